Background: an optimization exercise with open tools, aiming at small area. Do not read the settings as production practice. Function was checked by simulation only, so behaviour that the tests miss may differ from the original. Runs are listed by start time; runs that overlapped did not see each other's results, and the first one shown may already differ from the original design. Some runs may be left out. An edit can pass the tests and still lose a function that they never use. Power figures rest on the tool's default switching activity, not on a simulated workload. The flow treats the clock pin as an ideal source, which a real chip does not have.

===== flow/config.mk =====
export PLATFORM = sky130hd
export DESIGN_NAME = ConvertAB_RCA_n3k32_1
export DESIGN_NICKNAME = ConvertAB_RCA_n3k32_1
export VERILOG_FILES = /design/flow/design.v
export SDC_FILE = /design/flow/constraint.sdc
export NUM_CORES = 8
export LEC_CHECK = 0
export CAP_MARGIN = 20
export CORE_MARGIN = 2
export CORE_UTILIZATION = 40
export PLACE_DENSITY = 0.6
export SETUP_SLACK_MARGIN = 0.3
export SLEW_MARGIN = 20

===== flow/constraint.sdc =====
create_clock -name core_clock -period 5.0 [get_ports {clk_i}]
set_input_delay 1.0000 -clock core_clock [delete_from_list [all_inputs] [get_ports {clk_i}]]
set_output_delay 1.0000 -clock core_clock [all_outputs]
set_load 0.01 [all_outputs]

===== flow/design.v =====
`default_nettype none
`timescale 1ns/1ps
module lix_and  #(
    parameter  W = 32
  )(
    input  wire [W-1:0] i_x,
    input  wire [W-1:0] i_y,
    output wire [W-1:0] o_z);
  genvar i;
  generate
  for (i = 0 ; i < W ; i = i + 1)begin: GAND
    assign o_z[i] = i_x[i] & i_y[i];
  end
  endgenerate
endmodule
`default_nettype none
`timescale 1ns/1ps
module lix_not #(
    parameter  W = 32
  )(
    input  wire  [W-1:0] i_x,
    output wire  [W-1:0] o_z);
  genvar i;
  generate
  for (i = 0 ; i < W ; i = i + 1)begin: GNOT
    assign o_z[i] = ~ i_x[i];
  end
  endgenerate
endmodule
`default_nettype none
`timescale 1ns/1ps
module lix_or  #(
    parameter  W = 32
  )(
    input  wire [W-1:0] i_x,
    input  wire [W-1:0] i_y,
    output wire [W-1:0] o_z);
  genvar i;
  generate
  for (i = 0 ; i < W ; i = i + 1)begin: GOR
    assign o_z[i] = i_x[i] | i_y[i];
  end
  endgenerate
endmodule
`default_nettype none
`timescale 1ns/1ps
module lix_reg #(
    parameter  W = 32
  )(
    input  wire          clk_i,
    input  wire          rst_ni,
    input  wire          i_vld,
    input  wire          i_en,
    input  wire  [W-1:0] i_x,
    output wire  [W-1:0] o_z);
  reg [W-1:0] data;
  genvar i;
  generate
  for (i = 0 ; i < W ; i = i + 1)begin: GREG
    always@(negedge rst_ni or posedge clk_i) begin
      if (~rst_ni)begin
        data[i] <= 1'b0;
      end else if (i_vld && i_en) begin
        data[i] <= i_x[i];
      end
    end
    assign o_z[i] = data[i];
  end
  endgenerate
endmodule
`default_nettype none
`timescale 1ns/1ps
module lix_shr0 #(
    parameter  W = 32   ,
    parameter  N = 2    
  )(
    input  wire          clk_i,
    input  wire          rst_ni,
    input  wire          i_vld,
    input  wire          i_en,
    input  wire  [W-1:0] i_x,
    output wire  [W-1:0] o_z);
  genvar i;
  wire [N-1:0] valid;
  wire [W-1:0] data [N:0];
  assign valid[0] = i_vld;
  generate
    for (i = 0 ; i < N -1; i = i +1)begin: GVLD
      lix_reg #(.W(1))
      u_reg_vld(
        .clk_i   (clk_i),
        .rst_ni  (rst_ni),
        .i_vld   (i_en),
        .i_en    (i_en),
        .i_x     (valid[i]),
        .o_z     (valid[i+1]));
    end
  endgenerate
  assign data[0] = i_x;
  generate
    for (i = 0 ; i < N ; i = i +1) begin: GDAT
      lix_reg #(.W(W))
      u_reg_dat(
        .clk_i   (clk_i),
        .rst_ni  (rst_ni),
        .i_vld   (valid[i]),
        .i_en    (i_en),
        .i_x     (data[i]),
        .o_z     (data[i+1]));
    end
  endgenerate
  assign o_z = data[N];
endmodule
`default_nettype none
`timescale 1ns/1ps
module lix_shr1 #(
    parameter  W = 32   ,
    parameter  N = 2    
  )(
    input  wire          clk_i,
    input  wire          rst_ni,
    input  wire          i_vld,
    input  wire          i_en,
    input  wire  [W-1:0] i_x,
    output wire          o_vld,
    output wire  [W-1:0] o_z);
  genvar i;
  wire [N:0] valid;
  wire [W-1:0] data [N:0];
  assign valid[0] = i_vld;
  generate
    for (i = 0 ; i < N ; i = i +1)begin: GVLD
      lix_reg #(.W(1))
      u_reg_vld(
        .clk_i   (clk_i),
        .rst_ni  (rst_ni),
        .i_vld   (i_en),
        .i_en    (i_en),
        .i_x     (valid[i]),
        .o_z     (valid[i+1]));
    end
  endgenerate
  assign o_vld = valid[N];
  assign data[0] = i_x;
  generate
    for (i = 0 ; i < N ; i = i +1) begin: GDAT
      lix_reg #(.W(W))
      u_reg_dat(
        .clk_i   (clk_i),
        .rst_ni  (rst_ni),
        .i_vld   (valid[i]),
        .i_en    (i_en),
        .i_x     (data[i]),
        .o_z     (data[i+1]));
    end
  endgenerate
  assign o_z = data[N];
endmodule
`default_nettype none
`timescale 1ns/1ps
module lix_xor  #(
    parameter  W = 32
  )(
    input  wire [W-1:0] i_x,
    input  wire [W-1:0] i_y,
    output wire [W-1:0] o_z);
  genvar i;
  generate
  for (i = 0 ; i < W ; i = i + 1)begin: GXOR
    assign o_z[i] = i_x[i] ^ i_y[i];
  end
  endgenerate
endmodule
`timescale 1ns/1ps
module ConvertAB_RCA_n3k32_1(
    input  wire         clk_i,
    input  wire         rst_ni,
    input  wire         i_dvld,
    input  wire         i_rvld,
    input  wire [123:0] i_n,
    input  wire  [95:0] i_a,
    output wire  [95:0] o_z,
    output wire         o_dvld);
wire     [31:0] x;
wire     [31:0] xd;
wire     [95:0] xp;
wire     [63:0] y;
wire     [63:0] yd;
wire     [95:0] yp;
wire            vrl;
wire            vy;
wire            vll;
assign vll = i_dvld;
assign x[ 0+:32] = i_a[ 0+:32];
lix_shr0
  #(.W (32),
    .N (62))
  u0_lix_shr0
   (.clk_i  (clk_i),
    .rst_ni (rst_ni),
    .i_vld  (vll),
    .i_en   (i_rvld),
    .i_x    (x[0+:32]),
    .o_z    (xd[0+:32]));
Expand1_n1o3k32
  u1_Expand1_n1o3k32
   (.i_x  (xd[0+:32]),
    .o_xp (xp[0+:96]));
ConvertAB_RCA_n2k32_1
  u2_ConvertAB_RCA_n2k32_1
   (.clk_i  (clk_i),
    .rst_ni (rst_ni),
    .i_dvld (i_dvld),
    .i_rvld (i_rvld),
    .i_n    (i_n[0+:31]),
    .i_a    (i_a[32+:64]),
    .o_z    (y[0+:64]),
    .o_dvld (vrl));
assign vy = vrl;
assign yd[ 0+:64] = y[ 0+:64];
Expand2_n2o3k32
  u3_Expand2_n2o3k32
   (.i_x  (yd[0+:64]),
    .o_xp (yp[0+:96]));
SecRCA_n3k32_1
  u4_SecRCA_n3k32_1
   (.clk_i  (clk_i),
    .rst_ni (rst_ni),
    .i_dvld (vy),
    .i_rvld (i_rvld),
    .i_n    (i_n[31+:93]),
    .i_x    (xp[0+:96]),
    .i_y    (yp[0+:96]),
    .o_z    (o_z[0+:96]),
    .o_dvld (o_dvld));
endmodule
`timescale 1ns/1ps
module Expand1_n1o3k32(
    input  wire [31:0] i_x,
    output wire [95:0] o_xp);
assign o_xp[ 0+:32] = i_x[ 0+:32];
assign o_xp[32+:32] = 32'd0;
assign o_xp[64+:32] = 32'd0;
endmodule
`timescale 1ns/1ps
module Expand2_n2o3k32(
    input  wire [63:0] i_x,
    output wire [95:0] o_xp);
assign o_xp[ 0+:32] = 32'd0;
assign o_xp[32+:32] = i_x[ 0+:32];
assign o_xp[64+:32] = i_x[32+:32];
endmodule
`timescale 1ns/1ps
module SecRCA_n3k32_1(
    input  wire        clk_i,
    input  wire        rst_ni,
    input  wire        i_dvld,
    input  wire        i_rvld,
    input  wire [92:0] i_n,
    input  wire [95:0] i_x,
    input  wire [95:0] i_y,
    output wire [95:0] o_z,
    output wire        o_dvld);
wire            dvld_0;
wire     [95:0] a_0;
wire     [95:0] x_0;
wire            c_0;
wire            dvld_1;
wire     [95:0] a_1;
wire     [92:0] x_1;
wire      [2:0] c_1;
wire            dvld_2;
wire     [95:0] a_2;
wire     [89:0] x_2;
wire      [5:0] c_2;
wire            dvld_3;
wire     [95:0] a_3;
wire     [86:0] x_3;
wire      [8:0] c_3;
wire            dvld_4;
wire     [95:0] a_4;
wire     [83:0] x_4;
wire     [11:0] c_4;
wire            dvld_5;
wire     [95:0] a_5;
wire     [80:0] x_5;
wire     [14:0] c_5;
wire            dvld_6;
wire     [95:0] a_6;
wire     [77:0] x_6;
wire     [17:0] c_6;
wire            dvld_7;
wire     [95:0] a_7;
wire     [74:0] x_7;
wire     [20:0] c_7;
wire            dvld_8;
wire     [95:0] a_8;
wire     [71:0] x_8;
wire     [23:0] c_8;
wire            dvld_9;
wire     [95:0] a_9;
wire     [68:0] x_9;
wire     [26:0] c_9;
wire            dvld_10;
wire     [95:0] a_10;
wire     [65:0] x_10;
wire     [29:0] c_10;
wire            dvld_11;
wire     [95:0] a_11;
wire     [62:0] x_11;
wire     [32:0] c_11;
wire            dvld_12;
wire     [95:0] a_12;
wire     [59:0] x_12;
wire     [35:0] c_12;
wire            dvld_13;
wire     [95:0] a_13;
wire     [56:0] x_13;
wire     [38:0] c_13;
wire            dvld_14;
wire     [95:0] a_14;
wire     [53:0] x_14;
wire     [41:0] c_14;
wire            dvld_15;
wire     [95:0] a_15;
wire     [50:0] x_15;
wire     [44:0] c_15;
wire            dvld_16;
wire     [95:0] a_16;
wire     [47:0] x_16;
wire     [47:0] c_16;
wire            dvld_17;
wire     [95:0] a_17;
wire     [44:0] x_17;
wire     [50:0] c_17;
wire            dvld_18;
wire     [95:0] a_18;
wire     [41:0] x_18;
wire     [53:0] c_18;
wire            dvld_19;
wire     [95:0] a_19;
wire     [38:0] x_19;
wire     [56:0] c_19;
wire            dvld_20;
wire     [95:0] a_20;
wire     [35:0] x_20;
wire     [59:0] c_20;
wire            dvld_21;
wire     [95:0] a_21;
wire     [32:0] x_21;
wire     [62:0] c_21;
wire            dvld_22;
wire     [95:0] a_22;
wire     [29:0] x_22;
wire     [65:0] c_22;
wire            dvld_23;
wire     [95:0] a_23;
wire     [26:0] x_23;
wire     [68:0] c_23;
wire            dvld_24;
wire     [95:0] a_24;
wire     [23:0] x_24;
wire     [71:0] c_24;
wire            dvld_25;
wire     [95:0] a_25;
wire     [20:0] x_25;
wire     [74:0] c_25;
wire            dvld_26;
wire     [95:0] a_26;
wire     [17:0] x_26;
wire     [77:0] c_26;
wire            dvld_27;
wire     [95:0] a_27;
wire     [14:0] x_27;
wire     [80:0] c_27;
wire            dvld_28;
wire     [95:0] a_28;
wire     [11:0] x_28;
wire     [83:0] c_28;
wire            dvld_29;
wire     [95:0] a_29;
wire      [8:0] x_29;
wire     [86:0] c_29;
wire            dvld_30;
wire     [95:0] a_30;
wire      [5:0] x_30;
wire     [89:0] c_30;
wire            dvld_31;
wire     [95:0] a_31;
wire      [2:0] x_31;
wire     [92:0] c_31;
wire     [95:0] c_e;
assign c_0 = 1'd0;
lix_xor
  #(.W (96))
  u0_lix_xor
   (.i_x (i_x),
    .i_y (i_y),
    .o_z (a_0));
assign x_0[ 0+:96] = i_x[ 0+:96];
assign dvld_0 = i_dvld;
SecRCA_1b_n3k32_0
  u1_SecRCA_1b_n3k32_0
   (.clk_i  (clk_i),
    .rst_ni (rst_ni),
    .i_dvld (dvld_0),
    .i_rvld (i_rvld),
    .i_n    (i_n[0+:3]),
    .i_a    (a_0),
    .i_x    (x_0),
    .i_c    (c_0),
    .o_a    (a_1),
    .o_x    (x_1),
    .o_c    (c_1),
    .o_dvld (dvld_1));
SecRCA_1b_n3k32_1
  u2_SecRCA_1b_n3k32_1
   (.clk_i  (clk_i),
    .rst_ni (rst_ni),
    .i_dvld (dvld_1),
    .i_rvld (i_rvld),
    .i_n    (i_n[3+:3]),
    .i_a    (a_1),
    .i_x    (x_1),
    .i_c    (c_1),
    .o_a    (a_2),
    .o_x    (x_2),
    .o_c    (c_2),
    .o_dvld (dvld_2));
SecRCA_1b_n3k32_2
  u3_SecRCA_1b_n3k32_2
   (.clk_i  (clk_i),
    .rst_ni (rst_ni),
    .i_dvld (dvld_2),
    .i_rvld (i_rvld),
    .i_n    (i_n[6+:3]),
    .i_a    (a_2),
    .i_x    (x_2),
    .i_c    (c_2),
    .o_a    (a_3),
    .o_x    (x_3),
    .o_c    (c_3),
    .o_dvld (dvld_3));
SecRCA_1b_n3k32_3
  u4_SecRCA_1b_n3k32_3
   (.clk_i  (clk_i),
    .rst_ni (rst_ni),
    .i_dvld (dvld_3),
    .i_rvld (i_rvld),
    .i_n    (i_n[9+:3]),
    .i_a    (a_3),
    .i_x    (x_3),
    .i_c    (c_3),
    .o_a    (a_4),
    .o_x    (x_4),
    .o_c    (c_4),
    .o_dvld (dvld_4));
SecRCA_1b_n3k32_4
  u5_SecRCA_1b_n3k32_4
   (.clk_i  (clk_i),
    .rst_ni (rst_ni),
    .i_dvld (dvld_4),
    .i_rvld (i_rvld),
    .i_n    (i_n[12+:3]),
    .i_a    (a_4),
    .i_x    (x_4),
    .i_c    (c_4),
    .o_a    (a_5),
    .o_x    (x_5),
    .o_c    (c_5),
    .o_dvld (dvld_5));
SecRCA_1b_n3k32_5
  u6_SecRCA_1b_n3k32_5
   (.clk_i  (clk_i),
    .rst_ni (rst_ni),
    .i_dvld (dvld_5),
    .i_rvld (i_rvld),
    .i_n    (i_n[15+:3]),
    .i_a    (a_5),
    .i_x    (x_5),
    .i_c    (c_5),
    .o_a    (a_6),
    .o_x    (x_6),
    .o_c    (c_6),
    .o_dvld (dvld_6));
SecRCA_1b_n3k32_6
  u7_SecRCA_1b_n3k32_6
   (.clk_i  (clk_i),
    .rst_ni (rst_ni),
    .i_dvld (dvld_6),
    .i_rvld (i_rvld),
    .i_n    (i_n[18+:3]),
    .i_a    (a_6),
    .i_x    (x_6),
    .i_c    (c_6),
    .o_a    (a_7),
    .o_x    (x_7),
    .o_c    (c_7),
    .o_dvld (dvld_7));
SecRCA_1b_n3k32_7
  u8_SecRCA_1b_n3k32_7
   (.clk_i  (clk_i),
    .rst_ni (rst_ni),
    .i_dvld (dvld_7),
    .i_rvld (i_rvld),
    .i_n    (i_n[21+:3]),
    .i_a    (a_7),
    .i_x    (x_7),
    .i_c    (c_7),
    .o_a    (a_8),
    .o_x    (x_8),
    .o_c    (c_8),
    .o_dvld (dvld_8));
SecRCA_1b_n3k32_8
  u9_SecRCA_1b_n3k32_8
   (.clk_i  (clk_i),
    .rst_ni (rst_ni),
    .i_dvld (dvld_8),
    .i_rvld (i_rvld),
    .i_n    (i_n[24+:3]),
    .i_a    (a_8),
    .i_x    (x_8),
    .i_c    (c_8),
    .o_a    (a_9),
    .o_x    (x_9),
    .o_c    (c_9),
    .o_dvld (dvld_9));
SecRCA_1b_n3k32_9
  u10_SecRCA_1b_n3k32_9
   (.clk_i  (clk_i),
    .rst_ni (rst_ni),
    .i_dvld (dvld_9),
    .i_rvld (i_rvld),
    .i_n    (i_n[27+:3]),
    .i_a    (a_9),
    .i_x    (x_9),
    .i_c    (c_9),
    .o_a    (a_10),
    .o_x    (x_10),
    .o_c    (c_10),
    .o_dvld (dvld_10));
SecRCA_1b_n3k32_10
  u11_SecRCA_1b_n3k32_10
   (.clk_i  (clk_i),
    .rst_ni (rst_ni),
    .i_dvld (dvld_10),
    .i_rvld (i_rvld),
    .i_n    (i_n[30+:3]),
    .i_a    (a_10),
    .i_x    (x_10),
    .i_c    (c_10),
    .o_a    (a_11),
    .o_x    (x_11),
    .o_c    (c_11),
    .o_dvld (dvld_11));
SecRCA_1b_n3k32_11
  u12_SecRCA_1b_n3k32_11
   (.clk_i  (clk_i),
    .rst_ni (rst_ni),
    .i_dvld (dvld_11),
    .i_rvld (i_rvld),
    .i_n    (i_n[33+:3]),
    .i_a    (a_11),
    .i_x    (x_11),
    .i_c    (c_11),
    .o_a    (a_12),
    .o_x    (x_12),
    .o_c    (c_12),
    .o_dvld (dvld_12));
SecRCA_1b_n3k32_12
  u13_SecRCA_1b_n3k32_12
   (.clk_i  (clk_i),
    .rst_ni (rst_ni),
    .i_dvld (dvld_12),
    .i_rvld (i_rvld),
    .i_n    (i_n[36+:3]),
    .i_a    (a_12),
    .i_x    (x_12),
    .i_c    (c_12),
    .o_a    (a_13),
    .o_x    (x_13),
    .o_c    (c_13),
    .o_dvld (dvld_13));
SecRCA_1b_n3k32_13
  u14_SecRCA_1b_n3k32_13
   (.clk_i  (clk_i),
    .rst_ni (rst_ni),
    .i_dvld (dvld_13),
    .i_rvld (i_rvld),
    .i_n    (i_n[39+:3]),
    .i_a    (a_13),
    .i_x    (x_13),
    .i_c    (c_13),
    .o_a    (a_14),
    .o_x    (x_14),
    .o_c    (c_14),
    .o_dvld (dvld_14));
SecRCA_1b_n3k32_14
  u15_SecRCA_1b_n3k32_14
   (.clk_i  (clk_i),
    .rst_ni (rst_ni),
    .i_dvld (dvld_14),
    .i_rvld (i_rvld),
    .i_n    (i_n[42+:3]),
    .i_a    (a_14),
    .i_x    (x_14),
    .i_c    (c_14),
    .o_a    (a_15),
    .o_x    (x_15),
    .o_c    (c_15),
    .o_dvld (dvld_15));
SecRCA_1b_n3k32_15
  u16_SecRCA_1b_n3k32_15
   (.clk_i  (clk_i),
    .rst_ni (rst_ni),
    .i_dvld (dvld_15),
    .i_rvld (i_rvld),
    .i_n    (i_n[45+:3]),
    .i_a    (a_15),
    .i_x    (x_15),
    .i_c    (c_15),
    .o_a    (a_16),
    .o_x    (x_16),
    .o_c    (c_16),
    .o_dvld (dvld_16));
SecRCA_1b_n3k32_16
  u17_SecRCA_1b_n3k32_16
   (.clk_i  (clk_i),
    .rst_ni (rst_ni),
    .i_dvld (dvld_16),
    .i_rvld (i_rvld),
    .i_n    (i_n[48+:3]),
    .i_a    (a_16),
    .i_x    (x_16),
    .i_c    (c_16),
    .o_a    (a_17),
    .o_x    (x_17),
    .o_c    (c_17),
    .o_dvld (dvld_17));
SecRCA_1b_n3k32_17
  u18_SecRCA_1b_n3k32_17
   (.clk_i  (clk_i),
    .rst_ni (rst_ni),
    .i_dvld (dvld_17),
    .i_rvld (i_rvld),
    .i_n    (i_n[51+:3]),
    .i_a    (a_17),
    .i_x    (x_17),
    .i_c    (c_17),
    .o_a    (a_18),
    .o_x    (x_18),
    .o_c    (c_18),
    .o_dvld (dvld_18));
SecRCA_1b_n3k32_18
  u19_SecRCA_1b_n3k32_18
   (.clk_i  (clk_i),
    .rst_ni (rst_ni),
    .i_dvld (dvld_18),
    .i_rvld (i_rvld),
    .i_n    (i_n[54+:3]),
    .i_a    (a_18),
    .i_x    (x_18),
    .i_c    (c_18),
    .o_a    (a_19),
    .o_x    (x_19),
    .o_c    (c_19),
    .o_dvld (dvld_19));
SecRCA_1b_n3k32_19
  u20_SecRCA_1b_n3k32_19
   (.clk_i  (clk_i),
    .rst_ni (rst_ni),
    .i_dvld (dvld_19),
    .i_rvld (i_rvld),
    .i_n    (i_n[57+:3]),
    .i_a    (a_19),
    .i_x    (x_19),
    .i_c    (c_19),
    .o_a    (a_20),
    .o_x    (x_20),
    .o_c    (c_20),
    .o_dvld (dvld_20));
SecRCA_1b_n3k32_20
  u21_SecRCA_1b_n3k32_20
   (.clk_i  (clk_i),
    .rst_ni (rst_ni),
    .i_dvld (dvld_20),
    .i_rvld (i_rvld),
    .i_n    (i_n[60+:3]),
    .i_a    (a_20),
    .i_x    (x_20),
    .i_c    (c_20),
    .o_a    (a_21),
    .o_x    (x_21),
    .o_c    (c_21),
    .o_dvld (dvld_21));
SecRCA_1b_n3k32_21
  u22_SecRCA_1b_n3k32_21
   (.clk_i  (clk_i),
    .rst_ni (rst_ni),
    .i_dvld (dvld_21),
    .i_rvld (i_rvld),
    .i_n    (i_n[63+:3]),
    .i_a    (a_21),
    .i_x    (x_21),
    .i_c    (c_21),
    .o_a    (a_22),
    .o_x    (x_22),
    .o_c    (c_22),
    .o_dvld (dvld_22));
SecRCA_1b_n3k32_22
  u23_SecRCA_1b_n3k32_22
   (.clk_i  (clk_i),
    .rst_ni (rst_ni),
    .i_dvld (dvld_22),
    .i_rvld (i_rvld),
    .i_n    (i_n[66+:3]),
    .i_a    (a_22),
    .i_x    (x_22),
    .i_c    (c_22),
    .o_a    (a_23),
    .o_x    (x_23),
    .o_c    (c_23),
    .o_dvld (dvld_23));
SecRCA_1b_n3k32_23
  u24_SecRCA_1b_n3k32_23
   (.clk_i  (clk_i),
    .rst_ni (rst_ni),
    .i_dvld (dvld_23),
    .i_rvld (i_rvld),
    .i_n    (i_n[69+:3]),
    .i_a    (a_23),
    .i_x    (x_23),
    .i_c    (c_23),
    .o_a    (a_24),
    .o_x    (x_24),
    .o_c    (c_24),
    .o_dvld (dvld_24));
SecRCA_1b_n3k32_24
  u25_SecRCA_1b_n3k32_24
   (.clk_i  (clk_i),
    .rst_ni (rst_ni),
    .i_dvld (dvld_24),
    .i_rvld (i_rvld),
    .i_n    (i_n[72+:3]),
    .i_a    (a_24),
    .i_x    (x_24),
    .i_c    (c_24),
    .o_a    (a_25),
    .o_x    (x_25),
    .o_c    (c_25),
    .o_dvld (dvld_25));
SecRCA_1b_n3k32_25
  u26_SecRCA_1b_n3k32_25
   (.clk_i  (clk_i),
    .rst_ni (rst_ni),
    .i_dvld (dvld_25),
    .i_rvld (i_rvld),
    .i_n    (i_n[75+:3]),
    .i_a    (a_25),
    .i_x    (x_25),
    .i_c    (c_25),
    .o_a    (a_26),
    .o_x    (x_26),
    .o_c    (c_26),
    .o_dvld (dvld_26));
SecRCA_1b_n3k32_26
  u27_SecRCA_1b_n3k32_26
   (.clk_i  (clk_i),
    .rst_ni (rst_ni),
    .i_dvld (dvld_26),
    .i_rvld (i_rvld),
    .i_n    (i_n[78+:3]),
    .i_a    (a_26),
    .i_x    (x_26),
    .i_c    (c_26),
    .o_a    (a_27),
    .o_x    (x_27),
    .o_c    (c_27),
    .o_dvld (dvld_27));
SecRCA_1b_n3k32_27
  u28_SecRCA_1b_n3k32_27
   (.clk_i  (clk_i),
    .rst_ni (rst_ni),
    .i_dvld (dvld_27),
    .i_rvld (i_rvld),
    .i_n    (i_n[81+:3]),
    .i_a    (a_27),
    .i_x    (x_27),
    .i_c    (c_27),
    .o_a    (a_28),
    .o_x    (x_28),
    .o_c    (c_28),
    .o_dvld (dvld_28));
SecRCA_1b_n3k32_28
  u29_SecRCA_1b_n3k32_28
   (.clk_i  (clk_i),
    .rst_ni (rst_ni),
    .i_dvld (dvld_28),
    .i_rvld (i_rvld),
    .i_n    (i_n[84+:3]),
    .i_a    (a_28),
    .i_x    (x_28),
    .i_c    (c_28),
    .o_a    (a_29),
    .o_x    (x_29),
    .o_c    (c_29),
    .o_dvld (dvld_29));
SecRCA_1b_n3k32_29
  u30_SecRCA_1b_n3k32_29
   (.clk_i  (clk_i),
    .rst_ni (rst_ni),
    .i_dvld (dvld_29),
    .i_rvld (i_rvld),
    .i_n    (i_n[87+:3]),
    .i_a    (a_29),
    .i_x    (x_29),
    .i_c    (c_29),
    .o_a    (a_30),
    .o_x    (x_30),
    .o_c    (c_30),
    .o_dvld (dvld_30));
SecRCA_1b_n3k32_30
  u31_SecRCA_1b_n3k32_30
   (.clk_i  (clk_i),
    .rst_ni (rst_ni),
    .i_dvld (dvld_30),
    .i_rvld (i_rvld),
    .i_n    (i_n[90+:3]),
    .i_a    (a_30),
    .i_x    (x_30),
    .i_c    (c_30),
    .o_a    (a_31),
    .o_x    (x_31),
    .o_c    (c_31),
    .o_dvld (dvld_31));
assign c_e[ 0+:32] = {c_31[ 0+:31],1'd0};
assign c_e[32+:32] = {c_31[31+:31],1'd0};
assign c_e[64+:32] = {c_31[62+:31],1'd0};
lix_xor
  #(.W (96))
  u32_lix_xor
   (.i_x (a_31),
    .i_y (c_e),
    .o_z (o_z));
assign o_dvld = dvld_31;
endmodule
`timescale 1ns/1ps
module SecRCA_1b_n3k32_0(
    input  wire        clk_i,
    input  wire        rst_ni,
    input  wire        i_dvld,
    input  wire        i_rvld,
    input  wire  [2:0] i_n,
    input  wire [95:0] i_a,
    input  wire [95:0] i_x,
    input  wire        i_c,
    output wire [95:0] o_a,
    output wire [92:0] o_x,
    output wire  [2:0] o_c,
    output wire        o_dvld);
wire      [2:0] aj;
wire      [2:0] xj;
wire     [92:0] xrs;
wire      [2:0] b;
wire      [2:0] tmp;
wire      [2:0] cj;
wire      [2:0] tx;
wire     [95:0] ad;
wire     [92:0] xd;
wire            cd;
wire      [2:0] xjd;
assign aj[ 0] = i_a[ 0];
assign aj[ 1] = i_a[32];
assign aj[ 2] = i_a[64];
assign xj[ 0] = i_x[ 0];
assign xj[ 1] = i_x[32];
assign xj[ 2] = i_x[64];
assign xrs[ 0+:31] = i_x[ 1+:31];
assign xrs[31+:31] = i_x[33+:31];
assign xrs[62+:31] = i_x[65+:31];
assign cj[0] = i_c;
assign cj[1] = i_c;
assign cj[2] = i_c;
lix_xor
  #(.W (3))
  u0_lix_xor
   (.i_x (xj),
    .i_y (cj),
    .o_z (b));
SecAnd_PINI1_n3k1_1
  u1_SecAnd_PINI1_n3k1_1
   (.clk_i  (clk_i),
    .rst_ni (rst_ni),
    .i_dvld (i_dvld),
    .i_rvld (i_rvld),
    .i_n    (i_n),
    .i_x    (b),
    .i_y    (aj),
    .o_c    (tmp),
    .o_dvld (o_dvld));
lix_shr0
  #(.W (96),
    .N (2))
  u2_lix_shr0
   (.clk_i  (clk_i),
    .rst_ni (rst_ni),
    .i_vld  (i_dvld),
    .i_en   (i_rvld),
    .i_x    (i_a[0+:96]),
    .o_z    (ad[0+:96]));
assign o_a[ 0+:96] = ad[ 0+:96];
lix_shr0
  #(.W (93),
    .N (2))
  u3_lix_shr0
   (.clk_i  (clk_i),
    .rst_ni (rst_ni),
    .i_vld  (i_dvld),
    .i_en   (i_rvld),
    .i_x    (xrs[0+:93]),
    .o_z    (xd[0+:93]));
assign o_x[ 0+:93] = xd[ 0+:93];
lix_shr0
  #(.W (1),
    .N (2))
  u4_lix_shr0
   (.clk_i  (clk_i),
    .rst_ni (rst_ni),
    .i_vld  (i_dvld),
    .i_en   (i_rvld),
    .i_x    (i_c),
    .o_z    (cd));
lix_shr0
  #(.W (3),
    .N (2))
  u5_lix_shr0
   (.clk_i  (clk_i),
    .rst_ni (rst_ni),
    .i_vld  (i_dvld),
    .i_en   (i_rvld),
    .i_x    (xj[0+:3]),
    .o_z    (xjd[0+:3]));
lix_xor
  #(.W (3))
  u6_lix_xor
   (.i_x (tmp),
    .i_y (xjd),
    .o_z (tx));
assign o_c[0] = {tx[0]};
assign o_c[1] = {tx[1]};
assign o_c[2] = {tx[2]};
endmodule
`timescale 1ns/1ps
module SecRCA_1b_n3k32_1(
    input  wire        clk_i,
    input  wire        rst_ni,
    input  wire        i_dvld,
    input  wire        i_rvld,
    input  wire  [2:0] i_n,
    input  wire [95:0] i_a,
    input  wire [92:0] i_x,
    input  wire  [2:0] i_c,
    output wire [95:0] o_a,
    output wire [89:0] o_x,
    output wire  [5:0] o_c,
    output wire        o_dvld);
wire      [2:0] aj;
wire      [2:0] xj;
wire     [89:0] xrs;
wire      [2:0] b;
wire      [2:0] tmp;
wire      [2:0] cj;
wire      [2:0] tx;
wire     [95:0] ad;
wire     [89:0] xd;
wire      [2:0] cd;
wire      [2:0] xjd;
assign aj[ 0] = i_a[ 1];
assign aj[ 1] = i_a[33];
assign aj[ 2] = i_a[65];
assign xj[ 0] = i_x[ 0];
assign xj[ 1] = i_x[31];
assign xj[ 2] = i_x[62];
assign xrs[ 0+:30] = i_x[ 1+:30];
assign xrs[30+:30] = i_x[32+:30];
assign xrs[60+:30] = i_x[63+:30];
assign cj[0] = i_c[0];
assign cj[1] = i_c[1];
assign cj[2] = i_c[2];
lix_xor
  #(.W (3))
  u0_lix_xor
   (.i_x (xj),
    .i_y (cj),
    .o_z (b));
SecAnd_PINI1_n3k1_1
  u1_SecAnd_PINI1_n3k1_1
   (.clk_i  (clk_i),
    .rst_ni (rst_ni),
    .i_dvld (i_dvld),
    .i_rvld (i_rvld),
    .i_n    (i_n),
    .i_x    (b),
    .i_y    (aj),
    .o_c    (tmp),
    .o_dvld (o_dvld));
lix_shr0
  #(.W (96),
    .N (2))
  u2_lix_shr0
   (.clk_i  (clk_i),
    .rst_ni (rst_ni),
    .i_vld  (i_dvld),
    .i_en   (i_rvld),
    .i_x    (i_a[0+:96]),
    .o_z    (ad[0+:96]));
assign o_a[ 0+:96] = ad[ 0+:96];
lix_shr0
  #(.W (90),
    .N (2))
  u3_lix_shr0
   (.clk_i  (clk_i),
    .rst_ni (rst_ni),
    .i_vld  (i_dvld),
    .i_en   (i_rvld),
    .i_x    (xrs[0+:90]),
    .o_z    (xd[0+:90]));
assign o_x[ 0+:90] = xd[ 0+:90];
lix_shr0
  #(.W (3),
    .N (2))
  u4_lix_shr0
   (.clk_i  (clk_i),
    .rst_ni (rst_ni),
    .i_vld  (i_dvld),
    .i_en   (i_rvld),
    .i_x    (i_c[0+:3]),
    .o_z    (cd[0+:3]));
lix_shr0
  #(.W (3),
    .N (2))
  u5_lix_shr0
   (.clk_i  (clk_i),
    .rst_ni (rst_ni),
    .i_vld  (i_dvld),
    .i_en   (i_rvld),
    .i_x    (xj[0+:3]),
    .o_z    (xjd[0+:3]));
lix_xor
  #(.W (3))
  u6_lix_xor
   (.i_x (tmp),
    .i_y (xjd),
    .o_z (tx));
assign o_c[0+:2] = {tx[0],cd[0]};
assign o_c[2+:2] = {tx[1],cd[1]};
assign o_c[4+:2] = {tx[2],cd[2]};
endmodule
`timescale 1ns/1ps
module SecRCA_1b_n3k32_2(
    input  wire        clk_i,
    input  wire        rst_ni,
    input  wire        i_dvld,
    input  wire        i_rvld,
    input  wire  [2:0] i_n,
    input  wire [95:0] i_a,
    input  wire [89:0] i_x,
    input  wire  [5:0] i_c,
    output wire [95:0] o_a,
    output wire [86:0] o_x,
    output wire  [8:0] o_c,
    output wire        o_dvld);
wire      [2:0] aj;
wire      [2:0] xj;
wire     [86:0] xrs;
wire      [2:0] b;
wire      [2:0] tmp;
wire      [2:0] cj;
wire      [2:0] tx;
wire     [95:0] ad;
wire     [86:0] xd;
wire      [5:0] cd;
wire      [2:0] xjd;
assign aj[ 0] = i_a[ 2];
assign aj[ 1] = i_a[34];
assign aj[ 2] = i_a[66];
assign xj[ 0] = i_x[ 0];
assign xj[ 1] = i_x[30];
assign xj[ 2] = i_x[60];
assign xrs[ 0+:29] = i_x[ 1+:29];
assign xrs[29+:29] = i_x[31+:29];
assign xrs[58+:29] = i_x[61+:29];
assign cj[0] = i_c[1];
assign cj[1] = i_c[3];
assign cj[2] = i_c[5];
lix_xor
  #(.W (3))
  u0_lix_xor
   (.i_x (xj),
    .i_y (cj),
    .o_z (b));
SecAnd_PINI1_n3k1_1
  u1_SecAnd_PINI1_n3k1_1
   (.clk_i  (clk_i),
    .rst_ni (rst_ni),
    .i_dvld (i_dvld),
    .i_rvld (i_rvld),
    .i_n    (i_n),
    .i_x    (b),
    .i_y    (aj),
    .o_c    (tmp),
    .o_dvld (o_dvld));
lix_shr0
  #(.W (96),
    .N (2))
  u2_lix_shr0
   (.clk_i  (clk_i),
    .rst_ni (rst_ni),
    .i_vld  (i_dvld),
    .i_en   (i_rvld),
    .i_x    (i_a[0+:96]),
    .o_z    (ad[0+:96]));
assign o_a[ 0+:96] = ad[ 0+:96];
lix_shr0
  #(.W (87),
    .N (2))
  u3_lix_shr0
   (.clk_i  (clk_i),
    .rst_ni (rst_ni),
    .i_vld  (i_dvld),
    .i_en   (i_rvld),
    .i_x    (xrs[0+:87]),
    .o_z    (xd[0+:87]));
assign o_x[ 0+:87] = xd[ 0+:87];
lix_shr0
  #(.W (6),
    .N (2))
  u4_lix_shr0
   (.clk_i  (clk_i),
    .rst_ni (rst_ni),
    .i_vld  (i_dvld),
    .i_en   (i_rvld),
    .i_x    (i_c[0+:6]),
    .o_z    (cd[0+:6]));
lix_shr0
  #(.W (3),
    .N (2))
  u5_lix_shr0
   (.clk_i  (clk_i),
    .rst_ni (rst_ni),
    .i_vld  (i_dvld),
    .i_en   (i_rvld),
    .i_x    (xj[0+:3]),
    .o_z    (xjd[0+:3]));
lix_xor
  #(.W (3))
  u6_lix_xor
   (.i_x (tmp),
    .i_y (xjd),
    .o_z (tx));
assign o_c[0+:3] = {tx[0],cd[0+:2]};
assign o_c[3+:3] = {tx[1],cd[2+:2]};
assign o_c[6+:3] = {tx[2],cd[4+:2]};
endmodule
`timescale 1ns/1ps
module SecRCA_1b_n3k32_3(
    input  wire        clk_i,
    input  wire        rst_ni,
    input  wire        i_dvld,
    input  wire        i_rvld,
    input  wire  [2:0] i_n,
    input  wire [95:0] i_a,
    input  wire [86:0] i_x,
    input  wire  [8:0] i_c,
    output wire [95:0] o_a,
    output wire [83:0] o_x,
    output wire [11:0] o_c,
    output wire        o_dvld);
wire      [2:0] aj;
wire      [2:0] xj;
wire     [83:0] xrs;
wire      [2:0] b;
wire      [2:0] tmp;
wire      [2:0] cj;
wire      [2:0] tx;
wire     [95:0] ad;
wire     [83:0] xd;
wire      [8:0] cd;
wire      [2:0] xjd;
assign aj[ 0] = i_a[ 3];
assign aj[ 1] = i_a[35];
assign aj[ 2] = i_a[67];
assign xj[ 0] = i_x[ 0];
assign xj[ 1] = i_x[29];
assign xj[ 2] = i_x[58];
assign xrs[ 0+:28] = i_x[ 1+:28];
assign xrs[28+:28] = i_x[30+:28];
assign xrs[56+:28] = i_x[59+:28];
assign cj[0] = i_c[2];
assign cj[1] = i_c[5];
assign cj[2] = i_c[8];
lix_xor
  #(.W (3))
  u0_lix_xor
   (.i_x (xj),
    .i_y (cj),
    .o_z (b));
SecAnd_PINI1_n3k1_1
  u1_SecAnd_PINI1_n3k1_1
   (.clk_i  (clk_i),
    .rst_ni (rst_ni),
    .i_dvld (i_dvld),
    .i_rvld (i_rvld),
    .i_n    (i_n),
    .i_x    (b),
    .i_y    (aj),
    .o_c    (tmp),
    .o_dvld (o_dvld));
lix_shr0
  #(.W (96),
    .N (2))
  u2_lix_shr0
   (.clk_i  (clk_i),
    .rst_ni (rst_ni),
    .i_vld  (i_dvld),
    .i_en   (i_rvld),
    .i_x    (i_a[0+:96]),
    .o_z    (ad[0+:96]));
assign o_a[ 0+:96] = ad[ 0+:96];
lix_shr0
  #(.W (84),
    .N (2))
  u3_lix_shr0
   (.clk_i  (clk_i),
    .rst_ni (rst_ni),
    .i_vld  (i_dvld),
    .i_en   (i_rvld),
    .i_x    (xrs[0+:84]),
    .o_z    (xd[0+:84]));
assign o_x[ 0+:84] = xd[ 0+:84];
lix_shr0
  #(.W (9),
    .N (2))
  u4_lix_shr0
   (.clk_i  (clk_i),
    .rst_ni (rst_ni),
    .i_vld  (i_dvld),
    .i_en   (i_rvld),
    .i_x    (i_c[0+:9]),
    .o_z    (cd[0+:9]));
lix_shr0
  #(.W (3),
    .N (2))
  u5_lix_shr0
   (.clk_i  (clk_i),
    .rst_ni (rst_ni),
    .i_vld  (i_dvld),
    .i_en   (i_rvld),
    .i_x    (xj[0+:3]),
    .o_z    (xjd[0+:3]));
lix_xor
  #(.W (3))
  u6_lix_xor
   (.i_x (tmp),
    .i_y (xjd),
    .o_z (tx));
assign o_c[ 0+: 4] = {tx[0],cd[ 0+: 3]};
assign o_c[ 4+: 4] = {tx[1],cd[ 3+: 3]};
assign o_c[ 8+: 4] = {tx[2],cd[ 6+: 3]};
endmodule
`timescale 1ns/1ps
module SecRCA_1b_n3k32_4(
    input  wire        clk_i,
    input  wire        rst_ni,
    input  wire        i_dvld,
    input  wire        i_rvld,
    input  wire  [2:0] i_n,
    input  wire [95:0] i_a,
    input  wire [83:0] i_x,
    input  wire [11:0] i_c,
    output wire [95:0] o_a,
    output wire [80:0] o_x,
    output wire [14:0] o_c,
    output wire        o_dvld);
wire      [2:0] aj;
wire      [2:0] xj;
wire     [80:0] xrs;
wire      [2:0] b;
wire      [2:0] tmp;
wire      [2:0] cj;
wire      [2:0] tx;
wire     [95:0] ad;
wire     [80:0] xd;
wire     [11:0] cd;
wire      [2:0] xjd;
assign aj[ 0] = i_a[ 4];
assign aj[ 1] = i_a[36];
assign aj[ 2] = i_a[68];
assign xj[ 0] = i_x[ 0];
assign xj[ 1] = i_x[28];
assign xj[ 2] = i_x[56];
assign xrs[ 0+:27] = i_x[ 1+:27];
assign xrs[27+:27] = i_x[29+:27];
assign xrs[54+:27] = i_x[57+:27];
assign cj[ 0] = i_c[ 3];
assign cj[ 1] = i_c[ 7];
assign cj[ 2] = i_c[11];
lix_xor
  #(.W (3))
  u0_lix_xor
   (.i_x (xj),
    .i_y (cj),
    .o_z (b));
SecAnd_PINI1_n3k1_1
  u1_SecAnd_PINI1_n3k1_1
   (.clk_i  (clk_i),
    .rst_ni (rst_ni),
    .i_dvld (i_dvld),
    .i_rvld (i_rvld),
    .i_n    (i_n),
    .i_x    (b),
    .i_y    (aj),
    .o_c    (tmp),
    .o_dvld (o_dvld));
lix_shr0
  #(.W (96),
    .N (2))
  u2_lix_shr0
   (.clk_i  (clk_i),
    .rst_ni (rst_ni),
    .i_vld  (i_dvld),
    .i_en   (i_rvld),
    .i_x    (i_a[0+:96]),
    .o_z    (ad[0+:96]));
assign o_a[ 0+:96] = ad[ 0+:96];
lix_shr0
  #(.W (81),
    .N (2))
  u3_lix_shr0
   (.clk_i  (clk_i),
    .rst_ni (rst_ni),
    .i_vld  (i_dvld),
    .i_en   (i_rvld),
    .i_x    (xrs[0+:81]),
    .o_z    (xd[0+:81]));
assign o_x[ 0+:81] = xd[ 0+:81];
lix_shr0
  #(.W (12),
    .N (2))
  u4_lix_shr0
   (.clk_i  (clk_i),
    .rst_ni (rst_ni),
    .i_vld  (i_dvld),
    .i_en   (i_rvld),
    .i_x    (i_c[0+:12]),
    .o_z    (cd[0+:12]));
lix_shr0
  #(.W (3),
    .N (2))
  u5_lix_shr0
   (.clk_i  (clk_i),
    .rst_ni (rst_ni),
    .i_vld  (i_dvld),
    .i_en   (i_rvld),
    .i_x    (xj[0+:3]),
    .o_z    (xjd[0+:3]));
lix_xor
  #(.W (3))
  u6_lix_xor
   (.i_x (tmp),
    .i_y (xjd),
    .o_z (tx));
assign o_c[ 0+: 5] = {tx[0],cd[ 0+: 4]};
assign o_c[ 5+: 5] = {tx[1],cd[ 4+: 4]};
assign o_c[10+: 5] = {tx[2],cd[ 8+: 4]};
endmodule
`timescale 1ns/1ps
module SecRCA_1b_n3k32_5(
    input  wire        clk_i,
    input  wire        rst_ni,
    input  wire        i_dvld,
    input  wire        i_rvld,
    input  wire  [2:0] i_n,
    input  wire [95:0] i_a,
    input  wire [80:0] i_x,
    input  wire [14:0] i_c,
    output wire [95:0] o_a,
    output wire [77:0] o_x,
    output wire [17:0] o_c,
    output wire        o_dvld);
wire      [2:0] aj;
wire      [2:0] xj;
wire     [77:0] xrs;
wire      [2:0] b;
wire      [2:0] tmp;
wire      [2:0] cj;
wire      [2:0] tx;
wire     [95:0] ad;
wire     [77:0] xd;
wire     [14:0] cd;
wire      [2:0] xjd;
assign aj[ 0] = i_a[ 5];
assign aj[ 1] = i_a[37];
assign aj[ 2] = i_a[69];
assign xj[ 0] = i_x[ 0];
assign xj[ 1] = i_x[27];
assign xj[ 2] = i_x[54];
assign xrs[ 0+:26] = i_x[ 1+:26];
assign xrs[26+:26] = i_x[28+:26];
assign xrs[52+:26] = i_x[55+:26];
assign cj[ 0] = i_c[ 4];
assign cj[ 1] = i_c[ 9];
assign cj[ 2] = i_c[14];
lix_xor
  #(.W (3))
  u0_lix_xor
   (.i_x (xj),
    .i_y (cj),
    .o_z (b));
SecAnd_PINI1_n3k1_1
  u1_SecAnd_PINI1_n3k1_1
   (.clk_i  (clk_i),
    .rst_ni (rst_ni),
    .i_dvld (i_dvld),
    .i_rvld (i_rvld),
    .i_n    (i_n),
    .i_x    (b),
    .i_y    (aj),
    .o_c    (tmp),
    .o_dvld (o_dvld));
lix_shr0
  #(.W (96),
    .N (2))
  u2_lix_shr0
   (.clk_i  (clk_i),
    .rst_ni (rst_ni),
    .i_vld  (i_dvld),
    .i_en   (i_rvld),
    .i_x    (i_a[0+:96]),
    .o_z    (ad[0+:96]));
assign o_a[ 0+:96] = ad[ 0+:96];
lix_shr0
  #(.W (78),
    .N (2))
  u3_lix_shr0
   (.clk_i  (clk_i),
    .rst_ni (rst_ni),
    .i_vld  (i_dvld),
    .i_en   (i_rvld),
    .i_x    (xrs[0+:78]),
    .o_z    (xd[0+:78]));
assign o_x[ 0+:78] = xd[ 0+:78];
lix_shr0
  #(.W (15),
    .N (2))
  u4_lix_shr0
   (.clk_i  (clk_i),
    .rst_ni (rst_ni),
    .i_vld  (i_dvld),
    .i_en   (i_rvld),
    .i_x    (i_c[0+:15]),
    .o_z    (cd[0+:15]));
lix_shr0
  #(.W (3),
    .N (2))
  u5_lix_shr0
   (.clk_i  (clk_i),
    .rst_ni (rst_ni),
    .i_vld  (i_dvld),
    .i_en   (i_rvld),
    .i_x    (xj[0+:3]),
    .o_z    (xjd[0+:3]));
lix_xor
  #(.W (3))
  u6_lix_xor
   (.i_x (tmp),
    .i_y (xjd),
    .o_z (tx));
assign o_c[ 0+: 6] = {tx[0],cd[ 0+: 5]};
assign o_c[ 6+: 6] = {tx[1],cd[ 5+: 5]};
assign o_c[12+: 6] = {tx[2],cd[10+: 5]};
endmodule
`timescale 1ns/1ps
module SecRCA_1b_n3k32_6(
    input  wire        clk_i,
    input  wire        rst_ni,
    input  wire        i_dvld,
    input  wire        i_rvld,
    input  wire  [2:0] i_n,
    input  wire [95:0] i_a,
    input  wire [77:0] i_x,
    input  wire [17:0] i_c,
    output wire [95:0] o_a,
    output wire [74:0] o_x,
    output wire [20:0] o_c,
    output wire        o_dvld);
wire      [2:0] aj;
wire      [2:0] xj;
wire     [74:0] xrs;
wire      [2:0] b;
wire      [2:0] tmp;
wire      [2:0] cj;
wire      [2:0] tx;
wire     [95:0] ad;
wire     [74:0] xd;
wire     [17:0] cd;
wire      [2:0] xjd;
assign aj[ 0] = i_a[ 6];
assign aj[ 1] = i_a[38];
assign aj[ 2] = i_a[70];
assign xj[ 0] = i_x[ 0];
assign xj[ 1] = i_x[26];
assign xj[ 2] = i_x[52];
assign xrs[ 0+:25] = i_x[ 1+:25];
assign xrs[25+:25] = i_x[27+:25];
assign xrs[50+:25] = i_x[53+:25];
assign cj[ 0] = i_c[ 5];
assign cj[ 1] = i_c[11];
assign cj[ 2] = i_c[17];
lix_xor
  #(.W (3))
  u0_lix_xor
   (.i_x (xj),
    .i_y (cj),
    .o_z (b));
SecAnd_PINI1_n3k1_1
  u1_SecAnd_PINI1_n3k1_1
   (.clk_i  (clk_i),
    .rst_ni (rst_ni),
    .i_dvld (i_dvld),
    .i_rvld (i_rvld),
    .i_n    (i_n),
    .i_x    (b),
    .i_y    (aj),
    .o_c    (tmp),
    .o_dvld (o_dvld));
lix_shr0
  #(.W (96),
    .N (2))
  u2_lix_shr0
   (.clk_i  (clk_i),
    .rst_ni (rst_ni),
    .i_vld  (i_dvld),
    .i_en   (i_rvld),
    .i_x    (i_a[0+:96]),
    .o_z    (ad[0+:96]));
assign o_a[ 0+:96] = ad[ 0+:96];
lix_shr0
  #(.W (75),
    .N (2))
  u3_lix_shr0
   (.clk_i  (clk_i),
    .rst_ni (rst_ni),
    .i_vld  (i_dvld),
    .i_en   (i_rvld),
    .i_x    (xrs[0+:75]),
    .o_z    (xd[0+:75]));
assign o_x[ 0+:75] = xd[ 0+:75];
lix_shr0
  #(.W (18),
    .N (2))
  u4_lix_shr0
   (.clk_i  (clk_i),
    .rst_ni (rst_ni),
    .i_vld  (i_dvld),
    .i_en   (i_rvld),
    .i_x    (i_c[0+:18]),
    .o_z    (cd[0+:18]));
lix_shr0
  #(.W (3),
    .N (2))
  u5_lix_shr0
   (.clk_i  (clk_i),
    .rst_ni (rst_ni),
    .i_vld  (i_dvld),
    .i_en   (i_rvld),
    .i_x    (xj[0+:3]),
    .o_z    (xjd[0+:3]));
lix_xor
  #(.W (3))
  u6_lix_xor
   (.i_x (tmp),
    .i_y (xjd),
    .o_z (tx));
assign o_c[ 0+: 7] = {tx[0],cd[ 0+: 6]};
assign o_c[ 7+: 7] = {tx[1],cd[ 6+: 6]};
assign o_c[14+: 7] = {tx[2],cd[12+: 6]};
endmodule
`timescale 1ns/1ps
module SecRCA_1b_n3k32_7(
    input  wire        clk_i,
    input  wire        rst_ni,
    input  wire        i_dvld,
    input  wire        i_rvld,
    input  wire  [2:0] i_n,
    input  wire [95:0] i_a,
    input  wire [74:0] i_x,
    input  wire [20:0] i_c,
    output wire [95:0] o_a,
    output wire [71:0] o_x,
    output wire [23:0] o_c,
    output wire        o_dvld);
wire      [2:0] aj;
wire      [2:0] xj;
wire     [71:0] xrs;
wire      [2:0] b;
wire      [2:0] tmp;
wire      [2:0] cj;
wire      [2:0] tx;
wire     [95:0] ad;
wire     [71:0] xd;
wire     [20:0] cd;
wire      [2:0] xjd;
assign aj[ 0] = i_a[ 7];
assign aj[ 1] = i_a[39];
assign aj[ 2] = i_a[71];
assign xj[ 0] = i_x[ 0];
assign xj[ 1] = i_x[25];
assign xj[ 2] = i_x[50];
assign xrs[ 0+:24] = i_x[ 1+:24];
assign xrs[24+:24] = i_x[26+:24];
assign xrs[48+:24] = i_x[51+:24];
assign cj[ 0] = i_c[ 6];
assign cj[ 1] = i_c[13];
assign cj[ 2] = i_c[20];
lix_xor
  #(.W (3))
  u0_lix_xor
   (.i_x (xj),
    .i_y (cj),
    .o_z (b));
SecAnd_PINI1_n3k1_1
  u1_SecAnd_PINI1_n3k1_1
   (.clk_i  (clk_i),
    .rst_ni (rst_ni),
    .i_dvld (i_dvld),
    .i_rvld (i_rvld),
    .i_n    (i_n),
    .i_x    (b),
    .i_y    (aj),
    .o_c    (tmp),
    .o_dvld (o_dvld));
lix_shr0
  #(.W (96),
    .N (2))
  u2_lix_shr0
   (.clk_i  (clk_i),
    .rst_ni (rst_ni),
    .i_vld  (i_dvld),
    .i_en   (i_rvld),
    .i_x    (i_a[0+:96]),
    .o_z    (ad[0+:96]));
assign o_a[ 0+:96] = ad[ 0+:96];
lix_shr0
  #(.W (72),
    .N (2))
  u3_lix_shr0
   (.clk_i  (clk_i),
    .rst_ni (rst_ni),
    .i_vld  (i_dvld),
    .i_en   (i_rvld),
    .i_x    (xrs[0+:72]),
    .o_z    (xd[0+:72]));
assign o_x[ 0+:72] = xd[ 0+:72];
lix_shr0
  #(.W (21),
    .N (2))
  u4_lix_shr0
   (.clk_i  (clk_i),
    .rst_ni (rst_ni),
    .i_vld  (i_dvld),
    .i_en   (i_rvld),
    .i_x    (i_c[0+:21]),
    .o_z    (cd[0+:21]));
lix_shr0
  #(.W (3),
    .N (2))
  u5_lix_shr0
   (.clk_i  (clk_i),
    .rst_ni (rst_ni),
    .i_vld  (i_dvld),
    .i_en   (i_rvld),
    .i_x    (xj[0+:3]),
    .o_z    (xjd[0+:3]));
lix_xor
  #(.W (3))
  u6_lix_xor
   (.i_x (tmp),
    .i_y (xjd),
    .o_z (tx));
assign o_c[ 0+: 8] = {tx[0],cd[ 0+: 7]};
assign o_c[ 8+: 8] = {tx[1],cd[ 7+: 7]};
assign o_c[16+: 8] = {tx[2],cd[14+: 7]};
endmodule
`timescale 1ns/1ps
module SecRCA_1b_n3k32_8(
    input  wire        clk_i,
    input  wire        rst_ni,
    input  wire        i_dvld,
    input  wire        i_rvld,
    input  wire  [2:0] i_n,
    input  wire [95:0] i_a,
    input  wire [71:0] i_x,
    input  wire [23:0] i_c,
    output wire [95:0] o_a,
    output wire [68:0] o_x,
    output wire [26:0] o_c,
    output wire        o_dvld);
wire      [2:0] aj;
wire      [2:0] xj;
wire     [68:0] xrs;
wire      [2:0] b;
wire      [2:0] tmp;
wire      [2:0] cj;
wire      [2:0] tx;
wire     [95:0] ad;
wire     [68:0] xd;
wire     [23:0] cd;
wire      [2:0] xjd;
assign aj[ 0] = i_a[ 8];
assign aj[ 1] = i_a[40];
assign aj[ 2] = i_a[72];
assign xj[ 0] = i_x[ 0];
assign xj[ 1] = i_x[24];
assign xj[ 2] = i_x[48];
assign xrs[ 0+:23] = i_x[ 1+:23];
assign xrs[23+:23] = i_x[25+:23];
assign xrs[46+:23] = i_x[49+:23];
assign cj[ 0] = i_c[ 7];
assign cj[ 1] = i_c[15];
assign cj[ 2] = i_c[23];
lix_xor
  #(.W (3))
  u0_lix_xor
   (.i_x (xj),
    .i_y (cj),
    .o_z (b));
SecAnd_PINI1_n3k1_1
  u1_SecAnd_PINI1_n3k1_1
   (.clk_i  (clk_i),
    .rst_ni (rst_ni),
    .i_dvld (i_dvld),
    .i_rvld (i_rvld),
    .i_n    (i_n),
    .i_x    (b),
    .i_y    (aj),
    .o_c    (tmp),
    .o_dvld (o_dvld));
lix_shr0
  #(.W (96),
    .N (2))
  u2_lix_shr0
   (.clk_i  (clk_i),
    .rst_ni (rst_ni),
    .i_vld  (i_dvld),
    .i_en   (i_rvld),
    .i_x    (i_a[0+:96]),
    .o_z    (ad[0+:96]));
assign o_a[ 0+:96] = ad[ 0+:96];
lix_shr0
  #(.W (69),
    .N (2))
  u3_lix_shr0
   (.clk_i  (clk_i),
    .rst_ni (rst_ni),
    .i_vld  (i_dvld),
    .i_en   (i_rvld),
    .i_x    (xrs[0+:69]),
    .o_z    (xd[0+:69]));
assign o_x[ 0+:69] = xd[ 0+:69];
lix_shr0
  #(.W (24),
    .N (2))
  u4_lix_shr0
   (.clk_i  (clk_i),
    .rst_ni (rst_ni),
    .i_vld  (i_dvld),
    .i_en   (i_rvld),
    .i_x    (i_c[0+:24]),
    .o_z    (cd[0+:24]));
lix_shr0
  #(.W (3),
    .N (2))
  u5_lix_shr0
   (.clk_i  (clk_i),
    .rst_ni (rst_ni),
    .i_vld  (i_dvld),
    .i_en   (i_rvld),
    .i_x    (xj[0+:3]),
    .o_z    (xjd[0+:3]));
lix_xor
  #(.W (3))
  u6_lix_xor
   (.i_x (tmp),
    .i_y (xjd),
    .o_z (tx));
assign o_c[ 0+: 9] = {tx[0],cd[ 0+: 8]};
assign o_c[ 9+: 9] = {tx[1],cd[ 8+: 8]};
assign o_c[18+: 9] = {tx[2],cd[16+: 8]};
endmodule
`timescale 1ns/1ps
module SecRCA_1b_n3k32_9(
    input  wire        clk_i,
    input  wire        rst_ni,
    input  wire        i_dvld,
    input  wire        i_rvld,
    input  wire  [2:0] i_n,
    input  wire [95:0] i_a,
    input  wire [68:0] i_x,
    input  wire [26:0] i_c,
    output wire [95:0] o_a,
    output wire [65:0] o_x,
    output wire [29:0] o_c,
    output wire        o_dvld);
wire      [2:0] aj;
wire      [2:0] xj;
wire     [65:0] xrs;
wire      [2:0] b;
wire      [2:0] tmp;
wire      [2:0] cj;
wire      [2:0] tx;
wire     [95:0] ad;
wire     [65:0] xd;
wire     [26:0] cd;
wire      [2:0] xjd;
assign aj[ 0] = i_a[ 9];
assign aj[ 1] = i_a[41];
assign aj[ 2] = i_a[73];
assign xj[ 0] = i_x[ 0];
assign xj[ 1] = i_x[23];
assign xj[ 2] = i_x[46];
assign xrs[ 0+:22] = i_x[ 1+:22];
assign xrs[22+:22] = i_x[24+:22];
assign xrs[44+:22] = i_x[47+:22];
assign cj[ 0] = i_c[ 8];
assign cj[ 1] = i_c[17];
assign cj[ 2] = i_c[26];
lix_xor
  #(.W (3))
  u0_lix_xor
   (.i_x (xj),
    .i_y (cj),
    .o_z (b));
SecAnd_PINI1_n3k1_1
  u1_SecAnd_PINI1_n3k1_1
   (.clk_i  (clk_i),
    .rst_ni (rst_ni),
    .i_dvld (i_dvld),
    .i_rvld (i_rvld),
    .i_n    (i_n),
    .i_x    (b),
    .i_y    (aj),
    .o_c    (tmp),
    .o_dvld (o_dvld));
lix_shr0
  #(.W (96),
    .N (2))
  u2_lix_shr0
   (.clk_i  (clk_i),
    .rst_ni (rst_ni),
    .i_vld  (i_dvld),
    .i_en   (i_rvld),
    .i_x    (i_a[0+:96]),
    .o_z    (ad[0+:96]));
assign o_a[ 0+:96] = ad[ 0+:96];
lix_shr0
  #(.W (66),
    .N (2))
  u3_lix_shr0
   (.clk_i  (clk_i),
    .rst_ni (rst_ni),
    .i_vld  (i_dvld),
    .i_en   (i_rvld),
    .i_x    (xrs[0+:66]),
    .o_z    (xd[0+:66]));
assign o_x[ 0+:66] = xd[ 0+:66];
lix_shr0
  #(.W (27),
    .N (2))
  u4_lix_shr0
   (.clk_i  (clk_i),
    .rst_ni (rst_ni),
    .i_vld  (i_dvld),
    .i_en   (i_rvld),
    .i_x    (i_c[0+:27]),
    .o_z    (cd[0+:27]));
lix_shr0
  #(.W (3),
    .N (2))
  u5_lix_shr0
   (.clk_i  (clk_i),
    .rst_ni (rst_ni),
    .i_vld  (i_dvld),
    .i_en   (i_rvld),
    .i_x    (xj[0+:3]),
    .o_z    (xjd[0+:3]));
lix_xor
  #(.W (3))
  u6_lix_xor
   (.i_x (tmp),
    .i_y (xjd),
    .o_z (tx));
assign o_c[ 0+:10] = {tx[0],cd[ 0+: 9]};
assign o_c[10+:10] = {tx[1],cd[ 9+: 9]};
assign o_c[20+:10] = {tx[2],cd[18+: 9]};
endmodule
`timescale 1ns/1ps
module SecRCA_1b_n3k32_10(
    input  wire        clk_i,
    input  wire        rst_ni,
    input  wire        i_dvld,
    input  wire        i_rvld,
    input  wire  [2:0] i_n,
    input  wire [95:0] i_a,
    input  wire [65:0] i_x,
    input  wire [29:0] i_c,
    output wire [95:0] o_a,
    output wire [62:0] o_x,
    output wire [32:0] o_c,
    output wire        o_dvld);
wire      [2:0] aj;
wire      [2:0] xj;
wire     [62:0] xrs;
wire      [2:0] b;
wire      [2:0] tmp;
wire      [2:0] cj;
wire      [2:0] tx;
wire     [95:0] ad;
wire     [62:0] xd;
wire     [29:0] cd;
wire      [2:0] xjd;
assign aj[ 0] = i_a[10];
assign aj[ 1] = i_a[42];
assign aj[ 2] = i_a[74];
assign xj[ 0] = i_x[ 0];
assign xj[ 1] = i_x[22];
assign xj[ 2] = i_x[44];
assign xrs[ 0+:21] = i_x[ 1+:21];
assign xrs[21+:21] = i_x[23+:21];
assign xrs[42+:21] = i_x[45+:21];
assign cj[ 0] = i_c[ 9];
assign cj[ 1] = i_c[19];
assign cj[ 2] = i_c[29];
lix_xor
  #(.W (3))
  u0_lix_xor
   (.i_x (xj),
    .i_y (cj),
    .o_z (b));
SecAnd_PINI1_n3k1_1
  u1_SecAnd_PINI1_n3k1_1
   (.clk_i  (clk_i),
    .rst_ni (rst_ni),
    .i_dvld (i_dvld),
    .i_rvld (i_rvld),
    .i_n    (i_n),
    .i_x    (b),
    .i_y    (aj),
    .o_c    (tmp),
    .o_dvld (o_dvld));
lix_shr0
  #(.W (96),
    .N (2))
  u2_lix_shr0
   (.clk_i  (clk_i),
    .rst_ni (rst_ni),
    .i_vld  (i_dvld),
    .i_en   (i_rvld),
    .i_x    (i_a[0+:96]),
    .o_z    (ad[0+:96]));
assign o_a[ 0+:96] = ad[ 0+:96];
lix_shr0
  #(.W (63),
    .N (2))
  u3_lix_shr0
   (.clk_i  (clk_i),
    .rst_ni (rst_ni),
    .i_vld  (i_dvld),
    .i_en   (i_rvld),
    .i_x    (xrs[0+:63]),
    .o_z    (xd[0+:63]));
assign o_x[ 0+:63] = xd[ 0+:63];
lix_shr0
  #(.W (30),
    .N (2))
  u4_lix_shr0
   (.clk_i  (clk_i),
    .rst_ni (rst_ni),
    .i_vld  (i_dvld),
    .i_en   (i_rvld),
    .i_x    (i_c[0+:30]),
    .o_z    (cd[0+:30]));
lix_shr0
  #(.W (3),
    .N (2))
  u5_lix_shr0
   (.clk_i  (clk_i),
    .rst_ni (rst_ni),
    .i_vld  (i_dvld),
    .i_en   (i_rvld),
    .i_x    (xj[0+:3]),
    .o_z    (xjd[0+:3]));
lix_xor
  #(.W (3))
  u6_lix_xor
   (.i_x (tmp),
    .i_y (xjd),
    .o_z (tx));
assign o_c[ 0+:11] = {tx[0],cd[ 0+:10]};
assign o_c[11+:11] = {tx[1],cd[10+:10]};
assign o_c[22+:11] = {tx[2],cd[20+:10]};
endmodule
`timescale 1ns/1ps
module SecRCA_1b_n3k32_11(
    input  wire        clk_i,
    input  wire        rst_ni,
    input  wire        i_dvld,
    input  wire        i_rvld,
    input  wire  [2:0] i_n,
    input  wire [95:0] i_a,
    input  wire [62:0] i_x,
    input  wire [32:0] i_c,
    output wire [95:0] o_a,
    output wire [59:0] o_x,
    output wire [35:0] o_c,
    output wire        o_dvld);
wire      [2:0] aj;
wire      [2:0] xj;
wire     [59:0] xrs;
wire      [2:0] b;
wire      [2:0] tmp;
wire      [2:0] cj;
wire      [2:0] tx;
wire     [95:0] ad;
wire     [59:0] xd;
wire     [32:0] cd;
wire      [2:0] xjd;
assign aj[ 0] = i_a[11];
assign aj[ 1] = i_a[43];
assign aj[ 2] = i_a[75];
assign xj[ 0] = i_x[ 0];
assign xj[ 1] = i_x[21];
assign xj[ 2] = i_x[42];
assign xrs[ 0+:20] = i_x[ 1+:20];
assign xrs[20+:20] = i_x[22+:20];
assign xrs[40+:20] = i_x[43+:20];
assign cj[ 0] = i_c[10];
assign cj[ 1] = i_c[21];
assign cj[ 2] = i_c[32];
lix_xor
  #(.W (3))
  u0_lix_xor
   (.i_x (xj),
    .i_y (cj),
    .o_z (b));
SecAnd_PINI1_n3k1_1
  u1_SecAnd_PINI1_n3k1_1
   (.clk_i  (clk_i),
    .rst_ni (rst_ni),
    .i_dvld (i_dvld),
    .i_rvld (i_rvld),
    .i_n    (i_n),
    .i_x    (b),
    .i_y    (aj),
    .o_c    (tmp),
    .o_dvld (o_dvld));
lix_shr0
  #(.W (96),
    .N (2))
  u2_lix_shr0
   (.clk_i  (clk_i),
    .rst_ni (rst_ni),
    .i_vld  (i_dvld),
    .i_en   (i_rvld),
    .i_x    (i_a[0+:96]),
    .o_z    (ad[0+:96]));
assign o_a[ 0+:96] = ad[ 0+:96];
lix_shr0
  #(.W (60),
    .N (2))
  u3_lix_shr0
   (.clk_i  (clk_i),
    .rst_ni (rst_ni),
    .i_vld  (i_dvld),
    .i_en   (i_rvld),
    .i_x    (xrs[0+:60]),
    .o_z    (xd[0+:60]));
assign o_x[ 0+:60] = xd[ 0+:60];
lix_shr0
  #(.W (33),
    .N (2))
  u4_lix_shr0
   (.clk_i  (clk_i),
    .rst_ni (rst_ni),
    .i_vld  (i_dvld),
    .i_en   (i_rvld),
    .i_x    (i_c[0+:33]),
    .o_z    (cd[0+:33]));
lix_shr0
  #(.W (3),
    .N (2))
  u5_lix_shr0
   (.clk_i  (clk_i),
    .rst_ni (rst_ni),
    .i_vld  (i_dvld),
    .i_en   (i_rvld),
    .i_x    (xj[0+:3]),
    .o_z    (xjd[0+:3]));
lix_xor
  #(.W (3))
  u6_lix_xor
   (.i_x (tmp),
    .i_y (xjd),
    .o_z (tx));
assign o_c[ 0+:12] = {tx[0],cd[ 0+:11]};
assign o_c[12+:12] = {tx[1],cd[11+:11]};
assign o_c[24+:12] = {tx[2],cd[22+:11]};
endmodule
`timescale 1ns/1ps
module SecRCA_1b_n3k32_12(
    input  wire        clk_i,
    input  wire        rst_ni,
    input  wire        i_dvld,
    input  wire        i_rvld,
    input  wire  [2:0] i_n,
    input  wire [95:0] i_a,
    input  wire [59:0] i_x,
    input  wire [35:0] i_c,
    output wire [95:0] o_a,
    output wire [56:0] o_x,
    output wire [38:0] o_c,
    output wire        o_dvld);
wire      [2:0] aj;
wire      [2:0] xj;
wire     [56:0] xrs;
wire      [2:0] b;
wire      [2:0] tmp;
wire      [2:0] cj;
wire      [2:0] tx;
wire     [95:0] ad;
wire     [56:0] xd;
wire     [35:0] cd;
wire      [2:0] xjd;
assign aj[ 0] = i_a[12];
assign aj[ 1] = i_a[44];
assign aj[ 2] = i_a[76];
assign xj[ 0] = i_x[ 0];
assign xj[ 1] = i_x[20];
assign xj[ 2] = i_x[40];
assign xrs[ 0+:19] = i_x[ 1+:19];
assign xrs[19+:19] = i_x[21+:19];
assign xrs[38+:19] = i_x[41+:19];
assign cj[ 0] = i_c[11];
assign cj[ 1] = i_c[23];
assign cj[ 2] = i_c[35];
lix_xor
  #(.W (3))
  u0_lix_xor
   (.i_x (xj),
    .i_y (cj),
    .o_z (b));
SecAnd_PINI1_n3k1_1
  u1_SecAnd_PINI1_n3k1_1
   (.clk_i  (clk_i),
    .rst_ni (rst_ni),
    .i_dvld (i_dvld),
    .i_rvld (i_rvld),
    .i_n    (i_n),
    .i_x    (b),
    .i_y    (aj),
    .o_c    (tmp),
    .o_dvld (o_dvld));
lix_shr0
  #(.W (96),
    .N (2))
  u2_lix_shr0
   (.clk_i  (clk_i),
    .rst_ni (rst_ni),
    .i_vld  (i_dvld),
    .i_en   (i_rvld),
    .i_x    (i_a[0+:96]),
    .o_z    (ad[0+:96]));
assign o_a[ 0+:96] = ad[ 0+:96];
lix_shr0
  #(.W (57),
    .N (2))
  u3_lix_shr0
   (.clk_i  (clk_i),
    .rst_ni (rst_ni),
    .i_vld  (i_dvld),
    .i_en   (i_rvld),
    .i_x    (xrs[0+:57]),
    .o_z    (xd[0+:57]));
assign o_x[ 0+:57] = xd[ 0+:57];
lix_shr0
  #(.W (36),
    .N (2))
  u4_lix_shr0
   (.clk_i  (clk_i),
    .rst_ni (rst_ni),
    .i_vld  (i_dvld),
    .i_en   (i_rvld),
    .i_x    (i_c[0+:36]),
    .o_z    (cd[0+:36]));
lix_shr0
  #(.W (3),
    .N (2))
  u5_lix_shr0
   (.clk_i  (clk_i),
    .rst_ni (rst_ni),
    .i_vld  (i_dvld),
    .i_en   (i_rvld),
    .i_x    (xj[0+:3]),
    .o_z    (xjd[0+:3]));
lix_xor
  #(.W (3))
  u6_lix_xor
   (.i_x (tmp),
    .i_y (xjd),
    .o_z (tx));
assign o_c[ 0+:13] = {tx[0],cd[ 0+:12]};
assign o_c[13+:13] = {tx[1],cd[12+:12]};
assign o_c[26+:13] = {tx[2],cd[24+:12]};
endmodule
`timescale 1ns/1ps
module SecRCA_1b_n3k32_13(
    input  wire        clk_i,
    input  wire        rst_ni,
    input  wire        i_dvld,
    input  wire        i_rvld,
    input  wire  [2:0] i_n,
    input  wire [95:0] i_a,
    input  wire [56:0] i_x,
    input  wire [38:0] i_c,
    output wire [95:0] o_a,
    output wire [53:0] o_x,
    output wire [41:0] o_c,
    output wire        o_dvld);
wire      [2:0] aj;
wire      [2:0] xj;
wire     [53:0] xrs;
wire      [2:0] b;
wire      [2:0] tmp;
wire      [2:0] cj;
wire      [2:0] tx;
wire     [95:0] ad;
wire     [53:0] xd;
wire     [38:0] cd;
wire      [2:0] xjd;
assign aj[ 0] = i_a[13];
assign aj[ 1] = i_a[45];
assign aj[ 2] = i_a[77];
assign xj[ 0] = i_x[ 0];
assign xj[ 1] = i_x[19];
assign xj[ 2] = i_x[38];
assign xrs[ 0+:18] = i_x[ 1+:18];
assign xrs[18+:18] = i_x[20+:18];
assign xrs[36+:18] = i_x[39+:18];
assign cj[ 0] = i_c[12];
assign cj[ 1] = i_c[25];
assign cj[ 2] = i_c[38];
lix_xor
  #(.W (3))
  u0_lix_xor
   (.i_x (xj),
    .i_y (cj),
    .o_z (b));
SecAnd_PINI1_n3k1_1
  u1_SecAnd_PINI1_n3k1_1
   (.clk_i  (clk_i),
    .rst_ni (rst_ni),
    .i_dvld (i_dvld),
    .i_rvld (i_rvld),
    .i_n    (i_n),
    .i_x    (b),
    .i_y    (aj),
    .o_c    (tmp),
    .o_dvld (o_dvld));
lix_shr0
  #(.W (96),
    .N (2))
  u2_lix_shr0
   (.clk_i  (clk_i),
    .rst_ni (rst_ni),
    .i_vld  (i_dvld),
    .i_en   (i_rvld),
    .i_x    (i_a[0+:96]),
    .o_z    (ad[0+:96]));
assign o_a[ 0+:96] = ad[ 0+:96];
lix_shr0
  #(.W (54),
    .N (2))
  u3_lix_shr0
   (.clk_i  (clk_i),
    .rst_ni (rst_ni),
    .i_vld  (i_dvld),
    .i_en   (i_rvld),
    .i_x    (xrs[0+:54]),
    .o_z    (xd[0+:54]));
assign o_x[ 0+:54] = xd[ 0+:54];
lix_shr0
  #(.W (39),
    .N (2))
  u4_lix_shr0
   (.clk_i  (clk_i),
    .rst_ni (rst_ni),
    .i_vld  (i_dvld),
    .i_en   (i_rvld),
    .i_x    (i_c[0+:39]),
    .o_z    (cd[0+:39]));
lix_shr0
  #(.W (3),
    .N (2))
  u5_lix_shr0
   (.clk_i  (clk_i),
    .rst_ni (rst_ni),
    .i_vld  (i_dvld),
    .i_en   (i_rvld),
    .i_x    (xj[0+:3]),
    .o_z    (xjd[0+:3]));
lix_xor
  #(.W (3))
  u6_lix_xor
   (.i_x (tmp),
    .i_y (xjd),
    .o_z (tx));
assign o_c[ 0+:14] = {tx[0],cd[ 0+:13]};
assign o_c[14+:14] = {tx[1],cd[13+:13]};
assign o_c[28+:14] = {tx[2],cd[26+:13]};
endmodule
`timescale 1ns/1ps
module SecRCA_1b_n3k32_14(
    input  wire        clk_i,
    input  wire        rst_ni,
    input  wire        i_dvld,
    input  wire        i_rvld,
    input  wire  [2:0] i_n,
    input  wire [95:0] i_a,
    input  wire [53:0] i_x,
    input  wire [41:0] i_c,
    output wire [95:0] o_a,
    output wire [50:0] o_x,
    output wire [44:0] o_c,
    output wire        o_dvld);
wire      [2:0] aj;
wire      [2:0] xj;
wire     [50:0] xrs;
wire      [2:0] b;
wire      [2:0] tmp;
wire      [2:0] cj;
wire      [2:0] tx;
wire     [95:0] ad;
wire     [50:0] xd;
wire     [41:0] cd;
wire      [2:0] xjd;
assign aj[ 0] = i_a[14];
assign aj[ 1] = i_a[46];
assign aj[ 2] = i_a[78];
assign xj[ 0] = i_x[ 0];
assign xj[ 1] = i_x[18];
assign xj[ 2] = i_x[36];
assign xrs[ 0+:17] = i_x[ 1+:17];
assign xrs[17+:17] = i_x[19+:17];
assign xrs[34+:17] = i_x[37+:17];
assign cj[ 0] = i_c[13];
assign cj[ 1] = i_c[27];
assign cj[ 2] = i_c[41];
lix_xor
  #(.W (3))
  u0_lix_xor
   (.i_x (xj),
    .i_y (cj),
    .o_z (b));
SecAnd_PINI1_n3k1_1
  u1_SecAnd_PINI1_n3k1_1
   (.clk_i  (clk_i),
    .rst_ni (rst_ni),
    .i_dvld (i_dvld),
    .i_rvld (i_rvld),
    .i_n    (i_n),
    .i_x    (b),
    .i_y    (aj),
    .o_c    (tmp),
    .o_dvld (o_dvld));
lix_shr0
  #(.W (96),
    .N (2))
  u2_lix_shr0
   (.clk_i  (clk_i),
    .rst_ni (rst_ni),
    .i_vld  (i_dvld),
    .i_en   (i_rvld),
    .i_x    (i_a[0+:96]),
    .o_z    (ad[0+:96]));
assign o_a[ 0+:96] = ad[ 0+:96];
lix_shr0
  #(.W (51),
    .N (2))
  u3_lix_shr0
   (.clk_i  (clk_i),
    .rst_ni (rst_ni),
    .i_vld  (i_dvld),
    .i_en   (i_rvld),
    .i_x    (xrs[0+:51]),
    .o_z    (xd[0+:51]));
assign o_x[ 0+:51] = xd[ 0+:51];
lix_shr0
  #(.W (42),
    .N (2))
  u4_lix_shr0
   (.clk_i  (clk_i),
    .rst_ni (rst_ni),
    .i_vld  (i_dvld),
    .i_en   (i_rvld),
    .i_x    (i_c[0+:42]),
    .o_z    (cd[0+:42]));
lix_shr0
  #(.W (3),
    .N (2))
  u5_lix_shr0
   (.clk_i  (clk_i),
    .rst_ni (rst_ni),
    .i_vld  (i_dvld),
    .i_en   (i_rvld),
    .i_x    (xj[0+:3]),
    .o_z    (xjd[0+:3]));
lix_xor
  #(.W (3))
  u6_lix_xor
   (.i_x (tmp),
    .i_y (xjd),
    .o_z (tx));
assign o_c[ 0+:15] = {tx[0],cd[ 0+:14]};
assign o_c[15+:15] = {tx[1],cd[14+:14]};
assign o_c[30+:15] = {tx[2],cd[28+:14]};
endmodule
`timescale 1ns/1ps
module SecRCA_1b_n3k32_15(
    input  wire        clk_i,
    input  wire        rst_ni,
    input  wire        i_dvld,
    input  wire        i_rvld,
    input  wire  [2:0] i_n,
    input  wire [95:0] i_a,
    input  wire [50:0] i_x,
    input  wire [44:0] i_c,
    output wire [95:0] o_a,
    output wire [47:0] o_x,
    output wire [47:0] o_c,
    output wire        o_dvld);
wire      [2:0] aj;
wire      [2:0] xj;
wire     [47:0] xrs;
wire      [2:0] b;
wire      [2:0] tmp;
wire      [2:0] cj;
wire      [2:0] tx;
wire     [95:0] ad;
wire     [47:0] xd;
wire     [44:0] cd;
wire      [2:0] xjd;
assign aj[ 0] = i_a[15];
assign aj[ 1] = i_a[47];
assign aj[ 2] = i_a[79];
assign xj[ 0] = i_x[ 0];
assign xj[ 1] = i_x[17];
assign xj[ 2] = i_x[34];
assign xrs[ 0+:16] = i_x[ 1+:16];
assign xrs[16+:16] = i_x[18+:16];
assign xrs[32+:16] = i_x[35+:16];
assign cj[ 0] = i_c[14];
assign cj[ 1] = i_c[29];
assign cj[ 2] = i_c[44];
lix_xor
  #(.W (3))
  u0_lix_xor
   (.i_x (xj),
    .i_y (cj),
    .o_z (b));
SecAnd_PINI1_n3k1_1
  u1_SecAnd_PINI1_n3k1_1
   (.clk_i  (clk_i),
    .rst_ni (rst_ni),
    .i_dvld (i_dvld),
    .i_rvld (i_rvld),
    .i_n    (i_n),
    .i_x    (b),
    .i_y    (aj),
    .o_c    (tmp),
    .o_dvld (o_dvld));
lix_shr0
  #(.W (96),
    .N (2))
  u2_lix_shr0
   (.clk_i  (clk_i),
    .rst_ni (rst_ni),
    .i_vld  (i_dvld),
    .i_en   (i_rvld),
    .i_x    (i_a[0+:96]),
    .o_z    (ad[0+:96]));
assign o_a[ 0+:96] = ad[ 0+:96];
lix_shr0
  #(.W (48),
    .N (2))
  u3_lix_shr0
   (.clk_i  (clk_i),
    .rst_ni (rst_ni),
    .i_vld  (i_dvld),
    .i_en   (i_rvld),
    .i_x    (xrs[0+:48]),
    .o_z    (xd[0+:48]));
assign o_x[ 0+:48] = xd[ 0+:48];
lix_shr0
  #(.W (45),
    .N (2))
  u4_lix_shr0
   (.clk_i  (clk_i),
    .rst_ni (rst_ni),
    .i_vld  (i_dvld),
    .i_en   (i_rvld),
    .i_x    (i_c[0+:45]),
    .o_z    (cd[0+:45]));
lix_shr0
  #(.W (3),
    .N (2))
  u5_lix_shr0
   (.clk_i  (clk_i),
    .rst_ni (rst_ni),
    .i_vld  (i_dvld),
    .i_en   (i_rvld),
    .i_x    (xj[0+:3]),
    .o_z    (xjd[0+:3]));
lix_xor
  #(.W (3))
  u6_lix_xor
   (.i_x (tmp),
    .i_y (xjd),
    .o_z (tx));
assign o_c[ 0+:16] = {tx[0],cd[ 0+:15]};
assign o_c[16+:16] = {tx[1],cd[15+:15]};
assign o_c[32+:16] = {tx[2],cd[30+:15]};
endmodule
`timescale 1ns/1ps
module SecRCA_1b_n3k32_16(
    input  wire        clk_i,
    input  wire        rst_ni,
    input  wire        i_dvld,
    input  wire        i_rvld,
    input  wire  [2:0] i_n,
    input  wire [95:0] i_a,
    input  wire [47:0] i_x,
    input  wire [47:0] i_c,
    output wire [95:0] o_a,
    output wire [44:0] o_x,
    output wire [50:0] o_c,
    output wire        o_dvld);
wire      [2:0] aj;
wire      [2:0] xj;
wire     [44:0] xrs;
wire      [2:0] b;
wire      [2:0] tmp;
wire      [2:0] cj;
wire      [2:0] tx;
wire     [95:0] ad;
wire     [44:0] xd;
wire     [47:0] cd;
wire      [2:0] xjd;
assign aj[ 0] = i_a[16];
assign aj[ 1] = i_a[48];
assign aj[ 2] = i_a[80];
assign xj[ 0] = i_x[ 0];
assign xj[ 1] = i_x[16];
assign xj[ 2] = i_x[32];
assign xrs[ 0+:15] = i_x[ 1+:15];
assign xrs[15+:15] = i_x[17+:15];
assign xrs[30+:15] = i_x[33+:15];
assign cj[ 0] = i_c[15];
assign cj[ 1] = i_c[31];
assign cj[ 2] = i_c[47];
lix_xor
  #(.W (3))
  u0_lix_xor
   (.i_x (xj),
    .i_y (cj),
    .o_z (b));
SecAnd_PINI1_n3k1_1
  u1_SecAnd_PINI1_n3k1_1
   (.clk_i  (clk_i),
    .rst_ni (rst_ni),
    .i_dvld (i_dvld),
    .i_rvld (i_rvld),
    .i_n    (i_n),
    .i_x    (b),
    .i_y    (aj),
    .o_c    (tmp),
    .o_dvld (o_dvld));
lix_shr0
  #(.W (96),
    .N (2))
  u2_lix_shr0
   (.clk_i  (clk_i),
    .rst_ni (rst_ni),
    .i_vld  (i_dvld),
    .i_en   (i_rvld),
    .i_x    (i_a[0+:96]),
    .o_z    (ad[0+:96]));
assign o_a[ 0+:96] = ad[ 0+:96];
lix_shr0
  #(.W (45),
    .N (2))
  u3_lix_shr0
   (.clk_i  (clk_i),
    .rst_ni (rst_ni),
    .i_vld  (i_dvld),
    .i_en   (i_rvld),
    .i_x    (xrs[0+:45]),
    .o_z    (xd[0+:45]));
assign o_x[ 0+:45] = xd[ 0+:45];
lix_shr0
  #(.W (48),
    .N (2))
  u4_lix_shr0
   (.clk_i  (clk_i),
    .rst_ni (rst_ni),
    .i_vld  (i_dvld),
    .i_en   (i_rvld),
    .i_x    (i_c[0+:48]),
    .o_z    (cd[0+:48]));
lix_shr0
  #(.W (3),
    .N (2))
  u5_lix_shr0
   (.clk_i  (clk_i),
    .rst_ni (rst_ni),
    .i_vld  (i_dvld),
    .i_en   (i_rvld),
    .i_x    (xj[0+:3]),
    .o_z    (xjd[0+:3]));
lix_xor
  #(.W (3))
  u6_lix_xor
   (.i_x (tmp),
    .i_y (xjd),
    .o_z (tx));
assign o_c[ 0+:17] = {tx[0],cd[ 0+:16]};
assign o_c[17+:17] = {tx[1],cd[16+:16]};
assign o_c[34+:17] = {tx[2],cd[32+:16]};
endmodule
`timescale 1ns/1ps
module SecRCA_1b_n3k32_17(
    input  wire        clk_i,
    input  wire        rst_ni,
    input  wire        i_dvld,
    input  wire        i_rvld,
    input  wire  [2:0] i_n,
    input  wire [95:0] i_a,
    input  wire [44:0] i_x,
    input  wire [50:0] i_c,
    output wire [95:0] o_a,
    output wire [41:0] o_x,
    output wire [53:0] o_c,
    output wire        o_dvld);
wire      [2:0] aj;
wire      [2:0] xj;
wire     [41:0] xrs;
wire      [2:0] b;
wire      [2:0] tmp;
wire      [2:0] cj;
wire      [2:0] tx;
wire     [95:0] ad;
wire     [41:0] xd;
wire     [50:0] cd;
wire      [2:0] xjd;
assign aj[ 0] = i_a[17];
assign aj[ 1] = i_a[49];
assign aj[ 2] = i_a[81];
assign xj[ 0] = i_x[ 0];
assign xj[ 1] = i_x[15];
assign xj[ 2] = i_x[30];
assign xrs[ 0+:14] = i_x[ 1+:14];
assign xrs[14+:14] = i_x[16+:14];
assign xrs[28+:14] = i_x[31+:14];
assign cj[ 0] = i_c[16];
assign cj[ 1] = i_c[33];
assign cj[ 2] = i_c[50];
lix_xor
  #(.W (3))
  u0_lix_xor
   (.i_x (xj),
    .i_y (cj),
    .o_z (b));
SecAnd_PINI1_n3k1_1
  u1_SecAnd_PINI1_n3k1_1
   (.clk_i  (clk_i),
    .rst_ni (rst_ni),
    .i_dvld (i_dvld),
    .i_rvld (i_rvld),
    .i_n    (i_n),
    .i_x    (b),
    .i_y    (aj),
    .o_c    (tmp),
    .o_dvld (o_dvld));
lix_shr0
  #(.W (96),
    .N (2))
  u2_lix_shr0
   (.clk_i  (clk_i),
    .rst_ni (rst_ni),
    .i_vld  (i_dvld),
    .i_en   (i_rvld),
    .i_x    (i_a[0+:96]),
    .o_z    (ad[0+:96]));
assign o_a[ 0+:96] = ad[ 0+:96];
lix_shr0
  #(.W (42),
    .N (2))
  u3_lix_shr0
   (.clk_i  (clk_i),
    .rst_ni (rst_ni),
    .i_vld  (i_dvld),
    .i_en   (i_rvld),
    .i_x    (xrs[0+:42]),
    .o_z    (xd[0+:42]));
assign o_x[ 0+:42] = xd[ 0+:42];
lix_shr0
  #(.W (51),
    .N (2))
  u4_lix_shr0
   (.clk_i  (clk_i),
    .rst_ni (rst_ni),
    .i_vld  (i_dvld),
    .i_en   (i_rvld),
    .i_x    (i_c[0+:51]),
    .o_z    (cd[0+:51]));
lix_shr0
  #(.W (3),
    .N (2))
  u5_lix_shr0
   (.clk_i  (clk_i),
    .rst_ni (rst_ni),
    .i_vld  (i_dvld),
    .i_en   (i_rvld),
    .i_x    (xj[0+:3]),
    .o_z    (xjd[0+:3]));
lix_xor
  #(.W (3))
  u6_lix_xor
   (.i_x (tmp),
    .i_y (xjd),
    .o_z (tx));
assign o_c[ 0+:18] = {tx[0],cd[ 0+:17]};
assign o_c[18+:18] = {tx[1],cd[17+:17]};
assign o_c[36+:18] = {tx[2],cd[34+:17]};
endmodule
`timescale 1ns/1ps
module SecRCA_1b_n3k32_18(
    input  wire        clk_i,
    input  wire        rst_ni,
    input  wire        i_dvld,
    input  wire        i_rvld,
    input  wire  [2:0] i_n,
    input  wire [95:0] i_a,
    input  wire [41:0] i_x,
    input  wire [53:0] i_c,
    output wire [95:0] o_a,
    output wire [38:0] o_x,
    output wire [56:0] o_c,
    output wire        o_dvld);
wire      [2:0] aj;
wire      [2:0] xj;
wire     [38:0] xrs;
wire      [2:0] b;
wire      [2:0] tmp;
wire      [2:0] cj;
wire      [2:0] tx;
wire     [95:0] ad;
wire     [38:0] xd;
wire     [53:0] cd;
wire      [2:0] xjd;
assign aj[ 0] = i_a[18];
assign aj[ 1] = i_a[50];
assign aj[ 2] = i_a[82];
assign xj[ 0] = i_x[ 0];
assign xj[ 1] = i_x[14];
assign xj[ 2] = i_x[28];
assign xrs[ 0+:13] = i_x[ 1+:13];
assign xrs[13+:13] = i_x[15+:13];
assign xrs[26+:13] = i_x[29+:13];
assign cj[ 0] = i_c[17];
assign cj[ 1] = i_c[35];
assign cj[ 2] = i_c[53];
lix_xor
  #(.W (3))
  u0_lix_xor
   (.i_x (xj),
    .i_y (cj),
    .o_z (b));
SecAnd_PINI1_n3k1_1
  u1_SecAnd_PINI1_n3k1_1
   (.clk_i  (clk_i),
    .rst_ni (rst_ni),
    .i_dvld (i_dvld),
    .i_rvld (i_rvld),
    .i_n    (i_n),
    .i_x    (b),
    .i_y    (aj),
    .o_c    (tmp),
    .o_dvld (o_dvld));
lix_shr0
  #(.W (96),
    .N (2))
  u2_lix_shr0
   (.clk_i  (clk_i),
    .rst_ni (rst_ni),
    .i_vld  (i_dvld),
    .i_en   (i_rvld),
    .i_x    (i_a[0+:96]),
    .o_z    (ad[0+:96]));
assign o_a[ 0+:96] = ad[ 0+:96];
lix_shr0
  #(.W (39),
    .N (2))
  u3_lix_shr0
   (.clk_i  (clk_i),
    .rst_ni (rst_ni),
    .i_vld  (i_dvld),
    .i_en   (i_rvld),
    .i_x    (xrs[0+:39]),
    .o_z    (xd[0+:39]));
assign o_x[ 0+:39] = xd[ 0+:39];
lix_shr0
  #(.W (54),
    .N (2))
  u4_lix_shr0
   (.clk_i  (clk_i),
    .rst_ni (rst_ni),
    .i_vld  (i_dvld),
    .i_en   (i_rvld),
    .i_x    (i_c[0+:54]),
    .o_z    (cd[0+:54]));
lix_shr0
  #(.W (3),
    .N (2))
  u5_lix_shr0
   (.clk_i  (clk_i),
    .rst_ni (rst_ni),
    .i_vld  (i_dvld),
    .i_en   (i_rvld),
    .i_x    (xj[0+:3]),
    .o_z    (xjd[0+:3]));
lix_xor
  #(.W (3))
  u6_lix_xor
   (.i_x (tmp),
    .i_y (xjd),
    .o_z (tx));
assign o_c[ 0+:19] = {tx[0],cd[ 0+:18]};
assign o_c[19+:19] = {tx[1],cd[18+:18]};
assign o_c[38+:19] = {tx[2],cd[36+:18]};
endmodule
`timescale 1ns/1ps
module SecRCA_1b_n3k32_19(
    input  wire        clk_i,
    input  wire        rst_ni,
    input  wire        i_dvld,
    input  wire        i_rvld,
    input  wire  [2:0] i_n,
    input  wire [95:0] i_a,
    input  wire [38:0] i_x,
    input  wire [56:0] i_c,
    output wire [95:0] o_a,
    output wire [35:0] o_x,
    output wire [59:0] o_c,
    output wire        o_dvld);
wire      [2:0] aj;
wire      [2:0] xj;
wire     [35:0] xrs;
wire      [2:0] b;
wire      [2:0] tmp;
wire      [2:0] cj;
wire      [2:0] tx;
wire     [95:0] ad;
wire     [35:0] xd;
wire     [56:0] cd;
wire      [2:0] xjd;
assign aj[ 0] = i_a[19];
assign aj[ 1] = i_a[51];
assign aj[ 2] = i_a[83];
assign xj[ 0] = i_x[ 0];
assign xj[ 1] = i_x[13];
assign xj[ 2] = i_x[26];
assign xrs[ 0+:12] = i_x[ 1+:12];
assign xrs[12+:12] = i_x[14+:12];
assign xrs[24+:12] = i_x[27+:12];
assign cj[ 0] = i_c[18];
assign cj[ 1] = i_c[37];
assign cj[ 2] = i_c[56];
lix_xor
  #(.W (3))
  u0_lix_xor
   (.i_x (xj),
    .i_y (cj),
    .o_z (b));
SecAnd_PINI1_n3k1_1
  u1_SecAnd_PINI1_n3k1_1
   (.clk_i  (clk_i),
    .rst_ni (rst_ni),
    .i_dvld (i_dvld),
    .i_rvld (i_rvld),
    .i_n    (i_n),
    .i_x    (b),
    .i_y    (aj),
    .o_c    (tmp),
    .o_dvld (o_dvld));
lix_shr0
  #(.W (96),
    .N (2))
  u2_lix_shr0
   (.clk_i  (clk_i),
    .rst_ni (rst_ni),
    .i_vld  (i_dvld),
    .i_en   (i_rvld),
    .i_x    (i_a[0+:96]),
    .o_z    (ad[0+:96]));
assign o_a[ 0+:96] = ad[ 0+:96];
lix_shr0
  #(.W (36),
    .N (2))
  u3_lix_shr0
   (.clk_i  (clk_i),
    .rst_ni (rst_ni),
    .i_vld  (i_dvld),
    .i_en   (i_rvld),
    .i_x    (xrs[0+:36]),
    .o_z    (xd[0+:36]));
assign o_x[ 0+:36] = xd[ 0+:36];
lix_shr0
  #(.W (57),
    .N (2))
  u4_lix_shr0
   (.clk_i  (clk_i),
    .rst_ni (rst_ni),
    .i_vld  (i_dvld),
    .i_en   (i_rvld),
    .i_x    (i_c[0+:57]),
    .o_z    (cd[0+:57]));
lix_shr0
  #(.W (3),
    .N (2))
  u5_lix_shr0
   (.clk_i  (clk_i),
    .rst_ni (rst_ni),
    .i_vld  (i_dvld),
    .i_en   (i_rvld),
    .i_x    (xj[0+:3]),
    .o_z    (xjd[0+:3]));
lix_xor
  #(.W (3))
  u6_lix_xor
   (.i_x (tmp),
    .i_y (xjd),
    .o_z (tx));
assign o_c[ 0+:20] = {tx[0],cd[ 0+:19]};
assign o_c[20+:20] = {tx[1],cd[19+:19]};
assign o_c[40+:20] = {tx[2],cd[38+:19]};
endmodule
`timescale 1ns/1ps
module SecRCA_1b_n3k32_20(
    input  wire        clk_i,
    input  wire        rst_ni,
    input  wire        i_dvld,
    input  wire        i_rvld,
    input  wire  [2:0] i_n,
    input  wire [95:0] i_a,
    input  wire [35:0] i_x,
    input  wire [59:0] i_c,
    output wire [95:0] o_a,
    output wire [32:0] o_x,
    output wire [62:0] o_c,
    output wire        o_dvld);
wire      [2:0] aj;
wire      [2:0] xj;
wire     [32:0] xrs;
wire      [2:0] b;
wire      [2:0] tmp;
wire      [2:0] cj;
wire      [2:0] tx;
wire     [95:0] ad;
wire     [32:0] xd;
wire     [59:0] cd;
wire      [2:0] xjd;
assign aj[ 0] = i_a[20];
assign aj[ 1] = i_a[52];
assign aj[ 2] = i_a[84];
assign xj[ 0] = i_x[ 0];
assign xj[ 1] = i_x[12];
assign xj[ 2] = i_x[24];
assign xrs[ 0+:11] = i_x[ 1+:11];
assign xrs[11+:11] = i_x[13+:11];
assign xrs[22+:11] = i_x[25+:11];
assign cj[ 0] = i_c[19];
assign cj[ 1] = i_c[39];
assign cj[ 2] = i_c[59];
lix_xor
  #(.W (3))
  u0_lix_xor
   (.i_x (xj),
    .i_y (cj),
    .o_z (b));
SecAnd_PINI1_n3k1_1
  u1_SecAnd_PINI1_n3k1_1
   (.clk_i  (clk_i),
    .rst_ni (rst_ni),
    .i_dvld (i_dvld),
    .i_rvld (i_rvld),
    .i_n    (i_n),
    .i_x    (b),
    .i_y    (aj),
    .o_c    (tmp),
    .o_dvld (o_dvld));
lix_shr0
  #(.W (96),
    .N (2))
  u2_lix_shr0
   (.clk_i  (clk_i),
    .rst_ni (rst_ni),
    .i_vld  (i_dvld),
    .i_en   (i_rvld),
    .i_x    (i_a[0+:96]),
    .o_z    (ad[0+:96]));
assign o_a[ 0+:96] = ad[ 0+:96];
lix_shr0
  #(.W (33),
    .N (2))
  u3_lix_shr0
   (.clk_i  (clk_i),
    .rst_ni (rst_ni),
    .i_vld  (i_dvld),
    .i_en   (i_rvld),
    .i_x    (xrs[0+:33]),
    .o_z    (xd[0+:33]));
assign o_x[ 0+:33] = xd[ 0+:33];
lix_shr0
  #(.W (60),
    .N (2))
  u4_lix_shr0
   (.clk_i  (clk_i),
    .rst_ni (rst_ni),
    .i_vld  (i_dvld),
    .i_en   (i_rvld),
    .i_x    (i_c[0+:60]),
    .o_z    (cd[0+:60]));
lix_shr0
  #(.W (3),
    .N (2))
  u5_lix_shr0
   (.clk_i  (clk_i),
    .rst_ni (rst_ni),
    .i_vld  (i_dvld),
    .i_en   (i_rvld),
    .i_x    (xj[0+:3]),
    .o_z    (xjd[0+:3]));
lix_xor
  #(.W (3))
  u6_lix_xor
   (.i_x (tmp),
    .i_y (xjd),
    .o_z (tx));
assign o_c[ 0+:21] = {tx[0],cd[ 0+:20]};
assign o_c[21+:21] = {tx[1],cd[20+:20]};
assign o_c[42+:21] = {tx[2],cd[40+:20]};
endmodule
`timescale 1ns/1ps
module SecRCA_1b_n3k32_21(
    input  wire        clk_i,
    input  wire        rst_ni,
    input  wire        i_dvld,
    input  wire        i_rvld,
    input  wire  [2:0] i_n,
    input  wire [95:0] i_a,
    input  wire [32:0] i_x,
    input  wire [62:0] i_c,
    output wire [95:0] o_a,
    output wire [29:0] o_x,
    output wire [65:0] o_c,
    output wire        o_dvld);
wire      [2:0] aj;
wire      [2:0] xj;
wire     [29:0] xrs;
wire      [2:0] b;
wire      [2:0] tmp;
wire      [2:0] cj;
wire      [2:0] tx;
wire     [95:0] ad;
wire     [29:0] xd;
wire     [62:0] cd;
wire      [2:0] xjd;
assign aj[ 0] = i_a[21];
assign aj[ 1] = i_a[53];
assign aj[ 2] = i_a[85];
assign xj[ 0] = i_x[ 0];
assign xj[ 1] = i_x[11];
assign xj[ 2] = i_x[22];
assign xrs[ 0+:10] = i_x[ 1+:10];
assign xrs[10+:10] = i_x[12+:10];
assign xrs[20+:10] = i_x[23+:10];
assign cj[ 0] = i_c[20];
assign cj[ 1] = i_c[41];
assign cj[ 2] = i_c[62];
lix_xor
  #(.W (3))
  u0_lix_xor
   (.i_x (xj),
    .i_y (cj),
    .o_z (b));
SecAnd_PINI1_n3k1_1
  u1_SecAnd_PINI1_n3k1_1
   (.clk_i  (clk_i),
    .rst_ni (rst_ni),
    .i_dvld (i_dvld),
    .i_rvld (i_rvld),
    .i_n    (i_n),
    .i_x    (b),
    .i_y    (aj),
    .o_c    (tmp),
    .o_dvld (o_dvld));
lix_shr0
  #(.W (96),
    .N (2))
  u2_lix_shr0
   (.clk_i  (clk_i),
    .rst_ni (rst_ni),
    .i_vld  (i_dvld),
    .i_en   (i_rvld),
    .i_x    (i_a[0+:96]),
    .o_z    (ad[0+:96]));
assign o_a[ 0+:96] = ad[ 0+:96];
lix_shr0
  #(.W (30),
    .N (2))
  u3_lix_shr0
   (.clk_i  (clk_i),
    .rst_ni (rst_ni),
    .i_vld  (i_dvld),
    .i_en   (i_rvld),
    .i_x    (xrs[0+:30]),
    .o_z    (xd[0+:30]));
assign o_x[ 0+:30] = xd[ 0+:30];
lix_shr0
  #(.W (63),
    .N (2))
  u4_lix_shr0
   (.clk_i  (clk_i),
    .rst_ni (rst_ni),
    .i_vld  (i_dvld),
    .i_en   (i_rvld),
    .i_x    (i_c[0+:63]),
    .o_z    (cd[0+:63]));
lix_shr0
  #(.W (3),
    .N (2))
  u5_lix_shr0
   (.clk_i  (clk_i),
    .rst_ni (rst_ni),
    .i_vld  (i_dvld),
    .i_en   (i_rvld),
    .i_x    (xj[0+:3]),
    .o_z    (xjd[0+:3]));
lix_xor
  #(.W (3))
  u6_lix_xor
   (.i_x (tmp),
    .i_y (xjd),
    .o_z (tx));
assign o_c[ 0+:22] = {tx[0],cd[ 0+:21]};
assign o_c[22+:22] = {tx[1],cd[21+:21]};
assign o_c[44+:22] = {tx[2],cd[42+:21]};
endmodule
`timescale 1ns/1ps
module SecRCA_1b_n3k32_22(
    input  wire        clk_i,
    input  wire        rst_ni,
    input  wire        i_dvld,
    input  wire        i_rvld,
    input  wire  [2:0] i_n,
    input  wire [95:0] i_a,
    input  wire [29:0] i_x,
    input  wire [65:0] i_c,
    output wire [95:0] o_a,
    output wire [26:0] o_x,
    output wire [68:0] o_c,
    output wire        o_dvld);
wire      [2:0] aj;
wire      [2:0] xj;
wire     [26:0] xrs;
wire      [2:0] b;
wire      [2:0] tmp;
wire      [2:0] cj;
wire      [2:0] tx;
wire     [95:0] ad;
wire     [26:0] xd;
wire     [65:0] cd;
wire      [2:0] xjd;
assign aj[ 0] = i_a[22];
assign aj[ 1] = i_a[54];
assign aj[ 2] = i_a[86];
assign xj[ 0] = i_x[ 0];
assign xj[ 1] = i_x[10];
assign xj[ 2] = i_x[20];
assign xrs[ 0+: 9] = i_x[ 1+: 9];
assign xrs[ 9+: 9] = i_x[11+: 9];
assign xrs[18+: 9] = i_x[21+: 9];
assign cj[ 0] = i_c[21];
assign cj[ 1] = i_c[43];
assign cj[ 2] = i_c[65];
lix_xor
  #(.W (3))
  u0_lix_xor
   (.i_x (xj),
    .i_y (cj),
    .o_z (b));
SecAnd_PINI1_n3k1_1
  u1_SecAnd_PINI1_n3k1_1
   (.clk_i  (clk_i),
    .rst_ni (rst_ni),
    .i_dvld (i_dvld),
    .i_rvld (i_rvld),
    .i_n    (i_n),
    .i_x    (b),
    .i_y    (aj),
    .o_c    (tmp),
    .o_dvld (o_dvld));
lix_shr0
  #(.W (96),
    .N (2))
  u2_lix_shr0
   (.clk_i  (clk_i),
    .rst_ni (rst_ni),
    .i_vld  (i_dvld),
    .i_en   (i_rvld),
    .i_x    (i_a[0+:96]),
    .o_z    (ad[0+:96]));
assign o_a[ 0+:96] = ad[ 0+:96];
lix_shr0
  #(.W (27),
    .N (2))
  u3_lix_shr0
   (.clk_i  (clk_i),
    .rst_ni (rst_ni),
    .i_vld  (i_dvld),
    .i_en   (i_rvld),
    .i_x    (xrs[0+:27]),
    .o_z    (xd[0+:27]));
assign o_x[ 0+:27] = xd[ 0+:27];
lix_shr0
  #(.W (66),
    .N (2))
  u4_lix_shr0
   (.clk_i  (clk_i),
    .rst_ni (rst_ni),
    .i_vld  (i_dvld),
    .i_en   (i_rvld),
    .i_x    (i_c[0+:66]),
    .o_z    (cd[0+:66]));
lix_shr0
  #(.W (3),
    .N (2))
  u5_lix_shr0
   (.clk_i  (clk_i),
    .rst_ni (rst_ni),
    .i_vld  (i_dvld),
    .i_en   (i_rvld),
    .i_x    (xj[0+:3]),
    .o_z    (xjd[0+:3]));
lix_xor
  #(.W (3))
  u6_lix_xor
   (.i_x (tmp),
    .i_y (xjd),
    .o_z (tx));
assign o_c[ 0+:23] = {tx[0],cd[ 0+:22]};
assign o_c[23+:23] = {tx[1],cd[22+:22]};
assign o_c[46+:23] = {tx[2],cd[44+:22]};
endmodule
`timescale 1ns/1ps
module SecRCA_1b_n3k32_23(
    input  wire        clk_i,
    input  wire        rst_ni,
    input  wire        i_dvld,
    input  wire        i_rvld,
    input  wire  [2:0] i_n,
    input  wire [95:0] i_a,
    input  wire [26:0] i_x,
    input  wire [68:0] i_c,
    output wire [95:0] o_a,
    output wire [23:0] o_x,
    output wire [71:0] o_c,
    output wire        o_dvld);
wire      [2:0] aj;
wire      [2:0] xj;
wire     [23:0] xrs;
wire      [2:0] b;
wire      [2:0] tmp;
wire      [2:0] cj;
wire      [2:0] tx;
wire     [95:0] ad;
wire     [23:0] xd;
wire     [68:0] cd;
wire      [2:0] xjd;
assign aj[ 0] = i_a[23];
assign aj[ 1] = i_a[55];
assign aj[ 2] = i_a[87];
assign xj[ 0] = i_x[ 0];
assign xj[ 1] = i_x[ 9];
assign xj[ 2] = i_x[18];
assign xrs[ 0+: 8] = i_x[ 1+: 8];
assign xrs[ 8+: 8] = i_x[10+: 8];
assign xrs[16+: 8] = i_x[19+: 8];
assign cj[ 0] = i_c[22];
assign cj[ 1] = i_c[45];
assign cj[ 2] = i_c[68];
lix_xor
  #(.W (3))
  u0_lix_xor
   (.i_x (xj),
    .i_y (cj),
    .o_z (b));
SecAnd_PINI1_n3k1_1
  u1_SecAnd_PINI1_n3k1_1
   (.clk_i  (clk_i),
    .rst_ni (rst_ni),
    .i_dvld (i_dvld),
    .i_rvld (i_rvld),
    .i_n    (i_n),
    .i_x    (b),
    .i_y    (aj),
    .o_c    (tmp),
    .o_dvld (o_dvld));
lix_shr0
  #(.W (96),
    .N (2))
  u2_lix_shr0
   (.clk_i  (clk_i),
    .rst_ni (rst_ni),
    .i_vld  (i_dvld),
    .i_en   (i_rvld),
    .i_x    (i_a[0+:96]),
    .o_z    (ad[0+:96]));
assign o_a[ 0+:96] = ad[ 0+:96];
lix_shr0
  #(.W (24),
    .N (2))
  u3_lix_shr0
   (.clk_i  (clk_i),
    .rst_ni (rst_ni),
    .i_vld  (i_dvld),
    .i_en   (i_rvld),
    .i_x    (xrs[0+:24]),
    .o_z    (xd[0+:24]));
assign o_x[ 0+:24] = xd[ 0+:24];
lix_shr0
  #(.W (69),
    .N (2))
  u4_lix_shr0
   (.clk_i  (clk_i),
    .rst_ni (rst_ni),
    .i_vld  (i_dvld),
    .i_en   (i_rvld),
    .i_x    (i_c[0+:69]),
    .o_z    (cd[0+:69]));
lix_shr0
  #(.W (3),
    .N (2))
  u5_lix_shr0
   (.clk_i  (clk_i),
    .rst_ni (rst_ni),
    .i_vld  (i_dvld),
    .i_en   (i_rvld),
    .i_x    (xj[0+:3]),
    .o_z    (xjd[0+:3]));
lix_xor
  #(.W (3))
  u6_lix_xor
   (.i_x (tmp),
    .i_y (xjd),
    .o_z (tx));
assign o_c[ 0+:24] = {tx[0],cd[ 0+:23]};
assign o_c[24+:24] = {tx[1],cd[23+:23]};
assign o_c[48+:24] = {tx[2],cd[46+:23]};
endmodule
`timescale 1ns/1ps
module SecRCA_1b_n3k32_24(
    input  wire        clk_i,
    input  wire        rst_ni,
    input  wire        i_dvld,
    input  wire        i_rvld,
    input  wire  [2:0] i_n,
    input  wire [95:0] i_a,
    input  wire [23:0] i_x,
    input  wire [71:0] i_c,
    output wire [95:0] o_a,
    output wire [20:0] o_x,
    output wire [74:0] o_c,
    output wire        o_dvld);
wire      [2:0] aj;
wire      [2:0] xj;
wire     [20:0] xrs;
wire      [2:0] b;
wire      [2:0] tmp;
wire      [2:0] cj;
wire      [2:0] tx;
wire     [95:0] ad;
wire     [20:0] xd;
wire     [71:0] cd;
wire      [2:0] xjd;
assign aj[ 0] = i_a[24];
assign aj[ 1] = i_a[56];
assign aj[ 2] = i_a[88];
assign xj[ 0] = i_x[ 0];
assign xj[ 1] = i_x[ 8];
assign xj[ 2] = i_x[16];
assign xrs[ 0+: 7] = i_x[ 1+: 7];
assign xrs[ 7+: 7] = i_x[ 9+: 7];
assign xrs[14+: 7] = i_x[17+: 7];
assign cj[ 0] = i_c[23];
assign cj[ 1] = i_c[47];
assign cj[ 2] = i_c[71];
lix_xor
  #(.W (3))
  u0_lix_xor
   (.i_x (xj),
    .i_y (cj),
    .o_z (b));
SecAnd_PINI1_n3k1_1
  u1_SecAnd_PINI1_n3k1_1
   (.clk_i  (clk_i),
    .rst_ni (rst_ni),
    .i_dvld (i_dvld),
    .i_rvld (i_rvld),
    .i_n    (i_n),
    .i_x    (b),
    .i_y    (aj),
    .o_c    (tmp),
    .o_dvld (o_dvld));
lix_shr0
  #(.W (96),
    .N (2))
  u2_lix_shr0
   (.clk_i  (clk_i),
    .rst_ni (rst_ni),
    .i_vld  (i_dvld),
    .i_en   (i_rvld),
    .i_x    (i_a[0+:96]),
    .o_z    (ad[0+:96]));
assign o_a[ 0+:96] = ad[ 0+:96];
lix_shr0
  #(.W (21),
    .N (2))
  u3_lix_shr0
   (.clk_i  (clk_i),
    .rst_ni (rst_ni),
    .i_vld  (i_dvld),
    .i_en   (i_rvld),
    .i_x    (xrs[0+:21]),
    .o_z    (xd[0+:21]));
assign o_x[ 0+:21] = xd[ 0+:21];
lix_shr0
  #(.W (72),
    .N (2))
  u4_lix_shr0
   (.clk_i  (clk_i),
    .rst_ni (rst_ni),
    .i_vld  (i_dvld),
    .i_en   (i_rvld),
    .i_x    (i_c[0+:72]),
    .o_z    (cd[0+:72]));
lix_shr0
  #(.W (3),
    .N (2))
  u5_lix_shr0
   (.clk_i  (clk_i),
    .rst_ni (rst_ni),
    .i_vld  (i_dvld),
    .i_en   (i_rvld),
    .i_x    (xj[0+:3]),
    .o_z    (xjd[0+:3]));
lix_xor
  #(.W (3))
  u6_lix_xor
   (.i_x (tmp),
    .i_y (xjd),
    .o_z (tx));
assign o_c[ 0+:25] = {tx[0],cd[ 0+:24]};
assign o_c[25+:25] = {tx[1],cd[24+:24]};
assign o_c[50+:25] = {tx[2],cd[48+:24]};
endmodule
`timescale 1ns/1ps
module SecRCA_1b_n3k32_25(
    input  wire        clk_i,
    input  wire        rst_ni,
    input  wire        i_dvld,
    input  wire        i_rvld,
    input  wire  [2:0] i_n,
    input  wire [95:0] i_a,
    input  wire [20:0] i_x,
    input  wire [74:0] i_c,
    output wire [95:0] o_a,
    output wire [17:0] o_x,
    output wire [77:0] o_c,
    output wire        o_dvld);
wire      [2:0] aj;
wire      [2:0] xj;
wire     [17:0] xrs;
wire      [2:0] b;
wire      [2:0] tmp;
wire      [2:0] cj;
wire      [2:0] tx;
wire     [95:0] ad;
wire     [17:0] xd;
wire     [74:0] cd;
wire      [2:0] xjd;
assign aj[ 0] = i_a[25];
assign aj[ 1] = i_a[57];
assign aj[ 2] = i_a[89];
assign xj[ 0] = i_x[ 0];
assign xj[ 1] = i_x[ 7];
assign xj[ 2] = i_x[14];
assign xrs[ 0+: 6] = i_x[ 1+: 6];
assign xrs[ 6+: 6] = i_x[ 8+: 6];
assign xrs[12+: 6] = i_x[15+: 6];
assign cj[ 0] = i_c[24];
assign cj[ 1] = i_c[49];
assign cj[ 2] = i_c[74];
lix_xor
  #(.W (3))
  u0_lix_xor
   (.i_x (xj),
    .i_y (cj),
    .o_z (b));
SecAnd_PINI1_n3k1_1
  u1_SecAnd_PINI1_n3k1_1
   (.clk_i  (clk_i),
    .rst_ni (rst_ni),
    .i_dvld (i_dvld),
    .i_rvld (i_rvld),
    .i_n    (i_n),
    .i_x    (b),
    .i_y    (aj),
    .o_c    (tmp),
    .o_dvld (o_dvld));
lix_shr0
  #(.W (96),
    .N (2))
  u2_lix_shr0
   (.clk_i  (clk_i),
    .rst_ni (rst_ni),
    .i_vld  (i_dvld),
    .i_en   (i_rvld),
    .i_x    (i_a[0+:96]),
    .o_z    (ad[0+:96]));
assign o_a[ 0+:96] = ad[ 0+:96];
lix_shr0
  #(.W (18),
    .N (2))
  u3_lix_shr0
   (.clk_i  (clk_i),
    .rst_ni (rst_ni),
    .i_vld  (i_dvld),
    .i_en   (i_rvld),
    .i_x    (xrs[0+:18]),
    .o_z    (xd[0+:18]));
assign o_x[ 0+:18] = xd[ 0+:18];
lix_shr0
  #(.W (75),
    .N (2))
  u4_lix_shr0
   (.clk_i  (clk_i),
    .rst_ni (rst_ni),
    .i_vld  (i_dvld),
    .i_en   (i_rvld),
    .i_x    (i_c[0+:75]),
    .o_z    (cd[0+:75]));
lix_shr0
  #(.W (3),
    .N (2))
  u5_lix_shr0
   (.clk_i  (clk_i),
    .rst_ni (rst_ni),
    .i_vld  (i_dvld),
    .i_en   (i_rvld),
    .i_x    (xj[0+:3]),
    .o_z    (xjd[0+:3]));
lix_xor
  #(.W (3))
  u6_lix_xor
   (.i_x (tmp),
    .i_y (xjd),
    .o_z (tx));
assign o_c[ 0+:26] = {tx[0],cd[ 0+:25]};
assign o_c[26+:26] = {tx[1],cd[25+:25]};
assign o_c[52+:26] = {tx[2],cd[50+:25]};
endmodule
`timescale 1ns/1ps
module SecRCA_1b_n3k32_26(
    input  wire        clk_i,
    input  wire        rst_ni,
    input  wire        i_dvld,
    input  wire        i_rvld,
    input  wire  [2:0] i_n,
    input  wire [95:0] i_a,
    input  wire [17:0] i_x,
    input  wire [77:0] i_c,
    output wire [95:0] o_a,
    output wire [14:0] o_x,
    output wire [80:0] o_c,
    output wire        o_dvld);
wire      [2:0] aj;
wire      [2:0] xj;
wire     [14:0] xrs;
wire      [2:0] b;
wire      [2:0] tmp;
wire      [2:0] cj;
wire      [2:0] tx;
wire     [95:0] ad;
wire     [14:0] xd;
wire     [77:0] cd;
wire      [2:0] xjd;
assign aj[ 0] = i_a[26];
assign aj[ 1] = i_a[58];
assign aj[ 2] = i_a[90];
assign xj[ 0] = i_x[ 0];
assign xj[ 1] = i_x[ 6];
assign xj[ 2] = i_x[12];
assign xrs[ 0+: 5] = i_x[ 1+: 5];
assign xrs[ 5+: 5] = i_x[ 7+: 5];
assign xrs[10+: 5] = i_x[13+: 5];
assign cj[ 0] = i_c[25];
assign cj[ 1] = i_c[51];
assign cj[ 2] = i_c[77];
lix_xor
  #(.W (3))
  u0_lix_xor
   (.i_x (xj),
    .i_y (cj),
    .o_z (b));
SecAnd_PINI1_n3k1_1
  u1_SecAnd_PINI1_n3k1_1
   (.clk_i  (clk_i),
    .rst_ni (rst_ni),
    .i_dvld (i_dvld),
    .i_rvld (i_rvld),
    .i_n    (i_n),
    .i_x    (b),
    .i_y    (aj),
    .o_c    (tmp),
    .o_dvld (o_dvld));
lix_shr0
  #(.W (96),
    .N (2))
  u2_lix_shr0
   (.clk_i  (clk_i),
    .rst_ni (rst_ni),
    .i_vld  (i_dvld),
    .i_en   (i_rvld),
    .i_x    (i_a[0+:96]),
    .o_z    (ad[0+:96]));
assign o_a[ 0+:96] = ad[ 0+:96];
lix_shr0
  #(.W (15),
    .N (2))
  u3_lix_shr0
   (.clk_i  (clk_i),
    .rst_ni (rst_ni),
    .i_vld  (i_dvld),
    .i_en   (i_rvld),
    .i_x    (xrs[0+:15]),
    .o_z    (xd[0+:15]));
assign o_x[ 0+:15] = xd[ 0+:15];
lix_shr0
  #(.W (78),
    .N (2))
  u4_lix_shr0
   (.clk_i  (clk_i),
    .rst_ni (rst_ni),
    .i_vld  (i_dvld),
    .i_en   (i_rvld),
    .i_x    (i_c[0+:78]),
    .o_z    (cd[0+:78]));
lix_shr0
  #(.W (3),
    .N (2))
  u5_lix_shr0
   (.clk_i  (clk_i),
    .rst_ni (rst_ni),
    .i_vld  (i_dvld),
    .i_en   (i_rvld),
    .i_x    (xj[0+:3]),
    .o_z    (xjd[0+:3]));
lix_xor
  #(.W (3))
  u6_lix_xor
   (.i_x (tmp),
    .i_y (xjd),
    .o_z (tx));
assign o_c[ 0+:27] = {tx[0],cd[ 0+:26]};
assign o_c[27+:27] = {tx[1],cd[26+:26]};
assign o_c[54+:27] = {tx[2],cd[52+:26]};
endmodule
`timescale 1ns/1ps
module SecRCA_1b_n3k32_27(
    input  wire        clk_i,
    input  wire        rst_ni,
    input  wire        i_dvld,
    input  wire        i_rvld,
    input  wire  [2:0] i_n,
    input  wire [95:0] i_a,
    input  wire [14:0] i_x,
    input  wire [80:0] i_c,
    output wire [95:0] o_a,
    output wire [11:0] o_x,
    output wire [83:0] o_c,
    output wire        o_dvld);
wire      [2:0] aj;
wire      [2:0] xj;
wire     [11:0] xrs;
wire      [2:0] b;
wire      [2:0] tmp;
wire      [2:0] cj;
wire      [2:0] tx;
wire     [95:0] ad;
wire     [11:0] xd;
wire     [80:0] cd;
wire      [2:0] xjd;
assign aj[ 0] = i_a[27];
assign aj[ 1] = i_a[59];
assign aj[ 2] = i_a[91];
assign xj[ 0] = i_x[ 0];
assign xj[ 1] = i_x[ 5];
assign xj[ 2] = i_x[10];
assign xrs[ 0+: 4] = i_x[ 1+: 4];
assign xrs[ 4+: 4] = i_x[ 6+: 4];
assign xrs[ 8+: 4] = i_x[11+: 4];
assign cj[ 0] = i_c[26];
assign cj[ 1] = i_c[53];
assign cj[ 2] = i_c[80];
lix_xor
  #(.W (3))
  u0_lix_xor
   (.i_x (xj),
    .i_y (cj),
    .o_z (b));
SecAnd_PINI1_n3k1_1
  u1_SecAnd_PINI1_n3k1_1
   (.clk_i  (clk_i),
    .rst_ni (rst_ni),
    .i_dvld (i_dvld),
    .i_rvld (i_rvld),
    .i_n    (i_n),
    .i_x    (b),
    .i_y    (aj),
    .o_c    (tmp),
    .o_dvld (o_dvld));
lix_shr0
  #(.W (96),
    .N (2))
  u2_lix_shr0
   (.clk_i  (clk_i),
    .rst_ni (rst_ni),
    .i_vld  (i_dvld),
    .i_en   (i_rvld),
    .i_x    (i_a[0+:96]),
    .o_z    (ad[0+:96]));
assign o_a[ 0+:96] = ad[ 0+:96];
lix_shr0
  #(.W (12),
    .N (2))
  u3_lix_shr0
   (.clk_i  (clk_i),
    .rst_ni (rst_ni),
    .i_vld  (i_dvld),
    .i_en   (i_rvld),
    .i_x    (xrs[0+:12]),
    .o_z    (xd[0+:12]));
assign o_x[ 0+:12] = xd[ 0+:12];
lix_shr0
  #(.W (81),
    .N (2))
  u4_lix_shr0
   (.clk_i  (clk_i),
    .rst_ni (rst_ni),
    .i_vld  (i_dvld),
    .i_en   (i_rvld),
    .i_x    (i_c[0+:81]),
    .o_z    (cd[0+:81]));
lix_shr0
  #(.W (3),
    .N (2))
  u5_lix_shr0
   (.clk_i  (clk_i),
    .rst_ni (rst_ni),
    .i_vld  (i_dvld),
    .i_en   (i_rvld),
    .i_x    (xj[0+:3]),
    .o_z    (xjd[0+:3]));
lix_xor
  #(.W (3))
  u6_lix_xor
   (.i_x (tmp),
    .i_y (xjd),
    .o_z (tx));
assign o_c[ 0+:28] = {tx[0],cd[ 0+:27]};
assign o_c[28+:28] = {tx[1],cd[27+:27]};
assign o_c[56+:28] = {tx[2],cd[54+:27]};
endmodule
`timescale 1ns/1ps
module SecRCA_1b_n3k32_28(
    input  wire        clk_i,
    input  wire        rst_ni,
    input  wire        i_dvld,
    input  wire        i_rvld,
    input  wire  [2:0] i_n,
    input  wire [95:0] i_a,
    input  wire [11:0] i_x,
    input  wire [83:0] i_c,
    output wire [95:0] o_a,
    output wire  [8:0] o_x,
    output wire [86:0] o_c,
    output wire        o_dvld);
wire      [2:0] aj;
wire      [2:0] xj;
wire      [8:0] xrs;
wire      [2:0] b;
wire      [2:0] tmp;
wire      [2:0] cj;
wire      [2:0] tx;
wire     [95:0] ad;
wire      [8:0] xd;
wire     [83:0] cd;
wire      [2:0] xjd;
assign aj[ 0] = i_a[28];
assign aj[ 1] = i_a[60];
assign aj[ 2] = i_a[92];
assign xj[ 0] = i_x[ 0];
assign xj[ 1] = i_x[ 4];
assign xj[ 2] = i_x[ 8];
assign xrs[ 0+: 3] = i_x[ 1+: 3];
assign xrs[ 3+: 3] = i_x[ 5+: 3];
assign xrs[ 6+: 3] = i_x[ 9+: 3];
assign cj[ 0] = i_c[27];
assign cj[ 1] = i_c[55];
assign cj[ 2] = i_c[83];
lix_xor
  #(.W (3))
  u0_lix_xor
   (.i_x (xj),
    .i_y (cj),
    .o_z (b));
SecAnd_PINI1_n3k1_1
  u1_SecAnd_PINI1_n3k1_1
   (.clk_i  (clk_i),
    .rst_ni (rst_ni),
    .i_dvld (i_dvld),
    .i_rvld (i_rvld),
    .i_n    (i_n),
    .i_x    (b),
    .i_y    (aj),
    .o_c    (tmp),
    .o_dvld (o_dvld));
lix_shr0
  #(.W (96),
    .N (2))
  u2_lix_shr0
   (.clk_i  (clk_i),
    .rst_ni (rst_ni),
    .i_vld  (i_dvld),
    .i_en   (i_rvld),
    .i_x    (i_a[0+:96]),
    .o_z    (ad[0+:96]));
assign o_a[ 0+:96] = ad[ 0+:96];
lix_shr0
  #(.W (9),
    .N (2))
  u3_lix_shr0
   (.clk_i  (clk_i),
    .rst_ni (rst_ni),
    .i_vld  (i_dvld),
    .i_en   (i_rvld),
    .i_x    (xrs[0+:9]),
    .o_z    (xd[0+:9]));
assign o_x[0+:9] = xd[0+:9];
lix_shr0
  #(.W (84),
    .N (2))
  u4_lix_shr0
   (.clk_i  (clk_i),
    .rst_ni (rst_ni),
    .i_vld  (i_dvld),
    .i_en   (i_rvld),
    .i_x    (i_c[0+:84]),
    .o_z    (cd[0+:84]));
lix_shr0
  #(.W (3),
    .N (2))
  u5_lix_shr0
   (.clk_i  (clk_i),
    .rst_ni (rst_ni),
    .i_vld  (i_dvld),
    .i_en   (i_rvld),
    .i_x    (xj[0+:3]),
    .o_z    (xjd[0+:3]));
lix_xor
  #(.W (3))
  u6_lix_xor
   (.i_x (tmp),
    .i_y (xjd),
    .o_z (tx));
assign o_c[ 0+:29] = {tx[0],cd[ 0+:28]};
assign o_c[29+:29] = {tx[1],cd[28+:28]};
assign o_c[58+:29] = {tx[2],cd[56+:28]};
endmodule
`timescale 1ns/1ps
module SecRCA_1b_n3k32_29(
    input  wire        clk_i,
    input  wire        rst_ni,
    input  wire        i_dvld,
    input  wire        i_rvld,
    input  wire  [2:0] i_n,
    input  wire [95:0] i_a,
    input  wire  [8:0] i_x,
    input  wire [86:0] i_c,
    output wire [95:0] o_a,
    output wire  [5:0] o_x,
    output wire [89:0] o_c,
    output wire        o_dvld);
wire      [2:0] aj;
wire      [2:0] xj;
wire      [5:0] xrs;
wire      [2:0] b;
wire      [2:0] tmp;
wire      [2:0] cj;
wire      [2:0] tx;
wire     [95:0] ad;
wire      [5:0] xd;
wire     [86:0] cd;
wire      [2:0] xjd;
assign aj[ 0] = i_a[29];
assign aj[ 1] = i_a[61];
assign aj[ 2] = i_a[93];
assign xj[0] = i_x[0];
assign xj[1] = i_x[3];
assign xj[2] = i_x[6];
assign xrs[0+:2] = i_x[1+:2];
assign xrs[2+:2] = i_x[4+:2];
assign xrs[4+:2] = i_x[7+:2];
assign cj[ 0] = i_c[28];
assign cj[ 1] = i_c[57];
assign cj[ 2] = i_c[86];
lix_xor
  #(.W (3))
  u0_lix_xor
   (.i_x (xj),
    .i_y (cj),
    .o_z (b));
SecAnd_PINI1_n3k1_1
  u1_SecAnd_PINI1_n3k1_1
   (.clk_i  (clk_i),
    .rst_ni (rst_ni),
    .i_dvld (i_dvld),
    .i_rvld (i_rvld),
    .i_n    (i_n),
    .i_x    (b),
    .i_y    (aj),
    .o_c    (tmp),
    .o_dvld (o_dvld));
lix_shr0
  #(.W (96),
    .N (2))
  u2_lix_shr0
   (.clk_i  (clk_i),
    .rst_ni (rst_ni),
    .i_vld  (i_dvld),
    .i_en   (i_rvld),
    .i_x    (i_a[0+:96]),
    .o_z    (ad[0+:96]));
assign o_a[ 0+:96] = ad[ 0+:96];
lix_shr0
  #(.W (6),
    .N (2))
  u3_lix_shr0
   (.clk_i  (clk_i),
    .rst_ni (rst_ni),
    .i_vld  (i_dvld),
    .i_en   (i_rvld),
    .i_x    (xrs[0+:6]),
    .o_z    (xd[0+:6]));
assign o_x[0+:6] = xd[0+:6];
lix_shr0
  #(.W (87),
    .N (2))
  u4_lix_shr0
   (.clk_i  (clk_i),
    .rst_ni (rst_ni),
    .i_vld  (i_dvld),
    .i_en   (i_rvld),
    .i_x    (i_c[0+:87]),
    .o_z    (cd[0+:87]));
lix_shr0
  #(.W (3),
    .N (2))
  u5_lix_shr0
   (.clk_i  (clk_i),
    .rst_ni (rst_ni),
    .i_vld  (i_dvld),
    .i_en   (i_rvld),
    .i_x    (xj[0+:3]),
    .o_z    (xjd[0+:3]));
lix_xor
  #(.W (3))
  u6_lix_xor
   (.i_x (tmp),
    .i_y (xjd),
    .o_z (tx));
assign o_c[ 0+:30] = {tx[0],cd[ 0+:29]};
assign o_c[30+:30] = {tx[1],cd[29+:29]};
assign o_c[60+:30] = {tx[2],cd[58+:29]};
endmodule
`timescale 1ns/1ps
module SecRCA_1b_n3k32_30(
    input  wire        clk_i,
    input  wire        rst_ni,
    input  wire        i_dvld,
    input  wire        i_rvld,
    input  wire  [2:0] i_n,
    input  wire [95:0] i_a,
    input  wire  [5:0] i_x,
    input  wire [89:0] i_c,
    output wire [95:0] o_a,
    output wire  [2:0] o_x,
    output wire [92:0] o_c,
    output wire        o_dvld);
wire      [2:0] aj;
wire      [2:0] xj;
wire      [2:0] xrs;
wire      [2:0] b;
wire      [2:0] tmp;
wire      [2:0] cj;
wire      [2:0] tx;
wire     [95:0] ad;
wire      [2:0] xd;
wire     [89:0] cd;
wire      [2:0] xjd;
assign aj[ 0] = i_a[30];
assign aj[ 1] = i_a[62];
assign aj[ 2] = i_a[94];
assign xj[0] = i_x[0];
assign xj[1] = i_x[2];
assign xj[2] = i_x[4];
assign xrs[0+:1] = i_x[1+:1];
assign xrs[1+:1] = i_x[3+:1];
assign xrs[2+:1] = i_x[5+:1];
assign cj[ 0] = i_c[29];
assign cj[ 1] = i_c[59];
assign cj[ 2] = i_c[89];
lix_xor
  #(.W (3))
  u0_lix_xor
   (.i_x (xj),
    .i_y (cj),
    .o_z (b));
SecAnd_PINI1_n3k1_1
  u1_SecAnd_PINI1_n3k1_1
   (.clk_i  (clk_i),
    .rst_ni (rst_ni),
    .i_dvld (i_dvld),
    .i_rvld (i_rvld),
    .i_n    (i_n),
    .i_x    (b),
    .i_y    (aj),
    .o_c    (tmp),
    .o_dvld (o_dvld));
lix_shr0
  #(.W (96),
    .N (2))
  u2_lix_shr0
   (.clk_i  (clk_i),
    .rst_ni (rst_ni),
    .i_vld  (i_dvld),
    .i_en   (i_rvld),
    .i_x    (i_a[0+:96]),
    .o_z    (ad[0+:96]));
assign o_a[ 0+:96] = ad[ 0+:96];
lix_shr0
  #(.W (3),
    .N (2))
  u3_lix_shr0
   (.clk_i  (clk_i),
    .rst_ni (rst_ni),
    .i_vld  (i_dvld),
    .i_en   (i_rvld),
    .i_x    (xrs[0+:3]),
    .o_z    (xd[0+:3]));
assign o_x[0+:3] = xd[0+:3];
lix_shr0
  #(.W (90),
    .N (2))
  u4_lix_shr0
   (.clk_i  (clk_i),
    .rst_ni (rst_ni),
    .i_vld  (i_dvld),
    .i_en   (i_rvld),
    .i_x    (i_c[0+:90]),
    .o_z    (cd[0+:90]));
lix_shr0
  #(.W (3),
    .N (2))
  u5_lix_shr0
   (.clk_i  (clk_i),
    .rst_ni (rst_ni),
    .i_vld  (i_dvld),
    .i_en   (i_rvld),
    .i_x    (xj[0+:3]),
    .o_z    (xjd[0+:3]));
lix_xor
  #(.W (3))
  u6_lix_xor
   (.i_x (tmp),
    .i_y (xjd),
    .o_z (tx));
assign o_c[ 0+:31] = {tx[0],cd[ 0+:30]};
assign o_c[31+:31] = {tx[1],cd[30+:30]};
assign o_c[62+:31] = {tx[2],cd[60+:30]};
endmodule
`timescale 1ns/1ps
module SecAnd_PINI1_n3k1_1(
    input  wire       clk_i,
    input  wire       rst_ni,
    input  wire       i_dvld,
    input  wire       i_rvld,
    input  wire [2:0] i_n,
    input  wire [2:0] i_x,
    input  wire [2:0] i_y,
    output wire [2:0] o_c,
    output wire       o_dvld);
(*DONT_TOUCH="YES"*)(*KEEP="TRUE"*)wire  vldd1; 
(*DONT_TOUCH="YES"*)(*KEEP="TRUE"*)wire [0:0] xd_0; 
(*DONT_TOUCH="YES"*)(*KEEP="TRUE"*)wire [0:0] xd_1; 
(*DONT_TOUCH="YES"*)(*KEEP="TRUE"*)wire [0:0] xd_2; 
(*DONT_TOUCH="YES"*)(*KEEP="TRUE"*)wire [0:0] yd_0; 
(*DONT_TOUCH="YES"*)(*KEEP="TRUE"*)wire [0:0] yd_1; 
(*DONT_TOUCH="YES"*)(*KEEP="TRUE"*)wire [0:0] yd_2; 
(*DONT_TOUCH="YES"*)(*KEEP="TRUE"*)wire [0:0] r_0; 
(*DONT_TOUCH="YES"*)(*KEEP="TRUE"*)wire [0:0] r_1; 
(*DONT_TOUCH="YES"*)(*KEEP="TRUE"*)wire [0:0] r_2; 
(*DONT_TOUCH="YES"*)(*KEEP="TRUE"*)wire [0:0] r_3; 
(*DONT_TOUCH="YES"*)(*KEEP="TRUE"*)wire [0:0] r_4; 
(*DONT_TOUCH="YES"*)(*KEEP="TRUE"*)wire [0:0] r_5; 
(*DONT_TOUCH="YES"*)(*KEEP="TRUE"*)wire [0:0] yxn_0; 
(*DONT_TOUCH="YES"*)(*KEEP="TRUE"*)wire [0:0] yxn_1; 
(*DONT_TOUCH="YES"*)(*KEEP="TRUE"*)wire [0:0] yxn_2; 
(*DONT_TOUCH="YES"*)(*KEEP="TRUE"*)wire [0:0] yxn_3; 
(*DONT_TOUCH="YES"*)(*KEEP="TRUE"*)wire [0:0] yxn_4; 
(*DONT_TOUCH="YES"*)(*KEEP="TRUE"*)wire [0:0] yxn_5; 
(*DONT_TOUCH="YES"*)(*KEEP="TRUE"*)wire [0:0] v_0; 
(*DONT_TOUCH="YES"*)(*KEEP="TRUE"*)wire [0:0] v_1; 
(*DONT_TOUCH="YES"*)(*KEEP="TRUE"*)wire [0:0] v_2; 
(*DONT_TOUCH="YES"*)(*KEEP="TRUE"*)wire [0:0] v_3; 
(*DONT_TOUCH="YES"*)(*KEEP="TRUE"*)wire [0:0] v_4; 
(*DONT_TOUCH="YES"*)(*KEEP="TRUE"*)wire [0:0] v_5; 
(*DONT_TOUCH="YES"*)(*KEEP="TRUE"*)wire vldd2;
(*DONT_TOUCH="YES"*)(*KEEP="TRUE"*)wire [0:0] xdn_0; 
(*DONT_TOUCH="YES"*)(*KEEP="TRUE"*)wire [0:0] xdn_1; 
(*DONT_TOUCH="YES"*)(*KEEP="TRUE"*)wire [0:0] xdn_2; 
(*DONT_TOUCH="YES"*)(*KEEP="TRUE"*)wire [0:0] xdn_3; 
(*DONT_TOUCH="YES"*)(*KEEP="TRUE"*)wire [0:0] xdn_4; 
(*DONT_TOUCH="YES"*)(*KEEP="TRUE"*)wire [0:0] xdn_5; 
(*DONT_TOUCH="YES"*)(*KEEP="TRUE"*)wire [0:0] xar_0; 
(*DONT_TOUCH="YES"*)(*KEEP="TRUE"*)wire [0:0] xar_1; 
(*DONT_TOUCH="YES"*)(*KEEP="TRUE"*)wire [0:0] xar_2; 
(*DONT_TOUCH="YES"*)(*KEEP="TRUE"*)wire [0:0] xar_3; 
(*DONT_TOUCH="YES"*)(*KEEP="TRUE"*)wire [0:0] xar_4; 
(*DONT_TOUCH="YES"*)(*KEEP="TRUE"*)wire [0:0] xar_5; 
(*DONT_TOUCH="YES"*)(*KEEP="TRUE"*)wire [0:0] u_0; 
(*DONT_TOUCH="YES"*)(*KEEP="TRUE"*)wire [0:0] u_1; 
(*DONT_TOUCH="YES"*)(*KEEP="TRUE"*)wire [0:0] u_2; 
(*DONT_TOUCH="YES"*)(*KEEP="TRUE"*)wire [0:0] u_3; 
(*DONT_TOUCH="YES"*)(*KEEP="TRUE"*)wire [0:0] u_4; 
(*DONT_TOUCH="YES"*)(*KEEP="TRUE"*)wire [0:0] u_5; 
(*DONT_TOUCH="YES"*)(*KEEP="TRUE"*)wire [0:0] xay_0; 
(*DONT_TOUCH="YES"*)(*KEEP="TRUE"*)wire [0:0] xay_1; 
(*DONT_TOUCH="YES"*)(*KEEP="TRUE"*)wire [0:0] xay_2; 
(*DONT_TOUCH="YES"*)(*KEEP="TRUE"*)wire [0:0] k_0; 
(*DONT_TOUCH="YES"*)(*KEEP="TRUE"*)wire [0:0] k_1; 
(*DONT_TOUCH="YES"*)(*KEEP="TRUE"*)wire [0:0] k_2; 
(*DONT_TOUCH="YES"*)(*KEEP="TRUE"*)wire [0:0] xav_0; 
(*DONT_TOUCH="YES"*)(*KEEP="TRUE"*)wire [0:0] xav_1; 
(*DONT_TOUCH="YES"*)(*KEEP="TRUE"*)wire [0:0] xav_2; 
(*DONT_TOUCH="YES"*)(*KEEP="TRUE"*)wire [0:0] xav_3; 
(*DONT_TOUCH="YES"*)(*KEEP="TRUE"*)wire [0:0] xav_4; 
(*DONT_TOUCH="YES"*)(*KEEP="TRUE"*)wire [0:0] xav_5; 
(*DONT_TOUCH="YES"*)(*KEEP="TRUE"*)wire [0:0] t_0; 
(*DONT_TOUCH="YES"*)(*KEEP="TRUE"*)wire [0:0] t_1; 
(*DONT_TOUCH="YES"*)(*KEEP="TRUE"*)wire [0:0] t_2; 
(*DONT_TOUCH="YES"*)(*KEEP="TRUE"*)wire [0:0] t_3; 
(*DONT_TOUCH="YES"*)(*KEEP="TRUE"*)wire [0:0] t_4; 
(*DONT_TOUCH="YES"*)(*KEEP="TRUE"*)wire [0:0] t_5; 
(*DONT_TOUCH="YES"*)(*KEEP="TRUE"*)wire [0:0] z_0; 
(*DONT_TOUCH="YES"*)(*KEEP="TRUE"*)wire [0:0] z_1; 
(*DONT_TOUCH="YES"*)(*KEEP="TRUE"*)wire [0:0] z_2; 
(*DONT_TOUCH="YES"*)(*KEEP="TRUE"*)wire [0:0] z_3; 
(*DONT_TOUCH="YES"*)(*KEEP="TRUE"*)wire [0:0] z_4; 
(*DONT_TOUCH="YES"*)(*KEEP="TRUE"*)wire [0:0] z_5; 
(*DONT_TOUCH="YES"*)(*KEEP="TRUE"*)wire [0:0] zxz_0; 
(*DONT_TOUCH="YES"*)(*KEEP="TRUE"*)wire [0:0] zxz_1; 
(*DONT_TOUCH="YES"*)(*KEEP="TRUE"*)wire [0:0] zxz_2; 
lix_reg
  #(.W (1))
  u0_lix_reg
   (.clk_i  (clk_i),
    .rst_ni (rst_ni),
    .i_vld  (1'd1),
    .i_en   (i_rvld),
    .i_x    (i_dvld),
    .o_z    (vldd1));
lix_reg
  #(.W (1))
  u1_lix_reg
   (.clk_i  (clk_i),
    .rst_ni (rst_ni),
    .i_vld  (i_dvld),
    .i_en   (i_rvld),
    .i_x    (i_x[0+:1]),
    .o_z    (xd_0));
lix_reg
  #(.W (1))
  u2_lix_reg
   (.clk_i  (clk_i),
    .rst_ni (rst_ni),
    .i_vld  (i_dvld),
    .i_en   (i_rvld),
    .i_x    (i_x[1+:1]),
    .o_z    (xd_1));
lix_reg
  #(.W (1))
  u3_lix_reg
   (.clk_i  (clk_i),
    .rst_ni (rst_ni),
    .i_vld  (i_dvld),
    .i_en   (i_rvld),
    .i_x    (i_x[2+:1]),
    .o_z    (xd_2));
lix_reg
  #(.W (1))
  u4_lix_reg
   (.clk_i  (clk_i),
    .rst_ni (rst_ni),
    .i_vld  (i_dvld),
    .i_en   (i_rvld),
    .i_x    (i_y[0+:1]),
    .o_z    (yd_0));
lix_reg
  #(.W (1))
  u5_lix_reg
   (.clk_i  (clk_i),
    .rst_ni (rst_ni),
    .i_vld  (i_dvld),
    .i_en   (i_rvld),
    .i_x    (i_y[1+:1]),
    .o_z    (yd_1));
lix_reg
  #(.W (1))
  u6_lix_reg
   (.clk_i  (clk_i),
    .rst_ni (rst_ni),
    .i_vld  (i_dvld),
    .i_en   (i_rvld),
    .i_x    (i_y[2+:1]),
    .o_z    (yd_2));
lix_reg
  #(.W (1))
  u7_lix_reg
   (.clk_i  (clk_i),
    .rst_ni (rst_ni),
    .i_vld  (i_dvld),
    .i_en   (i_rvld),
    .i_x    (i_n[0+:1]),
    .o_z    (r_0));
lix_reg
  #(.W (1))
  u8_lix_reg
   (.clk_i  (clk_i),
    .rst_ni (rst_ni),
    .i_vld  (i_dvld),
    .i_en   (i_rvld),
    .i_x    (i_n[1+:1]),
    .o_z    (r_1));
lix_reg
  #(.W (1))
  u9_lix_reg
   (.clk_i  (clk_i),
    .rst_ni (rst_ni),
    .i_vld  (i_dvld),
    .i_en   (i_rvld),
    .i_x    (i_n[0+:1]),
    .o_z    (r_2));
lix_reg
  #(.W (1))
  u10_lix_reg
   (.clk_i  (clk_i),
    .rst_ni (rst_ni),
    .i_vld  (i_dvld),
    .i_en   (i_rvld),
    .i_x    (i_n[2+:1]),
    .o_z    (r_3));
lix_reg
  #(.W (1))
  u11_lix_reg
   (.clk_i  (clk_i),
    .rst_ni (rst_ni),
    .i_vld  (i_dvld),
    .i_en   (i_rvld),
    .i_x    (i_n[1+:1]),
    .o_z    (r_4));
lix_reg
  #(.W (1))
  u12_lix_reg
   (.clk_i  (clk_i),
    .rst_ni (rst_ni),
    .i_vld  (i_dvld),
    .i_en   (i_rvld),
    .i_x    (i_n[2+:1]),
    .o_z    (r_5));
lix_xor
  #(.W (1))
  u13_lix_xor
   (.i_x (i_y[1+:1]),
    .i_y (i_n[0+:1]),
    .o_z (yxn_0));
lix_xor
  #(.W (1))
  u14_lix_xor
   (.i_x (i_y[2+:1]),
    .i_y (i_n[1+:1]),
    .o_z (yxn_1));
lix_xor
  #(.W (1))
  u15_lix_xor
   (.i_x (i_y[0+:1]),
    .i_y (i_n[0+:1]),
    .o_z (yxn_2));
lix_xor
  #(.W (1))
  u16_lix_xor
   (.i_x (i_y[2+:1]),
    .i_y (i_n[2+:1]),
    .o_z (yxn_3));
lix_xor
  #(.W (1))
  u17_lix_xor
   (.i_x (i_y[0+:1]),
    .i_y (i_n[1+:1]),
    .o_z (yxn_4));
lix_xor
  #(.W (1))
  u18_lix_xor
   (.i_x (i_y[1+:1]),
    .i_y (i_n[2+:1]),
    .o_z (yxn_5));
lix_reg
  #(.W (1))
  u19_lix_reg
   (.clk_i  (clk_i),
    .rst_ni (rst_ni),
    .i_vld  (i_dvld),
    .i_en   (i_rvld),
    .i_x    (yxn_0),
    .o_z    (v_0));
lix_reg
  #(.W (1))
  u20_lix_reg
   (.clk_i  (clk_i),
    .rst_ni (rst_ni),
    .i_vld  (i_dvld),
    .i_en   (i_rvld),
    .i_x    (yxn_1),
    .o_z    (v_1));
lix_reg
  #(.W (1))
  u21_lix_reg
   (.clk_i  (clk_i),
    .rst_ni (rst_ni),
    .i_vld  (i_dvld),
    .i_en   (i_rvld),
    .i_x    (yxn_2),
    .o_z    (v_2));
lix_reg
  #(.W (1))
  u22_lix_reg
   (.clk_i  (clk_i),
    .rst_ni (rst_ni),
    .i_vld  (i_dvld),
    .i_en   (i_rvld),
    .i_x    (yxn_3),
    .o_z    (v_3));
lix_reg
  #(.W (1))
  u23_lix_reg
   (.clk_i  (clk_i),
    .rst_ni (rst_ni),
    .i_vld  (i_dvld),
    .i_en   (i_rvld),
    .i_x    (yxn_4),
    .o_z    (v_4));
lix_reg
  #(.W (1))
  u24_lix_reg
   (.clk_i  (clk_i),
    .rst_ni (rst_ni),
    .i_vld  (i_dvld),
    .i_en   (i_rvld),
    .i_x    (yxn_5),
    .o_z    (v_5));
lix_reg
  #(.W (1))
  u25_lix_reg
   (.clk_i  (clk_i),
    .rst_ni (rst_ni),
    .i_vld  (1'd1),
    .i_en   (i_rvld),
    .i_x    (vldd1),
    .o_z    (vldd2));
lix_not
  #(.W (1))
  u26_lix_not
   (.i_x (xd_0),
    .o_z (xdn_0));
lix_not
  #(.W (1))
  u27_lix_not
   (.i_x (xd_1),
    .o_z (xdn_1));
lix_not
  #(.W (1))
  u28_lix_not
   (.i_x (xd_2),
    .o_z (xdn_2));
lix_and
  #(.W (1))
  u29_lix_and
   (.i_x (xdn_0),
    .i_y (r_0),
    .o_z (xar_0));
lix_and
  #(.W (1))
  u30_lix_and
   (.i_x (xdn_0),
    .i_y (r_1),
    .o_z (xar_1));
lix_and
  #(.W (1))
  u31_lix_and
   (.i_x (xdn_1),
    .i_y (r_2),
    .o_z (xar_2));
lix_and
  #(.W (1))
  u32_lix_and
   (.i_x (xdn_1),
    .i_y (r_3),
    .o_z (xar_3));
lix_and
  #(.W (1))
  u33_lix_and
   (.i_x (xdn_2),
    .i_y (r_4),
    .o_z (xar_4));
lix_and
  #(.W (1))
  u34_lix_and
   (.i_x (xdn_2),
    .i_y (r_5),
    .o_z (xar_5));
lix_reg
  #(.W (1))
  u35_lix_reg
   (.clk_i  (clk_i),
    .rst_ni (rst_ni),
    .i_vld  (vldd1),
    .i_en   (i_rvld),
    .i_x    (xar_0),
    .o_z    (u_0));
lix_reg
  #(.W (1))
  u36_lix_reg
   (.clk_i  (clk_i),
    .rst_ni (rst_ni),
    .i_vld  (vldd1),
    .i_en   (i_rvld),
    .i_x    (xar_1),
    .o_z    (u_1));
lix_reg
  #(.W (1))
  u37_lix_reg
   (.clk_i  (clk_i),
    .rst_ni (rst_ni),
    .i_vld  (vldd1),
    .i_en   (i_rvld),
    .i_x    (xar_2),
    .o_z    (u_2));
lix_reg
  #(.W (1))
  u38_lix_reg
   (.clk_i  (clk_i),
    .rst_ni (rst_ni),
    .i_vld  (vldd1),
    .i_en   (i_rvld),
    .i_x    (xar_3),
    .o_z    (u_3));
lix_reg
  #(.W (1))
  u39_lix_reg
   (.clk_i  (clk_i),
    .rst_ni (rst_ni),
    .i_vld  (vldd1),
    .i_en   (i_rvld),
    .i_x    (xar_4),
    .o_z    (u_4));
lix_reg
  #(.W (1))
  u40_lix_reg
   (.clk_i  (clk_i),
    .rst_ni (rst_ni),
    .i_vld  (vldd1),
    .i_en   (i_rvld),
    .i_x    (xar_5),
    .o_z    (u_5));
lix_and
  #(.W (1))
  u41_lix_and
   (.i_x (xd_0),
    .i_y (yd_0),
    .o_z (xay_0));
lix_and
  #(.W (1))
  u42_lix_and
   (.i_x (xd_1),
    .i_y (yd_1),
    .o_z (xay_1));
lix_and
  #(.W (1))
  u43_lix_and
   (.i_x (xd_2),
    .i_y (yd_2),
    .o_z (xay_2));
lix_reg
  #(.W (1))
  u44_lix_reg
   (.clk_i  (clk_i),
    .rst_ni (rst_ni),
    .i_vld  (vldd1),
    .i_en   (i_rvld),
    .i_x    (xay_0),
    .o_z    (k_0));
lix_reg
  #(.W (1))
  u45_lix_reg
   (.clk_i  (clk_i),
    .rst_ni (rst_ni),
    .i_vld  (vldd1),
    .i_en   (i_rvld),
    .i_x    (xay_1),
    .o_z    (k_1));
lix_reg
  #(.W (1))
  u46_lix_reg
   (.clk_i  (clk_i),
    .rst_ni (rst_ni),
    .i_vld  (vldd1),
    .i_en   (i_rvld),
    .i_x    (xay_2),
    .o_z    (k_2));
lix_and
  #(.W (1))
  u47_lix_and
   (.i_x (xd_0),
    .i_y (v_0),
    .o_z (xav_0));
lix_and
  #(.W (1))
  u48_lix_and
   (.i_x (xd_0),
    .i_y (v_1),
    .o_z (xav_1));
lix_and
  #(.W (1))
  u49_lix_and
   (.i_x (xd_1),
    .i_y (v_2),
    .o_z (xav_2));
lix_and
  #(.W (1))
  u50_lix_and
   (.i_x (xd_1),
    .i_y (v_3),
    .o_z (xav_3));
lix_and
  #(.W (1))
  u51_lix_and
   (.i_x (xd_2),
    .i_y (v_4),
    .o_z (xav_4));
lix_and
  #(.W (1))
  u52_lix_and
   (.i_x (xd_2),
    .i_y (v_5),
    .o_z (xav_5));
lix_reg
  #(.W (1))
  u53_lix_reg
   (.clk_i  (clk_i),
    .rst_ni (rst_ni),
    .i_vld  (vldd1),
    .i_en   (i_rvld),
    .i_x    (xav_0),
    .o_z    (t_0));
lix_reg
  #(.W (1))
  u54_lix_reg
   (.clk_i  (clk_i),
    .rst_ni (rst_ni),
    .i_vld  (vldd1),
    .i_en   (i_rvld),
    .i_x    (xav_1),
    .o_z    (t_1));
lix_reg
  #(.W (1))
  u55_lix_reg
   (.clk_i  (clk_i),
    .rst_ni (rst_ni),
    .i_vld  (vldd1),
    .i_en   (i_rvld),
    .i_x    (xav_2),
    .o_z    (t_2));
lix_reg
  #(.W (1))
  u56_lix_reg
   (.clk_i  (clk_i),
    .rst_ni (rst_ni),
    .i_vld  (vldd1),
    .i_en   (i_rvld),
    .i_x    (xav_3),
    .o_z    (t_3));
lix_reg
  #(.W (1))
  u57_lix_reg
   (.clk_i  (clk_i),
    .rst_ni (rst_ni),
    .i_vld  (vldd1),
    .i_en   (i_rvld),
    .i_x    (xav_4),
    .o_z    (t_4));
lix_reg
  #(.W (1))
  u58_lix_reg
   (.clk_i  (clk_i),
    .rst_ni (rst_ni),
    .i_vld  (vldd1),
    .i_en   (i_rvld),
    .i_x    (xav_5),
    .o_z    (t_5));
lix_xor
  #(.W (1))
  u59_lix_xor
   (.i_x (u_0),
    .i_y (t_0),
    .o_z (z_0));
lix_xor
  #(.W (1))
  u60_lix_xor
   (.i_x (u_1),
    .i_y (t_1),
    .o_z (z_1));
lix_xor
  #(.W (1))
  u61_lix_xor
   (.i_x (u_2),
    .i_y (t_2),
    .o_z (z_2));
lix_xor
  #(.W (1))
  u62_lix_xor
   (.i_x (u_3),
    .i_y (t_3),
    .o_z (z_3));
lix_xor
  #(.W (1))
  u63_lix_xor
   (.i_x (u_4),
    .i_y (t_4),
    .o_z (z_4));
lix_xor
  #(.W (1))
  u64_lix_xor
   (.i_x (u_5),
    .i_y (t_5),
    .o_z (z_5));
lix_xor
  #(.W (1))
  u65_lix_xor
   (.i_x (z_0),
    .i_y (z_1),
    .o_z (zxz_0));
lix_xor
  #(.W (1))
  u66_lix_xor
   (.i_x (z_2),
    .i_y (z_3),
    .o_z (zxz_1));
lix_xor
  #(.W (1))
  u67_lix_xor
   (.i_x (z_4),
    .i_y (z_5),
    .o_z (zxz_2));
lix_xor
  #(.W (1))
  u68_lix_xor
   (.i_x (k_0),
    .i_y (zxz_0),
    .o_z (o_c[0+:1]));
lix_xor
  #(.W (1))
  u69_lix_xor
   (.i_x (k_1),
    .i_y (zxz_1),
    .o_z (o_c[1+:1]));
lix_xor
  #(.W (1))
  u70_lix_xor
   (.i_x (k_2),
    .i_y (zxz_2),
    .o_z (o_c[2+:1]));
assign o_dvld = vldd2;
endmodule
`timescale 1ns/1ps
module ConvertAB_RCA_n2k32_1(
    input  wire        clk_i,
    input  wire        rst_ni,
    input  wire        i_dvld,
    input  wire        i_rvld,
    input  wire [30:0] i_n,
    input  wire [63:0] i_a,
    output wire [63:0] o_z,
    output wire        o_dvld);
wire     [31:0] x;
wire     [31:0] xd;
wire     [63:0] xp;
wire     [31:0] y;
wire     [31:0] yd;
wire     [63:0] yp;
wire            vrl;
wire            vy;
assign x[ 0+:32] = i_a[ 0+:32];
assign xd[ 0+:32] = x[ 0+:32];
Expand1_n1o2k32
  u0_Expand1_n1o2k32
   (.i_x  (xd[0+:32]),
    .o_xp (xp[0+:64]));
assign vrl = i_dvld;
assign y[ 0+:32] = i_a[32+:32];
assign vy = vrl;
assign yd[ 0+:32] = y[ 0+:32];
Expand2_n1o2k32
  u1_Expand2_n1o2k32
   (.i_x  (yd[0+:32]),
    .o_xp (yp[0+:64]));
SecRCA_n2k32_1
  u2_SecRCA_n2k32_1
   (.clk_i  (clk_i),
    .rst_ni (rst_ni),
    .i_dvld (vy),
    .i_rvld (i_rvld),
    .i_n    (i_n[0+:31]),
    .i_x    (xp[0+:64]),
    .i_y    (yp[0+:64]),
    .o_z    (o_z[0+:64]),
    .o_dvld (o_dvld));
endmodule
`timescale 1ns/1ps
module Expand1_n1o2k32(
    input  wire [31:0] i_x,
    output wire [63:0] o_xp);
assign o_xp[ 0+:32] = i_x[ 0+:32];
assign o_xp[32+:32] = 32'd0;
endmodule
`timescale 1ns/1ps
module Expand2_n1o2k32(
    input  wire [31:0] i_x,
    output wire [63:0] o_xp);
assign o_xp[ 0+:32] = 32'd0;
assign o_xp[32+:32] = i_x[ 0+:32];
endmodule
`timescale 1ns/1ps
module SecRCA_n2k32_1(
    input  wire        clk_i,
    input  wire        rst_ni,
    input  wire        i_dvld,
    input  wire        i_rvld,
    input  wire [30:0] i_n,
    input  wire [63:0] i_x,
    input  wire [63:0] i_y,
    output wire [63:0] o_z,
    output wire        o_dvld);
wire            dvld_0;
wire     [63:0] a_0;
wire     [63:0] x_0;
wire            c_0;
wire            dvld_1;
wire     [63:0] a_1;
wire     [61:0] x_1;
wire      [1:0] c_1;
wire            dvld_2;
wire     [63:0] a_2;
wire     [59:0] x_2;
wire      [3:0] c_2;
wire            dvld_3;
wire     [63:0] a_3;
wire     [57:0] x_3;
wire      [5:0] c_3;
wire            dvld_4;
wire     [63:0] a_4;
wire     [55:0] x_4;
wire      [7:0] c_4;
wire            dvld_5;
wire     [63:0] a_5;
wire     [53:0] x_5;
wire      [9:0] c_5;
wire            dvld_6;
wire     [63:0] a_6;
wire     [51:0] x_6;
wire     [11:0] c_6;
wire            dvld_7;
wire     [63:0] a_7;
wire     [49:0] x_7;
wire     [13:0] c_7;
wire            dvld_8;
wire     [63:0] a_8;
wire     [47:0] x_8;
wire     [15:0] c_8;
wire            dvld_9;
wire     [63:0] a_9;
wire     [45:0] x_9;
wire     [17:0] c_9;
wire            dvld_10;
wire     [63:0] a_10;
wire     [43:0] x_10;
wire     [19:0] c_10;
wire            dvld_11;
wire     [63:0] a_11;
wire     [41:0] x_11;
wire     [21:0] c_11;
wire            dvld_12;
wire     [63:0] a_12;
wire     [39:0] x_12;
wire     [23:0] c_12;
wire            dvld_13;
wire     [63:0] a_13;
wire     [37:0] x_13;
wire     [25:0] c_13;
wire            dvld_14;
wire     [63:0] a_14;
wire     [35:0] x_14;
wire     [27:0] c_14;
wire            dvld_15;
wire     [63:0] a_15;
wire     [33:0] x_15;
wire     [29:0] c_15;
wire            dvld_16;
wire     [63:0] a_16;
wire     [31:0] x_16;
wire     [31:0] c_16;
wire            dvld_17;
wire     [63:0] a_17;
wire     [29:0] x_17;
wire     [33:0] c_17;
wire            dvld_18;
wire     [63:0] a_18;
wire     [27:0] x_18;
wire     [35:0] c_18;
wire            dvld_19;
wire     [63:0] a_19;
wire     [25:0] x_19;
wire     [37:0] c_19;
wire            dvld_20;
wire     [63:0] a_20;
wire     [23:0] x_20;
wire     [39:0] c_20;
wire            dvld_21;
wire     [63:0] a_21;
wire     [21:0] x_21;
wire     [41:0] c_21;
wire            dvld_22;
wire     [63:0] a_22;
wire     [19:0] x_22;
wire     [43:0] c_22;
wire            dvld_23;
wire     [63:0] a_23;
wire     [17:0] x_23;
wire     [45:0] c_23;
wire            dvld_24;
wire     [63:0] a_24;
wire     [15:0] x_24;
wire     [47:0] c_24;
wire            dvld_25;
wire     [63:0] a_25;
wire     [13:0] x_25;
wire     [49:0] c_25;
wire            dvld_26;
wire     [63:0] a_26;
wire     [11:0] x_26;
wire     [51:0] c_26;
wire            dvld_27;
wire     [63:0] a_27;
wire      [9:0] x_27;
wire     [53:0] c_27;
wire            dvld_28;
wire     [63:0] a_28;
wire      [7:0] x_28;
wire     [55:0] c_28;
wire            dvld_29;
wire     [63:0] a_29;
wire      [5:0] x_29;
wire     [57:0] c_29;
wire            dvld_30;
wire     [63:0] a_30;
wire      [3:0] x_30;
wire     [59:0] c_30;
wire            dvld_31;
wire     [63:0] a_31;
wire      [1:0] x_31;
wire     [61:0] c_31;
wire     [63:0] c_e;
assign c_0 = 1'd0;
lix_xor
  #(.W (64))
  u0_lix_xor
   (.i_x (i_x),
    .i_y (i_y),
    .o_z (a_0));
assign x_0[ 0+:64] = i_x[ 0+:64];
assign dvld_0 = i_dvld;
SecRCA_1b_n2k32_0
  u1_SecRCA_1b_n2k32_0
   (.clk_i  (clk_i),
    .rst_ni (rst_ni),
    .i_dvld (dvld_0),
    .i_rvld (i_rvld),
    .i_n    (i_n[0+:1]),
    .i_a    (a_0),
    .i_x    (x_0),
    .i_c    (c_0),
    .o_a    (a_1),
    .o_x    (x_1),
    .o_c    (c_1),
    .o_dvld (dvld_1));
SecRCA_1b_n2k32_1
  u2_SecRCA_1b_n2k32_1
   (.clk_i  (clk_i),
    .rst_ni (rst_ni),
    .i_dvld (dvld_1),
    .i_rvld (i_rvld),
    .i_n    (i_n[1+:1]),
    .i_a    (a_1),
    .i_x    (x_1),
    .i_c    (c_1),
    .o_a    (a_2),
    .o_x    (x_2),
    .o_c    (c_2),
    .o_dvld (dvld_2));
SecRCA_1b_n2k32_2
  u3_SecRCA_1b_n2k32_2
   (.clk_i  (clk_i),
    .rst_ni (rst_ni),
    .i_dvld (dvld_2),
    .i_rvld (i_rvld),
    .i_n    (i_n[2+:1]),
    .i_a    (a_2),
    .i_x    (x_2),
    .i_c    (c_2),
    .o_a    (a_3),
    .o_x    (x_3),
    .o_c    (c_3),
    .o_dvld (dvld_3));
SecRCA_1b_n2k32_3
  u4_SecRCA_1b_n2k32_3
   (.clk_i  (clk_i),
    .rst_ni (rst_ni),
    .i_dvld (dvld_3),
    .i_rvld (i_rvld),
    .i_n    (i_n[3+:1]),
    .i_a    (a_3),
    .i_x    (x_3),
    .i_c    (c_3),
    .o_a    (a_4),
    .o_x    (x_4),
    .o_c    (c_4),
    .o_dvld (dvld_4));
SecRCA_1b_n2k32_4
  u5_SecRCA_1b_n2k32_4
   (.clk_i  (clk_i),
    .rst_ni (rst_ni),
    .i_dvld (dvld_4),
    .i_rvld (i_rvld),
    .i_n    (i_n[4+:1]),
    .i_a    (a_4),
    .i_x    (x_4),
    .i_c    (c_4),
    .o_a    (a_5),
    .o_x    (x_5),
    .o_c    (c_5),
    .o_dvld (dvld_5));
SecRCA_1b_n2k32_5
  u6_SecRCA_1b_n2k32_5
   (.clk_i  (clk_i),
    .rst_ni (rst_ni),
    .i_dvld (dvld_5),
    .i_rvld (i_rvld),
    .i_n    (i_n[5+:1]),
    .i_a    (a_5),
    .i_x    (x_5),
    .i_c    (c_5),
    .o_a    (a_6),
    .o_x    (x_6),
    .o_c    (c_6),
    .o_dvld (dvld_6));
SecRCA_1b_n2k32_6
  u7_SecRCA_1b_n2k32_6
   (.clk_i  (clk_i),
    .rst_ni (rst_ni),
    .i_dvld (dvld_6),
    .i_rvld (i_rvld),
    .i_n    (i_n[6+:1]),
    .i_a    (a_6),
    .i_x    (x_6),
    .i_c    (c_6),
    .o_a    (a_7),
    .o_x    (x_7),
    .o_c    (c_7),
    .o_dvld (dvld_7));
SecRCA_1b_n2k32_7
  u8_SecRCA_1b_n2k32_7
   (.clk_i  (clk_i),
    .rst_ni (rst_ni),
    .i_dvld (dvld_7),
    .i_rvld (i_rvld),
    .i_n    (i_n[7+:1]),
    .i_a    (a_7),
    .i_x    (x_7),
    .i_c    (c_7),
    .o_a    (a_8),
    .o_x    (x_8),
    .o_c    (c_8),
    .o_dvld (dvld_8));
SecRCA_1b_n2k32_8
  u9_SecRCA_1b_n2k32_8
   (.clk_i  (clk_i),
    .rst_ni (rst_ni),
    .i_dvld (dvld_8),
    .i_rvld (i_rvld),
    .i_n    (i_n[8+:1]),
    .i_a    (a_8),
    .i_x    (x_8),
    .i_c    (c_8),
    .o_a    (a_9),
    .o_x    (x_9),
    .o_c    (c_9),
    .o_dvld (dvld_9));
SecRCA_1b_n2k32_9
  u10_SecRCA_1b_n2k32_9
   (.clk_i  (clk_i),
    .rst_ni (rst_ni),
    .i_dvld (dvld_9),
    .i_rvld (i_rvld),
    .i_n    (i_n[9+:1]),
    .i_a    (a_9),
    .i_x    (x_9),
    .i_c    (c_9),
    .o_a    (a_10),
    .o_x    (x_10),
    .o_c    (c_10),
    .o_dvld (dvld_10));
SecRCA_1b_n2k32_10
  u11_SecRCA_1b_n2k32_10
   (.clk_i  (clk_i),
    .rst_ni (rst_ni),
    .i_dvld (dvld_10),
    .i_rvld (i_rvld),
    .i_n    (i_n[10+:1]),
    .i_a    (a_10),
    .i_x    (x_10),
    .i_c    (c_10),
    .o_a    (a_11),
    .o_x    (x_11),
    .o_c    (c_11),
    .o_dvld (dvld_11));
SecRCA_1b_n2k32_11
  u12_SecRCA_1b_n2k32_11
   (.clk_i  (clk_i),
    .rst_ni (rst_ni),
    .i_dvld (dvld_11),
    .i_rvld (i_rvld),
    .i_n    (i_n[11+:1]),
    .i_a    (a_11),
    .i_x    (x_11),
    .i_c    (c_11),
    .o_a    (a_12),
    .o_x    (x_12),
    .o_c    (c_12),
    .o_dvld (dvld_12));
SecRCA_1b_n2k32_12
  u13_SecRCA_1b_n2k32_12
   (.clk_i  (clk_i),
    .rst_ni (rst_ni),
    .i_dvld (dvld_12),
    .i_rvld (i_rvld),
    .i_n    (i_n[12+:1]),
    .i_a    (a_12),
    .i_x    (x_12),
    .i_c    (c_12),
    .o_a    (a_13),
    .o_x    (x_13),
    .o_c    (c_13),
    .o_dvld (dvld_13));
SecRCA_1b_n2k32_13
  u14_SecRCA_1b_n2k32_13
   (.clk_i  (clk_i),
    .rst_ni (rst_ni),
    .i_dvld (dvld_13),
    .i_rvld (i_rvld),
    .i_n    (i_n[13+:1]),
    .i_a    (a_13),
    .i_x    (x_13),
    .i_c    (c_13),
    .o_a    (a_14),
    .o_x    (x_14),
    .o_c    (c_14),
    .o_dvld (dvld_14));
SecRCA_1b_n2k32_14
  u15_SecRCA_1b_n2k32_14
   (.clk_i  (clk_i),
    .rst_ni (rst_ni),
    .i_dvld (dvld_14),
    .i_rvld (i_rvld),
    .i_n    (i_n[14+:1]),
    .i_a    (a_14),
    .i_x    (x_14),
    .i_c    (c_14),
    .o_a    (a_15),
    .o_x    (x_15),
    .o_c    (c_15),
    .o_dvld (dvld_15));
SecRCA_1b_n2k32_15
  u16_SecRCA_1b_n2k32_15
   (.clk_i  (clk_i),
    .rst_ni (rst_ni),
    .i_dvld (dvld_15),
    .i_rvld (i_rvld),
    .i_n    (i_n[15+:1]),
    .i_a    (a_15),
    .i_x    (x_15),
    .i_c    (c_15),
    .o_a    (a_16),
    .o_x    (x_16),
    .o_c    (c_16),
    .o_dvld (dvld_16));
SecRCA_1b_n2k32_16
  u17_SecRCA_1b_n2k32_16
   (.clk_i  (clk_i),
    .rst_ni (rst_ni),
    .i_dvld (dvld_16),
    .i_rvld (i_rvld),
    .i_n    (i_n[16+:1]),
    .i_a    (a_16),
    .i_x    (x_16),
    .i_c    (c_16),
    .o_a    (a_17),
    .o_x    (x_17),
    .o_c    (c_17),
    .o_dvld (dvld_17));
SecRCA_1b_n2k32_17
  u18_SecRCA_1b_n2k32_17
   (.clk_i  (clk_i),
    .rst_ni (rst_ni),
    .i_dvld (dvld_17),
    .i_rvld (i_rvld),
    .i_n    (i_n[17+:1]),
    .i_a    (a_17),
    .i_x    (x_17),
    .i_c    (c_17),
    .o_a    (a_18),
    .o_x    (x_18),
    .o_c    (c_18),
    .o_dvld (dvld_18));
SecRCA_1b_n2k32_18
  u19_SecRCA_1b_n2k32_18
   (.clk_i  (clk_i),
    .rst_ni (rst_ni),
    .i_dvld (dvld_18),
    .i_rvld (i_rvld),
    .i_n    (i_n[18+:1]),
    .i_a    (a_18),
    .i_x    (x_18),
    .i_c    (c_18),
    .o_a    (a_19),
    .o_x    (x_19),
    .o_c    (c_19),
    .o_dvld (dvld_19));
SecRCA_1b_n2k32_19
  u20_SecRCA_1b_n2k32_19
   (.clk_i  (clk_i),
    .rst_ni (rst_ni),
    .i_dvld (dvld_19),
    .i_rvld (i_rvld),
    .i_n    (i_n[19+:1]),
    .i_a    (a_19),
    .i_x    (x_19),
    .i_c    (c_19),
    .o_a    (a_20),
    .o_x    (x_20),
    .o_c    (c_20),
    .o_dvld (dvld_20));
SecRCA_1b_n2k32_20
  u21_SecRCA_1b_n2k32_20
   (.clk_i  (clk_i),
    .rst_ni (rst_ni),
    .i_dvld (dvld_20),
    .i_rvld (i_rvld),
    .i_n    (i_n[20+:1]),
    .i_a    (a_20),
    .i_x    (x_20),
    .i_c    (c_20),
    .o_a    (a_21),
    .o_x    (x_21),
    .o_c    (c_21),
    .o_dvld (dvld_21));
SecRCA_1b_n2k32_21
  u22_SecRCA_1b_n2k32_21
   (.clk_i  (clk_i),
    .rst_ni (rst_ni),
    .i_dvld (dvld_21),
    .i_rvld (i_rvld),
    .i_n    (i_n[21+:1]),
    .i_a    (a_21),
    .i_x    (x_21),
    .i_c    (c_21),
    .o_a    (a_22),
    .o_x    (x_22),
    .o_c    (c_22),
    .o_dvld (dvld_22));
SecRCA_1b_n2k32_22
  u23_SecRCA_1b_n2k32_22
   (.clk_i  (clk_i),
    .rst_ni (rst_ni),
    .i_dvld (dvld_22),
    .i_rvld (i_rvld),
    .i_n    (i_n[22+:1]),
    .i_a    (a_22),
    .i_x    (x_22),
    .i_c    (c_22),
    .o_a    (a_23),
    .o_x    (x_23),
    .o_c    (c_23),
    .o_dvld (dvld_23));
SecRCA_1b_n2k32_23
  u24_SecRCA_1b_n2k32_23
   (.clk_i  (clk_i),
    .rst_ni (rst_ni),
    .i_dvld (dvld_23),
    .i_rvld (i_rvld),
    .i_n    (i_n[23+:1]),
    .i_a    (a_23),
    .i_x    (x_23),
    .i_c    (c_23),
    .o_a    (a_24),
    .o_x    (x_24),
    .o_c    (c_24),
    .o_dvld (dvld_24));
SecRCA_1b_n2k32_24
  u25_SecRCA_1b_n2k32_24
   (.clk_i  (clk_i),
    .rst_ni (rst_ni),
    .i_dvld (dvld_24),
    .i_rvld (i_rvld),
    .i_n    (i_n[24+:1]),
    .i_a    (a_24),
    .i_x    (x_24),
    .i_c    (c_24),
    .o_a    (a_25),
    .o_x    (x_25),
    .o_c    (c_25),
    .o_dvld (dvld_25));
SecRCA_1b_n2k32_25
  u26_SecRCA_1b_n2k32_25
   (.clk_i  (clk_i),
    .rst_ni (rst_ni),
    .i_dvld (dvld_25),
    .i_rvld (i_rvld),
    .i_n    (i_n[25+:1]),
    .i_a    (a_25),
    .i_x    (x_25),
    .i_c    (c_25),
    .o_a    (a_26),
    .o_x    (x_26),
    .o_c    (c_26),
    .o_dvld (dvld_26));
SecRCA_1b_n2k32_26
  u27_SecRCA_1b_n2k32_26
   (.clk_i  (clk_i),
    .rst_ni (rst_ni),
    .i_dvld (dvld_26),
    .i_rvld (i_rvld),
    .i_n    (i_n[26+:1]),
    .i_a    (a_26),
    .i_x    (x_26),
    .i_c    (c_26),
    .o_a    (a_27),
    .o_x    (x_27),
    .o_c    (c_27),
    .o_dvld (dvld_27));
SecRCA_1b_n2k32_27
  u28_SecRCA_1b_n2k32_27
   (.clk_i  (clk_i),
    .rst_ni (rst_ni),
    .i_dvld (dvld_27),
    .i_rvld (i_rvld),
    .i_n    (i_n[27+:1]),
    .i_a    (a_27),
    .i_x    (x_27),
    .i_c    (c_27),
    .o_a    (a_28),
    .o_x    (x_28),
    .o_c    (c_28),
    .o_dvld (dvld_28));
SecRCA_1b_n2k32_28
  u29_SecRCA_1b_n2k32_28
   (.clk_i  (clk_i),
    .rst_ni (rst_ni),
    .i_dvld (dvld_28),
    .i_rvld (i_rvld),
    .i_n    (i_n[28+:1]),
    .i_a    (a_28),
    .i_x    (x_28),
    .i_c    (c_28),
    .o_a    (a_29),
    .o_x    (x_29),
    .o_c    (c_29),
    .o_dvld (dvld_29));
SecRCA_1b_n2k32_29
  u30_SecRCA_1b_n2k32_29
   (.clk_i  (clk_i),
    .rst_ni (rst_ni),
    .i_dvld (dvld_29),
    .i_rvld (i_rvld),
    .i_n    (i_n[29+:1]),
    .i_a    (a_29),
    .i_x    (x_29),
    .i_c    (c_29),
    .o_a    (a_30),
    .o_x    (x_30),
    .o_c    (c_30),
    .o_dvld (dvld_30));
SecRCA_1b_n2k32_30
  u31_SecRCA_1b_n2k32_30
   (.clk_i  (clk_i),
    .rst_ni (rst_ni),
    .i_dvld (dvld_30),
    .i_rvld (i_rvld),
    .i_n    (i_n[30+:1]),
    .i_a    (a_30),
    .i_x    (x_30),
    .i_c    (c_30),
    .o_a    (a_31),
    .o_x    (x_31),
    .o_c    (c_31),
    .o_dvld (dvld_31));
assign c_e[ 0+:32] = {c_31[ 0+:31],1'd0};
assign c_e[32+:32] = {c_31[31+:31],1'd0};
lix_xor
  #(.W (64))
  u32_lix_xor
   (.i_x (a_31),
    .i_y (c_e),
    .o_z (o_z));
assign o_dvld = dvld_31;
endmodule
`timescale 1ns/1ps
module SecRCA_1b_n2k32_0(
    input  wire        clk_i,
    input  wire        rst_ni,
    input  wire        i_dvld,
    input  wire        i_rvld,
    input  wire  [0:0] i_n,
    input  wire [63:0] i_a,
    input  wire [63:0] i_x,
    input  wire        i_c,
    output wire [63:0] o_a,
    output wire [61:0] o_x,
    output wire  [1:0] o_c,
    output wire        o_dvld);
wire      [1:0] aj;
wire      [1:0] xj;
wire     [61:0] xrs;
wire      [1:0] b;
wire      [1:0] tmp;
wire      [1:0] cj;
wire      [1:0] tx;
wire     [63:0] ad;
wire     [61:0] xd;
wire            cd;
wire      [1:0] xjd;
assign aj[ 0] = i_a[ 0];
assign aj[ 1] = i_a[32];
assign xj[ 0] = i_x[ 0];
assign xj[ 1] = i_x[32];
assign xrs[ 0+:31] = i_x[ 1+:31];
assign xrs[31+:31] = i_x[33+:31];
assign cj[0] = i_c;
assign cj[1] = i_c;
lix_xor
  #(.W (2))
  u0_lix_xor
   (.i_x (xj),
    .i_y (cj),
    .o_z (b));
SecAnd_PINI1_n2k1_1
  u1_SecAnd_PINI1_n2k1_1
   (.clk_i  (clk_i),
    .rst_ni (rst_ni),
    .i_dvld (i_dvld),
    .i_rvld (i_rvld),
    .i_n    (i_n),
    .i_x    (b),
    .i_y    (aj),
    .o_c    (tmp),
    .o_dvld (o_dvld));
lix_shr0
  #(.W (64),
    .N (2))
  u2_lix_shr0
   (.clk_i  (clk_i),
    .rst_ni (rst_ni),
    .i_vld  (i_dvld),
    .i_en   (i_rvld),
    .i_x    (i_a[0+:64]),
    .o_z    (ad[0+:64]));
assign o_a[ 0+:64] = ad[ 0+:64];
lix_shr0
  #(.W (62),
    .N (2))
  u3_lix_shr0
   (.clk_i  (clk_i),
    .rst_ni (rst_ni),
    .i_vld  (i_dvld),
    .i_en   (i_rvld),
    .i_x    (xrs[0+:62]),
    .o_z    (xd[0+:62]));
assign o_x[ 0+:62] = xd[ 0+:62];
lix_shr0
  #(.W (1),
    .N (2))
  u4_lix_shr0
   (.clk_i  (clk_i),
    .rst_ni (rst_ni),
    .i_vld  (i_dvld),
    .i_en   (i_rvld),
    .i_x    (i_c),
    .o_z    (cd));
lix_shr0
  #(.W (2),
    .N (2))
  u5_lix_shr0
   (.clk_i  (clk_i),
    .rst_ni (rst_ni),
    .i_vld  (i_dvld),
    .i_en   (i_rvld),
    .i_x    (xj[0+:2]),
    .o_z    (xjd[0+:2]));
lix_xor
  #(.W (2))
  u6_lix_xor
   (.i_x (tmp),
    .i_y (xjd),
    .o_z (tx));
assign o_c[0] = {tx[0]};
assign o_c[1] = {tx[1]};
endmodule
`timescale 1ns/1ps
module SecRCA_1b_n2k32_1(
    input  wire        clk_i,
    input  wire        rst_ni,
    input  wire        i_dvld,
    input  wire        i_rvld,
    input  wire  [0:0] i_n,
    input  wire [63:0] i_a,
    input  wire [61:0] i_x,
    input  wire  [1:0] i_c,
    output wire [63:0] o_a,
    output wire [59:0] o_x,
    output wire  [3:0] o_c,
    output wire        o_dvld);
wire      [1:0] aj;
wire      [1:0] xj;
wire     [59:0] xrs;
wire      [1:0] b;
wire      [1:0] tmp;
wire      [1:0] cj;
wire      [1:0] tx;
wire     [63:0] ad;
wire     [59:0] xd;
wire      [1:0] cd;
wire      [1:0] xjd;
assign aj[ 0] = i_a[ 1];
assign aj[ 1] = i_a[33];
assign xj[ 0] = i_x[ 0];
assign xj[ 1] = i_x[31];
assign xrs[ 0+:30] = i_x[ 1+:30];
assign xrs[30+:30] = i_x[32+:30];
assign cj[0] = i_c[0];
assign cj[1] = i_c[1];
lix_xor
  #(.W (2))
  u0_lix_xor
   (.i_x (xj),
    .i_y (cj),
    .o_z (b));
SecAnd_PINI1_n2k1_1
  u1_SecAnd_PINI1_n2k1_1
   (.clk_i  (clk_i),
    .rst_ni (rst_ni),
    .i_dvld (i_dvld),
    .i_rvld (i_rvld),
    .i_n    (i_n),
    .i_x    (b),
    .i_y    (aj),
    .o_c    (tmp),
    .o_dvld (o_dvld));
lix_shr0
  #(.W (64),
    .N (2))
  u2_lix_shr0
   (.clk_i  (clk_i),
    .rst_ni (rst_ni),
    .i_vld  (i_dvld),
    .i_en   (i_rvld),
    .i_x    (i_a[0+:64]),
    .o_z    (ad[0+:64]));
assign o_a[ 0+:64] = ad[ 0+:64];
lix_shr0
  #(.W (60),
    .N (2))
  u3_lix_shr0
   (.clk_i  (clk_i),
    .rst_ni (rst_ni),
    .i_vld  (i_dvld),
    .i_en   (i_rvld),
    .i_x    (xrs[0+:60]),
    .o_z    (xd[0+:60]));
assign o_x[ 0+:60] = xd[ 0+:60];
lix_shr0
  #(.W (2),
    .N (2))
  u4_lix_shr0
   (.clk_i  (clk_i),
    .rst_ni (rst_ni),
    .i_vld  (i_dvld),
    .i_en   (i_rvld),
    .i_x    (i_c[0+:2]),
    .o_z    (cd[0+:2]));
lix_shr0
  #(.W (2),
    .N (2))
  u5_lix_shr0
   (.clk_i  (clk_i),
    .rst_ni (rst_ni),
    .i_vld  (i_dvld),
    .i_en   (i_rvld),
    .i_x    (xj[0+:2]),
    .o_z    (xjd[0+:2]));
lix_xor
  #(.W (2))
  u6_lix_xor
   (.i_x (tmp),
    .i_y (xjd),
    .o_z (tx));
assign o_c[0+:2] = {tx[0],cd[0]};
assign o_c[2+:2] = {tx[1],cd[1]};
endmodule
`timescale 1ns/1ps
module SecRCA_1b_n2k32_2(
    input  wire        clk_i,
    input  wire        rst_ni,
    input  wire        i_dvld,
    input  wire        i_rvld,
    input  wire  [0:0] i_n,
    input  wire [63:0] i_a,
    input  wire [59:0] i_x,
    input  wire  [3:0] i_c,
    output wire [63:0] o_a,
    output wire [57:0] o_x,
    output wire  [5:0] o_c,
    output wire        o_dvld);
wire      [1:0] aj;
wire      [1:0] xj;
wire     [57:0] xrs;
wire      [1:0] b;
wire      [1:0] tmp;
wire      [1:0] cj;
wire      [1:0] tx;
wire     [63:0] ad;
wire     [57:0] xd;
wire      [3:0] cd;
wire      [1:0] xjd;
assign aj[ 0] = i_a[ 2];
assign aj[ 1] = i_a[34];
assign xj[ 0] = i_x[ 0];
assign xj[ 1] = i_x[30];
assign xrs[ 0+:29] = i_x[ 1+:29];
assign xrs[29+:29] = i_x[31+:29];
assign cj[0] = i_c[1];
assign cj[1] = i_c[3];
lix_xor
  #(.W (2))
  u0_lix_xor
   (.i_x (xj),
    .i_y (cj),
    .o_z (b));
SecAnd_PINI1_n2k1_1
  u1_SecAnd_PINI1_n2k1_1
   (.clk_i  (clk_i),
    .rst_ni (rst_ni),
    .i_dvld (i_dvld),
    .i_rvld (i_rvld),
    .i_n    (i_n),
    .i_x    (b),
    .i_y    (aj),
    .o_c    (tmp),
    .o_dvld (o_dvld));
lix_shr0
  #(.W (64),
    .N (2))
  u2_lix_shr0
   (.clk_i  (clk_i),
    .rst_ni (rst_ni),
    .i_vld  (i_dvld),
    .i_en   (i_rvld),
    .i_x    (i_a[0+:64]),
    .o_z    (ad[0+:64]));
assign o_a[ 0+:64] = ad[ 0+:64];
lix_shr0
  #(.W (58),
    .N (2))
  u3_lix_shr0
   (.clk_i  (clk_i),
    .rst_ni (rst_ni),
    .i_vld  (i_dvld),
    .i_en   (i_rvld),
    .i_x    (xrs[0+:58]),
    .o_z    (xd[0+:58]));
assign o_x[ 0+:58] = xd[ 0+:58];
lix_shr0
  #(.W (4),
    .N (2))
  u4_lix_shr0
   (.clk_i  (clk_i),
    .rst_ni (rst_ni),
    .i_vld  (i_dvld),
    .i_en   (i_rvld),
    .i_x    (i_c[0+:4]),
    .o_z    (cd[0+:4]));
lix_shr0
  #(.W (2),
    .N (2))
  u5_lix_shr0
   (.clk_i  (clk_i),
    .rst_ni (rst_ni),
    .i_vld  (i_dvld),
    .i_en   (i_rvld),
    .i_x    (xj[0+:2]),
    .o_z    (xjd[0+:2]));
lix_xor
  #(.W (2))
  u6_lix_xor
   (.i_x (tmp),
    .i_y (xjd),
    .o_z (tx));
assign o_c[0+:3] = {tx[0],cd[0+:2]};
assign o_c[3+:3] = {tx[1],cd[2+:2]};
endmodule
`timescale 1ns/1ps
module SecRCA_1b_n2k32_3(
    input  wire        clk_i,
    input  wire        rst_ni,
    input  wire        i_dvld,
    input  wire        i_rvld,
    input  wire  [0:0] i_n,
    input  wire [63:0] i_a,
    input  wire [57:0] i_x,
    input  wire  [5:0] i_c,
    output wire [63:0] o_a,
    output wire [55:0] o_x,
    output wire  [7:0] o_c,
    output wire        o_dvld);
wire      [1:0] aj;
wire      [1:0] xj;
wire     [55:0] xrs;
wire      [1:0] b;
wire      [1:0] tmp;
wire      [1:0] cj;
wire      [1:0] tx;
wire     [63:0] ad;
wire     [55:0] xd;
wire      [5:0] cd;
wire      [1:0] xjd;
assign aj[ 0] = i_a[ 3];
assign aj[ 1] = i_a[35];
assign xj[ 0] = i_x[ 0];
assign xj[ 1] = i_x[29];
assign xrs[ 0+:28] = i_x[ 1+:28];
assign xrs[28+:28] = i_x[30+:28];
assign cj[0] = i_c[2];
assign cj[1] = i_c[5];
lix_xor
  #(.W (2))
  u0_lix_xor
   (.i_x (xj),
    .i_y (cj),
    .o_z (b));
SecAnd_PINI1_n2k1_1
  u1_SecAnd_PINI1_n2k1_1
   (.clk_i  (clk_i),
    .rst_ni (rst_ni),
    .i_dvld (i_dvld),
    .i_rvld (i_rvld),
    .i_n    (i_n),
    .i_x    (b),
    .i_y    (aj),
    .o_c    (tmp),
    .o_dvld (o_dvld));
lix_shr0
  #(.W (64),
    .N (2))
  u2_lix_shr0
   (.clk_i  (clk_i),
    .rst_ni (rst_ni),
    .i_vld  (i_dvld),
    .i_en   (i_rvld),
    .i_x    (i_a[0+:64]),
    .o_z    (ad[0+:64]));
assign o_a[ 0+:64] = ad[ 0+:64];
lix_shr0
  #(.W (56),
    .N (2))
  u3_lix_shr0
   (.clk_i  (clk_i),
    .rst_ni (rst_ni),
    .i_vld  (i_dvld),
    .i_en   (i_rvld),
    .i_x    (xrs[0+:56]),
    .o_z    (xd[0+:56]));
assign o_x[ 0+:56] = xd[ 0+:56];
lix_shr0
  #(.W (6),
    .N (2))
  u4_lix_shr0
   (.clk_i  (clk_i),
    .rst_ni (rst_ni),
    .i_vld  (i_dvld),
    .i_en   (i_rvld),
    .i_x    (i_c[0+:6]),
    .o_z    (cd[0+:6]));
lix_shr0
  #(.W (2),
    .N (2))
  u5_lix_shr0
   (.clk_i  (clk_i),
    .rst_ni (rst_ni),
    .i_vld  (i_dvld),
    .i_en   (i_rvld),
    .i_x    (xj[0+:2]),
    .o_z    (xjd[0+:2]));
lix_xor
  #(.W (2))
  u6_lix_xor
   (.i_x (tmp),
    .i_y (xjd),
    .o_z (tx));
assign o_c[0+:4] = {tx[0],cd[0+:3]};
assign o_c[4+:4] = {tx[1],cd[3+:3]};
endmodule
`timescale 1ns/1ps
module SecRCA_1b_n2k32_4(
    input  wire        clk_i,
    input  wire        rst_ni,
    input  wire        i_dvld,
    input  wire        i_rvld,
    input  wire  [0:0] i_n,
    input  wire [63:0] i_a,
    input  wire [55:0] i_x,
    input  wire  [7:0] i_c,
    output wire [63:0] o_a,
    output wire [53:0] o_x,
    output wire  [9:0] o_c,
    output wire        o_dvld);
wire      [1:0] aj;
wire      [1:0] xj;
wire     [53:0] xrs;
wire      [1:0] b;
wire      [1:0] tmp;
wire      [1:0] cj;
wire      [1:0] tx;
wire     [63:0] ad;
wire     [53:0] xd;
wire      [7:0] cd;
wire      [1:0] xjd;
assign aj[ 0] = i_a[ 4];
assign aj[ 1] = i_a[36];
assign xj[ 0] = i_x[ 0];
assign xj[ 1] = i_x[28];
assign xrs[ 0+:27] = i_x[ 1+:27];
assign xrs[27+:27] = i_x[29+:27];
assign cj[0] = i_c[3];
assign cj[1] = i_c[7];
lix_xor
  #(.W (2))
  u0_lix_xor
   (.i_x (xj),
    .i_y (cj),
    .o_z (b));
SecAnd_PINI1_n2k1_1
  u1_SecAnd_PINI1_n2k1_1
   (.clk_i  (clk_i),
    .rst_ni (rst_ni),
    .i_dvld (i_dvld),
    .i_rvld (i_rvld),
    .i_n    (i_n),
    .i_x    (b),
    .i_y    (aj),
    .o_c    (tmp),
    .o_dvld (o_dvld));
lix_shr0
  #(.W (64),
    .N (2))
  u2_lix_shr0
   (.clk_i  (clk_i),
    .rst_ni (rst_ni),
    .i_vld  (i_dvld),
    .i_en   (i_rvld),
    .i_x    (i_a[0+:64]),
    .o_z    (ad[0+:64]));
assign o_a[ 0+:64] = ad[ 0+:64];
lix_shr0
  #(.W (54),
    .N (2))
  u3_lix_shr0
   (.clk_i  (clk_i),
    .rst_ni (rst_ni),
    .i_vld  (i_dvld),
    .i_en   (i_rvld),
    .i_x    (xrs[0+:54]),
    .o_z    (xd[0+:54]));
assign o_x[ 0+:54] = xd[ 0+:54];
lix_shr0
  #(.W (8),
    .N (2))
  u4_lix_shr0
   (.clk_i  (clk_i),
    .rst_ni (rst_ni),
    .i_vld  (i_dvld),
    .i_en   (i_rvld),
    .i_x    (i_c[0+:8]),
    .o_z    (cd[0+:8]));
lix_shr0
  #(.W (2),
    .N (2))
  u5_lix_shr0
   (.clk_i  (clk_i),
    .rst_ni (rst_ni),
    .i_vld  (i_dvld),
    .i_en   (i_rvld),
    .i_x    (xj[0+:2]),
    .o_z    (xjd[0+:2]));
lix_xor
  #(.W (2))
  u6_lix_xor
   (.i_x (tmp),
    .i_y (xjd),
    .o_z (tx));
assign o_c[0+:5] = {tx[0],cd[0+:4]};
assign o_c[5+:5] = {tx[1],cd[4+:4]};
endmodule
`timescale 1ns/1ps
module SecRCA_1b_n2k32_5(
    input  wire        clk_i,
    input  wire        rst_ni,
    input  wire        i_dvld,
    input  wire        i_rvld,
    input  wire  [0:0] i_n,
    input  wire [63:0] i_a,
    input  wire [53:0] i_x,
    input  wire  [9:0] i_c,
    output wire [63:0] o_a,
    output wire [51:0] o_x,
    output wire [11:0] o_c,
    output wire        o_dvld);
wire      [1:0] aj;
wire      [1:0] xj;
wire     [51:0] xrs;
wire      [1:0] b;
wire      [1:0] tmp;
wire      [1:0] cj;
wire      [1:0] tx;
wire     [63:0] ad;
wire     [51:0] xd;
wire      [9:0] cd;
wire      [1:0] xjd;
assign aj[ 0] = i_a[ 5];
assign aj[ 1] = i_a[37];
assign xj[ 0] = i_x[ 0];
assign xj[ 1] = i_x[27];
assign xrs[ 0+:26] = i_x[ 1+:26];
assign xrs[26+:26] = i_x[28+:26];
assign cj[0] = i_c[4];
assign cj[1] = i_c[9];
lix_xor
  #(.W (2))
  u0_lix_xor
   (.i_x (xj),
    .i_y (cj),
    .o_z (b));
SecAnd_PINI1_n2k1_1
  u1_SecAnd_PINI1_n2k1_1
   (.clk_i  (clk_i),
    .rst_ni (rst_ni),
    .i_dvld (i_dvld),
    .i_rvld (i_rvld),
    .i_n    (i_n),
    .i_x    (b),
    .i_y    (aj),
    .o_c    (tmp),
    .o_dvld (o_dvld));
lix_shr0
  #(.W (64),
    .N (2))
  u2_lix_shr0
   (.clk_i  (clk_i),
    .rst_ni (rst_ni),
    .i_vld  (i_dvld),
    .i_en   (i_rvld),
    .i_x    (i_a[0+:64]),
    .o_z    (ad[0+:64]));
assign o_a[ 0+:64] = ad[ 0+:64];
lix_shr0
  #(.W (52),
    .N (2))
  u3_lix_shr0
   (.clk_i  (clk_i),
    .rst_ni (rst_ni),
    .i_vld  (i_dvld),
    .i_en   (i_rvld),
    .i_x    (xrs[0+:52]),
    .o_z    (xd[0+:52]));
assign o_x[ 0+:52] = xd[ 0+:52];
lix_shr0
  #(.W (10),
    .N (2))
  u4_lix_shr0
   (.clk_i  (clk_i),
    .rst_ni (rst_ni),
    .i_vld  (i_dvld),
    .i_en   (i_rvld),
    .i_x    (i_c[0+:10]),
    .o_z    (cd[0+:10]));
lix_shr0
  #(.W (2),
    .N (2))
  u5_lix_shr0
   (.clk_i  (clk_i),
    .rst_ni (rst_ni),
    .i_vld  (i_dvld),
    .i_en   (i_rvld),
    .i_x    (xj[0+:2]),
    .o_z    (xjd[0+:2]));
lix_xor
  #(.W (2))
  u6_lix_xor
   (.i_x (tmp),
    .i_y (xjd),
    .o_z (tx));
assign o_c[ 0+: 6] = {tx[0],cd[ 0+: 5]};
assign o_c[ 6+: 6] = {tx[1],cd[ 5+: 5]};
endmodule
`timescale 1ns/1ps
module SecRCA_1b_n2k32_6(
    input  wire        clk_i,
    input  wire        rst_ni,
    input  wire        i_dvld,
    input  wire        i_rvld,
    input  wire  [0:0] i_n,
    input  wire [63:0] i_a,
    input  wire [51:0] i_x,
    input  wire [11:0] i_c,
    output wire [63:0] o_a,
    output wire [49:0] o_x,
    output wire [13:0] o_c,
    output wire        o_dvld);
wire      [1:0] aj;
wire      [1:0] xj;
wire     [49:0] xrs;
wire      [1:0] b;
wire      [1:0] tmp;
wire      [1:0] cj;
wire      [1:0] tx;
wire     [63:0] ad;
wire     [49:0] xd;
wire     [11:0] cd;
wire      [1:0] xjd;
assign aj[ 0] = i_a[ 6];
assign aj[ 1] = i_a[38];
assign xj[ 0] = i_x[ 0];
assign xj[ 1] = i_x[26];
assign xrs[ 0+:25] = i_x[ 1+:25];
assign xrs[25+:25] = i_x[27+:25];
assign cj[ 0] = i_c[ 5];
assign cj[ 1] = i_c[11];
lix_xor
  #(.W (2))
  u0_lix_xor
   (.i_x (xj),
    .i_y (cj),
    .o_z (b));
SecAnd_PINI1_n2k1_1
  u1_SecAnd_PINI1_n2k1_1
   (.clk_i  (clk_i),
    .rst_ni (rst_ni),
    .i_dvld (i_dvld),
    .i_rvld (i_rvld),
    .i_n    (i_n),
    .i_x    (b),
    .i_y    (aj),
    .o_c    (tmp),
    .o_dvld (o_dvld));
lix_shr0
  #(.W (64),
    .N (2))
  u2_lix_shr0
   (.clk_i  (clk_i),
    .rst_ni (rst_ni),
    .i_vld  (i_dvld),
    .i_en   (i_rvld),
    .i_x    (i_a[0+:64]),
    .o_z    (ad[0+:64]));
assign o_a[ 0+:64] = ad[ 0+:64];
lix_shr0
  #(.W (50),
    .N (2))
  u3_lix_shr0
   (.clk_i  (clk_i),
    .rst_ni (rst_ni),
    .i_vld  (i_dvld),
    .i_en   (i_rvld),
    .i_x    (xrs[0+:50]),
    .o_z    (xd[0+:50]));
assign o_x[ 0+:50] = xd[ 0+:50];
lix_shr0
  #(.W (12),
    .N (2))
  u4_lix_shr0
   (.clk_i  (clk_i),
    .rst_ni (rst_ni),
    .i_vld  (i_dvld),
    .i_en   (i_rvld),
    .i_x    (i_c[0+:12]),
    .o_z    (cd[0+:12]));
lix_shr0
  #(.W (2),
    .N (2))
  u5_lix_shr0
   (.clk_i  (clk_i),
    .rst_ni (rst_ni),
    .i_vld  (i_dvld),
    .i_en   (i_rvld),
    .i_x    (xj[0+:2]),
    .o_z    (xjd[0+:2]));
lix_xor
  #(.W (2))
  u6_lix_xor
   (.i_x (tmp),
    .i_y (xjd),
    .o_z (tx));
assign o_c[ 0+: 7] = {tx[0],cd[ 0+: 6]};
assign o_c[ 7+: 7] = {tx[1],cd[ 6+: 6]};
endmodule
`timescale 1ns/1ps
module SecRCA_1b_n2k32_7(
    input  wire        clk_i,
    input  wire        rst_ni,
    input  wire        i_dvld,
    input  wire        i_rvld,
    input  wire  [0:0] i_n,
    input  wire [63:0] i_a,
    input  wire [49:0] i_x,
    input  wire [13:0] i_c,
    output wire [63:0] o_a,
    output wire [47:0] o_x,
    output wire [15:0] o_c,
    output wire        o_dvld);
wire      [1:0] aj;
wire      [1:0] xj;
wire     [47:0] xrs;
wire      [1:0] b;
wire      [1:0] tmp;
wire      [1:0] cj;
wire      [1:0] tx;
wire     [63:0] ad;
wire     [47:0] xd;
wire     [13:0] cd;
wire      [1:0] xjd;
assign aj[ 0] = i_a[ 7];
assign aj[ 1] = i_a[39];
assign xj[ 0] = i_x[ 0];
assign xj[ 1] = i_x[25];
assign xrs[ 0+:24] = i_x[ 1+:24];
assign xrs[24+:24] = i_x[26+:24];
assign cj[ 0] = i_c[ 6];
assign cj[ 1] = i_c[13];
lix_xor
  #(.W (2))
  u0_lix_xor
   (.i_x (xj),
    .i_y (cj),
    .o_z (b));
SecAnd_PINI1_n2k1_1
  u1_SecAnd_PINI1_n2k1_1
   (.clk_i  (clk_i),
    .rst_ni (rst_ni),
    .i_dvld (i_dvld),
    .i_rvld (i_rvld),
    .i_n    (i_n),
    .i_x    (b),
    .i_y    (aj),
    .o_c    (tmp),
    .o_dvld (o_dvld));
lix_shr0
  #(.W (64),
    .N (2))
  u2_lix_shr0
   (.clk_i  (clk_i),
    .rst_ni (rst_ni),
    .i_vld  (i_dvld),
    .i_en   (i_rvld),
    .i_x    (i_a[0+:64]),
    .o_z    (ad[0+:64]));
assign o_a[ 0+:64] = ad[ 0+:64];
lix_shr0
  #(.W (48),
    .N (2))
  u3_lix_shr0
   (.clk_i  (clk_i),
    .rst_ni (rst_ni),
    .i_vld  (i_dvld),
    .i_en   (i_rvld),
    .i_x    (xrs[0+:48]),
    .o_z    (xd[0+:48]));
assign o_x[ 0+:48] = xd[ 0+:48];
lix_shr0
  #(.W (14),
    .N (2))
  u4_lix_shr0
   (.clk_i  (clk_i),
    .rst_ni (rst_ni),
    .i_vld  (i_dvld),
    .i_en   (i_rvld),
    .i_x    (i_c[0+:14]),
    .o_z    (cd[0+:14]));
lix_shr0
  #(.W (2),
    .N (2))
  u5_lix_shr0
   (.clk_i  (clk_i),
    .rst_ni (rst_ni),
    .i_vld  (i_dvld),
    .i_en   (i_rvld),
    .i_x    (xj[0+:2]),
    .o_z    (xjd[0+:2]));
lix_xor
  #(.W (2))
  u6_lix_xor
   (.i_x (tmp),
    .i_y (xjd),
    .o_z (tx));
assign o_c[ 0+: 8] = {tx[0],cd[ 0+: 7]};
assign o_c[ 8+: 8] = {tx[1],cd[ 7+: 7]};
endmodule
`timescale 1ns/1ps
module SecRCA_1b_n2k32_8(
    input  wire        clk_i,
    input  wire        rst_ni,
    input  wire        i_dvld,
    input  wire        i_rvld,
    input  wire  [0:0] i_n,
    input  wire [63:0] i_a,
    input  wire [47:0] i_x,
    input  wire [15:0] i_c,
    output wire [63:0] o_a,
    output wire [45:0] o_x,
    output wire [17:0] o_c,
    output wire        o_dvld);
wire      [1:0] aj;
wire      [1:0] xj;
wire     [45:0] xrs;
wire      [1:0] b;
wire      [1:0] tmp;
wire      [1:0] cj;
wire      [1:0] tx;
wire     [63:0] ad;
wire     [45:0] xd;
wire     [15:0] cd;
wire      [1:0] xjd;
assign aj[ 0] = i_a[ 8];
assign aj[ 1] = i_a[40];
assign xj[ 0] = i_x[ 0];
assign xj[ 1] = i_x[24];
assign xrs[ 0+:23] = i_x[ 1+:23];
assign xrs[23+:23] = i_x[25+:23];
assign cj[ 0] = i_c[ 7];
assign cj[ 1] = i_c[15];
lix_xor
  #(.W (2))
  u0_lix_xor
   (.i_x (xj),
    .i_y (cj),
    .o_z (b));
SecAnd_PINI1_n2k1_1
  u1_SecAnd_PINI1_n2k1_1
   (.clk_i  (clk_i),
    .rst_ni (rst_ni),
    .i_dvld (i_dvld),
    .i_rvld (i_rvld),
    .i_n    (i_n),
    .i_x    (b),
    .i_y    (aj),
    .o_c    (tmp),
    .o_dvld (o_dvld));
lix_shr0
  #(.W (64),
    .N (2))
  u2_lix_shr0
   (.clk_i  (clk_i),
    .rst_ni (rst_ni),
    .i_vld  (i_dvld),
    .i_en   (i_rvld),
    .i_x    (i_a[0+:64]),
    .o_z    (ad[0+:64]));
assign o_a[ 0+:64] = ad[ 0+:64];
lix_shr0
  #(.W (46),
    .N (2))
  u3_lix_shr0
   (.clk_i  (clk_i),
    .rst_ni (rst_ni),
    .i_vld  (i_dvld),
    .i_en   (i_rvld),
    .i_x    (xrs[0+:46]),
    .o_z    (xd[0+:46]));
assign o_x[ 0+:46] = xd[ 0+:46];
lix_shr0
  #(.W (16),
    .N (2))
  u4_lix_shr0
   (.clk_i  (clk_i),
    .rst_ni (rst_ni),
    .i_vld  (i_dvld),
    .i_en   (i_rvld),
    .i_x    (i_c[0+:16]),
    .o_z    (cd[0+:16]));
lix_shr0
  #(.W (2),
    .N (2))
  u5_lix_shr0
   (.clk_i  (clk_i),
    .rst_ni (rst_ni),
    .i_vld  (i_dvld),
    .i_en   (i_rvld),
    .i_x    (xj[0+:2]),
    .o_z    (xjd[0+:2]));
lix_xor
  #(.W (2))
  u6_lix_xor
   (.i_x (tmp),
    .i_y (xjd),
    .o_z (tx));
assign o_c[ 0+: 9] = {tx[0],cd[ 0+: 8]};
assign o_c[ 9+: 9] = {tx[1],cd[ 8+: 8]};
endmodule
`timescale 1ns/1ps
module SecRCA_1b_n2k32_9(
    input  wire        clk_i,
    input  wire        rst_ni,
    input  wire        i_dvld,
    input  wire        i_rvld,
    input  wire  [0:0] i_n,
    input  wire [63:0] i_a,
    input  wire [45:0] i_x,
    input  wire [17:0] i_c,
    output wire [63:0] o_a,
    output wire [43:0] o_x,
    output wire [19:0] o_c,
    output wire        o_dvld);
wire      [1:0] aj;
wire      [1:0] xj;
wire     [43:0] xrs;
wire      [1:0] b;
wire      [1:0] tmp;
wire      [1:0] cj;
wire      [1:0] tx;
wire     [63:0] ad;
wire     [43:0] xd;
wire     [17:0] cd;
wire      [1:0] xjd;
assign aj[ 0] = i_a[ 9];
assign aj[ 1] = i_a[41];
assign xj[ 0] = i_x[ 0];
assign xj[ 1] = i_x[23];
assign xrs[ 0+:22] = i_x[ 1+:22];
assign xrs[22+:22] = i_x[24+:22];
assign cj[ 0] = i_c[ 8];
assign cj[ 1] = i_c[17];
lix_xor
  #(.W (2))
  u0_lix_xor
   (.i_x (xj),
    .i_y (cj),
    .o_z (b));
SecAnd_PINI1_n2k1_1
  u1_SecAnd_PINI1_n2k1_1
   (.clk_i  (clk_i),
    .rst_ni (rst_ni),
    .i_dvld (i_dvld),
    .i_rvld (i_rvld),
    .i_n    (i_n),
    .i_x    (b),
    .i_y    (aj),
    .o_c    (tmp),
    .o_dvld (o_dvld));
lix_shr0
  #(.W (64),
    .N (2))
  u2_lix_shr0
   (.clk_i  (clk_i),
    .rst_ni (rst_ni),
    .i_vld  (i_dvld),
    .i_en   (i_rvld),
    .i_x    (i_a[0+:64]),
    .o_z    (ad[0+:64]));
assign o_a[ 0+:64] = ad[ 0+:64];
lix_shr0
  #(.W (44),
    .N (2))
  u3_lix_shr0
   (.clk_i  (clk_i),
    .rst_ni (rst_ni),
    .i_vld  (i_dvld),
    .i_en   (i_rvld),
    .i_x    (xrs[0+:44]),
    .o_z    (xd[0+:44]));
assign o_x[ 0+:44] = xd[ 0+:44];
lix_shr0
  #(.W (18),
    .N (2))
  u4_lix_shr0
   (.clk_i  (clk_i),
    .rst_ni (rst_ni),
    .i_vld  (i_dvld),
    .i_en   (i_rvld),
    .i_x    (i_c[0+:18]),
    .o_z    (cd[0+:18]));
lix_shr0
  #(.W (2),
    .N (2))
  u5_lix_shr0
   (.clk_i  (clk_i),
    .rst_ni (rst_ni),
    .i_vld  (i_dvld),
    .i_en   (i_rvld),
    .i_x    (xj[0+:2]),
    .o_z    (xjd[0+:2]));
lix_xor
  #(.W (2))
  u6_lix_xor
   (.i_x (tmp),
    .i_y (xjd),
    .o_z (tx));
assign o_c[ 0+:10] = {tx[0],cd[ 0+: 9]};
assign o_c[10+:10] = {tx[1],cd[ 9+: 9]};
endmodule
`timescale 1ns/1ps
module SecRCA_1b_n2k32_10(
    input  wire        clk_i,
    input  wire        rst_ni,
    input  wire        i_dvld,
    input  wire        i_rvld,
    input  wire  [0:0] i_n,
    input  wire [63:0] i_a,
    input  wire [43:0] i_x,
    input  wire [19:0] i_c,
    output wire [63:0] o_a,
    output wire [41:0] o_x,
    output wire [21:0] o_c,
    output wire        o_dvld);
wire      [1:0] aj;
wire      [1:0] xj;
wire     [41:0] xrs;
wire      [1:0] b;
wire      [1:0] tmp;
wire      [1:0] cj;
wire      [1:0] tx;
wire     [63:0] ad;
wire     [41:0] xd;
wire     [19:0] cd;
wire      [1:0] xjd;
assign aj[ 0] = i_a[10];
assign aj[ 1] = i_a[42];
assign xj[ 0] = i_x[ 0];
assign xj[ 1] = i_x[22];
assign xrs[ 0+:21] = i_x[ 1+:21];
assign xrs[21+:21] = i_x[23+:21];
assign cj[ 0] = i_c[ 9];
assign cj[ 1] = i_c[19];
lix_xor
  #(.W (2))
  u0_lix_xor
   (.i_x (xj),
    .i_y (cj),
    .o_z (b));
SecAnd_PINI1_n2k1_1
  u1_SecAnd_PINI1_n2k1_1
   (.clk_i  (clk_i),
    .rst_ni (rst_ni),
    .i_dvld (i_dvld),
    .i_rvld (i_rvld),
    .i_n    (i_n),
    .i_x    (b),
    .i_y    (aj),
    .o_c    (tmp),
    .o_dvld (o_dvld));
lix_shr0
  #(.W (64),
    .N (2))
  u2_lix_shr0
   (.clk_i  (clk_i),
    .rst_ni (rst_ni),
    .i_vld  (i_dvld),
    .i_en   (i_rvld),
    .i_x    (i_a[0+:64]),
    .o_z    (ad[0+:64]));
assign o_a[ 0+:64] = ad[ 0+:64];
lix_shr0
  #(.W (42),
    .N (2))
  u3_lix_shr0
   (.clk_i  (clk_i),
    .rst_ni (rst_ni),
    .i_vld  (i_dvld),
    .i_en   (i_rvld),
    .i_x    (xrs[0+:42]),
    .o_z    (xd[0+:42]));
assign o_x[ 0+:42] = xd[ 0+:42];
lix_shr0
  #(.W (20),
    .N (2))
  u4_lix_shr0
   (.clk_i  (clk_i),
    .rst_ni (rst_ni),
    .i_vld  (i_dvld),
    .i_en   (i_rvld),
    .i_x    (i_c[0+:20]),
    .o_z    (cd[0+:20]));
lix_shr0
  #(.W (2),
    .N (2))
  u5_lix_shr0
   (.clk_i  (clk_i),
    .rst_ni (rst_ni),
    .i_vld  (i_dvld),
    .i_en   (i_rvld),
    .i_x    (xj[0+:2]),
    .o_z    (xjd[0+:2]));
lix_xor
  #(.W (2))
  u6_lix_xor
   (.i_x (tmp),
    .i_y (xjd),
    .o_z (tx));
assign o_c[ 0+:11] = {tx[0],cd[ 0+:10]};
assign o_c[11+:11] = {tx[1],cd[10+:10]};
endmodule
`timescale 1ns/1ps
module SecRCA_1b_n2k32_11(
    input  wire        clk_i,
    input  wire        rst_ni,
    input  wire        i_dvld,
    input  wire        i_rvld,
    input  wire  [0:0] i_n,
    input  wire [63:0] i_a,
    input  wire [41:0] i_x,
    input  wire [21:0] i_c,
    output wire [63:0] o_a,
    output wire [39:0] o_x,
    output wire [23:0] o_c,
    output wire        o_dvld);
wire      [1:0] aj;
wire      [1:0] xj;
wire     [39:0] xrs;
wire      [1:0] b;
wire      [1:0] tmp;
wire      [1:0] cj;
wire      [1:0] tx;
wire     [63:0] ad;
wire     [39:0] xd;
wire     [21:0] cd;
wire      [1:0] xjd;
assign aj[ 0] = i_a[11];
assign aj[ 1] = i_a[43];
assign xj[ 0] = i_x[ 0];
assign xj[ 1] = i_x[21];
assign xrs[ 0+:20] = i_x[ 1+:20];
assign xrs[20+:20] = i_x[22+:20];
assign cj[ 0] = i_c[10];
assign cj[ 1] = i_c[21];
lix_xor
  #(.W (2))
  u0_lix_xor
   (.i_x (xj),
    .i_y (cj),
    .o_z (b));
SecAnd_PINI1_n2k1_1
  u1_SecAnd_PINI1_n2k1_1
   (.clk_i  (clk_i),
    .rst_ni (rst_ni),
    .i_dvld (i_dvld),
    .i_rvld (i_rvld),
    .i_n    (i_n),
    .i_x    (b),
    .i_y    (aj),
    .o_c    (tmp),
    .o_dvld (o_dvld));
lix_shr0
  #(.W (64),
    .N (2))
  u2_lix_shr0
   (.clk_i  (clk_i),
    .rst_ni (rst_ni),
    .i_vld  (i_dvld),
    .i_en   (i_rvld),
    .i_x    (i_a[0+:64]),
    .o_z    (ad[0+:64]));
assign o_a[ 0+:64] = ad[ 0+:64];
lix_shr0
  #(.W (40),
    .N (2))
  u3_lix_shr0
   (.clk_i  (clk_i),
    .rst_ni (rst_ni),
    .i_vld  (i_dvld),
    .i_en   (i_rvld),
    .i_x    (xrs[0+:40]),
    .o_z    (xd[0+:40]));
assign o_x[ 0+:40] = xd[ 0+:40];
lix_shr0
  #(.W (22),
    .N (2))
  u4_lix_shr0
   (.clk_i  (clk_i),
    .rst_ni (rst_ni),
    .i_vld  (i_dvld),
    .i_en   (i_rvld),
    .i_x    (i_c[0+:22]),
    .o_z    (cd[0+:22]));
lix_shr0
  #(.W (2),
    .N (2))
  u5_lix_shr0
   (.clk_i  (clk_i),
    .rst_ni (rst_ni),
    .i_vld  (i_dvld),
    .i_en   (i_rvld),
    .i_x    (xj[0+:2]),
    .o_z    (xjd[0+:2]));
lix_xor
  #(.W (2))
  u6_lix_xor
   (.i_x (tmp),
    .i_y (xjd),
    .o_z (tx));
assign o_c[ 0+:12] = {tx[0],cd[ 0+:11]};
assign o_c[12+:12] = {tx[1],cd[11+:11]};
endmodule
`timescale 1ns/1ps
module SecRCA_1b_n2k32_12(
    input  wire        clk_i,
    input  wire        rst_ni,
    input  wire        i_dvld,
    input  wire        i_rvld,
    input  wire  [0:0] i_n,
    input  wire [63:0] i_a,
    input  wire [39:0] i_x,
    input  wire [23:0] i_c,
    output wire [63:0] o_a,
    output wire [37:0] o_x,
    output wire [25:0] o_c,
    output wire        o_dvld);
wire      [1:0] aj;
wire      [1:0] xj;
wire     [37:0] xrs;
wire      [1:0] b;
wire      [1:0] tmp;
wire      [1:0] cj;
wire      [1:0] tx;
wire     [63:0] ad;
wire     [37:0] xd;
wire     [23:0] cd;
wire      [1:0] xjd;
assign aj[ 0] = i_a[12];
assign aj[ 1] = i_a[44];
assign xj[ 0] = i_x[ 0];
assign xj[ 1] = i_x[20];
assign xrs[ 0+:19] = i_x[ 1+:19];
assign xrs[19+:19] = i_x[21+:19];
assign cj[ 0] = i_c[11];
assign cj[ 1] = i_c[23];
lix_xor
  #(.W (2))
  u0_lix_xor
   (.i_x (xj),
    .i_y (cj),
    .o_z (b));
SecAnd_PINI1_n2k1_1
  u1_SecAnd_PINI1_n2k1_1
   (.clk_i  (clk_i),
    .rst_ni (rst_ni),
    .i_dvld (i_dvld),
    .i_rvld (i_rvld),
    .i_n    (i_n),
    .i_x    (b),
    .i_y    (aj),
    .o_c    (tmp),
    .o_dvld (o_dvld));
lix_shr0
  #(.W (64),
    .N (2))
  u2_lix_shr0
   (.clk_i  (clk_i),
    .rst_ni (rst_ni),
    .i_vld  (i_dvld),
    .i_en   (i_rvld),
    .i_x    (i_a[0+:64]),
    .o_z    (ad[0+:64]));
assign o_a[ 0+:64] = ad[ 0+:64];
lix_shr0
  #(.W (38),
    .N (2))
  u3_lix_shr0
   (.clk_i  (clk_i),
    .rst_ni (rst_ni),
    .i_vld  (i_dvld),
    .i_en   (i_rvld),
    .i_x    (xrs[0+:38]),
    .o_z    (xd[0+:38]));
assign o_x[ 0+:38] = xd[ 0+:38];
lix_shr0
  #(.W (24),
    .N (2))
  u4_lix_shr0
   (.clk_i  (clk_i),
    .rst_ni (rst_ni),
    .i_vld  (i_dvld),
    .i_en   (i_rvld),
    .i_x    (i_c[0+:24]),
    .o_z    (cd[0+:24]));
lix_shr0
  #(.W (2),
    .N (2))
  u5_lix_shr0
   (.clk_i  (clk_i),
    .rst_ni (rst_ni),
    .i_vld  (i_dvld),
    .i_en   (i_rvld),
    .i_x    (xj[0+:2]),
    .o_z    (xjd[0+:2]));
lix_xor
  #(.W (2))
  u6_lix_xor
   (.i_x (tmp),
    .i_y (xjd),
    .o_z (tx));
assign o_c[ 0+:13] = {tx[0],cd[ 0+:12]};
assign o_c[13+:13] = {tx[1],cd[12+:12]};
endmodule
`timescale 1ns/1ps
module SecRCA_1b_n2k32_13(
    input  wire        clk_i,
    input  wire        rst_ni,
    input  wire        i_dvld,
    input  wire        i_rvld,
    input  wire  [0:0] i_n,
    input  wire [63:0] i_a,
    input  wire [37:0] i_x,
    input  wire [25:0] i_c,
    output wire [63:0] o_a,
    output wire [35:0] o_x,
    output wire [27:0] o_c,
    output wire        o_dvld);
wire      [1:0] aj;
wire      [1:0] xj;
wire     [35:0] xrs;
wire      [1:0] b;
wire      [1:0] tmp;
wire      [1:0] cj;
wire      [1:0] tx;
wire     [63:0] ad;
wire     [35:0] xd;
wire     [25:0] cd;
wire      [1:0] xjd;
assign aj[ 0] = i_a[13];
assign aj[ 1] = i_a[45];
assign xj[ 0] = i_x[ 0];
assign xj[ 1] = i_x[19];
assign xrs[ 0+:18] = i_x[ 1+:18];
assign xrs[18+:18] = i_x[20+:18];
assign cj[ 0] = i_c[12];
assign cj[ 1] = i_c[25];
lix_xor
  #(.W (2))
  u0_lix_xor
   (.i_x (xj),
    .i_y (cj),
    .o_z (b));
SecAnd_PINI1_n2k1_1
  u1_SecAnd_PINI1_n2k1_1
   (.clk_i  (clk_i),
    .rst_ni (rst_ni),
    .i_dvld (i_dvld),
    .i_rvld (i_rvld),
    .i_n    (i_n),
    .i_x    (b),
    .i_y    (aj),
    .o_c    (tmp),
    .o_dvld (o_dvld));
lix_shr0
  #(.W (64),
    .N (2))
  u2_lix_shr0
   (.clk_i  (clk_i),
    .rst_ni (rst_ni),
    .i_vld  (i_dvld),
    .i_en   (i_rvld),
    .i_x    (i_a[0+:64]),
    .o_z    (ad[0+:64]));
assign o_a[ 0+:64] = ad[ 0+:64];
lix_shr0
  #(.W (36),
    .N (2))
  u3_lix_shr0
   (.clk_i  (clk_i),
    .rst_ni (rst_ni),
    .i_vld  (i_dvld),
    .i_en   (i_rvld),
    .i_x    (xrs[0+:36]),
    .o_z    (xd[0+:36]));
assign o_x[ 0+:36] = xd[ 0+:36];
lix_shr0
  #(.W (26),
    .N (2))
  u4_lix_shr0
   (.clk_i  (clk_i),
    .rst_ni (rst_ni),
    .i_vld  (i_dvld),
    .i_en   (i_rvld),
    .i_x    (i_c[0+:26]),
    .o_z    (cd[0+:26]));
lix_shr0
  #(.W (2),
    .N (2))
  u5_lix_shr0
   (.clk_i  (clk_i),
    .rst_ni (rst_ni),
    .i_vld  (i_dvld),
    .i_en   (i_rvld),
    .i_x    (xj[0+:2]),
    .o_z    (xjd[0+:2]));
lix_xor
  #(.W (2))
  u6_lix_xor
   (.i_x (tmp),
    .i_y (xjd),
    .o_z (tx));
assign o_c[ 0+:14] = {tx[0],cd[ 0+:13]};
assign o_c[14+:14] = {tx[1],cd[13+:13]};
endmodule
`timescale 1ns/1ps
module SecRCA_1b_n2k32_14(
    input  wire        clk_i,
    input  wire        rst_ni,
    input  wire        i_dvld,
    input  wire        i_rvld,
    input  wire  [0:0] i_n,
    input  wire [63:0] i_a,
    input  wire [35:0] i_x,
    input  wire [27:0] i_c,
    output wire [63:0] o_a,
    output wire [33:0] o_x,
    output wire [29:0] o_c,
    output wire        o_dvld);
wire      [1:0] aj;
wire      [1:0] xj;
wire     [33:0] xrs;
wire      [1:0] b;
wire      [1:0] tmp;
wire      [1:0] cj;
wire      [1:0] tx;
wire     [63:0] ad;
wire     [33:0] xd;
wire     [27:0] cd;
wire      [1:0] xjd;
assign aj[ 0] = i_a[14];
assign aj[ 1] = i_a[46];
assign xj[ 0] = i_x[ 0];
assign xj[ 1] = i_x[18];
assign xrs[ 0+:17] = i_x[ 1+:17];
assign xrs[17+:17] = i_x[19+:17];
assign cj[ 0] = i_c[13];
assign cj[ 1] = i_c[27];
lix_xor
  #(.W (2))
  u0_lix_xor
   (.i_x (xj),
    .i_y (cj),
    .o_z (b));
SecAnd_PINI1_n2k1_1
  u1_SecAnd_PINI1_n2k1_1
   (.clk_i  (clk_i),
    .rst_ni (rst_ni),
    .i_dvld (i_dvld),
    .i_rvld (i_rvld),
    .i_n    (i_n),
    .i_x    (b),
    .i_y    (aj),
    .o_c    (tmp),
    .o_dvld (o_dvld));
lix_shr0
  #(.W (64),
    .N (2))
  u2_lix_shr0
   (.clk_i  (clk_i),
    .rst_ni (rst_ni),
    .i_vld  (i_dvld),
    .i_en   (i_rvld),
    .i_x    (i_a[0+:64]),
    .o_z    (ad[0+:64]));
assign o_a[ 0+:64] = ad[ 0+:64];
lix_shr0
  #(.W (34),
    .N (2))
  u3_lix_shr0
   (.clk_i  (clk_i),
    .rst_ni (rst_ni),
    .i_vld  (i_dvld),
    .i_en   (i_rvld),
    .i_x    (xrs[0+:34]),
    .o_z    (xd[0+:34]));
assign o_x[ 0+:34] = xd[ 0+:34];
lix_shr0
  #(.W (28),
    .N (2))
  u4_lix_shr0
   (.clk_i  (clk_i),
    .rst_ni (rst_ni),
    .i_vld  (i_dvld),
    .i_en   (i_rvld),
    .i_x    (i_c[0+:28]),
    .o_z    (cd[0+:28]));
lix_shr0
  #(.W (2),
    .N (2))
  u5_lix_shr0
   (.clk_i  (clk_i),
    .rst_ni (rst_ni),
    .i_vld  (i_dvld),
    .i_en   (i_rvld),
    .i_x    (xj[0+:2]),
    .o_z    (xjd[0+:2]));
lix_xor
  #(.W (2))
  u6_lix_xor
   (.i_x (tmp),
    .i_y (xjd),
    .o_z (tx));
assign o_c[ 0+:15] = {tx[0],cd[ 0+:14]};
assign o_c[15+:15] = {tx[1],cd[14+:14]};
endmodule
`timescale 1ns/1ps
module SecRCA_1b_n2k32_15(
    input  wire        clk_i,
    input  wire        rst_ni,
    input  wire        i_dvld,
    input  wire        i_rvld,
    input  wire  [0:0] i_n,
    input  wire [63:0] i_a,
    input  wire [33:0] i_x,
    input  wire [29:0] i_c,
    output wire [63:0] o_a,
    output wire [31:0] o_x,
    output wire [31:0] o_c,
    output wire        o_dvld);
wire      [1:0] aj;
wire      [1:0] xj;
wire     [31:0] xrs;
wire      [1:0] b;
wire      [1:0] tmp;
wire      [1:0] cj;
wire      [1:0] tx;
wire     [63:0] ad;
wire     [31:0] xd;
wire     [29:0] cd;
wire      [1:0] xjd;
assign aj[ 0] = i_a[15];
assign aj[ 1] = i_a[47];
assign xj[ 0] = i_x[ 0];
assign xj[ 1] = i_x[17];
assign xrs[ 0+:16] = i_x[ 1+:16];
assign xrs[16+:16] = i_x[18+:16];
assign cj[ 0] = i_c[14];
assign cj[ 1] = i_c[29];
lix_xor
  #(.W (2))
  u0_lix_xor
   (.i_x (xj),
    .i_y (cj),
    .o_z (b));
SecAnd_PINI1_n2k1_1
  u1_SecAnd_PINI1_n2k1_1
   (.clk_i  (clk_i),
    .rst_ni (rst_ni),
    .i_dvld (i_dvld),
    .i_rvld (i_rvld),
    .i_n    (i_n),
    .i_x    (b),
    .i_y    (aj),
    .o_c    (tmp),
    .o_dvld (o_dvld));
lix_shr0
  #(.W (64),
    .N (2))
  u2_lix_shr0
   (.clk_i  (clk_i),
    .rst_ni (rst_ni),
    .i_vld  (i_dvld),
    .i_en   (i_rvld),
    .i_x    (i_a[0+:64]),
    .o_z    (ad[0+:64]));
assign o_a[ 0+:64] = ad[ 0+:64];
lix_shr0
  #(.W (32),
    .N (2))
  u3_lix_shr0
   (.clk_i  (clk_i),
    .rst_ni (rst_ni),
    .i_vld  (i_dvld),
    .i_en   (i_rvld),
    .i_x    (xrs[0+:32]),
    .o_z    (xd[0+:32]));
assign o_x[ 0+:32] = xd[ 0+:32];
lix_shr0
  #(.W (30),
    .N (2))
  u4_lix_shr0
   (.clk_i  (clk_i),
    .rst_ni (rst_ni),
    .i_vld  (i_dvld),
    .i_en   (i_rvld),
    .i_x    (i_c[0+:30]),
    .o_z    (cd[0+:30]));
lix_shr0
  #(.W (2),
    .N (2))
  u5_lix_shr0
   (.clk_i  (clk_i),
    .rst_ni (rst_ni),
    .i_vld  (i_dvld),
    .i_en   (i_rvld),
    .i_x    (xj[0+:2]),
    .o_z    (xjd[0+:2]));
lix_xor
  #(.W (2))
  u6_lix_xor
   (.i_x (tmp),
    .i_y (xjd),
    .o_z (tx));
assign o_c[ 0+:16] = {tx[0],cd[ 0+:15]};
assign o_c[16+:16] = {tx[1],cd[15+:15]};
endmodule
`timescale 1ns/1ps
module SecRCA_1b_n2k32_16(
    input  wire        clk_i,
    input  wire        rst_ni,
    input  wire        i_dvld,
    input  wire        i_rvld,
    input  wire  [0:0] i_n,
    input  wire [63:0] i_a,
    input  wire [31:0] i_x,
    input  wire [31:0] i_c,
    output wire [63:0] o_a,
    output wire [29:0] o_x,
    output wire [33:0] o_c,
    output wire        o_dvld);
wire      [1:0] aj;
wire      [1:0] xj;
wire     [29:0] xrs;
wire      [1:0] b;
wire      [1:0] tmp;
wire      [1:0] cj;
wire      [1:0] tx;
wire     [63:0] ad;
wire     [29:0] xd;
wire     [31:0] cd;
wire      [1:0] xjd;
assign aj[ 0] = i_a[16];
assign aj[ 1] = i_a[48];
assign xj[ 0] = i_x[ 0];
assign xj[ 1] = i_x[16];
assign xrs[ 0+:15] = i_x[ 1+:15];
assign xrs[15+:15] = i_x[17+:15];
assign cj[ 0] = i_c[15];
assign cj[ 1] = i_c[31];
lix_xor
  #(.W (2))
  u0_lix_xor
   (.i_x (xj),
    .i_y (cj),
    .o_z (b));
SecAnd_PINI1_n2k1_1
  u1_SecAnd_PINI1_n2k1_1
   (.clk_i  (clk_i),
    .rst_ni (rst_ni),
    .i_dvld (i_dvld),
    .i_rvld (i_rvld),
    .i_n    (i_n),
    .i_x    (b),
    .i_y    (aj),
    .o_c    (tmp),
    .o_dvld (o_dvld));
lix_shr0
  #(.W (64),
    .N (2))
  u2_lix_shr0
   (.clk_i  (clk_i),
    .rst_ni (rst_ni),
    .i_vld  (i_dvld),
    .i_en   (i_rvld),
    .i_x    (i_a[0+:64]),
    .o_z    (ad[0+:64]));
assign o_a[ 0+:64] = ad[ 0+:64];
lix_shr0
  #(.W (30),
    .N (2))
  u3_lix_shr0
   (.clk_i  (clk_i),
    .rst_ni (rst_ni),
    .i_vld  (i_dvld),
    .i_en   (i_rvld),
    .i_x    (xrs[0+:30]),
    .o_z    (xd[0+:30]));
assign o_x[ 0+:30] = xd[ 0+:30];
lix_shr0
  #(.W (32),
    .N (2))
  u4_lix_shr0
   (.clk_i  (clk_i),
    .rst_ni (rst_ni),
    .i_vld  (i_dvld),
    .i_en   (i_rvld),
    .i_x    (i_c[0+:32]),
    .o_z    (cd[0+:32]));
lix_shr0
  #(.W (2),
    .N (2))
  u5_lix_shr0
   (.clk_i  (clk_i),
    .rst_ni (rst_ni),
    .i_vld  (i_dvld),
    .i_en   (i_rvld),
    .i_x    (xj[0+:2]),
    .o_z    (xjd[0+:2]));
lix_xor
  #(.W (2))
  u6_lix_xor
   (.i_x (tmp),
    .i_y (xjd),
    .o_z (tx));
assign o_c[ 0+:17] = {tx[0],cd[ 0+:16]};
assign o_c[17+:17] = {tx[1],cd[16+:16]};
endmodule
`timescale 1ns/1ps
module SecRCA_1b_n2k32_17(
    input  wire        clk_i,
    input  wire        rst_ni,
    input  wire        i_dvld,
    input  wire        i_rvld,
    input  wire  [0:0] i_n,
    input  wire [63:0] i_a,
    input  wire [29:0] i_x,
    input  wire [33:0] i_c,
    output wire [63:0] o_a,
    output wire [27:0] o_x,
    output wire [35:0] o_c,
    output wire        o_dvld);
wire      [1:0] aj;
wire      [1:0] xj;
wire     [27:0] xrs;
wire      [1:0] b;
wire      [1:0] tmp;
wire      [1:0] cj;
wire      [1:0] tx;
wire     [63:0] ad;
wire     [27:0] xd;
wire     [33:0] cd;
wire      [1:0] xjd;
assign aj[ 0] = i_a[17];
assign aj[ 1] = i_a[49];
assign xj[ 0] = i_x[ 0];
assign xj[ 1] = i_x[15];
assign xrs[ 0+:14] = i_x[ 1+:14];
assign xrs[14+:14] = i_x[16+:14];
assign cj[ 0] = i_c[16];
assign cj[ 1] = i_c[33];
lix_xor
  #(.W (2))
  u0_lix_xor
   (.i_x (xj),
    .i_y (cj),
    .o_z (b));
SecAnd_PINI1_n2k1_1
  u1_SecAnd_PINI1_n2k1_1
   (.clk_i  (clk_i),
    .rst_ni (rst_ni),
    .i_dvld (i_dvld),
    .i_rvld (i_rvld),
    .i_n    (i_n),
    .i_x    (b),
    .i_y    (aj),
    .o_c    (tmp),
    .o_dvld (o_dvld));
lix_shr0
  #(.W (64),
    .N (2))
  u2_lix_shr0
   (.clk_i  (clk_i),
    .rst_ni (rst_ni),
    .i_vld  (i_dvld),
    .i_en   (i_rvld),
    .i_x    (i_a[0+:64]),
    .o_z    (ad[0+:64]));
assign o_a[ 0+:64] = ad[ 0+:64];
lix_shr0
  #(.W (28),
    .N (2))
  u3_lix_shr0
   (.clk_i  (clk_i),
    .rst_ni (rst_ni),
    .i_vld  (i_dvld),
    .i_en   (i_rvld),
    .i_x    (xrs[0+:28]),
    .o_z    (xd[0+:28]));
assign o_x[ 0+:28] = xd[ 0+:28];
lix_shr0
  #(.W (34),
    .N (2))
  u4_lix_shr0
   (.clk_i  (clk_i),
    .rst_ni (rst_ni),
    .i_vld  (i_dvld),
    .i_en   (i_rvld),
    .i_x    (i_c[0+:34]),
    .o_z    (cd[0+:34]));
lix_shr0
  #(.W (2),
    .N (2))
  u5_lix_shr0
   (.clk_i  (clk_i),
    .rst_ni (rst_ni),
    .i_vld  (i_dvld),
    .i_en   (i_rvld),
    .i_x    (xj[0+:2]),
    .o_z    (xjd[0+:2]));
lix_xor
  #(.W (2))
  u6_lix_xor
   (.i_x (tmp),
    .i_y (xjd),
    .o_z (tx));
assign o_c[ 0+:18] = {tx[0],cd[ 0+:17]};
assign o_c[18+:18] = {tx[1],cd[17+:17]};
endmodule
`timescale 1ns/1ps
module SecRCA_1b_n2k32_18(
    input  wire        clk_i,
    input  wire        rst_ni,
    input  wire        i_dvld,
    input  wire        i_rvld,
    input  wire  [0:0] i_n,
    input  wire [63:0] i_a,
    input  wire [27:0] i_x,
    input  wire [35:0] i_c,
    output wire [63:0] o_a,
    output wire [25:0] o_x,
    output wire [37:0] o_c,
    output wire        o_dvld);
wire      [1:0] aj;
wire      [1:0] xj;
wire     [25:0] xrs;
wire      [1:0] b;
wire      [1:0] tmp;
wire      [1:0] cj;
wire      [1:0] tx;
wire     [63:0] ad;
wire     [25:0] xd;
wire     [35:0] cd;
wire      [1:0] xjd;
assign aj[ 0] = i_a[18];
assign aj[ 1] = i_a[50];
assign xj[ 0] = i_x[ 0];
assign xj[ 1] = i_x[14];
assign xrs[ 0+:13] = i_x[ 1+:13];
assign xrs[13+:13] = i_x[15+:13];
assign cj[ 0] = i_c[17];
assign cj[ 1] = i_c[35];
lix_xor
  #(.W (2))
  u0_lix_xor
   (.i_x (xj),
    .i_y (cj),
    .o_z (b));
SecAnd_PINI1_n2k1_1
  u1_SecAnd_PINI1_n2k1_1
   (.clk_i  (clk_i),
    .rst_ni (rst_ni),
    .i_dvld (i_dvld),
    .i_rvld (i_rvld),
    .i_n    (i_n),
    .i_x    (b),
    .i_y    (aj),
    .o_c    (tmp),
    .o_dvld (o_dvld));
lix_shr0
  #(.W (64),
    .N (2))
  u2_lix_shr0
   (.clk_i  (clk_i),
    .rst_ni (rst_ni),
    .i_vld  (i_dvld),
    .i_en   (i_rvld),
    .i_x    (i_a[0+:64]),
    .o_z    (ad[0+:64]));
assign o_a[ 0+:64] = ad[ 0+:64];
lix_shr0
  #(.W (26),
    .N (2))
  u3_lix_shr0
   (.clk_i  (clk_i),
    .rst_ni (rst_ni),
    .i_vld  (i_dvld),
    .i_en   (i_rvld),
    .i_x    (xrs[0+:26]),
    .o_z    (xd[0+:26]));
assign o_x[ 0+:26] = xd[ 0+:26];
lix_shr0
  #(.W (36),
    .N (2))
  u4_lix_shr0
   (.clk_i  (clk_i),
    .rst_ni (rst_ni),
    .i_vld  (i_dvld),
    .i_en   (i_rvld),
    .i_x    (i_c[0+:36]),
    .o_z    (cd[0+:36]));
lix_shr0
  #(.W (2),
    .N (2))
  u5_lix_shr0
   (.clk_i  (clk_i),
    .rst_ni (rst_ni),
    .i_vld  (i_dvld),
    .i_en   (i_rvld),
    .i_x    (xj[0+:2]),
    .o_z    (xjd[0+:2]));
lix_xor
  #(.W (2))
  u6_lix_xor
   (.i_x (tmp),
    .i_y (xjd),
    .o_z (tx));
assign o_c[ 0+:19] = {tx[0],cd[ 0+:18]};
assign o_c[19+:19] = {tx[1],cd[18+:18]};
endmodule
`timescale 1ns/1ps
module SecRCA_1b_n2k32_19(
    input  wire        clk_i,
    input  wire        rst_ni,
    input  wire        i_dvld,
    input  wire        i_rvld,
    input  wire  [0:0] i_n,
    input  wire [63:0] i_a,
    input  wire [25:0] i_x,
    input  wire [37:0] i_c,
    output wire [63:0] o_a,
    output wire [23:0] o_x,
    output wire [39:0] o_c,
    output wire        o_dvld);
wire      [1:0] aj;
wire      [1:0] xj;
wire     [23:0] xrs;
wire      [1:0] b;
wire      [1:0] tmp;
wire      [1:0] cj;
wire      [1:0] tx;
wire     [63:0] ad;
wire     [23:0] xd;
wire     [37:0] cd;
wire      [1:0] xjd;
assign aj[ 0] = i_a[19];
assign aj[ 1] = i_a[51];
assign xj[ 0] = i_x[ 0];
assign xj[ 1] = i_x[13];
assign xrs[ 0+:12] = i_x[ 1+:12];
assign xrs[12+:12] = i_x[14+:12];
assign cj[ 0] = i_c[18];
assign cj[ 1] = i_c[37];
lix_xor
  #(.W (2))
  u0_lix_xor
   (.i_x (xj),
    .i_y (cj),
    .o_z (b));
SecAnd_PINI1_n2k1_1
  u1_SecAnd_PINI1_n2k1_1
   (.clk_i  (clk_i),
    .rst_ni (rst_ni),
    .i_dvld (i_dvld),
    .i_rvld (i_rvld),
    .i_n    (i_n),
    .i_x    (b),
    .i_y    (aj),
    .o_c    (tmp),
    .o_dvld (o_dvld));
lix_shr0
  #(.W (64),
    .N (2))
  u2_lix_shr0
   (.clk_i  (clk_i),
    .rst_ni (rst_ni),
    .i_vld  (i_dvld),
    .i_en   (i_rvld),
    .i_x    (i_a[0+:64]),
    .o_z    (ad[0+:64]));
assign o_a[ 0+:64] = ad[ 0+:64];
lix_shr0
  #(.W (24),
    .N (2))
  u3_lix_shr0
   (.clk_i  (clk_i),
    .rst_ni (rst_ni),
    .i_vld  (i_dvld),
    .i_en   (i_rvld),
    .i_x    (xrs[0+:24]),
    .o_z    (xd[0+:24]));
assign o_x[ 0+:24] = xd[ 0+:24];
lix_shr0
  #(.W (38),
    .N (2))
  u4_lix_shr0
   (.clk_i  (clk_i),
    .rst_ni (rst_ni),
    .i_vld  (i_dvld),
    .i_en   (i_rvld),
    .i_x    (i_c[0+:38]),
    .o_z    (cd[0+:38]));
lix_shr0
  #(.W (2),
    .N (2))
  u5_lix_shr0
   (.clk_i  (clk_i),
    .rst_ni (rst_ni),
    .i_vld  (i_dvld),
    .i_en   (i_rvld),
    .i_x    (xj[0+:2]),
    .o_z    (xjd[0+:2]));
lix_xor
  #(.W (2))
  u6_lix_xor
   (.i_x (tmp),
    .i_y (xjd),
    .o_z (tx));
assign o_c[ 0+:20] = {tx[0],cd[ 0+:19]};
assign o_c[20+:20] = {tx[1],cd[19+:19]};
endmodule
`timescale 1ns/1ps
module SecRCA_1b_n2k32_20(
    input  wire        clk_i,
    input  wire        rst_ni,
    input  wire        i_dvld,
    input  wire        i_rvld,
    input  wire  [0:0] i_n,
    input  wire [63:0] i_a,
    input  wire [23:0] i_x,
    input  wire [39:0] i_c,
    output wire [63:0] o_a,
    output wire [21:0] o_x,
    output wire [41:0] o_c,
    output wire        o_dvld);
wire      [1:0] aj;
wire      [1:0] xj;
wire     [21:0] xrs;
wire      [1:0] b;
wire      [1:0] tmp;
wire      [1:0] cj;
wire      [1:0] tx;
wire     [63:0] ad;
wire     [21:0] xd;
wire     [39:0] cd;
wire      [1:0] xjd;
assign aj[ 0] = i_a[20];
assign aj[ 1] = i_a[52];
assign xj[ 0] = i_x[ 0];
assign xj[ 1] = i_x[12];
assign xrs[ 0+:11] = i_x[ 1+:11];
assign xrs[11+:11] = i_x[13+:11];
assign cj[ 0] = i_c[19];
assign cj[ 1] = i_c[39];
lix_xor
  #(.W (2))
  u0_lix_xor
   (.i_x (xj),
    .i_y (cj),
    .o_z (b));
SecAnd_PINI1_n2k1_1
  u1_SecAnd_PINI1_n2k1_1
   (.clk_i  (clk_i),
    .rst_ni (rst_ni),
    .i_dvld (i_dvld),
    .i_rvld (i_rvld),
    .i_n    (i_n),
    .i_x    (b),
    .i_y    (aj),
    .o_c    (tmp),
    .o_dvld (o_dvld));
lix_shr0
  #(.W (64),
    .N (2))
  u2_lix_shr0
   (.clk_i  (clk_i),
    .rst_ni (rst_ni),
    .i_vld  (i_dvld),
    .i_en   (i_rvld),
    .i_x    (i_a[0+:64]),
    .o_z    (ad[0+:64]));
assign o_a[ 0+:64] = ad[ 0+:64];
lix_shr0
  #(.W (22),
    .N (2))
  u3_lix_shr0
   (.clk_i  (clk_i),
    .rst_ni (rst_ni),
    .i_vld  (i_dvld),
    .i_en   (i_rvld),
    .i_x    (xrs[0+:22]),
    .o_z    (xd[0+:22]));
assign o_x[ 0+:22] = xd[ 0+:22];
lix_shr0
  #(.W (40),
    .N (2))
  u4_lix_shr0
   (.clk_i  (clk_i),
    .rst_ni (rst_ni),
    .i_vld  (i_dvld),
    .i_en   (i_rvld),
    .i_x    (i_c[0+:40]),
    .o_z    (cd[0+:40]));
lix_shr0
  #(.W (2),
    .N (2))
  u5_lix_shr0
   (.clk_i  (clk_i),
    .rst_ni (rst_ni),
    .i_vld  (i_dvld),
    .i_en   (i_rvld),
    .i_x    (xj[0+:2]),
    .o_z    (xjd[0+:2]));
lix_xor
  #(.W (2))
  u6_lix_xor
   (.i_x (tmp),
    .i_y (xjd),
    .o_z (tx));
assign o_c[ 0+:21] = {tx[0],cd[ 0+:20]};
assign o_c[21+:21] = {tx[1],cd[20+:20]};
endmodule
`timescale 1ns/1ps
module SecRCA_1b_n2k32_21(
    input  wire        clk_i,
    input  wire        rst_ni,
    input  wire        i_dvld,
    input  wire        i_rvld,
    input  wire  [0:0] i_n,
    input  wire [63:0] i_a,
    input  wire [21:0] i_x,
    input  wire [41:0] i_c,
    output wire [63:0] o_a,
    output wire [19:0] o_x,
    output wire [43:0] o_c,
    output wire        o_dvld);
wire      [1:0] aj;
wire      [1:0] xj;
wire     [19:0] xrs;
wire      [1:0] b;
wire      [1:0] tmp;
wire      [1:0] cj;
wire      [1:0] tx;
wire     [63:0] ad;
wire     [19:0] xd;
wire     [41:0] cd;
wire      [1:0] xjd;
assign aj[ 0] = i_a[21];
assign aj[ 1] = i_a[53];
assign xj[ 0] = i_x[ 0];
assign xj[ 1] = i_x[11];
assign xrs[ 0+:10] = i_x[ 1+:10];
assign xrs[10+:10] = i_x[12+:10];
assign cj[ 0] = i_c[20];
assign cj[ 1] = i_c[41];
lix_xor
  #(.W (2))
  u0_lix_xor
   (.i_x (xj),
    .i_y (cj),
    .o_z (b));
SecAnd_PINI1_n2k1_1
  u1_SecAnd_PINI1_n2k1_1
   (.clk_i  (clk_i),
    .rst_ni (rst_ni),
    .i_dvld (i_dvld),
    .i_rvld (i_rvld),
    .i_n    (i_n),
    .i_x    (b),
    .i_y    (aj),
    .o_c    (tmp),
    .o_dvld (o_dvld));
lix_shr0
  #(.W (64),
    .N (2))
  u2_lix_shr0
   (.clk_i  (clk_i),
    .rst_ni (rst_ni),
    .i_vld  (i_dvld),
    .i_en   (i_rvld),
    .i_x    (i_a[0+:64]),
    .o_z    (ad[0+:64]));
assign o_a[ 0+:64] = ad[ 0+:64];
lix_shr0
  #(.W (20),
    .N (2))
  u3_lix_shr0
   (.clk_i  (clk_i),
    .rst_ni (rst_ni),
    .i_vld  (i_dvld),
    .i_en   (i_rvld),
    .i_x    (xrs[0+:20]),
    .o_z    (xd[0+:20]));
assign o_x[ 0+:20] = xd[ 0+:20];
lix_shr0
  #(.W (42),
    .N (2))
  u4_lix_shr0
   (.clk_i  (clk_i),
    .rst_ni (rst_ni),
    .i_vld  (i_dvld),
    .i_en   (i_rvld),
    .i_x    (i_c[0+:42]),
    .o_z    (cd[0+:42]));
lix_shr0
  #(.W (2),
    .N (2))
  u5_lix_shr0
   (.clk_i  (clk_i),
    .rst_ni (rst_ni),
    .i_vld  (i_dvld),
    .i_en   (i_rvld),
    .i_x    (xj[0+:2]),
    .o_z    (xjd[0+:2]));
lix_xor
  #(.W (2))
  u6_lix_xor
   (.i_x (tmp),
    .i_y (xjd),
    .o_z (tx));
assign o_c[ 0+:22] = {tx[0],cd[ 0+:21]};
assign o_c[22+:22] = {tx[1],cd[21+:21]};
endmodule
`timescale 1ns/1ps
module SecRCA_1b_n2k32_22(
    input  wire        clk_i,
    input  wire        rst_ni,
    input  wire        i_dvld,
    input  wire        i_rvld,
    input  wire  [0:0] i_n,
    input  wire [63:0] i_a,
    input  wire [19:0] i_x,
    input  wire [43:0] i_c,
    output wire [63:0] o_a,
    output wire [17:0] o_x,
    output wire [45:0] o_c,
    output wire        o_dvld);
wire      [1:0] aj;
wire      [1:0] xj;
wire     [17:0] xrs;
wire      [1:0] b;
wire      [1:0] tmp;
wire      [1:0] cj;
wire      [1:0] tx;
wire     [63:0] ad;
wire     [17:0] xd;
wire     [43:0] cd;
wire      [1:0] xjd;
assign aj[ 0] = i_a[22];
assign aj[ 1] = i_a[54];
assign xj[ 0] = i_x[ 0];
assign xj[ 1] = i_x[10];
assign xrs[ 0+: 9] = i_x[ 1+: 9];
assign xrs[ 9+: 9] = i_x[11+: 9];
assign cj[ 0] = i_c[21];
assign cj[ 1] = i_c[43];
lix_xor
  #(.W (2))
  u0_lix_xor
   (.i_x (xj),
    .i_y (cj),
    .o_z (b));
SecAnd_PINI1_n2k1_1
  u1_SecAnd_PINI1_n2k1_1
   (.clk_i  (clk_i),
    .rst_ni (rst_ni),
    .i_dvld (i_dvld),
    .i_rvld (i_rvld),
    .i_n    (i_n),
    .i_x    (b),
    .i_y    (aj),
    .o_c    (tmp),
    .o_dvld (o_dvld));
lix_shr0
  #(.W (64),
    .N (2))
  u2_lix_shr0
   (.clk_i  (clk_i),
    .rst_ni (rst_ni),
    .i_vld  (i_dvld),
    .i_en   (i_rvld),
    .i_x    (i_a[0+:64]),
    .o_z    (ad[0+:64]));
assign o_a[ 0+:64] = ad[ 0+:64];
lix_shr0
  #(.W (18),
    .N (2))
  u3_lix_shr0
   (.clk_i  (clk_i),
    .rst_ni (rst_ni),
    .i_vld  (i_dvld),
    .i_en   (i_rvld),
    .i_x    (xrs[0+:18]),
    .o_z    (xd[0+:18]));
assign o_x[ 0+:18] = xd[ 0+:18];
lix_shr0
  #(.W (44),
    .N (2))
  u4_lix_shr0
   (.clk_i  (clk_i),
    .rst_ni (rst_ni),
    .i_vld  (i_dvld),
    .i_en   (i_rvld),
    .i_x    (i_c[0+:44]),
    .o_z    (cd[0+:44]));
lix_shr0
  #(.W (2),
    .N (2))
  u5_lix_shr0
   (.clk_i  (clk_i),
    .rst_ni (rst_ni),
    .i_vld  (i_dvld),
    .i_en   (i_rvld),
    .i_x    (xj[0+:2]),
    .o_z    (xjd[0+:2]));
lix_xor
  #(.W (2))
  u6_lix_xor
   (.i_x (tmp),
    .i_y (xjd),
    .o_z (tx));
assign o_c[ 0+:23] = {tx[0],cd[ 0+:22]};
assign o_c[23+:23] = {tx[1],cd[22+:22]};
endmodule
`timescale 1ns/1ps
module SecRCA_1b_n2k32_23(
    input  wire        clk_i,
    input  wire        rst_ni,
    input  wire        i_dvld,
    input  wire        i_rvld,
    input  wire  [0:0] i_n,
    input  wire [63:0] i_a,
    input  wire [17:0] i_x,
    input  wire [45:0] i_c,
    output wire [63:0] o_a,
    output wire [15:0] o_x,
    output wire [47:0] o_c,
    output wire        o_dvld);
wire      [1:0] aj;
wire      [1:0] xj;
wire     [15:0] xrs;
wire      [1:0] b;
wire      [1:0] tmp;
wire      [1:0] cj;
wire      [1:0] tx;
wire     [63:0] ad;
wire     [15:0] xd;
wire     [45:0] cd;
wire      [1:0] xjd;
assign aj[ 0] = i_a[23];
assign aj[ 1] = i_a[55];
assign xj[ 0] = i_x[ 0];
assign xj[ 1] = i_x[ 9];
assign xrs[ 0+: 8] = i_x[ 1+: 8];
assign xrs[ 8+: 8] = i_x[10+: 8];
assign cj[ 0] = i_c[22];
assign cj[ 1] = i_c[45];
lix_xor
  #(.W (2))
  u0_lix_xor
   (.i_x (xj),
    .i_y (cj),
    .o_z (b));
SecAnd_PINI1_n2k1_1
  u1_SecAnd_PINI1_n2k1_1
   (.clk_i  (clk_i),
    .rst_ni (rst_ni),
    .i_dvld (i_dvld),
    .i_rvld (i_rvld),
    .i_n    (i_n),
    .i_x    (b),
    .i_y    (aj),
    .o_c    (tmp),
    .o_dvld (o_dvld));
lix_shr0
  #(.W (64),
    .N (2))
  u2_lix_shr0
   (.clk_i  (clk_i),
    .rst_ni (rst_ni),
    .i_vld  (i_dvld),
    .i_en   (i_rvld),
    .i_x    (i_a[0+:64]),
    .o_z    (ad[0+:64]));
assign o_a[ 0+:64] = ad[ 0+:64];
lix_shr0
  #(.W (16),
    .N (2))
  u3_lix_shr0
   (.clk_i  (clk_i),
    .rst_ni (rst_ni),
    .i_vld  (i_dvld),
    .i_en   (i_rvld),
    .i_x    (xrs[0+:16]),
    .o_z    (xd[0+:16]));
assign o_x[ 0+:16] = xd[ 0+:16];
lix_shr0
  #(.W (46),
    .N (2))
  u4_lix_shr0
   (.clk_i  (clk_i),
    .rst_ni (rst_ni),
    .i_vld  (i_dvld),
    .i_en   (i_rvld),
    .i_x    (i_c[0+:46]),
    .o_z    (cd[0+:46]));
lix_shr0
  #(.W (2),
    .N (2))
  u5_lix_shr0
   (.clk_i  (clk_i),
    .rst_ni (rst_ni),
    .i_vld  (i_dvld),
    .i_en   (i_rvld),
    .i_x    (xj[0+:2]),
    .o_z    (xjd[0+:2]));
lix_xor
  #(.W (2))
  u6_lix_xor
   (.i_x (tmp),
    .i_y (xjd),
    .o_z (tx));
assign o_c[ 0+:24] = {tx[0],cd[ 0+:23]};
assign o_c[24+:24] = {tx[1],cd[23+:23]};
endmodule
`timescale 1ns/1ps
module SecRCA_1b_n2k32_24(
    input  wire        clk_i,
    input  wire        rst_ni,
    input  wire        i_dvld,
    input  wire        i_rvld,
    input  wire  [0:0] i_n,
    input  wire [63:0] i_a,
    input  wire [15:0] i_x,
    input  wire [47:0] i_c,
    output wire [63:0] o_a,
    output wire [13:0] o_x,
    output wire [49:0] o_c,
    output wire        o_dvld);
wire      [1:0] aj;
wire      [1:0] xj;
wire     [13:0] xrs;
wire      [1:0] b;
wire      [1:0] tmp;
wire      [1:0] cj;
wire      [1:0] tx;
wire     [63:0] ad;
wire     [13:0] xd;
wire     [47:0] cd;
wire      [1:0] xjd;
assign aj[ 0] = i_a[24];
assign aj[ 1] = i_a[56];
assign xj[ 0] = i_x[ 0];
assign xj[ 1] = i_x[ 8];
assign xrs[ 0+: 7] = i_x[ 1+: 7];
assign xrs[ 7+: 7] = i_x[ 9+: 7];
assign cj[ 0] = i_c[23];
assign cj[ 1] = i_c[47];
lix_xor
  #(.W (2))
  u0_lix_xor
   (.i_x (xj),
    .i_y (cj),
    .o_z (b));
SecAnd_PINI1_n2k1_1
  u1_SecAnd_PINI1_n2k1_1
   (.clk_i  (clk_i),
    .rst_ni (rst_ni),
    .i_dvld (i_dvld),
    .i_rvld (i_rvld),
    .i_n    (i_n),
    .i_x    (b),
    .i_y    (aj),
    .o_c    (tmp),
    .o_dvld (o_dvld));
lix_shr0
  #(.W (64),
    .N (2))
  u2_lix_shr0
   (.clk_i  (clk_i),
    .rst_ni (rst_ni),
    .i_vld  (i_dvld),
    .i_en   (i_rvld),
    .i_x    (i_a[0+:64]),
    .o_z    (ad[0+:64]));
assign o_a[ 0+:64] = ad[ 0+:64];
lix_shr0
  #(.W (14),
    .N (2))
  u3_lix_shr0
   (.clk_i  (clk_i),
    .rst_ni (rst_ni),
    .i_vld  (i_dvld),
    .i_en   (i_rvld),
    .i_x    (xrs[0+:14]),
    .o_z    (xd[0+:14]));
assign o_x[ 0+:14] = xd[ 0+:14];
lix_shr0
  #(.W (48),
    .N (2))
  u4_lix_shr0
   (.clk_i  (clk_i),
    .rst_ni (rst_ni),
    .i_vld  (i_dvld),
    .i_en   (i_rvld),
    .i_x    (i_c[0+:48]),
    .o_z    (cd[0+:48]));
lix_shr0
  #(.W (2),
    .N (2))
  u5_lix_shr0
   (.clk_i  (clk_i),
    .rst_ni (rst_ni),
    .i_vld  (i_dvld),
    .i_en   (i_rvld),
    .i_x    (xj[0+:2]),
    .o_z    (xjd[0+:2]));
lix_xor
  #(.W (2))
  u6_lix_xor
   (.i_x (tmp),
    .i_y (xjd),
    .o_z (tx));
assign o_c[ 0+:25] = {tx[0],cd[ 0+:24]};
assign o_c[25+:25] = {tx[1],cd[24+:24]};
endmodule
`timescale 1ns/1ps
module SecRCA_1b_n2k32_25(
    input  wire        clk_i,
    input  wire        rst_ni,
    input  wire        i_dvld,
    input  wire        i_rvld,
    input  wire  [0:0] i_n,
    input  wire [63:0] i_a,
    input  wire [13:0] i_x,
    input  wire [49:0] i_c,
    output wire [63:0] o_a,
    output wire [11:0] o_x,
    output wire [51:0] o_c,
    output wire        o_dvld);
wire      [1:0] aj;
wire      [1:0] xj;
wire     [11:0] xrs;
wire      [1:0] b;
wire      [1:0] tmp;
wire      [1:0] cj;
wire      [1:0] tx;
wire     [63:0] ad;
wire     [11:0] xd;
wire     [49:0] cd;
wire      [1:0] xjd;
assign aj[ 0] = i_a[25];
assign aj[ 1] = i_a[57];
assign xj[ 0] = i_x[ 0];
assign xj[ 1] = i_x[ 7];
assign xrs[ 0+: 6] = i_x[ 1+: 6];
assign xrs[ 6+: 6] = i_x[ 8+: 6];
assign cj[ 0] = i_c[24];
assign cj[ 1] = i_c[49];
lix_xor
  #(.W (2))
  u0_lix_xor
   (.i_x (xj),
    .i_y (cj),
    .o_z (b));
SecAnd_PINI1_n2k1_1
  u1_SecAnd_PINI1_n2k1_1
   (.clk_i  (clk_i),
    .rst_ni (rst_ni),
    .i_dvld (i_dvld),
    .i_rvld (i_rvld),
    .i_n    (i_n),
    .i_x    (b),
    .i_y    (aj),
    .o_c    (tmp),
    .o_dvld (o_dvld));
lix_shr0
  #(.W (64),
    .N (2))
  u2_lix_shr0
   (.clk_i  (clk_i),
    .rst_ni (rst_ni),
    .i_vld  (i_dvld),
    .i_en   (i_rvld),
    .i_x    (i_a[0+:64]),
    .o_z    (ad[0+:64]));
assign o_a[ 0+:64] = ad[ 0+:64];
lix_shr0
  #(.W (12),
    .N (2))
  u3_lix_shr0
   (.clk_i  (clk_i),
    .rst_ni (rst_ni),
    .i_vld  (i_dvld),
    .i_en   (i_rvld),
    .i_x    (xrs[0+:12]),
    .o_z    (xd[0+:12]));
assign o_x[ 0+:12] = xd[ 0+:12];
lix_shr0
  #(.W (50),
    .N (2))
  u4_lix_shr0
   (.clk_i  (clk_i),
    .rst_ni (rst_ni),
    .i_vld  (i_dvld),
    .i_en   (i_rvld),
    .i_x    (i_c[0+:50]),
    .o_z    (cd[0+:50]));
lix_shr0
  #(.W (2),
    .N (2))
  u5_lix_shr0
   (.clk_i  (clk_i),
    .rst_ni (rst_ni),
    .i_vld  (i_dvld),
    .i_en   (i_rvld),
    .i_x    (xj[0+:2]),
    .o_z    (xjd[0+:2]));
lix_xor
  #(.W (2))
  u6_lix_xor
   (.i_x (tmp),
    .i_y (xjd),
    .o_z (tx));
assign o_c[ 0+:26] = {tx[0],cd[ 0+:25]};
assign o_c[26+:26] = {tx[1],cd[25+:25]};
endmodule
`timescale 1ns/1ps
module SecRCA_1b_n2k32_26(
    input  wire        clk_i,
    input  wire        rst_ni,
    input  wire        i_dvld,
    input  wire        i_rvld,
    input  wire  [0:0] i_n,
    input  wire [63:0] i_a,
    input  wire [11:0] i_x,
    input  wire [51:0] i_c,
    output wire [63:0] o_a,
    output wire  [9:0] o_x,
    output wire [53:0] o_c,
    output wire        o_dvld);
wire      [1:0] aj;
wire      [1:0] xj;
wire      [9:0] xrs;
wire      [1:0] b;
wire      [1:0] tmp;
wire      [1:0] cj;
wire      [1:0] tx;
wire     [63:0] ad;
wire      [9:0] xd;
wire     [51:0] cd;
wire      [1:0] xjd;
assign aj[ 0] = i_a[26];
assign aj[ 1] = i_a[58];
assign xj[ 0] = i_x[ 0];
assign xj[ 1] = i_x[ 6];
assign xrs[ 0+: 5] = i_x[ 1+: 5];
assign xrs[ 5+: 5] = i_x[ 7+: 5];
assign cj[ 0] = i_c[25];
assign cj[ 1] = i_c[51];
lix_xor
  #(.W (2))
  u0_lix_xor
   (.i_x (xj),
    .i_y (cj),
    .o_z (b));
SecAnd_PINI1_n2k1_1
  u1_SecAnd_PINI1_n2k1_1
   (.clk_i  (clk_i),
    .rst_ni (rst_ni),
    .i_dvld (i_dvld),
    .i_rvld (i_rvld),
    .i_n    (i_n),
    .i_x    (b),
    .i_y    (aj),
    .o_c    (tmp),
    .o_dvld (o_dvld));
lix_shr0
  #(.W (64),
    .N (2))
  u2_lix_shr0
   (.clk_i  (clk_i),
    .rst_ni (rst_ni),
    .i_vld  (i_dvld),
    .i_en   (i_rvld),
    .i_x    (i_a[0+:64]),
    .o_z    (ad[0+:64]));
assign o_a[ 0+:64] = ad[ 0+:64];
lix_shr0
  #(.W (10),
    .N (2))
  u3_lix_shr0
   (.clk_i  (clk_i),
    .rst_ni (rst_ni),
    .i_vld  (i_dvld),
    .i_en   (i_rvld),
    .i_x    (xrs[0+:10]),
    .o_z    (xd[0+:10]));
assign o_x[0+:10] = xd[0+:10];
lix_shr0
  #(.W (52),
    .N (2))
  u4_lix_shr0
   (.clk_i  (clk_i),
    .rst_ni (rst_ni),
    .i_vld  (i_dvld),
    .i_en   (i_rvld),
    .i_x    (i_c[0+:52]),
    .o_z    (cd[0+:52]));
lix_shr0
  #(.W (2),
    .N (2))
  u5_lix_shr0
   (.clk_i  (clk_i),
    .rst_ni (rst_ni),
    .i_vld  (i_dvld),
    .i_en   (i_rvld),
    .i_x    (xj[0+:2]),
    .o_z    (xjd[0+:2]));
lix_xor
  #(.W (2))
  u6_lix_xor
   (.i_x (tmp),
    .i_y (xjd),
    .o_z (tx));
assign o_c[ 0+:27] = {tx[0],cd[ 0+:26]};
assign o_c[27+:27] = {tx[1],cd[26+:26]};
endmodule
`timescale 1ns/1ps
module SecRCA_1b_n2k32_27(
    input  wire        clk_i,
    input  wire        rst_ni,
    input  wire        i_dvld,
    input  wire        i_rvld,
    input  wire  [0:0] i_n,
    input  wire [63:0] i_a,
    input  wire  [9:0] i_x,
    input  wire [53:0] i_c,
    output wire [63:0] o_a,
    output wire  [7:0] o_x,
    output wire [55:0] o_c,
    output wire        o_dvld);
wire      [1:0] aj;
wire      [1:0] xj;
wire      [7:0] xrs;
wire      [1:0] b;
wire      [1:0] tmp;
wire      [1:0] cj;
wire      [1:0] tx;
wire     [63:0] ad;
wire      [7:0] xd;
wire     [53:0] cd;
wire      [1:0] xjd;
assign aj[ 0] = i_a[27];
assign aj[ 1] = i_a[59];
assign xj[0] = i_x[0];
assign xj[1] = i_x[5];
assign xrs[0+:4] = i_x[1+:4];
assign xrs[4+:4] = i_x[6+:4];
assign cj[ 0] = i_c[26];
assign cj[ 1] = i_c[53];
lix_xor
  #(.W (2))
  u0_lix_xor
   (.i_x (xj),
    .i_y (cj),
    .o_z (b));
SecAnd_PINI1_n2k1_1
  u1_SecAnd_PINI1_n2k1_1
   (.clk_i  (clk_i),
    .rst_ni (rst_ni),
    .i_dvld (i_dvld),
    .i_rvld (i_rvld),
    .i_n    (i_n),
    .i_x    (b),
    .i_y    (aj),
    .o_c    (tmp),
    .o_dvld (o_dvld));
lix_shr0
  #(.W (64),
    .N (2))
  u2_lix_shr0
   (.clk_i  (clk_i),
    .rst_ni (rst_ni),
    .i_vld  (i_dvld),
    .i_en   (i_rvld),
    .i_x    (i_a[0+:64]),
    .o_z    (ad[0+:64]));
assign o_a[ 0+:64] = ad[ 0+:64];
lix_shr0
  #(.W (8),
    .N (2))
  u3_lix_shr0
   (.clk_i  (clk_i),
    .rst_ni (rst_ni),
    .i_vld  (i_dvld),
    .i_en   (i_rvld),
    .i_x    (xrs[0+:8]),
    .o_z    (xd[0+:8]));
assign o_x[0+:8] = xd[0+:8];
lix_shr0
  #(.W (54),
    .N (2))
  u4_lix_shr0
   (.clk_i  (clk_i),
    .rst_ni (rst_ni),
    .i_vld  (i_dvld),
    .i_en   (i_rvld),
    .i_x    (i_c[0+:54]),
    .o_z    (cd[0+:54]));
lix_shr0
  #(.W (2),
    .N (2))
  u5_lix_shr0
   (.clk_i  (clk_i),
    .rst_ni (rst_ni),
    .i_vld  (i_dvld),
    .i_en   (i_rvld),
    .i_x    (xj[0+:2]),
    .o_z    (xjd[0+:2]));
lix_xor
  #(.W (2))
  u6_lix_xor
   (.i_x (tmp),
    .i_y (xjd),
    .o_z (tx));
assign o_c[ 0+:28] = {tx[0],cd[ 0+:27]};
assign o_c[28+:28] = {tx[1],cd[27+:27]};
endmodule
`timescale 1ns/1ps
module SecRCA_1b_n2k32_28(
    input  wire        clk_i,
    input  wire        rst_ni,
    input  wire        i_dvld,
    input  wire        i_rvld,
    input  wire  [0:0] i_n,
    input  wire [63:0] i_a,
    input  wire  [7:0] i_x,
    input  wire [55:0] i_c,
    output wire [63:0] o_a,
    output wire  [5:0] o_x,
    output wire [57:0] o_c,
    output wire        o_dvld);
wire      [1:0] aj;
wire      [1:0] xj;
wire      [5:0] xrs;
wire      [1:0] b;
wire      [1:0] tmp;
wire      [1:0] cj;
wire      [1:0] tx;
wire     [63:0] ad;
wire      [5:0] xd;
wire     [55:0] cd;
wire      [1:0] xjd;
assign aj[ 0] = i_a[28];
assign aj[ 1] = i_a[60];
assign xj[0] = i_x[0];
assign xj[1] = i_x[4];
assign xrs[0+:3] = i_x[1+:3];
assign xrs[3+:3] = i_x[5+:3];
assign cj[ 0] = i_c[27];
assign cj[ 1] = i_c[55];
lix_xor
  #(.W (2))
  u0_lix_xor
   (.i_x (xj),
    .i_y (cj),
    .o_z (b));
SecAnd_PINI1_n2k1_1
  u1_SecAnd_PINI1_n2k1_1
   (.clk_i  (clk_i),
    .rst_ni (rst_ni),
    .i_dvld (i_dvld),
    .i_rvld (i_rvld),
    .i_n    (i_n),
    .i_x    (b),
    .i_y    (aj),
    .o_c    (tmp),
    .o_dvld (o_dvld));
lix_shr0
  #(.W (64),
    .N (2))
  u2_lix_shr0
   (.clk_i  (clk_i),
    .rst_ni (rst_ni),
    .i_vld  (i_dvld),
    .i_en   (i_rvld),
    .i_x    (i_a[0+:64]),
    .o_z    (ad[0+:64]));
assign o_a[ 0+:64] = ad[ 0+:64];
lix_shr0
  #(.W (6),
    .N (2))
  u3_lix_shr0
   (.clk_i  (clk_i),
    .rst_ni (rst_ni),
    .i_vld  (i_dvld),
    .i_en   (i_rvld),
    .i_x    (xrs[0+:6]),
    .o_z    (xd[0+:6]));
assign o_x[0+:6] = xd[0+:6];
lix_shr0
  #(.W (56),
    .N (2))
  u4_lix_shr0
   (.clk_i  (clk_i),
    .rst_ni (rst_ni),
    .i_vld  (i_dvld),
    .i_en   (i_rvld),
    .i_x    (i_c[0+:56]),
    .o_z    (cd[0+:56]));
lix_shr0
  #(.W (2),
    .N (2))
  u5_lix_shr0
   (.clk_i  (clk_i),
    .rst_ni (rst_ni),
    .i_vld  (i_dvld),
    .i_en   (i_rvld),
    .i_x    (xj[0+:2]),
    .o_z    (xjd[0+:2]));
lix_xor
  #(.W (2))
  u6_lix_xor
   (.i_x (tmp),
    .i_y (xjd),
    .o_z (tx));
assign o_c[ 0+:29] = {tx[0],cd[ 0+:28]};
assign o_c[29+:29] = {tx[1],cd[28+:28]};
endmodule
`timescale 1ns/1ps
module SecRCA_1b_n2k32_29(
    input  wire        clk_i,
    input  wire        rst_ni,
    input  wire        i_dvld,
    input  wire        i_rvld,
    input  wire  [0:0] i_n,
    input  wire [63:0] i_a,
    input  wire  [5:0] i_x,
    input  wire [57:0] i_c,
    output wire [63:0] o_a,
    output wire  [3:0] o_x,
    output wire [59:0] o_c,
    output wire        o_dvld);
wire      [1:0] aj;
wire      [1:0] xj;
wire      [3:0] xrs;
wire      [1:0] b;
wire      [1:0] tmp;
wire      [1:0] cj;
wire      [1:0] tx;
wire     [63:0] ad;
wire      [3:0] xd;
wire     [57:0] cd;
wire      [1:0] xjd;
assign aj[ 0] = i_a[29];
assign aj[ 1] = i_a[61];
assign xj[0] = i_x[0];
assign xj[1] = i_x[3];
assign xrs[0+:2] = i_x[1+:2];
assign xrs[2+:2] = i_x[4+:2];
assign cj[ 0] = i_c[28];
assign cj[ 1] = i_c[57];
lix_xor
  #(.W (2))
  u0_lix_xor
   (.i_x (xj),
    .i_y (cj),
    .o_z (b));
SecAnd_PINI1_n2k1_1
  u1_SecAnd_PINI1_n2k1_1
   (.clk_i  (clk_i),
    .rst_ni (rst_ni),
    .i_dvld (i_dvld),
    .i_rvld (i_rvld),
    .i_n    (i_n),
    .i_x    (b),
    .i_y    (aj),
    .o_c    (tmp),
    .o_dvld (o_dvld));
lix_shr0
  #(.W (64),
    .N (2))
  u2_lix_shr0
   (.clk_i  (clk_i),
    .rst_ni (rst_ni),
    .i_vld  (i_dvld),
    .i_en   (i_rvld),
    .i_x    (i_a[0+:64]),
    .o_z    (ad[0+:64]));
assign o_a[ 0+:64] = ad[ 0+:64];
lix_shr0
  #(.W (4),
    .N (2))
  u3_lix_shr0
   (.clk_i  (clk_i),
    .rst_ni (rst_ni),
    .i_vld  (i_dvld),
    .i_en   (i_rvld),
    .i_x    (xrs[0+:4]),
    .o_z    (xd[0+:4]));
assign o_x[0+:4] = xd[0+:4];
lix_shr0
  #(.W (58),
    .N (2))
  u4_lix_shr0
   (.clk_i  (clk_i),
    .rst_ni (rst_ni),
    .i_vld  (i_dvld),
    .i_en   (i_rvld),
    .i_x    (i_c[0+:58]),
    .o_z    (cd[0+:58]));
lix_shr0
  #(.W (2),
    .N (2))
  u5_lix_shr0
   (.clk_i  (clk_i),
    .rst_ni (rst_ni),
    .i_vld  (i_dvld),
    .i_en   (i_rvld),
    .i_x    (xj[0+:2]),
    .o_z    (xjd[0+:2]));
lix_xor
  #(.W (2))
  u6_lix_xor
   (.i_x (tmp),
    .i_y (xjd),
    .o_z (tx));
assign o_c[ 0+:30] = {tx[0],cd[ 0+:29]};
assign o_c[30+:30] = {tx[1],cd[29+:29]};
endmodule
`timescale 1ns/1ps
module SecRCA_1b_n2k32_30(
    input  wire        clk_i,
    input  wire        rst_ni,
    input  wire        i_dvld,
    input  wire        i_rvld,
    input  wire  [0:0] i_n,
    input  wire [63:0] i_a,
    input  wire  [3:0] i_x,
    input  wire [59:0] i_c,
    output wire [63:0] o_a,
    output wire  [1:0] o_x,
    output wire [61:0] o_c,
    output wire        o_dvld);
wire      [1:0] aj;
wire      [1:0] xj;
wire      [1:0] xrs;
wire      [1:0] b;
wire      [1:0] tmp;
wire      [1:0] cj;
wire      [1:0] tx;
wire     [63:0] ad;
wire      [1:0] xd;
wire     [59:0] cd;
wire      [1:0] xjd;
assign aj[ 0] = i_a[30];
assign aj[ 1] = i_a[62];
assign xj[0] = i_x[0];
assign xj[1] = i_x[2];
assign xrs[0+:1] = i_x[1+:1];
assign xrs[1+:1] = i_x[3+:1];
assign cj[ 0] = i_c[29];
assign cj[ 1] = i_c[59];
lix_xor
  #(.W (2))
  u0_lix_xor
   (.i_x (xj),
    .i_y (cj),
    .o_z (b));
SecAnd_PINI1_n2k1_1
  u1_SecAnd_PINI1_n2k1_1
   (.clk_i  (clk_i),
    .rst_ni (rst_ni),
    .i_dvld (i_dvld),
    .i_rvld (i_rvld),
    .i_n    (i_n),
    .i_x    (b),
    .i_y    (aj),
    .o_c    (tmp),
    .o_dvld (o_dvld));
lix_shr0
  #(.W (64),
    .N (2))
  u2_lix_shr0
   (.clk_i  (clk_i),
    .rst_ni (rst_ni),
    .i_vld  (i_dvld),
    .i_en   (i_rvld),
    .i_x    (i_a[0+:64]),
    .o_z    (ad[0+:64]));
assign o_a[ 0+:64] = ad[ 0+:64];
lix_shr0
  #(.W (2),
    .N (2))
  u3_lix_shr0
   (.clk_i  (clk_i),
    .rst_ni (rst_ni),
    .i_vld  (i_dvld),
    .i_en   (i_rvld),
    .i_x    (xrs[0+:2]),
    .o_z    (xd[0+:2]));
assign o_x[0+:2] = xd[0+:2];
lix_shr0
  #(.W (60),
    .N (2))
  u4_lix_shr0
   (.clk_i  (clk_i),
    .rst_ni (rst_ni),
    .i_vld  (i_dvld),
    .i_en   (i_rvld),
    .i_x    (i_c[0+:60]),
    .o_z    (cd[0+:60]));
lix_shr0
  #(.W (2),
    .N (2))
  u5_lix_shr0
   (.clk_i  (clk_i),
    .rst_ni (rst_ni),
    .i_vld  (i_dvld),
    .i_en   (i_rvld),
    .i_x    (xj[0+:2]),
    .o_z    (xjd[0+:2]));
lix_xor
  #(.W (2))
  u6_lix_xor
   (.i_x (tmp),
    .i_y (xjd),
    .o_z (tx));
assign o_c[ 0+:31] = {tx[0],cd[ 0+:30]};
assign o_c[31+:31] = {tx[1],cd[30+:30]};
endmodule
`timescale 1ns/1ps
module SecAnd_PINI1_n2k1_1(
    input  wire       clk_i,
    input  wire       rst_ni,
    input  wire       i_dvld,
    input  wire       i_rvld,
    input  wire [0:0] i_n,
    input  wire [1:0] i_x,
    input  wire [1:0] i_y,
    output wire [1:0] o_c,
    output wire       o_dvld);
(*DONT_TOUCH="YES"*)(*KEEP="TRUE"*)wire  vldd1; 
(*DONT_TOUCH="YES"*)(*KEEP="TRUE"*)wire [0:0] xd_0; 
(*DONT_TOUCH="YES"*)(*KEEP="TRUE"*)wire [0:0] xd_1; 
(*DONT_TOUCH="YES"*)(*KEEP="TRUE"*)wire [0:0] yd_0; 
(*DONT_TOUCH="YES"*)(*KEEP="TRUE"*)wire [0:0] yd_1; 
(*DONT_TOUCH="YES"*)(*KEEP="TRUE"*)wire [0:0] r_0; 
(*DONT_TOUCH="YES"*)(*KEEP="TRUE"*)wire [0:0] r_1; 
(*DONT_TOUCH="YES"*)(*KEEP="TRUE"*)wire [0:0] yxn_0; 
(*DONT_TOUCH="YES"*)(*KEEP="TRUE"*)wire [0:0] yxn_1; 
(*DONT_TOUCH="YES"*)(*KEEP="TRUE"*)wire [0:0] v_0; 
(*DONT_TOUCH="YES"*)(*KEEP="TRUE"*)wire [0:0] v_1; 
(*DONT_TOUCH="YES"*)(*KEEP="TRUE"*)wire vldd2;
(*DONT_TOUCH="YES"*)(*KEEP="TRUE"*)wire [0:0] xdn_0; 
(*DONT_TOUCH="YES"*)(*KEEP="TRUE"*)wire [0:0] xdn_1; 
(*DONT_TOUCH="YES"*)(*KEEP="TRUE"*)wire [0:0] xar_0; 
(*DONT_TOUCH="YES"*)(*KEEP="TRUE"*)wire [0:0] xar_1; 
(*DONT_TOUCH="YES"*)(*KEEP="TRUE"*)wire [0:0] u_0; 
(*DONT_TOUCH="YES"*)(*KEEP="TRUE"*)wire [0:0] u_1; 
(*DONT_TOUCH="YES"*)(*KEEP="TRUE"*)wire [0:0] xay_0; 
(*DONT_TOUCH="YES"*)(*KEEP="TRUE"*)wire [0:0] xay_1; 
(*DONT_TOUCH="YES"*)(*KEEP="TRUE"*)wire [0:0] k_0; 
(*DONT_TOUCH="YES"*)(*KEEP="TRUE"*)wire [0:0] k_1; 
(*DONT_TOUCH="YES"*)(*KEEP="TRUE"*)wire [0:0] xav_0; 
(*DONT_TOUCH="YES"*)(*KEEP="TRUE"*)wire [0:0] xav_1; 
(*DONT_TOUCH="YES"*)(*KEEP="TRUE"*)wire [0:0] t_0; 
(*DONT_TOUCH="YES"*)(*KEEP="TRUE"*)wire [0:0] t_1; 
(*DONT_TOUCH="YES"*)(*KEEP="TRUE"*)wire [0:0] z_0; 
(*DONT_TOUCH="YES"*)(*KEEP="TRUE"*)wire [0:0] z_1; 
lix_reg
  #(.W (1))
  u0_lix_reg
   (.clk_i  (clk_i),
    .rst_ni (rst_ni),
    .i_vld  (1'd1),
    .i_en   (i_rvld),
    .i_x    (i_dvld),
    .o_z    (vldd1));
lix_reg
  #(.W (1))
  u1_lix_reg
   (.clk_i  (clk_i),
    .rst_ni (rst_ni),
    .i_vld  (i_dvld),
    .i_en   (i_rvld),
    .i_x    (i_x[0+:1]),
    .o_z    (xd_0));
lix_reg
  #(.W (1))
  u2_lix_reg
   (.clk_i  (clk_i),
    .rst_ni (rst_ni),
    .i_vld  (i_dvld),
    .i_en   (i_rvld),
    .i_x    (i_x[1+:1]),
    .o_z    (xd_1));
lix_reg
  #(.W (1))
  u3_lix_reg
   (.clk_i  (clk_i),
    .rst_ni (rst_ni),
    .i_vld  (i_dvld),
    .i_en   (i_rvld),
    .i_x    (i_y[0+:1]),
    .o_z    (yd_0));
lix_reg
  #(.W (1))
  u4_lix_reg
   (.clk_i  (clk_i),
    .rst_ni (rst_ni),
    .i_vld  (i_dvld),
    .i_en   (i_rvld),
    .i_x    (i_y[1+:1]),
    .o_z    (yd_1));
lix_reg
  #(.W (1))
  u5_lix_reg
   (.clk_i  (clk_i),
    .rst_ni (rst_ni),
    .i_vld  (i_dvld),
    .i_en   (i_rvld),
    .i_x    (i_n[0+:1]),
    .o_z    (r_0));
lix_reg
  #(.W (1))
  u6_lix_reg
   (.clk_i  (clk_i),
    .rst_ni (rst_ni),
    .i_vld  (i_dvld),
    .i_en   (i_rvld),
    .i_x    (i_n[0+:1]),
    .o_z    (r_1));
lix_xor
  #(.W (1))
  u7_lix_xor
   (.i_x (i_y[1+:1]),
    .i_y (i_n[0+:1]),
    .o_z (yxn_0));
lix_xor
  #(.W (1))
  u8_lix_xor
   (.i_x (i_y[0+:1]),
    .i_y (i_n[0+:1]),
    .o_z (yxn_1));
lix_reg
  #(.W (1))
  u9_lix_reg
   (.clk_i  (clk_i),
    .rst_ni (rst_ni),
    .i_vld  (i_dvld),
    .i_en   (i_rvld),
    .i_x    (yxn_0),
    .o_z    (v_0));
lix_reg
  #(.W (1))
  u10_lix_reg
   (.clk_i  (clk_i),
    .rst_ni (rst_ni),
    .i_vld  (i_dvld),
    .i_en   (i_rvld),
    .i_x    (yxn_1),
    .o_z    (v_1));
lix_reg
  #(.W (1))
  u11_lix_reg
   (.clk_i  (clk_i),
    .rst_ni (rst_ni),
    .i_vld  (1'd1),
    .i_en   (i_rvld),
    .i_x    (vldd1),
    .o_z    (vldd2));
lix_not
  #(.W (1))
  u12_lix_not
   (.i_x (xd_0),
    .o_z (xdn_0));
lix_not
  #(.W (1))
  u13_lix_not
   (.i_x (xd_1),
    .o_z (xdn_1));
lix_and
  #(.W (1))
  u14_lix_and
   (.i_x (xdn_0),
    .i_y (r_0),
    .o_z (xar_0));
lix_and
  #(.W (1))
  u15_lix_and
   (.i_x (xdn_1),
    .i_y (r_1),
    .o_z (xar_1));
lix_reg
  #(.W (1))
  u16_lix_reg
   (.clk_i  (clk_i),
    .rst_ni (rst_ni),
    .i_vld  (vldd1),
    .i_en   (i_rvld),
    .i_x    (xar_0),
    .o_z    (u_0));
lix_reg
  #(.W (1))
  u17_lix_reg
   (.clk_i  (clk_i),
    .rst_ni (rst_ni),
    .i_vld  (vldd1),
    .i_en   (i_rvld),
    .i_x    (xar_1),
    .o_z    (u_1));
lix_and
  #(.W (1))
  u18_lix_and
   (.i_x (xd_0),
    .i_y (yd_0),
    .o_z (xay_0));
lix_and
  #(.W (1))
  u19_lix_and
   (.i_x (xd_1),
    .i_y (yd_1),
    .o_z (xay_1));
lix_reg
  #(.W (1))
  u20_lix_reg
   (.clk_i  (clk_i),
    .rst_ni (rst_ni),
    .i_vld  (vldd1),
    .i_en   (i_rvld),
    .i_x    (xay_0),
    .o_z    (k_0));
lix_reg
  #(.W (1))
  u21_lix_reg
   (.clk_i  (clk_i),
    .rst_ni (rst_ni),
    .i_vld  (vldd1),
    .i_en   (i_rvld),
    .i_x    (xay_1),
    .o_z    (k_1));
lix_and
  #(.W (1))
  u22_lix_and
   (.i_x (xd_0),
    .i_y (v_0),
    .o_z (xav_0));
lix_and
  #(.W (1))
  u23_lix_and
   (.i_x (xd_1),
    .i_y (v_1),
    .o_z (xav_1));
lix_reg
  #(.W (1))
  u24_lix_reg
   (.clk_i  (clk_i),
    .rst_ni (rst_ni),
    .i_vld  (vldd1),
    .i_en   (i_rvld),
    .i_x    (xav_0),
    .o_z    (t_0));
lix_reg
  #(.W (1))
  u25_lix_reg
   (.clk_i  (clk_i),
    .rst_ni (rst_ni),
    .i_vld  (vldd1),
    .i_en   (i_rvld),
    .i_x    (xav_1),
    .o_z    (t_1));
lix_xor
  #(.W (1))
  u26_lix_xor
   (.i_x (u_0),
    .i_y (t_0),
    .o_z (z_0));
lix_xor
  #(.W (1))
  u27_lix_xor
   (.i_x (u_1),
    .i_y (t_1),
    .o_z (z_1));
lix_xor
  #(.W (1))
  u28_lix_xor
   (.i_x (k_0),
    .i_y (z_0),
    .o_z (o_c[0+:1]));
lix_xor
  #(.W (1))
  u29_lix_xor
   (.i_x (k_1),
    .i_y (z_1),
    .o_z (o_c[1+:1]));
assign o_dvld = vldd2;
endmodule

===== flow/run.sh =====
#!/bin/bash
# synth_recipe.tcl (not shown) runs the flow's synth.tcl, then flattens the netlist and writes it again
# the make line also repeats each setting of config.mk as NAME=value (left out here)
make -C /OpenROAD-flow-scripts/flow DESIGN_CONFIG=/design/flow/config.mk WORK_HOME=/design/flow/orfs CLKGATE_MAP_FILE= SYNTH_SCRIPT=/design/flow/synth_recipe.tcl finish

==> flow_results.org, run 1 <==
** Status
- The run finished with no timing, DRC or antenna violations.

** Global route
- Vias in the first global route :: around 350k
- Entering global routing, the biggest net connects about 140 pins.
- Summed over all layers, the global routing overflow is 0.
- The initial antenna violation count was 152.
- The first global-routing pass estimated approximately 2100000 um of wire.
- Across every metal layer, demand over resource in global routing totals approximately 16%.

** Cells and area
- Multi-input logic area :: 212000 sq um
- Of the cells placed in the final design, the portion with a size suffix greater than 1 is between 40% and 50%.
- Final-layout fill cell count :: 143000
- The final layout contains about 42000 nets.
- Relative to the synthesized area, the layout overhead comes to 13.8%.
- Combined flip-flop and latch cell area :: approximately 440000 sq um

** Synthesis
- Synthesis instantiated 16 different standard cells from the library.
- Total of warnings raised by yosys :: 111
- The number of nets handed over by synthesis was around 41000.
- After synthesis, flip-flops and latches occupy between 60% and 70% of the total area.
- Summing the areas of all compound-gate instances in the mapped netlist gives less than 1% of the synthesized area.
- After Yosys synthesis, full adders, half adders and majority gates account for 0% of the synthesized area.
- Average cell area after synthesis :: roughly 16 sq um
- Mux contribution to synthesized area :: between 20% and 30%
- The synthesized netlist devotes between 1 and 1.5% of its cell area to simple gates.
- Counting every instance in the synthesized netlist gives about 40000.
- Main combinational cell family by area after synthesis :: multiplexers
- The synthesized design contains 17700 register bits.
- The cell area that synthesis handed to floorplanning was about 670000 sq um.
- After Yosys synthesis, XOR and XNOR cells account for 1.61% of the synthesized area.

** Power
- Part of the total power dissipated in the clock network :: approximately two fifths
- Of the total power, the share spent switching nets is between 20% and 30%.
- Largest vdd supply drop :: between 0.3 and 0.4 mV
- In this run, the combinational gates consume 9.1% of the power.
- In this run the power density over the cells is roughly 430 nW/um^2.
- Internal power comes to about 250 mW.
- Summed over all cells, the static leakage comes to 387 nW.
- Net Sw Power :: about 77 mW
- Sequential cells burn 49.6% of the power.

** STA
- Worst path setup slack after routing :: 0.764 ns
- Worst slew margin relative to its limit :: between 20% and 30%
- Final-report hold violation count :: 0
- The final number of max-transition violations was 0.
- Worst hold-check slack :: around 0.28 ns
- Max Clock Freq :: 236 MHz
- Setup violations remaining at the end of the flow were counted as 0.
- Setup repair after global routing left no endpoint under its margin.
- For the final database, setup skew stands at between 0.1 and 0.15 ns.
- At the pin with the least slew margin, the transition time is between 1 and 1.5 ns.
- After layout, the minimum clock period comes to 4.24 ns.
- Setup_tns :: 0 ns
- Final cycle utilization of the critical path :: 84.7%

** Worst hold path
- Min-Delay Path Class :: input port to register
- Counting instances, the worst hold path has a depth of 2.

** CTS
- CTS clock-pin slew for the worst setup and hold paths :: ~0.060 ns
- Worst skew pair latency :: roughly 1.4 ns
- Number of cells upsized or downsized after cts :: 0
- In this run the number of H-tree levels came out at 7.
- TritonCTS built the clock tree.
- CTS Sinks :: 17700
- # Post-CTS Setup Buffers :: 0
- Counting the buffers created by CTS gives 1830.
- Root buffer selected by CTS :: clkbuf_16
- Clk buf depth :: 6
- Buffers inserted to repair hold after CTS numbered 0.

** Routing
- For this run, design rule violations remaining after detail routing come to 0.
- Highest metal layer used by the detailed router :: met5
- Dividing the detail-routed via count by the number of cells gives a little under 5.
- Summed over all nets, wire length on met2 after detailed routing comes to between 600000 and 700000 um.
- Per-cell routed wire length :: between 20 and 25 um
- Detailed-route via count :: between 300k and 400k
- Detailed-route wire length :: ~1300000 um
- For this run, the detailed router's first-pass iteration total came to 5.
- Initial DRC Count :: between 10000 and 15000
- Met3 wire len :: approximately 37000 um
- In the final routing, the length of wire on met1 measures about 580000 um.
- Final antenna-violating net count :: 0

** Floorplan
- Number of primary I/O pins :: around 320
- The die covers between 1500000 and 2000000 sq um.
- # rows :: 474
- Core outline area :: around 1700000 sq um
- Initial standard-cell utilization of the core :: 40.0%
- The floorplan step set the die height to between 1000 and 1500 um.
- The die is roughly 1300 um wide.

** Worst setup path
- Critical path data required time :: approximately 4.0 ns
- Endpoint class of the critical path :: output pin
- Launching element type of the critical path :: register
- Reg2reg path depth :: 3
- Data arrival time at the worst-slack endpoint :: about 3.2 ns
- For flop-to-flop paths, the worst setup slack is between 2 and 3 ns.
- Of all nets on the critical path, the largest fanout is 2.
- The critical path is of the register to output pin type.

** Placed design
- Worst setup slack after placement :: ~1.1 ns
- Count of port buffers added during placement :: 320
- At the end of routability-driven placement, the weighted congestion stood at 0.764.
- Half-perimeter wire length after detailed placement :: 887000 um

** Job
- Across the run, the number of max-cap violations was 0.
per-layer routing:
metal | GRT usage [%] | up-vias
met5 | 0 | -
met4 | 3.93 | 24
met3 | 1.90 | 2157
met2 | 27.1 | 3282
met1 | 20.9 | 170000
li1 | - | 144000
power groups by stage:
| stage | Sequential [mW] | Clock [mW] | Combinational (mW) |
|---|---|---|---|
| floorplan | 161 | 0 | 22.2 |
| global placement | 165 | 0 | 29.7 |
| detailed placement | 165 | 0 | 30.6 |
| CTS | 163 | 139 | 30.7 |
| global route | 164 | 145 | 33.2 |
| finish | 162 | 135 | 29.9 |
per-stage QoR:
stage | instances | power, mW | util (%) | cell area, sq um
after floorplan | 40500 | 183 | - | 666000
after global placement | 61700 | 194 | 41.9 | 697000
after detailed placement | 61700 | 196 | 41.9 | 697000
after CTS | 65000 | 332 | 45.5 | 757000
after global routing | 65000 | 342 | 45.6 | 757000
final | 65000 | 327 | 45.6 | 757000
worst paths after layout:
check | start | endpoint
max | register | o_z[4]
min | i_a[46] | register
max reg2reg | register | register
min reg2reg | register | register
max in group asynchronous | rst_ni | u0_lix_shr0.GDAT[6].u_reg_dat.data[20]$_DFFE_PN0P_
min in group asynchronous | rst_ni | async pin
cells in the mapped netlist:
master / number / area (sq um)
xor2_1: 136 / 1190
buf_6: 19 / 214
nand2b_1: 243 / 1520
buf_2: 1557 / 7790
xor3_1: 29 / 689
xnor2_1: 633 / 5540
nand2_1: 1617 / 6070
dfrtp_1: 17700 / 444000
inv_1: 124 / 465
buf_4: 250 / 1880
xnor3_1: 147 / 3310
buf_1: 13 / 48.8
mux2_2: 16500 / 186000
nand2_2: 33 / 206
clkbuf_1: 208 / 781
o21ai_0: 1257 / 6290
worst max-delay path, stage by stage (launching register included):
cell and delay, ns:
dfrtp_1 0.39, xor2_1 0.86, clkdlybuf4s50_1 0.70
final cells by class:
| type | count | area share, % |
|---|---|---|
| Antenna cell | 50 | 0.0165 |
| Clock buffer | 2809 | 7.28 |
| Clock inverter | 436 | 0.678 |
| Inverter | 124 | 0.0615 |
| Multi-Input combinational cell | 20600 | 27.9 |
| Sequential cell | 17700 | 58.6 |
| Tap cell | 22100 | 3.66 |
| Timing Repair Buffer | 1129 | 1.75 |
cells by family after synthesis:
family	after synthesis
XOR/XNOR	945
AND/OR/NAND/NOR	1893
AO/OA/AOI/OAI	1257
flip-flops	17700
buffers and inverters	2171
multiplexers	16500
cell usage in the layout, fill, tap and decap left out:
cell type        synthesis  final
buf_12                   0    307
buf_16                   0      6
buf_4                  250    497
buf_8                    0      1
bufinv_16                0     99
clkbuf_1               208    441
clkbuf_16                0   1852
clkbuf_8                 0    516
clkdlybuf4s50_1          0    318
clkinv_16                0      6
clkinv_2                 0    282
clkinv_4                 0      2
clkinv_8                 0      8
clkinvlp_4               0     16
dfrtp_1              17700  17700
diode_2                  0     50
inv_1                  124    124
inv_16                   0      8
inv_6                    0     11
inv_8                    0      4
mux2_2               16500  16500
nand2_1               1617   1526
nand2_4                  0    102
nand2_8                  0     22
nand2b_1               243    243
o21ai_0               1257   1257
xnor2_1                633    632
xnor2_2                  0      1
xnor3_1                147    147
xor2_1                 136    136
xor3_1                  29     29
==> run 2, diff against run 1 <==
==> flow/design.v (replaced) <==
`default_nettype none
`timescale 1ns/1ps
module lix_and  #(
    parameter  W = 32
  )(
    input  wire [W-1:0] i_x,
    input  wire [W-1:0] i_y,
    output wire [W-1:0] o_z);
  genvar i;
  generate
  for (i = 0 ; i < W ; i = i + 1)begin: GAND
    assign o_z[i] = i_x[i] & i_y[i];
  end
  endgenerate
endmodule
`default_nettype none
`timescale 1ns/1ps
module lix_not #(
    parameter  W = 32
  )(
    input  wire  [W-1:0] i_x,
    output wire  [W-1:0] o_z);
  genvar i;
  generate
  for (i = 0 ; i < W ; i = i + 1)begin: GNOT
    assign o_z[i] = ~ i_x[i];
  end
  endgenerate
endmodule
`default_nettype none
`timescale 1ns/1ps
module lix_or  #(
    parameter  W = 32
  )(
    input  wire [W-1:0] i_x,
    input  wire [W-1:0] i_y,
    output wire [W-1:0] o_z);
  genvar i;
  generate
  for (i = 0 ; i < W ; i = i + 1)begin: GOR
    assign o_z[i] = i_x[i] | i_y[i];
  end
  endgenerate
endmodule
`default_nettype none
`timescale 1ns/1ps
module lix_reg #(
    parameter  W = 32
  )(
    input  wire          clk_i,
    input  wire          i_en,
    input  wire  [W-1:0] i_x,
    output wire  [W-1:0] o_z);
  reg [W-1:0] data;
  always @(posedge clk_i) begin
    if (i_en) begin
      data <= i_x;
    end
  end
  assign o_z = data;
endmodule
`default_nettype none
`timescale 1ns/1ps
module lix_shr0 #(
    parameter  W = 32   ,
    parameter  N = 2
  )(
    input  wire          clk_i,
    input  wire          i_en,
    input  wire  [W-1:0] i_x,
    output wire  [W-1:0] o_z);
  genvar i;
  wire [W-1:0] data [N:0];
  assign data[0] = i_x;
  generate
    for (i = 0 ; i < N ; i = i + 1) begin: GDAT
      lix_reg #(.W(W))
      u_reg_dat(
        .clk_i   (clk_i),
        .i_en    (i_en),
        .i_x     (data[i]),
        .o_z     (data[i+1]));
    end
  endgenerate
  assign o_z = data[N];
endmodule
`default_nettype none
`timescale 1ns/1ps
module lix_shr1 #(
    parameter  N = 2
  )(
    input  wire          clk_i,
    input  wire          rst_ni,
    input  wire          i_vld,
    input  wire          i_en,
    output wire          o_vld);
  reg [N-1:0] valid;
  always @(negedge rst_ni or posedge clk_i) begin
    if (~rst_ni) begin
      valid <= {N{1'b0}};
    end else if (i_en) begin
      valid <= {valid[N-2:0], i_vld};
    end
  end
  assign o_vld = valid[N-1];
endmodule
`default_nettype none
`timescale 1ns/1ps
module lix_xor  #(
    parameter  W = 32
  )(
    input  wire [W-1:0] i_x,
    input  wire [W-1:0] i_y,
    output wire [W-1:0] o_z);
  genvar i;
  generate
  for (i = 0 ; i < W ; i = i + 1)begin: GXOR
    assign o_z[i] = i_x[i] ^ i_y[i];
  end
  endgenerate
endmodule
`timescale 1ns/1ps
module ConvertAB_RCA_n3k32_1(
    input  wire         clk_i,
    input  wire         rst_ni,
    input  wire         i_dvld,
    input  wire         i_rvld,
    input  wire [123:0] i_n,
    input  wire  [95:0] i_a,
    output wire  [95:0] o_z,
    output wire         o_dvld);
wire     [31:0] xd;
wire     [63:0] y;
lix_shr1
  #(.N (124))
  u0_lix_shr1
   (.clk_i  (clk_i),
    .rst_ni (rst_ni),
    .i_vld  (i_dvld),
    .i_en   (i_rvld),
    .o_vld  (o_dvld));
lix_shr0
  #(.W (32),
    .N (62))
  u1_lix_shr0
   (.clk_i  (clk_i),
    .i_en   (i_rvld),
    .i_x    (i_a[0+:32]),
    .o_z    (xd));
ConvertAB_RCA_n2k32_1
  u2_ConvertAB_RCA_n2k32_1
   (.clk_i  (clk_i),
    .i_rvld (i_rvld),
    .i_n    (i_n[0+:31]),
    .i_a    (i_a[32+:64]),
    .o_z    (y));
SecRCA_n3k32_1
  u4_SecRCA_n3k32_1
   (.clk_i  (clk_i),
    .i_rvld (i_rvld),
    .i_n    (i_n[31+:93]),
    .i_x0   (xd),
    .i_y    (y),
    .o_z    (o_z));
endmodule
`timescale 1ns/1ps
module SecRCA_n3k32_1(
    input  wire        clk_i,
    input  wire        i_rvld,
    input  wire [92:0] i_n,
    input  wire [31:0] i_x0,
    input  wire [63:0] i_y,
    output wire [95:0] o_z);
wire [95:0] a [0:31];
wire  [2:0] c [0:31];
assign a[0] = {i_y, i_x0};
assign c[0] = 3'd0;
genvar j;
generate
  for (j = 0; j < 31; j = j + 1) begin: GBIT
    SecRCA_1b_n3k32
      #(.J (j))
      u_SecRCA_1b_n3k32
       (.clk_i  (clk_i),
        .i_rvld (i_rvld),
        .i_n    (i_n[3*j +: 3]),
        .i_a    (a[j]),
        .i_c    (c[j]),
        .o_a    (a[j+1]),
        .o_c    (c[j+1]));
  end
endgenerate
assign o_z[ 0+:31] = a[31][ 0+:31];
assign o_z[32+:31] = a[31][32+:31];
assign o_z[64+:31] = a[31][64+:31];
assign o_z[31]     = a[31][31] ^ c[31][0];
assign o_z[63]     = a[31][63] ^ c[31][1];
assign o_z[95]     = a[31][95] ^ c[31][2];
endmodule
`timescale 1ns/1ps
module SecRCA_1b_n3k32 #(
    parameter J = 0
  )(
    input  wire        clk_i,
    input  wire        i_rvld,
    input  wire  [2:0] i_n,
    input  wire [95:0] i_a,
    input  wire  [2:0] i_c,
    output wire [95:0] o_a,
    output wire  [2:0] o_c);
wire      [2:0] aj;
wire      [2:0] xj;
wire      [2:0] b;
wire      [2:0] xd;
wire      [2:0] tmp;
wire     [95:0] ad;
wire     [95:0] zd;
wire            xjd;
assign aj = {i_a[64+J], i_a[32+J], i_a[J]};
assign xj = {2'd0, i_a[J]};
lix_xor #(.W (3)) u0_lix_xor (.i_x (xj), .i_y (i_c), .o_z (b));
SecAnd_PINI1_n3k1_1
  u1_SecAnd_PINI1_n3k1_1
   (.clk_i  (clk_i),
    .i_rvld (i_rvld),
    .i_n    (i_n),
    .i_x    (b),
    .i_y    (aj),
    .o_xd   (xd),
    .o_c    (tmp));
lix_reg #(.W (96)) u2_lix_reg (.clk_i (clk_i), .i_en (i_rvld), .i_x (i_a), .o_z (ad));
genvar s;
generate
  for (s = 0; s < 3; s = s + 1) begin: GSUM
    if (J > 0) begin: GLO
      assign zd[32*s +: J] = ad[32*s +: J];
    end
    if (s == 0) begin: GS0
      assign zd[32*s + J] = xd[0];
    end else begin: GSN
      assign zd[32*s + J] = ad[32*s + J] ^ xd[s];
    end
    if (J < 31) begin: GHI
      assign zd[32*s + J + 1 +: 31 - J] = ad[32*s + J + 1 +: 31 - J];
    end
  end
endgenerate
lix_reg #(.W (96)) u3_lix_reg (.clk_i (clk_i), .i_en (i_rvld), .i_x (zd), .o_z (o_a));
lix_reg #(.W (1)) u4_lix_reg (.clk_i (clk_i), .i_en (i_rvld), .i_x (ad[J]), .o_z (xjd));
assign o_c = tmp ^ {2'd0, xjd};
endmodule
`timescale 1ns/1ps
module SecAnd_PINI1_n3k1_1(
    input  wire       clk_i,
    input  wire       i_rvld,
    input  wire [2:0] i_n,
    input  wire [2:0] i_x,
    input  wire [2:0] i_y,
    output wire [2:0] o_xd,
    output wire [2:0] o_c);
wire [2:0] xd;
wire [2:0] yd;
wire [5:0] r;
wire [5:0] yxn;
wire [5:0] v;
wire [2:0] xdn;
wire [5:0] xar;
wire [5:0] u;
wire [2:0] xay;
wire [2:0] k;
wire [5:0] xav;
wire [5:0] t;
wire [5:0] z;
wire [2:0] zxz;
lix_reg #(.W (3))  u0_lix_reg (.clk_i (clk_i), .i_en (i_rvld), .i_x (i_x), .o_z (xd));
lix_reg #(.W (3))  u1_lix_reg (.clk_i (clk_i), .i_en (i_rvld), .i_x (i_y), .o_z (yd));
lix_reg #(.W (6))  u2_lix_reg (.clk_i (clk_i), .i_en (i_rvld),
                               .i_x ({i_n[2], i_n[1], i_n[2], i_n[0], i_n[1], i_n[0]}),
                               .o_z (r));
lix_xor #(.W (6))  u3_lix_xor (.i_x ({i_y[1], i_y[0], i_y[2], i_y[0], i_y[2], i_y[1]}),
                               .i_y ({i_n[2], i_n[1], i_n[2], i_n[0], i_n[1], i_n[0]}),
                               .o_z (yxn));
lix_reg #(.W (6))  u4_lix_reg (.clk_i (clk_i), .i_en (i_rvld), .i_x (yxn), .o_z (v));
lix_not #(.W (3))  u5_lix_not (.i_x (xd), .o_z (xdn));
lix_and #(.W (6))  u6_lix_and (.i_x ({xdn[2], xdn[2], xdn[1], xdn[1], xdn[0], xdn[0]}),
                               .i_y (r), .o_z (xar));
lix_reg #(.W (6))  u7_lix_reg (.clk_i (clk_i), .i_en (i_rvld), .i_x (xar), .o_z (u));
lix_and #(.W (3))  u8_lix_and (.i_x (xd), .i_y (yd), .o_z (xay));
lix_reg #(.W (3))  u9_lix_reg (.clk_i (clk_i), .i_en (i_rvld), .i_x (xay), .o_z (k));
lix_and #(.W (6))  u10_lix_and (.i_x ({xd[2], xd[2], xd[1], xd[1], xd[0], xd[0]}),
                                .i_y (v), .o_z (xav));
lix_reg #(.W (6))  u11_lix_reg (.clk_i (clk_i), .i_en (i_rvld), .i_x (xav), .o_z (t));
lix_xor #(.W (6))  u12_lix_xor (.i_x (u), .i_y (t), .o_z (z));
lix_xor #(.W (3))  u13_lix_xor (.i_x ({z[4], z[2], z[0]}), .i_y ({z[5], z[3], z[1]}), .o_z (zxz));
lix_xor #(.W (3))  u14_lix_xor (.i_x (k), .i_y (zxz), .o_z (o_c));
assign o_xd = xd;
endmodule
`timescale 1ns/1ps
module ConvertAB_RCA_n2k32_1(
    input  wire        clk_i,
    input  wire        i_rvld,
    input  wire [30:0] i_n,
    input  wire [63:0] i_a,
    output wire [63:0] o_z);
SecRCA_n2k32_1
  u2_SecRCA_n2k32_1
   (.clk_i  (clk_i),
    .i_rvld (i_rvld),
    .i_n    (i_n),
    .i_x0   (i_a[ 0+:32]),
    .i_y1   (i_a[32+:32]),
    .o_z    (o_z));
endmodule
`timescale 1ns/1ps
module SecRCA_n2k32_1(
    input  wire        clk_i,
    input  wire        i_rvld,
    input  wire [30:0] i_n,
    input  wire [31:0] i_x0,
    input  wire [31:0] i_y1,
    output wire [63:0] o_z);
wire [63:0] a [0:31];
wire  [1:0] c [0:31];
assign a[0] = {i_y1, i_x0};
assign c[0] = 2'd0;
genvar j;
generate
  for (j = 0; j < 31; j = j + 1) begin: GBIT
    SecRCA_1b_n2k32
      #(.J (j))
      u_SecRCA_1b_n2k32
       (.clk_i  (clk_i),
        .i_rvld (i_rvld),
        .i_n    (i_n[j]),
        .i_a    (a[j]),
        .i_c    (c[j]),
        .o_a    (a[j+1]),
        .o_c    (c[j+1]));
  end
endgenerate
assign o_z[ 0+:31] = a[31][ 0+:31];
assign o_z[32+:31] = a[31][32+:31];
assign o_z[31]     = a[31][31] ^ c[31][0];
assign o_z[63]     = a[31][63] ^ c[31][1];
endmodule
`timescale 1ns/1ps
module SecRCA_1b_n2k32 #(
    parameter J = 0
  )(
    input  wire        clk_i,
    input  wire        i_rvld,
    input  wire  [0:0] i_n,
    input  wire [63:0] i_a,
    input  wire  [1:0] i_c,
    output wire [63:0] o_a,
    output wire  [1:0] o_c);
wire      [1:0] aj;
wire      [1:0] xj;
wire      [1:0] b;
wire      [1:0] xd;
wire      [1:0] tmp;
wire     [63:0] ad;
wire     [63:0] zd;
wire            xjd;
assign aj = {i_a[32+J], i_a[J]};
assign xj = {1'd0, i_a[J]};
lix_xor #(.W (2)) u0_lix_xor (.i_x (xj), .i_y (i_c), .o_z (b));
SecAnd_PINI1_n2k1_1
  u1_SecAnd_PINI1_n2k1_1
   (.clk_i  (clk_i),
    .i_rvld (i_rvld),
    .i_n    (i_n),
    .i_x    (b),
    .i_y    (aj),
    .o_xd   (xd),
    .o_c    (tmp));
lix_reg #(.W (64)) u2_lix_reg (.clk_i (clk_i), .i_en (i_rvld), .i_x (i_a), .o_z (ad));
genvar s;
generate
  for (s = 0; s < 2; s = s + 1) begin: GSUM
    if (J > 0) begin: GLO
      assign zd[32*s +: J] = ad[32*s +: J];
    end
    if (s == 0) begin: GS0
      assign zd[32*s + J] = xd[0];
    end else begin: GSN
      assign zd[32*s + J] = ad[32*s + J] ^ xd[s];
    end
    if (J < 31) begin: GHI
      assign zd[32*s + J + 1 +: 31 - J] = ad[32*s + J + 1 +: 31 - J];
    end
  end
endgenerate
lix_reg #(.W (64)) u3_lix_reg (.clk_i (clk_i), .i_en (i_rvld), .i_x (zd), .o_z (o_a));
lix_reg #(.W (1)) u4_lix_reg (.clk_i (clk_i), .i_en (i_rvld), .i_x (ad[J]), .o_z (xjd));
assign o_c = tmp ^ {1'd0, xjd};
endmodule
`timescale 1ns/1ps
module SecAnd_PINI1_n2k1_1(
    input  wire       clk_i,
    input  wire       i_rvld,
    input  wire [0:0] i_n,
    input  wire [1:0] i_x,
    input  wire [1:0] i_y,
    output wire [1:0] o_xd,
    output wire [1:0] o_c);
wire [1:0] xd;
wire [1:0] yd;
wire [1:0] r;
wire [1:0] yxn;
wire [1:0] v;
wire [1:0] xdn;
wire [1:0] xar;
wire [1:0] u;
wire [1:0] xay;
wire [1:0] k;
wire [1:0] xav;
wire [1:0] t;
wire [1:0] z;
lix_reg #(.W (2))  u0_lix_reg (.clk_i (clk_i), .i_en (i_rvld), .i_x (i_x), .o_z (xd));
lix_reg #(.W (2))  u1_lix_reg (.clk_i (clk_i), .i_en (i_rvld), .i_x (i_y), .o_z (yd));
lix_reg #(.W (2))  u2_lix_reg (.clk_i (clk_i), .i_en (i_rvld), .i_x ({i_n[0], i_n[0]}), .o_z (r));
lix_xor #(.W (2))  u3_lix_xor (.i_x ({i_y[0], i_y[1]}), .i_y ({i_n[0], i_n[0]}), .o_z (yxn));
lix_reg #(.W (2))  u4_lix_reg (.clk_i (clk_i), .i_en (i_rvld), .i_x (yxn), .o_z (v));
lix_not #(.W (2))  u5_lix_not (.i_x (xd), .o_z (xdn));
lix_and #(.W (2))  u6_lix_and (.i_x (xdn), .i_y (r), .o_z (xar));
lix_reg #(.W (2))  u7_lix_reg (.clk_i (clk_i), .i_en (i_rvld), .i_x (xar), .o_z (u));
lix_and #(.W (2))  u8_lix_and (.i_x (xd), .i_y (yd), .o_z (xay));
lix_reg #(.W (2))  u9_lix_reg (.clk_i (clk_i), .i_en (i_rvld), .i_x (xay), .o_z (k));
lix_and #(.W (2))  u10_lix_and (.i_x (xd), .i_y (v), .o_z (xav));
lix_reg #(.W (2))  u11_lix_reg (.clk_i (clk_i), .i_en (i_rvld), .i_x (xav), .o_z (t));
lix_xor #(.W (2))  u12_lix_xor (.i_x (u), .i_y (t), .o_z (z));
lix_xor #(.W (2))  u13_lix_xor (.i_x (k), .i_y (z), .o_z (o_c));
assign o_xd = xd;
endmodule
==> run 2 against run 1 <==
  * Largest power group unchanged
  * Synthesized cell count decreased by 63%
  * Still clean
  * Routed wire length decreased by 65%
  * Count of clock-buffer cells in the layout decreased by 1197
  * Critical path depth increased by 1
  * Register-to-register slack improved by 0.94 ns
  * Via count decreased by 58%
  * Die area decreased by 38%
  * Clock power decreased by about 30%
  * Sequential power decreased by 17%
  * Area after synthesis decreased by 38%
  * First-iteration DRC count decreased by 19%
  * Sequential share of layout area increased by 25 points
==> flow_results.org, run 2 <==
** Synthesis
- Most instantiated flip-flop cell in the synthesis netlist :: edfxtp_1
- The fraction of synthesis flops using an asynchronous set or reset pin is 0.936% (-99 points).
- The average cell area after synthesis came to 27.8 sq um (+69%).
- The net count after synthesis was 15100 (-63%).
- The number of enable-type register cells in the synthesized netlist is 13100 (+13100).
- After synthesis, the most frequently instantiated cells are edfxtp_1, xor2_1, and2_1.
- The sequential-to-total area share from yosys stat was 96.3% (+30 points).
- Top cells by area, synth :: edfxtp_1, xnor3_1, dfrtp_1
- The summed instance area of the synthesized netlist is 412000 sq um (-38%).
- Cell type with the largest total area after synthesis :: edfxtp_1
- The cell count after synthesis was 14800 (-63%).
- The number of synthesized register bits came to 13200 (-25%).
- Unique masters post-synth :: 13 (-3)
- The count of yosys warnings during synthesis was 11 (-90%).
- The share of the synthesized area in the top cell type was 95.6% (+29 points).
- edfxtp_1 is the most common cell in the netlist.

** Power
- The combinational share of power is 2.4% (-6.7 points).
- The sequential group share of total power came to 57.1% (+7.5 points).
- Total power consumption of the routed design :: 234 mW (-28%)
- The worst IR drop on VDD was 0.322 mV (-3.9%).
- The switching power was 45.8 mW (-41%).
- Internal power summed over all cells :: 188 mW (-25%)
- The power density of the placed cells was 490 nW/um^2 (+13%).
- Leakage :: 161 nW (-58%)
- Switching fraction of total power :: 19.6% (-4.0 points)
- The proportion of power drawn by the clock network is 40.4% (-0.9 points).

** STA
- The count of endpoints failing hold in the final timing report is 0 (unchanged).
- Slew at the pin closest to its max-slew limit :: 1.01 ns (-0.147 ns)
- Setup violators final :: 0 (unchanged)
- The final clock skew was 0.0693 ns (-0.0511 ns).
- The worst slew slack as a fraction of its limit is 32.8% (+9.8 points).
- Setup repair after global routing missed its margin :: false
- Final cycle utilization of the critical path :: 74.2% (-11 points)
- The final number of max-transition violations came to 0 (unchanged).
- Setup_tns :: 0 ns (unchanged)
- The post-route minimum period came to 3.71 ns (-0.528 ns).
- The maximum clock frequency came to 270 MHz (+14%).

** Global route
- Total overflow reported by the global router :: 0 (unchanged)
- Total routing resource utilization after global routing :: 8.47% (-7.2 points)
- The initial antenna violation count came to 81 (-47%).
- The maximum number of pins on one net before global-route repair is 182 (+28%).
- The via count of the first global-routing pass was 135000 (-61%).
- The wire length of the first global-routing pass came to 726000 um (-66%).

** Cells and area
- The library cell used most frequently in the layout, excluding fill and tap cells, is edfxtp_1.
- Final-layout fill cell count :: 83200 (-42%)
- The area used by sequential logic in the layout came to 397000 sq um (-11%).
- The share of cells above drive strength 1 came to 12.4% (-35 points).
- The net count reported at finish came to 16900 (-59%).
- Multi-input logic area :: 14400 sq um (-93%)
- Highest-count cells in the layout ignoring fill and taps :: edfxtp_1, clkbuf_16, xor2_1
- Compared with the post-synthesis result, the final layout area differs by 15.7%.

** Floorplan
- Initial standard-cell utilization of the core :: 40.0% (about the same)
- The die extent in x is 1020 um (-21%).
- Number of primary I/O pins :: 321 (unchanged)
- The die span in y was 1020 um (-21%).
- The total die area was 1040000 sq um (-38%).
- # rows :: 373 (-21%)
- The area inside the core boundary came to 1030000 sq um (-38%).

** Worst setup path
- End of the critical path :: o_z[31]
- The critical path arrival is 2.71 ns (-0.53 ns).
- Critical path fanouts, max :: 1 (-1)
- Class of the most critical setup path :: register to output pin
- The worst setup path is launched from a register.
- STA classifies the critical path endpoint as an output pin.
- Reg2reg path depth :: 2 (-1)
- The required time at the worst-slack endpoint came to 4.00 ns (about the same).
- The register-to-register setup slack is 3.49 ns (+0.94 ns).

** Job
- The number of violations of the max-capacitance limit came to 0 (unchanged).

** CTS
- TritonCTS built the clock tree.
- The TritonCTS buffer count came to 1322 (-28%).
- The sink count of the clock tree was 13200 (-25%).
- CTS clock-pin slew for the worst setup and hold paths :: 0.06 ns (about the same)
- The worst-skew pair later-pin latency was 1.23 ns (-0.14 ns).
- Clk buf depth :: 5 (-1)
- Root buffer selected by CTS :: clkbuf_16
- H-tree lvl count :: 7 (unchanged)

** Routing
- The count of TritonRoute iterations in the first routing pass was 5 (unchanged).
- The count of routing violations after the opening detailed-route iteration was 11600 (-19%).
- Final antenna-violating net count :: 0 (unchanged)
- DR DRC count :: 0 (unchanged)
- Per-cell routed wire length :: 14.7 um (-27%)
- Detailed-route wire length :: 462000 um (-65%)
- Avg Vias per Cell :: 4.28 (-13%)
- Detailed-route via count :: 134000 (-58%)

** Worst hold path
- Min-Delay Path Class :: input port to async pin

** Placed design
- Count of port buffers added during placement :: 320 (unchanged)
- The routability-driven placement congestion ratio came to 0.674 (-12%).
- The half-perimeter wire length after placement was 219000 um (-75%).

** Status
- Run status :: no timing/DRC/antenna violations
[run 2: changes by cell type after synthesis, sizes merged, moves of 416 or more]
cell	delta
nand2	-1650
mux2	-16400
buf	-1732
dfrtp	-17600
xnor2	-416
edfxtp	+13100
o21ai	-1257
[run 2: worst min path at each step]
stage | cells after the start | endpoint | slack [ns]
global route | 2 | u0_lix_shr1.valid[1]$_DFFE_PN0P_ | 0.10
detailed placement | 0 | u1_lix_shr0.GDAT[10].u_reg_dat.data[24]$_DFFE_PP_ | 0.40
floorplan | 0 | u1_lix_shr0.GDAT[10].u_reg_dat.data[0]$_DFFE_PP_ | 0.40
global placement | 0 | register | 0.40
finish | 2 | u0_lix_shr1.valid[115]$_DFFE_PN0P_ | 0.20
CTS | 2 | u0_lix_shr1.valid[114]$_DFFE_PN0P_ | 0.03
[run 2: critical path, cell delays in order, from the launching register on]
cell	delay (ns)
edfxtp_1	0.37
xnor3_1	0.38
xnor3_1	0.23
clkdlybuf4s50_1	0.54
[run 2: power groups by stage]
stage          clock, mW  combinational (mW)  sequential (mW)
6_report            94.6                5.69              134
3_3_place_gp           0                5.66              136
4_1_cts             98.5                5.90              134
3_5_place_dp           0                5.87              136
5_1_grt              103                6.35              134
2_1_floorplan          0                2.65              135
[run 2: per-layer routing]
layer / wire length (um) / global-route usage [%] / vias up
li1: - / - / 63100
met1: 210000 / 11.6 / 67900
met2: 205000 / 12.6 / 2031
met3: 28400 / 2.62 / 1339
met4: 17200 / 3.64 / 54
met5: 340 / 0 / -
[run 2: timing repair]
item / 4_1_cts / 5_1_grt
hold endpoints to repair: 63 / 0
buffers inserted: 0 / 0
setup endpoints to repair: 0 / 0
resized for setup: 0 / 0
hold buffers: 1 / 0
[run 2: area by class of cell]
type / instances / share of cell area [%]
Sequential cell: 13200 / 83.2
Clock inverter: 784 / 1.57
Timing Repair Buffer: 573 / 1.34
Tap cell: 13700 / 3.59
Antenna cell: 21 / 0.0110
Multi-Input combinational cell: 1463 / 3.02
Clock buffer: 1612 / 7.26
[run 2: cells by family after synthesis]
group | Yosys count | synth area share, %
flops | 13200 | 96.3
xor+xnor | 703 | 2.00
simple gates | 546 | 0.828
mux | 124 | 0.393
buf+inv | 107 | 0.198
fa+ha+maj | 90 | 0.273
[run 2: metrics by stage]
stage / std cells / worst slack [ns] / cell area (sq um) / utilization (%) / hold slack, ns
after CTS: 31400 / 1.11 / 477000 / 46.4 / 0.0338
after global placement: 29000 / 1.70 / 435000 / 42.3 / 0.400
after global routing: 31400 / 1.11 / 477000 / 46.4 / 0.100
after floorplan: 14800 / 3.04 / 412000 / - / 0.400
after detailed placement: 29000 / 1.66 / 435000 / 42.3 / 0.405
final: 31400 / 1.29 / 477000 / 46.4 / 0.204
==> run 3, diff against run 2 <==
--- a/flow/config.mk
+++ b/flow/config.mk
@@ -8,6 +8,8 @@
 export CAP_MARGIN = 20
 export CORE_MARGIN = 2
 export CORE_UTILIZATION = 40
+export CTS_CLUSTER_DIAMETER = 100
+export CTS_CLUSTER_SIZE = 30
 export PLACE_DENSITY = 0.6
 export SETUP_SLACK_MARGIN = 0.3
 export SLEW_MARGIN = 20
==> run 3 against run 2 <==
  * Die area stayed put
  * Power is 18% lower
  * Via count is 4.3% lower
  * Utilization is 2.5 points lower
  * Worst setup slack better by 0.17 ns
  * Sequential cell count stayed put
  * Area after synthesis stayed put
  * Critical path type unchanged
  * Largest power group unchanged
==> flow_results.org, run 3 <==
** Cells and area
- The net count reported at finish came to 16200 (-4.5%).
- The library cell used most frequently in the layout, excluding fill and tap cells, is edfxtp_1.
- The non-filler instance count after layout came to 29700 (-5.4%).
- The total non-filler cell area in the finished layout came to 451000 sq um (-5.5%).
- From synthesis to final layout, the design area changed by 9.40%.
- Core occupancy in the finished layout :: 43.8% (-2.5 points)
- Final-layout fill cell count :: 85400 (+2.6%)
- Combined flip-flop and latch cell area :: 397000 sq um (unchanged)
- The share of cells above drive strength 1 was 6.61% (-5.8 points).
- Highest-count cells in the layout ignoring fill and taps :: edfxtp_1, clkbuf_16, xor2_1
- Multi-input logic area :: 14400 sq um (unchanged)

** Global route
- The initial antenna violation count came to 80 (-1.2%).
- The total track usage came to 8.06% (-0.41 points).
- The wire length of the first global-routing pass was 692000 um (-4.8%).
- The maximum number of pins on one net before global-route repair came to 182 (unchanged).
- The leftover overflow at the end of global routing is 0 (unchanged).
- The via count of the first global-routing pass was 127000 (-6.2%).

** Placed design
- The half-perimeter wire length after placement was 219000 um (unchanged).
- The worst setup timing slack at the placement stage came to 1.66 ns (unchanged).
- The routability-driven placement congestion ratio is 0.674 (unchanged).
- The total placed cells including tap cells came to 29000 (unchanged).
- The count of input and output buffers came to 320 (unchanged).
- Area after DPL :: 435000 sq um (unchanged)

** Worst setup path
- STA classifies the critical path endpoint as an output pin.
- Delay of the slowest cell on the worst path :: 0.54 ns (about the same)
- The slowest stage of the critical path belongs to the cell clkdlybuf4s50_1.
- Walking the worst path, the cells encountered are xnor3_1, xnor3_1, clkdlybuf4s50_1.
- The worst setup path is of the register to output pin kind.
- Critical path fanouts, max :: 1 (unchanged)
- The buffers plus inverters on the worst setup path came to 1 (unchanged).
- The worst reg2reg path depth was 2 (unchanged).
- Flop2flop setup slack :: 3.50 ns (about the same)
- Cell seen most often among critical-path stages :: xnor3_1
- The required time at the worst-slack endpoint was 4.00 ns (about the same).
- Data arrival time at the worst-slack endpoint :: 2.54 ns (-0.17 ns)
- On the critical path the largest part of the delay comes from XOR/XNOR gates.
- Launching element type of the critical path :: register

** Routing
- Detailed-route wire length :: 443000 um (-4.0%)
- The count of routing violations after the opening detailed-route iteration is 12600 (+8.6%).
- Per-cell routed wire length :: 14.9 um (+1.4%)
- The remaining routing DRC violations is 0 (unchanged).
- Final antenna-violating net count :: 0 (unchanged)
- The via count of the routed design was 129000 (-4.3%).
- The detail-routed via count per cell came to 4.33 (+1.2%).
- Detailed Routing Iterations Pass 1 :: 5 (unchanged)

** STA
- Setup repair after global routing missed its margin :: false
- Final-report max-slew violation count :: 0 (unchanged)
- The slack of the critical path is 1.46 ns (+0.169 ns).
- Worst slew margin relative to its limit :: 30.3% (-2.5 points)
- Minimum clock period after layout :: 3.54 ns (-0.169 ns)
- Max Clock Freq :: 283 MHz (+4.8%)
- Layout Skew :: 0.0865 ns (+0.0172 ns)
- Final-report hold violation count :: 0 (unchanged)
- The minimum hold slack came to 0.347 ns (+0.144 ns).
- The worst-margin pin slew is 1.04 ns (+0.0376 ns).
- Final cycle utilization of the critical path :: 70.8% (-3.4 points)
- The sum of negative setup slack is 0 ns (unchanged).
- Setup violators final :: 0 (unchanged)

** CTS
- The sink count of the clock tree was 13200 (unchanged).
- The post-cts resize count came to 0 (unchanged).
- H-tree lvl count :: 6 (-1)
- Clk buf depth :: 5 (unchanged)
- CTS tree :: done
- The number of buffers inserted for hold repair after clock tree synthesis came to 1 (unchanged).
- The worst-skew pair later-pin latency was 1.08 ns (-0.15 ns).
- # Post-CTS Setup Buffers :: 0 (unchanged)
- Root buffer selected by CTS :: clkbuf_16
- The TritonCTS buffer count was 556 (-58%).
- CTS clock-pin slew for the worst setup and hold paths :: 0.11 ns (+0.05 ns)

** Floorplan
- Core outline area :: 1030000 sq um (unchanged)
- Number of primary I/O pins :: 321 (unchanged)
- Horizontal die dimension :: 1020 um (unchanged)
- # rows :: 373 (unchanged)
- The initial cell density of the core came to 40.0% (unchanged).
- The total die area is 1040000 sq um (unchanged).
- Die Y :: 1020 um (unchanged)

** Power
- Leakage :: 148 nW (-7.9%)
- Largest vdd supply drop :: 0.244 mV (-24%)
- P per Cell Area :: 426 nW/um^2 (-13%)
- The power after layout is 192 mW (-18%).

** Synthesis
- Top cells by area, synth :: edfxtp_1, xnor3_1, dfrtp_1
- Of all cell types, the one taking the most synthesized area is edfxtp_1.
- Counting instances in the post-synthesis netlist gives the leading cell types as edfxtp_1, xor2_1, and2_1.
- The cell count after synthesis was 14800 (unchanged).
- The count of yosys warnings during synthesis is 11 (unchanged).
- The fraction of synthesis flops using an asynchronous set or reset pin came to 0.936% (unchanged).
- Sequential cell area fraction in the yosys report :: 96.3% (unchanged)
- Average cell area after synthesis :: 27.8 sq um (unchanged)
- The distinct cell type count after synthesis was 13 (unchanged).
- The number of enable-type register cells in the synthesized netlist was 13100 (unchanged).
- Flip-flop and latch count after synthesis :: 13200 (unchanged)
- Library cell with the highest instance count after synthesis :: edfxtp_1
- The summed instance area of the synthesized netlist came to 412000 sq um (unchanged).
- The share of the synthesized area in the top cell type is 95.6% (unchanged).
- Most instantiated flip-flop cell in the synthesis netlist :: edfxtp_1
- Net count after synthesis :: 15100 (unchanged)

** Status
- The run finished with no timing, DRC or antenna violations.

** Worst hold path
- Min-Delay Path Class :: input port to async pin

** Job
- Reported max-cap violation count :: 0 (unchanged)
run 3: cell counts after synthesis:
Identical to the previous run, type by type.
run 3: power by group:
part	switching, mW	leakage (nW)	total (mW)	internal, mW
sequential	2.55	130	133	131
combinational	3.19	9.94	5.69	2.49
clock	31.4	7.78	53.2	21.8
run 3: layer usage:
layer,vias to the layer above,track usage [%],part of all wire [%]
met3,779,2.08,5.0
met1,66200,11.5,47
li1,60500,-,-
met4,52,2.40,2.7
met5,-,0,0.069
met2,1211,12.4,45
run 3: area by class of cell:
class	instances	share of cell area, %
diodes	24	0.0133
clock buffers	586	3.18
well taps	13700	3.80
clock inverters	118	0.369
repair buffers	573	1.42
flip-flops and latches	13200	88.0
multi-input cells	1463	3.19
run 3: worst max path at each step:
stage	startpoint	endpoint	slack [ns]	depth (start not counted)
after floorplan	register	o_z[31]	3.04	2
after global placement	i_rvld	register	1.70	4
after detailed placement	i_rvld	register	1.66	4
after CTS	register	o_z[31]	1.30	3
after global routing	register	o_z[31]	1.27	3
final	register	o_z[31]	1.46	3
run 3: kinds of logic after synthesis:
kind of cell | synth area share (%)
adder cells (fa/ha/maj) | 0.273
AND/OR/NAND/NOR | 0.828
buffers and inverters | 0.198
multiplexers | 0.393
XOR/XNOR | 2.00
flip-flops | 96.3
==> run 4, diff against run 3 <==
--- a/flow/design.v
+++ b/flow/design.v
@@ -49,13 +49,12 @@
   )(
     input  wire          clk_i,
     input  wire          i_en,
+    input  wire          i_en_n,
     input  wire  [W-1:0] i_x,
     output wire  [W-1:0] o_z);
   reg [W-1:0] data;
   always @(posedge clk_i) begin
-    if (i_en) begin
-      data <= i_x;
-    end
+    data <= (i_x & {W{i_en}}) | (data & {W{i_en_n}});
   end
   assign o_z = data;
 endmodule
@@ -67,6 +66,7 @@
   )(
     input  wire          clk_i,
     input  wire          i_en,
+    input  wire          i_en_n,
     input  wire  [W-1:0] i_x,
     output wire  [W-1:0] o_z);
   genvar i;
@@ -78,6 +78,7 @@
       u_reg_dat(
         .clk_i   (clk_i),
         .i_en    (i_en),
+        .i_en_n  (i_en_n),
         .i_x     (data[i]),
         .o_z     (data[i+1]));
     end
@@ -93,13 +94,14 @@
     input  wire          rst_ni,
     input  wire          i_vld,
     input  wire          i_en,
+    input  wire          i_en_n,
     output wire          o_vld);
   reg [N-1:0] valid;
   always @(negedge rst_ni or posedge clk_i) begin
     if (~rst_ni) begin
       valid <= {N{1'b0}};
-    end else if (i_en) begin
-      valid <= {valid[N-2:0], i_vld};
+    end else begin
+      valid <= ({valid[N-2:0], i_vld} & {N{i_en}}) | (valid & {N{i_en_n}});
     end
   end
   assign o_vld = valid[N-1];
@@ -120,11 +122,12 @@
   endgenerate
 endmodule
 `timescale 1ns/1ps
-module ConvertAB_RCA_n3k32_1(
+module ConvertAB_RCA_n3k32_1_core(
     input  wire         clk_i,
     input  wire         rst_ni,
     input  wire         i_dvld,
     input  wire         i_rvld,
+    input  wire         i_rvld_n,
     input  wire [123:0] i_n,
     input  wire  [95:0] i_a,
     output wire  [95:0] o_z,
@@ -138,6 +141,7 @@
     .rst_ni (rst_ni),
     .i_vld  (i_dvld),
     .i_en   (i_rvld),
+    .i_en_n (i_rvld_n),
     .o_vld  (o_dvld));
 lix_shr0
   #(.W (32),
@@ -145,12 +149,14 @@
   u1_lix_shr0
    (.clk_i  (clk_i),
     .i_en   (i_rvld),
+    .i_en_n (i_rvld_n),
     .i_x    (i_a[0+:32]),
     .o_z    (xd));
 ConvertAB_RCA_n2k32_1
   u2_ConvertAB_RCA_n2k32_1
    (.clk_i  (clk_i),
     .i_rvld (i_rvld),
+    .i_rvld_n (i_rvld_n),
     .i_n    (i_n[0+:31]),
     .i_a    (i_a[32+:64]),
     .o_z    (y));
@@ -158,15 +164,41 @@
   u4_SecRCA_n3k32_1
    (.clk_i  (clk_i),
     .i_rvld (i_rvld),
+    .i_rvld_n (i_rvld_n),
     .i_n    (i_n[31+:93]),
     .i_x0   (xd),
     .i_y    (y),
     .o_z    (o_z));
 endmodule
 `timescale 1ns/1ps
+module ConvertAB_RCA_n3k32_1(
+    input  wire         clk_i,
+    input  wire         rst_ni,
+    input  wire         i_dvld,
+    input  wire         i_rvld,
+    input  wire [123:0] i_n,
+    input  wire  [95:0] i_a,
+    output wire  [95:0] o_z,
+    output wire         o_dvld);
+wire rvld_n;
+assign rvld_n = ~i_rvld;
+ConvertAB_RCA_n3k32_1_core
+  u_core
+   (.clk_i    (clk_i),
+    .rst_ni   (rst_ni),
+    .i_dvld   (i_dvld),
+    .i_rvld   (i_rvld),
+    .i_rvld_n (rvld_n),
+    .i_n      (i_n),
+    .i_a      (i_a),
+    .o_z      (o_z),
+    .o_dvld   (o_dvld));
+endmodule
+`timescale 1ns/1ps
 module SecRCA_n3k32_1(
     input  wire        clk_i,
     input  wire        i_rvld,
+    input  wire        i_rvld_n,
     input  wire [92:0] i_n,
     input  wire [31:0] i_x0,
     input  wire [63:0] i_y,
@@ -183,6 +215,7 @@
       u_SecRCA_1b_n3k32
        (.clk_i  (clk_i),
         .i_rvld (i_rvld),
+        .i_rvld_n (i_rvld_n),
         .i_n    (i_n[3*j +: 3]),
         .i_a    (a[j]),
         .i_c    (c[j]),
@@ -203,6 +236,7 @@
   )(
     input  wire        clk_i,
     input  wire        i_rvld,
+    input  wire        i_rvld_n,
     input  wire  [2:0] i_n,
     input  wire [95:0] i_a,
     input  wire  [2:0] i_c,
@@ -223,12 +257,14 @@
   u1_SecAnd_PINI1_n3k1_1
    (.clk_i  (clk_i),
     .i_rvld (i_rvld),
+    .i_rvld_n (i_rvld_n),
     .i_n    (i_n),
     .i_x    (b),
     .i_y    (aj),
+    .i_yd   ({ad[64+J], ad[32+J], ad[J]}),
     .o_xd   (xd),
     .o_c    (tmp));
-lix_reg #(.W (96)) u2_lix_reg (.clk_i (clk_i), .i_en (i_rvld), .i_x (i_a), .o_z (ad));
+lix_reg #(.W (96)) u2_lix_reg (.clk_i (clk_i), .i_en (i_rvld), .i_en_n (i_rvld_n), .i_x (i_a), .o_z (ad));
 genvar s;
 generate
   for (s = 0; s < 3; s = s + 1) begin: GSUM
@@ -245,21 +281,24 @@
     end
   end
 endgenerate
-lix_reg #(.W (96)) u3_lix_reg (.clk_i (clk_i), .i_en (i_rvld), .i_x (zd), .o_z (o_a));
-lix_reg #(.W (1)) u4_lix_reg (.clk_i (clk_i), .i_en (i_rvld), .i_x (ad[J]), .o_z (xjd));
+lix_reg #(.W (96)) u3_lix_reg (.clk_i (clk_i), .i_en (i_rvld), .i_en_n (i_rvld_n), .i_x (zd), .o_z (o_a));
+lix_reg #(.W (1)) u4_lix_reg (.clk_i (clk_i), .i_en (i_rvld), .i_en_n (i_rvld_n), .i_x (ad[J]), .o_z (xjd));
 assign o_c = tmp ^ {2'd0, xjd};
 endmodule
 `timescale 1ns/1ps
 module SecAnd_PINI1_n3k1_1(
     input  wire       clk_i,
     input  wire       i_rvld,
+    input  wire       i_rvld_n,
     input  wire [2:0] i_n,
     input  wire [2:0] i_x,
     input  wire [2:0] i_y,
+    input  wire [2:0] i_yd,
     output wire [2:0] o_xd,
     output wire [2:0] o_c);
 wire [2:0] xd;
 wire [2:0] yd;
+wire [2:0] rn;
 wire [5:0] r;
 wire [5:0] yxn;
 wire [5:0] v;
@@ -272,24 +311,23 @@
 wire [5:0] t;
 wire [5:0] z;
 wire [2:0] zxz;
-lix_reg #(.W (3))  u0_lix_reg (.clk_i (clk_i), .i_en (i_rvld), .i_x (i_x), .o_z (xd));
-lix_reg #(.W (3))  u1_lix_reg (.clk_i (clk_i), .i_en (i_rvld), .i_x (i_y), .o_z (yd));
-lix_reg #(.W (6))  u2_lix_reg (.clk_i (clk_i), .i_en (i_rvld),
-                               .i_x ({i_n[2], i_n[1], i_n[2], i_n[0], i_n[1], i_n[0]}),
-                               .o_z (r));
+lix_reg #(.W (3))  u0_lix_reg (.clk_i (clk_i), .i_en (i_rvld), .i_en_n (i_rvld_n), .i_x (i_x), .o_z (xd));
+assign yd = i_yd;
+lix_reg #(.W (3))  u2_lix_reg (.clk_i (clk_i), .i_en (i_rvld), .i_en_n (i_rvld_n), .i_x (i_n), .o_z (rn));
+assign r = {rn[2], rn[1], rn[2], rn[0], rn[1], rn[0]};
 lix_xor #(.W (6))  u3_lix_xor (.i_x ({i_y[1], i_y[0], i_y[2], i_y[0], i_y[2], i_y[1]}),
                                .i_y ({i_n[2], i_n[1], i_n[2], i_n[0], i_n[1], i_n[0]}),
                                .o_z (yxn));
-lix_reg #(.W (6))  u4_lix_reg (.clk_i (clk_i), .i_en (i_rvld), .i_x (yxn), .o_z (v));
+lix_reg #(.W (6))  u4_lix_reg (.clk_i (clk_i), .i_en (i_rvld), .i_en_n (i_rvld_n), .i_x (yxn), .o_z (v));
 lix_not #(.W (3))  u5_lix_not (.i_x (xd), .o_z (xdn));
 lix_and #(.W (6))  u6_lix_and (.i_x ({xdn[2], xdn[2], xdn[1], xdn[1], xdn[0], xdn[0]}),
                                .i_y (r), .o_z (xar));
-lix_reg #(.W (6))  u7_lix_reg (.clk_i (clk_i), .i_en (i_rvld), .i_x (xar), .o_z (u));
+lix_reg #(.W (6))  u7_lix_reg (.clk_i (clk_i), .i_en (i_rvld), .i_en_n (i_rvld_n), .i_x (xar), .o_z (u));
 lix_and #(.W (3))  u8_lix_and (.i_x (xd), .i_y (yd), .o_z (xay));
-lix_reg #(.W (3))  u9_lix_reg (.clk_i (clk_i), .i_en (i_rvld), .i_x (xay), .o_z (k));
+lix_reg #(.W (3))  u9_lix_reg (.clk_i (clk_i), .i_en (i_rvld), .i_en_n (i_rvld_n), .i_x (xay), .o_z (k));
 lix_and #(.W (6))  u10_lix_and (.i_x ({xd[2], xd[2], xd[1], xd[1], xd[0], xd[0]}),
                                 .i_y (v), .o_z (xav));
-lix_reg #(.W (6))  u11_lix_reg (.clk_i (clk_i), .i_en (i_rvld), .i_x (xav), .o_z (t));
+lix_reg #(.W (6))  u11_lix_reg (.clk_i (clk_i), .i_en (i_rvld), .i_en_n (i_rvld_n), .i_x (xav), .o_z (t));
 lix_xor #(.W (6))  u12_lix_xor (.i_x (u), .i_y (t), .o_z (z));
 lix_xor #(.W (3))  u13_lix_xor (.i_x ({z[4], z[2], z[0]}), .i_y ({z[5], z[3], z[1]}), .o_z (zxz));
 lix_xor #(.W (3))  u14_lix_xor (.i_x (k), .i_y (zxz), .o_z (o_c));
@@ -299,6 +337,7 @@
 module ConvertAB_RCA_n2k32_1(
     input  wire        clk_i,
     input  wire        i_rvld,
+    input  wire        i_rvld_n,
     input  wire [30:0] i_n,
     input  wire [63:0] i_a,
     output wire [63:0] o_z);
@@ -306,6 +345,7 @@
   u2_SecRCA_n2k32_1
    (.clk_i  (clk_i),
     .i_rvld (i_rvld),
+    .i_rvld_n (i_rvld_n),
     .i_n    (i_n),
     .i_x0   (i_a[ 0+:32]),
     .i_y1   (i_a[32+:32]),
@@ -315,6 +355,7 @@
 module SecRCA_n2k32_1(
     input  wire        clk_i,
     input  wire        i_rvld,
+    input  wire        i_rvld_n,
     input  wire [30:0] i_n,
     input  wire [31:0] i_x0,
     input  wire [31:0] i_y1,
@@ -331,6 +372,7 @@
       u_SecRCA_1b_n2k32
        (.clk_i  (clk_i),
         .i_rvld (i_rvld),
+        .i_rvld_n (i_rvld_n),
         .i_n    (i_n[j]),
         .i_a    (a[j]),
         .i_c    (c[j]),
@@ -349,6 +391,7 @@
   )(
     input  wire        clk_i,
     input  wire        i_rvld,
+    input  wire        i_rvld_n,
     input  wire  [0:0] i_n,
     input  wire [63:0] i_a,
     input  wire  [1:0] i_c,
@@ -369,12 +412,14 @@
   u1_SecAnd_PINI1_n2k1_1
    (.clk_i  (clk_i),
     .i_rvld (i_rvld),
+    .i_rvld_n (i_rvld_n),
     .i_n    (i_n),
     .i_x    (b),
     .i_y    (aj),
+    .i_yd   ({ad[32+J], ad[J]}),
     .o_xd   (xd),
     .o_c    (tmp));
-lix_reg #(.W (64)) u2_lix_reg (.clk_i (clk_i), .i_en (i_rvld), .i_x (i_a), .o_z (ad));
+lix_reg #(.W (64)) u2_lix_reg (.clk_i (clk_i), .i_en (i_rvld), .i_en_n (i_rvld_n), .i_x (i_a), .o_z (ad));
 genvar s;
 generate
   for (s = 0; s < 2; s = s + 1) begin: GSUM
@@ -391,21 +436,24 @@
     end
   end
 endgenerate
-lix_reg #(.W (64)) u3_lix_reg (.clk_i (clk_i), .i_en (i_rvld), .i_x (zd), .o_z (o_a));
-lix_reg #(.W (1)) u4_lix_reg (.clk_i (clk_i), .i_en (i_rvld), .i_x (ad[J]), .o_z (xjd));
+lix_reg #(.W (64)) u3_lix_reg (.clk_i (clk_i), .i_en (i_rvld), .i_en_n (i_rvld_n), .i_x (zd), .o_z (o_a));
+lix_reg #(.W (1)) u4_lix_reg (.clk_i (clk_i), .i_en (i_rvld), .i_en_n (i_rvld_n), .i_x (ad[J]), .o_z (xjd));
 assign o_c = tmp ^ {1'd0, xjd};
 endmodule
 `timescale 1ns/1ps
 module SecAnd_PINI1_n2k1_1(
     input  wire       clk_i,
     input  wire       i_rvld,
+    input  wire       i_rvld_n,
     input  wire [0:0] i_n,
     input  wire [1:0] i_x,
     input  wire [1:0] i_y,
+    input  wire [1:0] i_yd,
     output wire [1:0] o_xd,
     output wire [1:0] o_c);
 wire [1:0] xd;
 wire [1:0] yd;
+wire [0:0] rn;
 wire [1:0] r;
 wire [1:0] yxn;
 wire [1:0] v;
@@ -417,18 +465,19 @@
 wire [1:0] xav;
 wire [1:0] t;
 wire [1:0] z;
-lix_reg #(.W (2))  u0_lix_reg (.clk_i (clk_i), .i_en (i_rvld), .i_x (i_x), .o_z (xd));
-lix_reg #(.W (2))  u1_lix_reg (.clk_i (clk_i), .i_en (i_rvld), .i_x (i_y), .o_z (yd));
-lix_reg #(.W (2))  u2_lix_reg (.clk_i (clk_i), .i_en (i_rvld), .i_x ({i_n[0], i_n[0]}), .o_z (r));
+lix_reg #(.W (2))  u0_lix_reg (.clk_i (clk_i), .i_en (i_rvld), .i_en_n (i_rvld_n), .i_x (i_x), .o_z (xd));
+assign yd = i_yd;
+lix_reg #(.W (1))  u2_lix_reg (.clk_i (clk_i), .i_en (i_rvld), .i_en_n (i_rvld_n), .i_x (i_n), .o_z (rn));
+assign r = {rn, rn};
 lix_xor #(.W (2))  u3_lix_xor (.i_x ({i_y[0], i_y[1]}), .i_y ({i_n[0], i_n[0]}), .o_z (yxn));
-lix_reg #(.W (2))  u4_lix_reg (.clk_i (clk_i), .i_en (i_rvld), .i_x (yxn), .o_z (v));
+lix_reg #(.W (2))  u4_lix_reg (.clk_i (clk_i), .i_en (i_rvld), .i_en_n (i_rvld_n), .i_x (yxn), .o_z (v));
 lix_not #(.W (2))  u5_lix_not (.i_x (xd), .o_z (xdn));
 lix_and #(.W (2))  u6_lix_and (.i_x (xdn), .i_y (r), .o_z (xar));
-lix_reg #(.W (2))  u7_lix_reg (.clk_i (clk_i), .i_en (i_rvld), .i_x (xar), .o_z (u));
+lix_reg #(.W (2))  u7_lix_reg (.clk_i (clk_i), .i_en (i_rvld), .i_en_n (i_rvld_n), .i_x (xar), .o_z (u));
 lix_and #(.W (2))  u8_lix_and (.i_x (xd), .i_y (yd), .o_z (xay));
-lix_reg #(.W (2))  u9_lix_reg (.clk_i (clk_i), .i_en (i_rvld), .i_x (xay), .o_z (k));
+lix_reg #(.W (2))  u9_lix_reg (.clk_i (clk_i), .i_en (i_rvld), .i_en_n (i_rvld_n), .i_x (xay), .o_z (k));
 lix_and #(.W (2))  u10_lix_and (.i_x (xd), .i_y (v), .o_z (xav));
-lix_reg #(.W (2))  u11_lix_reg (.clk_i (clk_i), .i_en (i_rvld), .i_x (xav), .o_z (t));
+lix_reg #(.W (2))  u11_lix_reg (.clk_i (clk_i), .i_en (i_rvld), .i_en_n (i_rvld_n), .i_x (xav), .o_z (t));
 lix_xor #(.W (2))  u12_lix_xor (.i_x (u), .i_y (t), .o_z (z));
 lix_xor #(.W (2))  u13_lix_xor (.i_x (k), .i_y (z), .o_z (o_c));
 assign o_xd = xd;
--- a/flow/config.mk
+++ b/flow/config.mk
@@ -13,3 +13,5 @@
 export PLACE_DENSITY = 0.6
 export SETUP_SLACK_MARGIN = 0.3
 export SLEW_MARGIN = 20
+export SYNTH_HIERARCHICAL = 1
+export SYNTH_MINIMUM_KEEP_SIZE = 1000
==> run 4 against run 3 <==
  * Largest power group unchanged
  * Largest cell class unchanged
  * Clock power decreased by 2%
  * Sequential share of layout area decreased by 27 points
  * Area after synthesis decreased by 0.83%
  * Synthesized cell count increased by 110%
  * Worst setup slack got worse by 0.11 ns
  * Combinational power increased to 3.1 times the previous value
  * Still clean
  * Clock skew decreased by 0.014 ns
==> flow_results.org, run 4 <==
** Routing
- The remaining routing DRC violations was 0 (unchanged).
- Final antenna-violating net count :: 0 (unchanged)
- The detail-routed via count per cell was 5.37 (+24%).
- Initial DRC Count :: 18000 (+43%)
- The aggregate routed wire length is 696000 um (+57%).
- Detailed Routing Iterations Pass 1 :: 5 (unchanged)
- Detailed-route via count :: 229000 (+78%)
- Per-cell routed wire length :: 16.3 um (+9.3%)

** Floorplan
- Area of the die :: 1030000 sq um (-0.83%)
- The initial cell density of the core was 40.1% (+0.046 points).
- The area inside the core boundary is 1020000 sq um (-0.94%).
- # rows :: 371 (-0.54%)
- Number of primary I/O pins :: 321 (unchanged)
- The die span in y was 1020 um (-0.41%).
- Horizontal die dimension :: 1020 um (-0.41%)

** STA
- The worst slew slack as a fraction of its limit came to 22.4% (-7.9 points).
- The worst-margin pin slew came to 1.16 ns (+0.119 ns).
- The final number of max-transition violations was 0 (unchanged).
- The number of endpoints failing setup at the final stage was 0 (unchanged).
- Setup_tns :: 0 ns (unchanged)
- Setup repair after global routing missed its margin :: false
- The slack of the critical path was 1.35 ns (-0.109 ns).
- The count of endpoints failing hold in the final timing report came to 0 (unchanged).
- Max Clock Freq :: 274 MHz (-3.0%)
- Layout Skew :: 0.0726 ns (-0.0139 ns)
- The post-route minimum period was 3.65 ns (+0.109 ns).
- The final worst-path cycle share is 73.0% (+2.2 points).

** Synthesis
- The sequential-to-total area share from yosys stat came to 65.1% (-31 points).
- Cell type with the largest total area after synthesis :: dfxtp_1
- The average cell area after synthesis came to 13.3 sq um (-52%).
- Number of flops mapped to enable cells by yosys :: 0 (-100%)
- The number of synthesized register bits was 13300 (+0.17%).
- Top cell type's share of synthesized area :: 64.3% (-31 points)
- Proportion of synthesized flip-flops having asynchronous set or reset :: 0.935% (-0.0016 points)
- The summed instance area of the synthesized netlist came to 409000 sq um (-0.83%).
- The count of yosys warnings during synthesis came to 17 (+6).
- Cells after synthesis :: 30700 (+110%)
- After synthesis, the cell types taking the most area are dfxtp_1, a22o_1, buf_2.
- The commonest cells after synthesis are dfxtp_1, a22o_1, buf_2.
- Among all flip-flop cells after synthesis, the most frequent one is dfxtp_1.
- dfxtp_1 is the most common cell in the netlist.
- The distinct cell type count after synthesis is 20 (+7).
- Net count after synthesis :: 31000 (+100%)

** Worst setup path
- Reg2reg path depth :: 3 (+1)
- Cell with the largest stage delay on the worst path :: clkdlybuf4s50_1
- Delay of the slowest cell on the worst path :: 0.61 ns (+0.07 ns)
- STA classifies the critical path endpoint as an output pin.
- Cells along the critical path :: xor2_1, xnor2_1, xnor2_1, clkdlybuf4s50_1
- Critical path data required time :: 4.00 ns (about the same)
- Critical path fanouts, max :: 2 (+1)
- Class of the most critical setup path :: register to output pin
- STA classifies the critical path startpoint as a register.
- Cell seen most often among critical-path stages :: xnor2_1
- The critical path arrival came to 2.65 ns (+0.11 ns).
- Flop2flop setup slack :: 3.16 ns (-0.34 ns)

** Worst hold path
- The tightest min-delay check is of the register to register type.
- Number of cells on the worst hold path :: 1

** Global route
- Vias in the first global route :: 213000 (+68%)
- The maximum number of pins on one net before global-route repair is 259 (+42%).
- Global-route wire length before repair :: 1150000 um (+66%)
- The leftover overflow at the end of global routing came to 0 (unchanged).
- Antenna violations before repair :: 91 (+14%)
- The total track usage was 12.7% (+4.6 points).

** Placed design
- Worst setup slack after placement :: 1.40 ns (-0.261 ns)
- The half-perimeter wire length after placement is 402000 um (+84%).
- The routability-driven placement congestion ratio is 0.717 (+6.3%).
- Count of port buffers added during placement :: 320 (unchanged)

** Cells and area
- The fraction of the core area covered by cells at the end of the flow came to 42.6% (-1.3 points).
- The net count reported at finish came to 29200 (+81%).
- Most frequent standard cell in the layout excluding fill and tap cells :: dfxtp_1
- Share of cells above drive strength 1 :: 4.01% (-2.6 points)
- Area delta synth->final :: 6.15%
- In the layout the commonest cells are dfxtp_1, a22o_1, clkbuf_16.

** Power
- The switching power is 45.7 mW (+23%).
- P per Cell Area :: 447 nW/um^2 (+4.8%)
- The cell leakage power came to 171 nW (+15%).
- Switching fraction of total power :: 23.5% (+4.2 points)
- The sequential group share of total power was 64.1% (-5.3 points).
- The worst IR drop on VDD is 0.251 mV (+2.8%).
- The cell internal power dissipation was 148 mW (-4.4%).
- Combinational share of power :: 9.0% (+6.0 points)
- Part of the total power dissipated in the clock network :: 26.9% (-0.8 points)

** CTS
- H-tree lvl count :: 6 (unchanged)
- The maximum clock insertion buffer count was 5 (unchanged).
- Worst skew pair latency :: 1.08 ns (about the same)
- The TritonCTS buffer count came to 541 (-2.7%).
- The sink count of the clock tree came to 13300 (+0.17%).
- TritonCTS built the clock tree.
- CTS clock-pin slew for the worst setup and hold paths :: 0.11 ns (about the same)
- The setup fix buffers added after clock tree synthesis was 0 (unchanged).
- Root buffer selected by CTS :: clkbuf_16

** Status
- Run status :: no timing/DRC/antenna violations

** Job
- The number of violations of the max-capacitance limit came to 0 (unchanged).
## run 4: what timing repair did
item,CTS,global route
gates resized for setup,0,0
hold endpoints to repair,0,76
hold buffers,0,1
setup endpoints to repair,0,0
## run 4: metrics by stage
| step | total power, mW | hold slack (ns) | cells | area (sq um) |
|---|---|---|---|---|
| after floorplan | 139 | 0.430 | 30700 | 409000 |
| after global placement | 144 | 0.442 | 42000 | 419000 |
| after detailed placement | 144 | 0.449 | 42000 | 419000 |
| after CTS | 197 | 0.00437 | 42600 | 434000 |
| after global routing | 204 | 0.425 | 42600 | 434000 |
| final | 194 | 0.410 | 42600 | 434000 |
## run 4: layer usage
| metal | GRT usage, % | wire (um) |
|---|---|---|
| met1 | 19.2 | 364000 |
| met2 | 19.0 | 296000 |
| met3 | 1.79 | 21300 |
| met4 | 2.83 | 14500 |
| met5 | 0 | 190 |
## run 4: cells by family (layout without fill, tap and decap cells)
kind of cell | count (synthesis) | in the layout | synth area share, %
DFF | 13300 | 13300 | 65.1
AOI/OAI and AO/OA | 13300 | 13300 | 28.4
buffers and inverters | 3106 | 1424 | 3.87
xor gates and xnor gates | 721 | 721 | 2.05
and+or+nand+nor | 238 | 238 | 0.256
adders and majority gates | 93 | 93 | 0.285
other | 0 | 22 | 0
## run 4: critical path: cells and delay by family, from the launching register on
kind | cells | cell delay [ns]
buffers and inverters | 1 | 0.61
XOR/XNOR | 3 | 0.61
flip-flops | 1 | 0.37
## run 4: area by class of cell
class                   instances  area [sq um]
diodes                         22          55.1
clock buffers                 573         13900
clock inverters                69          1020
fillers                     92200        586000
inverters                      15          63.8
multi-input cells           14300        127000
flip-flops and latches      13300        266000
well taps                   13600         17000
repair buffers                767          8880
## run 4: power groups by stage
stage	sequential [mW]	combinational [mW]	clock, mW
2_1_floorplan	124	15.2	0
3_3_place_gp	127	17.1	0
3_5_place_dp	127	17.6	0
4_1_cts	124	17.7	55.0
5_1_grt	126	19.3	58.4
6_report	124	17.4	52.3
## run 4: modules after synthesis, one instance, submodules excluded
module | copies in the design | cell area, sq um | cells inside
ConvertAB_RCA_n3k32_1 | 1 | 3.75 | 1
SecRCA_n2k32_1 | 1 | 133000 | 10000
SecRCA_n3k32_1 | 1 | 212000 | 16000
ConvertAB_RCA_n3k32_1_core | 1 | 63600 | 4684
## run 4: how the worst max path moves through the flow
stage	startpoint	endpoint	slack, ns	depth (start not counted)
2_1_floorplan	i_rvld	register	3.01	6
3_3_place_gp	i_rvld	register	1.42	7
3_5_place_dp	i_rvld	register	1.40	6
4_1_cts	register	o_z[31]	1.15	4
5_1_grt	register	o_z[31]	1.16	4
6_report	register	o_z[31]	1.35	4
==> run 5, diff against run 4 <==
--- a/flow/config.mk
+++ b/flow/config.mk
@@ -7,10 +7,10 @@
 export LEC_CHECK = 0
 export CAP_MARGIN = 20
 export CORE_MARGIN = 2
-export CORE_UTILIZATION = 40
+export CORE_UTILIZATION = 65
 export CTS_CLUSTER_DIAMETER = 100
 export CTS_CLUSTER_SIZE = 30
-export PLACE_DENSITY = 0.6
+export PLACE_DENSITY = 0.75
 export SETUP_SLACK_MARGIN = 0.3
 export SLEW_MARGIN = 20
 export SYNTH_HIERARCHICAL = 1
==> run 5 against run 4 <==
  * Count of clock-buffer cells in the layout down 72
  * Still clean on timing, DRC and antenna
  * Global-route usage rose by 7.2 points
  * Power down 2.5%
  * Non-clock buffer count is 15 higher
  * Sequential power barely moved
  * Utilization is 25 points higher
  * Area after synthesis unchanged
  * Sequential cell count stayed put
  * Register-to-register slack gained 0.07 ns
  * Cell count shrank 13%
  * Routed wire length fell by 3.7%
==> flow_results.org, run 5 <==
** Status
- Run status :: no timing/DRC/antenna violations

** CTS
- The cell sitting at the root of the clock tree is a clkbuf_16.
- CTS tree :: done
- Clk buf depth :: 4 (-1)
- Worst skew pair latency :: 1.08 ns (about the same)
- The clock-pin slew on the worst setup and hold paths was 0.11 ns (about the same).
- The sink count of the clock tree was 13300 (unchanged).
- The post-cts resize count was 0 (unchanged).
- Number of buffers created by CTS :: 481 (-11%)
- The number of levels the H-tree was split into is 5 (-1).

** Routing
- The post-detailed-route wirelength per cell came to 18.0 um (+10%).
- Initial DRC Count :: 18200 (+0.95%)
- Detailed Routing Iterations Pass 1 :: 6 (+1)
- The remaining routing DRC violations was 0 (unchanged).
- The post-detailed-route count of antenna-violating nets is 0 (unchanged).
- The aggregate routed wire length came to 670000 um (-3.7%).
- The via count of the routed design is 230000 (+0.33%).
- Avg Vias per Cell :: 6.17 (+15%)

** STA
- The count of endpoints failing hold in the final timing report was 0 (unchanged).
- Setup violators final :: 0 (unchanged)
- Final-report max-slew violation count :: 0 (unchanged)
- Minimum clock period after layout :: 3.79 ns (+0.145 ns)
- Worst slew margin relative to its limit :: 23.7% (+1.3 points)
- Slew at the pin closest to its max-slew limit :: 1.14 ns (-0.0201 ns)
- The sum of negative setup slack is 0 ns (unchanged).
- The final worst-path cycle share came to 75.9% (+2.9 points).
- Layout Skew :: 0.0325 ns (-0.0400 ns)
- Worst path setup slack after routing :: 1.21 ns (-0.145 ns)
- Max Clock Freq :: 264 MHz (-3.8%)
- Setup repair after global routing missed its margin :: false

** Worst setup path
- Launching element type of the critical path :: register
- The critical path arrival was 2.79 ns (+0.14 ns).
- Critical path fanouts, max :: 2 (unchanged)
- Critical path data required time :: 4.00 ns (about the same)
- The critical path is of the register to output pin type.
- The worst setup path is captured at an output pin.

** Global route
- The via count of the first global-routing pass was 212000 (-0.14%).
- Total overflow reported by the global router :: 0 (unchanged)
- The initial antenna violation count was 39 (-57%).
- Pin count of the biggest net entering global routing :: 279 (+7.7%)
- The wire length of the first global-routing pass is 1110000 um (-3.2%).
- Total routing resource utilization after global routing :: 19.9% (+7.2 points)

** Synthesis
- Average cell area after synthesis :: 13.3 sq um (unchanged)
- Yosys instantiated no cell more often than dfxtp_1.
- The number of enable-type register cells in the synthesized netlist came to 0 (unchanged).
- Top cells by area, synth :: dfxtp_1, a22o_1, buf_2
- Post-synth top cells :: dfxtp_1, a22o_1, buf_2
- The net count after synthesis is 31000 (unchanged).
- Total of warnings raised by yosys :: 17 (unchanged)
- Cells after synthesis :: 30700 (unchanged)
- Proportion of synthesized flip-flops having asynchronous set or reset :: 0.935% (unchanged)
- Post-synth design cell area :: 409000 sq um (unchanged)
- Most instantiated flip-flop cell in the synthesis netlist :: dfxtp_1
- The distinct cell type count after synthesis is 20 (unchanged).
- Top cell type's share of synthesized area :: 64.3% (unchanged)
- Sequential cell area fraction in the yosys report :: 65.1% (unchanged)
- Flip-flop and latch count after synthesis :: 13300 (unchanged)
- Cell type with the largest total area after synthesis :: dfxtp_1

** Placed design
- The count of input and output buffers came to 320 (unchanged).
- The worst setup timing slack at the placement stage came to 1.44 ns (+0.0455 ns).
- Half-perimeter wire length after detailed placement :: 399000 um (-0.63%)
- The routability-driven placement congestion ratio was 0.748 (+4.4%).

** Floorplan
- # rows :: 291 (-22%)
- Number of primary I/O pins :: 321 (unchanged)
- The die span in y is 797 um (-21%).
- The die extent in x came to 797 um (-21%).
- Area of the die :: 635000 sq um (-38%)
- Core outline area :: 627000 sq um (-38%)
- Initial standard-cell utilization of the core :: 65.2% (+25 points)

** Power
- The worst IR drop on VDD is 0.441 mV (+76%).
- The power density of the placed cells was 445 nW/um^2 (-0.40%).
- The cell leakage power was 170 nW (-0.64%).

** Cells and area
- Area delta synth->final :: 3.95%
- In the layout the commonest cells are dfxtp_1, a22o_1, clkbuf_16.
- The net count reported at finish was 29200 (-0.15%).
- The library cell used most frequently in the layout, excluding fill and tap cells, is dfxtp_1.
- The share of cells above drive strength 1 was 3.66% (-0.34 points).
- The fraction of the core area covered by cells at the end of the flow is 67.8% (+25 points).

** Job
- The number of violations of the max-capacitance limit was 0 (unchanged).

** Worst hold path
- The tightest min-delay check is of the register to register type.
-- run 5: through the flow --
step	power, mW	std cells	area (sq um)	hold WS (ns)
after CTS	191	37200	425000	0.0440
final	189	37300	425000	0.454
after floorplan	139	30700	409000	0.430
after global routing	198	37300	425000	0.429
after detailed placement	145	36700	412000	0.450
after global placement	144	36700	412000	0.442
-- run 5: cells by family (layout without fill, tap and decap cells) --
logic type / after synthesis / after routing / synth area share, %
flip-flops: 13300 / 13300 / 65.1
XOR/XNOR: 721 / 721 / 2.05
AND/OR/NAND/NOR: 238 / 238 / 0.256
other: 0 / 8 / 0
AO/OA/AOI/OAI: 13300 / 13300 / 28.4
buffers and inverters: 3106 / 1314 / 3.87
adder cells (fa/ha/maj): 93 / 93 / 0.285
-- run 5: timing repair --
item	4_1_cts	5_1_grt
setup buffers	0	0
endpoints found under the hold margin	0	55
hold buffers	0	1
-- run 5: area by class of cell --
type	count	area [sq um]
sequential	13300	266000
fill	45100	202000
multi-input combinational	14300	127000
clock buffer	501	12300
tap	8350	10400
timing repair buffer	782	8960
clock inverter	16	194
inverter	15	63.8
antenna	8	20.0
-- run 5: worst max-delay path: stages (launching register included) --
cell             delay, ns
dfxtp_1               0.55
xor2_1                0.24
xnor2_1               0.11
xnor2_1               0.23
clkdlybuf4s50_1       0.58
-- run 5: worst paths after layout --
path / from / endpoint / slack, ns / cells after the start
max: register / o_z[31] / 1.21 / 4
min: register / register / 0.45 / 1
max reg2reg: register / register / 3.23 / 3
min reg2reg: register / register / 0.45 / 1
max in group asynchronous: rst_ni / u_core.u0_lix_shr1.valid[97]$_DFF_PN0_ / 3.48 / 3
min in group asynchronous: rst_ni / u_core.u0_lix_shr1.valid[35]$_DFF_PN0_ / 0.56 / 2
-- run 5: power by group --
part | internal (mW) | switching, mW
combinational | 10.7 | 6.75
clock | 17.7 | 29.5
sequential | 117 | 7.59
total | 145 | 43.8
-- run 5: metal layers --
| layer | global-route usage (%) | up-vias | share of wire, % | wire, um |
|---|---|---|---|---|
| li1 | - | 114000 | - | - |
| met1 | 29.8 | 113000 | 50 | 338000 |
| met2 | 31.6 | 1733 | 45 | 302000 |
| met3 | 1.81 | 744 | 2.3 | 15300 |
| met4 | 4.12 | 24 | 2.2 | 14400 |
| met5 | 0 | - | 0.024 | 161 |
-- run 5: modules after synthesis, one instance, submodules excluded --
module,cells inside,copies in the design,flip-flops and latches
ConvertAB_RCA_n3k32_1,1,1,0
ConvertAB_RCA_n3k32_1_core,4684,1,2108
SecRCA_n2k32_1,10000,1,4340
SecRCA_n3k32_1,16000,1,6820
==> run 6, diff against run 5 <==
--- a/flow/design.v
+++ b/flow/design.v
@@ -253,17 +253,33 @@
 assign aj = {i_a[64+J], i_a[32+J], i_a[J]};
 assign xj = {2'd0, i_a[J]};
 lix_xor #(.W (3)) u0_lix_xor (.i_x (xj), .i_y (i_c), .o_z (b));
-SecAnd_PINI1_n3k1_1
-  u1_SecAnd_PINI1_n3k1_1
-   (.clk_i  (clk_i),
-    .i_rvld (i_rvld),
-    .i_rvld_n (i_rvld_n),
-    .i_n    (i_n),
-    .i_x    (b),
-    .i_y    (aj),
-    .i_yd   ({ad[64+J], ad[32+J], ad[J]}),
-    .o_xd   (xd),
-    .o_c    (tmp));
+generate
+  if (J == 0) begin: GX0
+    SecAnd_PINI1_n3k1_1_x0
+      u1_SecAnd_PINI1_n3k1_1
+       (.clk_i  (clk_i),
+        .i_rvld (i_rvld),
+        .i_rvld_n (i_rvld_n),
+        .i_n    (i_n),
+        .i_y    (aj),
+        .i_yd   ({ad[64+J], ad[32+J], ad[J]}),
+        .i_ydd  (o_a[0]),
+        .o_xd   (xd),
+        .o_c    (tmp));
+  end else begin: GXJ
+    SecAnd_PINI1_n3k1_1
+      u1_SecAnd_PINI1_n3k1_1
+       (.clk_i  (clk_i),
+        .i_rvld (i_rvld),
+        .i_rvld_n (i_rvld_n),
+        .i_n    (i_n),
+        .i_x    (b),
+        .i_y    (aj),
+        .i_yd   ({ad[64+J], ad[32+J], ad[J]}),
+        .o_xd   (xd),
+        .o_c    (tmp));
+  end
+endgenerate
 lix_reg #(.W (96)) u2_lix_reg (.clk_i (clk_i), .i_en (i_rvld), .i_en_n (i_rvld_n), .i_x (i_a), .o_z (ad));
 genvar s;
 generate
@@ -282,7 +298,13 @@
   end
 endgenerate
 lix_reg #(.W (96)) u3_lix_reg (.clk_i (clk_i), .i_en (i_rvld), .i_en_n (i_rvld_n), .i_x (zd), .o_z (o_a));
-lix_reg #(.W (1)) u4_lix_reg (.clk_i (clk_i), .i_en (i_rvld), .i_en_n (i_rvld_n), .i_x (ad[J]), .o_z (xjd));
+generate
+  if (J == 0) begin: GXD0
+    assign xjd = o_a[0];
+  end else begin: GXDJ
+    lix_reg #(.W (1)) u4_lix_reg (.clk_i (clk_i), .i_en (i_rvld), .i_en_n (i_rvld_n), .i_x (ad[J]), .o_z (xjd));
+  end
+endgenerate
 assign o_c = tmp ^ {2'd0, xjd};
 endmodule
 `timescale 1ns/1ps
@@ -334,6 +356,50 @@
 assign o_xd = xd;
 endmodule
 `timescale 1ns/1ps
+module SecAnd_PINI1_n3k1_1_x0(
+    input  wire       clk_i,
+    input  wire       i_rvld,
+    input  wire       i_rvld_n,
+    input  wire [2:0] i_n,
+    input  wire [2:0] i_y,
+    input  wire [2:0] i_yd,
+    input  wire       i_ydd,
+    output wire [2:0] o_xd,
+    output wire [2:0] o_c);
+wire [2:0] xd;
+wire [2:0] rn;
+wire [1:0] yxn;
+wire [1:0] v;
+wire       xdn;
+wire [1:0] xar;
+wire [1:0] u01;
+wire [2:0] u234;
+wire [5:0] u;
+wire [2:0] k;
+wire [1:0] xav;
+wire [1:0] t01;
+wire [5:0] t;
+wire [5:0] z;
+wire [2:0] zxz;
+assign xd = {2'd0, i_yd[0]};
+lix_reg #(.W (3))  u2_lix_reg (.clk_i (clk_i), .i_en (i_rvld), .i_en_n (i_rvld_n), .i_x (i_n), .o_z (rn));
+lix_xor #(.W (2))  u3_lix_xor (.i_x ({i_y[2], i_y[1]}), .i_y ({i_n[1], i_n[0]}), .o_z (yxn));
+lix_reg #(.W (2))  u4_lix_reg (.clk_i (clk_i), .i_en (i_rvld), .i_en_n (i_rvld_n), .i_x (yxn), .o_z (v));
+lix_not #(.W (1))  u5_lix_not (.i_x (xd[0]), .o_z (xdn));
+lix_and #(.W (2))  u6_lix_and (.i_x ({xdn, xdn}), .i_y ({rn[1], rn[0]}), .o_z (xar));
+lix_reg #(.W (2))  u7_lix_reg (.clk_i (clk_i), .i_en (i_rvld), .i_en_n (i_rvld_n), .i_x (xar), .o_z (u01));
+lix_reg #(.W (3))  u71_lix_reg (.clk_i (clk_i), .i_en (i_rvld), .i_en_n (i_rvld_n), .i_x ({rn[1], rn[2], rn[0]}), .o_z (u234));
+assign u = {u234[1], u234[2], u234[1], u234[0], u01};
+assign k = {2'd0, i_ydd};
+lix_and #(.W (2))  u10_lix_and (.i_x ({xd[0], xd[0]}), .i_y (v), .o_z (xav));
+lix_reg #(.W (2))  u11_lix_reg (.clk_i (clk_i), .i_en (i_rvld), .i_en_n (i_rvld_n), .i_x (xav), .o_z (t01));
+assign t = {4'd0, t01};
+lix_xor #(.W (6))  u12_lix_xor (.i_x (u), .i_y (t), .o_z (z));
+lix_xor #(.W (3))  u13_lix_xor (.i_x ({z[4], z[2], z[0]}), .i_y ({z[5], z[3], z[1]}), .o_z (zxz));
+lix_xor #(.W (3))  u14_lix_xor (.i_x (k), .i_y (zxz), .o_z (o_c));
+assign o_xd = xd;
+endmodule
+`timescale 1ns/1ps
 module ConvertAB_RCA_n2k32_1(
     input  wire        clk_i,
     input  wire        i_rvld,
@@ -408,17 +474,33 @@
 assign aj = {i_a[32+J], i_a[J]};
 assign xj = {1'd0, i_a[J]};
 lix_xor #(.W (2)) u0_lix_xor (.i_x (xj), .i_y (i_c), .o_z (b));
-SecAnd_PINI1_n2k1_1
-  u1_SecAnd_PINI1_n2k1_1
-   (.clk_i  (clk_i),
-    .i_rvld (i_rvld),
-    .i_rvld_n (i_rvld_n),
-    .i_n    (i_n),
-    .i_x    (b),
-    .i_y    (aj),
-    .i_yd   ({ad[32+J], ad[J]}),
-    .o_xd   (xd),
-    .o_c    (tmp));
+generate
+  if (J == 0) begin: GX0
+    SecAnd_PINI1_n2k1_1_x0
+      u1_SecAnd_PINI1_n2k1_1
+       (.clk_i  (clk_i),
+        .i_rvld (i_rvld),
+        .i_rvld_n (i_rvld_n),
+        .i_n    (i_n),
+        .i_y    (aj),
+        .i_yd   ({ad[32+J], ad[J]}),
+        .i_ydd  (o_a[0]),
+        .o_xd   (xd),
+        .o_c    (tmp));
+  end else begin: GXJ
+    SecAnd_PINI1_n2k1_1
+      u1_SecAnd_PINI1_n2k1_1
+       (.clk_i  (clk_i),
+        .i_rvld (i_rvld),
+        .i_rvld_n (i_rvld_n),
+        .i_n    (i_n),
+        .i_x    (b),
+        .i_y    (aj),
+        .i_yd   ({ad[32+J], ad[J]}),
+        .o_xd   (xd),
+        .o_c    (tmp));
+  end
+endgenerate
 lix_reg #(.W (64)) u2_lix_reg (.clk_i (clk_i), .i_en (i_rvld), .i_en_n (i_rvld_n), .i_x (i_a), .o_z (ad));
 genvar s;
 generate
@@ -437,7 +519,13 @@
   end
 endgenerate
 lix_reg #(.W (64)) u3_lix_reg (.clk_i (clk_i), .i_en (i_rvld), .i_en_n (i_rvld_n), .i_x (zd), .o_z (o_a));
-lix_reg #(.W (1)) u4_lix_reg (.clk_i (clk_i), .i_en (i_rvld), .i_en_n (i_rvld_n), .i_x (ad[J]), .o_z (xjd));
+generate
+  if (J == 0) begin: GXD0
+    assign xjd = o_a[0];
+  end else begin: GXDJ
+    lix_reg #(.W (1)) u4_lix_reg (.clk_i (clk_i), .i_en (i_rvld), .i_en_n (i_rvld_n), .i_x (ad[J]), .o_z (xjd));
+  end
+endgenerate
 assign o_c = tmp ^ {1'd0, xjd};
 endmodule
 `timescale 1ns/1ps
@@ -481,4 +569,42 @@
 lix_xor #(.W (2))  u12_lix_xor (.i_x (u), .i_y (t), .o_z (z));
 lix_xor #(.W (2))  u13_lix_xor (.i_x (k), .i_y (z), .o_z (o_c));
 assign o_xd = xd;
+endmodule
+`timescale 1ns/1ps
+module SecAnd_PINI1_n2k1_1_x0(
+    input  wire       clk_i,
+    input  wire       i_rvld,
+    input  wire       i_rvld_n,
+    input  wire [0:0] i_n,
+    input  wire [1:0] i_y,
+    input  wire [1:0] i_yd,
+    input  wire       i_ydd,
+    output wire [1:0] o_xd,
+    output wire [1:0] o_c);
+wire [1:0] xd;
+wire [0:0] rn;
+wire [0:0] yxn;
+wire [0:0] v;
+wire       xdn;
+wire [0:0] xar;
+wire [1:0] u;
+wire [1:0] k;
+wire [0:0] xav;
+wire [0:0] t0;
+wire [1:0] t;
+wire [1:0] z;
+assign xd = {1'd0, i_yd[0]};
+lix_reg #(.W (1))  u2_lix_reg (.clk_i (clk_i), .i_en (i_rvld), .i_en_n (i_rvld_n), .i_x (i_n), .o_z (rn));
+lix_xor #(.W (1))  u3_lix_xor (.i_x (i_y[1]), .i_y (i_n[0]), .o_z (yxn));
+lix_reg #(.W (1))  u4_lix_reg (.clk_i (clk_i), .i_en (i_rvld), .i_en_n (i_rvld_n), .i_x (yxn), .o_z (v));
+lix_not #(.W (1))  u5_lix_not (.i_x (xd[0]), .o_z (xdn));
+lix_and #(.W (1))  u6_lix_and (.i_x (xdn), .i_y (rn), .o_z (xar));
+lix_reg #(.W (2))  u7_lix_reg (.clk_i (clk_i), .i_en (i_rvld), .i_en_n (i_rvld_n), .i_x ({rn, xar}), .o_z (u));
+assign k = {1'd0, i_ydd};
+lix_and #(.W (1))  u10_lix_and (.i_x (xd[0]), .i_y (v), .o_z (xav));
+lix_reg #(.W (1))  u11_lix_reg (.clk_i (clk_i), .i_en (i_rvld), .i_en_n (i_rvld_n), .i_x (xav), .o_z (t0));
+assign t = {1'd0, t0};
+lix_xor #(.W (2))  u12_lix_xor (.i_x (u), .i_y (t), .o_z (z));
+lix_xor #(.W (2))  u13_lix_xor (.i_x (k), .i_y (z), .o_z (o_c));
+assign o_xd = xd;
 endmodule
==> flow/flow/run.sh (new file) <==
#!/bin/bash
# Layout flow: the standard layout (standard.sh, ORFS from synthesis to
# the final layout) unchanged, except that the buffer that global placement
# puts on every input and output port is the smallest buffer cell,
# sky130_fd_sc_hd__buf_1, instead of the cell buffer_ports picks by default.
# make's output goes to flow_make.log; each ORFS step logs to orfs/logs/.
set -euo pipefail
export BUFFER_PORTS_ARGS="-buffer_cell sky130_fd_sc_hd__buf_1"
bash standard.sh finish > flow_make.log 2>&1
==> flow/standard.sh (new file) <==
#!/bin/bash
# synth_recipe.tcl (not shown) runs the flow's synth.tcl, then flattens the netlist and writes it again
# the make line also repeats each setting of config.mk as NAME=value (left out here)
make -C /OpenROAD-flow-scripts/flow DESIGN_CONFIG=/design/flow/config.mk WORK_HOME=/design/flow/orfs CLKGATE_MAP_FILE= SYNTH_SCRIPT=/design/flow/synth_recipe.tcl "${@:-finish}"
removed: flow/run.sh
==> run 6 against run 5 <==
  * Non-clock buffer count grew 28
  * Final area shrank 0.58%
  * Critical endpoint unchanged
  * Utilization shrank 0.43 points
  * Critical path depth is the same
  * Still clean
  * Hold slack lost 0.33 ns
  * Global-route usage grew 0.19 points
  * Largest cell class unchanged
  * Power shrank 0.25%
==> flow_results.org, run 6 <==
** CTS
- The TritonCTS buffer count was 480 (-0.21%).
- CTS clock-pin slew for the worst setup and hold paths :: 0.11 ns (about the same)
- The setup fix buffers added after clock tree synthesis is 0 (unchanged).
- Worst skew pair latency :: 1.07 ns (about the same)
- Number of cells upsized or downsized after cts :: 0 (unchanged)
- TritonCTS built the clock tree.
- In this run the clock root is driven by a clkbuf_16.
- H-tree lvl count :: 5 (unchanged)
- The sink count of the clock tree was 13200 (-0.17%).
- Clk buf depth :: 4 (unchanged)

** Floorplan
- Horizontal die dimension :: 798 um (about the same)
- The die span in y was 798 um (about the same).
- # rows :: 291 (unchanged)
- Area of the die :: 636000 sq um (+0.12%)
- The initial cell density of the core is 65.2% (about the same).
- Core outline area :: 628000 sq um (about the same)
- Number of primary I/O pins :: 321 (unchanged)

** STA
- Worst path setup slack after routing :: 1.64 ns (+0.430 ns)
- The final worst-path cycle share was 67.3% (-8.6 points).
- The post-route minimum period is 3.36 ns (-0.430 ns).
- Setup violators final :: 0 (unchanged)
- Worst hold-check slack :: 0.121 ns (-0.333 ns)
- Final-report max-slew violation count :: 0 (unchanged)
- The count of endpoints failing hold in the final timing report came to 0 (unchanged).
- The final clock skew was 0.0384 ns (+0.00590 ns).
- The maximum clock frequency was 297 MHz (+13%).
- Worst slew margin relative to its limit :: 20.1% (-3.6 points)
- Slew at the pin closest to its max-slew limit :: 1.20 ns (+0.0542 ns)
- Setup_tns :: 0 ns (unchanged)
- Setup repair after global routing missed its margin :: false

** Synthesis
- dfxtp_1 takes more of the synthesized area than any other cell.
- The number of synthesized register bits is 13200 (-0.17%).
- Most instantiated flip-flop cell in the synthesis netlist :: dfxtp_1
- The sequential-to-total area share from yosys stat is 64.9% (-0.19 points).
- Net count after synthesis :: 31000 (-0.18%)
- Post-synth design cell area :: 409000 sq um (+0.12%)
- The cell count after synthesis came to 30600 (-0.17%).
- The distinct cell type count after synthesis came to 18 (-10%).
- The share of the synthesized area in the top cell type came to 64.2% (-0.19 points).
- Number of flops mapped to enable cells by yosys :: 0 (unchanged)
- Top cells by area, synth :: dfxtp_1, a22o_1, buf_2
- Average cell area after synthesis :: 13.4 sq um (+0.29%)
- dfxtp_1 is the most common cell in the netlist.
- Proportion of synthesized flip-flops having asynchronous set or reset :: 0.936% (+0.0016 points)
- By count the netlist is led by dfxtp_1, a22o_1, buf_2.
- Total of warnings raised by yosys :: 17 (unchanged)

** Global route
- Total overflow reported by the global router :: 0 (unchanged)
- Global-route wire length before repair :: 1120000 um (+0.76%)
- Antenna violations before repair :: 61 (+56%)
- Pin count of the biggest net entering global routing :: 250 (-10%)
- The via count of the first global-routing pass came to 212000 (-0.012%).
- The total track usage was 20.1% (+0.19 points).

** Cells and area
- The library cell used most frequently in the layout, excluding fill and tap cells, is dfxtp_1.
- The top cell types in the final layout, fill and taps aside, are dfxtp_1, a22o_1, clkbuf_16.
- The net count reported at finish was 29200 (-0.079%).
- Share of cells above drive strength 1 :: 3.45% (-0.21 points)
- The non-filler instance count after layout was 37200 (-0.024%).
- Final-layout fill cell count :: 45400 (+0.50%)
- The fraction of the core area covered by cells at the end of the flow came to 67.3% (-0.43 points).
- Final Instance Area :: 423000 sq um (-0.58%)
- From synthesis to final layout, the design area changed by 3.23%.

** Placed design
- Area after DPL :: 410000 sq um (-0.59%)
- The routability-driven placement congestion ratio is 0.752 (+0.45%).
- Count of port buffers added during placement :: 320 (unchanged)
- The half-perimeter wire length after placement was 404000 um (+1.2%).
- Worst setup slack after placement :: 1.67 ns (+0.229 ns)
- The total placed cells including tap cells is 36700 (-0.046%).

** Power
- P per Cell Area :: 447 nW/um^2 (+0.33%)
- Largest vdd supply drop :: 0.387 mV (-12%)
- Leakage :: 169 nW (-0.48%)
- The power after layout came to 189 mW (-0.25%).

** Worst hold path
- The tightest min-delay check is of the input port to register type.

** Routing
- The post-detailed-route count of antenna-violating nets is 0 (unchanged).
- The via count of the routed design is 230000 (-0.065%).
- The detail-routed via count per cell came to 6.17 (about the same).
- Wire length on met2 :: 304000 um (+0.62%)
- Highest metal layer used by the detailed router :: met5
- DR DRC count :: 0 (unchanged)
- The count of routing violations after the opening detailed-route iteration is 18500 (+1.8%).
- The post-detailed-route wirelength per cell came to 18.2 um (+1.0%).
- Met3 wire len :: 16200 um (+5.7%)
- M1 WL :: 340000 um (+0.53%)
- The aggregate routed wire length was 677000 um (+0.99%).
- Detailed Routing Iterations Pass 1 :: 5 (-1)

** Worst setup path
- Data arrival time at the worst-slack endpoint :: 2.36 ns (-0.43 ns)
- By startpoint and endpoint, the worst setup path is classified as register to output pin.
- Critical path fanouts, max :: 2 (unchanged)
- STA classifies the critical path endpoint as an output pin.
- Critical path data required time :: 4.00 ns (about the same)
- Launching element type of the critical path :: register

** Job
- Reported max-cap violation count :: 0 (unchanged)

** Status
- The flow ran to the end and the layout has no timing, DRC or antenna violations.
## run 6: layout make-up
| cell class | instances | area (sq um) | area share (%) |
|---|---|---|---|
| antenna | 20 | 50.0 | 0.0118 |
| clock buffer | 498 | 12200 | 2.90 |
| clock inverter | 17 | 285 | 0.0675 |
| inverter | 11 | 48.8 | 0.0115 |
| multi-input combinational | 14300 | 126000 | 29.9 |
| sequential | 13200 | 266000 | 62.9 |
| tap | 8350 | 10400 | 2.47 |
| timing repair buffer | 810 | 7480 | 1.77 |
## run 6: logic make-up after synthesis
logic type / share of synthesized area (%)
flip-flops: 64.9
AO/OA/AOI/OAI: 28.3
adder cells (fa/ha/maj): 0.275
buffers and inverters: 4.23
AND/OR/NAND/NOR: 0.266
XOR/XNOR: 2.01
## run 6: Yosys stat by module (local to each module, per instance)
module	area (sq um)	cells	flops+latches	times used
SecRCA_n2k32_1	133000	10000	4333	1
ConvertAB_RCA_n3k32_1	3.75	1	0	1
SecRCA_n3k32_1	213000	15900	6804	1
ConvertAB_RCA_n3k32_1_core	63600	4684	2108	1
## run 6: critical path, cell delays in order, from the launching register on
cell and delay (ns):
dfxtp_1 0.50, xor2_1 0.27, xnor2_1 0.19, xnor2_1 0.15, buf_1 0.17
## run 6: worst paths after layout
check	depth (start not counted)	end	slack, ns	from
max in group asynchronous	3	u_core.u0_lix_shr1.valid[59]$_DFF_PN0_	3.40	rst_ni
setup reg to reg	3	register	3.27	register
hold / removal	2	u_core.u1_lix_shr0.GDAT[0].u_reg_dat.data[17]$_DFF_P_	0.12	i_a[17]
hold reg to reg	1	register	0.45	register
setup / recovery	4	o_z[31]	1.64	register
min in group asynchronous	2	u_core.u0_lix_shr1.valid[0]$_DFF_PN0_	0.54	rst_ni
## run 6: repair_timing
action / in CTS / in global routing
hold endpoints to repair: 53 / 0
endpoints found under the setup margin: 0 / 0
hold buffers: 1 / 0
## run 6: where the power goes
part	switching (mW)	internal, mW
Combinational	6.73	10.4
Clock	29.5	17.7
Sequential	7.65	117
Total	43.9	145
## run 6: metal layers
metal | global-route usage [%] | up-vias
met5 | 0 | -
met4 | 4.68 | 36
met3 | 2.00 | 813
met2 | 31.6 | 1808
met1 | 30.1 | 113000
li1 | - | 114000
==> run 7, diff against run 6 <==
--- a/flow/config.mk
+++ b/flow/config.mk
@@ -7,10 +7,10 @@
 export LEC_CHECK = 0
 export CAP_MARGIN = 20
 export CORE_MARGIN = 2
-export CORE_UTILIZATION = 65
+export CORE_UTILIZATION = 72
 export CTS_CLUSTER_DIAMETER = 100
-export CTS_CLUSTER_SIZE = 30
-export PLACE_DENSITY = 0.75
+export CTS_CLUSTER_SIZE = 33
+export PLACE_DENSITY = 0.8
 export SETUP_SLACK_MARGIN = 0.3
 export SLEW_MARGIN = 20
 export SYNTH_HIERARCHICAL = 1
==> run 7 against run 6 <==
  * Largest power group unchanged
  * Clock skew fell by 0.0047 ns
  * Die area is 9.7% lower
  * Sequential share of layout area rose by 0.38 points
  * Critical endpoint unchanged
  * Synthesized cell count stayed put
  * Fmax increased by 4.8%
  * Hold slack improved by 0.0080 ns
  * Power down 0.93%
  * Sequential cell count stayed put
  * Global-route usage grew 2.1 points
  * Non-clock buffer count down 12
  * Critical path depth unchanged
==> flow_results.org, run 7 <==
** Synthesis
- The synthesized design spends more area on one cell type than any other, namely dfxtp_1.
- Top cells by area, synth :: dfxtp_1, a22o_1, buf_2
- Total of warnings raised by yosys :: 17 (unchanged)
- Unique masters post-synth :: 18 (unchanged)
- Top cell type's share of synthesized area :: 64.2% (unchanged)
- Sequential cell area fraction in the yosys report :: 64.9% (unchanged)
- Most instantiated flip-flop cell in the synthesis netlist :: dfxtp_1
- The number of synthesized register bits came to 13200 (unchanged).
- The average cell area after synthesis is 13.4 sq um (unchanged).
- The net count after synthesis was 31000 (unchanged).
- The most common cell in the synthesized netlist is dfxtp_1.
- The cell count after synthesis is 30600 (unchanged).
- The fraction of synthesis flops using an asynchronous set or reset pin came to 0.936% (unchanged).
- The number of enable-type register cells in the synthesized netlist was 0 (unchanged).
- The summed instance area of the synthesized netlist came to 409000 sq um (unchanged).
- Counting instances in the post-synthesis netlist gives the leading cell types as dfxtp_1, a22o_1, buf_2.

** CTS
- The clock-pin slew on the worst setup and hold paths was 0.11 ns (about the same).
- Number of cells upsized or downsized after cts :: 0 (unchanged)
- The tree is rooted in a clkbuf_16.
- The sink count of the clock tree came to 13200 (unchanged).
- The setup fix buffers added after clock tree synthesis came to 0 (unchanged).
- CTS tree :: done
- Post-CTS Hold Buffers :: 1 (unchanged)
- The maximum clock insertion buffer count is 4 (unchanged).
- The number of levels the H-tree was split into is 5 (unchanged).
- Worst skew pair latency :: 1.08 ns (about the same)
- The TritonCTS buffer count came to 440 (-8.3%).

** Routing
- The detail-routed via count per cell was 6.34 (+2.8%).
- The post-detailed-route count of antenna-violating nets is 0 (unchanged).
- The remaining routing DRC violations is 0 (unchanged).
- Initial DRC Count :: 18300 (-1.3%)
- The post-detailed-route wirelength per cell came to 18.6 um (+2.1%).
- Detailed-route wire length :: 675000 um (-0.34%)
- The count of TritonRoute iterations in the first routing pass was 5 (unchanged).
- The via count of the routed design was 230000 (+0.29%).

** Floorplan
- Horizontal die dimension :: 758 um (-5.0%)
- The area inside the core boundary was 566000 sq um (-9.9%).
- The floorplan row count is 276 (-5.2%).
- Die Y :: 758 um (-5.0%)
- The initial cell density of the core is 72.4% (+7.2 points).
- Area of the die :: 575000 sq um (-9.7%)
- The total I/O pin count is 321 (unchanged).

** Worst setup path
- Launching element type of the critical path :: register
- Endpoint class of the critical path :: output pin
- Data arrival time at the worst-slack endpoint :: 2.21 ns (-0.15 ns)
- The worst setup path is of the register to output pin kind.
- The required time at the worst-slack endpoint is 4.00 ns (about the same).
- Flop2flop setup slack :: 3.31 ns (+0.04 ns)
- The top fanout value on the critical path is 2 (unchanged).
- The worst reg2reg path depth was 3 (unchanged).

** Placed design
- RePlAce Congestion :: 0.745 (-0.88%)
- Area after DPL :: 409000 sq um (-0.37%)
- Cell total after placement :: 35900 (-2.3%)
- Count of port buffers added during placement :: 320 (unchanged)
- The half-perimeter wire length after placement is 407000 um (+0.64%).

** Status
- The run finished with no timing, DRC or antenna violations.

** STA
- Max Clock Freq :: 312 MHz (+4.8%)
- Final-report hold violation count :: 0 (unchanged)
- The final worst-path cycle share was 64.2% (-3.1 points).
- Worst hold-check slack :: 0.129 ns (+0.00804 ns)
- The final number of max-transition violations came to 0 (unchanged).
- Setup_tns :: 0 ns (unchanged)
- Setup violators final :: 0 (unchanged)
- The post-route minimum period is 3.21 ns (-0.153 ns).
- The worst-margin pin slew is 1.19 ns (-0.00655 ns).
- The worst slew slack as a fraction of its limit came to 20.6% (+0.44 points).
- The final clock skew is 0.0338 ns (-0.00469 ns).
- Setup repair after global routing left no endpoint under its margin.

** Cells and area
- Compared with the post-synthesis result, the final layout area differs by 2.61%.
- The total of fill cells in the finished design is 37100 (-18%).
- The non-filler instance count after layout is 36300 (-2.4%).
- The library cell used most frequently in the layout, excluding fill and tap cells, is dfxtp_1.
- Share of cells above drive strength 1 :: 3.28% (-0.17 points)
- The total non-filler cell area in the finished layout came to 420000 sq um (-0.60%).
- The net count reported at finish came to 29100 (-0.18%).
- Highest-count cells in the layout ignoring fill and taps :: dfxtp_1, a22o_1, clkbuf_16

** Worst hold path
- In this run the worst hold path is classified as input port to register.
- Worst min-delay path endpoint :: u_core.u1_lix_shr0.GDAT[0].u_reg_dat.data[16]$_DFF_P_
- In this run the most critical hold path is launched from i_a[16].
- The count of cells along the worst hold path came to 2 (unchanged).

** Global route
- Total overflow reported by the global router :: 0 (unchanged)
- Antenna violations before repair :: 43 (-30%)
- Total routing resource utilization after global routing :: 22.2% (+2.1 points)
- Pin count of the biggest net entering global routing :: 263 (+5.2%)
- The via count of the first global-routing pass is 213000 (+0.33%).
- The wire length of the first global-routing pass was 1110000 um (-0.86%).

** Power
- Leakage :: 168 nW (-0.40%)
- Largest vdd supply drop :: 0.399 mV (+3.2%)
- The power density of the placed cells came to 445 nW/um^2 (-0.33%).
- Total power consumption of the routed design :: 187 mW (-0.93%)

** Job
- The number of violations of the max-capacitance limit was 0 (unchanged).
[run 7: worst max-delay path, stage by stage (launching register included)]
cell and delay (ns):
dfxtp_1 0.43, xor2_1 0.19, xnor2_1 0.18, xnor2_1 0.16, buf_1 0.17
[run 7: worst max-delay path by stage]
stage / depth (start not counted) / to / start
finish: 4 / o_z[31] / register
global route: 4 / o_z[31] / register
CTS: 4 / o_z[31] / register
detailed placement: 6 / register / i_rvld
floorplan: 7 / register / i_rvld
global placement: 5 / u_core.u1_lix_shr0.GDAT[19].u_reg_dat.data[13]$_DFF_P_ / i_rvld
[run 7: logic make-up after synthesis]
group                      synth area share, %
AOI/OAI and AO/OA                         28.3
buffers and inverters                     4.23
xor gates and xnor gates                  2.01
adders and majority gates                0.275
and+or+nand+nor                          0.266
DFF                                       64.9
[run 7: final cells by class]
class,count,area (sq um),area share [%]
Tap cell,7506,9390,2.24
Inverter,11,48.8,0.0116
Sequential cell,13200,266000,63.3
Clock inverter,12,170,0.0405
Multi-Input combinational cell,14300,126000,30.1
Antenna cell,10,25.0,0.00596
Timing Repair Buffer,798,7010,1.67
Clock buffer,463,11400,2.71
[run 7: power by group]
part           switching (mW)  leakage, nW  internal [mW]
Sequential               7.70          109            117
Clock                    28.9         5.67           16.4
Combinational            6.74         53.8           10.4
[run 7: through the flow]
| step | util (%) | setup slack (ns) |
|---|---|---|
| 2_1_floorplan | - | 2.98 |
| 3_3_place_gp | 72.2 | 1.38 |
| 3_5_place_dp | 72.2 | 1.35 |
| 4_1_cts | 74.3 | 1.67 |
| 5_1_grt | 74.3 | 1.66 |
| 6_report | 74.3 | 1.79 |
[run 7: modules after synthesis, one instance, submodules excluded]
module	cells inside	flip-flops and latches	copies in the design
SecRCA_n2k32_1	10000	4333	1
ConvertAB_RCA_n3k32_1_core	4684	2108	1
ConvertAB_RCA_n3k32_1	1	0	1
SecRCA_n3k32_1	15900	6804	1
[run 7: per-layer routing]
layer | part of all wire (%) | global-route usage [%] | vias to the layer above
li1 | - | - | 114000
met1 | 49 | 32.8 | 114000
met2 | 46 | 35.8 | 1814
met3 | 2.3 | 2.08 | 757
met4 | 2.1 | 4.60 | 30
met5 | 0.030 | 0 | -
## Run 8: large edit since run 7, in outline
flow/design.v: 610 -> 8809 lines; modules unchanged: 4
  lix_reg: edited, 14 -> 36 lines
  lix_shr0: edited, 25 -> 41 lines
  lix_shr1: edited, 19 -> 43 lines
  ConvertAB_RCA_n3k32_1: edited, 23 -> 62 lines
  Expand1_n1o3k32: new, 7 lines
  Expand2_n2o3k32: new, 7 lines
  SecRCA_n3k32_1: edited, 35 -> 593 lines, not shown
  SecRCA_1b_n3k32_0: new, 105 lines, not shown
  SecRCA_1b_n3k32_1: new, 105 lines, not shown
  SecRCA_1b_n3k32_2: new, 105 lines, not shown
  SecRCA_1b_n3k32_3: new, 105 lines, not shown
  SecRCA_1b_n3k32_4: new, 105 lines, not shown
  SecRCA_1b_n3k32_5: new, 105 lines, not shown
  SecRCA_1b_n3k32_6: new, 105 lines, not shown
  SecRCA_1b_n3k32_7: new, 105 lines, not shown
  SecRCA_1b_n3k32_8: new, 105 lines, not shown
  SecRCA_1b_n3k32_9: new, 105 lines, not shown
  SecRCA_1b_n3k32_10: new, 105 lines, not shown
  SecRCA_1b_n3k32_11: new, 105 lines, not shown
  SecRCA_1b_n3k32_12: new, 105 lines, not shown
  SecRCA_1b_n3k32_13: new, 105 lines, not shown
  SecRCA_1b_n3k32_14: new, 105 lines, not shown
  SecRCA_1b_n3k32_15: new, 105 lines, not shown
  SecRCA_1b_n3k32_16: new, 105 lines, not shown
  SecRCA_1b_n3k32_17: new, 105 lines, not shown
  SecRCA_1b_n3k32_18: new, 105 lines, not shown
  SecRCA_1b_n3k32_19: new, 105 lines, not shown
  SecRCA_1b_n3k32_20: new, 105 lines, not shown
  SecRCA_1b_n3k32_21: new, 105 lines, not shown
  SecRCA_1b_n3k32_22: new, 105 lines, not shown
  SecAnd_PINI1_n3k1_1: edited, 47 -> 613 lines, shown in part
  and 44 more new or edited modules, 12 of them shown
  removed: ConvertAB_RCA_n3k32_1_core, SecRCA_1b_n3k32, SecAnd_PINI1_n3k1_1_x0, SecRCA_1b_n2k32, SecAnd_PINI1_n2k1_1_x0
  code outside the modules changed too, not shown
==> module lix_reg as of run 8 <==
module lix_reg #(
    parameter  W = 32,
    parameter  VR = 0
  )(
    input  wire          clk_i,
    input  wire          rst_ni,
    input  wire          i_vld,
    input  wire          i_en,
    input  wire  [W-1:0] i_x,
    output wire  [W-1:0] o_z);
  reg [W-1:0] data;
  genvar i;
  generate
  if (VR) begin: GVR
  for (i = 0 ; i < W ; i = i + 1)begin: GREG
    always@(negedge rst_ni or posedge clk_i) begin
      if (~rst_ni)begin
        data[i] <= 1'b0;
      end else if (i_vld && i_en) begin
        data[i] <= i_x[i];
      end
    end
    assign o_z[i] = data[i];
  end
  end else begin: GDR
  for (i = 0 ; i < W ; i = i + 1)begin: GREG
    always@(posedge clk_i) begin
      if (i_en) begin
        data[i] <= i_x[i];
      end
    end
    assign o_z[i] = data[i];
  end
  end
  endgenerate
endmodule
==> module lix_shr0 as of run 8 <==
module lix_shr0 #(
    parameter  W = 32   ,
    parameter  N = 2    
  )(
    input  wire          clk_i,
    input  wire          rst_ni,
    input  wire          i_vld,
    input  wire          i_en,
    input  wire  [W-1:0] i_x,
    output wire  [W-1:0] o_z);
  genvar i;
  wire [N-1:0] valid;
  wire [W-1:0] data [N:0];
  assign valid[0] = i_vld;
  generate
    for (i = 0 ; i < N -1; i = i +1)begin: GVLD
      lix_reg #(.W(1), .VR(1))
      u_reg_vld(
        .clk_i   (clk_i),
        .rst_ni  (rst_ni),
        .i_vld   (i_en),
        .i_en    (i_en),
        .i_x     (valid[i]),
        .o_z     (valid[i+1]));
    end
  endgenerate
  assign data[0] = i_x;
  generate
    for (i = 0 ; i < N ; i = i +1) begin: GDAT
      lix_reg #(.W(W))
      u_reg_dat(
        .clk_i   (clk_i),
        .rst_ni  (rst_ni),
        .i_vld   (valid[i]),
        .i_en    (i_en),
        .i_x     (data[i]),
        .o_z     (data[i+1]));
    end
  endgenerate
  assign o_z = data[N];
endmodule
==> module lix_shr1 as of run 8 <==
module lix_shr1 #(
    parameter  W = 32   ,
    parameter  N = 2    
  )(
    input  wire          clk_i,
    input  wire          rst_ni,
    input  wire          i_vld,
    input  wire          i_en,
    input  wire  [W-1:0] i_x,
    output wire          o_vld,
    output wire  [W-1:0] o_z);
  genvar i;
  wire [N:0] valid;
  wire [W-1:0] data [N:0];
  assign valid[0] = i_vld;
  generate
    for (i = 0 ; i < N ; i = i +1)begin: GVLD
      lix_reg #(.W(1), .VR(1))
      u_reg_vld(
        .clk_i   (clk_i),
        .rst_ni  (rst_ni),
        .i_vld   (i_en),
        .i_en    (i_en),
        .i_x     (valid[i]),
        .o_z     (valid[i+1]));
    end
  endgenerate
  assign o_vld = valid[N];
  assign data[0] = i_x;
  generate
    for (i = 0 ; i < N ; i = i +1) begin: GDAT
      lix_reg #(.W(W))
      u_reg_dat(
        .clk_i   (clk_i),
        .rst_ni  (rst_ni),
        .i_vld   (valid[i]),
        .i_en    (i_en),
        .i_x     (data[i]),
        .o_z     (data[i+1]));
    end
  endgenerate
  assign o_z = data[N];
endmodule
==> module ConvertAB_RCA_n3k32_1 as of run 8 <==
module ConvertAB_RCA_n3k32_1(
    input  wire         clk_i,
    input  wire         rst_ni,
    input  wire         i_dvld,
    input  wire         i_rvld,
    input  wire [123:0] i_n,
    input  wire  [95:0] i_a,
    output wire  [95:0] o_z,
    output wire         o_dvld);
wire     [31:0] x;
wire     [31:0] xd;
wire     [95:0] xp;
wire     [63:0] y;
wire     [63:0] yd;
wire     [95:0] yp;
wire            vrl;
wire            vy;
wire            vll;
assign vll = i_dvld;
assign x[ 0+:32] = i_a[ 0+:32];
lix_shr0
  #(.W (32),
    .N (62))
  u0_lix_shr0
   (.clk_i  (clk_i),
    .rst_ni (rst_ni),
    .i_vld  (vll),
    .i_en   (i_rvld),
    .i_x    (x[0+:32]),
    .o_z    (xd[0+:32]));
Expand1_n1o3k32
  u1_Expand1_n1o3k32
   (.i_x  (xd[0+:32]),
    .o_xp (xp[0+:96]));
ConvertAB_RCA_n2k32_1
  u2_ConvertAB_RCA_n2k32_1
   (.clk_i  (clk_i),
    .rst_ni (rst_ni),
    .i_dvld (i_dvld),
    .i_rvld (i_rvld),
    .i_n    (i_n[0+:31]),
    .i_a    (i_a[32+:64]),
    .o_z    (y[0+:64]),
    .o_dvld (vrl));
assign vy = vrl;
assign yd[ 0+:64] = y[ 0+:64];
Expand2_n2o3k32
  u3_Expand2_n2o3k32
   (.i_x  (yd[0+:64]),
    .o_xp (yp[0+:96]));
SecRCA_n3k32_1
  u4_SecRCA_n3k32_1
   (.clk_i  (clk_i),
    .rst_ni (rst_ni),
    .i_dvld (vy),
    .i_rvld (i_rvld),
    .i_n    (i_n[31+:93]),
    .i_x    (xp[0+:96]),
    .i_y    (yp[0+:96]),
    .o_z    (o_z[0+:96]),
    .o_dvld (o_dvld));
endmodule
==> module Expand1_n1o3k32 as of run 8 <==
module Expand1_n1o3k32(
    input  wire [31:0] i_x,
    output wire [95:0] o_xp);
assign o_xp[ 0+:32] = i_x[ 0+:32];
assign o_xp[32+:32] = 32'd0;
assign o_xp[64+:32] = 32'd0;
endmodule
==> module Expand2_n2o3k32 as of run 8 <==
module Expand2_n2o3k32(
    input  wire [63:0] i_x,
    output wire [95:0] o_xp);
assign o_xp[ 0+:32] = 32'd0;
assign o_xp[32+:32] = i_x[ 0+:32];
assign o_xp[64+:32] = i_x[32+:32];
endmodule
==> module SecAnd_PINI1_n3k1_1 as of run 8, first 38 of 613 lines <==
module SecAnd_PINI1_n3k1_1(
    input  wire       clk_i,
    input  wire       rst_ni,
    input  wire       i_dvld,
    input  wire       i_rvld,
    input  wire [2:0] i_n,
    input  wire [2:0] i_x,
    input  wire [2:0] i_y,
    output wire [2:0] o_c,
    output wire       o_dvld);
(*DONT_TOUCH="YES"*)(*KEEP="TRUE"*)wire  vldd1; 
(*DONT_TOUCH="YES"*)(*KEEP="TRUE"*)wire [0:0] xd_0; 
(*DONT_TOUCH="YES"*)(*KEEP="TRUE"*)wire [0:0] xd_1; 
(*DONT_TOUCH="YES"*)(*KEEP="TRUE"*)wire [0:0] xd_2; 
(*DONT_TOUCH="YES"*)(*KEEP="TRUE"*)wire [0:0] yd_0; 
(*DONT_TOUCH="YES"*)(*KEEP="TRUE"*)wire [0:0] yd_1; 
(*DONT_TOUCH="YES"*)(*KEEP="TRUE"*)wire [0:0] yd_2; 
(*DONT_TOUCH="YES"*)(*KEEP="TRUE"*)wire [0:0] r_0; 
(*DONT_TOUCH="YES"*)(*KEEP="TRUE"*)wire [0:0] r_1; 
(*DONT_TOUCH="YES"*)(*KEEP="TRUE"*)wire [0:0] r_2; 
(*DONT_TOUCH="YES"*)(*KEEP="TRUE"*)wire [0:0] r_3; 
(*DONT_TOUCH="YES"*)(*KEEP="TRUE"*)wire [0:0] r_4; 
(*DONT_TOUCH="YES"*)(*KEEP="TRUE"*)wire [0:0] r_5; 
(*DONT_TOUCH="YES"*)(*KEEP="TRUE"*)wire [0:0] yxn_0; 
(*DONT_TOUCH="YES"*)(*KEEP="TRUE"*)wire [0:0] yxn_1; 
(*DONT_TOUCH="YES"*)(*KEEP="TRUE"*)wire [0:0] yxn_2; 
(*DONT_TOUCH="YES"*)(*KEEP="TRUE"*)wire [0:0] yxn_3; 
(*DONT_TOUCH="YES"*)(*KEEP="TRUE"*)wire [0:0] yxn_4; 
(*DONT_TOUCH="YES"*)(*KEEP="TRUE"*)wire [0:0] yxn_5; 
(*DONT_TOUCH="YES"*)(*KEEP="TRUE"*)wire [0:0] v_0; 
(*DONT_TOUCH="YES"*)(*KEEP="TRUE"*)wire [0:0] v_1; 
(*DONT_TOUCH="YES"*)(*KEEP="TRUE"*)wire [0:0] v_2; 
(*DONT_TOUCH="YES"*)(*KEEP="TRUE"*)wire [0:0] v_3; 
(*DONT_TOUCH="YES"*)(*KEEP="TRUE"*)wire [0:0] v_4; 
(*DONT_TOUCH="YES"*)(*KEEP="TRUE"*)wire [0:0] v_5; 
(*DONT_TOUCH="YES"*)(*KEEP="TRUE"*)wire vldd2;
(*DONT_TOUCH="YES"*)(*KEEP="TRUE"*)wire [0:0] xdn_0; 
(*DONT_TOUCH="YES"*)(*KEEP="TRUE"*)wire [0:0] xdn_1; 
==> module ConvertAB_RCA_n2k32_1 as of run 8 <==
module ConvertAB_RCA_n2k32_1(
    input  wire        clk_i,
    input  wire        rst_ni,
    input  wire        i_dvld,
    input  wire        i_rvld,
    input  wire [30:0] i_n,
    input  wire [63:0] i_a,
    output wire [63:0] o_z,
    output wire        o_dvld);
wire     [31:0] x;
wire     [31:0] xd;
wire     [63:0] xp;
wire     [31:0] y;
wire     [31:0] yd;
wire     [63:0] yp;
wire            vrl;
wire            vy;
assign x[ 0+:32] = i_a[ 0+:32];
assign xd[ 0+:32] = x[ 0+:32];
Expand1_n1o2k32
  u0_Expand1_n1o2k32
   (.i_x  (xd[0+:32]),
    .o_xp (xp[0+:64]));
assign vrl = i_dvld;
assign y[ 0+:32] = i_a[32+:32];
assign vy = vrl;
assign yd[ 0+:32] = y[ 0+:32];
Expand2_n1o2k32
  u1_Expand2_n1o2k32
   (.i_x  (yd[0+:32]),
    .o_xp (yp[0+:64]));
SecRCA_n2k32_1
  u2_SecRCA_n2k32_1
   (.clk_i  (clk_i),
    .rst_ni (rst_ni),
    .i_dvld (vy),
    .i_rvld (i_rvld),
    .i_n    (i_n[0+:31]),
    .i_x    (xp[0+:64]),
    .i_y    (yp[0+:64]),
    .o_z    (o_z[0+:64]),
    .o_dvld (o_dvld));
endmodule
==> module Expand1_n1o2k32 as of run 8 <==
module Expand1_n1o2k32(
    input  wire [31:0] i_x,
    output wire [63:0] o_xp);
assign o_xp[ 0+:32] = i_x[ 0+:32];
assign o_xp[32+:32] = 32'd0;
endmodule
==> module Expand2_n1o2k32 as of run 8 <==
module Expand2_n1o2k32(
    input  wire [31:0] i_x,
    output wire [63:0] o_xp);
assign o_xp[ 0+:32] = 32'd0;
assign o_xp[32+:32] = i_x[ 0+:32];
endmodule
==> module SecRCA_1b_n2k32_0 as of run 8 <==
module SecRCA_1b_n2k32_0(
    input  wire        clk_i,
    input  wire        rst_ni,
    input  wire        i_dvld,
    input  wire        i_rvld,
    input  wire  [0:0] i_n,
    input  wire [63:0] i_a,
    input  wire [63:0] i_x,
    input  wire        i_c,
    output wire [63:0] o_a,
    output wire [61:0] o_x,
    output wire  [1:0] o_c,
    output wire        o_dvld);
wire      [1:0] aj;
wire      [1:0] xj;
wire     [61:0] xrs;
wire      [1:0] b;
wire      [1:0] tmp;
wire      [1:0] cj;
wire      [1:0] tx;
wire     [63:0] ad;
wire     [61:0] xd;
wire            cd;
wire      [1:0] xjd;
assign aj[ 0] = i_a[ 0];
assign aj[ 1] = i_a[32];
assign xj[ 0] = i_x[ 0];
assign xj[ 1] = i_x[32];
assign xrs[ 0+:31] = i_x[ 1+:31];
assign xrs[31+:31] = i_x[33+:31];
assign cj[0] = i_c;
assign cj[1] = i_c;
lix_xor
  #(.W (2))
  u0_lix_xor
   (.i_x (xj),
    .i_y (cj),
    .o_z (b));
SecAnd_PINI1_n2k1_1
  u1_SecAnd_PINI1_n2k1_1
   (.clk_i  (clk_i),
    .rst_ni (rst_ni),
    .i_dvld (i_dvld),
    .i_rvld (i_rvld),
    .i_n    (i_n),
    .i_x    (b),
    .i_y    (aj),
    .o_c    (tmp),
    .o_dvld (o_dvld));
lix_shr0
  #(.W (64),
    .N (2))
  u2_lix_shr0
   (.clk_i  (clk_i),
    .rst_ni (rst_ni),
    .i_vld  (i_dvld),
    .i_en   (i_rvld),
    .i_x    (i_a[0+:64]),
    .o_z    (ad[0+:64]));
assign o_a[ 0+:64] = ad[ 0+:64];
lix_shr0
  #(.W (62),
    .N (2))
  u3_lix_shr0
   (.clk_i  (clk_i),
    .rst_ni (rst_ni),
    .i_vld  (i_dvld),
    .i_en   (i_rvld),
    .i_x    (xrs[0+:62]),
    .o_z    (xd[0+:62]));
assign o_x[ 0+:62] = xd[ 0+:62];
lix_shr0
  #(.W (1),
    .N (2))
  u4_lix_shr0
   (.clk_i  (clk_i),
    .rst_ni (rst_ni),
    .i_vld  (i_dvld),
    .i_en   (i_rvld),
    .i_x    (i_c),
    .o_z    (cd));
lix_shr0
  #(.W (2),
    .N (2))
  u5_lix_shr0
   (.clk_i  (clk_i),
    .rst_ni (rst_ni),
    .i_vld  (i_dvld),
    .i_en   (i_rvld),
    .i_x    (xj[0+:2]),
    .o_z    (xjd[0+:2]));
lix_xor
  #(.W (2))
  u6_lix_xor
   (.i_x (tmp),
    .i_y (xjd),
    .o_z (tx));
assign o_c[0] = {tx[0]};
assign o_c[1] = {tx[1]};
endmodule
==> module SecRCA_1b_n2k32_1 as of run 8 <==
module SecRCA_1b_n2k32_1(
    input  wire        clk_i,
    input  wire        rst_ni,
    input  wire        i_dvld,
    input  wire        i_rvld,
    input  wire  [0:0] i_n,
    input  wire [63:0] i_a,
    input  wire [61:0] i_x,
    input  wire  [1:0] i_c,
    output wire [63:0] o_a,
    output wire [59:0] o_x,
    output wire  [3:0] o_c,
    output wire        o_dvld);
wire      [1:0] aj;
wire      [1:0] xj;
wire     [59:0] xrs;
wire      [1:0] b;
wire      [1:0] tmp;
wire      [1:0] cj;
wire      [1:0] tx;
wire     [63:0] ad;
wire     [59:0] xd;
wire      [1:0] cd;
wire      [1:0] xjd;
assign aj[ 0] = i_a[ 1];
assign aj[ 1] = i_a[33];
assign xj[ 0] = i_x[ 0];
assign xj[ 1] = i_x[31];
assign xrs[ 0+:30] = i_x[ 1+:30];
assign xrs[30+:30] = i_x[32+:30];
assign cj[0] = i_c[0];
assign cj[1] = i_c[1];
lix_xor
  #(.W (2))
  u0_lix_xor
   (.i_x (xj),
    .i_y (cj),
    .o_z (b));
SecAnd_PINI1_n2k1_1
  u1_SecAnd_PINI1_n2k1_1
   (.clk_i  (clk_i),
    .rst_ni (rst_ni),
    .i_dvld (i_dvld),
    .i_rvld (i_rvld),
    .i_n    (i_n),
    .i_x    (b),
    .i_y    (aj),
    .o_c    (tmp),
    .o_dvld (o_dvld));
lix_shr0
  #(.W (64),
    .N (2))
  u2_lix_shr0
   (.clk_i  (clk_i),
    .rst_ni (rst_ni),
    .i_vld  (i_dvld),
    .i_en   (i_rvld),
    .i_x    (i_a[0+:64]),
    .o_z    (ad[0+:64]));
assign o_a[ 0+:64] = ad[ 0+:64];
lix_shr0
  #(.W (60),
    .N (2))
  u3_lix_shr0
   (.clk_i  (clk_i),
    .rst_ni (rst_ni),
    .i_vld  (i_dvld),
    .i_en   (i_rvld),
    .i_x    (xrs[0+:60]),
    .o_z    (xd[0+:60]));
assign o_x[ 0+:60] = xd[ 0+:60];
lix_shr0
  #(.W (2),
    .N (2))
  u4_lix_shr0
   (.clk_i  (clk_i),
    .rst_ni (rst_ni),
    .i_vld  (i_dvld),
    .i_en   (i_rvld),
    .i_x    (i_c[0+:2]),
    .o_z    (cd[0+:2]));
lix_shr0
  #(.W (2),
    .N (2))
  u5_lix_shr0
   (.clk_i  (clk_i),
    .rst_ni (rst_ni),
    .i_vld  (i_dvld),
    .i_en   (i_rvld),
    .i_x    (xj[0+:2]),
    .o_z    (xjd[0+:2]));
lix_xor
  #(.W (2))
  u6_lix_xor
   (.i_x (tmp),
    .i_y (xjd),
    .o_z (tx));
assign o_c[0+:2] = {tx[0],cd[0]};
assign o_c[2+:2] = {tx[1],cd[1]};
endmodule
==> module SecRCA_1b_n2k32_2 as of run 8 <==
module SecRCA_1b_n2k32_2(
    input  wire        clk_i,
    input  wire        rst_ni,
    input  wire        i_dvld,
    input  wire        i_rvld,
    input  wire  [0:0] i_n,
    input  wire [63:0] i_a,
    input  wire [59:0] i_x,
    input  wire  [3:0] i_c,
    output wire [63:0] o_a,
    output wire [57:0] o_x,
    output wire  [5:0] o_c,
    output wire        o_dvld);
wire      [1:0] aj;
wire      [1:0] xj;
wire     [57:0] xrs;
wire      [1:0] b;
wire      [1:0] tmp;
wire      [1:0] cj;
wire      [1:0] tx;
wire     [63:0] ad;
wire     [57:0] xd;
wire      [3:0] cd;
wire      [1:0] xjd;
assign aj[ 0] = i_a[ 2];
assign aj[ 1] = i_a[34];
assign xj[ 0] = i_x[ 0];
assign xj[ 1] = i_x[30];
assign xrs[ 0+:29] = i_x[ 1+:29];
assign xrs[29+:29] = i_x[31+:29];
assign cj[0] = i_c[1];
assign cj[1] = i_c[3];
lix_xor
  #(.W (2))
  u0_lix_xor
   (.i_x (xj),
    .i_y (cj),
    .o_z (b));
SecAnd_PINI1_n2k1_1
  u1_SecAnd_PINI1_n2k1_1
   (.clk_i  (clk_i),
    .rst_ni (rst_ni),
    .i_dvld (i_dvld),
    .i_rvld (i_rvld),
    .i_n    (i_n),
    .i_x    (b),
    .i_y    (aj),
    .o_c    (tmp),
    .o_dvld (o_dvld));
lix_shr0
  #(.W (64),
    .N (2))
  u2_lix_shr0
   (.clk_i  (clk_i),
    .rst_ni (rst_ni),
    .i_vld  (i_dvld),
    .i_en   (i_rvld),
    .i_x    (i_a[0+:64]),
    .o_z    (ad[0+:64]));
assign o_a[ 0+:64] = ad[ 0+:64];
lix_shr0
  #(.W (58),
    .N (2))
  u3_lix_shr0
   (.clk_i  (clk_i),
    .rst_ni (rst_ni),
    .i_vld  (i_dvld),
    .i_en   (i_rvld),
    .i_x    (xrs[0+:58]),
    .o_z    (xd[0+:58]));
assign o_x[ 0+:58] = xd[ 0+:58];
lix_shr0
  #(.W (4),
    .N (2))
  u4_lix_shr0
   (.clk_i  (clk_i),
    .rst_ni (rst_ni),
    .i_vld  (i_dvld),
    .i_en   (i_rvld),
    .i_x    (i_c[0+:4]),
    .o_z    (cd[0+:4]));
lix_shr0
  #(.W (2),
    .N (2))
  u5_lix_shr0
   (.clk_i  (clk_i),
    .rst_ni (rst_ni),
    .i_vld  (i_dvld),
    .i_en   (i_rvld),
    .i_x    (xj[0+:2]),
    .o_z    (xjd[0+:2]));
lix_xor
  #(.W (2))
  u6_lix_xor
   (.i_x (tmp),
    .i_y (xjd),
    .o_z (tx));
assign o_c[0+:3] = {tx[0],cd[0+:2]};
assign o_c[3+:3] = {tx[1],cd[2+:2]};
endmodule
==> module SecRCA_1b_n2k32_3 as of run 8 <==
module SecRCA_1b_n2k32_3(
    input  wire        clk_i,
    input  wire        rst_ni,
    input  wire        i_dvld,
    input  wire        i_rvld,
    input  wire  [0:0] i_n,
    input  wire [63:0] i_a,
    input  wire [57:0] i_x,
    input  wire  [5:0] i_c,
    output wire [63:0] o_a,
    output wire [55:0] o_x,
    output wire  [7:0] o_c,
    output wire        o_dvld);
wire      [1:0] aj;
wire      [1:0] xj;
wire     [55:0] xrs;
wire      [1:0] b;
wire      [1:0] tmp;
wire      [1:0] cj;
wire      [1:0] tx;
wire     [63:0] ad;
wire     [55:0] xd;
wire      [5:0] cd;
wire      [1:0] xjd;
assign aj[ 0] = i_a[ 3];
assign aj[ 1] = i_a[35];
assign xj[ 0] = i_x[ 0];
assign xj[ 1] = i_x[29];
assign xrs[ 0+:28] = i_x[ 1+:28];
assign xrs[28+:28] = i_x[30+:28];
assign cj[0] = i_c[2];
assign cj[1] = i_c[5];
lix_xor
  #(.W (2))
  u0_lix_xor
   (.i_x (xj),
    .i_y (cj),
    .o_z (b));
SecAnd_PINI1_n2k1_1
  u1_SecAnd_PINI1_n2k1_1
   (.clk_i  (clk_i),
    .rst_ni (rst_ni),
    .i_dvld (i_dvld),
    .i_rvld (i_rvld),
    .i_n    (i_n),
    .i_x    (b),
    .i_y    (aj),
    .o_c    (tmp),
    .o_dvld (o_dvld));
lix_shr0
  #(.W (64),
    .N (2))
  u2_lix_shr0
   (.clk_i  (clk_i),
    .rst_ni (rst_ni),
    .i_vld  (i_dvld),
    .i_en   (i_rvld),
    .i_x    (i_a[0+:64]),
    .o_z    (ad[0+:64]));
assign o_a[ 0+:64] = ad[ 0+:64];
lix_shr0
  #(.W (56),
    .N (2))
  u3_lix_shr0
   (.clk_i  (clk_i),
    .rst_ni (rst_ni),
    .i_vld  (i_dvld),
    .i_en   (i_rvld),
    .i_x    (xrs[0+:56]),
    .o_z    (xd[0+:56]));
assign o_x[ 0+:56] = xd[ 0+:56];
lix_shr0
  #(.W (6),
    .N (2))
  u4_lix_shr0
   (.clk_i  (clk_i),
    .rst_ni (rst_ni),
    .i_vld  (i_dvld),
    .i_en   (i_rvld),
    .i_x    (i_c[0+:6]),
    .o_z    (cd[0+:6]));
lix_shr0
  #(.W (2),
    .N (2))
  u5_lix_shr0
   (.clk_i  (clk_i),
    .rst_ni (rst_ni),
    .i_vld  (i_dvld),
    .i_en   (i_rvld),
    .i_x    (xj[0+:2]),
    .o_z    (xjd[0+:2]));
lix_xor
  #(.W (2))
  u6_lix_xor
   (.i_x (tmp),
    .i_y (xjd),
    .o_z (tx));
assign o_c[0+:4] = {tx[0],cd[0+:3]};
assign o_c[4+:4] = {tx[1],cd[3+:3]};
endmodule
==> module SecRCA_1b_n2k32_4 as of run 8 <==
module SecRCA_1b_n2k32_4(
    input  wire        clk_i,
    input  wire        rst_ni,
    input  wire        i_dvld,
    input  wire        i_rvld,
    input  wire  [0:0] i_n,
    input  wire [63:0] i_a,
    input  wire [55:0] i_x,
    input  wire  [7:0] i_c,
    output wire [63:0] o_a,
    output wire [53:0] o_x,
    output wire  [9:0] o_c,
    output wire        o_dvld);
wire      [1:0] aj;
wire      [1:0] xj;
wire     [53:0] xrs;
wire      [1:0] b;
wire      [1:0] tmp;
wire      [1:0] cj;
wire      [1:0] tx;
wire     [63:0] ad;
wire     [53:0] xd;
wire      [7:0] cd;
wire      [1:0] xjd;
assign aj[ 0] = i_a[ 4];
assign aj[ 1] = i_a[36];
assign xj[ 0] = i_x[ 0];
assign xj[ 1] = i_x[28];
assign xrs[ 0+:27] = i_x[ 1+:27];
assign xrs[27+:27] = i_x[29+:27];
assign cj[0] = i_c[3];
assign cj[1] = i_c[7];
lix_xor
  #(.W (2))
  u0_lix_xor
   (.i_x (xj),
    .i_y (cj),
    .o_z (b));
SecAnd_PINI1_n2k1_1
  u1_SecAnd_PINI1_n2k1_1
   (.clk_i  (clk_i),
    .rst_ni (rst_ni),
    .i_dvld (i_dvld),
    .i_rvld (i_rvld),
    .i_n    (i_n),
    .i_x    (b),
    .i_y    (aj),
    .o_c    (tmp),
    .o_dvld (o_dvld));
lix_shr0
  #(.W (64),
    .N (2))
  u2_lix_shr0
   (.clk_i  (clk_i),
    .rst_ni (rst_ni),
    .i_vld  (i_dvld),
    .i_en   (i_rvld),
    .i_x    (i_a[0+:64]),
    .o_z    (ad[0+:64]));
assign o_a[ 0+:64] = ad[ 0+:64];
lix_shr0
  #(.W (54),
    .N (2))
  u3_lix_shr0
   (.clk_i  (clk_i),
    .rst_ni (rst_ni),
    .i_vld  (i_dvld),
    .i_en   (i_rvld),
    .i_x    (xrs[0+:54]),
    .o_z    (xd[0+:54]));
assign o_x[ 0+:54] = xd[ 0+:54];
lix_shr0
  #(.W (8),
    .N (2))
  u4_lix_shr0
   (.clk_i  (clk_i),
    .rst_ni (rst_ni),
    .i_vld  (i_dvld),
    .i_en   (i_rvld),
    .i_x    (i_c[0+:8]),
    .o_z    (cd[0+:8]));
lix_shr0
  #(.W (2),
    .N (2))
  u5_lix_shr0
   (.clk_i  (clk_i),
    .rst_ni (rst_ni),
    .i_vld  (i_dvld),
    .i_en   (i_rvld),
    .i_x    (xj[0+:2]),
    .o_z    (xjd[0+:2]));
lix_xor
  #(.W (2))
  u6_lix_xor
   (.i_x (tmp),
    .i_y (xjd),
    .o_z (tx));
assign o_c[0+:5] = {tx[0],cd[0+:4]};
assign o_c[5+:5] = {tx[1],cd[4+:4]};
endmodule
==> module SecRCA_1b_n2k32_27 as of run 8 <==
module SecRCA_1b_n2k32_27(
    input  wire        clk_i,
    input  wire        rst_ni,
    input  wire        i_dvld,
    input  wire        i_rvld,
    input  wire  [0:0] i_n,
    input  wire [63:0] i_a,
    input  wire  [9:0] i_x,
    input  wire [53:0] i_c,
    output wire [63:0] o_a,
    output wire  [7:0] o_x,
    output wire [55:0] o_c,
    output wire        o_dvld);
wire      [1:0] aj;
wire      [1:0] xj;
wire      [7:0] xrs;
wire      [1:0] b;
wire      [1:0] tmp;
wire      [1:0] cj;
wire      [1:0] tx;
wire     [63:0] ad;
wire      [7:0] xd;
wire     [53:0] cd;
wire      [1:0] xjd;
assign aj[ 0] = i_a[27];
assign aj[ 1] = i_a[59];
assign xj[0] = i_x[0];
assign xj[1] = i_x[5];
assign xrs[0+:4] = i_x[1+:4];
assign xrs[4+:4] = i_x[6+:4];
assign cj[ 0] = i_c[26];
assign cj[ 1] = i_c[53];
lix_xor
  #(.W (2))
  u0_lix_xor
   (.i_x (xj),
    .i_y (cj),
    .o_z (b));
SecAnd_PINI1_n2k1_1
  u1_SecAnd_PINI1_n2k1_1
   (.clk_i  (clk_i),
    .rst_ni (rst_ni),
    .i_dvld (i_dvld),
    .i_rvld (i_rvld),
    .i_n    (i_n),
    .i_x    (b),
    .i_y    (aj),
    .o_c    (tmp),
    .o_dvld (o_dvld));
lix_shr0
  #(.W (64),
    .N (2))
  u2_lix_shr0
   (.clk_i  (clk_i),
    .rst_ni (rst_ni),
    .i_vld  (i_dvld),
    .i_en   (i_rvld),
    .i_x    (i_a[0+:64]),
    .o_z    (ad[0+:64]));
assign o_a[ 0+:64] = ad[ 0+:64];
lix_shr0
  #(.W (8),
    .N (2))
  u3_lix_shr0
   (.clk_i  (clk_i),
    .rst_ni (rst_ni),
    .i_vld  (i_dvld),
    .i_en   (i_rvld),
    .i_x    (xrs[0+:8]),
    .o_z    (xd[0+:8]));
assign o_x[0+:8] = xd[0+:8];
lix_shr0
  #(.W (54),
    .N (2))
  u4_lix_shr0
   (.clk_i  (clk_i),
    .rst_ni (rst_ni),
    .i_vld  (i_dvld),
    .i_en   (i_rvld),
    .i_x    (i_c[0+:54]),
    .o_z    (cd[0+:54]));
lix_shr0
  #(.W (2),
    .N (2))
  u5_lix_shr0
   (.clk_i  (clk_i),
    .rst_ni (rst_ni),
    .i_vld  (i_dvld),
    .i_en   (i_rvld),
    .i_x    (xj[0+:2]),
    .o_z    (xjd[0+:2]));
lix_xor
  #(.W (2))
  u6_lix_xor
   (.i_x (tmp),
    .i_y (xjd),
    .o_z (tx));
assign o_c[ 0+:28] = {tx[0],cd[ 0+:27]};
assign o_c[28+:28] = {tx[1],cd[27+:27]};
endmodule
==> module SecRCA_1b_n2k32_28 as of run 8 <==
module SecRCA_1b_n2k32_28(
    input  wire        clk_i,
    input  wire        rst_ni,
    input  wire        i_dvld,
    input  wire        i_rvld,
    input  wire  [0:0] i_n,
    input  wire [63:0] i_a,
    input  wire  [7:0] i_x,
    input  wire [55:0] i_c,
    output wire [63:0] o_a,
    output wire  [5:0] o_x,
    output wire [57:0] o_c,
    output wire        o_dvld);
wire      [1:0] aj;
wire      [1:0] xj;
wire      [5:0] xrs;
wire      [1:0] b;
wire      [1:0] tmp;
wire      [1:0] cj;
wire      [1:0] tx;
wire     [63:0] ad;
wire      [5:0] xd;
wire     [55:0] cd;
wire      [1:0] xjd;
assign aj[ 0] = i_a[28];
assign aj[ 1] = i_a[60];
assign xj[0] = i_x[0];
assign xj[1] = i_x[4];
assign xrs[0+:3] = i_x[1+:3];
assign xrs[3+:3] = i_x[5+:3];
assign cj[ 0] = i_c[27];
assign cj[ 1] = i_c[55];
lix_xor
  #(.W (2))
  u0_lix_xor
   (.i_x (xj),
    .i_y (cj),
    .o_z (b));
SecAnd_PINI1_n2k1_1
  u1_SecAnd_PINI1_n2k1_1
   (.clk_i  (clk_i),
    .rst_ni (rst_ni),
    .i_dvld (i_dvld),
    .i_rvld (i_rvld),
    .i_n    (i_n),
    .i_x    (b),
    .i_y    (aj),
    .o_c    (tmp),
    .o_dvld (o_dvld));
lix_shr0
  #(.W (64),
    .N (2))
  u2_lix_shr0
   (.clk_i  (clk_i),
    .rst_ni (rst_ni),
    .i_vld  (i_dvld),
    .i_en   (i_rvld),
    .i_x    (i_a[0+:64]),
    .o_z    (ad[0+:64]));
assign o_a[ 0+:64] = ad[ 0+:64];
lix_shr0
  #(.W (6),
    .N (2))
  u3_lix_shr0
   (.clk_i  (clk_i),
    .rst_ni (rst_ni),
    .i_vld  (i_dvld),
    .i_en   (i_rvld),
    .i_x    (xrs[0+:6]),
    .o_z    (xd[0+:6]));
assign o_x[0+:6] = xd[0+:6];
lix_shr0
  #(.W (56),
    .N (2))
  u4_lix_shr0
   (.clk_i  (clk_i),
    .rst_ni (rst_ni),
    .i_vld  (i_dvld),
    .i_en   (i_rvld),
    .i_x    (i_c[0+:56]),
    .o_z    (cd[0+:56]));
lix_shr0
  #(.W (2),
    .N (2))
  u5_lix_shr0
   (.clk_i  (clk_i),
    .rst_ni (rst_ni),
    .i_vld  (i_dvld),
    .i_en   (i_rvld),
    .i_x    (xj[0+:2]),
    .o_z    (xjd[0+:2]));
lix_xor
  #(.W (2))
  u6_lix_xor
   (.i_x (tmp),
    .i_y (xjd),
    .o_z (tx));
assign o_c[ 0+:29] = {tx[0],cd[ 0+:28]};
assign o_c[29+:29] = {tx[1],cd[28+:28]};
endmodule
==> module SecRCA_1b_n2k32_29 as of run 8 <==
module SecRCA_1b_n2k32_29(
    input  wire        clk_i,
    input  wire        rst_ni,
    input  wire        i_dvld,
    input  wire        i_rvld,
    input  wire  [0:0] i_n,
    input  wire [63:0] i_a,
    input  wire  [5:0] i_x,
    input  wire [57:0] i_c,
    output wire [63:0] o_a,
    output wire  [3:0] o_x,
    output wire [59:0] o_c,
    output wire        o_dvld);
wire      [1:0] aj;
wire      [1:0] xj;
wire      [3:0] xrs;
wire      [1:0] b;
wire      [1:0] tmp;
wire      [1:0] cj;
wire      [1:0] tx;
wire     [63:0] ad;
wire      [3:0] xd;
wire     [57:0] cd;
wire      [1:0] xjd;
assign aj[ 0] = i_a[29];
assign aj[ 1] = i_a[61];
assign xj[0] = i_x[0];
assign xj[1] = i_x[3];
assign xrs[0+:2] = i_x[1+:2];
assign xrs[2+:2] = i_x[4+:2];
assign cj[ 0] = i_c[28];
assign cj[ 1] = i_c[57];
lix_xor
  #(.W (2))
  u0_lix_xor
   (.i_x (xj),
    .i_y (cj),
    .o_z (b));
SecAnd_PINI1_n2k1_1
  u1_SecAnd_PINI1_n2k1_1
   (.clk_i  (clk_i),
    .rst_ni (rst_ni),
    .i_dvld (i_dvld),
    .i_rvld (i_rvld),
    .i_n    (i_n),
    .i_x    (b),
    .i_y    (aj),
    .o_c    (tmp),
    .o_dvld (o_dvld));
lix_shr0
  #(.W (64),
    .N (2))
  u2_lix_shr0
   (.clk_i  (clk_i),
    .rst_ni (rst_ni),
    .i_vld  (i_dvld),
    .i_en   (i_rvld),
    .i_x    (i_a[0+:64]),
    .o_z    (ad[0+:64]));
assign o_a[ 0+:64] = ad[ 0+:64];
lix_shr0
  #(.W (4),
    .N (2))
  u3_lix_shr0
   (.clk_i  (clk_i),
    .rst_ni (rst_ni),
    .i_vld  (i_dvld),
    .i_en   (i_rvld),
    .i_x    (xrs[0+:4]),
    .o_z    (xd[0+:4]));
assign o_x[0+:4] = xd[0+:4];
lix_shr0
  #(.W (58),
    .N (2))
  u4_lix_shr0
   (.clk_i  (clk_i),
    .rst_ni (rst_ni),
    .i_vld  (i_dvld),
    .i_en   (i_rvld),
    .i_x    (i_c[0+:58]),
    .o_z    (cd[0+:58]));
lix_shr0
  #(.W (2),
    .N (2))
  u5_lix_shr0
   (.clk_i  (clk_i),
    .rst_ni (rst_ni),
    .i_vld  (i_dvld),
    .i_en   (i_rvld),
    .i_x    (xj[0+:2]),
    .o_z    (xjd[0+:2]));
lix_xor
  #(.W (2))
  u6_lix_xor
   (.i_x (tmp),
    .i_y (xjd),
    .o_z (tx));
assign o_c[ 0+:30] = {tx[0],cd[ 0+:29]};
assign o_c[30+:30] = {tx[1],cd[29+:29]};
endmodule
==> module SecRCA_1b_n2k32_30 as of run 8 <==
module SecRCA_1b_n2k32_30(
    input  wire        clk_i,
    input  wire        rst_ni,
    input  wire        i_dvld,
    input  wire        i_rvld,
    input  wire  [0:0] i_n,
    input  wire [63:0] i_a,
    input  wire  [3:0] i_x,
    input  wire [59:0] i_c,
    output wire [63:0] o_a,
    output wire  [1:0] o_x,
    output wire [61:0] o_c,
    output wire        o_dvld);
wire      [1:0] aj;
wire      [1:0] xj;
wire      [1:0] xrs;
wire      [1:0] b;
wire      [1:0] tmp;
wire      [1:0] cj;
wire      [1:0] tx;
wire     [63:0] ad;
wire      [1:0] xd;
wire     [59:0] cd;
wire      [1:0] xjd;
assign aj[ 0] = i_a[30];
assign aj[ 1] = i_a[62];
assign xj[0] = i_x[0];
assign xj[1] = i_x[2];
assign xrs[0+:1] = i_x[1+:1];
assign xrs[1+:1] = i_x[3+:1];
assign cj[ 0] = i_c[29];
assign cj[ 1] = i_c[59];
lix_xor
  #(.W (2))
  u0_lix_xor
   (.i_x (xj),
    .i_y (cj),
    .o_z (b));
SecAnd_PINI1_n2k1_1
  u1_SecAnd_PINI1_n2k1_1
   (.clk_i  (clk_i),
    .rst_ni (rst_ni),
    .i_dvld (i_dvld),
    .i_rvld (i_rvld),
    .i_n    (i_n),
    .i_x    (b),
    .i_y    (aj),
    .o_c    (tmp),
    .o_dvld (o_dvld));
lix_shr0
  #(.W (64),
    .N (2))
  u2_lix_shr0
   (.clk_i  (clk_i),
    .rst_ni (rst_ni),
    .i_vld  (i_dvld),
    .i_en   (i_rvld),
    .i_x    (i_a[0+:64]),
    .o_z    (ad[0+:64]));
assign o_a[ 0+:64] = ad[ 0+:64];
lix_shr0
  #(.W (2),
    .N (2))
  u3_lix_shr0
   (.clk_i  (clk_i),
    .rst_ni (rst_ni),
    .i_vld  (i_dvld),
    .i_en   (i_rvld),
    .i_x    (xrs[0+:2]),
    .o_z    (xd[0+:2]));
assign o_x[0+:2] = xd[0+:2];
lix_shr0
  #(.W (60),
    .N (2))
  u4_lix_shr0
   (.clk_i  (clk_i),
    .rst_ni (rst_ni),
    .i_vld  (i_dvld),
    .i_en   (i_rvld),
    .i_x    (i_c[0+:60]),
    .o_z    (cd[0+:60]));
lix_shr0
  #(.W (2),
    .N (2))
  u5_lix_shr0
   (.clk_i  (clk_i),
    .rst_ni (rst_ni),
    .i_vld  (i_dvld),
    .i_en   (i_rvld),
    .i_x    (xj[0+:2]),
    .o_z    (xjd[0+:2]));
lix_xor
  #(.W (2))
  u6_lix_xor
   (.i_x (tmp),
    .i_y (xjd),
    .o_z (tx));
assign o_c[ 0+:31] = {tx[0],cd[ 0+:30]};
assign o_c[31+:31] = {tx[1],cd[30+:30]};
endmodule
--- a/flow/config.mk
+++ b/flow/config.mk
@@ -8,10 +8,6 @@
 export CAP_MARGIN = 20
 export CORE_MARGIN = 2
 export CORE_UTILIZATION = 72
-export CTS_CLUSTER_DIAMETER = 100
-export CTS_CLUSTER_SIZE = 33
 export PLACE_DENSITY = 0.8
 export SETUP_SLACK_MARGIN = 0.3
 export SLEW_MARGIN = 20
-export SYNTH_HIERARCHICAL = 1
-export SYNTH_MINIMUM_KEEP_SIZE = 1000
==> run 8 against run 7 <==
  * The run now fails in clock tree synthesis
  * Area after synthesis is 34% higher
  * Synthesized cell count is 36% lower
==> flow_results.org, run 8 <==
** Synthesis
- Cells after synthesis :: 19500 (-36%)
- Flip-flop and latch count after synthesis :: 17700 (+34%)
- The average cell area after synthesis came to 28.2 sq um (+110%).
- Total of warnings raised by yosys :: 112 (+95)
- Top cells by area, synth :: edfxtp_1, xor2_1, xnor3_1
- Most instantiated flip-flop cell in the synthesis netlist :: edfxtp_1
- Post-synth top cells :: edfxtp_1, xor2_1, and2_1
- Post-synth design cell area :: 549000 sq um (+34%)
- The fraction of synthesis flops using an asynchronous set or reset pin came to 0.699% (-0.24 points).
- The number of enable-type register cells in the synthesized netlist is 17600 (+17600).
- Cell type with the largest total area after synthesis :: edfxtp_1
- The sequential-to-total area share from yosys stat is 97.0% (+32 points).
- Unique masters post-synth :: 12 (-6)
- The share of the synthesized area in the top cell type was 96.4% (+32 points).
- Yosys instantiated no cell more often than edfxtp_1.
- The net count after synthesis is 19700 (-36%).

** CTS
- Post-CTS Hold Buffers :: 218 (+217)
- Number of buffers created by CTS :: 1629 (+270%)
- # Post-CTS Setup Buffers :: 0 (unchanged)
- Clk buf depth :: 5 (+1)
- The root buffer cell chosen for the clock tree is clkbuf_16.
- Number of cells upsized or downsized after cts :: 0 (unchanged)
- CTS Sinks :: 17700 (+34%)
- The number of levels the H-tree was split into is 7 (+2).

** Floorplan
- The initial cell density of the core is 72.2% (-0.14 points).
- # rows :: 320 (+16%)
- The die span in y is 877 um (+16%).
- The total I/O pin count is 321 (unchanged).
- The die extent in x is 877 um (+16%).

** Placed design
- The routability-driven placement congestion ratio was 0.717 (-3.8%).
- The half-perimeter wire length after placement was 334000 um (-18%).
- Count of port buffers added during placement :: 320 (unchanged)

** Status
- The run stopped with a tool error.
- The stage where the run came to a stop is clock tree synthesis.
- The tool reported: "[ERROR DPL-0033] detailed placement checks failed during check placement".
==> run 8: changes by cell type after synthesis, moves of 93 or more <==
cell,delta
a22o_1,-12800
a32o_1,-313
and2_1,+393
buf_2,-2549
buf_4,-171
buf_6,-240
clkbuf_1,-103
dfxtp_1,-13100
edfxtp_1,+17600
nand2_1,-207
nor2b_1,+193
o21ai_0,-93
xor2_1,+149
==> run 8: worst max-delay path by stage <==
stage	startpoint	end	cells past startpoint
3_3_place_gp	i_rvld	register	4
3_5_place_dp	i_rvld	register	5
2_1_floorplan	register	o_z[31]	2
==> run 8: stage by stage <==
| step | utilization (%) | instance area [sq um] | hold slack [ns] | instances | setup slack [ns] |
|---|---|---|---|---|---|
| detailed placement | 74.8 | 568000 | 0.405 | 30300 | 1.39 |
| floorplan | - | 549000 | 0.400 | 19500 | 3.04 |
| global placement | 74.8 | 568000 | 0.400 | 30300 | 1.48 |
==> run 8: kinds of logic after synthesis <==
kind of cell / share of synthesized area, %
DFF: 97.0
xor gates and xnor gates: 1.95
and+or+nand+nor: 0.725
muxes: 0.296
buffers and inverters: 0.0260
==> run 8: power groups by stage <==
stage | sequential, mW | combinational [mW] | clock [mW]
floorplan | 180 | 3.20 | 0
global placement | 181 | 6.88 | 0
detailed placement | 182 | 7.29 | 0
==> run 9, diff against run 8 <==
--- a/flow/config.mk
+++ b/flow/config.mk
@@ -7,7 +7,7 @@
 export LEC_CHECK = 0
 export CAP_MARGIN = 20
 export CORE_MARGIN = 2
-export CORE_UTILIZATION = 72
-export PLACE_DENSITY = 0.8
+export CORE_UTILIZATION = 55
+export PLACE_DENSITY = 0.7
 export SETUP_SLACK_MARGIN = 0.3
 export SLEW_MARGIN = 20
==> run 9 against run 8 <==
  * Synthesized cell count stayed put
  * Area after synthesis unchanged
  * Now clean on timing, DRC and antenna
==> flow_results.org, run 9 <==
** Floorplan
- Area of the die :: 1010000 sq um
- The die extent in x came to 1000 um (+14%).
- After floorplanning, the core was sized to cover ~1000000 sq um.
- The floorplan row count came to 366 (+14%).
- Initial standard-cell utilization of the core :: 55.2% (-17 points)
- Number of primary I/O pins :: 321 (unchanged)
- The die span in y was 1000 um (+14%).

** CTS
- The post-cts resize count was 0 (unchanged).
- The maximum clock insertion buffer count is 5 (unchanged).
- The number of buffers inserted for hold repair after clock tree synthesis is 72 (-67%).
- # Post-CTS Setup Buffers :: 0 (unchanged)
- The TritonCTS buffer count came to 1666 (+2.3%).
- The number of levels the H-tree was split into is 7 (unchanged).
- CTS clock-pin slew for the worst setup and hold paths :: 0.06 ns
- The sink count of the clock tree was 17700 (unchanged).
- TritonCTS built the clock tree.
- Worst skew pair latency :: around 1.2 ns
- Root buffer selected by CTS :: clkbuf_16

** Global route
- The initial antenna violation count is between 90 and 100.
- Total overflow reported by the global router :: 0
- Global-route wire length before repair :: around 940000 um
- Pin count of the biggest net entering global routing :: approximately 230
- Total routing resource utilization after global routing :: roughly 11%
- The via count of the first global-routing pass came to between 150k and 200k.

** Worst hold path
- Min-Delay Path Class :: input port to register

** STA
- Setup violations remaining at the end of the flow were counted as 0.
- Worst slew margin relative to its limit :: 33.4%
- Derived from the worst setup path, the maximum achievable clock frequency is 295 MHz.
- Summed over all failing endpoints, the final setup total negative slack is 0 ns.
- At the pin with the least slew margin, the transition time is between 0.9 and 1 ns.
- Minimum clock period after layout :: 3.39 ns
- Layout Skew :: 0.0866 ns
- Setup repair after global routing missed its margin :: false
- Worst hold-check slack :: 0.125 ns
- The final number of max-transition violations was 0.
- Final cycle utilization of the critical path :: 67.9%
- The count of endpoints failing hold in the final timing report came to 0.

** Synthesis
- The summed instance area of the synthesized netlist was 549000 sq um (unchanged).
- Sequential cell area fraction in the yosys report :: 97.0% (unchanged)
- Top cells by area, synth :: edfxtp_1, xor2_1, xnor3_1
- Flip-flop and latch count after synthesis :: 17700 (unchanged)
- Post-synth top cells :: edfxtp_1, xor2_1, and2_1
- Top cell type's share of synthesized area :: 96.4% (unchanged)
- Unique masters post-synth :: 12 (unchanged)
- Number of flops mapped to enable cells by yosys :: 17600 (unchanged)
- The count of yosys warnings during synthesis is 112 (unchanged).
- The average cell area after synthesis came to 28.2 sq um (unchanged).
- The biggest area contributor in the post-synthesis netlist is edfxtp_1.
- Proportion of synthesized flip-flops having asynchronous set or reset :: 0.699% (unchanged)
- Most instantiated flip-flop cell in the synthesis netlist :: edfxtp_1
- Cells after synthesis :: 19500 (unchanged)
- The net count after synthesis is 19700 (unchanged).
- The most common cell in the synthesized netlist is edfxtp_1.

** Routing
- The count of nets left with antenna violations once routing finished came out at 0.
- Across all layers, the routed design uses roughly 180k vias.
- Initial DRC Count :: 15300
- Per-cell routed wire length :: between 15 and 20 um
- Avg Vias per Cell :: 4.82
- Detailed Routing Iterations Pass 1 :: 7
- The routed design has ~600000 um of wire.
- In the routed design, unresolved DRC markers number 0.

** Status
- The flow ran to the end and the layout has no timing, DRC or antenna violations.

** Worst setup path
- CP top delay family :: XOR/XNOR gates
- Endpoint class of the critical path :: output pin
- The worst setup path is launched from a register.
- The setup path with the least slack is of type register to output pin.
- Data on the critical path is required at its endpoint by about 4 ns.
- Delay of the slowest cell on the worst path :: between 0.6 and 0.7 ns
- Cells along the critical path :: xor2_1, buf_1
- Critical path fanouts, max :: 1
- For this design, the slowest cell found on the critical path is xor2_1.
- Data arrival time at the worst-slack endpoint :: ~2.4 ns
- Together, buffers and inverters on the worst path number 1.

** Cells and area
- Across the whole layout, storage elements account for about 530000 sq um.
- Nets :: around 22000
- Highest-count cells in the layout ignoring fill and taps :: edfxtp_1, clkbuf_16, xor2_1
- Most frequent standard cell in the layout excluding fill and tap cells :: edfxtp_1
- Area delta synth->final :: 13.9%
- Summing all non-filler instances in the final layout gives an area of between 600000 and 700000 sq um.
- Multi-input logic area :: approximately 16000 sq um
- Of the cells placed in the final design, the portion with a size suffix greater than 1 is around an eighth.
- Final-layout fill cell count :: between 60000 and 70000

** Power
- Largest vdd supply drop :: ~0.37 mV
- Leakage :: approximately 210 nW
- Power spread over the standard cell area amounts to 491 nW/um^2.

** Placed design
- Area after DPL :: 570000 sq um (+0.43%)
- Half-perimeter wire length after detailed placement :: 294000 um (-12%)
- Count of port buffers added during placement :: 320 (unchanged)
- RePlAce Congestion :: 0.686 (-4.4%)

** Job
- Max-cap violations in this run came to 0.
-- run 9: cell counts after synthesis --
Identical to the previous run, type by type.
-- run 9: cells by family after synthesis --
| group | share of synthesized area [%] |
|---|---|
| simple gates | 0.725 |
| buf+inv | 0.0260 |
| mux | 0.296 |
| xor+xnor | 1.95 |
| flops | 97.0 |
-- run 9: metrics by stage --
stage	setup slack (ns)	std cells	utilization (%)	total power [mW]
CTS	1.39	36500	62.9	311
finish	1.61	36500	62.9	307
global placement	1.46	33400	57.4	188
floorplan	3.04	19500	-	183
detailed placement	1.38	33400	57.4	189
global route	1.40	36500	62.9	318
-- run 9: path summary, 6_finish.rpt --
| kind | startpoint | depth (start not counted) | slack [ns] | endpoint |
|---|---|---|---|---|
| max | register | 2 | 1.61 | o_z[66] |
| min in group asynchronous | rst_ni | 2 | 0.45 | async pin |
| max reg2reg | register | 2 | 3.15 | register |
| max in group asynchronous | rst_ni | 3 | 3.56 | async pin |
| min reg2reg | register | 0 | 0.33 | register |
| min | i_a[42] | 1 | 0.12 | register |
-- run 9: routing by layer --
metal	wire length, um	vias up	part of all wire (%)	GRT usage [%]
li1	-	83200	-	-
met1	265000	88500	44	15.7
met2	286000	2609	48	18.3
met3	26900	1508	4.5	2.59
met4	19300	34	3.2	4.32
met5	210	-	0.035	0
-- run 9: power by group --
| group | internal [mW] | total [mW] | switching (mW) |
|---|---|---|---|
| combinational | 2.84 | 6.92 | 4.08 |
| sequential | 175 | 179 | 3.25 |
| clock | 70.1 | 121 | 51.4 |
-- run 9: cell type report --
type,count,area share [%]
clock inverters,1076,1.69
flip-flops and latches,17700,85.1
clock buffers,1993,6.94
repair buffers,729,0.951
diodes,11,0.00440
multi-input cells,1701,2.61
well taps,13200,2.65

==> re-timing with driven ports <==
No port has a modelled driver above. Below, the same layouts with a new extraction and two added sets of constraints.
Step 1 assumes that a clkbuf_16 drives the clock port and a buf_2 every other input.
Step 2 times the ports against the registers' clock, not the clock port: input delays grow and output delays shrink by t, the midpoint of the rising clock arrivals with the driver on.
Three values: ideal ports, drivers, drivers and shift; two values: the first two.
run	t, ns	setup WS [ns]	hold WS [ns]
run 1	1.536	0.764 / 0.545 / 0.984	0.284 / 0.091 / 0.419
run 2	1.314	1.292 / 1.152 / 1.632	0.204 / 0.082 / 0.351
run 3	1.170	1.461 / 1.321 / 1.583	0.347 / 0.226 / 0.358
run 4	1.185	1.352 / 1.206 / 1.372	0.410 / 0.373 / 0.410
run 5	1.191	1.207 / 1.080 / 1.290	0.454 / 0.407 / 0.454
run 6	1.182	1.637 / 1.514 / 1.686	0.121 / 0.023 / 0.447
run 7	1.181	1.791 / 1.662 / 1.318	0.129 / 0.032 / 0.446
run 9	1.253	1.606 / 1.452 / 1.457	0.125 / -0.005 / 0.333
After both steps every run listed still meets setup and hold. For run 7, which loses most, drivers alone change the setup slack by -0.129 ns; drivers and shift together by -0.473 ns.
